This is an optimization exercise on Yosys and OpenROAD, whose aim is small area and a short achievable clock period, not a production implementation.
Where RTL was checked, it was by simulation tests only, not by an equivalence proof against the original.
Runs are listed by start time; runs that overlapped did not see each other's results, and the first one shown may already differ from the original design.
Some runs may be left out. An edit can pass the tests and still lose a function that they never use.
For runs 2 to 7, 10, 11, 18, 21 to 24, 28 to 32, 36 and 38 to 41, only the layout was checked, not whether the RTL still works.
No activity file was given, so power comes from the tool's default toggle rates.

==> flow/config.mk <==
export PLATFORM = sky130hd
export DESIGN_NAME = yuv422_to_rgb
export DESIGN_NICKNAME = yuv422_to_rgb
export VERILOG_FILES = /design/flow/design.v
export SDC_FILE = /design/flow/constraint.sdc
export NUM_CORES = 4
export LEC_CHECK = 0
export CAP_MARGIN = 20
export CORE_MARGIN = 2
export CORE_UTILIZATION = 40
export SLEW_MARGIN = 20
==> flow/constraint.sdc <==
create_clock -name core_clock -period 4.5 [get_ports {clk}]
set_input_delay 0.9000 -clock core_clock [delete_from_list [all_inputs] [get_ports {clk}]]
set_output_delay 0.9000 -clock core_clock [all_outputs]
set_load 0.01 [all_outputs]
==> flow/design.v <==
module yuv422_to_rgb
(
    input       wire        clk     ,
    input       wire        cke     ,
    input       wire        yuv_hs  ,
    input       wire        yuv_vs  ,
    input       wire        yuv_de  ,
    input       wire [9 :0] yuv_y   ,
    input       wire [9 :0] yuv_c   ,
    output      wire        rgb_hs  ,
    output      wire        rgb_vs  ,
    output      wire        rgb_de  ,
    output      wire [23:0] rgb_dat
);
reg        cr;
reg [1 :0] sft_hs;
reg [1 :0] sft_vs;
reg [1 :0] sft_de;
reg [9 :0] yuv_y_r;
wire       yuv444_hs  = sft_hs[1];
wire       yuv444_vs  = sft_vs[1];
wire       yuv444_de  = sft_de[1];
reg [9 :0] yuv444_y;
reg [9 :0] yuv444_cb;
reg [9 :0] yuv444_cr;
always @(posedge clk) begin
    if (cke) begin
        yuv_y_r   <= yuv_y;
        yuv444_y  <= yuv_y_r;
        sft_hs    <= {sft_hs, yuv_hs};
        sft_vs    <= {sft_vs, yuv_vs};
        sft_de    <= {sft_de, yuv_de};
    end
end
always @(posedge clk) begin
    if(cke)begin
        if (yuv_de) begin
            cr <= ~cr;
        end else begin
            cr <= 1'd0;
        end
    end
end
reg signed [9:0]buffer_cb;
always @(posedge clk) begin
    if(cke&&yuv_de)begin
        if (cr==0) begin
            buffer_cb <= yuv_c;
        end else begin
            yuv444_cb <= buffer_cb;
            yuv444_cr <= yuv_c;
        end
    end
end
wire        [7 :0] yuv444_8b_y   =  (yuv444_y[9:2] < 16 )?16  :
                                    (yuv444_y[9:2] > 235)?235 :
                                     yuv444_y[9:2];
wire        [7 :0] yuv444_8b_cb  =  (yuv444_cb[9:2] < 16 )?16 :
                                    (yuv444_cb[9:2] > 239)?239:
                                     yuv444_cb[9:2];      
wire        [7 :0] yuv444_8b_cr  =  (yuv444_cr[9:2] < 16 )?16 :
                                    (yuv444_cr[9:2] > 239)?239:
                                     yuv444_cr[9:2];  
reg signed [8 :0]y_coe;
reg signed [8 :0]u_coe;
reg signed [8 :0]v_coe;
reg signed [19:0]rgb_int0;
reg signed [19:0]rgb_int1;
reg signed [19:0]rgb_int2;
reg signed [19:0]rgb_int3;
reg signed [19:0]rgb_int4;
reg signed [19:0]rgb_b;
reg signed [19:0]rgb_g;
reg signed [19:0]rgb_r;
wire signed[9:0]rgb_b_cut=rgb_b>>10;
wire signed[9:0]rgb_g_cut=rgb_g>>10;
wire signed[9:0]rgb_r_cut=rgb_r>>10;
reg signed [7 :0]rgb_8b_b;
reg signed [7 :0]rgb_8b_g;
reg signed [7 :0]rgb_8b_r;
reg        [3:0]sft_yuv444_hs;
reg        [3:0]sft_yuv444_vs;
reg        [3:0]sft_yuv444_de;
assign rgb_hs = sft_yuv444_hs[3];
assign rgb_vs = sft_yuv444_vs[3];
assign rgb_de = sft_yuv444_de[3];
assign rgb_dat = {rgb_8b_r,rgb_8b_g,rgb_8b_b};
always @(posedge clk) begin
    if (cke) begin
        y_coe <= yuv444_8b_y  -  16;
        u_coe <= yuv444_8b_cb - 128;
        v_coe <= yuv444_8b_cr - 128;
        rgb_int0 <= 1192*y_coe;
        rgb_int1 <= 1634*v_coe;
        rgb_int2 <= 833 *v_coe;
        rgb_int3 <= 400 *u_coe;
        rgb_int4 <= 2066*u_coe;
        rgb_r    <= rgb_int0 + rgb_int1;
        rgb_g    <= rgb_int0 - rgb_int2 - rgb_int3;
        rgb_b    <= rgb_int0 + rgb_int4;
        rgb_8b_b <= (rgb_b_cut>255)?255:
                    (rgb_b_cut<  0)?0  :
                     rgb_b_cut[7:0];
        rgb_8b_g <= (rgb_g_cut>255)?255:
                    (rgb_g_cut<  0)?0  :
                     rgb_g_cut[7:0];
        rgb_8b_r <= (rgb_r_cut>255)?255:
                    (rgb_r_cut<  0)?0  :
                     rgb_r_cut[7:0];
        sft_yuv444_hs <= {sft_yuv444_hs,yuv444_hs};
        sft_yuv444_vs <= {sft_yuv444_vs,yuv444_vs};
        sft_yuv444_de <= {sft_yuv444_de,yuv444_de};
    end
end
endmodule
==> flow/run.sh <==
#!/bin/bash
# synth_recipe.tcl (not shown) runs the flow's synth.tcl, then flattens the netlist and writes it again
# the make line also repeats each setting of config.mk as NAME=value (left out here)
make -C /OpenROAD-flow-scripts/flow DESIGN_CONFIG=/design/flow/config.mk WORK_HOME=/design/flow/orfs CLKGATE_MAP_FILE= SYNTH_SCRIPT=/design/flow/synth_recipe.tcl finish
==> flow_summary.rst, run 1 <==
.. list-table::
   :header-rows: 1

   * - Metric
     - Value
   * - Result of the run
     - complete, no violations
   * - Worst-path cell with the longest stage delay
     - edfxtp_1
   * - Clock latency on the worst-skew pair
     - 0.52 ns
   * - Arrival time of the worst setup path
     - 4.65 ns
   * - Nets
     - 1588
   * - Synthesized netlist cell count
     - 1180
   * - Maximum operating frequency
     - 233 MHz
   * - IR Drop Worst-Case VDD
     - 324 uV
   * - Yosys warning total
     - 1
   * - Area enclosed by the die boundary
     - 0.0378 mm^2
   * - Data required time of the worst path
     - 4.87 ns
   * - Post-cts sizing count
     - 0
   * - Level count of the clock H-tree
     - 1
   * - Net Sw Frac
     - 0.350
   * - Number of flip-flops and latches in the synthesized netlist
     - 220
   * - Reported net switching power
     - 3.27 mW
   * - Fraction of synthesized cell area taken by the top area cell type
     - 0.455
   * - Iteration count of the initial detailed-routing pass
     - 4
   * - TritonCTS clock tree
     - built
   * - Net count after synthesis
     - 1515
   * - Internal power
     - 6.09 mW
   * - Power density over cell area
     - 570 mW/mm^2
   * - Initial antenna violation count
     - 0
   * - Register share of total power
     - 0.355
   * - Num CTS Buffers
     - 24
   * - Setup Viol. Count Final
     - 0
   * - Maximum number of pins on one net before global-route repair
     - 116
   * - Clock network fraction of total power
     - 0.207
   * - Critical Path Max Stage Delay
     - 0.54 ns
   * - Category of the most critical setup path
     - register to register
   * - Worst Hold Class
     - register to register
   * - Netlist cell types
     - 58
   * - Number of diodes added for antenna fixing
     - 0
   * - Launch instance of the worst min-delay path
     - sft_de[0]$_DFFE_PP_
   * - Met1 layer usage reported by global route
     - 0.184
   * - Total congestion overflow after global routing
     - 0
   * - Number of synthesized flops with an enable pin
     - 220
   * - Count of antenna-violating nets left after detailed routing
     - 0
   * - Setup_tns
     - 0 ns
   * - Leading cell types by total area after synthesis
     - edfxtp_1, ha_1, fa_1
   * - Number of hold violations in the final report
     - 0
   * - Max Transition Viols Final
     - 0
   * - Top_reg_cell synth
     - edfxtp_1
   * - Via count of the first global-routing pass
     - 8450
   * - Finished Cell Area
     - 0.0164 mm^2
   * - Wire length of the first global-routing pass
     - 42.4 mm
   * - GRT met3 Usage
     - 0.0160
   * - RSZ-0062 raised after global routing
     - false
   * - Layout area overhead
     - 13.1%
   * - Final period demand of the worst path
     - 4.29 ns
   * - Final HPWL DP
     - 20.5 mm
   * - Placer Congestion
     - 0.807
   * - Static leakage
     - 7.19 nW
   * - Effective utilization at floorplan
     - 0.407
   * - Maximum buffer depth of the clock tree
     - 3
   * - Power after layout
     - 9.36 mW
   * - Vias
     - 8555
   * - Core box area
     - 0.0357 mm^2
   * - Average via count per standard cell
     - 4.96
   * - Reg-to-reg startpoint
     - v_coe[5]$_SDFFCE_PP0P_
   * - DRT iter0 DRCs
     - 415
   * - IO Port Bufs
     - 47
   * - Slew headroom
     - 0.472
   * - Final setup skew
     - 0.0219 ns
   * - Share of the core filled with cells
     - 0.460
   * - Area of the mapped netlist
     - 0.0145 mm^2
   * - Category of the worst setup path launch point
     - register
   * - Slew at the pin closest to its max-slew limit
     - 0.792 ns
   * - I/O pin count
     - 52
   * - Die X
     - 194 um
   * - Clk sinks
     - 220
   * - Synth Area per Inst
     - 12.3 um^2
   * - Ratio of final minimum period to clock period
     - 0.952
   * - Max_cap viols
     - 0
   * - Row cnt
     - 69
   * - Cell breakdown of the critical path
     - ha_1, inv_1, fa_1, inv_1, fa_1, fa_1, ha_1, ha_1, nand2_1, o211ai_1, nand3_1, or4b_1, nand3_1
   * - CTS Root Cell
     - clkbuf_16
   * - Post-DR wirelength/cell
     - 14.9 um
   * - Post-CTS Hold Fix Bufs
     - 0
   * - Synth async-reset ratio
     - 0
   * - Share of post-route cells with drive strength above 1
     - 0.0475
   * - Crit path launch
     - v_coe[5]$_SDFFCE_PP0P_
   * - Met2 track demand over resource
     - 0.241
   * - Dominant cell type by area after synthesis
     - edfxtp_1
   * - Clk slew on worst S/H paths
     - 0.06 ns
   * - Busiest layer in global routing
     - met2
   * - GRT Util Overall
     - 0.139
   * - Drc violations
     - 0
   * - WL final
     - 25.7 mm
   * - Buffer count from post-CTS setup fixing
     - 0
   * - Share of the yosys chip area belonging to registers
     - 0.455
   * - Vertical extent of the die
     - 194 um
   * - Category of the worst setup path capture point
     - register
   * - Placed instance area
     - 0.0156 mm^2
   * - Gate power share
     - 0.438
   * - Crit-path max FO
     - 6
routing by layer:
metal  up-vias  routed length, um
met5         -                  0
met4         0                488
met3        33                651
met2       109              12500
met1      4041              12000
li1       4372                  -
cells in the mapped netlist, types with 12 or more instances:
cell type  count
fa_1          58
nor2_1       107
inv_1        140
nor3_1        13
a21oi_1       60
o21bai_1      12
o21ai_0       21
nand3_1       13
ha_1         252
edfxtp_1     220
nand2_1       40
xor2_1        21
xnor2_1       52
a21o_1        22
power by group through the flow:
stage / clock [mW] / combinational [mW] / sequential [mW]
2_1_floorplan: 0 / 3.11 / 3.25
3_3_place_gp: 0 / 4.01 / 3.37
3_5_place_dp: 0 / 4.08 / 3.38
4_1_cts: 2.00 / 4.12 / 3.34
5_1_grt: 2.07 / 4.69 / 3.38
6_report: 1.94 / 4.10 / 3.32
final cells by class:
cell class	instances	area, um^2
clock buffer	28	616
clock inverter	8	154
fill	3193	19200
inverter	140	526
multi-input combinational	808	7360
sequential	220	6610
tap	461	577
timing repair buffer	59	577
logic make-up after synthesis:
group	share of synthesized area
buffers and inverters	0.0396
AND/OR/NAND/NOR	0.0753
flip-flops	0.455
adder cells (fa/ha/maj)	0.297
XOR/XNOR	0.0441
multiplexers	0.00138
AO/OA/AOI/OAI	0.0873
state kept, by name, summed over array words and instances, names as in the netlist, 9 cells and up:
signal	flops
rgb_g	10
rgb_int2	20
rgb_r	10
rgb_int3	11
rgb_int4	19
rgb_b	10
rgb_int0	17
y_coe	9
rgb_int1	15
worst max-delay path, delay by kind of cell (launching register included):
family,cells,cell delay [ns]
AND/OR/NAND/NOR,4,0.84
adder cells (fa/ha/maj),6,2.35
buffers and inverters,2,0.14
flip-flops,1,0.54
AO/OA/AOI/OAI,1,0.25
per-stage QoR:
step / worst slack [ns] / hold WS [ns] / std cells
after floorplan: 0.203 / 0.400 / 1180
after global placement: 0.0956 / 0.403 / 1688
after detailed placement: 0.120 / 0.405 / 1688
after CTS: 0.0965 / 0.418 / 1724
after global routing: 0.0198 / 0.421 / 1724
final: 0.215 / 0.417 / 1724
worst paths after layout:
check,endpoint,slack [ns],depth (start not counted)
worst max-delay path,rgb_int1[19]$_DFFE_PP_,0.21,13
worst min-delay path,sft_de[1]$_DFFE_PP_,0.42,0
worst max register to register,rgb_int1[19]$_DFFE_PP_,0.21,13
worst min register to register,sft_de[1]$_DFFE_PP_,0.42,0
cells in the final DEF (no fill, tap or decap), types with 8 or more instances in the layout:
master / Yosys / final
a21o_1: 22 / 22
nand2b_1: 8 / 8
buf_4: 1 / 11
clkdlybuf4s50_1: 0 / 46
nor2b_1: 9 / 9
nor2_1: 107 / 107
edfxtp_1: 220 / 220
nand3_1: 13 / 13
fa_1: 58 / 58
and3_1: 10 / 10
xor2_1: 21 / 21
a211oi_1: 11 / 11
o21bai_1: 12 / 12
ha_1: 252 / 250
inv_1: 140 / 140
nor3_1: 13 / 13
or3_1: 8 / 8
o21a_1: 8 / 8
nand2_1: 40 / 40
xnor2_1: 52 / 52
o21ai_0: 21 / 19
a21oi_1: 60 / 60
clkbuf_16: 0 / 24
==> run 2: changes to the inputs <==
==> flow/design.v (replaced) <==
module yuv422_to_rgb
(
    input       wire        clk     ,
    input       wire        cke     ,
    input       wire        yuv_hs  ,
    input       wire        yuv_vs  ,
    input       wire        yuv_de  ,
    input       wire [9 :0] yuv_y   ,
    input       wire [9 :0] yuv_c   ,
    output      wire        rgb_hs  ,
    output      wire        rgb_vs  ,
    output      wire        rgb_de  ,
    output      wire [23:0] rgb_dat
);
wire [7:0] y8 = yuv_y[9:2];
wire [7:0] c8 = yuv_c[9:2];
wire [7:0] y_in = (y8 < 8'd16) ? 8'd0 : (y8 > 8'd235) ? 8'd219 : (y8 - 8'd16);
wire [7:0] c_cl = (c8 < 8'd16) ? 8'd16 : (c8 > 8'd239) ? 8'd239 : c8;
wire [7:0] c_in = {~c_cl[7], c_cl[6:0]};    
reg        cr;
reg  [7:0] s1_y;
reg  [7:0] cbuf;
reg [14:0] s2_t;
reg  [7:0] p_u, p_v;
reg  [2:0] sy1, sy2, sy3, sy4, sy5, sy6;
always @(posedge clk) begin
    if (cke) begin
        cr   <= yuv_de & ~cr;
        s1_y <= y_in;
        if (yuv_de & ~cr) cbuf <= c_in;
        if (yuv_de &  cr) begin
            p_u <= cbuf;
            p_v <= c_in;
        end
        s2_t <= s1_y * 8'd149;
        sy1 <= {yuv_hs, yuv_vs, yuv_de};
        sy2 <= sy1; sy3 <= sy2; sy4 <= sy3; sy5 <= sy4; sy6 <= sy5;
    end
end
wire signed [8:0]  su = {p_u[7], p_u};
wire signed [8:0]  sv = {p_v[7], p_v};
wire signed [20:0] t8 = {3'b000, s2_t, 3'b000};
wire signed [20:0] sum_r = t8 + 21'sd1634 * sv;
wire signed [20:0] sum_g = t8 - 21'sd833 * sv - 21'sd400 * su;
wire signed [20:0] sum_b = t8 + 21'sd2066 * su;
reg [9:0] s3_r, s3_g, s3_b;
reg [7:0] s4_r, s4_g, s4_b, s5_r, s5_g, s5_b, s6_r, s6_g, s6_b;
function [7:0] sat;
    input [9:0] v;
    sat = v[9] ? 8'd0 : v[8] ? 8'd255 : v[7:0];
endfunction
always @(posedge clk) begin
    if (cke) begin
        s3_r <= sum_r[19:10];
        s3_g <= sum_g[19:10];
        s3_b <= sum_b[19:10];
        s4_r <= sat(s3_r); s4_g <= sat(s3_g); s4_b <= sat(s3_b);
        s5_r <= s4_r; s5_g <= s4_g; s5_b <= s4_b;
        s6_r <= s5_r; s6_g <= s5_g; s6_b <= s5_b;
    end
end
assign {rgb_hs, rgb_vs, rgb_de} = sy6;
assign rgb_dat = {s6_r, s6_g, s6_b};
endmodule
==> flow_summary.rst, run 2 <==
.. list-table::
   :header-rows: 1

   * - Metric
     - Value
   * - Post-CTS Hold Fix Bufs
     - 0
   * - Clk sinks
     - 168
   * - Slew at the pin closest to its max-slew limit
     - 0.658 ns
   * - Internal power
     - 6.89 mW
   * - Placed instance area
     - 0.0143 mm^2
   * - Vertical extent of the die
     - 179 um
   * - Post-DR wirelength/cell
     - 13.7 um
   * - Category of the worst setup path launch point
     - register
   * - Data required time of the worst path
     - 4.70 ns
   * - Netlist cell types
     - 56
   * - Nets
     - 1561
   * - Number of synthesized flops with an enable pin
     - 168
   * - Power density over cell area
     - 710 mW/mm^2
   * - Net Sw Frac
     - 0.374
   * - Top_reg_cell synth
     - edfxtp_1
   * - Worst setup slack after layout
     - -1.56 ns
   * - Final HPWL DP
     - 17.5 mm
   * - Synth async-reset ratio
     - 0
   * - Family with the most delay on the worst path
     - adder cells
   * - Result of the run
     - finished with violations
   * - Dpl cells
     - 1588
   * - Causes of the layout check failure
     - negative setup slack
   * - I/O pin count
     - 52
   * - Worst Hold Class
     - register to register
   * - Post-Route Hold Slack
     - 0.420 ns
   * - Flip-flop count of the largest register, all copies and words added
     - 15
   * - IO Port Bufs
     - 47
   * - Count of antenna-violating nets left after detailed routing
     - 0
   * - Number of hold violations in the final report
     - 0
   * - Share of the yosys chip area belonging to registers
     - 0.412
   * - Clock network fraction of total power
     - 0.133
   * - Row cnt
     - 64
   * - Leading cell type in the layout, fill and taps excluded
     - ha_1
   * - Share of post-route cells with drive strength above 1
     - 0.223
   * - Max_cap viols
     - 0
   * - Reported net switching power
     - 4.12 mW
   * - Maximum operating frequency
     - 165 MHz
   * - TritonCTS clock tree
     - built
   * - Wire length of the first global-routing pass
     - 37.1 mm
   * - Post-synth top cells
     - ha_1, edfxtp_1, inv_1, nor2_1, fa_1
   * - Setup_tns
     - -18.33 ns
   * - Number of diodes added for antenna fixing
     - 0
   * - Place WS
     - -1.63 ns
   * - Die X
     - 179 um
   * - DRT iter0 DRCs
     - 301
   * - Placer Congestion
     - 0.815
   * - Number of flip-flops and latches in the synthesized netlist
     - 168
   * - Maximum buffer depth of the clock tree
     - 2
   * - Dominant cell type by area after synthesis
     - edfxtp_1
   * - Category of the most critical setup path
     - register to register
   * - Net count after synthesis
     - 1354
   * - Critical Path Max Stage Delay
     - 0.57 ns
   * - Max Transition Viols Final
     - 0
   * - Share of the core filled with cells
     - 0.511
   * - CTS Root Cell
     - clkbuf_16
   * - Initial antenna violation count
     - 0
   * - Arrival time of the worst setup path
     - 6.26 ns
   * - Filler-free cell count of the finished design
     - 1654
   * - Leading cell types by total area after synthesis
     - edfxtp_1, ha_1, fa_1
   * - Synth Area per Inst
     - 11.8 um^2
   * - Average via count per standard cell
     - 4.74
   * - Area of the mapped netlist
     - 0.0122 mm^2
   * - Register share of total power
     - 0.240
   * - Maximum number of pins on one net before global-route repair
     - 88
   * - Static leakage
     - 6.98 nW
   * - Ratio of final minimum period to clock period
     - 1.35
   * - Register with the most flip-flops
     - s2_t
   * - IR Drop Worst-Case VDD
     - 538 uV
   * - Power after layout
     - 11.0 mW
   * - Vias
     - 7833
   * - Total congestion overflow after global routing
     - 0
   * - Category of the worst setup path capture point
     - register
   * - WL final
     - 22.7 mm
   * - Gate power share
     - 0.627
   * - GRT Util Overall
     - 0.150
   * - Setup Viol. Count Final
     - 16
   * - Slew headroom
     - 0.561
   * - Crit-path max FO
     - 4
   * - Drc violations
     - 0
   * - Count leader, synth
     - ha_1
   * - Worst-path cell with the longest stage delay
     - fa_1
   * - Iteration count of the initial detailed-routing pass
     - 4
   * - Yosys warning total
     - 1
   * - Via count of the first global-routing pass
     - 7601
   * - Clock latency on the worst-skew pair
     - 0.45 ns
   * - Area enclosed by the die boundary
     - 0.0320 mm^2
   * - Most used cell along the critical path
     - fa_1
   * - Cell breakdown of the critical path
     - ha_4, fa_1, ha_4, ha_4, a21o_1, a21oi_2, xnor2_1, ha_1, fa_1, fa_1, fa_1, fa_1, inv_2, ha_4, a21o_1, a21oi_4, o21ai_2, and2_4, a41oi_4, a21oi_2, xor2_1
   * - Effective utilization at floorplan
     - 0.403
   * - Fraction of synthesized cell area taken by the top area cell type
     - 0.412
   * - Num CTS Buffers
     - 17
   * - Level count of the clock H-tree
     - 4
   * - RSZ-0062 raised after global routing
     - true
   * - Core box area
     - 0.0303 mm^2
   * - Commonest non-fill, non-tap cells in the layout
     - ha_1, edfxtp_1, inv_1
   * - Layout area overhead
     - 26.6%
   * - Clk slew on worst S/H paths
     - 0.07 ns
   * - Final setup skew
     - 0.0132 ns
   * - Final period demand of the worst path
     - 6.06 ns
   * - Number of buffer and inverter instances along the worst setup path
     - 1
   * - Synthesized netlist cell count
     - 1038
   * - Finished Cell Area
     - 0.0155 mm^2
==> run 2: final timing paths <==
check,to,depth (start not counted),slack [ns],start
setup / recovery,s3_g[8]$_DFFE_PP_,21,-1.56,p_u[2]$_DFFE_PP_
hold / removal,s6_r[2]$_DFFE_PP_,0,0.42,s5_r[2]$_DFFE_PP_
setup reg to reg,s3_g[8]$_DFFE_PP_,21,-1.56,p_u[2]$_DFFE_PP_
hold reg to reg,s6_r[2]$_DFFE_PP_,0,0.42,s5_r[2]$_DFFE_PP_
==> run 2: worst register-to-register path: stages (launching register included) <==
cell	delay (ns)
edfxtp_1	0.51
ha_4	0.29
fa_1	0.57
ha_4	0.24
ha_4	0.23
a21o_1	0.17
a21oi_2	0.17
xnor2_1	0.14
ha_1	0.26
fa_1	0.47
fa_1	0.52
fa_1	0.43
fa_1	0.53
inv_2	0.05
ha_4	0.21
a21o_1	0.18
a21oi_4	0.16
o21ai_2	0.08
and2_4	0.16
a41oi_4	0.20
a21oi_2	0.08
xor2_1	0.16
==> run 2: final cells by class <==
class,instances,area [um^2]
Clock buffer,17,425
Multi-Input combinational cell,694,7050
Inverter,165,619
Timing Repair Buffer,199,1690
Sequential cell,168,5040
Clock inverter,15,183
Tap cell,396,495
Fill cell,2652,14800
==> run 2: power groups by stage <==
| stage | clock network, mW | logic, mW | registers [mW] |
|---|---|---|---|
| after floorplan | 0 | 3.91 | 2.55 |
| after global placement | 0 | 5.54 | 2.68 |
| after detailed placement | 0 | 5.68 | 2.69 |
| after CTS | 1.51 | 6.30 | 2.66 |
| after global routing | 1.57 | 7.69 | 2.69 |
| final | 1.46 | 6.91 | 2.65 |
==> run 2: logic make-up after synthesis <==
| logic type | after synthesis | share of synthesized area |
|---|---|---|
| AOI/OAI and AO/OA | 155 | 0.0837 |
| xor gates and xnor gates | 60 | 0.0429 |
| adders and majority gates | 291 | 0.335 |
| buffers and inverters | 176 | 0.0541 |
| DFF | 168 | 0.412 |
| muxes | 2 | 0.00164 |
| and+or+nand+nor | 186 | 0.0708 |
==> run 2: layer usage <==
layer | part of all wire | global-route usage | up-vias | routed length (um)
met5 | 0 | 0 | - | 0
met1 | 0.48 | 0.199 | 3657 | 10800
li1 | - | - | 4063 | -
met4 | 0.022 | 0.0606 | 0 | 499
met2 | 0.48 | 0.242 | 89 | 10800
met3 | 0.028 | 0.0254 | 24 | 626
==> run 2: timing repair <==
item	CTS	global route
setup endpoints to repair	21	23
pin swaps	47	56
resized for setup	31	56
buffers inserted	30	7
==> run 3: changes to the inputs <==
--- a/flow/design.v
+++ b/flow/design.v
@@ -18,3 +18,3 @@
 wire [7:0] c_cl = (c8 < 8'd16) ? 8'd16 : (c8 > 8'd239) ? 8'd239 : c8;
-wire [7:0] c_in = {~c_cl[7], c_cl[6:0]};    
+wire [7:0] c_in = {~c_cl[7], c_cl[6:0]};
 reg        cr;
@@ -22,5 +22,11 @@
 reg  [7:0] cbuf;
-reg [14:0] s2_t;
+reg [14:0] s2_t, s3_t;
 reg  [7:0] p_u, p_v;
+reg signed [15:0] c_r, c_g, c_b;
 reg  [2:0] sy1, sy2, sy3, sy4, sy5, sy6;
+wire signed [8:0]  su = {p_u[7], p_u};
+wire signed [8:0]  sv = {p_v[7], p_v};
+wire signed [19:0] m_r = (sv<<<9)+(sv<<<8)+(sv<<<5)+(sv<<<4)+sv;
+wire signed [19:0] m_g = -((sv<<<9)+(sv<<<8)+(sv<<<6)+sv) - ((su<<<8)+(su<<<7)+(su<<<4));
+wire signed [19:0] m_b = (su<<<10)+(su<<<3)+su;
 always @(posedge clk) begin
@@ -34,3 +40,7 @@
         end
-        s2_t <= s1_y * 8'd149;
+        s2_t <= {s1_y,7'b0} + {s1_y,4'b0} + {s1_y,2'b0} + s1_y;
+        s3_t <= s2_t;
+        c_r  <= m_r[17:2];
+        c_g  <= m_g[18:3];
+        c_b  <= m_b[17:2];
         sy1 <= {yuv_hs, yuv_vs, yuv_de};
@@ -39,10 +49,8 @@
 end
-wire signed [8:0]  su = {p_u[7], p_u};
-wire signed [8:0]  sv = {p_v[7], p_v};
-wire signed [20:0] t8 = {3'b000, s2_t, 3'b000};
-wire signed [20:0] sum_r = t8 + 21'sd1634 * sv;
-wire signed [20:0] sum_g = t8 - 21'sd833 * sv - 21'sd400 * su;
-wire signed [20:0] sum_b = t8 + 21'sd2066 * su;
-reg [9:0] s3_r, s3_g, s3_b;
-reg [7:0] s4_r, s4_g, s4_b, s5_r, s5_g, s5_b, s6_r, s6_g, s6_b;
+wire signed [16:0] t17 = {2'b00, s3_t};
+wire signed [16:0] sum_r = t17 + c_r;
+wire signed [16:0] sum_g = t17 + c_g;
+wire signed [16:0] sum_b = t17 + c_b;
+reg [9:0] s4_r, s4_g, s4_b;
+reg [7:0] s5_r, s5_g, s5_b, s6_r, s6_g, s6_b;
 function [7:0] sat;
@@ -53,7 +61,6 @@
     if (cke) begin
-        s3_r <= sum_r[19:10];
-        s3_g <= sum_g[19:10];
-        s3_b <= sum_b[19:10];
-        s4_r <= sat(s3_r); s4_g <= sat(s3_g); s4_b <= sat(s3_b);
-        s5_r <= s4_r; s5_g <= s4_g; s5_b <= s4_b;
+        s4_r <= sum_r[16:7];
+        s4_g <= sum_g[16:7];
+        s4_b <= sum_b[16:7];
+        s5_r <= sat(s4_r); s5_g <= sat(s4_g); s5_b <= sat(s4_b);
         s6_r <= s5_r; s6_g <= s5_g; s6_b <= s5_b;
==> flow_summary.rst, run 3 <==
.. list-table::
   :header-rows: 1

   * - Metric
     - Value
   * - Post-DR wirelength/cell
     - 14.4 um
   * - Filler-free cell count of the finished design
     - 1466
   * - Layout area overhead
     - 18.8%
   * - Category of the worst setup path capture point
     - register
   * - Max_cap viols
     - 0
   * - Crit-path max FO
     - 5
   * - Slew at the pin closest to its max-slew limit
     - 0.783 ns
   * - Commonest non-fill, non-tap cells in the layout
     - edfxtp_1, ha_1, nor2_1
   * - Max Transition Viols Final
     - 0
   * - Nets
     - 1286
   * - Category of the most critical setup path
     - register to register
   * - Dominant cell type by area after synthesis
     - edfxtp_1
   * - Maximum buffer depth of the clock tree
     - 3
   * - Data required time of the worst path
     - 4.78 ns
   * - Post-synth top cells
     - edfxtp_1, ha_1, nor2_1, inv_1, a21oi_1
   * - Area fraction in compound gates after synthesis
     - 0.0944
   * - Fraction of synthesized cell area taken by the top area cell type
     - 0.507
   * - Biggest regs
     - c_b (16), c_g (16), c_r (16)
   * - Clock latency on the worst-skew pair
     - 0.52 ns
   * - Level count of the clock H-tree
     - 1
   * - Slew headroom
     - 0.478
   * - Wire length of the first global-routing pass
     - 34.1 mm
   * - Clk slew on worst S/H paths
     - 0.06 ns
   * - Power after layout
     - 7.39 mW
   * - RSZ-0062 raised after global routing
     - true
   * - Yosys warning total
     - 1
   * - I/O pin count
     - 52
   * - Area share of xor/xnor cells in the synthesized design
     - 0.0521
   * - Vertical extent of the die
     - 179 um
   * - Setup_tns
     - -0.108 ns
   * - Via count of the first global-routing pass
     - 6750
   * - Net count after synthesis
     - 1178
   * - Most used cell along the critical path
     - fa_1
   * - Number of hold violations in the final report
     - 0
   * - Vias
     - 7072
   * - Area of the mapped netlist
     - 0.0123 mm^2
   * - Die X
     - 179 um
   * - Arrival time of the worst setup path
     - 4.82 ns
   * - Synth Area per Inst
     - 13.0 um^2
   * - Worst setup slack after layout
     - -0.0427 ns
   * - Causes of the layout check failure
     - negative setup slack
   * - Share of post-route cells with drive strength above 1
     - 0.128
   * - Multiplexer fraction of the synthesized cell area
     - 0
   * - GRT Util Overall
     - 0.135
   * - IR Drop Worst-Case VDD
     - 257 uV
   * - Static leakage
     - 5.92 nW
   * - Share of the core filled with cells
     - 0.480
   * - Dpl cells
     - 1419
   * - Adder-cell share of the synthesized area
     - 0.247
   * - Share of the yosys chip area belonging to registers
     - 0.507
   * - Count leader, synth
     - edfxtp_1
   * - Cell breakdown of the critical path
     - ha_2, fa_2, a21oi_2, nor2_1, nor2_2, xnor2_2, inv_1, fa_1, fa_1, fa_1, ha_4, ha_4, and2_4, a311oi_4, o21ai_1, a21oi_1, xnor2_1
   * - Basic-gate share of the synthesized area counting and, or, nand and nor cells
     - 0.0694
   * - Number of diodes added for antenna fixing
     - 0
   * - Area enclosed by the die boundary
     - 0.0321 mm^2
   * - Drc violations
     - 0
   * - Power density over cell area
     - 507 mW/mm^2
   * - Critical Path Max Stage Delay
     - 0.54 ns
   * - Total congestion overflow after global routing
     - 0
   * - Count of antenna-violating nets left after detailed routing
     - 0
   * - Final HPWL DP
     - 16.0 mm
   * - Maximum operating frequency
     - 220 MHz
   * - Top_reg_cell synth
     - edfxtp_1
   * - Synthesized netlist cell count
     - 945
   * - Leading cell type in the layout, fill and taps excluded
     - edfxtp_1
   * - Num CTS Buffers
     - 23
   * - Leading cell types by total area after synthesis
     - edfxtp_1, ha_1, fa_1
   * - Placer Congestion
     - 0.855
   * - TritonCTS clock tree
     - built
   * - Effective utilization at floorplan
     - 0.404
   * - Ratio of final minimum period to clock period
     - 1.01
   * - Number of synthesized flops with an enable pin
     - 207
   * - Initial antenna violation count
     - 0
   * - Final setup skew
     - 0.0146 ns
   * - Synth async-reset ratio
     - 0
   * - IO Port Bufs
     - 47
   * - Final period demand of the worst path
     - 4.54 ns
   * - Category of the worst setup path launch point
     - register
   * - Worst Hold Class
     - register to register
   * - Setup Viol. Count Final
     - 4
   * - WL final
     - 21.2 mm
   * - Row cnt
     - 64
   * - Maximum number of pins on one net before global-route repair
     - 142
   * - Clk sinks
     - 207
   * - CTS Root Cell
     - clkbuf_16
   * - Core box area
     - 0.0303 mm^2
   * - DRT iter0 DRCs
     - 354
   * - Iteration count of the initial detailed-routing pass
     - 4
   * - Number of flip-flops and latches in the synthesized netlist
     - 207
   * - Worst-path cell with the longest stage delay
     - fa_1
   * - Average via count per standard cell
     - 4.82
   * - Result of the run
     - finished with violations
   * - Combinational family with the most area after synthesis
     - adder cells
   * - Netlist cell types
     - 55
## run 3: cell count changes after synthesis, sizes merged, moves of 5 or more
cell	before	now
xnor2	36	54
nand4	11	4
edfxtp	168	207
fa	61	56
xor2	24	19
o21ai	31	18
nor2	83	90
a21oi	50	70
nor3	17	9
a31oi	7	14
ha	230	152
inv	165	89
a21o	19	25
## run 3: worst max-delay path, delay by kind of cell (launching register included)
kind            cells  cell delay, ns
compound gates      4            0.67
xor+xnor            2            0.23
fa+ha+maj           7            2.52
buf+inv             1            0.08
flops               1            0.44
simple gates        3            0.36
## run 3: path summary, 6_finish.rpt
check	from	to	slack, ns	cells past startpoint
setup / recovery	p_v[1]$_DFFE_PP_	c_g[15]$_DFFE_PP_	-0.04	17
hold / removal	s2_t[1]$_DFFE_PP_	s3_t[1]$_DFFE_PP_	0.41	0
setup reg to reg	p_v[1]$_DFFE_PP_	c_g[15]$_DFFE_PP_	-0.04	17
hold reg to reg	s2_t[1]$_DFFE_PP_	s3_t[1]$_DFFE_PP_	0.41	0
## run 3: area by class of cell
class	count	area (um^2)
fillers	2711	15800
well taps	396	495
repair buffers	94	845
inverters	89	338
clock buffers	27	591
flip-flops and latches	207	6220
clock inverters	15	146
multi-input cells	638	5930
## run 3: kinds of logic (layout without fill, tap and decap cells)
| family | Yosys count | after routing |
|---|---|---|
| compound gates | 176 | 176 |
| fa+ha+maj | 208 | 208 |
| buf+inv | 100 | 225 |
| simple gates | 181 | 181 |
| flops | 207 | 207 |
| xor+xnor | 73 | 73 |
## run 3: metrics by stage
stage | area (um^2) | hold slack [ns] | setup WS [ns]
floorplan | 12400 | 0.400 | -0.0834
global placement | 13700 | 0.400 | -0.125
detailed placement | 13700 | 0.405 | -0.214
CTS | 14500 | 0.413 | -0.0799
global route | 14600 | 0.420 | -0.265
finish | 14600 | 0.413 | -0.0427
## run 3: what timing repair did
action	in CTS	in global routing
resized for setup	13	13
buffers inserted	5	0
setup endpoints to repair	5	6
cloned	0	0
pin swaps	17	4
hold buffers	0	0
## run 3: power by group
part	internal (mW)	switching, mW	total, mW
clock	1.06	0.742	1.80
sequential	2.75	0.182	2.93
combinational	1.34	1.31	2.65
total	5.15	2.24	7.39
## run 3: layer usage
metal  part of all wire  global-route usage  vias up
met5                  0                   0        -
met4              0.023              0.0359        0
met3              0.037              0.0223       36
met2               0.46               0.228      117
met1               0.48               0.181     3301
li1                   -                   -     3618
==> run 4: changes to the inputs <==
==> flow/design.v (replaced) <==
module yuv422_to_rgb
(
    input       wire        clk     ,
    input       wire        cke     ,
    input       wire        yuv_hs  ,
    input       wire        yuv_vs  ,
    input       wire        yuv_de  ,
    input       wire [9 :0] yuv_y   ,
    input       wire [9 :0] yuv_c   ,
    output      wire        rgb_hs  ,
    output      wire        rgb_vs  ,
    output      wire        rgb_de  ,
    output      wire [23:0] rgb_dat
);
wire [7:0] y8 = yuv_y[9:2];
wire [7:0] c8 = yuv_c[9:2];
wire [7:0] y_cl = (y8[7:4] == 4'd0) ? 8'd16 : (y8 > 8'd235) ? 8'd235 : y8;
wire [7:0] c_cl = (c8[7:4] == 4'd0) ? 8'd16 : (c8[7:4] == 4'd15) ? 8'd239 : c8;
reg        cr;
reg  [7:0] s1_y, cbuf, s2_y, p_u, p_v;
reg [13:0] p_gu;
reg [15:0] s3_t, s3_r, s3_g, s3_b;
reg  [9:0] s4_r, s4_g, s4_b;
reg  [7:0] s5_r, s5_g, s5_b, s6_r, s6_g, s6_b;
reg  [2:0] sy1, sy2, sy3, sy4, sy5, sy6;
wire [15:0] tyh;
assign tyh[0] = 16'h0000 >> s2_y[7:4];
assign tyh[1] = 16'h0000 >> s2_y[7:4];
assign tyh[2] = 16'h0000 >> s2_y[7:4];
assign tyh[3] = 16'h0000 >> s2_y[7:4];
assign tyh[4] = 16'haaaa >> s2_y[7:4];
assign tyh[5] = 16'hcccc >> s2_y[7:4];
assign tyh[6] = 16'h5a5a >> s2_y[7:4];
assign tyh[7] = 16'h936c >> s2_y[7:4];
assign tyh[8] = 16'hb6da >> s2_y[7:4];
assign tyh[9] = 16'hdb6c >> s2_y[7:4];
assign tyh[10] = 16'h1c70 >> s2_y[7:4];
assign tyh[11] = 16'hb52a >> s2_y[7:4];
assign tyh[12] = 16'h264c >> s2_y[7:4];
assign tyh[13] = 16'h3870 >> s2_y[7:4];
assign tyh[14] = 16'h3f80 >> s2_y[7:4];
assign tyh[15] = 16'hc000 >> s2_y[7:4];
wire [11:0] tyl;
assign tyl[0] = 16'haaaa >> s2_y[3:0];
assign tyl[1] = 16'hcccc >> s2_y[3:0];
assign tyl[2] = 16'h5a5a >> s2_y[3:0];
assign tyl[3] = 16'h936c >> s2_y[3:0];
assign tyl[4] = 16'hb6da >> s2_y[3:0];
assign tyl[5] = 16'hdb6c >> s2_y[3:0];
assign tyl[6] = 16'h1c70 >> s2_y[3:0];
assign tyl[7] = 16'hb52a >> s2_y[3:0];
assign tyl[8] = 16'h264c >> s2_y[3:0];
assign tyl[9] = 16'h3870 >> s2_y[3:0];
assign tyl[10] = 16'h3f80 >> s2_y[3:0];
assign tyl[11] = 16'hc000 >> s2_y[3:0];
wire [15:0] trh;
assign trh[0] = 16'h0000 >> p_v[7:4];
assign trh[1] = 16'h0000 >> p_v[7:4];
assign trh[2] = 16'haaaa >> p_v[7:4];
assign trh[3] = 16'hcccc >> p_v[7:4];
assign trh[4] = 16'h0f0f >> p_v[7:4];
assign trh[5] = 16'h0ff0 >> p_v[7:4];
assign trh[6] = 16'h5aaa >> p_v[7:4];
assign trh[7] = 16'h3999 >> p_v[7:4];
assign trh[8] = 16'h52d2 >> p_v[7:4];
assign trh[9] = 16'h631c >> p_v[7:4];
assign trh[10] = 16'h294a >> p_v[7:4];
assign trh[11] = 16'h18c6 >> p_v[7:4];
assign trh[12] = 16'had6b >> p_v[7:4];
assign trh[13] = 16'h318c >> p_v[7:4];
assign trh[14] = 16'hc1f0 >> p_v[7:4];
assign trh[15] = 16'hfe00 >> p_v[7:4];
wire [11:0] trl;
assign trl[0] = 16'hf0f0 >> p_v[3:0];
assign trl[1] = 16'hff00 >> p_v[3:0];
assign trl[2] = 16'haaaa >> p_v[3:0];
assign trl[3] = 16'h6666 >> p_v[3:0];
assign trl[4] = 16'hb4b4 >> p_v[3:0];
assign trl[5] = 16'hc738 >> p_v[3:0];
assign trl[6] = 16'had6a >> p_v[3:0];
assign trl[7] = 16'h9ce6 >> p_v[3:0];
assign trl[8] = 16'hd6b4 >> p_v[3:0];
assign trl[9] = 16'he738 >> p_v[3:0];
assign trl[10] = 16'h07c0 >> p_v[3:0];
assign trl[11] = 16'hf800 >> p_v[3:0];
wire [15:0] tbh;
assign tbh[0] = 16'h0000 >> p_u[7:4];
assign tbh[1] = 16'h0000 >> p_u[7:4];
assign tbh[2] = 16'haaaa >> p_u[7:4];
assign tbh[3] = 16'hcccc >> p_u[7:4];
assign tbh[4] = 16'h0f0e >> p_u[7:4];
assign tbh[5] = 16'ha55a >> p_u[7:4];
assign tbh[6] = 16'h366c >> p_u[7:4];
assign tbh[7] = 16'hc78e >> p_u[7:4];
assign tbh[8] = 16'hf80e >> p_u[7:4];
assign tbh[9] = 16'hfff0 >> p_u[7:4];
assign tbh[10] = 16'hfffe >> p_u[7:4];
assign tbh[11] = 16'h0000 >> p_u[7:4];
assign tbh[12] = 16'h5554 >> p_u[7:4];
assign tbh[13] = 16'h9998 >> p_u[7:4];
assign tbh[14] = 16'he1e0 >> p_u[7:4];
assign tbh[15] = 16'hfe00 >> p_u[7:4];
wire [11:0] tbl;
assign tbl[0] = 16'hf0f0 >> p_u[3:0];
assign tbl[1] = 16'h55aa >> p_u[3:0];
assign tbl[2] = 16'h66cc >> p_u[3:0];
assign tbl[3] = 16'h78f0 >> p_u[3:0];
assign tbl[4] = 16'h7f00 >> p_u[3:0];
assign tbl[5] = 16'h8000 >> p_u[3:0];
assign tbl[6] = 16'h0000 >> p_u[3:0];
assign tbl[7] = 16'h0000 >> p_u[3:0];
assign tbl[8] = 16'haaaa >> p_u[3:0];
assign tbl[9] = 16'hcccc >> p_u[3:0];
assign tbl[10] = 16'hf0f0 >> p_u[3:0];
assign tbl[11] = 16'hff00 >> p_u[3:0];
wire [15:0] tgvh;
assign tgvh[0] = 16'h0000 >> p_v[7:4];
assign tgvh[1] = 16'h2aaa >> p_v[7:4];
assign tgvh[2] = 16'h6666 >> p_v[7:4];
assign tgvh[3] = 16'h61e1 >> p_v[7:4];
assign tgvh[4] = 16'h601f >> p_v[7:4];
assign tgvh[5] = 16'h1fff >> p_v[7:4];
assign tgvh[6] = 16'h7fff >> p_v[7:4];
assign tgvh[7] = 16'h5555 >> p_v[7:4];
assign tgvh[8] = 16'h4ccc >> p_v[7:4];
assign tgvh[9] = 16'h6969 >> p_v[7:4];
assign tgvh[10] = 16'h0e71 >> p_v[7:4];
assign tgvh[11] = 16'h252b >> p_v[7:4];
assign tgvh[12] = 16'h6318 >> p_v[7:4];
assign tgvh[13] = 16'h60f8 >> p_v[7:4];
assign tgvh[14] = 16'h1ff8 >> p_v[7:4];
assign tgvh[15] = 16'h0007 >> p_v[7:4];
wire [10:0] tgvl;
assign tgvl[0] = 16'h01fe >> p_v[3:0];
assign tgvl[1] = 16'h0001 >> p_v[3:0];
assign tgvl[2] = 16'h0000 >> p_v[3:0];
assign tgvl[3] = 16'h5555 >> p_v[3:0];
assign tgvl[4] = 16'h3333 >> p_v[3:0];
assign tgvl[5] = 16'h5a5a >> p_v[3:0];
assign tgvl[6] = 16'h639c >> p_v[3:0];
assign tgvl[7] = 16'h294a >> p_v[3:0];
assign tgvl[8] = 16'h18c6 >> p_v[3:0];
assign tgvl[9] = 16'h07c1 >> p_v[3:0];
assign tgvl[10] = 16'h003f >> p_v[3:0];
wire [13:0] tguh;
assign tguh[0] = 16'h0000 >> cbuf[7:4];
assign tguh[1] = 16'h0000 >> cbuf[7:4];
assign tguh[2] = 16'h0000 >> cbuf[7:4];
assign tguh[3] = 16'h0000 >> cbuf[7:4];
assign tguh[4] = 16'h0000 >> cbuf[7:4];
assign tguh[5] = 16'h2aaa >> cbuf[7:4];
assign tguh[6] = 16'h1999 >> cbuf[7:4];
assign tguh[7] = 16'h0787 >> cbuf[7:4];
assign tguh[8] = 16'h2ad5 >> cbuf[7:4];
assign tguh[9] = 16'h3319 >> cbuf[7:4];
assign tguh[10] = 16'h16b4 >> cbuf[7:4];
assign tguh[11] = 16'h0e73 >> cbuf[7:4];
assign tguh[12] = 16'h01f0 >> cbuf[7:4];
assign tguh[13] = 16'h000f >> cbuf[7:4];
wire [9:0] tgul;
assign tgul[0] = 16'h0000 >> cbuf[3:0];
assign tgul[1] = 16'h5555 >> cbuf[3:0];
assign tgul[2] = 16'h3333 >> cbuf[3:0];
assign tgul[3] = 16'h0f0f >> cbuf[3:0];
assign tgul[4] = 16'h55aa >> cbuf[3:0];
assign tgul[5] = 16'h6633 >> cbuf[3:0];
assign tgul[6] = 16'h2d69 >> cbuf[3:0];
assign tgul[7] = 16'h1ce7 >> cbuf[3:0];
assign tgul[8] = 16'h03e0 >> cbuf[3:0];
assign tgul[9] = 16'h001f >> cbuf[3:0];
wire [16:0] sum_r = s3_t + s3_r;
wire [16:0] sum_g = s3_t + s3_g;
wire [16:0] sum_b = s3_t + s3_b;
function [7:0] sat;
    input [9:0] z;
    sat = z[9] ? 8'd255 : (z[8] ? z[7:0] : 8'd0);
endfunction
always @(posedge clk) begin
    if (cke) begin
        cr   <= yuv_de & ~cr;
        s1_y <= y_cl;
        if (yuv_de & ~cr) cbuf <= c_cl;
        if (yuv_de &  cr) begin
            p_u <= cbuf;
            p_v <= c_cl;
            p_gu <= tguh + tgul;
        end
        s2_y <= s1_y;
        s3_t <= tyh + tyl;
        s3_r <= trh + trl;
        s3_g <= tgvh + tgvl + p_gu;
        s3_b <= tbh + tbl;
        s4_r <= sum_r[16:7];
        s4_g <= sum_g[16:7];
        s4_b <= sum_b[16:7];
        s5_r <= sat(s4_r); s5_g <= sat(s4_g); s5_b <= sat(s4_b);
        s6_r <= s5_r; s6_g <= s5_g; s6_b <= s5_b;
        sy1 <= {yuv_hs, yuv_vs, yuv_de};
        sy2 <= sy1; sy3 <= sy2; sy4 <= sy3; sy5 <= sy4; sy6 <= sy5;
    end
end
assign {rgb_hs, rgb_vs, rgb_de} = sy6;
assign rgb_dat = {s6_r, s6_g, s6_b};
endmodule
==> flow_summary.rst, run 4 <==
.. list-table::
   :header-rows: 1

   * - Metric
     - Value
   * - Top_reg_cell synth
     - edfxtp_1
   * - Netlist cell types
     - 71
   * - Post-cts sizing count
     - 0
   * - Commonest non-fill, non-tap cells in the layout
     - edfxtp_1, ha_1, a21oi_1
   * - Setup Viol. Count Final
     - 0
   * - Num CTS Buffers
     - 24
   * - Launch instance of the worst min-delay path
     - s5_b[2]$_SDFFCE_PP1P_
   * - Synth Area per Inst
     - 11.6 um^2
   * - Number of flip-flops and latches in the synthesized netlist
     - 214
   * - I/O pin count
     - 52
   * - Row cnt
     - 65
   * - Drc violations
     - 0
   * - Vias
     - 8094
   * - Level count of the clock H-tree
     - 1
   * - Maximum number of pins on one net before global-route repair
     - 106
   * - Maximum buffer depth of the clock tree
     - 3
   * - Number of diodes added for antenna fixing
     - 0
   * - Number of buffer and inverter instances along the worst setup path
     - 0
   * - Share of the yosys chip area belonging to registers
     - 0.501
   * - Max_cap viols
     - 0
   * - Worst-path cell with the longest stage delay
     - edfxtp_1
   * - Clock latency on the worst-skew pair
     - 0.52 ns
   * - GRT Util Overall
     - 0.140
   * - Vertical extent of the die
     - 183 um
   * - Highest routed layer
     - met4
   * - Post-synth top cells
     - edfxtp_1, ha_1, a21oi_1, nor2_1, inv_1
   * - Result of the run
     - complete, no violations
   * - Max Transition Viols Final
     - 0
   * - CTS Root Cell
     - clkbuf_16
   * - Worst Hold Class
     - register to register
   * - Dominant cell type by area after synthesis
     - edfxtp_1
   * - Wire length on met2
     - 10.8 mm
   * - Category of the worst setup path launch point
     - register
   * - Static leakage
     - 5.81 nW
   * - Final setup skew
     - 0.0164 ns
   * - Post-Route Hold Slack
     - 0.416 ns
   * - Setup_tns
     - 0 ns
   * - Average via count per standard cell
     - 5.16
   * - Core box area
     - 0.0316 mm^2
   * - Category of the worst setup path capture point
     - register
   * - Data required time of the worst path
     - 4.76 ns
   * - IO Port Bufs
     - 47
   * - Routed met3 length
     - 670 um
   * - Power after layout
     - 5.85 mW
   * - Leading cell types by total area after synthesis
     - edfxtp_1, ha_1, xnor2_1
   * - Critical Path Max Stage Delay
     - 0.77 ns
   * - Most used cell along the critical path
     - fa_1
   * - Via count of the first global-routing pass
     - 7775
   * - Ratio of final minimum period to clock period
     - 0.855
   * - Yosys warning total
     - 1
   * - Synth async-reset ratio
     - 0
   * - Post-CTS Hold Fix Bufs
     - 0
   * - Fraction of synthesized cell area taken by the top area cell type
     - 0.501
   * - Clk sinks
     - 214
   * - Net count after synthesis
     - 1278
   * - Nets
     - 1322
   * - Family with the most delay on the worst path
     - adder cells
   * - Crit-path max FO
     - 17
   * - Number of synthesized flops with an enable pin
     - 214
   * - Final HPWL DP
     - 17.1 mm
   * - Synthesized netlist cell count
     - 1108
   * - Share of post-route cells with drive strength above 1
     - 0.0531
   * - Post-DR wirelength/cell
     - 14.7 um
   * - Buffer count from post-CTS setup fixing
     - 0
   * - Reg-to-reg startpoint
     - p_v[7]$_DFFE_PP_
   * - WL final
     - 23.1 mm
   * - Count of antenna-violating nets left after detailed routing
     - 0
   * - Power density over cell area
     - 406 mW/mm^2
   * - TritonCTS clock tree
     - built
   * - RSZ-0062 raised after global routing
     - false
   * - Slew headroom
     - 0.520
   * - Layout area overhead
     - 12.4%
   * - Clk slew on worst S/H paths
     - 0.06 ns
   * - Crit path launch
     - p_v[7]$_DFFE_PP_
   * - Number of hold violations in the final report
     - 0
   * - Placer Congestion
     - 0.830
   * - Iteration count of the initial detailed-routing pass
     - 4
   * - Arrival time of the worst setup path
     - 4.11 ns
   * - DRT iter0 DRCs
     - 449
   * - Cell breakdown of the critical path
     - nand2_1, mux2_2, fa_1, ha_1, fa_1, a21o_1, nand3_1, a31oi_1, a211oi_1, a21oi_1, xor2_1
   * - Metal-1 WL
     - 11.1 mm
   * - Count leader, synth
     - edfxtp_1
   * - Die X
     - 183 um
   * - Total congestion overflow after global routing
     - 0
   * - Area of the mapped netlist
     - 0.0128 mm^2
   * - Wire length of the first global-routing pass
     - 38.3 mm
   * - Final period demand of the worst path
     - 3.85 ns
   * - Leading cell type in the layout, fill and taps excluded
     - edfxtp_1
   * - IR Drop Worst-Case VDD
     - 264 uV
   * - Slew at the pin closest to its max-slew limit
     - 0.720 ns
   * - Effective utilization at floorplan
     - 0.406
   * - Maximum operating frequency
     - 260 MHz
   * - Area enclosed by the die boundary
     - 0.0335 mm^2
   * - Category of the most critical setup path
     - register to register
   * - Initial antenna violation count
     - 0
[run 4: metrics by stage]
step,instances,utilization,setup WS [ns],instance area [um^2]
after floorplan,1108,-,0.848,12800
after global placement,1528,0.434,0.711,13700
after detailed placement,1528,0.434,0.678,13700
after CTS,1570,0.457,0.667,14400
after global routing,1570,0.457,0.384,14400
final,1570,0.457,0.655,14400
[run 4: area by class of cell]
| class | count | area (um^2) |
|---|---|---|
| clock buffer | 32 | 631 |
| clock inverter | 10 | 75.1 |
| fill | 2900 | 17100 |
| inverter | 77 | 289 |
| multi-input combinational | 781 | 5950 |
| sequential | 214 | 6430 |
| tap | 402 | 503 |
| timing repair buffer | 54 | 537 |
[run 4: worst paths after layout]
check | to | cells after the start | slack, ns
worst max-delay path | s3_g[14]$_DFFE_PP_ | 11 | 0.65
worst min-delay path | s6_b[2]$_DFFE_PP_ | 0 | 0.42
worst max register to register | s3_g[14]$_DFFE_PP_ | 11 | 0.65
worst min register to register | s6_b[2]$_DFFE_PP_ | 0 | 0.42
[run 4: report_power, final]
group          total, mW  switching (mW)  leakage, nW  internal (mW)
sequential          2.74           0.154         2.06           2.59
clock               1.75           0.758        0.341          0.991
combinational       1.36           0.730         3.40          0.633
[run 4: cells by family (layout without fill, tap and decap cells)]
group,count (synthesis),in the layout,synth area share
flops,214,214,0.501
mux,24,24,0.0216
xor+xnor,76,76,0.0519
compound gates,303,303,0.154
simple gates,233,233,0.0872
fa+ha+maj,145,145,0.150
buf+inv,113,173,0.0349
[run 4: worst register-to-register path: cells and delay by family (launching register included)]
family,cells,cell delay (ns)
xor+xnor,1,0.16
flops,1,0.77
mux,1,0.36
compound gates,4,0.83
simple gates,2,0.41
fa+ha+maj,3,1.06
[run 4: metal layers]
layer / track usage / up-vias
met3: 0.0189 / 30
met4: 0.0374 / 0
met1: 0.189 / 3755
met5: 0 / -
li1: - / 4175
met2: 0.238 / 134
==> run 5: changes to the inputs <==
--- a/flow/config.mk
+++ b/flow/config.mk
@@ -9,3 +9,4 @@
 export CORE_MARGIN = 2
-export CORE_UTILIZATION = 40
+export CORE_UTILIZATION = 65
+export CTS_BUF_LIST = sky130_fd_sc_hd__clkbuf_4
 export SLEW_MARGIN = 20
==> flow_summary.rst, run 5 <==
.. list-table::
   :header-rows: 1

   * - Metric
     - Value
   * - Number of hold violations in the final report
     - 0
   * - Cell count of the worst hold path
     - 0
   * - I/O pin count
     - 52
   * - Reported net switching power
     - 1.62 mW
   * - Maximum number of pins on one net before global-route repair
     - 179
   * - DRT iter0 DRCs
     - 480
   * - Final HPWL DP
     - 16.4 mm
   * - Die X
     - 144 um
   * - Area enclosed by the die boundary
     - 0.0209 mm^2
   * - Post-synth top cells
     - edfxtp_1, ha_1, a21oi_1, nor2_1, inv_1
   * - Slew at the pin closest to its max-slew limit
     - 0.950 ns
   * - Crit-path max FO
     - 8
   * - Result of the run
     - complete, no violations
   * - Max_cap viols
     - 0
   * - Post-DR wirelength/cell
     - 15.1 um
   * - Wire length of the first global-routing pass
     - 35.9 mm
   * - Depth of the most critical reg-to-reg path
     - 13
   * - GRT Util Overall
     - 0.219
   * - Family with the most delay on the worst path
     - compound AO/OA/AOI/OAI gates
   * - RSZ-0062 raised after global routing
     - false
   * - Critical Path Stages
     - 13
   * - Level count of the clock H-tree
     - 2
   * - Share of the yosys chip area belonging to registers
     - 0.501
   * - IO Port Bufs
     - 47
   * - Count leader, synth
     - edfxtp_1
   * - Gate power share
     - 0.238
   * - Clock network fraction of total power
     - 0.283
   * - Footprint of the flip-flops and latches
     - 0.00643 mm^2
   * - Slew headroom
     - 0.367
   * - Yosys warning total
     - 1
   * - Layout area overhead
     - 11.1%
   * - IR Drop Worst-Case VDD
     - 248 uV
   * - CTS Root Cell
     - clkbuf_4
   * - Setup Viol. Count Final
     - 0
   * - Data required time of the worst path
     - 4.88 ns
   * - Count of antenna-violating nets left after detailed routing
     - 0
   * - Row cnt
     - 51
   * - Post-CTS Hold Fix Bufs
     - 0
   * - Count of filler cells inserted in the layout
     - 1434
   * - Effective utilization at floorplan
     - 0.661
   * - Category of the worst setup path launch point
     - register
   * - Synth async-reset ratio
     - 0
   * - WL final
     - 22.5 mm
   * - Nets
     - 1350
   * - Final period demand of the worst path
     - 3.86 ns
   * - Category of the most critical setup path
     - register to register
   * - Vertical extent of the die
     - 144 um
   * - Buffer count from post-CTS setup fixing
     - 0
   * - Top_reg_cell synth
     - edfxtp_1
   * - Clock latency on the worst-skew pair
     - 0.64 ns
   * - Area of the mapped netlist
     - 0.0128 mm^2
   * - Net count after synthesis
     - 1278
   * - Netlist cell types
     - 71
   * - Post-cts sizing count
     - 0
   * - Ratio of final minimum period to clock period
     - 0.857
   * - Number of flip-flops and latches in the synthesized netlist
     - 214
   * - Net Sw Frac
     - 0.284
   * - Launch instance of the worst min-delay path
     - s5_r[2]$_SDFFCE_PP1P_
   * - Number of buffer and inverter instances along the worst setup path
     - 2
   * - Via count of the first global-routing pass
     - 7449
   * - Setup_tns
     - 0 ns
   * - Synth Area per Inst
     - 11.6 um^2
   * - Internal power
     - 4.10 mW
   * - Dpl cells
     - 1390
   * - Combined area of the multi-input logic cells
     - 0.00595 mm^2
   * - Max Transition Viols Final
     - 0
   * - Arrival time of the worst setup path
     - 4.24 ns
   * - Register share of total power
     - 0.479
   * - Leading cell type in the layout, fill and taps excluded
     - edfxtp_1
   * - Total congestion overflow after global routing
     - 0
   * - Num CTS Buffers
     - 53
   * - Final setup skew
     - 0.0262 ns
   * - Reg-to-reg startpoint
     - p_v[0]$_DFFE_PP_
   * - Leading cell types by total area after synthesis
     - edfxtp_1, ha_1, xnor2_1
   * - Power density over cell area
     - 402 mW/mm^2
   * - Number of synthesized flops with an enable pin
     - 214
   * - Critical Path Max Stage Delay
     - 0.56 ns
   * - Filler-free cell count of the finished design
     - 1489
   * - Category of the worst setup path capture point
     - register
   * - TritonCTS clock tree
     - built
   * - Average via count per standard cell
     - 5.61
   * - Placer Congestion
     - 0.875
   * - Synthesized netlist cell count
     - 1108
   * - Drc violations
     - 0
   * - Worst Hold Class
     - register to register
   * - Share of post-route cells with drive strength above 1
     - 0.0908
   * - Core box area
     - 0.0194 mm^2
   * - Initial antenna violation count
     - 1
   * - Commonest non-fill, non-tap cells in the layout
     - edfxtp_1, ha_1, a21oi_1
   * - Vias
     - 8359
   * - Fraction of synthesized cell area taken by the top area cell type
     - 0.501
   * - Crit path launch
     - p_v[0]$_DFFE_PP_
   * - Most used cell along the critical path
     - a21oi_1
   * - Clk slew on worst S/H paths
     - 0.06 ns
   * - Static leakage
     - 5.88 nW
   * - Cell breakdown of the critical path
     - inv_1, ha_1, nor2_1, a21oi_1, o21ai_0, fa_1, inv_1, ha_1, a21oi_1, a31oi_1, a211oi_1, a21oi_1, xor2_1
   * - Clk sinks
     - 214
   * - Dominant cell type by area after synthesis
     - edfxtp_1
   * - Maximum buffer depth of the clock tree
     - 3
   * - Iteration count of the initial detailed-routing pass
     - 6
   * - Maximum operating frequency
     - 259 MHz
   * - Worst-path cell with the longest stage delay
     - edfxtp_1
==> run 5: cells by family (layout without fill, tap and decap cells) <==
logic type,count (synthesis),in the layout,share of synthesized area
compound gates,303,303,0.154
xor+xnor,76,76,0.0519
mux,24,24,0.0216
fa+ha+maj,145,145,0.150
flops,214,214,0.501
other cells,0,1,0
buf+inv,113,228,0.0349
simple gates,233,233,0.0872
==> run 5: layout make-up <==
class / count / area share
flip-flops and latches: 214 / 0.451
multi-input cells: 781 / 0.418
clock buffers: 74 / 0.0390
repair buffers: 53 / 0.0377
well taps: 265 / 0.0233
inverters: 77 / 0.0203
clock inverters: 24 / 0.0105
diodes: 1 / 0.000176
==> run 5: path summary, 6_finish.rpt <==
| check | endpoint | slack (ns) |
|---|---|---|
| min reg2reg | s6_r[2]$_DFFE_PP_ | 0.41 |
| max reg2reg | s3_g[14]$_DFFE_PP_ | 0.64 |
| max | s3_g[14]$_DFFE_PP_ | 0.64 |
| min | s6_r[2]$_DFFE_PP_ | 0.41 |
==> run 5: power by group through the flow <==
stage / Clock, mW / Sequential, mW / Combinational [mW]
global placement: 0 / 2.78 / 1.30
CTS: 1.68 / 2.75 / 1.36
global route: 1.78 / 2.77 / 1.54
detailed placement: 0 / 2.79 / 1.34
floorplan: 0 / 2.71 / 1.06
finish: 1.62 / 2.74 / 1.36
==> run 5: routing by layer <==
metal  wire (um)  track usage
met1       10200        0.294
met3        1140       0.0424
met4         453       0.0680
met2       10700        0.362
met5           0            0
==> run 5: metrics by stage <==
step           hold WS (ns)  setup slack [ns]  total power [mW]  utilization  cell area, um^2
3_3_place_gp          0.400             0.791              4.08        0.697            13500
4_1_cts               0.416             0.661              5.78        0.734            14200
2_1_floorplan         0.400             0.848              3.77            -            12800
5_1_grt               0.425             0.418              6.09        0.734            14200
3_5_place_dp          0.405             0.673              4.13        0.698            13500
6_report              0.408             0.642              5.72        0.734            14200
==> run 6: changes to the inputs <==
--- a/flow/config.mk
+++ b/flow/config.mk
@@ -9,4 +9,4 @@
 export CORE_MARGIN = 2
-export CORE_UTILIZATION = 65
-export CTS_BUF_LIST = sky130_fd_sc_hd__clkbuf_4
+export CORE_UTILIZATION = 40
+export SETUP_SLACK_MARGIN = 1.0
 export SLEW_MARGIN = 20
==> flow_summary.rst, run 6 <==
.. list-table::
   :header-rows: 1

   * - Metric
     - Value
   * - Number of buffer and inverter instances along the worst setup path
     - 0
   * - Share of the core filled with cells
     - 0.465
   * - Vertical extent of the die
     - 183 um
   * - Vias
     - 8124
   * - WL final
     - 23.0 mm
   * - Effective utilization at floorplan
     - 0.406
   * - Share of the yosys chip area belonging to registers
     - 0.501
   * - Core box area
     - 0.0316 mm^2
   * - Family with the most delay on the worst path
     - adder cells
   * - Post-CTS Hold Fix Bufs
     - 0
   * - Synthesized netlist cell count
     - 1108
   * - Fraction of synthesized cell area taken by the top area cell type
     - 0.501
   * - Clk slew on worst S/H paths
     - 0.06 ns
   * - Category of the worst setup path capture point
     - register
   * - Area enclosed by the die boundary
     - 0.0335 mm^2
   * - Dpl cells
     - 1528
   * - TritonCTS clock tree
     - built
   * - Yosys warning total
     - 1
   * - Result of the run
     - complete, no violations
   * - Cell breakdown of the critical path
     - nand2_2, mux2_2, fa_1, ha_2, fa_1, a21o_1, nand3_1, a31oi_1, a211oi_2, a21oi_1, xor2_1
   * - Count of antenna-violating nets left after detailed routing
     - 0
   * - Data required time of the worst path
     - 4.76 ns
   * - Final setup skew
     - 0.0134 ns
   * - Synth async-reset ratio
     - 0
   * - Filler-free cell count of the finished design
     - 1576
   * - IR Drop Worst-Case VDD
     - 274 uV
   * - Arrival time of the worst setup path
     - 3.63 ns
   * - Static leakage
     - 5.90 nW
   * - GRT Util Overall
     - 0.139
   * - Critical Path Max Stage Delay
     - 0.53 ns
   * - Number of synthesized flops with an enable pin
     - 214
   * - Drc violations
     - 0
   * - Setup_tns
     - 0 ns
   * - Final HPWL DP
     - 17.0 mm
   * - Leading cell type in the layout, fill and taps excluded
     - edfxtp_1
   * - Iteration count of the initial detailed-routing pass
     - 5
   * - Placed instance area
     - 0.0137 mm^2
   * - Category of the worst setup path launch point
     - register
   * - Top_reg_cell synth
     - edfxtp_1
   * - Net count after synthesis
     - 1278
   * - Row cnt
     - 65
   * - Slew headroom
     - 0.516
   * - Count leader, synth
     - edfxtp_1
   * - Via count of the first global-routing pass
     - 7710
   * - Setup Viol. Count Final
     - 0
   * - Total congestion overflow after global routing
     - 0
   * - Number of diodes added for antenna fixing
     - 0
   * - Netlist cell types
     - 71
   * - Initial antenna violation count
     - 0
   * - Maximum number of pins on one net before global-route repair
     - 79
   * - Area of the mapped netlist
     - 0.0128 mm^2
   * - Post-synth top cells
     - edfxtp_1, ha_1, a21oi_1, nor2_1, inv_1
   * - Clock latency on the worst-skew pair
     - 0.52 ns
   * - Power density over cell area
     - 422 mW/mm^2
   * - Number of flip-flops and latches in the synthesized netlist
     - 214
   * - Dominant cell type by area after synthesis
     - edfxtp_1
   * - Maximum buffer depth of the clock tree
     - 3
   * - Post-Route Hold Slack
     - 0.416 ns
   * - DRT iter0 DRCs
     - 402
   * - Worst Hold Class
     - register to register
   * - Commonest non-fill, non-tap cells in the layout
     - edfxtp_1, ha_1, a21oi_1
   * - Average via count per standard cell
     - 5.15
   * - RSZ-0062 raised after global routing
     - true
   * - Ratio of final minimum period to clock period
     - 0.748
   * - Worst-path cell with the longest stage delay
     - edfxtp_1
   * - Placer Congestion
     - 0.830
   * - Slew at the pin closest to its max-slew limit
     - 0.726 ns
   * - Leading cell types by total area after synthesis
     - edfxtp_1, ha_1, xnor2_1
   * - Post-DR wirelength/cell
     - 14.6 um
   * - Share of post-route cells with drive strength above 1
     - 0.0792
   * - I/O pin count
     - 52
   * - Finished Cell Area
     - 0.0147 mm^2
   * - Layout area overhead
     - 14.4%
   * - Category of the most critical setup path
     - register to register
   * - IO Port Bufs
     - 47
   * - Synth Area per Inst
     - 11.6 um^2
   * - Power after layout
     - 6.19 mW
   * - Worst setup slack after layout
     - 1.13 ns
   * - Most used cell along the critical path
     - fa_1
   * - Num CTS Buffers
     - 25
   * - Clk sinks
     - 214
   * - Crit-path max FO
     - 8
   * - Place WS
     - 0.816 ns
   * - Die X
     - 183 um
   * - Max Transition Viols Final
     - 0
   * - Number of hold violations in the final report
     - 0
   * - Final period demand of the worst path
     - 3.37 ns
   * - CTS Root Cell
     - clkbuf_16
   * - Max_cap viols
     - 0
   * - Level count of the clock H-tree
     - 1
   * - Maximum operating frequency
     - 297 MHz
   * - Nets
     - 1329
   * - Wire length of the first global-routing pass
     - 38.0 mm
==> run 6: worst paths after layout <==
kind                    startpoint                 end  slack (ns)  cells past startpoint
hold / removal    sy2[1]$_DFFE_PP_    sy3[1]$_DFFE_PP_        0.42                      0
setup / recovery  p_v[7]$_DFFE_PP_  s3_g[14]$_DFFE_PP_        1.13                     11
hold reg to reg   sy2[1]$_DFFE_PP_    sy3[1]$_DFFE_PP_        0.42                      0
setup reg to reg  p_v[7]$_DFFE_PP_  s3_g[14]$_DFFE_PP_        1.13                     11
==> run 6: metal layers <==
metal	GRT usage	wire length (um)
met1	0.186	10900
met5	0	0
met4	0.0509	757
met2	0.232	10500
met3	0.0189	804
==> run 6: final cells by class <==
type / instances / area [um^2]
fill: 2897 / 16900
sequential: 214 / 6430
clock buffer: 25 / 626
clock inverter: 17 / 223
inverter: 77 / 292
multi-input combinational: 781 / 6010
timing repair buffer: 60 / 586
tap: 402 / 503
==> run 6: logic make-up (layout without fill, tap and decap cells) <==
group / after synthesis / in the layout / share of synthesized area
XOR/XNOR: 76 / 76 / 0.0519
buffers and inverters: 113 / 179 / 0.0349
multiplexers: 24 / 24 / 0.0216
AO/OA/AOI/OAI: 303 / 303 / 0.154
flip-flops: 214 / 214 / 0.501
adder cells (fa/ha/maj): 145 / 145 / 0.150
AND/OR/NAND/NOR: 233 / 233 / 0.0872
==> run 6: power by group <==
part / switching [mW] / internal [mW] / leakage, nW / total, mW
Clock: 0.776 / 1.29 / 0.413 / 2.07
Sequential: 0.151 / 2.59 / 2.06 / 2.74
Combinational: 0.736 / 0.642 / 3.43 / 1.38
Total: 1.66 / 4.52 / 5.90 / 6.19
==> run 6: what timing repair did <==
action                                  4_1_cts  5_1_grt
gates resized for setup                       2       19
endpoints found under the setup margin        6        7
pin swaps                                     0        2
setup buffers                                 3        3
==> run 7: changes to the inputs <==
--- a/flow/config.mk
+++ b/flow/config.mk
@@ -10,3 +10,3 @@
 export CORE_UTILIZATION = 40
-export SETUP_SLACK_MARGIN = 1.0
+export SETUP_SLACK_MARGIN = 1.5
 export SLEW_MARGIN = 20
==> flow_summary.rst, run 7 <==
.. list-table::
   :header-rows: 1

   * - Metric
     - Value
   * - Result of the run
     - complete, no violations
   * - RSZ-0062 raised after global routing
     - true
   * - Fraction of synthesized cell area taken by the top area cell type
     - 0.501
   * - Synth async-reset ratio
     - 0
   * - Maximum operating frequency
     - 299 MHz
   * - Critical Path Max Stage Delay
     - 0.51 ns
   * - Total congestion overflow after global routing
     - 0
   * - Vias
     - 8296
   * - Crit-path max FO
     - 5
   * - Worst Hold Class
     - register to register
   * - Power density over cell area
     - 398 mW/mm^2
   * - Setup Viol. Count Final
     - 0
   * - Basic-gate share of the synthesized area counting and, or, nand and nor cells
     - 0.0872
   * - Net Sw Frac
     - 0.271
   * - Slew headroom
     - 0.545
   * - Area share of xor/xnor cells in the synthesized design
     - 0.0519
   * - Reported net switching power
     - 1.64 mW
   * - Initial antenna violation count
     - 0
   * - Combined area of the multi-input logic cells
     - 0.00623 mm^2
   * - Core box area
     - 0.0316 mm^2
   * - Post-synth top cells
     - edfxtp_1, ha_1, a21oi_1, nor2_1, inv_1
   * - Final setup skew
     - 0.00794 ns
   * - Clk sinks
     - 214
   * - Worst-path cell with the longest stage delay
     - fa_1
   * - Post-CTS Hold Fix Bufs
     - 0
   * - Wire length on met2
     - 11.2 mm
   * - Iteration count of the initial detailed-routing pass
     - 6
   * - Metal-1 WL
     - 11.1 mm
   * - CTS Root Cell
     - clkbuf_16
   * - Leading cell types by total area after synthesis
     - edfxtp_1, ha_1, xnor2_1
   * - Share of post-route cells with drive strength above 1
     - 0.139
   * - Footprint of the flip-flops and latches
     - 0.00643 mm^2
   * - Share of the yosys chip area belonging to registers
     - 0.501
   * - Count of antenna-violating nets left after detailed routing
     - 0
   * - Setup_tns
     - 0 ns
   * - Multiplexer fraction of the synthesized cell area
     - 0.0216
   * - GRT Util Overall
     - 0.139
   * - Combinational family with the most area after synthesis
     - compound AO/OA/AOI/OAI gates
   * - Category of the most critical setup path
     - register to register
   * - Final period demand of the worst path
     - 3.35 ns
   * - Net count after synthesis
     - 1278
   * - Synth Area per Inst
     - 11.6 um^2
   * - Vertical extent of the die
     - 183 um
   * - TritonCTS clock tree
     - built
   * - Top_reg_cell synth
     - edfxtp_1
   * - Placer Congestion
     - 0.838
   * - Count leader, synth
     - edfxtp_1
   * - Clock latency on the worst-skew pair
     - 0.50 ns
   * - Drc violations
     - 0
   * - Die X
     - 183 um
   * - Max_cap viols
     - 0
   * - Internal power
     - 4.40 mW
   * - Num CTS Buffers
     - 24
   * - Level count of the clock H-tree
     - 1
   * - WL final
     - 23.7 mm
   * - Average via count per standard cell
     - 5.11
   * - Number of flip-flops and latches in the synthesized netlist
     - 214
   * - Gate power share
     - 0.242
   * - Area enclosed by the die boundary
     - 0.0335 mm^2
   * - Clock network fraction of total power
     - 0.306
   * - DRT iter0 DRCs
     - 444
   * - Clk slew on worst S/H paths
     - 0.06 ns
   * - Number of diodes added for antenna fixing
     - 0
   * - Category of the worst setup path launch point
     - register
   * - Count of filler cells inserted in the layout
     - 2853
   * - Static leakage
     - 6.10 nW
   * - Flop-to-flop setup slack
     - 1.15 ns
   * - Area of the mapped netlist
     - 0.0128 mm^2
   * - Layout area overhead
     - 18.1%
   * - Leading cell type in the layout, fill and taps excluded
     - edfxtp_1
   * - Maximum number of pins on one net before global-route repair
     - 123
   * - Number of synthesized flops with an enable pin
     - 214
   * - Number of hold violations in the final report
     - 0
   * - Synthesized netlist cell count
     - 1108
   * - Effective utilization at floorplan
     - 0.406
   * - Netlist cell types
     - 71
   * - Arrival time of the worst setup path
     - 3.60 ns
   * - Commonest non-fill, non-tap cells in the layout
     - edfxtp_1, ha_1, nor2_1
   * - IR Drop Worst-Case VDD
     - 294 uV
   * - Cell breakdown of the critical path
     - clkinvlp_4, ha_4, nor2_4, a21oi_2, mux2i_1, fa_1, inv_2, fa_2, a21o_1, nand3_2, a31oi_4, a211oi_2, a21oi_1, xor2_1
   * - Routed met3 length
     - 828 um
   * - Row cnt
     - 65
   * - Ratio of final minimum period to clock period
     - 0.744
   * - Slew at the pin closest to its max-slew limit
     - 0.683 ns
   * - IO Port Bufs
     - 47
   * - Post-Route Hold Slack
     - 0.412 ns
   * - Max Transition Viols Final
     - 0
   * - Area fraction in compound gates after synthesis
     - 0.154
   * - Via count of the first global-routing pass
     - 7800
   * - Register share of total power
     - 0.452
   * - Maximum buffer depth of the clock tree
     - 3
   * - Highest routed layer
     - met4
   * - I/O pin count
     - 52
   * - Nets
     - 1376
   * - Post-DR wirelength/cell
     - 14.6 um
   * - Wire length of the first global-routing pass
     - 38.2 mm
   * - Data required time of the worst path
     - 4.75 ns
   * - Category of the worst setup path capture point
     - register
   * - Final HPWL DP
     - 16.8 mm
   * - Yosys warning total
     - 1
   * - Adder-cell share of the synthesized area
     - 0.150
   * - Dominant cell type by area after synthesis
     - edfxtp_1
==> run 7: cell counts after synthesis <==
No cell type changed its count.
==> run 7: timing repair <==
action / CTS / global route
setup buffers: 26 / 29
pin swaps: 16 / 15
gates resized for setup: 29 / 27
cloned: 0 / 0
endpoints found under the hold margin: 0 / 0
endpoints found under the setup margin: 24 / 27
==> run 7: worst paths after layout <==
check        cells past startpoint                  to              from
max                             14  s3_g[14]$_DFFE_PP_  p_v[5]$_DFFE_PP_
min                              0    sy4[1]$_DFFE_PP_  sy3[1]$_DFFE_PP_
max reg2reg                     14  s3_g[14]$_DFFE_PP_  p_v[5]$_DFFE_PP_
min reg2reg                      0    sy4[1]$_DFFE_PP_  sy3[1]$_DFFE_PP_
==> run 7: per-stage QoR <==
step | power (mW) | util | std cells | setup WS (ns) | instance area, um^2
after floorplan | 3.78 | - | 1108 | 1.17 | 12900
after global placement | 4.12 | 0.436 | 1527 | 0.832 | 13800
after detailed placement | 4.14 | 0.436 | 1527 | 0.848 | 13800
after CTS | 6.07 | 0.471 | 1595 | 1.17 | 14900
after global routing | 6.39 | 0.480 | 1624 | 1.05 | 15200
final | 6.04 | 0.480 | 1624 | 1.15 | 15200
==> run 7: logic make-up (layout without fill, tap and decap cells) <==
family	count (synthesis)	after routing
flops	214	214
compound gates	303	303
buf+inv	113	227
xor+xnor	76	76
mux	24	24
simple gates	233	233
fa+ha+maj	145	145
==> run 7: worst max-delay path: cells and delay by family (launching register included) <==
kind,cells,cell delay [ns]
flip-flops,1,0.44
buffers and inverters,2,0.28
AO/OA/AOI/OAI,5,0.75
multiplexers,1,0.11
AND/OR/NAND/NOR,2,0.14
XOR/XNOR,1,0.14
adder cells (fa/ha/maj),3,1.23
==> run 7: layer usage <==
metal / vias to the layer above / GRT usage
met1: 3838 / 0.186
met5: - / 0
met3: 38 / 0.0187
met4: 0 / 0.0410
li1: 4291 / -
met2: 129 / 0.238
==> run 7: power groups by stage <==
stage	Sequential [mW]	Combinational, mW	Clock [mW]
5_1_grt	2.76	1.65	1.98
6_report	2.73	1.46	1.85
2_1_floorplan	2.71	1.07	0
3_3_place_gp	2.78	1.34	0
3_5_place_dp	2.78	1.36	0
4_1_cts	2.74	1.42	1.90
==> run 7: layout make-up <==
| class | count | share of cell area |
|---|---|---|
| Clock buffer | 31 | 0.0428 |
| Multi-Input combinational cell | 781 | 0.411 |
| Tap cell | 402 | 0.0332 |
| Sequential cell | 214 | 0.424 |
| Timing Repair Buffer | 108 | 0.0629 |
| Inverter | 77 | 0.0193 |
| Clock inverter | 11 | 0.00669 |
==> run 8: changes to the inputs <==
--- a/flow/design.v
+++ b/flow/design.v
@@ -20,6 +20,5 @@
 reg  [7:0] s1_y, cbuf, s2_y, p_u, p_v;
-reg [13:0] p_gu;
-reg [15:0] s3_t, s3_r, s3_g, s3_b;
-reg  [9:0] s4_r, s4_g, s4_b;
-reg  [7:0] s5_r, s5_g, s5_b, s6_r, s6_g, s6_b;
+reg [15:0] s3_t, s3_r, s3_b, s3_gv;
+reg [13:0] s3_gu;
+reg  [7:0] s4_r, s4_g, s4_b, s5_r, s5_g, s5_b, s6_r, s6_g, s6_b;
 reg  [2:0] sy1, sy2, sy3, sy4, sy5, sy6;
@@ -145,29 +144,29 @@
 wire [13:0] tguh;
-assign tguh[0] = 16'h0000 >> cbuf[7:4];
-assign tguh[1] = 16'h0000 >> cbuf[7:4];
-assign tguh[2] = 16'h0000 >> cbuf[7:4];
-assign tguh[3] = 16'h0000 >> cbuf[7:4];
-assign tguh[4] = 16'h0000 >> cbuf[7:4];
-assign tguh[5] = 16'h2aaa >> cbuf[7:4];
-assign tguh[6] = 16'h1999 >> cbuf[7:4];
-assign tguh[7] = 16'h0787 >> cbuf[7:4];
-assign tguh[8] = 16'h2ad5 >> cbuf[7:4];
-assign tguh[9] = 16'h3319 >> cbuf[7:4];
-assign tguh[10] = 16'h16b4 >> cbuf[7:4];
-assign tguh[11] = 16'h0e73 >> cbuf[7:4];
-assign tguh[12] = 16'h01f0 >> cbuf[7:4];
-assign tguh[13] = 16'h000f >> cbuf[7:4];
+assign tguh[0] = 16'h0000 >> p_u[7:4];
+assign tguh[1] = 16'h0000 >> p_u[7:4];
+assign tguh[2] = 16'h0000 >> p_u[7:4];
+assign tguh[3] = 16'h0000 >> p_u[7:4];
+assign tguh[4] = 16'h0000 >> p_u[7:4];
+assign tguh[5] = 16'h2aaa >> p_u[7:4];
+assign tguh[6] = 16'h1999 >> p_u[7:4];
+assign tguh[7] = 16'h0787 >> p_u[7:4];
+assign tguh[8] = 16'h2ad5 >> p_u[7:4];
+assign tguh[9] = 16'h3319 >> p_u[7:4];
+assign tguh[10] = 16'h16b4 >> p_u[7:4];
+assign tguh[11] = 16'h0e73 >> p_u[7:4];
+assign tguh[12] = 16'h01f0 >> p_u[7:4];
+assign tguh[13] = 16'h000f >> p_u[7:4];
 wire [9:0] tgul;
-assign tgul[0] = 16'h0000 >> cbuf[3:0];
-assign tgul[1] = 16'h5555 >> cbuf[3:0];
-assign tgul[2] = 16'h3333 >> cbuf[3:0];
-assign tgul[3] = 16'h0f0f >> cbuf[3:0];
-assign tgul[4] = 16'h55aa >> cbuf[3:0];
-assign tgul[5] = 16'h6633 >> cbuf[3:0];
-assign tgul[6] = 16'h2d69 >> cbuf[3:0];
-assign tgul[7] = 16'h1ce7 >> cbuf[3:0];
-assign tgul[8] = 16'h03e0 >> cbuf[3:0];
-assign tgul[9] = 16'h001f >> cbuf[3:0];
+assign tgul[0] = 16'h0000 >> p_u[3:0];
+assign tgul[1] = 16'h5555 >> p_u[3:0];
+assign tgul[2] = 16'h3333 >> p_u[3:0];
+assign tgul[3] = 16'h0f0f >> p_u[3:0];
+assign tgul[4] = 16'h55aa >> p_u[3:0];
+assign tgul[5] = 16'h6633 >> p_u[3:0];
+assign tgul[6] = 16'h2d69 >> p_u[3:0];
+assign tgul[7] = 16'h1ce7 >> p_u[3:0];
+assign tgul[8] = 16'h03e0 >> p_u[3:0];
+assign tgul[9] = 16'h001f >> p_u[3:0];
 wire [16:0] sum_r = s3_t + s3_r;
-wire [16:0] sum_g = s3_t + s3_g;
+wire [16:0] sum_g = s3_t + s3_gv + s3_gu;
 wire [16:0] sum_b = s3_t + s3_b;
@@ -185,3 +184,2 @@
             p_v <= c_cl;
-            p_gu <= tguh + tgul;
         end
@@ -190,8 +188,9 @@
         s3_r <= trh + trl;
-        s3_g <= tgvh + tgvl + p_gu;
+        s3_gv <= tgvh + tgvl;
+        s3_gu <= tguh + tgul;
         s3_b <= tbh + tbl;
-        s4_r <= sum_r[16:7];
-        s4_g <= sum_g[16:7];
-        s4_b <= sum_b[16:7];
-        s5_r <= sat(s4_r); s5_g <= sat(s4_g); s5_b <= sat(s4_b);
+        s4_r <= sat(sum_r[16:7]);
+        s4_g <= sat(sum_g[16:7]);
+        s4_b <= sat(sum_b[16:7]);
+        s5_r <= s4_r; s5_g <= s4_g; s5_b <= s4_b;
         s6_r <= s5_r; s6_g <= s5_g; s6_b <= s5_b;
--- a/flow/config.mk
+++ b/flow/config.mk
@@ -10,3 +10,3 @@
 export CORE_UTILIZATION = 40
-export SETUP_SLACK_MARGIN = 1.5
+export SETUP_SLACK_MARGIN = 1.9
 export SLEW_MARGIN = 20
==> flow_summary.rst, run 8 <==
.. list-table::
   :header-rows: 1

   * - Metric
     - Value
   * - Result of the run
     - complete, no violations
   * - Worst Hold Class
     - register to register
   * - CTS Root Cell
     - clkbuf_16
   * - Synthesized netlist cell count
     - 1051
   * - Synth async-reset ratio
     - 0
   * - Die X
     - 180 um
   * - RSZ-0062 raised after global routing
     - true
   * - Via count of the first global-routing pass
     - 8545
   * - Yosys warning total
     - 1
   * - Category of the worst setup path capture point
     - register
   * - Netlist cell types
     - 63
   * - Slew at the pin closest to its max-slew limit
     - 0.741 ns
   * - Area enclosed by the die boundary
     - 0.0325 mm^2
   * - Layout area overhead
     - 35.5%
   * - Worst-path cell with the longest stage delay
     - fa_1
   * - Filler-free cell count of the finished design
     - 1674
   * - Number of synthesized flops with an enable pin
     - 207
   * - Level count of the clock H-tree
     - 1
   * - Post-DR wirelength/cell
     - 16.8 um
   * - Post-synth top cells
     - edfxtp_1, ha_1, a21oi_1, nor2_1, o21ai_0
   * - Average via count per standard cell
     - 5.23
   * - Category of the worst setup path launch point
     - register
   * - Static leakage
     - 6.55 nW
   * - Final setup skew
     - 0.0139 ns
   * - Leading cell types by total area after synthesis
     - edfxtp_1, ha_1, a21oi_1
   * - Critical Path Max Stage Delay
     - 0.48 ns
   * - TritonCTS clock tree
     - built
   * - Number of diodes added for antenna fixing
     - 0
   * - Number of buffer and inverter instances along the worst setup path
     - 1
   * - Area share of xor/xnor cells in the synthesized design
     - 0.0493
   * - Final HPWL DP
     - 17.2 mm
   * - Final period demand of the worst path
     - 3.00 ns
   * - Adder-cell share of the synthesized area
     - 0.153
   * - Share of the yosys chip area belonging to registers
     - 0.500
   * - Power density over cell area
     - 395 mW/mm^2
   * - Area of the mapped netlist
     - 0.0124 mm^2
   * - Place WS
     - 1.18 ns
   * - Ratio of final minimum period to clock period
     - 0.666
   * - Arrival time of the worst setup path
     - 3.25 ns
   * - Max_cap viols
     - 0
   * - Worst setup slack after layout
     - 1.50 ns
   * - Clk slew on worst S/H paths
     - 0.06 ns
   * - Setup Viol. Count Final
     - 0
   * - Family with the most delay on the worst path
     - compound AO/OA/AOI/OAI gates
   * - Iteration count of the initial detailed-routing pass
     - 5
   * - Row cnt
     - 64
   * - Category of the most critical setup path
     - register to register
   * - Initial antenna violation count
     - 0
   * - Basic-gate share of the synthesized area counting and, or, nand and nor cells
     - 0.0884
   * - Setup_tns
     - 0 ns
   * - Post-CTS Hold Fix Bufs
     - 0
   * - Data required time of the worst path
     - 4.76 ns
   * - Total congestion overflow after global routing
     - 0
   * - Vias
     - 8750
   * - Area fraction in compound gates after synthesis
     - 0.147
   * - Dpl cells
     - 1467
   * - Count leader, synth
     - edfxtp_1
   * - GRT Util Overall
     - 0.164
   * - Core box area
     - 0.0306 mm^2
   * - Nets
     - 1430
   * - Crit-path max FO
     - 8
   * - Share of post-route cells with drive strength above 1
     - 0.340
   * - Effective utilization at floorplan
     - 0.407
   * - WL final
     - 28.1 mm
   * - Max Transition Viols Final
     - 0
   * - Num CTS Buffers
     - 23
   * - Combinational family with the most area after synthesis
     - adder cells
   * - Dominant cell type by area after synthesis
     - edfxtp_1
   * - Leading cell type in the layout, fill and taps excluded
     - edfxtp_1
   * - Vertical extent of the die
     - 180 um
   * - Net count after synthesis
     - 1218
   * - Synth Area per Inst
     - 11.8 um^2
   * - Commonest non-fill, non-tap cells in the layout
     - edfxtp_1, buf_4, ha_1
   * - IR Drop Worst-Case VDD
     - 228 uV
   * - Count of filler cells inserted in the layout
     - 2523
   * - Number of hold violations in the final report
     - 0
   * - Cell breakdown of the critical path
     - fa_1, ha_1, nand4b_1, a221oi_4, buf_6, a211oi_4, o21ai_2, a31oi_4, xnor2_4, a31o_2
   * - Top_reg_cell synth
     - edfxtp_1
   * - Clk sinks
     - 207
   * - Fraction of synthesized cell area taken by the top area cell type
     - 0.500
   * - DRT iter0 DRCs
     - 518
   * - I/O pin count
     - 52
   * - Slew headroom
     - 0.506
   * - Maximum buffer depth of the clock tree
     - 3
   * - Drc violations
     - 0
   * - Number of flip-flops and latches in the synthesized netlist
     - 207
   * - Clock latency on the worst-skew pair
     - 0.51 ns
   * - Count of antenna-violating nets left after detailed routing
     - 0
   * - Placer Congestion
     - 0.846
   * - Multiplexer fraction of the synthesized cell area
     - 0.0346
   * - Wire length of the first global-routing pass
     - 43.8 mm
   * - Maximum operating frequency
     - 334 MHz
   * - Maximum number of pins on one net before global-route repair
     - 109
   * - IO Port Bufs
     - 47
==> run 8: logic make-up (layout without fill, tap and decap cells) <==
kind of cell             after synthesis  in the layout
buffers and inverters                 89            316
adder cells (fa/ha/maj)              142            142
XOR/XNOR                              70             70
AO/OA/AOI/OAI                        287            287
AND/OR/NAND/NOR                      223            223
multiplexers                          33             33
flip-flops                           207            207
==> run 8: cell type report <==
| type | instances | area (um^2) | share of cell area |
|---|---|---|---|
| Clock inverter | 15 | 159 | 0.00943 |
| Sequential cell | 207 | 6220 | 0.369 |
| Inverter | 56 | 226 | 0.0134 |
| Tap cell | 396 | 495 | 0.0294 |
| Multi-Input combinational cell | 755 | 7210 | 0.428 |
| Timing Repair Buffer | 220 | 1970 | 0.117 |
| Clock buffer | 25 | 583 | 0.0346 |
==> run 8: worst paths after layout <==
kind	cells after the start	slack (ns)	startpoint	end
worst min-delay path	0	0.41	sy3[0]$_DFFE_PP_	sy4[0]$_DFFE_PP_
worst min register to register	0	0.41	sy3[0]$_DFFE_PP_	sy4[0]$_DFFE_PP_
worst max register to register	10	1.50	s3_t[2]$_DFFE_PP_	s4_g[0]$_SDFFCE_PP1P_
worst max-delay path	10	1.50	s3_t[2]$_DFFE_PP_	s4_g[0]$_SDFFCE_PP1P_
==> run 8: per-stage QoR <==
stage / hold slack [ns] / total power [mW] / cell area [um^2] / utilization
floorplan: 0.400 / 3.81 / 12800 / -
global placement: 0.400 / 4.21 / 13700 / 0.447
detailed placement: 0.405 / 4.24 / 13700 / 0.447
CTS: 0.410 / 6.51 / 16100 / 0.527
global route: 0.414 / 7.03 / 16900 / 0.551
finish: 0.408 / 6.66 / 16900 / 0.551
==> run 8: power breakdown <==
group / internal [mW] / total, mW / switching [mW]
combinational: 1.12 / 2.20 / 1.08
sequential: 2.49 / 2.61 / 0.127
clock: 1.11 / 1.84 / 0.736
total: 4.72 / 6.66 / 1.94
==> run 8: metal layers <==
layer | vias to the layer above | track usage | routed length [um]
li1 | 4334 | - | -
met1 | 4177 | 0.226 | 12600
met2 | 179 | 0.272 | 13500
met3 | 60 | 0.0188 | 1020
met4 | 0 | 0.0519 | 987
met5 | - | 0 | 0
==> run 8: timing repair <==
action,in CTS,in global routing
buffers inserted,131,36
endpoints found under the setup margin,60,61
pin swaps,109,83
gates resized for setup,152,90
==> run 9: changes to the inputs <==
--- a/flow/config.mk
+++ b/flow/config.mk
@@ -10,3 +10,3 @@
 export CORE_UTILIZATION = 40
-export SETUP_SLACK_MARGIN = 1.9
+export SETUP_SLACK_MARGIN = 1.5
 export SLEW_MARGIN = 20
==> flow_summary.rst, run 9 <==
.. list-table::
   :header-rows: 1

   * - Metric
     - Value
   * - Family with the most delay on the worst path
     - compound AO/OA/AOI/OAI gates
   * - Die X
     - 180 um
   * - Capturing point of the worst reg2reg path
     - s3_gv[14]$_DFFE_PP_
   * - Share of the yosys chip area belonging to registers
     - 0.500
   * - Number of hold violations in the final report
     - 0
   * - Area enclosed by the die boundary
     - 0.0325 mm^2
   * - Fraction of synthesized cell area taken by the top area cell type
     - 0.500
   * - Ratio of final minimum period to clock period
     - 0.665
   * - Power density over cell area
     - 408 mW/mm^2
   * - Share of post-route cells with drive strength above 1
     - 0.203
   * - Net count after synthesis
     - 1218
   * - Clock latency on the worst-skew pair
     - 0.51 ns
   * - Netlist cell types
     - 63
   * - IR Drop Worst-Case VDD
     - 208 uV
   * - Via count of the first global-routing pass
     - 7553
   * - Num CTS Buffers
     - 23
   * - Depth of the most critical reg-to-reg path
     - 14
   * - Commonest non-fill, non-tap cells in the layout
     - edfxtp_1, ha_1, buf_4
   * - Post-CTS Hold Fix Bufs
     - 0
   * - Setup_tns
     - 0 ns
   * - Leading cell types by total area after synthesis
     - edfxtp_1, ha_1, a21oi_1
   * - Placed instance area
     - 0.0134 mm^2
   * - Synth async-reset ratio
     - 0
   * - Routed met3 length
     - 1.00 mm
   * - Row cnt
     - 64
   * - Number of buffer and inverter instances along the worst setup path
     - 2
   * - Clk sinks
     - 207
   * - Area of the mapped netlist
     - 0.0124 mm^2
   * - Core box area
     - 0.0306 mm^2
   * - Iteration count of the initial detailed-routing pass
     - 5
   * - RSZ-0062 raised after global routing
     - true
   * - Number of synthesized flops with an enable pin
     - 207
   * - Maximum operating frequency
     - 334 MHz
   * - Post-synth top cells
     - edfxtp_1, ha_1, a21oi_1, nor2_1, o21ai_0
   * - Max Transition Viols Final
     - 0
   * - Number of diodes added for antenna fixing
     - 0
   * - Metal-1 WL
     - 12.0 mm
   * - Count leader, synth
     - edfxtp_1
   * - Drc violations
     - 0
   * - Highest routed layer
     - met4
   * - Post-DR wirelength/cell
     - 15.8 um
   * - CTS Root Cell
     - clkbuf_16
   * - Vias
     - 8317
   * - Wire length of the first global-routing pass
     - 39.6 mm
   * - Static leakage
     - 5.99 nW
   * - Final setup skew
     - 0.0172 ns
   * - Crit-path max FO
     - 6
   * - Layout area overhead
     - 22.6%
   * - Slew headroom
     - 0.521
   * - Reg-to-reg startpoint
     - p_v[4]$_DFFE_PP_
   * - WL final
     - 25.2 mm
   * - Max_cap viols
     - 0
   * - Finished Cell Area
     - 0.0152 mm^2
   * - Worst-path cell with the longest stage delay
     - edfxtp_1
   * - Maximum buffer depth of the clock tree
     - 3
   * - Dpl cells
     - 1466
   * - Synth Area per Inst
     - 11.8 um^2
   * - Setup Viol. Count Final
     - 0
   * - Launch instance of the worst min-delay path
     - s4_r[4]$_SDFFCE_PP1P_
   * - Total congestion overflow after global routing
     - 0
   * - Worst Hold Class
     - register to register
   * - Synthesized netlist cell count
     - 1051
   * - Vertical extent of the die
     - 180 um
   * - Dominant cell type by area after synthesis
     - edfxtp_1
   * - TritonCTS clock tree
     - built
   * - Count of antenna-violating nets left after detailed routing
     - 0
   * - DRT iter0 DRCs
     - 490
   * - Result of the run
     - complete, no violations
   * - Number of flip-flops and latches in the synthesized netlist
     - 207
   * - IO Port Bufs
     - 47
   * - Hold endpoint
     - s5_r[4]$_DFFE_PP_
   * - Cell breakdown of the critical path
     - buf_6, inv_8, ha_4, nand2b_4, o211ai_1, o21ai_1, ha_1, a31oi_4, o21ba_4, o211ai_1, nand4_1, nand3_2, mux2i_1, o21ai_1
   * - I/O pin count
     - 52
   * - Filler-free cell count of the finished design
     - 1595
   * - Final HPWL DP
     - 17.1 mm
   * - Data required time of the worst path
     - 4.74 ns
   * - Cell count of the worst hold path
     - 0
   * - Effective utilization at floorplan
     - 0.407
   * - Flop-to-flop setup slack
     - 1.51 ns
   * - Average via count per standard cell
     - 5.21
   * - Slew at the pin closest to its max-slew limit
     - 0.719 ns
   * - Wire length on met2
     - 11.8 mm
   * - Arrival time of the worst setup path
     - 3.23 ns
   * - Placer Congestion
     - 0.841
   * - Initial antenna violation count
     - 0
   * - Final period demand of the worst path
     - 2.99 ns
   * - Category of the worst setup path launch point
     - register
   * - Top_reg_cell synth
     - edfxtp_1
   * - Power after layout
     - 6.22 mW
   * - Level count of the clock H-tree
     - 1
   * - Leading cell type in the layout, fill and taps excluded
     - edfxtp_1
   * - Yosys warning total
     - 1
   * - Nets
     - 1350
   * - Clk slew on worst S/H paths
     - 0.06 ns
   * - Category of the most critical setup path
     - register to register
   * - Category of the worst setup path capture point
     - register
   * - Maximum number of pins on one net before global-route repair
     - 109
   * - Critical Path Max Stage Delay
     - 0.41 ns
   * - GRT Util Overall
     - 0.148
[run 9: cell counts after synthesis]
No cell type changed its count.
[run 9: power breakdown]
group / internal (mW) / switching, mW / total [mW]
clock: 1.17 / 0.718 / 1.89
combinational: 0.817 / 0.911 / 1.73
sequential: 2.49 / 0.123 / 2.61
[run 9: timing repair]
item	CTS	global route
resized for setup	47	66
setup buffers	35	52
cloned	0	1
setup endpoints to repair	33	32
endpoints found under the hold margin	0	0
pin swaps	24	57
[run 9: logic make-up after synthesis]
family | synth area share
DFF | 0.500
muxes | 0.0346
buffers and inverters | 0.0280
xor gates and xnor gates | 0.0493
AOI/OAI and AO/OA | 0.147
and+or+nand+nor | 0.0884
adders and majority gates | 0.153
[run 9: per-stage QoR]
step	hold WS [ns]	utilization	setup slack (ns)
global route	0.419	0.498	1.39
floorplan	0.400	-	1.49
CTS	0.412	0.476	1.46
detailed placement	0.405	0.437	1.05
global placement	0.400	0.437	1.08
finish	0.414	0.498	1.51
[run 9: worst max path at each step]
stage / from / endpoint / depth (start not counted)
6_report: p_v[4]$_DFFE_PP_ / s3_gv[14]$_DFFE_PP_ / 14
5_1_grt: p_v[4]$_DFFE_PP_ / s3_gv[14]$_DFFE_PP_ / 14
4_1_cts: p_v[1]$_DFFE_PP_ / s3_gv[12]$_DFFE_PP_ / 12
3_5_place_dp: p_v[0]$_DFFE_PP_ / s3_gv[15]$_DFFE_PP_ / 11
3_3_place_gp: p_v[5]$_DFFE_PP_ / s3_gv[15]$_DFFE_PP_ / 13
2_1_floorplan: p_v[5]$_DFFE_PP_ / s3_gv[15]$_DFFE_PP_ / 14
[run 9: layout make-up]
type,instances,area (um^2)
fill,2715,15300
multi-input combinational,755,6340
sequential,207,6220
timing repair buffer,140,1210
clock buffer,29,598
tap,396,495
inverter,56,220
clock inverter,12,163
[run 9: layer usage]
layer,GRT usage,up-vias
li1,-,4178
met1,0.214,3945
met2,0.231,159
met3,0.0245,35
met4,0.0355,0
met5,0,-
==> run 10: changes to the inputs <==
==> flow/design.v (replaced) <==
module yuv422_to_rgb
(
    input       wire        clk     ,
    input       wire        cke     ,
    input       wire        yuv_hs  ,
    input       wire        yuv_vs  ,
    input       wire        yuv_de  ,
    input       wire [9 :0] yuv_y   ,
    input       wire [9 :0] yuv_c   ,
    output      wire        rgb_hs  ,
    output      wire        rgb_vs  ,
    output      wire        rgb_de  ,
    output      wire [23:0] rgb_dat
);
wire [7:0] y8 = yuv_y[9:2];
wire [7:0] c8 = yuv_c[9:2];
wire [7:0] y_cl = (y8[7:4] == 4'd0) ? 8'd16 : (y8 > 8'd235) ? 8'd235 : y8;
wire [7:0] c_cl = (c8[7:4] == 4'd0) ? 8'd16 : (c8[7:4] == 4'd15) ? 8'd239 : c8;
reg        cr;
reg  [7:0] s1_y, cbuf, s2_y, p_u, p_v;
reg [15:0] s3_t;      
reg [17:0] s3_p;      
reg [12:0] s3_m;      
reg [15:0] s3_b;      
reg  [7:0] s4_r, s4_g, s4_b, s5_r, s5_g, s5_b, s6_r, s6_g, s6_b;
reg  [2:0] sy1, sy2, sy3, sy4, sy5, sy6;
wire [15:0] tyh;
assign tyh[0] = 16'h0000 >> s2_y[7:4];
assign tyh[1] = 16'h0000 >> s2_y[7:4];
assign tyh[2] = 16'h0000 >> s2_y[7:4];
assign tyh[3] = 16'h0000 >> s2_y[7:4];
assign tyh[4] = 16'haaaa >> s2_y[7:4];
assign tyh[5] = 16'hcccc >> s2_y[7:4];
assign tyh[6] = 16'h5a5a >> s2_y[7:4];
assign tyh[7] = 16'h936c >> s2_y[7:4];
assign tyh[8] = 16'hb6da >> s2_y[7:4];
assign tyh[9] = 16'hdb6c >> s2_y[7:4];
assign tyh[10] = 16'h1c70 >> s2_y[7:4];
assign tyh[11] = 16'hb52a >> s2_y[7:4];
assign tyh[12] = 16'h264c >> s2_y[7:4];
assign tyh[13] = 16'h3870 >> s2_y[7:4];
assign tyh[14] = 16'h3f80 >> s2_y[7:4];
assign tyh[15] = 16'hc000 >> s2_y[7:4];
wire [11:0] tyl;
assign tyl[0] = 16'haaaa >> s2_y[3:0];
assign tyl[1] = 16'hcccc >> s2_y[3:0];
assign tyl[2] = 16'h5a5a >> s2_y[3:0];
assign tyl[3] = 16'h936c >> s2_y[3:0];
assign tyl[4] = 16'hb6da >> s2_y[3:0];
assign tyl[5] = 16'hdb6c >> s2_y[3:0];
assign tyl[6] = 16'h1c70 >> s2_y[3:0];
assign tyl[7] = 16'hb52a >> s2_y[3:0];
assign tyl[8] = 16'h264c >> s2_y[3:0];
assign tyl[9] = 16'h3870 >> s2_y[3:0];
assign tyl[10] = 16'h3f80 >> s2_y[3:0];
assign tyl[11] = 16'hc000 >> s2_y[3:0];
wire [17:0] tph;
assign tph[0] = 16'h0000 >> p_v[7:4];
assign tph[1] = 16'h0000 >> p_v[7:4];
assign tph[2] = 16'h0000 >> p_v[7:4];
assign tph[3] = 16'h0000 >> p_v[7:4];
assign tph[4] = 16'h2aaa >> p_v[7:4];
assign tph[5] = 16'h4ccc >> p_v[7:4];
assign tph[6] = 16'h0f0f >> p_v[7:4];
assign tph[7] = 16'h0ff0 >> p_v[7:4];
assign tph[8] = 16'h5aaa >> p_v[7:4];
assign tph[9] = 16'h3999 >> p_v[7:4];
assign tph[10] = 16'h52d2 >> p_v[7:4];
assign tph[11] = 16'h631c >> p_v[7:4];
assign tph[12] = 16'h294a >> p_v[7:4];
assign tph[13] = 16'h18c6 >> p_v[7:4];
assign tph[14] = 16'h2d6b >> p_v[7:4];
assign tph[15] = 16'h318c >> p_v[7:4];
assign tph[16] = 16'h41f0 >> p_v[7:4];
assign tph[17] = 16'h7e00 >> p_v[7:4];
wire [13:0] tpl;
assign tpl[0] = 16'haaaa >> p_v[3:0];
assign tpl[1] = 16'hcccc >> p_v[3:0];
assign tpl[2] = 16'hf0f0 >> p_v[3:0];
assign tpl[3] = 16'hff00 >> p_v[3:0];
assign tpl[4] = 16'haaaa >> p_v[3:0];
assign tpl[5] = 16'h6666 >> p_v[3:0];
assign tpl[6] = 16'hb4b4 >> p_v[3:0];
assign tpl[7] = 16'hc738 >> p_v[3:0];
assign tpl[8] = 16'had6a >> p_v[3:0];
assign tpl[9] = 16'h9ce6 >> p_v[3:0];
assign tpl[10] = 16'hd6b4 >> p_v[3:0];
assign tpl[11] = 16'he738 >> p_v[3:0];
assign tpl[12] = 16'h07c0 >> p_v[3:0];
assign tpl[13] = 16'hf800 >> p_v[3:0];
wire [8:0]  m_a = p_v + p_u;
wire [9:0]  m_b = {p_u, 1'b0} + p_u;
wire [18:0] sum_r = {1'b0, s3_t, 2'b00} + s3_p;
wire [19:0] sum_g = {1'b0, s3_t, 3'b000} - s3_p - {s3_m, 4'b0000} + 20'd417856;
wire [16:0] sum_b = s3_t + s3_b;
function [7:0] sat;
    input [9:0] z;
    sat = z[9] ? 8'd255 : (z[8] ? z[7:0] : 8'd0);
endfunction
always @(posedge clk) begin
    if (cke) begin
        cr   <= yuv_de & ~cr;
        s1_y <= y_cl;
        if (yuv_de & ~cr) cbuf <= c_cl;
        if (yuv_de &  cr) begin
            p_u <= cbuf;
            p_v <= c_cl;
        end
        s2_y <= s1_y;
        s3_t <= tyh + tyl;
        s3_p <= tph + tpl;
        s3_m <= m_a + {m_b, 3'b000};
        s3_b <= {p_u, 2'b00, p_u[7:2]} + {p_u, 1'b0} - 16'd2672;
        s4_r <= sat(sum_r[18:9]);
        s4_g <= sat(sum_g[19:10]);
        s4_b <= sat(sum_b[16:7]);
        s5_r <= s4_r; s5_g <= s4_g; s5_b <= s4_b;
        s6_r <= s5_r; s6_g <= s5_g; s6_b <= s5_b;
        sy1 <= {yuv_hs, yuv_vs, yuv_de};
        sy2 <= sy1; sy3 <= sy2; sy4 <= sy3; sy5 <= sy4; sy6 <= sy5;
    end
end
assign {rgb_hs, rgb_vs, rgb_de} = sy6;
assign rgb_dat = {s6_r, s6_g, s6_b};
endmodule
==> flow_summary.rst, run 10 <==
.. list-table::
   :header-rows: 1

   * - Metric
     - Value
   * - Clock network fraction of total power
     - 0.231
   * - Category of the worst setup path capture point
     - register
   * - Core box area
     - 0.0288 mm^2
   * - Maximum buffer depth of the clock tree
     - 2
   * - Area enclosed by the die boundary
     - 0.0307 mm^2
   * - Final HPWL DP
     - 15.0 mm
   * - Gate power share
     - 0.392
   * - Static leakage
     - 6.13 nW
   * - Biggest regs
     - s3_p (18), s3_b (16), s3_t (16)
   * - DRT iter0 DRCs
     - 439
   * - Wire length of the first global-routing pass
     - 37.3 mm
   * - Category of the worst setup path launch point
     - register
   * - Ratio of final minimum period to clock period
     - 0.749
   * - Clk sinks
     - 194
   * - IO Port Bufs
     - 47
   * - Share of post-route cells with drive strength above 1
     - 0.273
   * - Yosys warning total
     - 1
   * - Dominant cell type by area after synthesis
     - edfxtp_1
   * - Register with the most flip-flops
     - s3_p
   * - Power after layout
     - 6.57 mW
   * - Die X
     - 175 um
   * - GRT Util Overall
     - 0.153
   * - Nets
     - 1350
   * - Netlist cell types
     - 58
   * - Maximum number of pins on one net before global-route repair
     - 148
   * - Commonest non-fill, non-tap cells in the layout
     - edfxtp_1, ha_1, inv_1
   * - TritonCTS clock tree
     - built
   * - Register share of total power
     - 0.377
   * - Placer Congestion
     - 0.825
   * - Total congestion overflow after global routing
     - 0
   * - Number of synthesized flops with an enable pin
     - 194
   * - Clock latency on the worst-skew pair
     - 0.44 ns
   * - Net Sw Frac
     - 0.332
   * - Top_reg_cell synth
     - edfxtp_1
   * - Count of antenna-violating nets left after detailed routing
     - 0
   * - Worst setup slack after layout
     - 1.13 ns
   * - Setup_tns
     - 0 ns
   * - Vias
     - 7841
   * - Leading cell type in the layout, fill and taps excluded
     - edfxtp_1
   * - Category of the most critical setup path
     - register to register
   * - Final setup skew
     - 0.0165 ns
   * - Data required time of the worst path
     - 4.69 ns
   * - RSZ-0062 raised after global routing
     - true
   * - Synth Area per Inst
     - 11.8 um^2
   * - Place WS
     - 0.863 ns
   * - Iteration count of the initial detailed-routing pass
     - 5
   * - Count of filler cells inserted in the layout
     - 2385
   * - Fraction of synthesized cell area taken by the top area cell type
     - 0.496
   * - Placed instance area
     - 0.0128 mm^2
   * - Power density over cell area
     - 434 mW/mm^2
   * - Result of the run
     - complete, no violations
   * - Area of the mapped netlist
     - 0.0117 mm^2
   * - Flop-to-flop setup slack
     - 1.13 ns
   * - Slew at the pin closest to its max-slew limit
     - 0.802 ns
   * - Post-DR wirelength/cell
     - 15.4 um
   * - Level count of the clock H-tree
     - 4
   * - Effective utilization at floorplan
     - 0.408
   * - WL final
     - 23.9 mm
   * - Flip-flop count of the largest register, all copies and words added
     - 18
   * - Share of the yosys chip area belonging to registers
     - 0.496
   * - CTS Root Cell
     - clkbuf_16
   * - Share of the core filled with cells
     - 0.526
   * - Count leader, synth
     - edfxtp_1
   * - Initial antenna violation count
     - 0
   * - Finished Cell Area
     - 0.0151 mm^2
   * - Maximum operating frequency
     - 297 MHz
   * - Crit-path max FO
     - 3
   * - Drc violations
     - 0
   * - I/O pin count
     - 52
   * - Slew headroom
     - 0.466
   * - Number of diodes added for antenna fixing
     - 0
   * - Arrival time of the worst setup path
     - 3.56 ns
   * - Number of hold violations in the final report
     - 0
   * - Average via count per standard cell
     - 5.05
   * - Max_cap viols
     - 0
   * - Post-synth top cells
     - edfxtp_1, ha_1, inv_1, a21oi_1, nor2_1
   * - IR Drop Worst-Case VDD
     - 273 uV
   * - Number of flip-flops and latches in the synthesized netlist
     - 194
   * - Worst Hold Class
     - register to register
   * - Internal power
     - 4.39 mW
   * - Vertical extent of the die
     - 175 um
   * - Via count of the first global-routing pass
     - 7513
   * - Final period demand of the worst path
     - 3.37 ns
   * - Layout area overhead
     - 28.9%
   * - Max Transition Viols Final
     - 0
   * - Reported net switching power
     - 2.18 mW
   * - Net count after synthesis
     - 1185
   * - Synth async-reset ratio
     - 0
   * - Row cnt
     - 62
   * - Setup Viol. Count Final
     - 0
   * - Num CTS Buffers
     - 17
   * - Clk slew on worst S/H paths
     - 0.08 ns
   * - Synthesized netlist cell count
     - 992
   * - Leading cell types by total area after synthesis
     - edfxtp_1, ha_1, fa_1
[run 10: changes by cell type after synthesis, moves of 12 or more]
cell,before,now
a21oi_1,89,76
edfxtp_1,207,194
ha_1,125,144
inv_1,56,110
o21bai_1,21,9
[run 10: layout make-up]
type                    count  area, um^2  area share
repair buffers            166        1490      0.0985
flip-flops and latches    194        5830       0.385
clock inverters            15         169      0.0112
well taps                 384         480      0.0317
inverters                 110         418      0.0276
multi-input cells         668        6330       0.418
clock buffers              17         425      0.0281
[run 10: worst max-delay path, cell delays in order (launching register included)]
cell      delay (ns)
edfxtp_1        0.50
inv_2           0.07
fa_1            0.55
inv_2           0.05
ha_4            0.26
ha_4            0.19
o21a_4          0.21
buf_6           0.12
o22ai_4         0.14
o21ai_2         0.09
a31oi_2         0.25
a31o_2          0.23
a21oi_4         0.08
a21boi_2        0.16
a211o_1         0.24
[run 10: what timing repair did]
item                                   4_1_cts  5_1_grt
resized for setup                           69      142
setup endpoints to repair                   36       44
endpoints found under the hold margin        0        0
hold buffers                                 0        0
setup buffers                               84       34
cloned                                       0        0
pin swaps                                   50       77
[run 10: worst paths after layout]
path	startpoint	end	cells after the start
max	s3_t[1]$_DFFE_PP_	s4_g[7]$_SDFFCE_PP1P_	14
min	sy5[1]$_DFFE_PP_	sy6[1]$_DFFE_PP_	0
max reg2reg	s3_t[1]$_DFFE_PP_	s4_g[7]$_SDFFCE_PP1P_	14
min reg2reg	sy5[1]$_DFFE_PP_	sy6[1]$_DFFE_PP_	0
[run 10: cells by family after synthesis]
kind of cell / Yosys count / share of synthesized area
mux: 11 / 0.0128
simple gates: 174 / 0.0688
flops: 194 / 0.496
buf+inv: 130 / 0.0415
xor+xnor: 67 / 0.0506
fa+ha+maj: 168 / 0.194
compound gates: 248 / 0.136
[run 10: power by group through the flow]
stage	clock (mW)	combinational, mW	sequential, mW
after floorplan	0	1.55	2.49
final	1.52	2.58	2.48
after CTS	1.55	2.27	2.48
after global placement	0	1.95	2.53
after detailed placement	0	1.98	2.54
after global routing	1.62	2.85	2.51
[run 10: per-layer routing]
layer | wire (um) | up-vias | global-route usage | part of all wire
met2 | 11800 | 131 | 0.263 | 0.49
li1 | - | 3924 | - | -
met3 | 642 | 42 | 0.0264 | 0.027
met4 | 772 | 0 | 0.0608 | 0.032
met1 | 10700 | 3744 | 0.193 | 0.45
met5 | 0 | - | 0 | 0
[run 10: metrics by stage]
stage | hold WS [ns] | std cells
2_1_floorplan | 0.400 | 992
3_3_place_gp | 0.400 | 1404
3_5_place_dp | 0.405 | 1404
4_1_cts | 0.416 | 1520
5_1_grt | 0.423 | 1554
6_report | 0.416 | 1554
==> run 11: changes to the inputs <==
--- a/flow/design.v
+++ b/flow/design.v
@@ -90,7 +90,5 @@
 assign tpl[13] = 16'hf800 >> p_v[3:0];
-wire [8:0]  m_a = p_v + p_u;
-wire [9:0]  m_b = {p_u, 1'b0} + p_u;
 wire [18:0] sum_r = {1'b0, s3_t, 2'b00} + s3_p;
 wire [19:0] sum_g = {1'b0, s3_t, 3'b000} - s3_p - {s3_m, 4'b0000} + 20'd417856;
-wire [16:0] sum_b = s3_t + s3_b;
+wire [16:0] sum_b = s3_t + s3_b - 17'd2672;
 function [7:0] sat;
@@ -111,4 +109,4 @@
         s3_p <= tph + tpl;
-        s3_m <= m_a + {m_b, 3'b000};
-        s3_b <= {p_u, 2'b00, p_u[7:2]} + {p_u, 1'b0} - 16'd2672;
+        s3_m <= p_v + {p_u, 4'b0000} + {p_u, 3'b000} + p_u;
+        s3_b <= {p_u, 2'b00, p_u[7:2]} + {p_u, 1'b0};
         s4_r <= sat(sum_r[18:9]);
==> flow_summary.rst, run 11 <==
.. list-table::
   :header-rows: 1

   * - Metric
     - Value
   * - Finished Cell Area
     - 0.0144 mm^2
   * - Met1 layer usage reported by global route
     - 0.184
   * - TritonCTS clock tree
     - built
   * - Via count of the first global-routing pass
     - 7151
   * - Post-DR wirelength/cell
     - 14.6 um
   * - Top_reg_cell synth
     - edfxtp_1
   * - Placer Congestion
     - 0.860
   * - Ratio of final minimum period to clock period
     - 0.690
   * - Vertical extent of the die
     - 176 um
   * - Count of filler cells inserted in the layout
     - 2609
   * - Area of the mapped netlist
     - 0.0119 mm^2
   * - Fraction of synthesized cell area taken by the top area cell type
     - 0.491
   * - Depth of the most critical reg-to-reg path
     - 12
   * - Clock latency on the worst-skew pair
     - 0.44 ns
   * - Reported net switching power
     - 2.04 mW
   * - Drc violations
     - 0
   * - Synth Area per Inst
     - 11.9 um^2
   * - GRT met3 Usage
     - 0.0278
   * - Row cnt
     - 63
   * - Area enclosed by the die boundary
     - 0.0311 mm^2
   * - Dominant cell type by area after synthesis
     - edfxtp_1
   * - Register with the most flip-flops
     - s3_p
   * - Netlist cell types
     - 68
   * - Hold endpoint
     - sy6[0]$_DFFE_PP_
   * - Launch instance of the worst min-delay path
     - sy5[0]$_DFFE_PP_
   * - Cell breakdown of the critical path
     - inv_2, fa_1, inv_1, ha_1, ha_1, o21a_1, o2111ai_2, o21ai_2, a31o_4, a21o_4, a21oi_4, o31ai_1
   * - Max_cap viols
     - 0
   * - Die X
     - 176 um
   * - Setup Viol. Count Final
     - 0
   * - Post-synth top cells
     - edfxtp_1, ha_1, inv_1, a21oi_1, nor2_1
   * - Most used cell along the critical path
     - ha_1
   * - Post-Route Hold Slack
     - 0.417 ns
   * - Result of the run
     - complete, no violations
   * - Static leakage
     - 5.88 nW
   * - Critical Path Max Stage Delay
     - 0.53 ns
   * - Num CTS Buffers
     - 17
   * - Number of buffer and inverter instances along the worst setup path
     - 2
   * - Clk slew on worst S/H paths
     - 0.08 ns
   * - DRT iter0 DRCs
     - 428
   * - IR Drop Worst-Case VDD
     - 213 uV
   * - Count leader, synth
     - edfxtp_1
   * - Leading cell types by total area after synthesis
     - edfxtp_1, ha_1, fa_1
   * - Max Transition Viols Final
     - 0
   * - Place WS
     - 1.01 ns
   * - Net Sw Frac
     - 0.325
   * - Synthesized netlist cell count
     - 998
   * - Nets
     - 1321
   * - Vias
     - 7525
   * - Critical Path Stages
     - 12
   * - Worst setup slack after layout
     - 1.40 ns
   * - Maximum number of pins on one net before global-route repair
     - 148
   * - Worst-path cell with the longest stage delay
     - fa_1
   * - Reg-to-reg startpoint
     - s3_t[2]$_DFFE_PP_
   * - Worst Hold Class
     - register to register
   * - IO Port Bufs
     - 47
   * - Crit-path max FO
     - 7
   * - CTS Root Cell
     - clkbuf_16
   * - Clk sinks
     - 194
   * - Data required time of the worst path
     - 4.68 ns
   * - Iteration count of the initial detailed-routing pass
     - 5
   * - Number of synthesized flops with an enable pin
     - 194
   * - Share of post-route cells with drive strength above 1
     - 0.168
   * - Maximum operating frequency
     - 322 MHz
   * - Met2 track demand over resource
     - 0.255
   * - Commonest non-fill, non-tap cells in the layout
     - edfxtp_1, ha_1, inv_1
   * - Effective utilization at floorplan
     - 0.404
   * - WL final
     - 22.2 mm
   * - Post-CTS Hold Fix Bufs
     - 0
   * - Total congestion overflow after global routing
     - 0
   * - Cell count of the worst hold path
     - 0
   * - Final setup skew
     - 0.0104 ns
   * - Core box area
     - 0.0294 mm^2
   * - Arrival time of the worst setup path
     - 3.29 ns
   * - Synth async-reset ratio
     - 0
   * - I/O pin count
     - 52
   * - Layout area overhead
     - 21.2%
   * - Number of diodes added for antenna fixing
     - 0
   * - Slew at the pin closest to its max-slew limit
     - 0.896 ns
   * - Final HPWL DP
     - 15.5 mm
   * - Biggest regs
     - s3_p (18), s3_b (16), s3_t (16)
   * - Power density over cell area
     - 436 mW/mm^2
   * - RSZ-0062 raised after global routing
     - true
   * - Share of the yosys chip area belonging to registers
     - 0.491
   * - Clock network fraction of total power
     - 0.238
   * - Flop-to-flop setup slack
     - 1.40 ns
   * - Final period demand of the worst path
     - 3.10 ns
   * - Gate power share
     - 0.365
   * - Register share of total power
     - 0.397
   * - Internal power
     - 4.23 mW
   * - Category of the worst setup path launch point
     - register
   * - Category of the most critical setup path
     - register to register
   * - Number of flip-flops and latches in the synthesized netlist
     - 194
   * - Leading cell type in the layout, fill and taps excluded
     - edfxtp_1
   * - Capturing point of the worst reg2reg path
     - s4_g[3]$_SDFFCE_PP1P_
   * - Level count of the clock H-tree
     - 4
   * - Yosys warning total
     - 1
   * - Maximum buffer depth of the clock tree
     - 2
   * - GRT Util Overall
     - 0.146
   * - Average via count per standard cell
     - 4.95
   * - Placed instance area
     - 0.0129 mm^2
   * - Family with the most delay on the worst path
     - compound AO/OA/AOI/OAI gates
   * - Setup_tns
     - 0 ns
   * - Category of the worst setup path capture point
     - register
   * - Share of the core filled with cells
     - 0.490
   * - Initial antenna violation count
     - 0
   * - Number of hold violations in the final report
     - 0
   * - Wire length of the first global-routing pass
     - 35.4 mm
   * - Busiest layer in global routing
     - met2
   * - Slew headroom
     - 0.403
   * - Count of antenna-violating nets left after detailed routing
     - 0
   * - Net count after synthesis
     - 1201
   * - Flip-flop count of the largest register, all copies and words added
     - 18
-- run 11: worst max path at each step --
stage / slack, ns / end / from
floorplan: 1.38 / s3_m[12]$_DFFE_PP_ / p_u[1]$_DFFE_PP_
global placement: 1.03 / s3_p[17]$_DFFE_PP_ / p_v[7]$_DFFE_PP_
detailed placement: 1.01 / s3_p[17]$_DFFE_PP_ / p_v[7]$_DFFE_PP_
CTS: 1.37 / s4_g[3]$_SDFFCE_PP1P_ / s3_m[0]$_DFFE_PP_
global route: 1.21 / s4_g[1]$_SDFFCE_PP1P_ / s3_m[0]$_DFFE_PP_
finish: 1.40 / s4_g[3]$_SDFFCE_PP1P_ / s3_t[2]$_DFFE_PP_
-- run 11: power by group through the flow --
| stage | logic [mW] | clock network, mW | registers [mW] |
|---|---|---|---|
| detailed placement | 2.00 | 0 | 2.55 |
| finish | 2.29 | 1.49 | 2.49 |
| CTS | 2.20 | 1.54 | 2.50 |
| global route | 2.59 | 1.61 | 2.52 |
| global placement | 1.97 | 0 | 2.54 |
| floorplan | 1.56 | 0 | 2.50 |
-- run 11: per-stage QoR --
step	instances	power [mW]
final	1521	6.27
after global routing	1521	6.71
after CTS	1491	6.23
after detailed placement	1417	4.55
after global placement	1417	4.50
after floorplan	998	4.06
-- run 11: kinds of logic after synthesis --
kind of cell	share of synthesized area
xor+xnor	0.0455
mux	0.0155
flops	0.491
fa+ha+maj	0.205
buf+inv	0.0447
simple gates	0.0743
compound gates	0.125
-- run 11: routing by layer --
metal	routed length, um	vias to the layer above	part of all wire
li1	-	3842	-
met1	10200	3577	0.46
met2	11200	83	0.51
met3	471	23	0.021
met4	303	0	0.014
met5	0	-	0
-- run 11: cell type report --
cell class,count,area [um^2],share of cell area
Clock buffer,17,425,0.0296
Clock inverter,15,149,0.0103
Inverter,120,453,0.0315
Multi-Input combinational cell,665,6010,0.417
Sequential cell,194,5830,0.405
Tap cell,390,488,0.0339
Timing Repair Buffer,120,1050,0.0728
-- run 11: repair_timing --
| item | in CTS | in global routing |
|---|---|---|
| resized for setup | 35 | 51 |
| pin swaps | 30 | 27 |
| hold endpoints to repair | 0 | 0 |
| endpoints found under the setup margin | 35 | 39 |
| buffers inserted | 42 | 30 |
==> run 12: changes to the inputs <==
==> flow/design.v: back to that of run 8 <==
==> flow/flow/run.sh (new file) <==
#!/bin/bash
# Standard ORFS layout (standard.sh) with two changes:
#  - ports are buffered with buf_2 instead of the default delay-cell choice
#  - CTS inserts no dummy load cells
set -o pipefail
cp standard.sh standard_sh.txt
export BUFFER_PORTS_ARGS="-buffer_cell sky130_fd_sc_hd__buf_2"
export CTS_ARGS="-sink_clustering_enable -repair_clock_nets -dont_use_dummy_load"
bash standard.sh > standard.log 2>&1
==> flow/standard.sh (new file) <==
#!/bin/bash
# synth_recipe.tcl (not shown) runs the flow's synth.tcl, then flattens the netlist and writes it again
# the make line also repeats each setting of config.mk as NAME=value (left out here)
make -C /OpenROAD-flow-scripts/flow DESIGN_CONFIG=/design/flow/config.mk WORK_HOME=/design/flow/orfs CLKGATE_MAP_FILE= SYNTH_SCRIPT=/design/flow/synth_recipe.tcl "${@:-finish}"
removed: flow/run.sh
==> flow_summary.rst, run 12 <==
.. list-table::
   :header-rows: 1

   * - Metric
     - Value
   * - Share of the yosys chip area belonging to registers
     - 0.500
   * - Clock latency on the worst-skew pair
     - 0.50 ns
   * - Synthesized netlist cell count
     - 1051
   * - Total congestion overflow after global routing
     - 0
   * - Post-synth top cells
     - edfxtp_1, ha_1, a21oi_1, nor2_1, o21ai_0
   * - Ratio of final minimum period to clock period
     - 0.665
   * - Leading cell types by total area after synthesis
     - edfxtp_1, ha_1, a21oi_1
   * - Final HPWL DP
     - 17.2 mm
   * - Result of the run
     - complete, no violations
   * - Synth Area per Inst
     - 11.8 um^2
   * - Placer Congestion
     - 0.850
   * - Row cnt
     - 64
   * - Setup_tns
     - 0 ns
   * - Vias
     - 8298
   * - TritonCTS clock tree
     - built
   * - Leading cell type in the layout, fill and taps excluded
     - edfxtp_1
   * - Maximum buffer depth of the clock tree
     - 3
   * - Number of flip-flops and latches in the synthesized netlist
     - 207
   * - Worst Hold Class
     - register to register
   * - Final period demand of the worst path
     - 2.99 ns
   * - GRT Util Overall
     - 0.148
   * - Setup Viol. Count Final
     - 0
   * - Count of antenna-violating nets left after detailed routing
     - 0
   * - Commonest non-fill, non-tap cells in the layout
     - edfxtp_1, ha_1, buf_4
   * - Category of the worst setup path capture point
     - register
   * - Category of the most critical setup path
     - register to register
   * - Clk slew on worst S/H paths
     - 0.06 ns
   * - Clock network fraction of total power
     - 0.256
   * - Cell breakdown of the critical path
     - buf_6, inv_6, ha_4, nand2b_4, o211ai_1, o21ai_2, ha_4, a31oi_2, o21ba_2, o211ai_1, nand4_1, nand3_2, mux2i_1, o21ai_2
   * - Gate power share
     - 0.298
   * - Iteration count of the initial detailed-routing pass
     - 5
   * - CTS Root Cell
     - clkbuf_16
   * - Post-CTS Hold Fix Bufs
     - 0
   * - Initial antenna violation count
     - 0
   * - Reported net switching power
     - 1.70 mW
   * - Category of the worst setup path launch point
     - register
   * - Data required time of the worst path
     - 4.73 ns
   * - IR Drop Worst-Case VDD
     - 185 uV
   * - Number of diodes added for antenna fixing
     - 0
   * - Internal power
     - 4.15 mW
   * - Synth async-reset ratio
     - 0
   * - Power density over cell area
     - 393 mW/mm^2
   * - Drc violations
     - 0
   * - Max_cap viols
     - 0
   * - Share of post-route cells with drive strength above 1
     - 0.252
   * - WL final
     - 25.6 mm
   * - Effective utilization at floorplan
     - 0.407
   * - Worst-path cell with the longest stage delay
     - edfxtp_1
   * - Average via count per standard cell
     - 5.27
   * - Num CTS Buffers
     - 22
   * - Power after layout
     - 5.85 mW
   * - Core box area
     - 0.0306 mm^2
   * - Slew at the pin closest to its max-slew limit
     - 0.724 ns
   * - DRT iter0 DRCs
     - 467
   * - Arrival time of the worst setup path
     - 3.22 ns
   * - Top_reg_cell synth
     - edfxtp_1
   * - Slew headroom
     - 0.517
   * - Clk sinks
     - 207
   * - Via count of the first global-routing pass
     - 7652
   * - Nets
     - 1347
   * - Net count after synthesis
     - 1218
   * - Yosys warning total
     - 1
   * - Level count of the clock H-tree
     - 1
   * - Crit-path max FO
     - 9
   * - Die X
     - 180 um
   * - Number of buffer and inverter instances along the worst setup path
     - 2
   * - Critical Path Max Stage Delay
     - 0.38 ns
   * - Number of hold violations in the final report
     - 0
   * - Post-DR wirelength/cell
     - 16.3 um
   * - Area of the mapped netlist
     - 0.0124 mm^2
   * - Wire length of the first global-routing pass
     - 39.7 mm
   * - Net Sw Frac
     - 0.291
   * - Final setup skew
     - 0.0129 ns
   * - Register share of total power
     - 0.446
   * - Static leakage
     - 5.91 nW
   * - Maximum number of pins on one net before global-route repair
     - 109
   * - IO Port Bufs
     - 47
   * - Layout area overhead
     - 19.9%
   * - Dominant cell type by area after synthesis
     - edfxtp_1
   * - Max Transition Viols Final
     - 0
   * - Netlist cell types
     - 63
   * - Family with the most delay on the worst path
     - compound AO/OA/AOI/OAI gates
   * - I/O pin count
     - 52
   * - Vertical extent of the die
     - 180 um
   * - Maximum operating frequency
     - 334 MHz
   * - RSZ-0062 raised after global routing
     - true
   * - Fraction of synthesized cell area taken by the top area cell type
     - 0.500
   * - Number of synthesized flops with an enable pin
     - 207
   * - Count leader, synth
     - edfxtp_1
   * - Area enclosed by the die boundary
     - 0.0325 mm^2
-- run 12: repair_timing --
action                                  4_1_cts  5_1_grt
gates cloned                                  0        1
endpoints found under the setup margin       34       39
gates resized for setup                      52       86
endpoints found under the hold margin         0        0
setup buffers                                45       40
pin swaps                                    23       54
-- run 12: final cells by class --
cell class,count,area (um^2)
fill,2704,15700
sequential,207,6220
timing repair buffer,138,993
clock buffer,22,551
tap,396,495
multi-input combinational,755,6440
inverter,56,220
-- run 12: worst paths after layout --
path	start	to	slack (ns)	cells after the start
hold / removal	s4_g[2]$_SDFFCE_PP1P_	s5_g[2]$_DFFE_PP_	0.41	0
hold reg to reg	s4_g[2]$_SDFFCE_PP1P_	s5_g[2]$_DFFE_PP_	0.41	0
setup reg to reg	p_v[4]$_DFFE_PP_	s3_gv[14]$_DFFE_PP_	1.51	14
setup / recovery	p_v[4]$_DFFE_PP_	s3_gv[14]$_DFFE_PP_	1.51	14
-- run 12: cell families after synthesis --
| family | Yosys count | synth area share |
|---|---|---|
| xor+xnor | 70 | 0.0493 |
| flops | 207 | 0.500 |
| simple gates | 223 | 0.0884 |
| compound gates | 287 | 0.147 |
| fa+ha+maj | 142 | 0.153 |
| mux | 33 | 0.0346 |
| buf+inv | 89 | 0.0280 |
-- run 12: stage by stage --
step	setup slack (ns)	area, um^2	hold WS, ns	cells	util
after global placement	1.06	13100	0.400	1466	0.430
final	1.51	14900	0.412	1574	0.488
after CTS	1.50	14200	0.415	1533	0.465
after detailed placement	1.03	13100	0.405	1466	0.430
after floorplan	1.49	12500	0.400	1051	-
after global routing	1.41	14900	0.418	1574	0.488
-- run 12: power groups by stage --
stage | Combinational (mW) | Clock (mW) | Sequential (mW)
finish | 1.75 | 1.50 | 2.61
global route | 1.95 | 1.61 | 2.64
CTS | 1.58 | 1.55 | 2.62
detailed placement | 1.46 | 0 | 2.67
global placement | 1.44 | 0 | 2.66
floorplan | 1.12 | 0 | 2.62
-- run 12: metal layers --
| metal | track usage | vias to the layer above | part of all wire |
|---|---|---|---|
| li1 | - | 4163 | - |
| met1 | 0.212 | 3937 | 0.48 |
| met2 | 0.239 | 156 | 0.47 |
| met3 | 0.0188 | 42 | 0.037 |
| met4 | 0.0381 | 0 | 0.021 |
| met5 | 0 | - | 0 |
-- run 12: worst reg2reg max path: stages (launching register included) --
cell and delay, ns:
edfxtp_1 0.38, buf_6 0.15, inv_6 0.09, ha_4 0.25, nand2b_4 0.16, o211ai_1 0.11
o21ai_2 0.13, ha_4 0.31, a31oi_2 0.10, o21ba_2 0.23, o211ai_1 0.26, nand4_1 0.15
nand3_2 0.11, mux2i_1 0.22, o21ai_2 0.09
==> run 13: changes to the inputs <==
==> flow/design.v (replaced) <==
module yuv422_to_rgb
(
    input       wire        clk     ,
    input       wire        cke     ,
    input       wire        yuv_hs  ,
    input       wire        yuv_vs  ,
    input       wire        yuv_de  ,
    input       wire [9 :0] yuv_y   ,
    input       wire [9 :0] yuv_c   ,
    output      wire        rgb_hs  ,
    output      wire        rgb_vs  ,
    output      wire        rgb_de  ,
    output      wire [23:0] rgb_dat
);
wire [7:0] y8 = yuv_y[9:2];
wire [7:0] c8 = yuv_c[9:2];
wire [7:0] y_cl = (y8[7:4] == 4'd0) ? 8'd16 : (y8 > 8'd235) ? 8'd235 : y8;
wire [7:0] c_cl = (c8[7:4] == 4'd0) ? 8'd16 : (c8[7:4] == 4'd15) ? 8'd239 : c8;
reg        cr;
reg  [7:0] s1_y, cbuf, s2_y, p_u, p_v;
reg  [6:0] t_l;  reg t_c;  reg [8:0] t_h;
reg  [9:0] p_l;  reg p_c;  reg [7:0] p_h;
reg  [5:0] m_l;  reg [1:0] m_c;  reg [6:0] m_h;
reg  [6:0] b_l;  reg b_c;  reg [8:0] b_h;
reg  [9:0] r_h, g_h, b4_h;
reg  [2:0] r_c;  reg [3:0] g_c;  reg [1:0] b4_c;
reg  [7:0] s5_r, s5_g, s5_b, s6_r, s6_g, s6_b;
reg  [2:0] sy1, sy2, sy3, sy4, sy5, sy6;
wire [15:0] tyh;
assign tyh[0] = 16'h0000 >> s2_y[7:4];
assign tyh[1] = 16'h0000 >> s2_y[7:4];
assign tyh[2] = 16'h0000 >> s2_y[7:4];
assign tyh[3] = 16'h0000 >> s2_y[7:4];
assign tyh[4] = 16'haaaa >> s2_y[7:4];
assign tyh[5] = 16'hcccc >> s2_y[7:4];
assign tyh[6] = 16'h5a5a >> s2_y[7:4];
assign tyh[7] = 16'h936c >> s2_y[7:4];
assign tyh[8] = 16'hb6da >> s2_y[7:4];
assign tyh[9] = 16'hdb6c >> s2_y[7:4];
assign tyh[10] = 16'h1c70 >> s2_y[7:4];
assign tyh[11] = 16'hb52a >> s2_y[7:4];
assign tyh[12] = 16'h264c >> s2_y[7:4];
assign tyh[13] = 16'h3870 >> s2_y[7:4];
assign tyh[14] = 16'h3f80 >> s2_y[7:4];
assign tyh[15] = 16'hc000 >> s2_y[7:4];
wire [11:0] tyl;
assign tyl[0] = 16'haaaa >> s2_y[3:0];
assign tyl[1] = 16'hcccc >> s2_y[3:0];
assign tyl[2] = 16'h5a5a >> s2_y[3:0];
assign tyl[3] = 16'h936c >> s2_y[3:0];
assign tyl[4] = 16'hb6da >> s2_y[3:0];
assign tyl[5] = 16'hdb6c >> s2_y[3:0];
assign tyl[6] = 16'h1c70 >> s2_y[3:0];
assign tyl[7] = 16'hb52a >> s2_y[3:0];
assign tyl[8] = 16'h264c >> s2_y[3:0];
assign tyl[9] = 16'h3870 >> s2_y[3:0];
assign tyl[10] = 16'h3f80 >> s2_y[3:0];
assign tyl[11] = 16'hc000 >> s2_y[3:0];
wire [17:0] tph;
assign tph[0] = 16'h0000 >> p_v[7:4];
assign tph[1] = 16'h0000 >> p_v[7:4];
assign tph[2] = 16'h0000 >> p_v[7:4];
assign tph[3] = 16'h0000 >> p_v[7:4];
assign tph[4] = 16'h2aaa >> p_v[7:4];
assign tph[5] = 16'h4ccc >> p_v[7:4];
assign tph[6] = 16'h0f0f >> p_v[7:4];
assign tph[7] = 16'h0ff0 >> p_v[7:4];
assign tph[8] = 16'h5aaa >> p_v[7:4];
assign tph[9] = 16'h3999 >> p_v[7:4];
assign tph[10] = 16'h52d2 >> p_v[7:4];
assign tph[11] = 16'h631c >> p_v[7:4];
assign tph[12] = 16'h294a >> p_v[7:4];
assign tph[13] = 16'h18c6 >> p_v[7:4];
assign tph[14] = 16'h2d6b >> p_v[7:4];
assign tph[15] = 16'h318c >> p_v[7:4];
assign tph[16] = 16'h41f0 >> p_v[7:4];
assign tph[17] = 16'h7e00 >> p_v[7:4];
wire [13:0] tpl;
assign tpl[0] = 16'haaaa >> p_v[3:0];
assign tpl[1] = 16'hcccc >> p_v[3:0];
assign tpl[2] = 16'hf0f0 >> p_v[3:0];
assign tpl[3] = 16'hff00 >> p_v[3:0];
assign tpl[4] = 16'haaaa >> p_v[3:0];
assign tpl[5] = 16'h6666 >> p_v[3:0];
assign tpl[6] = 16'hb4b4 >> p_v[3:0];
assign tpl[7] = 16'hc738 >> p_v[3:0];
assign tpl[8] = 16'had6a >> p_v[3:0];
assign tpl[9] = 16'h9ce6 >> p_v[3:0];
assign tpl[10] = 16'hd6b4 >> p_v[3:0];
assign tpl[11] = 16'he738 >> p_v[3:0];
assign tpl[12] = 16'h07c0 >> p_v[3:0];
assign tpl[13] = 16'hf800 >> p_v[3:0];
wire [7:0]  t_lo = tyh[6:0] + tyl[6:0];
wire [8:0]  t_hi = tyh[15:7] + tyl[11:7];
wire [10:0] p_lo = tph[9:0] + tpl[9:0];
wire [7:0]  p_hi = tph[17:10] + tpl[13:10];
wire [7:0]  m_lo = p_v[5:0] + p_u[5:0] + {p_u[2:0], 3'b000} + {p_u[1:0], 4'b0000};
wire [6:0]  m_hi = p_v[7:6] + p_u[7:6] + p_u[7:3] + p_u[7:2];
wire [7:0]  b_lo = {1'b0, p_u[7:2]} + {p_u[5:0], 1'b0} + 7'd16;
wire [8:0]  b_hi = {p_u, 1'b0} + p_u[7:6] - 9'd21;
wire [11:0] r_lo = {t_l, 2'b00} + p_l + {p_c, t_c, 9'd0};
wire [9:0]  r_hi = t_h + {p_h, 1'b0};
wire [13:0] g_lo = {t_l, 3'b000} + {4'b0000, ~p_l} + {~m_l, 4'b0000} + {t_c, 10'd0} + {~p_c, 10'd0} + {~m_c, 10'd0} + 14'd81;
wire [9:0]  g_hi = t_h + {2'b00, ~p_h} + {3'b000, ~m_h} + 10'd20;
wire [8:0]  b4_lo = t_l + b_l + {b_c, 7'd0} + {t_c, 7'd0};
wire [9:0]  b4_hi = t_h + b_h;
function [7:0] sat;
    input [9:0] z;
    sat = z[9] ? 8'd255 : (z[8] ? z[7:0] : 8'd0);
endfunction
always @(posedge clk) begin
    if (cke) begin
        cr   <= yuv_de & ~cr;
        s1_y <= y_cl;
        if (yuv_de & ~cr) cbuf <= c_cl;
        if (yuv_de &  cr) begin
            p_u <= cbuf;
            p_v <= c_cl;
        end
        s2_y <= s1_y;
        t_l <= t_lo[6:0];  t_c <= t_lo[7];   t_h <= t_hi;
        p_l <= p_lo[9:0];  p_c <= p_lo[10];  p_h <= p_hi;
        m_l <= m_lo[5:0];  m_c <= m_lo[7:6]; m_h <= m_hi;
        b_l <= b_lo[6:0];  b_c <= b_lo[7];   b_h <= b_hi;
        r_h  <= r_hi;   r_c  <= r_lo[11:9];
        g_h  <= g_hi;   g_c  <= g_lo[13:10];
        b4_h <= b4_hi;  b4_c <= b4_lo[8:7];
        s5_r <= sat(r_h + r_c);
        s5_g <= sat(g_h + g_c);
        s5_b <= sat(b4_h + b4_c);
        s6_r <= s5_r; s6_g <= s5_g; s6_b <= s5_b;
        sy1 <= {yuv_hs, yuv_vs, yuv_de};
        sy2 <= sy1; sy3 <= sy2; sy4 <= sy3; sy5 <= sy4; sy6 <= sy5;
    end
end
assign {rgb_hs, rgb_vs, rgb_de} = sy6;
assign rgb_dat = {s6_r, s6_g, s6_b};
endmodule
==> flow/run.sh (new file) <==
#!/bin/bash
# synth_recipe.tcl (not shown) runs the flow's synth.tcl, then flattens the netlist and writes it again
# the make line also repeats each setting of config.mk as NAME=value (left out here)
make -C /OpenROAD-flow-scripts/flow DESIGN_CONFIG=/design/flow/config.mk WORK_HOME=/design/flow/orfs CLKGATE_MAP_FILE= SYNTH_SCRIPT=/design/flow/synth_recipe.tcl finish
--- a/flow/config.mk
+++ b/flow/config.mk
@@ -10,3 +10,3 @@
 export CORE_UTILIZATION = 40
-export SETUP_SLACK_MARGIN = 1.5
+export SETUP_SLACK_MARGIN = 2.0
 export SLEW_MARGIN = 20
removed: flow/flow/run.sh
removed: flow/standard.sh
==> flow_summary.rst, run 13 <==
.. list-table::
   :header-rows: 1

   * - Metric
     - Value
   * - Num CTS Buffers
     - 25
   * - Initial antenna violation count
     - 0
   * - Worst Hold Class
     - register to register
   * - Count leader, synth
     - edfxtp_1
   * - Cell breakdown of the critical path
     - fa_2, inv_2, fa_1, ha_2, fa_2, a21o_1, a21oi_2, o21bai_1, a21oi_1, xnor2_1
   * - Placer Congestion
     - 0.815
   * - Category of the most critical setup path
     - register to register
   * - Number of buffer and inverter instances along the worst setup path
     - 1
   * - WL final
     - 23.8 mm
   * - Setup Viol. Count Final
     - 0
   * - Maximum number of pins on one net before global-route repair
     - 191
   * - DRT iter0 DRCs
     - 342
   * - Static leakage
     - 6.52 nW
   * - Clk slew on worst S/H paths
     - 0.07 ns
   * - Yosys warning total
     - 1
   * - Count of antenna-violating nets left after detailed routing
     - 0
   * - RSZ-0062 raised after global routing
     - true
   * - GRT Util Overall
     - 0.146
   * - Wire length of the first global-routing pass
     - 38.2 mm
   * - Final period demand of the worst path
     - 2.78 ns
   * - Post-synth top cells
     - edfxtp_1, ha_1, inv_1, a21oi_1, nor2_1
   * - Power density over cell area
     - 436 mW/mm^2
   * - Clock network fraction of total power
     - 0.272
   * - Maximum operating frequency
     - 359 MHz
   * - Commonest non-fill, non-tap cells in the layout
     - edfxtp_1, ha_1, inv_1
   * - Post-DR wirelength/cell
     - 15.0 um
   * - Internal power
     - 4.83 mW
   * - Slew headroom
     - 0.274
   * - Max Transition Viols Final
     - 0
   * - Top_reg_cell synth
     - edfxtp_1
   * - Category of the worst setup path capture point
     - register
   * - Critical Path Max Stage Delay
     - 0.41 ns
   * - Fraction of synthesized cell area taken by the top area cell type
     - 0.512
   * - Effective utilization at floorplan
     - 0.408
   * - Most used cell along the critical path
     - fa_2
   * - IO Port Bufs
     - 47
   * - Launch instance of the worst min-delay path
     - s5_b[5]$_SDFFCE_PP1P_
   * - Nets
     - 1396
   * - Final HPWL DP
     - 15.5 mm
   * - Dominant cell type by area after synthesis
     - edfxtp_1
   * - Reported net switching power
     - 2.04 mW
   * - Total congestion overflow after global routing
     - 0
   * - Share of post-route cells with drive strength above 1
     - 0.234
   * - Share of the yosys chip area belonging to registers
     - 0.512
   * - Category of the worst setup path launch point
     - register
   * - TritonCTS clock tree
     - built
   * - Dpl cells
     - 1434
   * - Level count of the clock H-tree
     - 1
   * - Area of the mapped netlist
     - 0.0126 mm^2
   * - Layout area overhead
     - 25.5%
   * - Core box area
     - 0.0307 mm^2
   * - Data required time of the worst path
     - 4.77 ns
   * - Reg-to-reg startpoint
     - m_h[1]$_DFFE_PP_
   * - Number of hold violations in the final report
     - 0
   * - Drc violations
     - 0
   * - Leading cell types by total area after synthesis
     - edfxtp_1, ha_1, fa_1
   * - Setup_tns
     - 0 ns
   * - Number of flip-flops and latches in the synthesized netlist
     - 214
   * - Max_cap viols
     - 0
   * - Via count of the first global-routing pass
     - 7659
   * - Leading cell type in the layout, fill and taps excluded
     - edfxtp_1
   * - Netlist cell types
     - 49
   * - Clock latency on the worst-skew pair
     - 0.53 ns
   * - Net Sw Frac
     - 0.297
   * - Average via count per standard cell
     - 4.83
   * - Maximum buffer depth of the clock tree
     - 3
   * - Number of synthesized flops with an enable pin
     - 214
   * - Number of diodes added for antenna fixing
     - 0
   * - Slew at the pin closest to its max-slew limit
     - 1.09 ns
   * - Worst-path cell with the longest stage delay
     - edfxtp_1
   * - Crit-path max FO
     - 2
   * - Arrival time of the worst setup path
     - 3.05 ns
   * - Final setup skew
     - 0.0244 ns
   * - Clk sinks
     - 214
   * - Vias
     - 7667
   * - Iteration count of the initial detailed-routing pass
     - 4
   * - Register share of total power
     - 0.415
   * - Crit path launch
     - m_h[1]$_DFFE_PP_
   * - Die X
     - 181 um
   * - Net count after synthesis
     - 1229
   * - Family with the most delay on the worst path
     - adder cells
   * - Row cnt
     - 64
   * - Gate power share
     - 0.312
   * - Synthesized netlist cell count
     - 1007
   * - Filler-free cell count of the finished design
     - 1588
   * - Synth Area per Inst
     - 12.5 um^2
   * - Area enclosed by the die boundary
     - 0.0328 mm^2
   * - Ratio of final minimum period to clock period
     - 0.618
   * - Vertical extent of the die
     - 181 um
   * - IR Drop Worst-Case VDD
     - 270 uV
   * - CTS Root Cell
     - clkbuf_16
   * - Synth async-reset ratio
     - 0
   * - Result of the run
     - complete, no violations
   * - I/O pin count
     - 52
-- run 13: cell types whose count changed after synthesis, moves of 11 or more --
cell and change:
a21oi_1 -23, fa_1 +19, ha_1 +36, inv_1 +69
mux2i_1 -11, nor2_1 -14, o21bai_1 -16
-- run 13: power groups by stage --
| stage | Clock (mW) | Sequential [mW] | Combinational (mW) |
|---|---|---|---|
| 4_1_cts | 1.92 | 2.86 | 2.01 |
| 5_1_grt | 2.01 | 2.89 | 2.43 |
| 6_report | 1.87 | 2.85 | 2.14 |
| 3_3_place_gp | 0 | 2.91 | 1.71 |
| 2_1_floorplan | 0 | 2.85 | 1.31 |
| 3_5_place_dp | 0 | 2.92 | 1.75 |
-- run 13: routing by layer --
layer  part of all wire  GRT usage  up-vias
li1                   -          -     3900
met1               0.44      0.180     3632
met2               0.51      0.266       95
met3              0.026     0.0173       40
met4              0.025     0.0429        0
met5                  0          0        -
-- run 13: worst paths after layout --
kind / endpoint / slack, ns / depth (start not counted)
hold / removal: s6_b[5]$_DFFE_PP_ / 0.42 / 0
setup reg to reg: g_h[8]$_DFFE_PP_ / 1.72 / 10
hold reg to reg: s6_b[5]$_DFFE_PP_ / 0.42 / 0
setup / recovery: g_h[8]$_DFFE_PP_ / 1.72 / 10
-- run 13: area by class of cell --
| cell class | instances | area (um^2) |
|---|---|---|
| multi-input combinational | 651 | 6210 |
| clock inverter | 17 | 129 |
| sequential | 214 | 6430 |
| clock buffer | 28 | 637 |
| tap | 396 | 495 |
| inverter | 125 | 477 |
| fill | 2705 | 15000 |
| timing repair buffer | 157 | 1370 |
-- run 13: kinds of logic after synthesis --
| family | count (synthesis) | synth area share |
|---|---|---|
| flip-flops | 214 | 0.512 |
| adder cells (fa/ha/maj) | 197 | 0.218 |
| AO/OA/AOI/OAI | 189 | 0.0905 |
| AND/OR/NAND/NOR | 170 | 0.0642 |
| buffers and inverters | 142 | 0.0437 |
| XOR/XNOR | 82 | 0.0572 |
| multiplexers | 13 | 0.0147 |
-- run 13: stage by stage --
stage / util / total power [mW] / hold slack, ns / instance area [um^2] / worst slack (ns)
floorplan: - / 4.17 / 0.400 / 12700 / 1.82
global placement: 0.443 / 4.62 / 0.400 / 13600 / 1.54
detailed placement: 0.443 / 4.67 / 0.405 / 13600 / 1.52
CTS: 0.498 / 6.79 / 0.416 / 15300 / 1.67
global route: 0.512 / 7.33 / 0.421 / 15800 / 1.57
finish: 0.512 / 6.87 / 0.418 / 15800 / 1.72
-- run 13: timing repair --
action,4_1_cts,5_1_grt
setup buffers,81,28
gates resized for setup,68,51
pin swaps,48,64
endpoints found under the setup margin,31,31
hold buffers,0,0
-- run 13: worst register-to-register path, stage by stage (launching register included) --
cell      delay, ns
edfxtp_1       0.41
fa_2           0.40
inv_2          0.06
fa_1           0.41
ha_2           0.20
fa_2           0.37
a21o_1         0.18
a21oi_2        0.15
o21bai_1       0.08
a21oi_1        0.17
xnor2_1        0.10
==> run 14: changes to the inputs <==
==> flow/flow/run.sh (new file) <==
#!/bin/bash
# Standard ORFS layout (standard.sh) with two changes:
#  - ports are buffered with buf_2 instead of the default delay-cell choice
#  - CTS inserts no dummy load cells
set -o pipefail
cp standard.sh standard_sh.txt
export BUFFER_PORTS_ARGS="-buffer_cell sky130_fd_sc_hd__buf_2"
export CTS_ARGS="-sink_clustering_enable -repair_clock_nets -dont_use_dummy_load"
bash standard.sh > standard.log 2>&1
==> flow/standard.sh (new file) <==
#!/bin/bash
# synth_recipe.tcl (not shown) runs the flow's synth.tcl, then flattens the netlist and writes it again
# the make line also repeats each setting of config.mk as NAME=value (left out here)
make -C /OpenROAD-flow-scripts/flow DESIGN_CONFIG=/design/flow/config.mk WORK_HOME=/design/flow/orfs CLKGATE_MAP_FILE= SYNTH_SCRIPT=/design/flow/synth_recipe.tcl "${@:-finish}"
removed: flow/run.sh
==> flow_summary.rst, run 14 <==
.. list-table::
   :header-rows: 1

   * - Metric
     - Value
   * - Maximum buffer depth of the clock tree
     - 3
   * - Maximum operating frequency
     - 364 MHz
   * - Data required time of the worst path
     - 4.77 ns
   * - Slew headroom
     - 0.527
   * - Post-synth top cells
     - edfxtp_1, ha_1, inv_1, a21oi_1, nor2_1
   * - Top_reg_cell synth
     - edfxtp_1
   * - Arrival time of the worst setup path
     - 3.01 ns
   * - IR Drop Worst-Case VDD
     - 299 uV
   * - Launch instance of the worst min-delay path
     - s5_g[2]$_SDFFCE_PP1P_
   * - TritonCTS clock tree
     - built
   * - Count of antenna-violating nets left after detailed routing
     - 0
   * - Share of the yosys chip area belonging to registers
     - 0.512
   * - I/O pin count
     - 52
   * - Max_cap viols
     - 0
   * - Commonest non-fill, non-tap cells in the layout
     - edfxtp_1, ha_1, inv_1
   * - Combinational family with the most area after synthesis
     - adder cells
   * - Core box area
     - 0.0307 mm^2
   * - Number of flip-flops and latches in the synthesized netlist
     - 214
   * - Reg-to-reg startpoint
     - m_h[1]$_DFFE_PP_
   * - Via count of the first global-routing pass
     - 7477
   * - Static leakage
     - 6.45 nW
   * - Critical Path Max Stage Delay
     - 0.42 ns
   * - Clk slew on worst S/H paths
     - 0.05 ns
   * - Post-CTS Hold Fix Bufs
     - 0
   * - Hold endpoint
     - s6_g[2]$_DFFE_PP_
   * - Count of filler cells inserted in the layout
     - 2704
   * - Fraction of synthesized cell area taken by the top area cell type
     - 0.512
   * - Level count of the clock H-tree
     - 1
   * - Area enclosed by the die boundary
     - 0.0328 mm^2
   * - Leading cell types by total area after synthesis
     - edfxtp_1, ha_1, fa_1
   * - Power density over cell area
     - 436 mW/mm^2
   * - RSZ-0062 raised after global routing
     - true
   * - Final setup skew
     - 0.0307 ns
   * - Metal-1 WL
     - 10.4 mm
   * - Row cnt
     - 64
   * - Synth async-reset ratio
     - 0
   * - Final HPWL DP
     - 15.3 mm
   * - Net count after synthesis
     - 1229
   * - Number of hold violations in the final report
     - 0
   * - Clock latency on the worst-skew pair
     - 0.51 ns
   * - Slew at the pin closest to its max-slew limit
     - 0.709 ns
   * - Nets
     - 1395
   * - Worst-path cell with the longest stage delay
     - fa_1
   * - Basic-gate share of the synthesized area counting and, or, nand and nor cells
     - 0.0642
   * - Netlist cell types
     - 49
   * - Area fraction in compound gates after synthesis
     - 0.0905
   * - Total congestion overflow after global routing
     - 0
   * - Area of the mapped netlist
     - 0.0126 mm^2
   * - CTS Root Cell
     - clkbuf_16
   * - Crit-path max FO
     - 2
   * - Vertical extent of the die
     - 181 um
   * - Effective utilization at floorplan
     - 0.408
   * - Result of the run
     - complete, no violations
   * - Initial antenna violation count
     - 0
   * - Wire length on met2
     - 11.5 mm
   * - Synthesized netlist cell count
     - 1007
   * - Worst Hold Class
     - register to register
   * - Category of the worst setup path capture point
     - register
   * - Capturing point of the worst reg2reg path
     - g_h[8]$_DFFE_PP_
   * - Leading cell type in the layout, fill and taps excluded
     - edfxtp_1
   * - Crit path launch
     - m_h[1]$_DFFE_PP_
   * - Wire length of the first global-routing pass
     - 37.5 mm
   * - Num CTS Buffers
     - 25
   * - Cell breakdown of the critical path
     - fa_2, inv_2, fa_1, ha_2, fa_2, a21o_1, a21oi_2, o21bai_1, a21oi_2, xnor2_1
   * - Yosys warning total
     - 1
   * - Adder-cell share of the synthesized area
     - 0.218
   * - Routed met3 length
     - 977 um
   * - Number of synthesized flops with an enable pin
     - 214
   * - IO Port Bufs
     - 47
   * - GRT Util Overall
     - 0.143
   * - Multiplexer fraction of the synthesized cell area
     - 0.0147
   * - Flop-to-flop setup slack
     - 1.75 ns
   * - Number of diodes added for antenna fixing
     - 0
   * - DRT iter0 DRCs
     - 315
   * - Clk sinks
     - 214
   * - Synth Area per Inst
     - 12.5 um^2
   * - Share of post-route cells with drive strength above 1
     - 0.278
   * - Iteration count of the initial detailed-routing pass
     - 4
   * - Count leader, synth
     - edfxtp_1
   * - Setup Viol. Count Final
     - 0
   * - Post-DR wirelength/cell
     - 15.0 um
   * - Layout area overhead
     - 23.5%
   * - Category of the worst setup path launch point
     - register
   * - Category of the most critical setup path
     - register to register
   * - Placer Congestion
     - 0.793
   * - Highest routed layer
     - met4
   * - Dominant cell type by area after synthesis
     - edfxtp_1
   * - Maximum number of pins on one net before global-route repair
     - 129
   * - Die X
     - 181 um
   * - Area share of xor/xnor cells in the synthesized design
     - 0.0572
   * - Vias
     - 7579
   * - Power after layout
     - 6.76 mW
   * - Cell count of the worst hold path
     - 0
   * - Final period demand of the worst path
     - 2.75 ns
   * - Drc violations
     - 0
   * - Max Transition Viols Final
     - 0
   * - Average via count per standard cell
     - 4.84
   * - WL final
     - 23.5 mm
   * - Depth of the most critical reg-to-reg path
     - 10
   * - Ratio of final minimum period to clock period
     - 0.610
   * - Setup_tns
     - 0 ns
run 14: cell counts after synthesis:
Identical to the previous run, type by type.
run 14: how the worst max path moves through the flow:
stage | endpoint | slack [ns] | depth (start not counted)
5_1_grt | g_h[8]$_DFFE_PP_ | 1.63 | 11
3_5_place_dp | m_h[6]$_DFFE_PP_ | 1.50 | 10
6_report | g_h[8]$_DFFE_PP_ | 1.75 | 10
4_1_cts | g_h[8]$_DFFE_PP_ | 1.69 | 11
2_1_floorplan | m_h[5]$_DFFE_PP_ | 1.82 | 11
3_3_place_gp | m_h[6]$_DFFE_PP_ | 1.53 | 10
run 14: per-stage QoR:
step / instances / utilization / setup WS [ns] / cell area (um^2) / hold WS (ns)
floorplan: 1007 / - / 1.82 / 12700 / 0.400
global placement: 1434 / 0.435 / 1.53 / 13400 / 0.400
detailed placement: 1434 / 0.435 / 1.50 / 13400 / 0.405
CTS: 1541 / 0.488 / 1.69 / 15000 / 0.415
global route: 1567 / 0.504 / 1.63 / 15500 / 0.422
finish: 1567 / 0.504 / 1.75 / 15500 / 0.414
run 14: repair_timing:
item	in CTS	in global routing
setup buffers	82	26
pin swaps	44	39
gates cloned	0	0
resized for setup	71	58
endpoints found under the setup margin	31	29
run 14: where the power goes:
part / internal (mW) / switching [mW] / leakage (nW)
sequential: 2.67 / 0.173 / 2.08
combinational: 1.13 / 1.13 / 4.06
clock: 0.965 / 0.690 / 0.308
run 14: logic make-up (layout without fill, tap and decap cells):
family                     count (synthesis)  count (layout)
DFF                                      214             214
adders and majority gates                197             197
AOI/OAI and AO/OA                        189             189
and+or+nand+nor                          170             170
buffers and inverters                    142             306
xor gates and xnor gates                  82              82
muxes                                     13              13
run 14: cell type report:
cell class / instances / area [um^2] / share of cell area
flip-flops and latches: 214 / 6430 / 0.414
multi-input cells: 651 / 6360 / 0.410
repair buffers: 156 / 1130 / 0.0730
clock buffers: 25 / 626 / 0.0403
well taps: 396 / 495 / 0.0320
inverters: 125 / 469 / 0.0303
run 14: per-layer routing:
layer  global-route usage  up-vias
met4               0.0433        0
met5                    0        -
met1                0.182     3543
met2                0.252      117
li1                     -     3876
met3               0.0187       43
run 14: worst max-delay path: cells and delay by family, from the launching register on:
family,cells,cell delay (ns)
fa+ha+maj,4,1.39
compound gates,4,0.55
flops,1,0.41
xor+xnor,1,0.08
buf+inv,1,0.06
==> run 15: changes to the inputs <==
--- a/flow/config.mk
+++ b/flow/config.mk
@@ -10,3 +10,3 @@
 export CORE_UTILIZATION = 40
-export SETUP_SLACK_MARGIN = 2.0
+export SETUP_SLACK_MARGIN = 1.8
 export SLEW_MARGIN = 20
==> flow_summary.rst, run 15 <==
.. list-table::
   :header-rows: 1

   * - Metric
     - Value
   * - Num CTS Buffers
     - 25
   * - Number of diodes added for antenna fixing
     - 0
   * - Nets
     - 1362
   * - Initial antenna violation count
     - 0
   * - Post-Route Hold Slack
     - 0.410 ns
   * - Clk slew on worst S/H paths
     - 0.06 ns
   * - Category of the worst setup path capture point
     - register
   * - Yosys warning total
     - 1
   * - Effective utilization at floorplan
     - 0.408
   * - Post-CTS Hold Fix Bufs
     - 0
   * - Final HPWL DP
     - 16.1 mm
   * - Ratio of final minimum period to clock period
     - 0.622
   * - Clk sinks
     - 214
   * - GRT Util Overall
     - 0.136
   * - RSZ-0062 raised after global routing
     - true
   * - IR Drop Worst-Case VDD
     - 248 uV
   * - Total congestion overflow after global routing
     - 0
   * - Cell breakdown of the critical path
     - fa_2, inv_2, fa_1, ha_2, fa_2, a21o_1, a21oi_2, o21bai_1, a21oi_1, xnor2_1
   * - Max_cap viols
     - 0
   * - Vias
     - 7486
   * - Maximum number of pins on one net before global-route repair
     - 129
   * - Net count after synthesis
     - 1229
   * - Level count of the clock H-tree
     - 1
   * - CTS Root Cell
     - clkbuf_16
   * - Drc violations
     - 0
   * - Crit-path max FO
     - 3
   * - Iteration count of the initial detailed-routing pass
     - 4
   * - Final period demand of the worst path
     - 2.80 ns
   * - Data required time of the worst path
     - 4.76 ns
   * - Maximum buffer depth of the clock tree
     - 3
   * - Maximum operating frequency
     - 357 MHz
   * - Average via count per standard cell
     - 4.88
   * - Layout area overhead
     - 18.4%
   * - Count of antenna-violating nets left after detailed routing
     - 0
   * - Static leakage
     - 6.24 nW
   * - Arrival time of the worst setup path
     - 3.06 ns
   * - Post-DR wirelength/cell
     - 14.8 um
   * - Power density over cell area
     - 442 mW/mm^2
   * - Dominant cell type by area after synthesis
     - edfxtp_1
   * - Number of hold violations in the final report
     - 0
   * - Row cnt
     - 64
   * - Synth async-reset ratio
     - 0
   * - Setup Viol. Count Final
     - 0
   * - Share of the yosys chip area belonging to registers
     - 0.512
   * - Area of the mapped netlist
     - 0.0126 mm^2
   * - IO Port Bufs
     - 47
   * - Die X
     - 181 um
   * - Number of synthesized flops with an enable pin
     - 214
   * - WL final
     - 22.6 mm
   * - Via count of the first global-routing pass
     - 7342
   * - Area enclosed by the die boundary
     - 0.0328 mm^2
   * - Worst Hold Class
     - register to register
   * - Wire length of the first global-routing pass
     - 36.2 mm
   * - Most used cell along the critical path
     - fa_2
   * - I/O pin count
     - 52
   * - Power after layout
     - 6.57 mW
   * - Synth Area per Inst
     - 12.5 um^2
   * - Count leader, synth
     - edfxtp_1
   * - TritonCTS clock tree
     - built
   * - Synthesized netlist cell count
     - 1007
   * - DRT iter0 DRCs
     - 330
   * - Vertical extent of the die
     - 181 um
   * - Commonest non-fill, non-tap cells in the layout
     - edfxtp_1, ha_1, inv_1
   * - Post-synth top cells
     - edfxtp_1, ha_1, inv_1, a21oi_1, nor2_1
   * - Leading cell type in the layout, fill and taps excluded
     - edfxtp_1
   * - Leading cell types by total area after synthesis
     - edfxtp_1, ha_1, fa_1
   * - Critical Path Max Stage Delay
     - 0.45 ns
   * - Count of filler cells inserted in the layout
     - 2701
   * - Slew headroom
     - 0.529
   * - Clock latency on the worst-skew pair
     - 0.51 ns
   * - Placer Congestion
     - 0.813
   * - Max Transition Viols Final
     - 0
   * - Top_reg_cell synth
     - edfxtp_1
   * - Category of the worst setup path launch point
     - register
   * - Netlist cell types
     - 49
   * - Setup_tns
     - 0 ns
   * - Final setup skew
     - 0.0201 ns
   * - Worst-path cell with the longest stage delay
     - edfxtp_1
   * - Slew at the pin closest to its max-slew limit
     - 0.705 ns
   * - Core box area
     - 0.0307 mm^2
   * - Share of post-route cells with drive strength above 1
     - 0.214
   * - Category of the most critical setup path
     - register to register
   * - Fraction of synthesized cell area taken by the top area cell type
     - 0.512
   * - Number of flip-flops and latches in the synthesized netlist
     - 214
   * - Result of the run
     - complete, no violations
[run 15: cell count changes in the layout (fill, tap and decap cells not counted), sizes merged]
| cell | previous run | this run |
|---|---|---|
| buf | 155 | 122 |
[run 15: final timing paths]
path | start | to | slack [ns] | cells past startpoint
max | p_h[1]$_DFFE_PP_ | g_h[8]$_DFFE_PP_ | 1.70 | 10
min | sy2[1]$_DFFE_PP_ | sy3[1]$_DFFE_PP_ | 0.41 | 0
max reg2reg | p_h[1]$_DFFE_PP_ | g_h[8]$_DFFE_PP_ | 1.70 | 10
min reg2reg | sy2[1]$_DFFE_PP_ | sy3[1]$_DFFE_PP_ | 0.41 | 0
[run 15: cell type report]
class                   count  area, um^2  area share
clock buffers              25         626      0.0421
inverters                 125         472      0.0317
multi-input cells         651        5980       0.402
flip-flops and latches    214        6430       0.432
well taps                 396         495      0.0333
repair buffers            123         862      0.0580
[run 15: per-layer routing]
layer  share of wire  global-route usage
met1            0.45               0.175
met2            0.48               0.235
met3           0.030              0.0189
met4           0.033              0.0498
met5               0                   0
[run 15: through the flow]
| stage | utilization | worst slack [ns] | std cells | instance area (um^2) |
|---|---|---|---|---|
| after CTS | 0.466 | 1.70 | 1500 | 14300 |
| after floorplan | - | 1.77 | 1007 | 12600 |
| after detailed placement | 0.431 | 1.50 | 1434 | 13300 |
| after global placement | 0.431 | 1.51 | 1434 | 13300 |
| final | 0.483 | 1.70 | 1534 | 14900 |
| after global routing | 0.483 | 1.61 | 1534 | 14900 |
[run 15: what timing repair did]
| item | CTS | global route |
|---|---|---|
| setup buffers | 41 | 34 |
| resized for setup | 29 | 59 |
| endpoints found under the setup margin | 24 | 23 |
| pin swaps | 24 | 28 |
[run 15: power by group]
group / total (mW) / switching [mW] / internal, mW
Sequential: 2.85 / 0.176 / 2.67
Combinational: 2.07 / 1.05 / 1.02
Clock: 1.65 / 0.687 / 0.966
Total: 6.57 / 1.91 / 4.66
[run 15: kinds of logic after synthesis]
group,count (synthesis),synth area share
fa+ha+maj,197,0.218
compound gates,189,0.0905
buf+inv,142,0.0437
mux,13,0.0147
simple gates,170,0.0642
xor+xnor,82,0.0572
flops,214,0.512
[run 15: worst max-delay path, delay by kind of cell, from the launching register on]
kind | cells | cell delay, ns
compound gates | 4 | 0.60
xor+xnor | 1 | 0.08
fa+ha+maj | 4 | 1.35
flops | 1 | 0.45
buf+inv | 1 | 0.06
==> run 16: changes to the inputs <==
--- a/flow/config.mk
+++ b/flow/config.mk
@@ -10,3 +10,3 @@
 export CORE_UTILIZATION = 40
-export SETUP_SLACK_MARGIN = 1.8
+export SETUP_SLACK_MARGIN = 1.6
 export SLEW_MARGIN = 20
==> flow_summary.rst, run 16 <==
.. list-table::
   :header-rows: 1

   * - Metric
     - Value
   * - Result of the run
     - complete, no violations
   * - Share of the yosys chip area belonging to registers
     - 0.512
   * - Maximum buffer depth of the clock tree
     - 3
   * - Clk sinks
     - 214
   * - Num CTS Buffers
     - 25
   * - Ratio of final minimum period to clock period
     - 0.635
   * - Area enclosed by the die boundary
     - 0.0328 mm^2
   * - Post-CTS Hold Fix Bufs
     - 0
   * - Arrival time of the worst setup path
     - 3.12 ns
   * - Final HPWL DP
     - 16.4 mm
   * - DRT iter0 DRCs
     - 265
   * - Worst Hold Class
     - register to register
   * - Level count of the clock H-tree
     - 1
   * - Final setup skew
     - 0.0197 ns
   * - Synth Area per Inst
     - 12.5 um^2
   * - Static leakage
     - 6.10 nW
   * - Drc violations
     - 0
   * - Die X
     - 181 um
   * - Final period demand of the worst path
     - 2.86 ns
   * - Maximum operating frequency
     - 350 MHz
   * - Netlist cell types
     - 49
   * - GRT Util Overall
     - 0.135
   * - Effective utilization at floorplan
     - 0.408
   * - WL final
     - 21.9 mm
   * - Slew at the pin closest to its max-slew limit
     - 0.725 ns
   * - Fraction of synthesized cell area taken by the top area cell type
     - 0.512
   * - Max Transition Viols Final
     - 0
   * - Yosys warning total
     - 1
   * - Maximum number of pins on one net before global-route repair
     - 87
   * - Synthesized netlist cell count
     - 1007
   * - Number of flip-flops and latches in the synthesized netlist
     - 214
   * - Top_reg_cell synth
     - edfxtp_1
   * - Number of diodes added for antenna fixing
     - 0
   * - RSZ-0062 raised after global routing
     - true
   * - Count of antenna-violating nets left after detailed routing
     - 0
   * - Share of the core filled with cells
     - 0.468
   * - Commonest non-fill, non-tap cells in the layout
     - edfxtp_1, ha_1, inv_1
   * - Category of the worst setup path launch point
     - register
   * - TritonCTS clock tree
     - built
   * - Count of filler cells inserted in the layout
     - 2800
   * - Dominant cell type by area after synthesis
     - edfxtp_1
   * - Data required time of the worst path
     - 4.76 ns
   * - Category of the most critical setup path
     - register to register
   * - Vias
     - 7314
   * - Placer Congestion
     - 0.836
   * - Finished Cell Area
     - 0.0144 mm^2
   * - Category of the worst setup path capture point
     - register
   * - Leading cell type in the layout, fill and taps excluded
     - edfxtp_1
   * - IR Drop Worst-Case VDD
     - 246 uV
   * - Total congestion overflow after global routing
     - 0
   * - Power density over cell area
     - 443 mW/mm^2
   * - Post-Route Hold Slack
     - 0.414 ns
   * - Wire length of the first global-routing pass
     - 35.8 mm
   * - Clk slew on worst S/H paths
     - 0.06 ns
   * - Initial antenna violation count
     - 0
   * - Core box area
     - 0.0307 mm^2
   * - Slew headroom
     - 0.517
   * - Setup_tns
     - 0 ns
   * - Post-synth top cells
     - edfxtp_1, ha_1, inv_1, a21oi_1, nor2_1
   * - Layout area overhead
     - 14.6%
   * - Leading cell types by total area after synthesis
     - edfxtp_1, ha_1, fa_1
   * - Max_cap viols
     - 0
   * - Iteration count of the initial detailed-routing pass
     - 4
   * - Count leader, synth
     - edfxtp_1
   * - Placed instance area
     - 0.0132 mm^2
   * - Nets
     - 1339
   * - Net count after synthesis
     - 1229
   * - Number of hold violations in the final report
     - 0
   * - Area of the mapped netlist
     - 0.0126 mm^2
   * - Row cnt
     - 64
   * - Power after layout
     - 6.37 mW
   * - Crit-path max FO
     - 2
   * - Synth async-reset ratio
     - 0
   * - CTS Root Cell
     - clkbuf_16
   * - Share of post-route cells with drive strength above 1
     - 0.162
   * - Post-DR wirelength/cell
     - 14.5 um
   * - Average via count per standard cell
     - 4.84
   * - Via count of the first global-routing pass
     - 7139
   * - I/O pin count
     - 52
   * - Vertical extent of the die
     - 181 um
   * - Clock latency on the worst-skew pair
     - 0.52 ns
   * - Number of synthesized flops with an enable pin
     - 214
   * - Setup Viol. Count Final
     - 0
   * - IO Port Bufs
     - 47
## run 16: cell counts after synthesis
Identical to the previous run, type by type.
## run 16: final cells by class
class                   count  area, um^2  area share
well taps                 396         495      0.0344
flip-flops and latches    214        6430       0.446
clock buffers              25         626      0.0435
repair buffers            100         646      0.0449
multi-input cells         651        5730       0.398
inverters                 125         469      0.0326
## run 16: final timing paths
check	start	endpoint	slack [ns]	cells after the start
max	p_h[1]$_DFFE_PP_	g_h[8]$_DFFE_PP_	1.64	10
min	cbuf[3]$_DFFE_PP_	p_u[3]$_DFFE_PP_	0.41	0
max reg2reg	p_h[1]$_DFFE_PP_	g_h[8]$_DFFE_PP_	1.64	10
min reg2reg	cbuf[3]$_DFFE_PP_	p_u[3]$_DFFE_PP_	0.41	0
## run 16: logic make-up (layout without fill, tap and decap cells)
group | after synthesis | count (layout) | synth area share
adder cells (fa/ha/maj) | 197 | 197 | 0.218
buffers and inverters | 142 | 250 | 0.0437
multiplexers | 13 | 13 | 0.0147
AND/OR/NAND/NOR | 170 | 170 | 0.0642
XOR/XNOR | 82 | 82 | 0.0572
AO/OA/AOI/OAI | 189 | 189 | 0.0905
flip-flops | 214 | 214 | 0.512
## run 16: through the flow
stage	std cells	worst slack, ns
floorplan	1007	1.63
global placement	1435	1.43
detailed placement	1435	1.41
CTS	1480	1.58
global route	1511	1.55
finish	1511	1.64
## run 16: repair_timing
action                                  CTS  global route
resized for setup                         4            40
pin swaps                                 0            19
buffers inserted                         20            31
endpoints found under the setup margin   10            11
## run 16: metal layers
metal / share of wire / up-vias / track usage
met4: 0.029 / 0 / 0.0423
met5: 0 / - / 0
li1: - / 3772 / -
met2: 0.48 / 105 / 0.231
met1: 0.46 / 3391 / 0.177
met3: 0.034 / 46 / 0.0208
## run 16: power breakdown
| part | switching (mW) | internal [mW] | leakage [nW] |
|---|---|---|---|
| sequential | 0.184 | 2.67 | 2.08 |
| clock | 0.678 | 0.966 | 0.308 |
| combinational | 0.976 | 0.893 | 3.71 |
## run 16: critical path, cell delays in order (launching register included)
cell,delay (ns)
edfxtp_1,0.43
fa_2,0.38
inv_2,0.06
fa_1,0.48
ha_4,0.21
fa_2,0.39
a21o_1,0.18
a21oi_2,0.16
o21bai_1,0.08
a21oi_1,0.17
xnor2_1,0.08
==> run 17: changes to the inputs <==
--- a/flow/config.mk
+++ b/flow/config.mk
@@ -10,3 +10,3 @@
 export CORE_UTILIZATION = 40
-export SETUP_SLACK_MARGIN = 1.6
+export SETUP_SLACK_MARGIN = 1.3
 export SLEW_MARGIN = 20
==> flow_summary.rst, run 17 <==
.. list-table::
   :header-rows: 1

   * - Metric
     - Value
   * - IO Port Bufs
     - 47
   * - Power density over cell area
     - 441 mW/mm^2
   * - Slew at the pin closest to its max-slew limit
     - 0.721 ns
   * - Result of the run
     - complete, no violations
   * - Slew headroom
     - 0.519
   * - Ratio of final minimum period to clock period
     - 0.680
   * - I/O pin count
     - 52
   * - Category of the worst setup path launch point
     - register
   * - Number of synthesized flops with an enable pin
     - 214
   * - Initial antenna violation count
     - 0
   * - Top_reg_cell synth
     - edfxtp_1
   * - IR Drop Worst-Case VDD
     - 244 uV
   * - Setup_tns
     - 0 ns
   * - Iteration count of the initial detailed-routing pass
     - 4
   * - Area enclosed by the die boundary
     - 0.0328 mm^2
   * - Die X
     - 181 um
   * - Max Transition Viols Final
     - 0
   * - Gate power share
     - 0.273
   * - Worst Hold Class
     - register to register
   * - Flop-to-flop setup slack
     - 1.44 ns
   * - Layout area overhead
     - 12.1%
   * - CTS Root Cell
     - clkbuf_16
   * - Area fraction in compound gates after synthesis
     - 0.0905
   * - Vias
     - 7175
   * - Setup Viol. Count Final
     - 0
   * - Level count of the clock H-tree
     - 1
   * - Number of diodes added for antenna fixing
     - 0
   * - Filler-free cell count of the finished design
     - 1488
   * - Clk slew on worst S/H paths
     - 0.05 ns
   * - Commonest non-fill, non-tap cells in the layout
     - edfxtp_1, ha_1, inv_1
   * - Wire length of the first global-routing pass
     - 35.2 mm
   * - Maximum number of pins on one net before global-route repair
     - 87
   * - Clock network fraction of total power
     - 0.265
   * - Clk sinks
     - 214
   * - Nets
     - 1316
   * - Post-DR wirelength/cell
     - 14.4 um
   * - Net count after synthesis
     - 1229
   * - Placed instance area
     - 0.0132 mm^2
   * - Footprint of the flip-flops and latches
     - 0.00643 mm^2
   * - Category of the worst setup path capture point
     - register
   * - Share of the yosys chip area belonging to registers
     - 0.512
   * - Final period demand of the worst path
     - 3.06 ns
   * - Category of the most critical setup path
     - register to register
   * - Area share of xor/xnor cells in the synthesized design
     - 0.0572
   * - Post-synth top cells
     - edfxtp_1, ha_1, inv_1, a21oi_1, nor2_1
   * - Fraction of synthesized cell area taken by the top area cell type
     - 0.512
   * - Final HPWL DP
     - 16.4 mm
   * - Combinational family with the most area after synthesis
     - adder cells
   * - Share of post-route cells with drive strength above 1
     - 0.108
   * - Reported net switching power
     - 1.78 mW
   * - Effective utilization at floorplan
     - 0.408
   * - Basic-gate share of the synthesized area counting and, or, nand and nor cells
     - 0.0642
   * - Post-CTS Hold Fix Bufs
     - 0
   * - GRT Util Overall
     - 0.133
   * - Via count of the first global-routing pass
     - 7017
   * - Num CTS Buffers
     - 25
   * - Internal power
     - 4.42 mW
   * - Combined area of the multi-input logic cells
     - 0.00558 mm^2
   * - Capturing point of the worst reg2reg path
     - t_h[8]$_DFFE_PP_
   * - Depth of the most critical reg-to-reg path
     - 11
   * - Total congestion overflow after global routing
     - 0
   * - Average via count per standard cell
     - 4.82
   * - Hold endpoint
     - s2_y[3]$_DFFE_PP_
   * - Final setup skew
     - 0.0189 ns
   * - Static leakage
     - 6.01 nW
   * - Number of flip-flops and latches in the synthesized netlist
     - 214
   * - RSZ-0062 raised after global routing
     - true
   * - Data required time of the worst path
     - 4.75 ns
   * - Cell count of the worst hold path
     - 0
   * - Arrival time of the worst setup path
     - 3.31 ns
   * - Leading cell type in the layout, fill and taps excluded
     - edfxtp_1
   * - Multiplexer fraction of the synthesized cell area
     - 0.0147
   * - Crit-path max FO
     - 6
   * - Reg-to-reg startpoint
     - s2_y[1]$_DFFE_PP_
   * - WL final
     - 21.4 mm
   * - Placer Congestion
     - 0.836
   * - Max_cap viols
     - 0
   * - Launch instance of the worst min-delay path
     - s1_y[3]$_SDFFCE_PP0P_
   * - Adder-cell share of the synthesized area
     - 0.218
   * - Dominant cell type by area after synthesis
     - edfxtp_1
   * - Core box area
     - 0.0307 mm^2
   * - Yosys warning total
     - 1
   * - DRT iter0 DRCs
     - 265
   * - Number of hold violations in the final report
     - 0
   * - Maximum buffer depth of the clock tree
     - 3
   * - Synthesized netlist cell count
     - 1007
   * - Leading cell types by total area after synthesis
     - edfxtp_1, ha_1, fa_1
   * - Count of antenna-violating nets left after detailed routing
     - 0
   * - Post-Route Hold Slack
     - 0.414 ns
   * - Register share of total power
     - 0.462
   * - Count leader, synth
     - edfxtp_1
   * - Maximum operating frequency
     - 327 MHz
   * - Clock latency on the worst-skew pair
     - 0.51 ns
   * - Synth async-reset ratio
     - 0
   * - Synth Area per Inst
     - 12.5 um^2
   * - Count of filler cells inserted in the layout
     - 2839
   * - Row cnt
     - 64
   * - Dpl cells
     - 1435
   * - Netlist cell types
     - 49
   * - Drc violations
     - 0
   * - Area of the mapped netlist
     - 0.0126 mm^2
   * - Net Sw Frac
     - 0.287
   * - Vertical extent of the die
     - 181 um
   * - TritonCTS clock tree
     - built
   * - Share of the core filled with cells
     - 0.458
   * - Finished Cell Area
     - 0.0141 mm^2
run 17: logic make-up (layout without fill, tap and decap cells):
logic type / after synthesis / count (layout)
flip-flops: 214 / 214
adder cells (fa/ha/maj): 197 / 197
AO/OA/AOI/OAI: 189 / 189
AND/OR/NAND/NOR: 170 / 170
buffers and inverters: 142 / 227
XOR/XNOR: 82 / 82
multiplexers: 13 / 13
run 17: stage by stage:
stage               setup WS, ns  power, mW
CTS                         1.40       6.28
global route                1.25       6.65
detailed placement          1.41       4.60
finish                      1.44       6.20
global placement            1.43       4.56
floorplan                   1.63       4.11
run 17: worst max path at each step:
stage / slack, ns / startpoint / to / depth (start not counted)
after global routing: 1.25 / s2_y[1]$_DFFE_PP_ / t_h[8]$_DFFE_PP_ / 11
final: 1.44 / s2_y[1]$_DFFE_PP_ / t_h[8]$_DFFE_PP_ / 11
after detailed placement: 1.41 / s2_y[1]$_DFFE_PP_ / t_h[8]$_DFFE_PP_ / 11
after global placement: 1.43 / t_h[1]$_DFFE_PP_ / g_h[8]$_DFFE_PP_ / 11
after floorplan: 1.63 / t_h[1]$_DFFE_PP_ / g_h[8]$_DFFE_PP_ / 11
after CTS: 1.40 / t_h[1]$_DFFE_PP_ / g_h[8]$_DFFE_PP_ / 11
run 17: power by group through the flow:
stage | sequential [mW] | combinational [mW] | clock, mW
6_report | 2.86 | 1.69 | 1.64
5_1_grt | 2.90 | 1.96 | 1.78
4_1_cts | 2.88 | 1.70 | 1.71
3_5_place_dp | 2.92 | 1.69 | 0
3_3_place_gp | 2.90 | 1.66 | 0
2_1_floorplan | 2.85 | 1.26 | 0
run 17: cell type report:
| cell class | count | area share |
|---|---|---|
| sequential | 214 | 0.457 |
| multi-input combinational | 651 | 0.397 |
| clock buffer | 25 | 0.0445 |
| tap | 396 | 0.0352 |
| timing repair buffer | 77 | 0.0333 |
| inverter | 125 | 0.0333 |
run 17: what timing repair did:
item / 4_1_cts / 5_1_grt
gates resized for setup: 0 / 1
setup endpoints to repair: 0 / 7
setup buffers: 0 / 28
run 17: metal layers:
metal | up-vias | GRT usage | wire, um
met5 | - | 0 | 0
li1 | 3727 | - | -
met2 | 97 | 0.225 | 10200
met1 | 3308 | 0.175 | 9950
met4 | 0 | 0.0413 | 569
met3 | 43 | 0.0206 | 700
run 17: critical path, stage by stage (launching register included):
cell	delay, ns
edfxtp_1	0.47
buf_4	0.18
ha_1	0.21
o311ai_0	0.30
o31ai_1	0.17
ha_1	0.27
fa_1	0.42
a21o_1	0.20
a21oi_1	0.21
nor2b_1	0.07
o21ai_1	0.20
o21ai_0	0.13
==> run 18: changes to the inputs <==
--- a/flow/design.v
+++ b/flow/design.v
@@ -23,5 +23,5 @@
 reg  [5:0] m_l;  reg [1:0] m_c;  reg [6:0] m_h;
-reg  [6:0] b_l;  reg b_c;  reg [8:0] b_h;
-reg  [9:0] r_h, g_h, b4_h;
-reg  [2:0] r_c;  reg [3:0] g_c;  reg [1:0] b4_c;
+reg  [7:0] s3_u;
+reg  [7:0] s4_r, s4_b;
+reg  [9:0] g_h;  reg [3:0] g_c;
 reg  [7:0] s5_r, s5_g, s5_b, s6_r, s6_g, s6_b;
@@ -98,10 +98,6 @@
 wire [6:0]  m_hi = p_v[7:6] + p_u[7:6] + p_u[7:3] + p_u[7:2];
-wire [7:0]  b_lo = {1'b0, p_u[7:2]} + {p_u[5:0], 1'b0} + 7'd16;
-wire [8:0]  b_hi = {p_u, 1'b0} + p_u[7:6] - 9'd21;
-wire [11:0] r_lo = {t_l, 2'b00} + p_l + {p_c, t_c, 9'd0};
-wire [9:0]  r_hi = t_h + {p_h, 1'b0};
+wire [19:0] r_sum = {1'b0, t_h, t_l, 2'b00} + {1'b0, p_h, p_l} + {t_c, 9'd0} + {p_c, 10'd0};
 wire [13:0] g_lo = {t_l, 3'b000} + {4'b0000, ~p_l} + {~m_l, 4'b0000} + {t_c, 10'd0} + {~p_c, 10'd0} + {~m_c, 10'd0} + 14'd81;
 wire [9:0]  g_hi = t_h + {2'b00, ~p_h} + {3'b000, ~m_h} + 10'd20;
-wire [8:0]  b4_lo = t_l + b_l + {b_c, 7'd0} + {t_c, 7'd0};
-wire [9:0]  b4_hi = t_h + b_h;
+wire [16:0] b_sum = {t_h, t_l} + {t_c, 7'd0} + {s3_u, 2'b00, s3_u[7:2]} + {s3_u, 1'b0} + 17'd128400;
 function [7:0] sat;
@@ -123,9 +119,9 @@
         m_l <= m_lo[5:0];  m_c <= m_lo[7:6]; m_h <= m_hi;
-        b_l <= b_lo[6:0];  b_c <= b_lo[7];   b_h <= b_hi;
-        r_h  <= r_hi;   r_c  <= r_lo[11:9];
+        s3_u <= p_u;
+        s4_r <= sat(r_sum[18:9]);
         g_h  <= g_hi;   g_c  <= g_lo[13:10];
-        b4_h <= b4_hi;  b4_c <= b4_lo[8:7];
-        s5_r <= sat(r_h + r_c);
+        s4_b <= sat(b_sum[16:7]);
+        s5_r <= s4_r;
         s5_g <= sat(g_h + g_c);
-        s5_b <= sat(b4_h + b4_c);
+        s5_b <= s4_b;
         s6_r <= s5_r; s6_g <= s5_g; s6_b <= s5_b;
--- a/flow/config.mk
+++ b/flow/config.mk
@@ -10,3 +10,3 @@
 export CORE_UTILIZATION = 40
-export SETUP_SLACK_MARGIN = 1.3
+export SETUP_SLACK_MARGIN = 1.6
 export SLEW_MARGIN = 20
==> flow_summary.rst, run 18 <==
.. list-table::
   :header-rows: 1

   * - Metric
     - Value
   * - Result of the run
     - complete, no violations
   * - Category of the worst setup path launch point
     - register
   * - Number of hold violations in the final report
     - 0
   * - Synth Area per Inst
     - 12.1 um^2
   * - WL final
     - 22.9 mm
   * - Drc violations
     - 0
   * - I/O pin count
     - 52
   * - Crit-path max FO
     - 8
   * - Final setup skew
     - 0.0271 ns
   * - Setup_tns
     - 0 ns
   * - Average via count per standard cell
     - 4.99
   * - Slew at the pin closest to its max-slew limit
     - 0.683 ns
   * - Maximum operating frequency
     - 332 MHz
   * - Cell breakdown of the critical path
     - ha_1, ha_1, ha_1, nand2_1, o21ai_2, a221o_1, or2_4, xnor2_4, o32ai_2
   * - Arrival time of the worst setup path
     - 3.17 ns
   * - Wire length of the first global-routing pass
     - 36.9 mm
   * - Count of filler cells inserted in the layout
     - 2688
   * - Clock latency on the worst-skew pair
     - 0.44 ns
   * - Layout area overhead
     - 18.9%
   * - Clk slew on worst S/H paths
     - 0.08 ns
   * - Area enclosed by the die boundary
     - 0.0319 mm^2
   * - Initial antenna violation count
     - 0
   * - Placed instance area
     - 0.0129 mm^2
   * - TritonCTS clock tree
     - built
   * - Max_cap viols
     - 0
   * - Category of the worst setup path capture point
     - register
   * - Share of the core filled with cells
     - 0.487
   * - Top_reg_cell synth
     - edfxtp_1
   * - RSZ-0062 raised after global routing
     - true
   * - Gate power share
     - 0.440
   * - Net count after synthesis
     - 1235
   * - Internal power
     - 4.65 mW
   * - Number of flip-flops and latches in the synthesized netlist
     - 196
   * - IO Port Bufs
     - 47
   * - DRT iter0 DRCs
     - 329
   * - Area of the mapped netlist
     - 0.0122 mm^2
   * - Level count of the clock H-tree
     - 4
   * - Synthesized netlist cell count
     - 1006
   * - Family with the most delay on the worst path
     - adder cells
   * - Count leader, synth
     - edfxtp_1
   * - Nets
     - 1374
   * - Number of buffer and inverter instances along the worst setup path
     - 0
   * - Final HPWL DP
     - 16.4 mm
   * - Commonest non-fill, non-tap cells in the layout
     - edfxtp_1, ha_1, inv_1
   * - Depth of the most critical reg-to-reg path
     - 9
   * - Reported net switching power
     - 2.31 mW
   * - Share of post-route cells with drive strength above 1
     - 0.235
   * - Power after layout
     - 6.96 mW
   * - Netlist cell types
     - 61
   * - Iteration count of the initial detailed-routing pass
     - 4
   * - Row cnt
     - 63
   * - Number of diodes added for antenna fixing
     - 0
   * - Yosys warning total
     - 1
   * - Post-synth top cells
     - edfxtp_1, ha_1, inv_1, a21oi_1, nor2_1
   * - Via count of the first global-routing pass
     - 7423
   * - Net Sw Frac
     - 0.332
   * - Combined area of the multi-input logic cells
     - 0.00624 mm^2
   * - Maximum number of pins on one net before global-route repair
     - 95
   * - Post-DR wirelength/cell
     - 14.9 um
   * - Power density over cell area
     - 480 mW/mm^2
   * - Maximum buffer depth of the clock tree
     - 2
   * - Final period demand of the worst path
     - 3.02 ns
   * - Placer Congestion
     - 0.877
   * - Worst Hold Class
     - register to register
   * - Slew headroom
     - 0.545
   * - Footprint of the flip-flops and latches
     - 0.00589 mm^2
   * - Finished Cell Area
     - 0.0145 mm^2
   * - Num CTS Buffers
     - 17
   * - Leading cell type in the layout, fill and taps excluded
     - edfxtp_1
   * - Data required time of the worst path
     - 4.66 ns
   * - Worst-path cell with the longest stage delay
     - edfxtp_1
   * - Clock network fraction of total power
     - 0.178
   * - Category of the most critical setup path
     - register to register
   * - Core box area
     - 0.0298 mm^2
   * - Critical Path Max Stage Delay
     - 0.49 ns
   * - Share of the yosys chip area belonging to registers
     - 0.483
   * - Vertical extent of the die
     - 179 um
   * - Cell count of the worst hold path
     - 0
   * - Max Transition Viols Final
     - 0
   * - Leading cell types by total area after synthesis
     - edfxtp_1, ha_1, fa_1
   * - Total congestion overflow after global routing
     - 0
   * - Effective utilization at floorplan
     - 0.409
   * - Count of antenna-violating nets left after detailed routing
     - 0
   * - Critical Path Stages
     - 9
   * - Static leakage
     - 6.20 nW
   * - Die X
     - 179 um
   * - Worst setup slack after layout
     - 1.48 ns
   * - Setup Viol. Count Final
     - 0
   * - Number of synthesized flops with an enable pin
     - 196
   * - Synth async-reset ratio
     - 0
   * - Vias
     - 7643
   * - Register share of total power
     - 0.382
   * - Biggest regs
     - g_h (10), p_l (10), t_h (9)
   * - IR Drop Worst-Case VDD
     - 331 uV
   * - Ratio of final minimum period to clock period
     - 0.670
   * - Clk sinks
     - 196
   * - CTS Root Cell
     - clkbuf_16
   * - GRT Util Overall
     - 0.150
   * - Fraction of synthesized cell area taken by the top area cell type
     - 0.483
   * - Dominant cell type by area after synthesis
     - edfxtp_1
   * - Place WS
     - 1.15 ns
   * - Most used cell along the critical path
     - ha_1
[run 18: changes by cell type after synthesis, moves of 4 or more]
cell | before | now
o21ai_1 | 4 | 23
edfxtp_1 | 214 | 196
o21ai_0 | 52 | 34
xnor2_1 | 50 | 39
xor2_1 | 32 | 21
a21oi_1 | 66 | 56
inv_1 | 125 | 134
o22ai_1 | 1 | 9
mux2i_1 | 5 | 11
nand3_1 | 9 | 15
a211o_1 | 0 | 4
ha_1 | 161 | 165
nand2_1 | 50 | 46
[run 18: kinds of logic after synthesis]
logic type	count (synthesis)	share of synthesized area
AO/OA/AOI/OAI	206	0.109
AND/OR/NAND/NOR	170	0.0669
XOR/XNOR	61	0.0453
adder cells (fa/ha/maj)	204	0.233
flip-flops	196	0.483
multiplexers	17	0.0164
buffers and inverters	152	0.0469
[run 18: worst register-to-register path, stage by stage, from the launching register on]
cell and delay, ns:
edfxtp_1 0.49, ha_1 0.35, ha_1 0.31, ha_1 0.39, nand2_1 0.14, o21ai_2 0.07, a221o_1 0.31, or2_4 0.26
xnor2_4 0.30, o32ai_2 0.13
[run 18: path summary, 6_finish.rpt]
| kind | from | to | slack, ns |
|---|---|---|---|
| max | t_h[2]$_DFFE_PP_ | s4_b[7]$_SDFFCE_PP1P_ | 1.48 |
| min | sy3[2]$_DFFE_PP_ | sy4[2]$_DFFE_PP_ | 0.40 |
| max reg2reg | t_h[2]$_DFFE_PP_ | s4_b[7]$_SDFFCE_PP1P_ | 1.48 |
| min reg2reg | sy3[2]$_DFFE_PP_ | sy4[2]$_DFFE_PP_ | 0.40 |
[run 18: layout make-up]
class,count,share of cell area
Clock buffer,17,0.0293
Inverter,134,0.0347
Multi-Input combinational cell,658,0.431
Sequential cell,196,0.406
Tap cell,390,0.0336
Timing Repair Buffer,138,0.0660
[run 18: timing repair]
item	in CTS	in global routing
pin swaps	46	25
setup buffers	49	40
hold buffers	0	0
resized for setup	61	50
endpoints found under the setup margin	29	31
[run 18: stage by stage]
stage	hold WS, ns	instances
detailed placement	0.405	1427
global placement	0.400	1427
CTS	0.404	1493
global route	0.407	1533
finish	0.404	1533
floorplan	0.400	1006
[run 18: layer usage]
metal / global-route usage / part of all wire / up-vias
met5: 0 / 0 / -
met4: 0.0396 / 0.012 / 0
met3: 0.0245 / 0.027 / 16
met2: 0.256 / 0.49 / 120
met1: 0.197 / 0.47 / 3670
li1: - / - / 3837
[run 18: power groups by stage]
| stage | Sequential (mW) | Combinational (mW) | Clock (mW) |
|---|---|---|---|
| 2_1_floorplan | 2.67 | 1.81 | 0 |
| 3_3_place_gp | 2.70 | 2.32 | 0 |
| 3_5_place_dp | 2.72 | 2.35 | 0 |
| 4_1_cts | 2.67 | 2.84 | 1.28 |
| 5_1_grt | 2.69 | 3.43 | 1.35 |
| 6_report | 2.66 | 3.06 | 1.24 |
==> run 19: changes to the inputs <==
--- a/flow/design.v
+++ b/flow/design.v
@@ -23,5 +23,5 @@
 reg  [5:0] m_l;  reg [1:0] m_c;  reg [6:0] m_h;
-reg  [7:0] s3_u;
-reg  [7:0] s4_r, s4_b;
-reg  [9:0] g_h;  reg [3:0] g_c;
+reg  [6:0] b_l;  reg b_c;  reg [8:0] b_h;
+reg  [9:0] r_h, g_h, b4_h;
+reg  [2:0] r_c;  reg [3:0] g_c;  reg [1:0] b4_c;
 reg  [7:0] s5_r, s5_g, s5_b, s6_r, s6_g, s6_b;
@@ -98,6 +98,10 @@
 wire [6:0]  m_hi = p_v[7:6] + p_u[7:6] + p_u[7:3] + p_u[7:2];
-wire [19:0] r_sum = {1'b0, t_h, t_l, 2'b00} + {1'b0, p_h, p_l} + {t_c, 9'd0} + {p_c, 10'd0};
+wire [7:0]  b_lo = {1'b0, p_u[7:2]} + {p_u[5:0], 1'b0} + 7'd16;
+wire [8:0]  b_hi = {p_u, 1'b0} + p_u[7:6] - 9'd21;
+wire [11:0] r_lo = {t_l, 2'b00} + p_l + {p_c, t_c, 9'd0};
+wire [9:0]  r_hi = t_h + {p_h, 1'b0};
 wire [13:0] g_lo = {t_l, 3'b000} + {4'b0000, ~p_l} + {~m_l, 4'b0000} + {t_c, 10'd0} + {~p_c, 10'd0} + {~m_c, 10'd0} + 14'd81;
 wire [9:0]  g_hi = t_h + {2'b00, ~p_h} + {3'b000, ~m_h} + 10'd20;
-wire [16:0] b_sum = {t_h, t_l} + {t_c, 7'd0} + {s3_u, 2'b00, s3_u[7:2]} + {s3_u, 1'b0} + 17'd128400;
+wire [8:0]  b4_lo = t_l + b_l + {b_c, 7'd0} + {t_c, 7'd0};
+wire [9:0]  b4_hi = t_h + b_h;
 function [7:0] sat;
@@ -119,9 +123,9 @@
         m_l <= m_lo[5:0];  m_c <= m_lo[7:6]; m_h <= m_hi;
-        s3_u <= p_u;
-        s4_r <= sat(r_sum[18:9]);
+        b_l <= b_lo[6:0];  b_c <= b_lo[7];   b_h <= b_hi;
+        r_h  <= r_hi;   r_c  <= r_lo[11:9];
         g_h  <= g_hi;   g_c  <= g_lo[13:10];
-        s4_b <= sat(b_sum[16:7]);
-        s5_r <= s4_r;
+        b4_h <= b4_hi;  b4_c <= b4_lo[8:7];
+        s5_r <= sat(r_h + r_c);
         s5_g <= sat(g_h + g_c);
-        s5_b <= s4_b;
+        s5_b <= sat(b4_h + b4_c);
         s6_r <= s5_r; s6_g <= s5_g; s6_b <= s5_b;
==> flow/flow/run.sh (replaced) <==
#!/bin/bash
# Standard ORFS layout (standard.sh) with changes that do not touch the design:
#  - ports are buffered with buf_2 instead of the default delay-cell choice
#  - CTS: no dummy load cells, chosen clock buffers and sink cluster size
set -o pipefail
export BUFFER_PORTS_ARGS="-buffer_cell sky130_fd_sc_hd__buf_2"
export CTS_ARGS="-sink_clustering_enable -repair_clock_nets -dont_use_dummy_load -buf_list sky130_fd_sc_hd__clkbuf_16 -sink_clustering_size 25 -sink_clustering_max_diameter 150"
bash standard.sh > standard.log 2>&1
==> flow_summary.rst, run 19 <==
.. list-table::
   :header-rows: 1

   * - Metric
     - Value
   * - Number of flip-flops and latches in the synthesized netlist
     - 214
   * - Category of the worst setup path capture point
     - register
   * - Vias
     - 7297
   * - Power density over cell area
     - 410 mW/mm^2
   * - Reported net switching power
     - 1.75 mW
   * - Maximum operating frequency
     - 349 MHz
   * - Synth async-reset ratio
     - 0
   * - Ratio of final minimum period to clock period
     - 0.637
   * - Leading cell type in the layout, fill and taps excluded
     - edfxtp_1
   * - TritonCTS clock tree
     - built
   * - Post-synth top cells
     - edfxtp_1, ha_1, inv_1, a21oi_1, nor2_1
   * - Area enclosed by the die boundary
     - 0.0328 mm^2
   * - Worst-path cell with the longest stage delay
     - fa_2
   * - Dominant cell type by area after synthesis
     - edfxtp_1
   * - IO Port Bufs
     - 47
   * - Final HPWL DP
     - 16.4 mm
   * - Clk sinks
     - 214
   * - Area of the mapped netlist
     - 0.0126 mm^2
   * - Iteration count of the initial detailed-routing pass
     - 4
   * - Category of the most critical setup path
     - register to register
   * - Synth Area per Inst
     - 12.5 um^2
   * - Worst setup slack after layout
     - 1.63 ns
   * - Final setup skew
     - 0.0464 ns
   * - Netlist cell types
     - 49
   * - DRT iter0 DRCs
     - 288
   * - Level count of the clock H-tree
     - 1
   * - Maximum buffer depth of the clock tree
     - 3
   * - Result of the run
     - complete, no violations
   * - Number of hold violations in the final report
     - 0
   * - Total congestion overflow after global routing
     - 0
   * - Net Sw Frac
     - 0.302
   * - Number of synthesized flops with an enable pin
     - 214
   * - Nets
     - 1331
   * - Max Transition Viols Final
     - 0
   * - Cell breakdown of the critical path
     - inv_2, fa_2, inv_2, fa_2, ha_2, fa_2, a21o_1, a21oi_2, o21bai_1, a21oi_1, xnor2_1
   * - Place WS
     - 1.41 ns
   * - Synthesized netlist cell count
     - 1007
   * - Placer Congestion
     - 0.836
   * - Average via count per standard cell
     - 4.85
   * - Clk slew on worst S/H paths
     - 0.10 ns
   * - Clock network fraction of total power
     - 0.185
   * - Final period demand of the worst path
     - 2.87 ns
   * - Register share of total power
     - 0.493
   * - Number of diodes added for antenna fixing
     - 0
   * - Crit-path max FO
     - 2
   * - Commonest non-fill, non-tap cells in the layout
     - edfxtp_1, ha_1, inv_1
   * - Count leader, synth
     - edfxtp_1
   * - WL final
     - 21.9 mm
   * - Placed instance area
     - 0.0132 mm^2
   * - Share of the yosys chip area belonging to registers
     - 0.512
   * - Internal power
     - 4.04 mW
   * - Most used cell along the critical path
     - fa_2
   * - Critical Path Max Stage Delay
     - 0.44 ns
   * - Wire length of the first global-routing pass
     - 35.5 mm
   * - Initial antenna violation count
     - 0
   * - Arrival time of the worst setup path
     - 3.12 ns
   * - Share of post-route cells with drive strength above 1
     - 0.155
   * - Worst Hold Class
     - register to register
   * - Yosys warning total
     - 1
   * - CTS Root Cell
     - clkbuf_16
   * - Leading cell types by total area after synthesis
     - edfxtp_1, ha_1, fa_1
   * - Num CTS Buffers
     - 12
   * - Top_reg_cell synth
     - edfxtp_1
   * - Clock latency on the worst-skew pair
     - 0.48 ns
   * - Layout area overhead
     - 12.3%
   * - Core box area
     - 0.0307 mm^2
   * - Count of filler cells inserted in the layout
     - 2833
   * - Post-DR wirelength/cell
     - 14.6 um
   * - Max_cap viols
     - 0
   * - I/O pin count
     - 52
   * - Static leakage
     - 5.97 nW
   * - Drc violations
     - 0
   * - Slew at the pin closest to its max-slew limit
     - 0.717 ns
   * - Data required time of the worst path
     - 4.75 ns
   * - Effective utilization at floorplan
     - 0.408
   * - RSZ-0062 raised after global routing
     - true
   * - Via count of the first global-routing pass
     - 7016
   * - Maximum number of pins on one net before global-route repair
     - 87
   * - Row cnt
     - 64
   * - Setup_tns
     - 0 ns
   * - Net count after synthesis
     - 1229
   * - Fraction of synthesized cell area taken by the top area cell type
     - 0.512
   * - Slew headroom
     - 0.522
   * - Vertical extent of the die
     - 181 um
   * - Finished Cell Area
     - 0.0141 mm^2
   * - Category of the worst setup path launch point
     - register
   * - Setup Viol. Count Final
     - 0
   * - IR Drop Worst-Case VDD
     - 212 uV
   * - Gate power share
     - 0.322
   * - Count of antenna-violating nets left after detailed routing
     - 0
   * - Die X
     - 181 um
   * - GRT Util Overall
     - 0.134
==> run 19: cell types whose count changed after synthesis, moves of 9 or more <==
cell	change
xor2_1	+11
xnor2_1	+11
edfxtp_1	+18
a21oi_1	+10
o21ai_0	+18
inv_1	-9
o21ai_1	-19
==> run 19: power by group through the flow <==
stage               registers, mW  logic, mW  clock network (mW)
finish                       2.85       1.86                1.07
global route                 2.89       2.13                1.18
CTS                          2.86       1.73                1.13
detailed placement           2.92       1.69                   0
global placement             2.90       1.66                   0
floorplan                    2.85       1.26                   0
==> run 19: cells by family after synthesis <==
logic type               after synthesis  synth area share
flip-flops                           214             0.512
adder cells (fa/ha/maj)              197             0.218
AO/OA/AOI/OAI                        189            0.0905
AND/OR/NAND/NOR                      170            0.0642
buffers and inverters                142            0.0437
XOR/XNOR                              82            0.0572
multiplexers                          13            0.0147
==> run 19: worst max-delay path: cells and delay by family, from the launching register on <==
kind,cells,cell delay [ns]
buffers and inverters,2,0.13
XOR/XNOR,1,0.08
adder cells (fa/ha/maj),4,1.43
flip-flops,1,0.39
AO/OA/AOI/OAI,4,0.60
==> run 19: metrics by stage <==
step | instances | total power, mW | utilization | hold slack, ns
3_3_place_gp | 1435 | 4.56 | 0.430 | 0.400
3_5_place_dp | 1435 | 4.60 | 0.430 | 0.405
5_1_grt | 1503 | 6.20 | 0.458 | 0.396
2_1_floorplan | 1007 | 4.11 | - | 0.400
4_1_cts | 1466 | 5.72 | 0.445 | 0.393
6_report | 1503 | 5.78 | 0.458 | 0.391
==> run 19: metal layers <==
| metal | global-route usage | routed length (um) | up-vias | share of wire |
|---|---|---|---|---|
| li1 | - | - | 3756 | - |
| met4 | 0.0410 | 610 | 0 | 0.028 |
| met1 | 0.177 | 10100 | 3416 | 0.46 |
| met5 | 0 | 0 | - | 0 |
| met3 | 0.0169 | 553 | 35 | 0.025 |
| met2 | 0.232 | 10600 | 90 | 0.48 |
==> run 19: repair_timing <==
| action | in CTS | in global routing |
|---|---|---|
| gates cloned | 0 | 0 |
| hold buffers | 0 | 0 |
| pin swaps | 0 | 19 |
| gates resized for setup | 3 | 39 |
| setup buffers | 19 | 37 |
| setup endpoints to repair | 10 | 11 |
==> run 19: final timing paths <==
kind | from | to | slack [ns] | cells past startpoint
worst min-delay path | s1_y[3]$_SDFFCE_PP0P_ | s2_y[3]$_DFFE_PP_ | 0.39 | 0
worst max register to register | t_h[1]$_DFFE_PP_ | g_h[8]$_DFFE_PP_ | 1.63 | 11
worst max-delay path | t_h[1]$_DFFE_PP_ | g_h[8]$_DFFE_PP_ | 1.63 | 11
worst min register to register | s1_y[3]$_SDFFCE_PP0P_ | s2_y[3]$_DFFE_PP_ | 0.39 | 0
==> run 19: area by class of cell <==
cell class / count / area, um^2 / share of cell area
clock buffers: 12 / 300 / 0.0213
inverters: 125 / 469 / 0.0333
multi-input cells: 651 / 5720 / 0.406
flip-flops and latches: 214 / 6430 / 0.456
well taps: 396 / 495 / 0.0352
repair buffers: 105 / 683 / 0.0485
==> run 20: changes to the inputs <==
--- a/flow/flow/run.sh
+++ b/flow/flow/run.sh
@@ -6,3 +6,3 @@
 export BUFFER_PORTS_ARGS="-buffer_cell sky130_fd_sc_hd__buf_2"
-export CTS_ARGS="-sink_clustering_enable -repair_clock_nets -dont_use_dummy_load -buf_list sky130_fd_sc_hd__clkbuf_16 -sink_clustering_size 25 -sink_clustering_max_diameter 150"
+export CTS_ARGS="-sink_clustering_enable -repair_clock_nets -dont_use_dummy_load -buf_list sky130_fd_sc_hd__clkbuf_8 -sink_clustering_size 16 -sink_clustering_max_diameter 100"
 bash standard.sh > standard.log 2>&1
==> flow_summary.rst, run 20 <==
.. list-table::
   :header-rows: 1

   * - Metric
     - Value
   * - Result of the run
     - complete, no violations
   * - Leading cell types by total area after synthesis
     - edfxtp_1, ha_1, fa_1
   * - Clk sinks
     - 214
   * - Core box area
     - 0.0307 mm^2
   * - Clk slew on worst S/H paths
     - 0.11 ns
   * - Effective utilization at floorplan
     - 0.408
   * - Vertical extent of the die
     - 181 um
   * - Worst setup slack after layout
     - 1.65 ns
   * - Number of diodes added for antenna fixing
     - 0
   * - Share of post-route cells with drive strength above 1
     - 0.162
   * - WL final
     - 22.0 mm
   * - Average via count per standard cell
     - 4.84
   * - Level count of the clock H-tree
     - 1
   * - Worst Hold Class
     - register to register
   * - IO Port Bufs
     - 47
   * - Slew at the pin closest to its max-slew limit
     - 0.719 ns
   * - Hold endpoint
     - sy6[2]$_DFFE_PP_
   * - Synth Area per Inst
     - 12.5 um^2
   * - Category of the worst setup path capture point
     - register
   * - Layout area overhead
     - 12.0%
   * - Dominant cell type by area after synthesis
     - edfxtp_1
   * - Flop-to-flop setup slack
     - 1.65 ns
   * - Data required time of the worst path
     - 4.79 ns
   * - CTS Root Cell
     - clkbuf_8
   * - RSZ-0062 raised after global routing
     - true
   * - Area enclosed by the die boundary
     - 0.0328 mm^2
   * - Vias
     - 7292
   * - Max_cap viols
     - 0
   * - Clock latency on the worst-skew pair
     - 0.53 ns
   * - Final setup skew
     - 0.0585 ns
   * - Power density over cell area
     - 405 mW/mm^2
   * - Post-DR wirelength/cell
     - 14.6 um
   * - Capturing point of the worst reg2reg path
     - g_h[8]$_DFFE_PP_
   * - Slew headroom
     - 0.521
   * - DRT iter0 DRCs
     - 277
   * - Setup Viol. Count Final
     - 0
   * - Num CTS Buffers
     - 17
   * - Max Transition Viols Final
     - 0
   * - Net count after synthesis
     - 1229
   * - Arrival time of the worst setup path
     - 3.14 ns
   * - Post-synth top cells
     - edfxtp_1, ha_1, inv_1, a21oi_1, nor2_1
   * - Share of the core filled with cells
     - 0.457
   * - Share of the yosys chip area belonging to registers
     - 0.512
   * - Static leakage
     - 5.95 nW
   * - Placer Congestion
     - 0.836
   * - Netlist cell types
     - 49
   * - Setup_tns
     - 0 ns
   * - IR Drop Worst-Case VDD
     - 203 uV
   * - Number of synthesized flops with an enable pin
     - 214
   * - Row cnt
     - 64
   * - Fraction of synthesized cell area taken by the top area cell type
     - 0.512
   * - Category of the worst setup path launch point
     - register
   * - Crit-path max FO
     - 2
   * - Top_reg_cell synth
     - edfxtp_1
   * - Leading cell type in the layout, fill and taps excluded
     - edfxtp_1
   * - Maximum buffer depth of the clock tree
     - 3
   * - Yosys warning total
     - 1
   * - Cell count of the worst hold path
     - 0
   * - Final period demand of the worst path
     - 2.85 ns
   * - Total congestion overflow after global routing
     - 0
   * - Die X
     - 181 um
   * - Maximum number of pins on one net before global-route repair
     - 87
   * - Area of the mapped netlist
     - 0.0126 mm^2
   * - TritonCTS clock tree
     - built
   * - Category of the most critical setup path
     - register to register
   * - Synthesized netlist cell count
     - 1007
   * - Commonest non-fill, non-tap cells in the layout
     - edfxtp_1, ha_1, inv_1
   * - Nets
     - 1336
   * - Iteration count of the initial detailed-routing pass
     - 4
   * - Reg-to-reg startpoint
     - t_h[1]$_DFFE_PP_
   * - Number of hold violations in the final report
     - 0
   * - Final HPWL DP
     - 16.4 mm
   * - Ratio of final minimum period to clock period
     - 0.633
   * - Place WS
     - 1.41 ns
   * - Wire length of the first global-routing pass
     - 35.5 mm
   * - Post-CTS Hold Fix Bufs
     - 0
   * - Maximum operating frequency
     - 351 MHz
   * - Launch instance of the worst min-delay path
     - sy5[2]$_DFFE_PP_
   * - I/O pin count
     - 52
   * - Count leader, synth
     - edfxtp_1
   * - Number of flip-flops and latches in the synthesized netlist
     - 214
   * - Via count of the first global-routing pass
     - 7033
   * - Initial antenna violation count
     - 0
   * - GRT Util Overall
     - 0.134
   * - Drc violations
     - 0
   * - Synth async-reset ratio
     - 0
   * - Depth of the most critical reg-to-reg path
     - 11
   * - Count of antenna-violating nets left after detailed routing
     - 0
## run 20: cell counts after synthesis
No cell type changed its count.
## run 20: worst max-delay path by stage
stage | endpoint | slack (ns) | start | depth (start not counted)
3_3_place_gp | g_h[8]$_DFFE_PP_ | 1.43 | t_h[1]$_DFFE_PP_ | 11
3_5_place_dp | t_h[8]$_DFFE_PP_ | 1.41 | s2_y[1]$_DFFE_PP_ | 11
4_1_cts | g_h[8]$_DFFE_PP_ | 1.51 | t_h[1]$_DFFE_PP_ | 11
2_1_floorplan | g_h[8]$_DFFE_PP_ | 1.63 | t_h[1]$_DFFE_PP_ | 11
5_1_grt | g_h[9]$_DFFE_PP_ | 1.56 | t_h[3]$_DFFE_PP_ | 10
6_report | g_h[8]$_DFFE_PP_ | 1.65 | t_h[1]$_DFFE_PP_ | 11
## run 20: area by class of cell
class                   instances  area (um^2)
fillers                      2841        16700
inverters                     125          469
well taps                     396          495
multi-input cells             651         5750
clock buffers                  17          234
flip-flops and latches        214         6430
repair buffers                105          683
## run 20: report_power, final
| group | switching, mW | internal [mW] |
|---|---|---|
| logic | 0.994 | 0.922 |
| clock network | 0.592 | 0.341 |
| registers | 0.184 | 2.67 |
## run 20: metal layers
metal  global-route usage  wire, um  vias to the layer above
met3               0.0173       543                       38
met5                    0         0                        -
met4               0.0433       694                        0
li1                     -         -                     3762
met2                0.230     10500                       88
met1                0.177     10200                     3404
## run 20: cell families after synthesis
logic type | Yosys count | synth area share
buf+inv | 142 | 0.0437
mux | 13 | 0.0147
flops | 214 | 0.512
fa+ha+maj | 197 | 0.218
simple gates | 170 | 0.0642
compound gates | 189 | 0.0905
xor+xnor | 82 | 0.0572
## run 20: worst max-delay path, cell delays in order (launching register included)
cell      delay [ns]
edfxtp_1        0.39
inv_2           0.07
fa_2            0.38
inv_2           0.06
fa_2            0.47
ha_4            0.20
fa_2            0.39
a21o_1          0.17
a21oi_2         0.15
o21bai_1        0.08
a21oi_1         0.16
xnor2_1         0.08
## run 20: metrics by stage
stage	power, mW	instances	hold slack (ns)	cell area (um^2)
after floorplan	4.11	1007	0.400	12600
after global placement	4.56	1435	0.400	13200
after detailed placement	4.60	1435	0.405	13200
after CTS	5.57	1469	0.420	13600
after global routing	6.12	1508	0.423	14100
final	5.70	1508	0.418	14100
## run 20: what timing repair did
action / in CTS / in global routing
hold endpoints to repair: 0 / 0
gates resized for setup: 2 / 47
endpoints found under the setup margin: 10 / 12
gates cloned: 0 / 0
buffers inserted: 17 / 39
pin swaps: 0 / 20
==> run 21: changes to the inputs <==
--- a/flow/design.v
+++ b/flow/design.v
@@ -103,3 +103,11 @@
 wire [13:0] g_lo = {t_l, 3'b000} + {4'b0000, ~p_l} + {~m_l, 4'b0000} + {t_c, 10'd0} + {~p_c, 10'd0} + {~m_c, 10'd0} + 14'd81;
-wire [9:0]  g_hi = t_h + {2'b00, ~p_h} + {3'b000, ~m_h} + 10'd20;
+wire [9:0]  ga = {1'b0, t_h};
+wire [9:0]  gb = {2'b00, ~p_h};
+wire [9:0]  gm = {3'b000, ~m_h};
+wire [9:0]  gs1 = ga ^ gb ^ gm;
+wire [9:0]  gc1 = {(ga[8:0] & gb[8:0]) | (ga[8:0] & gm[8:0]) | (gb[8:0] & gm[8:0]), 1'b0};
+wire [9:0]  gk = 10'd20;
+wire [9:0]  gs2 = gs1 ^ gc1 ^ gk;
+wire [9:0]  gc2 = {(gs1[8:0] & gc1[8:0]) | (gs1[8:0] & gk[8:0]) | (gc1[8:0] & gk[8:0]), 1'b0};
+wire [9:0]  g_hi = gs2 + gc2;
 wire [8:0]  b4_lo = t_l + b_l + {b_c, 7'd0} + {t_c, 7'd0};
==> flow_summary.rst, run 21 <==
.. list-table::
   :header-rows: 1

   * - Metric
     - Value
   * - Result of the run
     - complete, no violations
   * - Dpl cells
     - 1460
   * - Initial antenna violation count
     - 0
   * - Busiest layer in global routing
     - met2
   * - Maximum number of pins on one net before global-route repair
     - 118
   * - Flop-to-flop setup slack
     - 1.71 ns
   * - Launch instance of the worst min-delay path
     - sy2[1]$_DFFE_PP_
   * - Max Transition Viols Final
     - 0
   * - Filler-free cell count of the finished design
     - 1520
   * - Depth of the most critical reg-to-reg path
     - 10
   * - Total congestion overflow after global routing
     - 0
   * - Placed instance area
     - 0.0133 mm^2
   * - Leading cell types by total area after synthesis
     - edfxtp_1, ha_1, fa_1
   * - Share of post-route cells with drive strength above 1
     - 0.131
   * - Maximum operating frequency
     - 358 MHz
   * - Num CTS Buffers
     - 17
   * - Place WS
     - 1.28 ns
   * - Final period demand of the worst path
     - 2.79 ns
   * - Category of the worst setup path launch point
     - register
   * - TritonCTS clock tree
     - built
   * - Synth async-reset ratio
     - 0
   * - Yosys warning total
     - 1
   * - Net count after synthesis
     - 1249
   * - Average via count per standard cell
     - 4.88
   * - Cell count of the worst hold path
     - 0
   * - Post-CTS Hold Fix Bufs
     - 0
   * - Critical Path Max Stage Delay
     - 0.48 ns
   * - Met2 track demand over resource
     - 0.227
   * - Synth Area per Inst
     - 12.3 um^2
   * - Power density over cell area
     - 400 mW/mm^2
   * - CTS Root Cell
     - clkbuf_8
   * - Setup_tns
     - 0 ns
   * - Hold endpoint
     - sy3[1]$_DFFE_PP_
   * - GRT Util Overall
     - 0.129
   * - GRT met3 Usage
     - 0.0178
   * - Category of the worst setup path capture point
     - register
   * - Wire length of the first global-routing pass
     - 34.6 mm
   * - Number of hold violations in the final report
     - 0
   * - Effective utilization at floorplan
     - 0.403
   * - Maximum buffer depth of the clock tree
     - 3
   * - Worst setup slack after layout
     - 1.71 ns
   * - Leading cell type in the layout, fill and taps excluded
     - edfxtp_1
   * - Synthesized netlist cell count
     - 1028
   * - WL final
     - 21.5 mm
   * - Crit-path max FO
     - 4
   * - Power after layout
     - 5.59 mW
   * - Slew headroom
     - 0.492
   * - Layout area overhead
     - 10.8%
   * - Count of filler cells inserted in the layout
     - 2868
   * - Max_cap viols
     - 0
   * - Met1 layer usage reported by global route
     - 0.169
   * - RSZ-0062 raised after global routing
     - false
   * - Reg-to-reg startpoint
     - t_l[2]$_DFFE_PP_
   * - Ratio of final minimum period to clock period
     - 0.621
   * - Netlist cell types
     - 47
   * - Iteration count of the initial detailed-routing pass
     - 4
   * - Finished Cell Area
     - 0.0140 mm^2
   * - Area enclosed by the die boundary
     - 0.0330 mm^2
   * - Share of the yosys chip area belonging to registers
     - 0.509
   * - Arrival time of the worst setup path
     - 3.08 ns
   * - Dominant cell type by area after synthesis
     - edfxtp_1
   * - Placer Congestion
     - 0.766
   * - DRT iter0 DRCs
     - 312
   * - Commonest non-fill, non-tap cells in the layout
     - edfxtp_1, ha_1, inv_1
   * - Post-Route Hold Slack
     - 0.425 ns
   * - Vertical extent of the die
     - 182 um
   * - Nets
     - 1341
   * - I/O pin count
     - 52
   * - Slew at the pin closest to its max-slew limit
     - 0.763 ns
   * - Clk sinks
     - 214
   * - Number of buffer and inverter instances along the worst setup path
     - 2
   * - Fraction of synthesized cell area taken by the top area cell type
     - 0.509
   * - IR Drop Worst-Case VDD
     - 165 uV
   * - Capturing point of the worst reg2reg path
     - g_c[2]$_DFFE_PP_
   * - Category of the most critical setup path
     - register to register
   * - Via count of the first global-routing pass
     - 7043
   * - Count leader, synth
     - edfxtp_1
   * - Setup Viol. Count Final
     - 0
   * - Level count of the clock H-tree
     - 1
   * - Worst Hold Class
     - register to register
   * - Worst-path cell with the longest stage delay
     - fa_1
   * - Post-DR wirelength/cell
     - 14.1 um
   * - Cell breakdown of the critical path
     - inv_2, fa_2, fa_1, inv_1, ha_4, nand4_1, o211a_1, a211oi_4, o31a_2, a31oi_1
   * - IO Port Bufs
     - 47
   * - Final setup skew
     - 0.0672 ns
   * - Share of the core filled with cells
     - 0.447
   * - Footprint of the flip-flops and latches
     - 0.00643 mm^2
   * - Number of diodes added for antenna fixing
     - 0
   * - Core box area
     - 0.0313 mm^2
   * - Post-synth top cells
     - edfxtp_1, ha_1, inv_1, a21oi_1, nor2_1
   * - Number of synthesized flops with an enable pin
     - 214
   * - Combined area of the multi-input logic cells
     - 0.00579 mm^2
   * - Final HPWL DP
     - 15.6 mm
   * - Die X
     - 182 um
   * - Row cnt
     - 65
   * - Clock latency on the worst-skew pair
     - 0.53 ns
   * - Top_reg_cell synth
     - edfxtp_1
   * - Clk slew on worst S/H paths
     - 0.10 ns
   * - Area of the mapped netlist
     - 0.0126 mm^2
   * - Count of antenna-violating nets left after detailed routing
     - 0
   * - Data required time of the worst path
     - 4.78 ns
   * - Vias
     - 7412
   * - Family with the most delay on the worst path
     - adder cells
   * - Static leakage
     - 5.89 nW
   * - Drc violations
     - 0
   * - Number of flip-flops and latches in the synthesized netlist
     - 214
[run 21: worst max-delay path by stage]
stage	endpoint	start	slack, ns	cells past startpoint
detailed placement	t_h[8]$_DFFE_PP_	s2_y[0]$_DFFE_PP_	1.28	11
global route	g_c[2]$_DFFE_PP_	t_l[5]$_DFFE_PP_	1.58	10
global placement	p_h[6]$_DFFE_PP_	p_v[5]$_DFFE_PP_	1.38	12
floorplan	t_h[8]$_DFFE_PP_	s2_y[1]$_DFFE_PP_	1.67	9
finish	g_c[2]$_DFFE_PP_	t_l[2]$_DFFE_PP_	1.71	10
CTS	t_h[8]$_DFFE_PP_	s2_y[1]$_DFFE_PP_	1.58	9
[run 21: kinds of logic (layout without fill, tap and decap cells)]
kind of cell	Yosys count	after routing	synth area share
adders and majority gates	196	196	0.216
muxes	13	13	0.0147
xor gates and xnor gates	75	75	0.0520
DFF	214	214	0.509
and+or+nand+nor	189	189	0.0693
buffers and inverters	141	231	0.0419
AOI/OAI and AO/OA	200	200	0.0978
[run 21: repair_timing]
item                                   in CTS  in global routing
gates resized for setup                     3                 25
buffers inserted                           11                 32
setup endpoints to repair                   7                 14
pin swaps                                   1                 11
endpoints found under the hold margin       0                  0
[run 21: power by group]
part           internal, mW  switching [mW]  total [mW]  leakage (nW)
Combinational         0.842           0.964        1.81          3.69
Sequential             2.66           0.192        2.85          2.08
Clock                 0.342           0.592       0.933         0.122
[run 21: cell type report]
class / count / area share
Inverter: 123 / 0.0330
Tap cell: 402 / 0.0359
Timing Repair Buffer: 91 / 0.0419
Sequential cell: 214 / 0.459
Clock buffer: 17 / 0.0167
Multi-Input combinational cell: 673 / 0.413
[run 21: per-layer routing]
metal / share of wire / vias up
met5: 0 / -
met4: 0.024 / 0
met3: 0.033 / 32
met2: 0.49 / 101
met1: 0.45 / 3462
li1: - / 3817
==> run 22: changes to the inputs <==
--- a/flow/config.mk
+++ b/flow/config.mk
@@ -10,3 +10,3 @@
 export CORE_UTILIZATION = 40
-export SETUP_SLACK_MARGIN = 1.6
+export SETUP_SLACK_MARGIN = 1.7
 export SLEW_MARGIN = 20
==> flow_summary.rst, run 22 <==
.. list-table::
   :header-rows: 1

   * - Metric
     - Value
   * - Cell breakdown of the critical path
     - fa_2, fa_1, inv_2, ha_4, nand4_1, o211a_1, a211oi_4, o31a_2, a31oi_1
   * - Synth Area per Inst
     - 12.3 um^2
   * - Wire length of the first global-routing pass
     - 35.4 mm
   * - Category of the most critical setup path
     - register to register
   * - Initial antenna violation count
     - 0
   * - Depth of the most critical reg-to-reg path
     - 9
   * - Average via count per standard cell
     - 4.87
   * - Count leader, synth
     - edfxtp_1
   * - Layout area overhead
     - 12.3%
   * - Synth async-reset ratio
     - 0
   * - Effective utilization at floorplan
     - 0.403
   * - Worst Hold Class
     - register to register
   * - Fraction of synthesized cell area taken by the top area cell type
     - 0.509
   * - Nets
     - 1352
   * - Clk slew on worst S/H paths
     - 0.11 ns
   * - Count of filler cells inserted in the layout
     - 2866
   * - Combinational family with the most area after synthesis
     - adder cells
   * - Post-DR wirelength/cell
     - 14.5 um
   * - Ratio of final minimum period to clock period
     - 0.620
   * - Final HPWL DP
     - 15.8 mm
   * - Share of post-route cells with drive strength above 1
     - 0.158
   * - Num CTS Buffers
     - 17
   * - Launch instance of the worst min-delay path
     - cbuf[4]$_DFFE_PP_
   * - Data required time of the worst path
     - 4.77 ns
   * - Adder-cell share of the synthesized area
     - 0.216
   * - Category of the worst setup path capture point
     - register
   * - Footprint of the flip-flops and latches
     - 0.00643 mm^2
   * - Critical Path Max Stage Delay
     - 0.51 ns
   * - Max Transition Viols Final
     - 0
   * - Combined area of the multi-input logic cells
     - 0.00587 mm^2
   * - Setup Viol. Count Final
     - 0
   * - Number of hold violations in the final report
     - 0
   * - Row cnt
     - 65
   * - Area enclosed by the die boundary
     - 0.0330 mm^2
   * - Area fraction in compound gates after synthesis
     - 0.0978
   * - Routed met3 length
     - 619 um
   * - Arrival time of the worst setup path
     - 3.06 ns
   * - Reg-to-reg startpoint
     - m_l[1]$_DFFE_PP_
   * - I/O pin count
     - 52
   * - Max_cap viols
     - 0
   * - CTS Root Cell
     - clkbuf_8
   * - Netlist cell types
     - 47
   * - RSZ-0062 raised after global routing
     - true
   * - Level count of the clock H-tree
     - 1
   * - DRT iter0 DRCs
     - 382
   * - Leading cell types by total area after synthesis
     - edfxtp_1, ha_1, fa_1
   * - Number of diodes added for antenna fixing
     - 0
   * - Area share of xor/xnor cells in the synthesized design
     - 0.0520
   * - Number of flip-flops and latches in the synthesized netlist
     - 214
   * - TritonCTS clock tree
     - built
   * - Result of the run
     - complete, no violations
   * - WL final
     - 22.3 mm
   * - Vias
     - 7461
   * - Highest routed layer
     - met4
   * - Number of synthesized flops with an enable pin
     - 214
   * - Post-CTS Hold Fix Bufs
     - 0
   * - Worst-path cell with the longest stage delay
     - fa_1
   * - Post-Route Hold Slack
     - 0.405 ns
   * - Iteration count of the initial detailed-routing pass
     - 4
   * - Slew headroom
     - 0.506
   * - Metal-1 WL
     - 10.1 mm
   * - Total congestion overflow after global routing
     - 0
   * - Top_reg_cell synth
     - edfxtp_1
   * - Cell count of the worst hold path
     - 0
   * - Clk sinks
     - 214
   * - Slew at the pin closest to its max-slew limit
     - 0.739 ns
   * - Clock latency on the worst-skew pair
     - 0.53 ns
   * - Area of the mapped netlist
     - 0.0126 mm^2
   * - Yosys warning total
     - 1
   * - Wire length on met2
     - 11.1 mm
   * - Setup_tns
     - 0 ns
   * - Maximum operating frequency
     - 359 MHz
   * - Hold endpoint
     - p_u[4]$_DFFE_PP_
   * - Multiplexer fraction of the synthesized cell area
     - 0.0147
   * - Die X
     - 182 um
   * - Leading cell type in the layout, fill and taps excluded
     - edfxtp_1
   * - Vertical extent of the die
     - 182 um
   * - Via count of the first global-routing pass
     - 7117
   * - Capturing point of the worst reg2reg path
     - g_c[2]$_DFFE_PP_
   * - IR Drop Worst-Case VDD
     - 172 uV
   * - Placer Congestion
     - 0.799
   * - Crit-path max FO
     - 4
   * - Dominant cell type by area after synthesis
     - edfxtp_1
   * - Final period demand of the worst path
     - 2.79 ns
   * - Synthesized netlist cell count
     - 1028
   * - Power density over cell area
     - 399 mW/mm^2
   * - Maximum buffer depth of the clock tree
     - 3
   * - Drc violations
     - 0
   * - Post-synth top cells
     - edfxtp_1, ha_1, inv_1, a21oi_1, nor2_1
   * - Net count after synthesis
     - 1249
   * - Share of the yosys chip area belonging to registers
     - 0.509
   * - Commonest non-fill, non-tap cells in the layout
     - edfxtp_1, ha_1, inv_1
   * - Category of the worst setup path launch point
     - register
   * - IO Port Bufs
     - 47
   * - GRT Util Overall
     - 0.134
   * - Maximum number of pins on one net before global-route repair
     - 121
   * - Core box area
     - 0.0313 mm^2
   * - Count of antenna-violating nets left after detailed routing
     - 0
   * - Static leakage
     - 5.95 nW
   * - Final setup skew
     - 0.0550 ns
   * - Flop-to-flop setup slack
     - 1.71 ns
   * - Basic-gate share of the synthesized area counting and, or, nand and nor cells
     - 0.0693
## run 22: area by class of cell
cell class / count / share of cell area
Sequential cell: 214 / 0.453
Inverter: 123 / 0.0326
Clock buffer: 17 / 0.0165
Multi-Input combinational cell: 673 / 0.414
Timing Repair Buffer: 102 / 0.0483
Tap cell: 402 / 0.0355
## run 22: how the worst max path moves through the flow
stage,end,from,depth (start not counted)
6_report,g_c[2]$_DFFE_PP_,m_l[1]$_DFFE_PP_,9
5_1_grt,g_c[2]$_DFFE_PP_,t_l[2]$_DFFE_PP_,10
4_1_cts,g_h[8]$_DFFE_PP_,t_h[2]$_DFFE_PP_,11
3_5_place_dp,p_h[6]$_DFFE_PP_,p_v[5]$_DFFE_PP_,12
3_3_place_gp,p_h[6]$_DFFE_PP_,p_v[5]$_DFFE_PP_,12
2_1_floorplan,t_h[8]$_DFFE_PP_,s2_y[1]$_DFFE_PP_,9
## run 22: layer usage
| metal | vias to the layer above | GRT usage |
|---|---|---|
| met5 | - | 0 |
| met4 | 0 | 0.0299 |
| met3 | 24 | 0.0174 |
| met2 | 81 | 0.238 |
| met1 | 3512 | 0.174 |
| li1 | 3844 | - |
## run 22: report_power, final
group          switching, mW  internal [mW]  total [mW]
registers              0.187           2.66        2.85
logic                   1.00          0.868        1.87
clock network          0.600          0.342       0.941
## run 22: worst max-delay path: cells and delay by family (launching register included)
kind / cells / cell delay [ns]
compound gates: 4 / 0.84
buf+inv: 1 / 0.05
fa+ha+maj: 3 / 1.18
flops: 1 / 0.42
simple gates: 1 / 0.08
## run 22: stage by stage
step	instance area [um^2]	util	std cells	worst slack (ns)	power [mW]
after floorplan	12600	-	1028	1.73	4.15
after CTS	13900	0.443	1512	1.68	5.66
after global placement	13300	0.426	1460	1.36	4.57
after detailed placement	13300	0.426	1460	1.32	4.62
final	14200	0.453	1531	1.71	5.66
after global routing	14200	0.453	1531	1.59	6.09
## run 22: what timing repair did
action	CTS	global route
resized for setup	12	38
pin swaps	11	18
endpoints found under the setup margin	16	20
buffers inserted	35	19
## run 22: kinds of logic after synthesis
family	after synthesis
buffers and inverters	141
AND/OR/NAND/NOR	189
multiplexers	13
flip-flops	214
XOR/XNOR	75
adder cells (fa/ha/maj)	196
AO/OA/AOI/OAI	200
==> run 23: changes to the inputs <==
--- a/flow/config.mk
+++ b/flow/config.mk
@@ -9,4 +9,5 @@
 export CORE_MARGIN = 2
-export CORE_UTILIZATION = 40
-export SETUP_SLACK_MARGIN = 1.7
+export CORE_UTILIZATION = 60
+export PLACE_DENSITY = 0.75
+export SETUP_SLACK_MARGIN = 1.6
 export SLEW_MARGIN = 20
==> flow_summary.rst, run 23 <==
.. list-table::
   :header-rows: 1

   * - Metric
     - Value
   * - Result of the run
     - complete, no violations
   * - Yosys warning total
     - 1
   * - Crit path launch
     - t_l[2]$_DFFE_PP_
   * - Synthesized netlist cell count
     - 1028
   * - RSZ-0062 raised after global routing
     - true
   * - Share of post-route cells with drive strength above 1
     - 0.125
   * - Commonest non-fill, non-tap cells in the layout
     - edfxtp_1, ha_1, inv_1
   * - Average via count per standard cell
     - 5.42
   * - Category of the most critical setup path
     - register to register
   * - Flop-to-flop setup slack
     - 1.68 ns
   * - WL final
     - 21.1 mm
   * - Ratio of final minimum period to clock period
     - 0.626
   * - Static leakage
     - 5.85 nW
   * - Synth async-reset ratio
     - 0
   * - TritonCTS clock tree
     - built
   * - Synth Area per Inst
     - 12.3 um^2
   * - Vertical extent of the die
     - 149 um
   * - Reg-to-reg startpoint
     - t_l[2]$_DFFE_PP_
   * - Category of the worst setup path launch point
     - register
   * - Power density over cell area
     - 406 mW/mm^2
   * - Die X
     - 149 um
   * - Drc violations
     - 0
   * - Layout area overhead
     - 9.03%
   * - Nets
     - 1332
   * - Leading cell types by total area after synthesis
     - edfxtp_1, ha_1, fa_1
   * - Dominant cell type by area after synthesis
     - edfxtp_1
   * - Post-CTS Hold Fix Bufs
     - 0
   * - Wire length of the first global-routing pass
     - 34.4 mm
   * - Capturing point of the worst reg2reg path
     - g_c[2]$_DFFE_PP_
   * - Placed instance area
     - 0.0132 mm^2
   * - Count leader, synth
     - edfxtp_1
   * - Final HPWL DP
     - 15.6 mm
   * - Number of diodes added for antenna fixing
     - 0
   * - Maximum number of pins on one net before global-route repair
     - 104
   * - Post-synth top cells
     - edfxtp_1, ha_1, inv_1, a21oi_1, nor2_1
   * - Category of the worst setup path capture point
     - register
   * - Netlist cell types
     - 47
   * - Share of the yosys chip area belonging to registers
     - 0.509
   * - Num CTS Buffers
     - 17
   * - Total congestion overflow after global routing
     - 0
   * - Slew at the pin closest to its max-slew limit
     - 0.838 ns
   * - Data required time of the worst path
     - 4.76 ns
   * - Area enclosed by the die boundary
     - 0.0222 mm^2
   * - Worst Hold Class
     - register to register
   * - Via count of the first global-routing pass
     - 7224
   * - Crit-path max FO
     - 4
   * - Finished Cell Area
     - 0.0138 mm^2
   * - Depth of the most critical reg-to-reg path
     - 10
   * - Final setup skew
     - 0.0416 ns
   * - IR Drop Worst-Case VDD
     - 264 uV
   * - Top_reg_cell synth
     - edfxtp_1
   * - Placer Congestion
     - 0.839
   * - Clk slew on worst S/H paths
     - 0.10 ns
   * - Maximum buffer depth of the clock tree
     - 3
   * - Setup_tns
     - 0 ns
   * - DRT iter0 DRCs
     - 320
   * - Row cnt
     - 53
   * - Post-DR wirelength/cell
     - 15.2 um
   * - GRT Util Overall
     - 0.196
   * - Net count after synthesis
     - 1249
   * - Place WS
     - 1.38 ns
   * - Setup Viol. Count Final
     - 0
   * - Effective utilization at floorplan
     - 0.607
   * - Area of the mapped netlist
     - 0.0126 mm^2
   * - Number of hold violations in the final report
     - 0
   * - Maximum operating frequency
     - 355 MHz
   * - Number of synthesized flops with an enable pin
     - 214
   * - Clk sinks
     - 214
   * - Leading cell type in the layout, fill and taps excluded
     - edfxtp_1
   * - Core box area
     - 0.0208 mm^2
   * - Max Transition Viols Final
     - 0
   * - IO Port Bufs
     - 47
   * - Count of filler cells inserted in the layout
     - 1572
   * - Iteration count of the initial detailed-routing pass
     - 4
   * - Level count of the clock H-tree
     - 1
   * - Count of antenna-violating nets left after detailed routing
     - 0
   * - CTS Root Cell
     - clkbuf_8
   * - Clock latency on the worst-skew pair
     - 0.51 ns
   * - Slew headroom
     - 0.441
   * - Fraction of synthesized cell area taken by the top area cell type
     - 0.509
   * - Initial antenna violation count
     - 0
   * - Vias
     - 7503
   * - Arrival time of the worst setup path
     - 3.08 ns
   * - Final period demand of the worst path
     - 2.82 ns
   * - I/O pin count
     - 52
   * - Max_cap viols
     - 0
   * - Worst setup slack after layout
     - 1.68 ns
   * - Number of flip-flops and latches in the synthesized netlist
     - 214
   * - Endpoint of the worst setup timing path
     - g_c[2]$_DFFE_PP_
   * - Power after layout
     - 5.59 mW
-- run 23: cell counts after synthesis --
Identical to the previous run, type by type.
-- run 23: worst max-delay path, stage by stage, from the launching register on --
cell      delay, ns
edfxtp_1       0.40
inv_2          0.06
fa_2           0.39
fa_1           0.51
inv_2          0.05
ha_4           0.25
nand4_1        0.08
o211a_1        0.28
a211oi_4       0.29
o31a_2         0.20
a31oi_1        0.04
-- run 23: power by group --
| group | internal [mW] | switching [mW] | total [mW] | leakage [nW] |
|---|---|---|---|---|
| clock network | 0.342 | 0.571 | 0.913 | 0.122 |
| registers | 2.66 | 0.190 | 2.85 | 2.08 |
| logic | 0.837 | 0.985 | 1.82 | 3.65 |
| total | 3.84 | 1.75 | 5.59 | 5.85 |
-- run 23: cell type report --
cell class | instances | area (um^2) | share of cell area
sequential | 214 | 6430 | 0.467
multi-input combinational | 673 | 5790 | 0.420
timing repair buffer | 82 | 517 | 0.0375
inverter | 123 | 462 | 0.0335
tap | 275 | 344 | 0.0250
clock buffer | 17 | 234 | 0.0170
-- run 23: routing by layer --
metal	share of wire	up-vias	wire length, um	global-route usage
met2	0.51	105	10800	0.346
met4	0.024	0	516	0.0624
met1	0.44	3563	9220	0.254
li1	-	3805	-	-
met3	0.027	30	575	0.0226
met5	0	-	0	0
-- run 23: stage by stage --
stage          hold slack (ns)  utilization  cells
2_1_floorplan            0.400            -   1028
3_3_place_gp             0.400        0.632   1333
3_5_place_dp             0.405        0.632   1333
4_1_cts                  0.364        0.649   1365
5_1_grt                  0.379        0.661   1384
6_report                 0.367        0.661   1384
-- run 23: cells by family after synthesis --
kind of cell	Yosys count	synth area share
xor+xnor	75	0.0520
compound gates	200	0.0978
simple gates	189	0.0693
flops	214	0.509
buf+inv	141	0.0419
mux	13	0.0147
fa+ha+maj	196	0.216
-- run 23: repair_timing --
action	in CTS	in global routing
endpoints found under the setup margin	10	16
setup buffers	15	19
endpoints found under the hold margin	0	0
resized for setup	3	25
pin swaps	0	13
-- run 23: worst min-delay path by stage --
stage,to,startpoint,cells after the start,slack (ns)
after floorplan,p_u[0]$_DFFE_PP_,cbuf[0]$_DFFE_PP_,0,0.40
after global placement,s2_y[3]$_DFFE_PP_,s1_y[3]$_SDFFCE_PP0P_,0,0.40
after detailed placement,p_u[5]$_DFFE_PP_,cbuf[5]$_DFFE_PP_,0,0.40
after CTS,s2_y[4]$_DFFE_PP_,s1_y[4]$_SDFFCE_PP1P_,0,0.36
after global routing,s2_y[5]$_DFFE_PP_,s1_y[5]$_SDFFCE_PP0P_,0,0.38
final,s2_y[4]$_DFFE_PP_,s1_y[4]$_SDFFCE_PP1P_,0,0.37
==> run 24: changes to the inputs <==
--- a/flow/config.mk
+++ b/flow/config.mk
@@ -7,7 +7,7 @@
 export LEC_CHECK = 0
+export ABC_AREA = 1
 export CAP_MARGIN = 20
 export CORE_MARGIN = 2
-export CORE_UTILIZATION = 60
-export PLACE_DENSITY = 0.75
-export SETUP_SLACK_MARGIN = 1.6
+export CORE_UTILIZATION = 40
+export SETUP_SLACK_MARGIN = 1.7
 export SLEW_MARGIN = 20
==> flow_summary.rst, run 24 <==
.. list-table::
   :header-rows: 1

   * - Metric
     - Value
   * - Number of synthesized flops with an enable pin
     - 214
   * - Multiplexer fraction of the synthesized cell area
     - 0
   * - Wire length of the first global-routing pass
     - 37.6 mm
   * - Area share of xor/xnor cells in the synthesized design
     - 0.0386
   * - Commonest non-fill, non-tap cells in the layout
     - nand2_1, edfxtp_1, inv_1
   * - Leading cell type in the layout, fill and taps excluded
     - nand2_1
   * - Vias
     - 8291
   * - Power after layout
     - 5.69 mW
   * - Clk slew on worst S/H paths
     - 0.10 ns
   * - Number of diodes added for antenna fixing
     - 0
   * - Most used cell along the critical path
     - fa_1
   * - Via count of the first global-routing pass
     - 7920
   * - Reg-to-reg startpoint
     - p_u[3]$_DFFE_PP_
   * - Final period demand of the worst path
     - 2.71 ns
   * - Family with the most delay on the worst path
     - adder cells
   * - Dpl cells
     - 1705
   * - Number of buffer and inverter instances along the worst setup path
     - 0
   * - Depth of the most critical reg-to-reg path
     - 7
   * - Effective utilization at floorplan
     - 0.404
   * - Cell count of the worst hold path
     - 0
   * - Iteration count of the initial detailed-routing pass
     - 6
   * - Maximum number of pins on one net before global-route repair
     - 120
   * - Leading cell types by total area after synthesis
     - edfxtp_1, ha_1, nand2_1
   * - Drc violations
     - 0
   * - Slew at the pin closest to its max-slew limit
     - 0.652 ns
   * - Layout area overhead
     - 9.89%
   * - Hold endpoint
     - s2_y[2]$_DFFE_PP_
   * - Synthesized netlist cell count
     - 1225
   * - Filler-free cell count of the finished design
     - 1757
   * - RSZ-0062 raised after global routing
     - true
   * - Category of the worst setup path capture point
     - register
   * - I/O pin count
     - 52
   * - Nets
     - 1538
   * - Final setup skew
     - 0.0214 ns
   * - Netlist cell types
     - 44
   * - IR Drop Worst-Case VDD
     - 187 uV
   * - Core box area
     - 0.0324 mm^2
   * - Placer Congestion
     - 0.868
   * - Initial antenna violation count
     - 0
   * - Dominant cell type by area after synthesis
     - edfxtp_1
   * - CTS Root Cell
     - clkbuf_8
   * - Count leader, synth
     - nand2_1
   * - Vertical extent of the die
     - 185 um
   * - Adder-cell share of the synthesized area
     - 0.208
   * - GRT met3 Usage
     - 0.0185
   * - Max_cap viols
     - 0
   * - DRT iter0 DRCs
     - 432
   * - Setup_tns
     - 0 ns
   * - Post-CTS Hold Fix Bufs
     - 0
   * - Share of post-route cells with drive strength above 1
     - 0.118
   * - Post-DR wirelength/cell
     - 13.0 um
   * - Result of the run
     - complete, no violations
   * - Total congestion overflow after global routing
     - 0
   * - Setup Viol. Count Final
     - 0
   * - Basic-gate share of the synthesized area counting and, or, nand and nor cells
     - 0.139
   * - GRT Util Overall
     - 0.138
   * - Maximum buffer depth of the clock tree
     - 3
   * - Synth async-reset ratio
     - 0
   * - Row cnt
     - 66
   * - Max Transition Viols Final
     - 0
   * - Yosys warning total
     - 1
   * - Cell breakdown of the critical path
     - fa_1, fa_1, ha_2, fa_1, nand3_1, nand2_1, xor2_1
   * - Num CTS Buffers
     - 17
   * - Number of hold violations in the final report
     - 0
   * - Combinational family with the most area after synthesis
     - adder cells
   * - IO Port Bufs
     - 47
   * - Busiest layer in global routing
     - met2
   * - Average via count per standard cell
     - 4.72
   * - Data required time of the worst path
     - 4.76 ns
   * - Crit-path max FO
     - 3
   * - Clock latency on the worst-skew pair
     - 0.51 ns
   * - Area enclosed by the die boundary
     - 0.0342 mm^2
   * - Final HPWL DP
     - 17.2 mm
   * - WL final
     - 22.8 mm
   * - Static leakage
     - 6.59 nW
   * - Worst Hold Class
     - register to register
   * - Arrival time of the worst setup path
     - 2.96 ns
   * - Share of the yosys chip area belonging to registers
     - 0.491
   * - Post-synth top cells
     - nand2_1, edfxtp_1, inv_1, ha_1, nand3_1
   * - Top_reg_cell synth
     - edfxtp_1
   * - Synth Area per Inst
     - 10.7 um^2
   * - Category of the most critical setup path
     - register to register
   * - Launch instance of the worst min-delay path
     - s1_y[2]$_SDFFCE_PP0P_
   * - Area of the mapped netlist
     - 0.0131 mm^2
   * - Area fraction in compound gates after synthesis
     - 0.0607
   * - Met1 layer usage reported by global route
     - 0.177
   * - Capturing point of the worst reg2reg path
     - m_h[5]$_DFFE_PP_
   * - Ratio of final minimum period to clock period
     - 0.601
   * - Fraction of synthesized cell area taken by the top area cell type
     - 0.491
   * - Met2 track demand over resource
     - 0.240
   * - Count of antenna-violating nets left after detailed routing
     - 0
   * - Power density over cell area
     - 395 mW/mm^2
   * - TritonCTS clock tree
     - built
   * - Maximum operating frequency
     - 369 MHz
   * - Number of flip-flops and latches in the synthesized netlist
     - 214
   * - Net count after synthesis
     - 1446
   * - Critical Path Max Stage Delay
     - 0.60 ns
   * - Worst-path cell with the longest stage delay
     - fa_1
   * - Level count of the clock H-tree
     - 1
   * - Flop-to-flop setup slack
     - 1.79 ns
   * - Slew headroom
     - 0.565
   * - Die X
     - 185 um
   * - Category of the worst setup path launch point
     - register
   * - Clk sinks
     - 214
run 24: changes by cell type in the layout (fill, tap and decap cells not counted), sizes merged, moves of 13 or more:
cell,previous run,this run
a21o,24,6
xnor2,47,9
nor2b,16,0
nand3,9,71
xor2,28,47
nand4,5,18
o21ai,53,34
inv,123,204
nand2,57,239
run 24: worst max path at each step:
| stage | startpoint | to | slack [ns] | cells past startpoint |
|---|---|---|---|---|
| after floorplan | p_u[3]$_DFFE_PP_ | m_h[5]$_DFFE_PP_ | 1.81 | 7 |
| after global placement | p_v[0]$_DFFE_PP_ | p_h[6]$_DFFE_PP_ | 1.63 | 14 |
| after detailed placement | p_v[0]$_DFFE_PP_ | p_h[6]$_DFFE_PP_ | 1.59 | 14 |
| after CTS | p_u[1]$_DFFE_PP_ | m_c[1]$_DFFE_PP_ | 1.73 | 9 |
| after global routing | p_v[0]$_DFFE_PP_ | p_h[6]$_DFFE_PP_ | 1.66 | 14 |
| final | p_u[3]$_DFFE_PP_ | m_h[5]$_DFFE_PP_ | 1.79 | 7 |
run 24: layout make-up:
class,instances,area [um^2]
clock buffer,17,234
fill,3099,18000
inverter,204,768
multi-input combinational,796,5870
sequential,214,6430
tap,442,553
timing repair buffer,84,534
run 24: where the power goes:
group	leakage, nW	internal (mW)	switching, mW	total (mW)
logic	4.39	0.772	1.15	1.92
registers	2.08	2.65	0.192	2.84
clock network	0.122	0.341	0.587	0.928
total	6.59	3.76	1.93	5.69
run 24: timing repair:
action | 4_1_cts | 5_1_grt
endpoints found under the setup margin | 5 | 17
gates resized for setup | 0 | 10
setup buffers | 6 | 29
pin swaps | 0 | 1
run 24: metal layers:
layer,vias up,share of wire
li1,4306,-
met1,3823,0.47
met2,128,0.48
met3,34,0.030
met4,0,0.029
met5,-,0
run 24: cells by family (layout without fill, tap and decap cells):
kind of cell / count (synthesis) / in the layout
XOR/XNOR: 56 / 56
AO/OA/AOI/OAI: 138 / 138
flip-flops: 214 / 214
buffers and inverters: 215 / 305
adder cells (fa/ha/maj): 196 / 196
AND/OR/NAND/NOR: 406 / 406
run 24: metrics by stage:
stage	instance area, um^2	setup slack [ns]	util	hold WS [ns]
floorplan	13100	1.81	-	0.400
global placement	13900	1.63	0.428	0.400
detailed placement	13900	1.59	0.428	0.405
CTS	14100	1.73	0.437	0.406
global route	14400	1.66	0.444	0.406
finish	14400	1.79	0.444	0.402
==> run 25: changes to the inputs <==
--- a/flow/design.v
+++ b/flow/design.v
@@ -20,5 +20,6 @@
 reg  [7:0] s1_y, cbuf, s2_y, p_u, p_v;
+reg [12:0] p_25u;      
 reg  [6:0] t_l;  reg t_c;  reg [8:0] t_h;
 reg  [9:0] p_l;  reg p_c;  reg [7:0] p_h;
-reg  [5:0] m_l;  reg [1:0] m_c;  reg [6:0] m_h;
+reg  [5:0] m_l;  reg m_c;  reg [6:0] m_h;
 reg  [6:0] b_l;  reg b_c;  reg [8:0] b_h;
@@ -96,4 +97,5 @@
 wire [7:0]  p_hi = tph[17:10] + tpl[13:10];
-wire [7:0]  m_lo = p_v[5:0] + p_u[5:0] + {p_u[2:0], 3'b000} + {p_u[1:0], 4'b0000};
-wire [6:0]  m_hi = p_v[7:6] + p_u[7:6] + p_u[7:3] + p_u[7:2];
+wire [12:0] u25  = {cbuf, 4'b0000} + {cbuf, 3'b000} + cbuf;
+wire [6:0]  m_lo = p_v[5:0] + p_25u[5:0];
+wire [6:0]  m_hi = p_v[7:6] + p_25u[12:6];
 wire [7:0]  b_lo = {1'b0, p_u[7:2]} + {p_u[5:0], 1'b0} + 7'd16;
@@ -102,3 +104,3 @@
 wire [9:0]  r_hi = t_h + {p_h, 1'b0};
-wire [13:0] g_lo = {t_l, 3'b000} + {4'b0000, ~p_l} + {~m_l, 4'b0000} + {t_c, 10'd0} + {~p_c, 10'd0} + {~m_c, 10'd0} + 14'd81;
+wire [13:0] g_lo = {t_l, 3'b000} + {4'b0000, ~p_l} + {~m_l, 4'b0000} + {t_c, 10'd0} + {~p_c, 10'd0} + {~m_c, 10'd0} + 14'd2129;
 wire [9:0]  ga = {1'b0, t_h};
@@ -126,2 +128,3 @@
             p_v <= c_cl;
+            p_25u <= u25;
         end
@@ -130,3 +133,3 @@
         p_l <= p_lo[9:0];  p_c <= p_lo[10];  p_h <= p_hi;
-        m_l <= m_lo[5:0];  m_c <= m_lo[7:6]; m_h <= m_hi;
+        m_l <= m_lo[5:0];  m_c <= m_lo[6]; m_h <= m_hi;
         b_l <= b_lo[6:0];  b_c <= b_lo[7];   b_h <= b_hi;
--- a/flow/config.mk
+++ b/flow/config.mk
@@ -11,3 +11,3 @@
 export CORE_UTILIZATION = 40
-export SETUP_SLACK_MARGIN = 1.7
+export SETUP_SLACK_MARGIN = 2.1
 export SLEW_MARGIN = 20
==> flow_summary.rst, run 25 <==
.. list-table::
   :header-rows: 1

   * - Metric
     - Value
   * - Result of the run
     - complete, no violations
   * - DRT iter0 DRCs
     - 398
   * - Count leader, synth
     - nand2_1
   * - Layout area overhead
     - 16.1%
   * - Clk sinks
     - 223
   * - Area of the mapped netlist
     - 0.0135 mm^2
   * - Fraction of synthesized cell area taken by the top area cell type
     - 0.495
   * - Final setup skew
     - 0.0319 ns
   * - Category of the worst setup path launch point
     - register
   * - Core box area
     - 0.0334 mm^2
   * - Share of post-route cells with drive strength above 1
     - 0.209
   * - Share of the yosys chip area belonging to registers
     - 0.495
   * - Vias
     - 8927
   * - Maximum number of pins on one net before global-route repair
     - 115
   * - IO Port Bufs
     - 47
   * - Number of flip-flops and latches in the synthesized netlist
     - 223
   * - Worst Hold Class
     - register to register
   * - Net count after synthesis
     - 1495
   * - Commonest non-fill, non-tap cells in the layout
     - nand2_1, edfxtp_1, inv_1
   * - Initial antenna violation count
     - 0
   * - Count of antenna-violating nets left after detailed routing
     - 0
   * - Synth Area per Inst
     - 10.6 um^2
   * - Reg-to-reg startpoint
     - t_h[2]$_DFFE_PP_
   * - RSZ-0062 raised after global routing
     - true
   * - Data required time of the worst path
     - 4.77 ns
   * - Category of the worst setup path capture point
     - register
   * - Number of synthesized flops with an enable pin
     - 223
   * - Number of buffer and inverter instances along the worst setup path
     - 2
   * - Drc violations
     - 0
   * - Area enclosed by the die boundary
     - 0.0353 mm^2
   * - Leading cell types by total area after synthesis
     - edfxtp_1, ha_1, nand2_1
   * - Effective utilization at floorplan
     - 0.405
   * - Number of hold violations in the final report
     - 0
   * - Final HPWL DP
     - 18.3 mm
   * - Slew headroom
     - 0.263
   * - Slew at the pin closest to its max-slew limit
     - 1.10 ns
   * - Launch instance of the worst min-delay path
     - s5_g[1]$_SDFFCE_PP1P_
   * - TritonCTS clock tree
     - built
   * - Dominant cell type by area after synthesis
     - edfxtp_1
   * - Arrival time of the worst setup path
     - 2.75 ns
   * - Worst-path cell with the longest stage delay
     - edfxtp_1
   * - Final period demand of the worst path
     - 2.48 ns
   * - Max Transition Viols Final
     - 0
   * - Power after layout
     - 6.36 mW
   * - Synth async-reset ratio
     - 0
   * - Category of the most critical setup path
     - register to register
   * - Wire length of the first global-routing pass
     - 41.0 mm
   * - I/O pin count
     - 52
   * - Static leakage
     - 6.88 nW
   * - Synthesized netlist cell count
     - 1281
   * - Placer Congestion
     - 0.882
   * - Number of diodes added for antenna fixing
     - 0
   * - Top_reg_cell synth
     - edfxtp_1
   * - Yosys warning total
     - 1
   * - CTS Root Cell
     - clkbuf_8
   * - Ratio of final minimum period to clock period
     - 0.550
   * - Average via count per standard cell
     - 4.82
   * - Max_cap viols
     - 0
   * - Clock latency on the worst-skew pair
     - 0.54 ns
   * - GRT Util Overall
     - 0.143
   * - Leading cell type in the layout, fill and taps excluded
     - nand2_1
   * - Most used cell along the critical path
     - inv_2
   * - Setup_tns
     - 0 ns
   * - IR Drop Worst-Case VDD
     - 248 uV
   * - Num CTS Buffers
     - 17
   * - Via count of the first global-routing pass
     - 8546
   * - Iteration count of the initial detailed-routing pass
     - 4
   * - Post-synth top cells
     - nand2_1, edfxtp_1, inv_1, ha_1, nand3_1
   * - Critical Path Max Stage Delay
     - 0.47 ns
   * - Power density over cell area
     - 405 mW/mm^2
   * - Crit path launch
     - t_h[2]$_DFFE_PP_
   * - Maximum operating frequency
     - 404 MHz
   * - WL final
     - 25.7 mm
   * - Maximum buffer depth of the clock tree
     - 3
   * - Family with the most delay on the worst path
     - adder cells
   * - Nets
     - 1620
   * - Die X
     - 188 um
   * - Vertical extent of the die
     - 188 um
   * - Total congestion overflow after global routing
     - 0
   * - Row cnt
     - 67
   * - Crit-path max FO
     - 3
   * - Cell breakdown of the critical path
     - inv_2, fa_1, ha_1, inv_2, ha_4, fa_2, nand4_1, nand3_1, xor2_1
   * - Clk slew on worst S/H paths
     - 0.10 ns
   * - Netlist cell types
     - 42
   * - Post-DR wirelength/cell
     - 13.9 um
   * - Setup Viol. Count Final
     - 0
   * - Level count of the clock H-tree
     - 1
-- run 25: changes by cell type after synthesis, moves of 4 or more --
cell / before / now
nor3_1: 12 / 8
nor2_1: 49 / 57
nand3_1: 65 / 75
nand3_2: 6 / 2
xnor2_1: 9 / 18
xor2_1: 45 / 49
edfxtp_1: 214 / 223
o21ai_0: 26 / 32
nand4_1: 18 / 22
ha_1: 160 / 156
nand2_1: 228 / 253
-- run 25: report_power, final --
| part | leakage (nW) | switching, mW | internal, mW | total (mW) |
|---|---|---|---|---|
| registers | 2.16 | 0.191 | 2.74 | 2.93 |
| clock network | 0.122 | 0.616 | 0.342 | 0.958 |
| logic | 4.60 | 1.37 | 1.10 | 2.47 |
| total | 6.88 | 2.18 | 4.18 | 6.36 |
-- run 25: repair_timing --
action                     4_1_cts  5_1_grt
resized for setup               60       86
cloned                           0        1
setup endpoints to repair       27       26
pin swaps                       18       42
setup buffers                   33       36
hold buffers                     0        0
-- run 25: metal layers --
metal  global-route usage  share of wire  wire length, um
met4               0.0472          0.033              853
met5                    0              0                0
met1                0.183           0.45            11600
met2                0.251           0.49            12600
met3               0.0178          0.029              740
-- run 25: cell families after synthesis --
group,after synthesis,synth area share
xor gates and xnor gates,67,0.0434
buffers and inverters,212,0.0612
DFF,223,0.495
AOI/OAI and AO/OA,143,0.0609
and+or+nand+nor,447,0.146
adders and majority gates,189,0.193
-- run 25: cell type report --
type                            count  area [um^2]
Clock buffer                       17          234
Fill cell                        3095        17700
Inverter                          199          758
Multi-Input combinational cell    846         6630
Sequential cell                   223         6700
Tap cell                          448          561
Timing Repair Buffer              118          806
Timing Repair inverter              1         5.00
-- run 25: per-stage QoR --
step	setup slack (ns)	util	std cells	hold WS, ns	cell area [um^2]
2_1_floorplan	2.11	-	1281	0.400	13500
6_report	2.02	0.470	1852	0.405	15700
4_1_cts	2.04	0.452	1815	0.409	15100
3_3_place_gp	1.68	0.428	1765	0.400	14300
5_1_grt	1.94	0.470	1852	0.421	15700
3_5_place_dp	1.54	0.428	1765	0.405	14300
-- run 25: worst paths after layout --
path                                           to  cells past startpoint  slack, ns
worst max register to register   g_h[8]$_DFFE_PP_                      9       2.02
worst min-delay path            s6_g[1]$_DFFE_PP_                      0       0.41
worst min register to register  s6_g[1]$_DFFE_PP_                      0       0.41
worst max-delay path             g_h[8]$_DFFE_PP_                      9       2.02
==> run 26: changes to the inputs <==
--- a/flow/config.mk
+++ b/flow/config.mk
@@ -11,3 +11,3 @@
 export CORE_UTILIZATION = 40
-export SETUP_SLACK_MARGIN = 2.1
+export SETUP_SLACK_MARGIN = 1.7
 export SLEW_MARGIN = 20
==> flow_summary.rst, run 26 <==
.. list-table::
   :header-rows: 1

   * - Metric
     - Value
   * - Result of the run
     - complete, no violations
   * - Hold endpoint
     - s6_b[2]$_DFFE_PP_
   * - Launch instance of the worst min-delay path
     - s5_b[2]$_SDFFCE_PP1P_
   * - Most used cell along the critical path
     - nand2_1
   * - Vertical extent of the die
     - 188 um
   * - Setup_tns
     - 0 ns
   * - Crit-path max FO
     - 3
   * - Iteration count of the initial detailed-routing pass
     - 5
   * - Row cnt
     - 67
   * - Power density over cell area
     - 396 mW/mm^2
   * - Max Transition Viols Final
     - 0
   * - Final period demand of the worst path
     - 2.66 ns
   * - Crit path launch
     - t_l[4]$_DFFE_PP_
   * - TritonCTS clock tree
     - built
   * - Synth Area per Inst
     - 10.6 um^2
   * - Number of flip-flops and latches in the synthesized netlist
     - 223
   * - Netlist cell types
     - 42
   * - Level count of the clock H-tree
     - 1
   * - Wire length of the first global-routing pass
     - 39.6 mm
   * - GRT Util Overall
     - 0.137
   * - Area enclosed by the die boundary
     - 0.0353 mm^2
   * - Number of synthesized flops with an enable pin
     - 223
   * - Cell count of the worst hold path
     - 0
   * - Average via count per standard cell
     - 4.72
   * - Die X
     - 188 um
   * - Via count of the first global-routing pass
     - 8235
   * - Final HPWL DP
     - 18.2 mm
   * - Data required time of the worst path
     - 4.76 ns
   * - Core box area
     - 0.0334 mm^2
   * - Maximum number of pins on one net before global-route repair
     - 116
   * - Final setup skew
     - 0.0320 ns
   * - Drc violations
     - 0
   * - Synthesized netlist cell count
     - 1281
   * - Arrival time of the worst setup path
     - 2.92 ns
   * - Yosys warning total
     - 1
   * - Static leakage
     - 6.63 nW
   * - Family with the most delay on the worst path
     - adder cells
   * - Category of the worst setup path capture point
     - register
   * - Reg-to-reg startpoint
     - t_l[4]$_DFFE_PP_
   * - Capturing point of the worst reg2reg path
     - g_c[2]$_DFFE_PP_
   * - Nets
     - 1570
   * - Top_reg_cell synth
     - edfxtp_1
   * - Placer Congestion
     - 0.870
   * - Slew at the pin closest to its max-slew limit
     - 1.05 ns
   * - Dominant cell type by area after synthesis
     - edfxtp_1
   * - Number of hold violations in the final report
     - 0
   * - Maximum operating frequency
     - 375 MHz
   * - Area of the mapped netlist
     - 0.0135 mm^2
   * - Depth of the most critical reg-to-reg path
     - 11
   * - Category of the most critical setup path
     - register to register
   * - Synth async-reset ratio
     - 0
   * - Post-CTS Hold Fix Bufs
     - 0
   * - Category of the worst setup path launch point
     - register
   * - Ratio of final minimum period to clock period
     - 0.592
   * - Number of diodes added for antenna fixing
     - 0
   * - Total congestion overflow after global routing
     - 0
   * - WL final
     - 23.8 mm
   * - RSZ-0062 raised after global routing
     - false
   * - IR Drop Worst-Case VDD
     - 219 uV
   * - Clk sinks
     - 223
   * - Cell breakdown of the critical path
     - inv_1, fa_1, inv_1, ha_1, ha_1, a21oi_1, o21ai_0, nand2_1, nand3_1, nand2_1, nand2_1
   * - Leading cell type in the layout, fill and taps excluded
     - nand2_1
   * - Count leader, synth
     - nand2_1
   * - Leading cell types by total area after synthesis
     - edfxtp_1, ha_1, nand2_1
   * - Post-synth top cells
     - nand2_1, edfxtp_1, inv_1, ha_1, nand3_1
   * - Effective utilization at floorplan
     - 0.405
   * - Number of buffer and inverter instances along the worst setup path
     - 2
   * - Vias
     - 8497
   * - Critical Path Max Stage Delay
     - 0.54 ns
   * - Clock latency on the worst-skew pair
     - 0.53 ns
   * - Num CTS Buffers
     - 17
   * - Clk slew on worst S/H paths
     - 0.10 ns
   * - Dpl cells
     - 1765
   * - Share of post-route cells with drive strength above 1
     - 0.0960
   * - Flop-to-flop setup slack
     - 1.84 ns
   * - Count of antenna-violating nets left after detailed routing
     - 0
   * - Maximum buffer depth of the clock tree
     - 3
   * - Max_cap viols
     - 0
   * - Filler-free cell count of the finished design
     - 1802
   * - Initial antenna violation count
     - 0
   * - Commonest non-fill, non-tap cells in the layout
     - nand2_1, edfxtp_1, inv_1
   * - DRT iter0 DRCs
     - 339
   * - Worst-path cell with the longest stage delay
     - fa_1
   * - Setup Viol. Count Final
     - 0
   * - IO Port Bufs
     - 47
   * - Slew headroom
     - 0.291
   * - Net count after synthesis
     - 1495
   * - I/O pin count
     - 52
   * - Share of the yosys chip area belonging to registers
     - 0.495
   * - CTS Root Cell
     - clkbuf_8
   * - Fraction of synthesized cell area taken by the top area cell type
     - 0.495
   * - Worst Hold Class
     - register to register
   * - Post-DR wirelength/cell
     - 13.2 um
   * - Layout area overhead
     - 8.63%
-- run 26: cell types whose count changed in the layout (fill, tap and decap cells not counted), moves of 7 or more --
cell / previous run / this run
buf_4: 65 / 21
nand3_1: 65 / 73
o21ai_0: 21 / 31
ha_2: 8 / 0
ha_4: 26 / 0
nand3_2: 11 / 4
inv_1: 170 / 193
nand2_1: 235 / 253
nand2_2: 27 / 11
ha_1: 122 / 156
inv_2: 25 / 4
-- run 26: layer usage --
layer	track usage	vias up	wire length, um
li1	-	4459	-
met1	0.175	3897	11100
met2	0.245	109	11400
met3	0.0183	32	687
met4	0.0366	0	592
met5	0	-	0
-- run 26: layout make-up --
cell class / count / area, um^2
fillers: 3238 / 18700
flip-flops and latches: 223 / 6700
multi-input cells: 846 / 6020
inverters: 199 / 752
well taps: 448 / 561
repair buffers: 69 / 419
clock buffers: 17 / 234
-- run 26: worst register-to-register path, delay by kind of cell (launching register included) --
kind / cells / cell delay, ns
fa+ha+maj: 3 / 1.15
buf+inv: 2 / 0.13
compound gates: 2 / 0.31
flops: 1 / 0.46
simple gates: 4 / 0.33
-- run 26: kinds of logic after synthesis --
kind of cell	Yosys count	synth area share
adder cells (fa/ha/maj)	189	0.193
AND/OR/NAND/NOR	447	0.146
XOR/XNOR	67	0.0434
buffers and inverters	212	0.0612
AO/OA/AOI/OAI	143	0.0609
flip-flops	223	0.495
-- run 26: metrics by stage --
step                utilization  hold slack (ns)  worst slack [ns]  instance area [um^2]  total power [mW]
global placement          0.428            0.400              1.67                 14300              4.86
global route              0.440            0.433              1.70                 14700              6.28
detailed placement        0.428            0.405              1.61                 14300              4.89
finish                    0.440            0.418              1.84                 14700              5.82
floorplan                     -            0.400              1.96                 13500              4.35
CTS                       0.435            0.423              1.75                 14500              5.87
-- run 26: worst max-delay path by stage --
stage | to | slack [ns] | depth (start not counted)
final | g_c[2]$_DFFE_PP_ | 1.84 | 11
after global routing | p_c$_DFFE_PP_ | 1.70 | 12
after CTS | p_h[6]$_DFFE_PP_ | 1.75 | 11
after detailed placement | p_h[6]$_DFFE_PP_ | 1.61 | 14
after global placement | cbuf[1]$_DFFE_PP_ | 1.67 | 3
after floorplan | t_h[6]$_DFFE_PP_ | 1.96 | 14
-- run 26: power by group --
part	switching [mW]	total (mW)	internal [mW]	leakage (nW)
clock network	0.613	0.954	0.342	0.122
logic	1.16	1.93	0.768	4.35
registers	0.198	2.94	2.74	2.16
-- run 26: repair_timing --
item	CTS	global route
buffers inserted	3	17
resized for setup	0	8
pin swaps	0	1
setup endpoints to repair	4	9
==> run 27: changes to the inputs <==
--- a/flow/config.mk
+++ b/flow/config.mk
@@ -11,3 +11,3 @@
 export CORE_UTILIZATION = 40
-export SETUP_SLACK_MARGIN = 1.7
+export SETUP_SLACK_MARGIN = 1.9
 export SLEW_MARGIN = 20
==> flow_summary.rst, run 27 <==
.. list-table::
   :header-rows: 1

   * - Metric
     - Value
   * - Maximum number of pins on one net before global-route repair
     - 116
   * - Netlist cell types
     - 42
   * - Nets
     - 1577
   * - GRT Util Overall
     - 0.139
   * - Post-DR wirelength/cell
     - 13.4 um
   * - Count of antenna-violating nets left after detailed routing
     - 0
   * - Count leader, synth
     - nand2_1
   * - Die X
     - 188 um
   * - Average via count per standard cell
     - 4.75
   * - Number of flip-flops and latches in the synthesized netlist
     - 223
   * - Leading cell type in the layout, fill and taps excluded
     - nand2_1
   * - Finished Cell Area
     - 0.0149 mm^2
   * - Fraction of synthesized cell area taken by the top area cell type
     - 0.495
   * - Row cnt
     - 67
   * - Area enclosed by the die boundary
     - 0.0353 mm^2
   * - RSZ-0062 raised after global routing
     - true
   * - Layout area overhead
     - 10.4%
   * - Setup Viol. Count Final
     - 0
   * - Slew at the pin closest to its max-slew limit
     - 1.04 ns
   * - Clk sinks
     - 223
   * - Area fraction in compound gates after synthesis
     - 0.0609
   * - Placed instance area
     - 0.0143 mm^2
   * - Adder-cell share of the synthesized area
     - 0.193
   * - Drc violations
     - 0
   * - Synth Area per Inst
     - 10.6 um^2
   * - Final period demand of the worst path
     - 2.52 ns
   * - Core box area
     - 0.0334 mm^2
   * - Dpl cells
     - 1765
   * - Initial antenna violation count
     - 0
   * - Post-synth top cells
     - nand2_1, edfxtp_1, inv_1, ha_1, nand3_1
   * - Net count after synthesis
     - 1495
   * - Category of the worst setup path capture point
     - register
   * - IR Drop Worst-Case VDD
     - 219 uV
   * - DRT iter0 DRCs
     - 378
   * - Clock latency on the worst-skew pair
     - 0.53 ns
   * - Area of the mapped netlist
     - 0.0135 mm^2
   * - Iteration count of the initial detailed-routing pass
     - 4
   * - Multiplexer fraction of the synthesized cell area
     - 0
   * - Maximum operating frequency
     - 398 MHz
   * - Via count of the first global-routing pass
     - 8260
   * - Filler-free cell count of the finished design
     - 1809
   * - Slew headroom
     - 0.301
   * - Net Sw Frac
     - 0.339
   * - Result of the run
     - complete, no violations
   * - Level count of the clock H-tree
     - 1
   * - Max_cap viols
     - 0
   * - Final setup skew
     - 0.0287 ns
   * - TritonCTS clock tree
     - built
   * - Max Transition Viols Final
     - 0
   * - Crit-path max FO
     - 3
   * - Worst Hold Class
     - register to register
   * - Area share of xor/xnor cells in the synthesized design
     - 0.0434
   * - Vertical extent of the die
     - 188 um
   * - Commonest non-fill, non-tap cells in the layout
     - nand2_1, edfxtp_1, inv_1
   * - Number of synthesized flops with an enable pin
     - 223
   * - Power after layout
     - 6.00 mW
   * - Static leakage
     - 6.65 nW
   * - Num CTS Buffers
     - 17
   * - Leading cell types by total area after synthesis
     - edfxtp_1, ha_1, nand2_1
   * - Share of the yosys chip area belonging to registers
     - 0.495
   * - Basic-gate share of the synthesized area counting and, or, nand and nor cells
     - 0.146
   * - Category of the most critical setup path
     - register to register
   * - IO Port Bufs
     - 47
   * - Placer Congestion
     - 0.870
   * - Register share of total power
     - 0.489
   * - Top_reg_cell synth
     - edfxtp_1
   * - Combinational family with the most area after synthesis
     - adder cells
   * - Clk slew on worst S/H paths
     - 0.10 ns
   * - Total congestion overflow after global routing
     - 0
   * - Arrival time of the worst setup path
     - 2.78 ns
   * - Synth async-reset ratio
     - 0
   * - Effective utilization at floorplan
     - 0.405
   * - Reported net switching power
     - 2.03 mW
   * - Category of the worst setup path launch point
     - register
   * - Vias
     - 8601
   * - Count of filler cells inserted in the layout
     - 3193
   * - Internal power
     - 3.96 mW
   * - I/O pin count
     - 52
   * - Place WS
     - 1.61 ns
   * - Number of hold violations in the final report
     - 0
   * - Data required time of the worst path
     - 4.76 ns
   * - Gate power share
     - 0.352
   * - Final HPWL DP
     - 18.2 mm
   * - Maximum buffer depth of the clock tree
     - 3
   * - Worst setup slack after layout
     - 1.98 ns
   * - WL final
     - 24.3 mm
   * - Setup_tns
     - 0 ns
   * - Yosys warning total
     - 1
   * - Clock network fraction of total power
     - 0.159
   * - Ratio of final minimum period to clock period
     - 0.559
   * - Wire length of the first global-routing pass
     - 40.0 mm
   * - Number of diodes added for antenna fixing
     - 0
   * - Synthesized netlist cell count
     - 1281
   * - Power density over cell area
     - 402 mW/mm^2
   * - CTS Root Cell
     - clkbuf_8
   * - Dominant cell type by area after synthesis
     - edfxtp_1
   * - Share of post-route cells with drive strength above 1
     - 0.126
==> run 27: cell counts after synthesis <==
Identical to the previous run, type by type.
==> run 27: final timing paths <==
path | start | to | slack (ns) | depth (start not counted)
worst max-delay path | t_l[3]$_DFFE_PP_ | g_c[1]$_DFFE_PP_ | 1.98 | 10
worst min register to register | s5_b[2]$_SDFFCE_PP1P_ | s6_b[2]$_DFFE_PP_ | 0.42 | 0
worst min-delay path | s5_b[2]$_SDFFCE_PP1P_ | s6_b[2]$_DFFE_PP_ | 0.42 | 0
worst max register to register | t_l[3]$_DFFE_PP_ | g_c[1]$_DFFE_PP_ | 1.98 | 10
==> run 27: per-stage QoR <==
step,utilization,hold slack [ns]
finish,0.447,0.419
global route,0.447,0.433
CTS,0.439,0.423
detailed placement,0.428,0.405
global placement,0.428,0.400
floorplan,-,0.400
==> run 27: area by class of cell <==
cell class                 count  area (um^2)  area share
clock buffer                  17          234      0.0157
multi-input combinational    846         6210       0.416
timing repair buffer          76          472      0.0316
tap                          448          561      0.0376
inverter                     199          752      0.0504
sequential                   223         6700       0.449
==> run 27: power by group through the flow <==
stage | clock [mW] | combinational [mW] | sequential, mW
finish | 0.955 | 2.11 | 2.93
global placement | 0 | 1.86 | 2.99
CTS | 1.01 | 1.94 | 2.94
global route | 1.07 | 2.42 | 2.97
floorplan | 0 | 1.41 | 2.93
detailed placement | 0 | 1.89 | 3.00
==> run 27: cell families (layout without fill, tap and decap cells) <==
kind of cell               Yosys count  in the layout
xor gates and xnor gates            67             67
adders and majority gates          189            189
and+or+nand+nor                    447            447
AOI/OAI and AO/OA                  143            143
DFF                                223            223
buffers and inverters              212            292
==> run 27: repair_timing <==
action                                 4_1_cts  5_1_grt
buffers inserted                            19        8
setup endpoints to repair                   14       17
endpoints found under the hold margin        0        0
pin swaps                                    0        9
hold buffers                                 0        0
resized for setup                            5       44
==> run 27: worst max-delay path, stage by stage, from the launching register on <==
cell	delay [ns]
edfxtp_1	0.44
inv_1	0.07
ha_1	0.32
fa_1	0.51
inv_1	0.06
ha_4	0.27
nand2_1	0.07
nor3_2	0.19
nand3_2	0.10
nand4_1	0.11
nand2_1	0.11
==> run 27: routing by layer <==
metal | up-vias | track usage | share of wire
li1 | 4475 | - | -
met1 | 3956 | 0.180 | 0.46
met2 | 139 | 0.246 | 0.48
met3 | 31 | 0.0189 | 0.036
met4 | 0 | 0.0357 | 0.024
met5 | - | 0 | 0
==> run 28: changes to the inputs <==
--- a/flow/design.v
+++ b/flow/design.v
@@ -24,3 +24,3 @@
 reg  [5:0] m_l;  reg m_c;  reg [6:0] m_h;
-reg  [6:0] b_l;  reg b_c;  reg [8:0] b_h;
+reg  [7:0] s3_u;
 reg  [9:0] r_h, g_h, b4_h;
@@ -100,4 +100,2 @@
 wire [6:0]  m_hi = p_v[7:6] + p_25u[12:6];
-wire [7:0]  b_lo = {1'b0, p_u[7:2]} + {p_u[5:0], 1'b0} + 7'd16;
-wire [8:0]  b_hi = {p_u, 1'b0} + p_u[7:6] - 9'd21;
 wire [11:0] r_lo = {t_l, 2'b00} + p_l + {p_c, t_c, 9'd0};
@@ -114,4 +112,4 @@
 wire [9:0]  g_hi = gs2 + gc2;
-wire [8:0]  b4_lo = t_l + b_l + {b_c, 7'd0} + {t_c, 7'd0};
-wire [9:0]  b4_hi = t_h + b_h;
+wire [8:0]  b4_lo = t_l + {1'b0, s3_u[7:2]} + {s3_u[5:0], 1'b0} + {t_c, 7'd0} + 7'd16;
+wire [9:0]  b4_hi = t_h + {s3_u, 1'b0} + s3_u[7:6] - 10'd21;
 function [7:0] sat;
@@ -134,3 +132,3 @@
         m_l <= m_lo[5:0];  m_c <= m_lo[6]; m_h <= m_hi;
-        b_l <= b_lo[6:0];  b_c <= b_lo[7];   b_h <= b_hi;
+        s3_u <= p_u;
         r_h  <= r_hi;   r_c  <= r_lo[11:9];
==> flow_summary.rst, run 28 <==
.. list-table::
   :header-rows: 1

   * - Metric
     - Value
   * - Layout area overhead
     - 10.8%
   * - Clk sinks
     - 214
   * - Net count after synthesis
     - 1476
   * - Wire length of the first global-routing pass
     - 39.0 mm
   * - Clock latency on the worst-skew pair
     - 0.54 ns
   * - Area enclosed by the die boundary
     - 0.0342 mm^2
   * - Max_cap viols
     - 0
   * - Category of the worst setup path capture point
     - register
   * - Area of the mapped netlist
     - 0.0131 mm^2
   * - Count of antenna-violating nets left after detailed routing
     - 0
   * - Top_reg_cell synth
     - edfxtp_1
   * - Data required time of the worst path
     - 4.80 ns
   * - Leading cell type in the layout, fill and taps excluded
     - nand2_1
   * - Count of filler cells inserted in the layout
     - 3020
   * - Total congestion overflow after global routing
     - 0
   * - Placed instance area
     - 0.0139 mm^2
   * - Final period demand of the worst path
     - 2.55 ns
   * - Maximum number of pins on one net before global-route repair
     - 101
   * - Share of post-route cells with drive strength above 1
     - 0.120
   * - Count leader, synth
     - nand2_1
   * - Core box area
     - 0.0324 mm^2
   * - Synth Area per Inst
     - 10.4 um^2
   * - Final setup skew
     - 0.0641 ns
   * - Die X
     - 185 um
   * - Synthesized netlist cell count
     - 1263
   * - Num CTS Buffers
     - 17
   * - Leading cell types by total area after synthesis
     - edfxtp_1, ha_1, nand2_1
   * - Slew at the pin closest to its max-slew limit
     - 0.851 ns
   * - Clk slew on worst S/H paths
     - 0.10 ns
   * - Post-DR wirelength/cell
     - 13.4 um
   * - Netlist cell types
     - 41
   * - Vertical extent of the die
     - 185 um
   * - Max Transition Viols Final
     - 0
   * - Via count of the first global-routing pass
     - 8195
   * - Crit-path max FO
     - 4
   * - Filler-free cell count of the finished design
     - 1791
   * - IO Port Bufs
     - 47
   * - Level count of the clock H-tree
     - 1
   * - Setup Viol. Count Final
     - 0
   * - Dpl cells
     - 1742
   * - Worst setup slack after layout
     - 1.95 ns
   * - Slew headroom
     - 0.433
   * - Fraction of synthesized cell area taken by the top area cell type
     - 0.491
   * - I/O pin count
     - 52
   * - Yosys warning total
     - 1
   * - Final HPWL DP
     - 17.7 mm
   * - Number of hold violations in the final report
     - 0
   * - Iteration count of the initial detailed-routing pass
     - 7
   * - Worst Hold Class
     - register to register
   * - Static leakage
     - 6.59 nW
   * - Drc violations
     - 0
   * - Category of the worst setup path launch point
     - register
   * - Vias
     - 8455
   * - IR Drop Worst-Case VDD
     - 212 uV
   * - Power after layout
     - 6.00 mW
   * - Dominant cell type by area after synthesis
     - edfxtp_1
   * - GRT Util Overall
     - 0.142
   * - Nets
     - 1564
   * - Maximum operating frequency
     - 392 MHz
   * - Number of diodes added for antenna fixing
     - 0
   * - CTS Root Cell
     - clkbuf_8
   * - Commonest non-fill, non-tap cells in the layout
     - nand2_1, edfxtp_1, inv_1
   * - RSZ-0062 raised after global routing
     - false
   * - Share of the core filled with cells
     - 0.448
   * - Maximum buffer depth of the clock tree
     - 3
   * - Effective utilization at floorplan
     - 0.404
   * - Ratio of final minimum period to clock period
     - 0.567
   * - Post-Route Hold Slack
     - 0.418 ns
   * - Share of the yosys chip area belonging to registers
     - 0.491
   * - Power density over cell area
     - 414 mW/mm^2
   * - Initial antenna violation count
     - 0
   * - Finished Cell Area
     - 0.0145 mm^2
   * - Place WS
     - 1.74 ns
   * - Placer Congestion
     - 0.870
   * - Setup_tns
     - 0 ns
   * - Row cnt
     - 66
   * - Number of synthesized flops with an enable pin
     - 214
   * - TritonCTS clock tree
     - built
   * - WL final
     - 24.0 mm
   * - Result of the run
     - complete, no violations
   * - DRT iter0 DRCs
     - 389
   * - Post-synth top cells
     - nand2_1, inv_1, edfxtp_1, ha_1, nand3_1
   * - Average via count per standard cell
     - 4.72
   * - Number of flip-flops and latches in the synthesized netlist
     - 214
   * - Synth async-reset ratio
     - 0
   * - Category of the most critical setup path
     - register to register
   * - Arrival time of the worst setup path
     - 2.85 ns
run 28: layer usage:
metal,routed length (um),global-route usage,vias to the layer above
met1,10800,0.175,3903
li1,-,-,4388
met4,874,0.0540,0
met3,787,0.0201,49
met5,0,0,-
met2,11500,0.252,115
run 28: power breakdown:
group / total, mW / internal, mW / switching (mW)
clock: 0.953 / 0.341 / 0.612
sequential: 2.86 / 2.66 / 0.196
combinational: 2.19 / 0.916 / 1.28
total: 6.00 / 3.92 / 2.09
run 28: final timing paths:
path | startpoint | endpoint | slack (ns) | cells after the start
max | s2_y[0]$_DFFE_PP_ | t_h[5]$_DFFE_PP_ | 1.95 | 12
min | sy5[0]$_DFFE_PP_ | sy6[0]$_DFFE_PP_ | 0.42 | 0
min reg2reg | sy5[0]$_DFFE_PP_ | sy6[0]$_DFFE_PP_ | 0.42 | 0
max reg2reg | s2_y[0]$_DFFE_PP_ | t_h[5]$_DFFE_PP_ | 1.95 | 12
run 28: area by class of cell:
type | instances | area, um^2 | area share
clock buffers | 17 | 234 | 0.0161
inverters | 226 | 848 | 0.0584
multi-input cells | 810 | 5940 | 0.409
flip-flops and latches | 214 | 6430 | 0.443
well taps | 442 | 553 | 0.0381
repair buffers | 82 | 517 | 0.0356
run 28: worst max-delay path, cell delays in order, from the launching register on:
cell	delay (ns)
edfxtp_1	0.44
buf_4	0.16
buf_4	0.12
ha_1	0.18
nor2_1	0.09
nor2_1	0.06
nor3_1	0.32
ha_1	0.34
a21oi_1	0.15
nand2_1	0.10
nand2_1	0.07
nand2_1	0.10
xor2_1	0.17
run 28: logic make-up after synthesis:
family | Yosys count | share of synthesized area
flops | 214 | 0.491
simple gates | 415 | 0.136
buf+inv | 239 | 0.0695
xor+xnor | 54 | 0.0367
fa+ha+maj | 188 | 0.200
compound gates | 153 | 0.0665
run 28: timing repair:
action | 4_1_cts | 5_1_grt
resized for setup | 6 | 38
pin swaps | 0 | 7
buffers inserted | 19 | 13
hold buffers | 0 | 0
setup endpoints to repair | 17 | 23
==> run 29: changes to the inputs <==
--- a/flow/design.v
+++ b/flow/design.v
@@ -19,3 +19,3 @@
 reg        cr;
-reg  [7:0] s1_y, cbuf, s2_y, p_u, p_v;
+reg  [7:0] y1, c1, s2_y, cbuf, s3_y, p_u, p_v;
 reg [12:0] p_25u;      
@@ -25,36 +25,36 @@
 reg  [7:0] s3_u;
-reg  [9:0] r_h, g_h, b4_h;
-reg  [2:0] r_c;  reg [3:0] g_c;  reg [1:0] b4_c;
-reg  [7:0] s5_r, s5_g, s5_b, s6_r, s6_g, s6_b;
+reg  [9:0] g_h, b4_h;
+reg  [3:0] g_c;  reg [1:0] b4_c;
+reg  [7:0] s5_r, s6_r, s6_g, s6_b;
 reg  [2:0] sy1, sy2, sy3, sy4, sy5, sy6;
 wire [15:0] tyh;
-assign tyh[0] = 16'h0000 >> s2_y[7:4];
-assign tyh[1] = 16'h0000 >> s2_y[7:4];
-assign tyh[2] = 16'h0000 >> s2_y[7:4];
-assign tyh[3] = 16'h0000 >> s2_y[7:4];
-assign tyh[4] = 16'haaaa >> s2_y[7:4];
-assign tyh[5] = 16'hcccc >> s2_y[7:4];
-assign tyh[6] = 16'h5a5a >> s2_y[7:4];
-assign tyh[7] = 16'h936c >> s2_y[7:4];
-assign tyh[8] = 16'hb6da >> s2_y[7:4];
-assign tyh[9] = 16'hdb6c >> s2_y[7:4];
-assign tyh[10] = 16'h1c70 >> s2_y[7:4];
-assign tyh[11] = 16'hb52a >> s2_y[7:4];
-assign tyh[12] = 16'h264c >> s2_y[7:4];
-assign tyh[13] = 16'h3870 >> s2_y[7:4];
-assign tyh[14] = 16'h3f80 >> s2_y[7:4];
-assign tyh[15] = 16'hc000 >> s2_y[7:4];
+assign tyh[0] = 16'h0000 >> s3_y[7:4];
+assign tyh[1] = 16'h0000 >> s3_y[7:4];
+assign tyh[2] = 16'h0000 >> s3_y[7:4];
+assign tyh[3] = 16'h0000 >> s3_y[7:4];
+assign tyh[4] = 16'haaaa >> s3_y[7:4];
+assign tyh[5] = 16'hcccc >> s3_y[7:4];
+assign tyh[6] = 16'h5a5a >> s3_y[7:4];
+assign tyh[7] = 16'h936c >> s3_y[7:4];
+assign tyh[8] = 16'hb6da >> s3_y[7:4];
+assign tyh[9] = 16'hdb6c >> s3_y[7:4];
+assign tyh[10] = 16'h1c70 >> s3_y[7:4];
+assign tyh[11] = 16'hb52a >> s3_y[7:4];
+assign tyh[12] = 16'h264c >> s3_y[7:4];
+assign tyh[13] = 16'h3870 >> s3_y[7:4];
+assign tyh[14] = 16'h3f80 >> s3_y[7:4];
+assign tyh[15] = 16'hc000 >> s3_y[7:4];
 wire [11:0] tyl;
-assign tyl[0] = 16'haaaa >> s2_y[3:0];
-assign tyl[1] = 16'hcccc >> s2_y[3:0];
-assign tyl[2] = 16'h5a5a >> s2_y[3:0];
-assign tyl[3] = 16'h936c >> s2_y[3:0];
-assign tyl[4] = 16'hb6da >> s2_y[3:0];
-assign tyl[5] = 16'hdb6c >> s2_y[3:0];
-assign tyl[6] = 16'h1c70 >> s2_y[3:0];
-assign tyl[7] = 16'hb52a >> s2_y[3:0];
-assign tyl[8] = 16'h264c >> s2_y[3:0];
-assign tyl[9] = 16'h3870 >> s2_y[3:0];
-assign tyl[10] = 16'h3f80 >> s2_y[3:0];
-assign tyl[11] = 16'hc000 >> s2_y[3:0];
+assign tyl[0] = 16'haaaa >> s3_y[3:0];
+assign tyl[1] = 16'hcccc >> s3_y[3:0];
+assign tyl[2] = 16'h5a5a >> s3_y[3:0];
+assign tyl[3] = 16'h936c >> s3_y[3:0];
+assign tyl[4] = 16'hb6da >> s3_y[3:0];
+assign tyl[5] = 16'hdb6c >> s3_y[3:0];
+assign tyl[6] = 16'h1c70 >> s3_y[3:0];
+assign tyl[7] = 16'hb52a >> s3_y[3:0];
+assign tyl[8] = 16'h264c >> s3_y[3:0];
+assign tyl[9] = 16'h3870 >> s3_y[3:0];
+assign tyl[10] = 16'h3f80 >> s3_y[3:0];
+assign tyl[11] = 16'hc000 >> s3_y[3:0];
 wire [17:0] tph;
@@ -100,4 +100,3 @@
 wire [6:0]  m_hi = p_v[7:6] + p_25u[12:6];
-wire [11:0] r_lo = {t_l, 2'b00} + p_l + {p_c, t_c, 9'd0};
-wire [9:0]  r_hi = t_h + {p_h, 1'b0};
+wire [19:0] r_sum = {1'b0, t_h, t_l, 2'b00} + {1'b0, p_h, p_l} + {t_c, 9'd0} + {p_c, 10'd0};
 wire [13:0] g_lo = {t_l, 3'b000} + {4'b0000, ~p_l} + {~m_l, 4'b0000} + {t_c, 10'd0} + {~p_c, 10'd0} + {~m_c, 10'd0} + 14'd2129;
@@ -120,11 +119,13 @@
     if (cke) begin
-        cr   <= yuv_de & ~cr;
-        s1_y <= y_cl;
-        if (yuv_de & ~cr) cbuf <= c_cl;
-        if (yuv_de &  cr) begin
-            p_u <= cbuf;
-            p_v <= c_cl;
+        y1   <= y_cl;
+        c1   <= c_cl;
+        s2_y <= y1;
+        cr   <= sy1[0] & ~cr;
+        if (sy1[0] & ~cr) cbuf <= c1;
+        if (sy1[0] &  cr) begin
+            p_u   <= cbuf;
+            p_v   <= c1;
             p_25u <= u25;
         end
-        s2_y <= s1_y;
+        s3_y <= s2_y;
         t_l <= t_lo[6:0];  t_c <= t_lo[7];   t_h <= t_hi;
@@ -133,9 +134,8 @@
         s3_u <= p_u;
-        r_h  <= r_hi;   r_c  <= r_lo[11:9];
+        s5_r <= sat(r_sum[18:9]);
         g_h  <= g_hi;   g_c  <= g_lo[13:10];
         b4_h <= b4_hi;  b4_c <= b4_lo[8:7];
-        s5_r <= sat(r_h + r_c);
-        s5_g <= sat(g_h + g_c);
-        s5_b <= sat(b4_h + b4_c);
-        s6_r <= s5_r; s6_g <= s5_g; s6_b <= s5_b;
+        s6_r <= s5_r;
+        s6_g <= sat(g_h + g_c);
+        s6_b <= sat(b4_h + b4_c);
         sy1 <= {yuv_hs, yuv_vs, yuv_de};
==> flow_summary.rst, run 29 <==
.. list-table::
   :header-rows: 1

   * - Metric
     - Value
   * - Result of the run
     - complete, no violations
   * - Initial antenna violation count
     - 0
   * - Fraction of synthesized cell area taken by the top area cell type
     - 0.472
   * - Final HPWL DP
     - 17.5 mm
   * - Net count after synthesis
     - 1464
   * - Drc violations
     - 0
   * - WL final
     - 24.5 mm
   * - Number of synthesized flops with an enable pin
     - 201
   * - Maximum operating frequency
     - 383 MHz
   * - Post-synth top cells
     - nand2_1, inv_1, edfxtp_1, ha_1, a21oi_1
   * - Place WS
     - 1.64 ns
   * - Dominant cell type by area after synthesis
     - edfxtp_1
   * - Worst setup slack after layout
     - 1.89 ns
   * - Leading cell types by total area after synthesis
     - edfxtp_1, ha_1, nand2_1
   * - Nets
     - 1576
   * - Netlist cell types
     - 47
   * - Number of buffer and inverter instances along the worst setup path
     - 4
   * - Family with the most delay on the worst path
     - adder cells
   * - Post-CTS Hold Fix Bufs
     - 0
   * - Ratio of final minimum period to clock period
     - 0.580
   * - Slew at the pin closest to its max-slew limit
     - 1.06 ns
   * - Cell breakdown of the critical path
     - inv_2, fa_1, ha_1, inv_2, ha_4, fa_2, nand3_2, nand2_2, buf_4, buf_4, xor2_1
   * - Level count of the clock H-tree
     - 1
   * - Slew headroom
     - 0.288
   * - Number of flip-flops and latches in the synthesized netlist
     - 201
   * - Vias
     - 8482
   * - Power density over cell area
     - 422 mW/mm^2
   * - Synth async-reset ratio
     - 0
   * - Leading cell type in the layout, fill and taps excluded
     - nand2_1
   * - Layout area overhead
     - 14.5%
   * - Max Transition Viols Final
     - 0
   * - Die X
     - 183 um
   * - Maximum buffer depth of the clock tree
     - 3
   * - Final period demand of the worst path
     - 2.61 ns
   * - Synthesized netlist cell count
     - 1241
   * - Count leader, synth
     - nand2_1
   * - Via count of the first global-routing pass
     - 8080
   * - Arrival time of the worst setup path
     - 2.86 ns
   * - Category of the most critical setup path
     - register to register
   * - Wire length of the first global-routing pass
     - 39.5 mm
   * - Max_cap viols
     - 0
   * - Iteration count of the initial detailed-routing pass
     - 5
   * - Effective utilization at floorplan
     - 0.405
   * - GRT Util Overall
     - 0.147
   * - Count of filler cells inserted in the layout
     - 2927
   * - Count of antenna-violating nets left after detailed routing
     - 0
   * - Top_reg_cell synth
     - edfxtp_1
   * - Category of the worst setup path capture point
     - register
   * - Data required time of the worst path
     - 4.75 ns
   * - Category of the worst setup path launch point
     - register
   * - Area of the mapped netlist
     - 0.0128 mm^2
   * - Final setup skew
     - 0.0415 ns
   * - Row cnt
     - 65
   * - Critical Path Max Stage Delay
     - 0.45 ns
   * - Total congestion overflow after global routing
     - 0
   * - Worst-path cell with the longest stage delay
     - edfxtp_1
   * - Yosys warning total
     - 1
   * - Clk slew on worst S/H paths
     - 0.10 ns
   * - Synth Area per Inst
     - 10.3 um^2
   * - Core box area
     - 0.0316 mm^2
   * - Vertical extent of the die
     - 183 um
   * - I/O pin count
     - 52
   * - Clk sinks
     - 201
   * - Share of post-route cells with drive strength above 1
     - 0.186
   * - RSZ-0062 raised after global routing
     - true
   * - Placer Congestion
     - 0.852
   * - IO Port Bufs
     - 47
   * - Setup Viol. Count Final
     - 0
   * - Crit-path max FO
     - 2
   * - Area enclosed by the die boundary
     - 0.0334 mm^2
   * - IR Drop Worst-Case VDD
     - 202 uV
   * - Post-DR wirelength/cell
     - 14.0 um
   * - CTS Root Cell
     - clkbuf_8
   * - Commonest non-fill, non-tap cells in the layout
     - nand2_1, edfxtp_1, inv_1
   * - Number of hold violations in the final report
     - 0
   * - Num CTS Buffers
     - 16
   * - Worst Hold Class
     - register to register
   * - Share of the yosys chip area belonging to registers
     - 0.472
   * - DRT iter0 DRCs
     - 478
   * - Maximum number of pins on one net before global-route repair
     - 142
   * - Average via count per standard cell
     - 4.84
   * - Static leakage
     - 6.63 nW
   * - TritonCTS clock tree
     - built
   * - Setup_tns
     - 0 ns
   * - Number of diodes added for antenna fixing
     - 0
   * - Clock latency on the worst-skew pair
     - 0.53 ns
[run 29: cell types whose count changed in the layout (fill, tap and decap cells not counted), sizes merged, moves of 7 or more]
cell / previous run / this run
nand2: 245 / 238
inv: 226 / 215
ha: 152 / 162
xor2: 40 / 48
edfxtp: 214 / 201
buf: 82 / 106
o21ai: 51 / 44
[run 29: timing repair]
| item | CTS | global route |
|---|---|---|
| buffers inserted | 28 | 29 |
| setup endpoints to repair | 24 | 30 |
| pin swaps | 13 | 36 |
| gates resized for setup | 21 | 94 |
[run 29: worst reg2reg max path, stage by stage, from the launching register on]
cell and delay [ns]:
edfxtp_1 0.45, inv_2 0.08, fa_1 0.42, ha_1 0.30, inv_2 0.05, ha_4 0.15, fa_2 0.35, nand3_2 0.09
nand2_2 0.07, buf_4 0.13, buf_4 0.12, xor2_1 0.13
[run 29: final timing paths]
| path | cells after the start | end | from | slack, ns |
|---|---|---|---|---|
| worst max-delay path | 11 | g_h[6]$_DFFE_PP_ | t_h[2]$_DFFE_PP_ | 1.89 |
| worst min-delay path | 0 | s3_y[4]$_DFFE_PP_ | s2_y[4]$_DFFE_PP_ | 0.42 |
| worst max register to register | 11 | g_h[6]$_DFFE_PP_ | t_h[2]$_DFFE_PP_ | 1.89 |
| worst min register to register | 0 | s3_y[4]$_DFFE_PP_ | s2_y[4]$_DFFE_PP_ | 0.42 |
[run 29: kinds of logic after synthesis]
group | Yosys count | share of synthesized area
AND/OR/NAND/NOR | 413 | 0.141
buffers and inverters | 227 | 0.0683
flip-flops | 201 | 0.472
adder cells (fa/ha/maj) | 198 | 0.215
AO/OA/AOI/OAI | 139 | 0.0608
XOR/XNOR | 63 | 0.0437
[run 29: area by class of cell]
cell class	instances	area (um^2)	share of cell area
clock buffers	16	220	0.0150
well taps	402	503	0.0343
flip-flops and latches	201	6040	0.412
inverters	215	810	0.0552
repair buffers	106	708	0.0483
multi-input cells	813	6380	0.435
[run 29: through the flow]
stage	cell area, um^2	std cells	hold slack, ns	utilization	power, mW
after detailed placement	13500	1680	0.405	0.428	4.90
final	14700	1753	0.416	0.464	6.19
after global placement	13500	1680	0.401	0.428	4.86
after floorplan	12800	1241	0.400	-	4.35
after global routing	14700	1753	0.426	0.464	6.72
after CTS	14100	1724	0.414	0.446	6.00
[run 29: metal layers]
| layer | wire length, um | vias up | global-route usage |
|---|---|---|---|
| li1 | - | 4350 | - |
| met1 | 11000 | 3949 | 0.189 |
| met2 | 12200 | 150 | 0.261 |
| met3 | 800 | 33 | 0.0185 |
| met4 | 563 | 0 | 0.0394 |
| met5 | 0 | - | 0 |
[run 29: report_power, final]
| group | total [mW] | internal [mW] | leakage (nW) | switching, mW |
|---|---|---|---|---|
| registers | 2.65 | 2.49 | 1.95 | 0.161 |
| logic | 2.65 | 1.15 | 4.57 | 1.50 |
| clock network | 0.891 | 0.322 | 0.115 | 0.569 |
==> run 30: changes to the inputs <==
--- a/flow/config.mk
+++ b/flow/config.mk
@@ -11,3 +11,3 @@
 export CORE_UTILIZATION = 40
-export SETUP_SLACK_MARGIN = 1.9
+export SETUP_SLACK_MARGIN = 2.0
 export SLEW_MARGIN = 20
==> flow_summary.rst, run 30 <==
.. list-table::
   :header-rows: 1

   * - Metric
     - Value
   * - Result of the run
     - complete, no violations
   * - Post-synth top cells
     - nand2_1, inv_1, edfxtp_1, ha_1, a21oi_1
   * - Launch instance of the worst min-delay path
     - s2_y[6]$_DFFE_PP_
   * - Cell count of the worst hold path
     - 0
   * - Combined area of the multi-input logic cells
     - 0.00673 mm^2
   * - Slew at the pin closest to its max-slew limit
     - 1.08 ns
   * - Final period demand of the worst path
     - 2.59 ns
   * - Num CTS Buffers
     - 16
   * - Category of the worst setup path capture point
     - register
   * - Net count after synthesis
     - 1464
   * - DRT iter0 DRCs
     - 480
   * - Die X
     - 183 um
   * - Synth Area per Inst
     - 10.3 um^2
   * - Initial antenna violation count
     - 0
   * - Data required time of the worst path
     - 4.78 ns
   * - Cell breakdown of the critical path
     - fa_1, ha_1, inv_2, ha_4, fa_2, nand3_2, nand2_2, a21oi_2, nor2_1, nor2_1, xnor2_1
   * - Synthesized netlist cell count
     - 1241
   * - Yosys warning total
     - 1
   * - Average via count per standard cell
     - 4.82
   * - Static leakage
     - 6.79 nW
   * - Power density over cell area
     - 425 mW/mm^2
   * - Placer Congestion
     - 0.853
   * - IO Port Bufs
     - 47
   * - Clk slew on worst S/H paths
     - 0.10 ns
   * - Critical Path Max Stage Delay
     - 0.51 ns
   * - Area of the mapped netlist
     - 0.0128 mm^2
   * - Filler-free cell count of the finished design
     - 1778
   * - Share of the yosys chip area belonging to registers
     - 0.472
   * - Slew headroom
     - 0.282
   * - Clock latency on the worst-skew pair
     - 0.53 ns
   * - Maximum buffer depth of the clock tree
     - 3
   * - Family with the most delay on the worst path
     - adder cells
   * - Leading cell type in the layout, fill and taps excluded
     - nand2_1
   * - Number of synthesized flops with an enable pin
     - 201
   * - Total congestion overflow after global routing
     - 0
   * - Leading cell types by total area after synthesis
     - edfxtp_1, ha_1, nand2_1
   * - Commonest non-fill, non-tap cells in the layout
     - nand2_1, edfxtp_1, inv_1
   * - Reg-to-reg startpoint
     - p_h[2]$_DFFE_PP_
   * - Nets
     - 1601
   * - Vias
     - 8576
   * - Final setup skew
     - 0.0233 ns
   * - I/O pin count
     - 52
   * - Count leader, synth
     - nand2_1
   * - Category of the worst setup path launch point
     - register
   * - Crit-path max FO
     - 2
   * - Depth of the most critical reg-to-reg path
     - 11
   * - Worst Hold Class
     - register to register
   * - Max_cap viols
     - 0
   * - Max Transition Viols Final
     - 0
   * - Crit path launch
     - p_h[2]$_DFFE_PP_
   * - Iteration count of the initial detailed-routing pass
     - 5
   * - Worst-path cell with the longest stage delay
     - fa_1
   * - Flop-to-flop setup slack
     - 1.91 ns
   * - Synth async-reset ratio
     - 0
   * - Layout area overhead
     - 19.0%
   * - Setup Viol. Count Final
     - 0
   * - Via count of the first global-routing pass
     - 8096
   * - Drc violations
     - 0
   * - Wire length of the first global-routing pass
     - 39.6 mm
   * - Footprint of the flip-flops and latches
     - 0.00604 mm^2
   * - Maximum operating frequency
     - 385 MHz
   * - GRT Util Overall
     - 0.147
   * - Dominant cell type by area after synthesis
     - edfxtp_1
   * - Fraction of synthesized cell area taken by the top area cell type
     - 0.472
   * - WL final
     - 25.3 mm
   * - Capturing point of the worst reg2reg path
     - g_h[8]$_DFFE_PP_
   * - Ratio of final minimum period to clock period
     - 0.577
   * - Number of hold violations in the final report
     - 0
   * - Row cnt
     - 65
   * - Count of filler cells inserted in the layout
     - 2887
   * - Number of diodes added for antenna fixing
     - 0
   * - Level count of the clock H-tree
     - 1
   * - TritonCTS clock tree
     - built
   * - Clk sinks
     - 201
   * - Hold endpoint
     - s3_y[6]$_DFFE_PP_
   * - Post-DR wirelength/cell
     - 14.2 um
   * - Effective utilization at floorplan
     - 0.405
   * - Number of buffer and inverter instances along the worst setup path
     - 1
   * - Arrival time of the worst setup path
     - 2.88 ns
   * - Setup_tns
     - 0 ns
   * - Final HPWL DP
     - 17.4 mm
   * - Netlist cell types
     - 47
   * - RSZ-0062 raised after global routing
     - true
   * - Count of antenna-violating nets left after detailed routing
     - 0
   * - CTS Root Cell
     - clkbuf_8
   * - Core box area
     - 0.0316 mm^2
   * - Vertical extent of the die
     - 183 um
   * - IR Drop Worst-Case VDD
     - 210 uV
   * - Post-CTS Hold Fix Bufs
     - 0
   * - Share of post-route cells with drive strength above 1
     - 0.256
   * - Number of flip-flops and latches in the synthesized netlist
     - 201
   * - Most used cell along the critical path
     - nor2_1
   * - Top_reg_cell synth
     - edfxtp_1
   * - Area enclosed by the die boundary
     - 0.0334 mm^2
   * - Category of the most critical setup path
     - register to register
   * - Dpl cells
     - 1680
   * - Maximum number of pins on one net before global-route repair
     - 168
==> run 30: area by class of cell <==
| class | instances | area share |
|---|---|---|
| clock buffer | 16 | 0.0145 |
| timing repair buffer | 131 | 0.0611 |
| multi-input combinational | 813 | 0.442 |
| sequential | 201 | 0.396 |
| inverter | 215 | 0.0535 |
| tap | 402 | 0.0330 |
==> run 30: power by group <==
group          leakage [nW]  switching, mW  internal, mW
registers              1.95          0.163          2.49
clock network         0.115          0.570         0.322
logic                  4.73           1.63          1.30
total                  6.79           2.36          4.11
==> run 30: timing repair <==
| item | in CTS | in global routing |
|---|---|---|
| pin swaps | 23 | 80 |
| setup endpoints to repair | 31 | 31 |
| gates resized for setup | 49 | 169 |
| buffers inserted | 45 | 37 |
==> run 30: metrics by stage <==
| stage | cell area [um^2] | worst slack (ns) | hold WS, ns | power [mW] | util |
|---|---|---|---|---|---|
| 2_1_floorplan | 12800 | 1.99 | 0.400 | 4.35 | - |
| 3_3_place_gp | 13500 | 1.70 | 0.401 | 4.87 | 0.429 |
| 3_5_place_dp | 13500 | 1.69 | 0.405 | 4.91 | 0.429 |
| 4_1_cts | 14300 | 1.85 | 0.411 | 6.05 | 0.453 |
| 5_1_grt | 15200 | 1.78 | 0.432 | 6.98 | 0.483 |
| 6_report | 15200 | 1.91 | 0.410 | 6.47 | 0.483 |
==> run 30: logic make-up after synthesis <==
kind of cell	after synthesis	share of synthesized area
buffers and inverters	227	0.0683
AO/OA/AOI/OAI	139	0.0608
flip-flops	201	0.472
XOR/XNOR	63	0.0437
AND/OR/NAND/NOR	413	0.141
adder cells (fa/ha/maj)	198	0.215
==> run 30: how the worst max path moves through the flow <==
stage	cells past startpoint	end	slack [ns]
finish	11	g_h[8]$_DFFE_PP_	1.91
floorplan	12	t_h[6]$_DFFE_PP_	1.99
CTS	12	g_h[8]$_DFFE_PP_	1.85
global placement	15	p_h[6]$_DFFE_PP_	1.70
global route	12	b4_c[1]$_DFFE_PP_	1.78
detailed placement	15	p_h[6]$_DFFE_PP_	1.69
==> run 30: layer usage <==
layer	up-vias	track usage	wire length (um)
met5	-	0	0
met3	34	0.0171	898
li1	4406	-	-
met4	0	0.0358	581
met2	155	0.263	12700
met1	3981	0.189	11100
==> run 31: changes to the inputs <==
--- a/flow/design.v
+++ b/flow/design.v
@@ -25,5 +25,5 @@
 reg  [7:0] s3_u;
-reg  [9:0] g_h, b4_h;
-reg  [3:0] g_c;  reg [1:0] b4_c;
-reg  [7:0] s5_r, s6_r, s6_g, s6_b;
+reg  [9:0] r_h, g_h, b4_h;
+reg  [2:0] r_c;  reg [3:0] g_c;  reg [1:0] b4_c;
+reg  [7:0] s6_r, s6_g, s6_b;
 reg  [2:0] sy1, sy2, sy3, sy4, sy5, sy6;
@@ -100,3 +100,4 @@
 wire [6:0]  m_hi = p_v[7:6] + p_25u[12:6];
-wire [19:0] r_sum = {1'b0, t_h, t_l, 2'b00} + {1'b0, p_h, p_l} + {t_c, 9'd0} + {p_c, 10'd0};
+wire [11:0] r_lo = {t_l, 2'b00} + p_l + {p_c, t_c, 9'd0};
+wire [9:0]  r_hi = t_h + {p_h, 1'b0};
 wire [13:0] g_lo = {t_l, 3'b000} + {4'b0000, ~p_l} + {~m_l, 4'b0000} + {t_c, 10'd0} + {~p_c, 10'd0} + {~m_c, 10'd0} + 14'd2129;
@@ -134,6 +135,6 @@
         s3_u <= p_u;
-        s5_r <= sat(r_sum[18:9]);
+        r_h  <= r_hi;   r_c  <= r_lo[11:9];
         g_h  <= g_hi;   g_c  <= g_lo[13:10];
         b4_h <= b4_hi;  b4_c <= b4_lo[8:7];
-        s6_r <= s5_r;
+        s6_r <= sat(r_h + r_c);
         s6_g <= sat(g_h + g_c);
==> flow/flow/run.sh (replaced) <==
#!/bin/bash
# Standard ORFS layout (standard.sh) with changes that do not touch the design:
#  - ports are buffered with buf_1 instead of the default delay-cell choice
#  - CTS: no dummy load cells, chosen clock buffers and sink cluster size
set -o pipefail
export BUFFER_PORTS_ARGS="-buffer_cell sky130_fd_sc_hd__buf_1"
export CTS_ARGS="-sink_clustering_enable -repair_clock_nets -dont_use_dummy_load -buf_list sky130_fd_sc_hd__clkbuf_8 -sink_clustering_size 16 -sink_clustering_max_diameter 100"
bash standard.sh > standard.log 2>&1
--- a/flow/config.mk
+++ b/flow/config.mk
@@ -11,3 +11,3 @@
 export CORE_UTILIZATION = 40
-export SETUP_SLACK_MARGIN = 2.0
+export SETUP_SLACK_MARGIN = 1.9
 export SLEW_MARGIN = 20
==> flow_summary.rst, run 31 <==
.. list-table::
   :header-rows: 1

   * - Metric
     - Value
   * - Result of the run
     - complete, no violations
   * - CTS Root Cell
     - clkbuf_8
   * - Reported net switching power
     - 2.01 mW
   * - Share of post-route cells with drive strength above 1
     - 0.0803
   * - Layout area overhead
     - 9.83%
   * - Total congestion overflow after global routing
     - 0
   * - Netlist cell types
     - 41
   * - Vias
     - 8208
   * - Final HPWL DP
     - 17.4 mm
   * - Maximum operating frequency
     - 399 MHz
   * - Post-synth top cells
     - nand2_1, inv_1, edfxtp_1, ha_1, nand3_1
   * - Filler-free cell count of the finished design
     - 1735
   * - Number of flip-flops and latches in the synthesized netlist
     - 206
   * - Worst Hold Class
     - register to register
   * - TritonCTS clock tree
     - built
   * - Commonest non-fill, non-tap cells in the layout
     - nand2_1, inv_1, edfxtp_1
   * - Power density over cell area
     - 409 mW/mm^2
   * - Area of the mapped netlist
     - 0.0128 mm^2
   * - Area fraction in compound gates after synthesis
     - 0.0661
   * - Area enclosed by the die boundary
     - 0.0335 mm^2
   * - Basic-gate share of the synthesized area counting and, or, nand and nor cells
     - 0.139
   * - Slew headroom
     - 0.377
   * - Category of the most critical setup path
     - register to register
   * - Maximum buffer depth of the clock tree
     - 3
   * - Share of the core filled with cells
     - 0.447
   * - GRT Util Overall
     - 0.139
   * - Dpl cells
     - 1691
   * - Gate power share
     - 0.374
   * - Vertical extent of the die
     - 183 um
   * - Capturing point of the worst reg2reg path
     - g_c[2]$_DFFE_PP_
   * - RSZ-0062 raised after global routing
     - true
   * - Final setup skew
     - 0.0161 ns
   * - Dominant cell type by area after synthesis
     - edfxtp_1
   * - Count leader, synth
     - nand2_1
   * - Maximum number of pins on one net before global-route repair
     - 78
   * - Area share of xor/xnor cells in the synthesized design
     - 0.0381
   * - WL final
     - 22.6 mm
   * - Internal power
     - 3.76 mW
   * - Cell breakdown of the critical path
     - inv_1, fa_2, fa_1, inv_1, ha_4, nand2_1, nor3_2, nand3_2, nand4_1, nand2_1
   * - Final period demand of the worst path
     - 2.51 ns
   * - Setup_tns
     - 0 ns
   * - Share of the yosys chip area belonging to registers
     - 0.482
   * - Fraction of synthesized cell area taken by the top area cell type
     - 0.482
   * - Via count of the first global-routing pass
     - 8084
   * - Wire length of the first global-routing pass
     - 37.8 mm
   * - Adder-cell share of the synthesized area
     - 0.204
   * - Level count of the clock H-tree
     - 1
   * - Number of synthesized flops with an enable pin
     - 206
   * - Hold endpoint
     - sy6[2]$_DFFE_PP_
   * - Die X
     - 183 um
   * - IO Port Bufs
     - 47
   * - Ratio of final minimum period to clock period
     - 0.558
   * - Power after layout
     - 5.77 mW
   * - Number of diodes added for antenna fixing
     - 0
   * - Post-CTS Hold Fix Bufs
     - 0
   * - Leading cell types by total area after synthesis
     - edfxtp_1, ha_1, nand2_1
   * - Number of hold violations in the final report
     - 0
   * - Synthesized netlist cell count
     - 1251
   * - Leading cell type in the layout, fill and taps excluded
     - nand2_1
   * - Category of the worst setup path capture point
     - register
   * - Clk slew on worst S/H paths
     - 0.10 ns
   * - Post-Route Hold Slack
     - 0.422 ns
   * - Cell count of the worst hold path
     - 0
   * - Count of filler cells inserted in the layout
     - 2967
   * - Yosys warning total
     - 1
   * - Place WS
     - 1.74 ns
   * - Clk sinks
     - 206
   * - Synth async-reset ratio
     - 0
   * - Register share of total power
     - 0.472
   * - Arrival time of the worst setup path
     - 2.78 ns
   * - IR Drop Worst-Case VDD
     - 172 uV
   * - Core box area
     - 0.0316 mm^2
   * - I/O pin count
     - 52
   * - Data required time of the worst path
     - 4.77 ns
   * - Static leakage
     - 6.33 nW
   * - Row cnt
     - 65
   * - Setup Viol. Count Final
     - 0
   * - Nets
     - 1548
   * - Synth Area per Inst
     - 10.3 um^2
   * - Max Transition Viols Final
     - 0
   * - Critical Path Max Stage Delay
     - 0.49 ns
   * - Post-DR wirelength/cell
     - 13.0 um
   * - Max_cap viols
     - 0
   * - Clock latency on the worst-skew pair
     - 0.51 ns
   * - Worst setup slack after layout
     - 1.99 ns
   * - Reg-to-reg startpoint
     - t_l[2]$_DFFE_PP_
   * - Launch instance of the worst min-delay path
     - sy5[2]$_DFFE_PP_
   * - Initial antenna violation count
     - 0
   * - Worst-path cell with the longest stage delay
     - fa_1
   * - Iteration count of the initial detailed-routing pass
     - 5
   * - DRT iter0 DRCs
     - 353
   * - Category of the worst setup path launch point
     - register
   * - Clock network fraction of total power
     - 0.153
   * - Drc violations
     - 0
   * - Combinational family with the most area after synthesis
     - adder cells
   * - Net Sw Frac
     - 0.349
   * - Flop-to-flop setup slack
     - 1.99 ns
   * - Top_reg_cell synth
     - edfxtp_1
   * - Placed instance area
     - 0.0135 mm^2
   * - Average via count per standard cell
     - 4.73
   * - Crit-path max FO
     - 3
   * - Effective utilization at floorplan
     - 0.407
   * - Num CTS Buffers
     - 16
   * - Placer Congestion
     - 0.864
   * - Slew at the pin closest to its max-slew limit
     - 0.935 ns
   * - Net count after synthesis
     - 1464
   * - Finished Cell Area
     - 0.0141 mm^2
   * - Multiplexer fraction of the synthesized cell area
     - 0
   * - Depth of the most critical reg-to-reg path
     - 10
   * - Count of antenna-violating nets left after detailed routing
     - 0
run 31: cell types whose count changed in the layout (fill, tap and decap cells not counted), moves of 10 or more:
cell     delta
inv_2      -31
o21ai_0    +14
nand2_2    -22
nand3_1    +14
a21oi_2    -10
buf_4      -41
inv_1      +42
buf_1      +46
buf_6      -10
o21ai_2    -12
nand2_1    +31
buf_2      -46
ha_4       -24
ha_1       +16
run 31: worst max-delay path, delay by kind of cell (launching register included):
family	cells	cell delay, ns
adders and majority gates	3	1.17
and+or+nand+nor	5	0.57
DFF	1	0.38
buffers and inverters	2	0.15
run 31: worst max-delay path by stage:
| stage | depth (start not counted) | startpoint | to |
|---|---|---|---|
| floorplan | 2 | cke | p_25u[10]$_DFFE_PP_ |
| global placement | 11 | t_l[2]$_DFFE_PP_ | g_c[3]$_DFFE_PP_ |
| detailed placement | 12 | p_v[1]$_DFFE_PP_ | p_h[6]$_DFFE_PP_ |
| CTS | 10 | t_l[5]$_DFFE_PP_ | g_c[2]$_DFFE_PP_ |
| global route | 11 | t_c$_DFFE_PP_ | g_c[2]$_DFFE_PP_ |
| finish | 10 | t_l[2]$_DFFE_PP_ | g_c[2]$_DFFE_PP_ |
run 31: power by group through the flow:
stage	combinational, mW	clock (mW)	sequential (mW)
floorplan	1.51	0	2.75
global placement	1.94	0	2.78
detailed placement	1.97	0	2.79
CTS	2.01	0.935	2.74
global route	2.52	1.00	2.77
finish	2.16	0.886	2.73
run 31: cell type report:
cell class                 count  area (um^2)  share of cell area
sequential                   206         6190               0.439
inverter                     224          841              0.0596
tap                          402          503              0.0357
multi-input combinational    808         5930               0.421
timing repair buffer          79          420              0.0298
clock buffer                  16          220              0.0156
run 31: cells by family after synthesis:
family,Yosys count
AO/OA/AOI/OAI,149
XOR/XNOR,55
flip-flops,206
buffers and inverters,237
AND/OR/NAND/NOR,416
adder cells (fa/ha/maj),188
run 31: repair_timing:
item | in CTS | in global routing
endpoints found under the setup margin | 12 | 22
hold endpoints to repair | 0 | 0
gates resized for setup | 3 | 39
pin swaps | 0 | 9
setup buffers | 12 | 16
run 31: routing by layer:
layer / up-vias / routed length, um / track usage / part of all wire
li1: 4329 / - / - / -
met1: 3745 / 10400 / 0.174 / 0.46
met2: 100 / 11000 / 0.251 / 0.49
met3: 34 / 692 / 0.0179 / 0.031
met4: 0 / 481 / 0.0368 / 0.021
met5: - / 0 / 0 / 0
==> run 32: changes to the inputs <==
==> flow/flow/run.sh (replaced) <==
#!/bin/bash
# Standard ORFS layout (standard.sh) with changes that do not touch the design:
#  - ports are buffered with buf_2 instead of the default delay-cell choice
#  - CTS: no dummy load cells, chosen clock buffers and sink cluster size
set -o pipefail
export BUFFER_PORTS_ARGS="-buffer_cell sky130_fd_sc_hd__buf_2"
export CTS_ARGS="-sink_clustering_enable -repair_clock_nets -dont_use_dummy_load -buf_list sky130_fd_sc_hd__clkbuf_8 -sink_clustering_size 16 -sink_clustering_max_diameter 100"
bash standard.sh > standard.log 2>&1
==> flow_summary.rst, run 32 <==
.. list-table::
   :header-rows: 1

   * - Metric
     - Value
   * - Clk sinks
     - 206
   * - Worst Hold Class
     - register to register
   * - Critical Path Max Stage Delay
     - 0.53 ns
   * - Worst-path cell with the longest stage delay
     - fa_1
   * - Category of the worst setup path launch point
     - register
   * - Dpl cells
     - 1690
   * - Max Transition Viols Final
     - 0
   * - Clk slew on worst S/H paths
     - 0.10 ns
   * - RSZ-0062 raised after global routing
     - true
   * - Slew at the pin closest to its max-slew limit
     - 0.916 ns
   * - Final HPWL DP
     - 17.5 mm
   * - Synthesized netlist cell count
     - 1251
   * - Combined area of the multi-input logic cells
     - 0.00597 mm^2
   * - Core box area
     - 0.0316 mm^2
   * - Via count of the first global-routing pass
     - 7848
   * - Footprint of the flip-flops and latches
     - 0.00619 mm^2
   * - Post-Route Hold Slack
     - 0.418 ns
   * - Filler-free cell count of the finished design
     - 1742
   * - Net count after synthesis
     - 1464
   * - Count leader, synth
     - nand2_1
   * - Dominant cell type by area after synthesis
     - edfxtp_1
   * - Top_reg_cell synth
     - edfxtp_1
   * - Area enclosed by the die boundary
     - 0.0335 mm^2
   * - Commonest non-fill, non-tap cells in the layout
     - nand2_1, inv_1, edfxtp_1
   * - Leading cell type in the layout, fill and taps excluded
     - nand2_1
   * - Total congestion overflow after global routing
     - 0
   * - Crit-path max FO
     - 4
   * - Nets
     - 1555
   * - Synth Area per Inst
     - 10.3 um^2
   * - Count of filler cells inserted in the layout
     - 2939
   * - Vias
     - 8314
   * - Drc violations
     - 0
   * - Iteration count of the initial detailed-routing pass
     - 5
   * - CTS Root Cell
     - clkbuf_8
   * - GRT Util Overall
     - 0.138
   * - Arrival time of the worst setup path
     - 2.81 ns
   * - Initial antenna violation count
     - 0
   * - Number of diodes added for antenna fixing
     - 0
   * - Area of the mapped netlist
     - 0.0128 mm^2
   * - Power density over cell area
     - 408 mW/mm^2
   * - Setup Viol. Count Final
     - 0
   * - DRT iter0 DRCs
     - 344
   * - WL final
     - 23.0 mm
   * - Wire length of the first global-routing pass
     - 37.4 mm
   * - Slew headroom
     - 0.390
   * - Vertical extent of the die
     - 183 um
   * - Average via count per standard cell
     - 4.77
   * - Number of synthesized flops with an enable pin
     - 206
   * - Level count of the clock H-tree
     - 1
   * - Final setup skew
     - 0.0113 ns
   * - Cell breakdown of the critical path
     - inv_1, fa_1, inv_1, ha_4, ha_4, nand2_1, nor2_2, nand4_1, nand4_1, nand2_1
   * - Result of the run
     - complete, no violations
   * - Setup_tns
     - 0 ns
   * - Netlist cell types
     - 41
   * - Post-CTS Hold Fix Bufs
     - 0
   * - Placer Congestion
     - 0.858
   * - Die X
     - 183 um
   * - Count of antenna-violating nets left after detailed routing
     - 0
   * - Ratio of final minimum period to clock period
     - 0.565
   * - Number of hold violations in the final report
     - 0
   * - Placed instance area
     - 0.0135 mm^2
   * - Data required time of the worst path
     - 4.76 ns
   * - I/O pin count
     - 52
   * - Clock latency on the worst-skew pair
     - 0.51 ns
   * - Maximum number of pins on one net before global-route repair
     - 76
   * - Fraction of synthesized cell area taken by the top area cell type
     - 0.482
   * - TritonCTS clock tree
     - built
   * - IO Port Bufs
     - 47
   * - Number of flip-flops and latches in the synthesized netlist
     - 206
   * - IR Drop Worst-Case VDD
     - 198 uV
   * - Leading cell types by total area after synthesis
     - edfxtp_1, ha_1, nand2_1
   * - Layout area overhead
     - 11.0%
   * - Power after layout
     - 5.82 mW
   * - Maximum buffer depth of the clock tree
     - 3
   * - Category of the most critical setup path
     - register to register
   * - Post-synth top cells
     - nand2_1, inv_1, edfxtp_1, ha_1, nand3_1
   * - Row cnt
     - 65
   * - Post-DR wirelength/cell
     - 13.2 um
   * - Share of post-route cells with drive strength above 1
     - 0.126
   * - Synth async-reset ratio
     - 0
   * - Static leakage
     - 6.48 nW
   * - Share of the yosys chip area belonging to registers
     - 0.482
   * - Effective utilization at floorplan
     - 0.407
   * - Max_cap viols
     - 0
   * - Num CTS Buffers
     - 16
   * - Finished Cell Area
     - 0.0143 mm^2
   * - Category of the worst setup path capture point
     - register
   * - Yosys warning total
     - 1
   * - Final period demand of the worst path
     - 2.54 ns
   * - Flop-to-flop setup slack
     - 1.96 ns
   * - Maximum operating frequency
     - 393 MHz
-- run 32: cell types whose count changed in the layout (fill, tap and decap cells not counted), moves of 3 or more --
cell   previous run  this run
inv_2            10        14
buf_4            32        39
ha_1            139       135
inv_1           214       210
ha_4              9        12
buf_1            46         0
buf_2             0        46
-- run 32: final cells by class --
class | count | share of cell area
flip-flops and latches | 206 | 0.434
multi-input cells | 808 | 0.419
repair buffers | 86 | 0.0375
well taps | 402 | 0.0353
clock buffers | 16 | 0.0154
inverters | 224 | 0.0590
-- run 32: where the power goes --
part	switching, mW	internal [mW]	leakage [nW]
logic	1.29	0.941	4.37
registers	0.183	2.54	1.99
clock network	0.547	0.321	0.115
total	2.02	3.80	6.48
-- run 32: per-stage QoR --
| step | setup WS, ns | utilization |
|---|---|---|
| final | 1.96 | 0.452 |
| after global routing | 1.87 | 0.452 |
| after CTS | 1.90 | 0.439 |
| after detailed placement | 1.76 | 0.429 |
| after global placement | 1.77 | 0.429 |
| after floorplan | 2.04 | - |
-- run 32: cell families (layout without fill, tap and decap cells) --
logic type / Yosys count / in the layout / synth area share
DFF: 206 / 206 / 0.482
adders and majority gates: 188 / 188 / 0.204
AOI/OAI and AO/OA: 149 / 149 / 0.0661
and+or+nand+nor: 416 / 416 / 0.139
buffers and inverters: 237 / 326 / 0.0703
xor gates and xnor gates: 55 / 55 / 0.0381
-- run 32: path summary, 6_finish.rpt --
kind,start,end,depth (start not counted)
setup / recovery,t_c$_DFFE_PP_,g_c[1]$_DFFE_PP_,10
hold / removal,s2_y[3]$_DFFE_PP_,s3_y[3]$_DFFE_PP_,0
setup reg to reg,t_c$_DFFE_PP_,g_c[1]$_DFFE_PP_,10
hold reg to reg,s2_y[3]$_DFFE_PP_,s3_y[3]$_DFFE_PP_,0
-- run 32: what timing repair did --
| item | CTS | global route |
|---|---|---|
| gates resized for setup | 4 | 49 |
| pin swaps | 0 | 9 |
| gates cloned | 0 | 0 |
| setup buffers | 11 | 25 |
| endpoints found under the setup margin | 17 | 21 |
-- run 32: per-layer routing --
metal,track usage,part of all wire,routed length [um]
met1,0.173,0.45,10400
met2,0.250,0.49,11300
met5,0,0,0
met3,0.0155,0.025,581
met4,0.0429,0.028,643
-- run 32: critical path: cells and delay by family (launching register included) --
family,cells,cell delay (ns)
adder cells (fa/ha/maj),3,1.06
AND/OR/NAND/NOR,5,0.67
flip-flops,1,0.43
buffers and inverters,2,0.14
==> run 33: changes to the inputs <==
==> flow/design.v (replaced) <==
module yuv422_to_rgb
(
    input       wire        clk     ,
    input       wire        cke     ,
    input       wire        yuv_hs  ,
    input       wire        yuv_vs  ,
    input       wire        yuv_de  ,
    input       wire [9 :0] yuv_y   ,
    input       wire [9 :0] yuv_c   ,
    output      wire        rgb_hs  ,
    output      wire        rgb_vs  ,
    output      wire        rgb_de  ,
    output      wire [23:0] rgb_dat
);
wire [7:0] y8 = yuv_y[9:2];
wire [7:0] c8 = yuv_c[9:2];
wire [7:0] y_cl = (y8[7:4] == 4'd0) ? 8'd16 : (y8 > 8'd235) ? 8'd235 : y8;
wire [7:0] c_cl = (c8[7:4] == 4'd0) ? 8'd16 : (c8[7:4] == 4'd15) ? 8'd239 : c8;
reg  [2:0] sy1, sy2, sy3, sy4, sy5, sy6;        
reg  [7:0] y1, c1;                               
reg  [7:0] y2, cbuf;  reg cr;                    
reg  [7:0] y3, p_u, p_v;  reg [12:0] p_25u;      
reg  [6:0] t_l;  reg t_c;  reg [8:0] t_h;        
reg  [9:0] p_l;  reg p_c;  reg [7:0] p_h;
reg  [5:0] m_l;  reg m_c;  reg [6:0] m_h;
reg  [7:0] u4;
reg  [9:0] r_h, g_h, b_h;                        
reg  [2:0] r_c;  reg [3:0] g_c;  reg [1:0] b_c;
reg  [7:0] o_r, o_g, o_b;                        
wire [15:0] tyh;
assign tyh[0] = 16'h0000 >> y3[7:4];
assign tyh[1] = 16'h0000 >> y3[7:4];
assign tyh[2] = 16'h0000 >> y3[7:4];
assign tyh[3] = 16'h0000 >> y3[7:4];
assign tyh[4] = 16'haaaa >> y3[7:4];
assign tyh[5] = 16'hcccc >> y3[7:4];
assign tyh[6] = 16'h5a5a >> y3[7:4];
assign tyh[7] = 16'h936c >> y3[7:4];
assign tyh[8] = 16'hb6da >> y3[7:4];
assign tyh[9] = 16'hdb6c >> y3[7:4];
assign tyh[10] = 16'h1c70 >> y3[7:4];
assign tyh[11] = 16'hb52a >> y3[7:4];
assign tyh[12] = 16'h264c >> y3[7:4];
assign tyh[13] = 16'h3870 >> y3[7:4];
assign tyh[14] = 16'h3f80 >> y3[7:4];
assign tyh[15] = 16'hc000 >> y3[7:4];
wire [11:0] tyl;
assign tyl[0] = 16'haaaa >> y3[3:0];
assign tyl[1] = 16'hcccc >> y3[3:0];
assign tyl[2] = 16'h5a5a >> y3[3:0];
assign tyl[3] = 16'h936c >> y3[3:0];
assign tyl[4] = 16'hb6da >> y3[3:0];
assign tyl[5] = 16'hdb6c >> y3[3:0];
assign tyl[6] = 16'h1c70 >> y3[3:0];
assign tyl[7] = 16'hb52a >> y3[3:0];
assign tyl[8] = 16'h264c >> y3[3:0];
assign tyl[9] = 16'h3870 >> y3[3:0];
assign tyl[10] = 16'h3f80 >> y3[3:0];
assign tyl[11] = 16'hc000 >> y3[3:0];
wire [17:0] tph;
assign tph[0] = 16'h0000 >> p_v[7:4];
assign tph[1] = 16'h0000 >> p_v[7:4];
assign tph[2] = 16'h0000 >> p_v[7:4];
assign tph[3] = 16'h0000 >> p_v[7:4];
assign tph[4] = 16'h2aaa >> p_v[7:4];
assign tph[5] = 16'h4ccc >> p_v[7:4];
assign tph[6] = 16'h0f0f >> p_v[7:4];
assign tph[7] = 16'h0ff0 >> p_v[7:4];
assign tph[8] = 16'h5aaa >> p_v[7:4];
assign tph[9] = 16'h3999 >> p_v[7:4];
assign tph[10] = 16'h52d2 >> p_v[7:4];
assign tph[11] = 16'h631c >> p_v[7:4];
assign tph[12] = 16'h294a >> p_v[7:4];
assign tph[13] = 16'h18c6 >> p_v[7:4];
assign tph[14] = 16'h2d6b >> p_v[7:4];
assign tph[15] = 16'h318c >> p_v[7:4];
assign tph[16] = 16'h41f0 >> p_v[7:4];
assign tph[17] = 16'h7e00 >> p_v[7:4];
wire [13:0] tpl;
assign tpl[0] = 16'haaaa >> p_v[3:0];
assign tpl[1] = 16'hcccc >> p_v[3:0];
assign tpl[2] = 16'hf0f0 >> p_v[3:0];
assign tpl[3] = 16'hff00 >> p_v[3:0];
assign tpl[4] = 16'haaaa >> p_v[3:0];
assign tpl[5] = 16'h6666 >> p_v[3:0];
assign tpl[6] = 16'hb4b4 >> p_v[3:0];
assign tpl[7] = 16'hc738 >> p_v[3:0];
assign tpl[8] = 16'had6a >> p_v[3:0];
assign tpl[9] = 16'h9ce6 >> p_v[3:0];
assign tpl[10] = 16'hd6b4 >> p_v[3:0];
assign tpl[11] = 16'he738 >> p_v[3:0];
assign tpl[12] = 16'h07c0 >> p_v[3:0];
assign tpl[13] = 16'hf800 >> p_v[3:0];
wire [12:0] u25  = {cbuf, 4'b0000} + {cbuf, 3'b000} + cbuf;
wire [7:0]  t_lo = tyh[6:0] + tyl[6:0];
wire [8:0]  t_hi = tyh[15:7] + tyl[11:7];
wire [10:0] p_lo = tph[9:0] + tpl[9:0];
wire [7:0]  p_hi = tph[17:10] + tpl[13:10];
wire [6:0]  m_lo = p_v[5:0] + p_25u[5:0];
wire [6:0]  m_hi = p_v[7:6] + p_25u[12:6];
wire [11:0] r_lo = {t_l, 2'b00} + p_l + {p_c, t_c, 9'd0};
wire [9:0]  r_hi = t_h + {p_h, 1'b0};
wire [13:0] g_lo = {t_l, 3'b000} + {4'b0000, ~p_l} + {~m_l, 4'b0000}
                 + {t_c, 10'd0} + {~p_c, 10'd0} + {~m_c, 10'd0} + 14'd2129;
wire [9:0]  ga  = {1'b0, t_h};
wire [9:0]  gb  = {2'b00, ~p_h};
wire [9:0]  gm  = {3'b000, ~m_h};
wire [9:0]  gs1 = ga ^ gb ^ gm;
wire [9:0]  gc1 = {(ga[8:0] & gb[8:0]) | (ga[8:0] & gm[8:0]) | (gb[8:0] & gm[8:0]), 1'b0};
wire [9:0]  gk  = 10'd20;
wire [9:0]  gs2 = gs1 ^ gc1 ^ gk;
wire [9:0]  gc2 = {(gs1[8:0] & gc1[8:0]) | (gs1[8:0] & gk[8:0]) | (gc1[8:0] & gk[8:0]), 1'b0};
wire [9:0]  g_hi = gs2 + gc2;
wire [8:0]  b_lo = t_l + {1'b0, u4[7:2]} + {u4[5:0], 1'b0} + {t_c, 7'd0} + 7'd16;
wire [9:0]  b_hi = t_h + {u4, 1'b0} + u4[7:6] - 10'd21;
function [7:0] sat;
    input [9:0] z;
    sat = z[9] ? 8'd255 : (z[8] ? z[7:0] : 8'd0);
endfunction
always @(posedge clk) begin
    if (cke) begin
        sy1 <= {yuv_hs, yuv_vs, yuv_de};
        sy2 <= sy1; sy3 <= sy2; sy4 <= sy3; sy5 <= sy4; sy6 <= sy5;
        y1 <= y_cl;
        c1 <= c_cl;
        y2 <= y1;
        cr <= sy1[0] & ~cr;
        if (sy1[0] & ~cr) cbuf <= c1;
        y3 <= y2;
        if (sy1[0] & cr) begin
            p_u   <= cbuf;
            p_v   <= c1;
            p_25u <= u25;
        end
        t_l <= t_lo[6:0];  t_c <= t_lo[7];   t_h <= t_hi;
        p_l <= p_lo[9:0];  p_c <= p_lo[10];  p_h <= p_hi;
        m_l <= m_lo[5:0];  m_c <= m_lo[6];   m_h <= m_hi;
        u4  <= p_u;
        r_h <= r_hi;  r_c <= r_lo[11:9];
        g_h <= g_hi;  g_c <= g_lo[13:10];
        b_h <= b_hi;  b_c <= b_lo[8:7];
        o_r <= sat(r_h + r_c);
        o_g <= sat(g_h + g_c);
        o_b <= sat(b_h + b_c);
    end
end
assign {rgb_hs, rgb_vs, rgb_de} = sy6;
assign rgb_dat = {o_r, o_g, o_b};
endmodule
==> flow/flow/run.sh (replaced) <==
#!/bin/bash
# Standard ORFS layout (standard.sh) with changes that do not touch the design:
#  - ports are buffered with buf_1 instead of the default delay-cell choice
#  - CTS: no dummy load cells, chosen clock buffers and sink cluster size
set -o pipefail
export BUFFER_PORTS_ARGS="-buffer_cell sky130_fd_sc_hd__buf_1"
export CTS_ARGS="-sink_clustering_enable -repair_clock_nets -dont_use_dummy_load -buf_list sky130_fd_sc_hd__clkbuf_8 -sink_clustering_size 16 -sink_clustering_max_diameter 100"
bash standard.sh > standard.log 2>&1
==> flow_summary.rst, run 33 <==
.. list-table::
   :header-rows: 1

   * - Metric
     - Value
   * - Placer Congestion
     - 0.857
   * - Netlist cell types
     - 40
   * - Critical Path Max Stage Delay
     - 0.49 ns
   * - Yosys warning total
     - 1
   * - Arrival time of the worst setup path
     - 2.77 ns
   * - Max_cap viols
     - 0
   * - Vias
     - 8345
   * - Number of flip-flops and latches in the synthesized netlist
     - 206
   * - Cell breakdown of the critical path
     - inv_1, fa_2, fa_1, inv_1, ha_1, nand2_2, nor3_2, nand3_1, nand4_1, nand2_1
   * - Core box area
     - 0.0316 mm^2
   * - Clk sinks
     - 206
   * - Level count of the clock H-tree
     - 1
   * - Result of the run
     - complete, no violations
   * - Category of the worst setup path capture point
     - register
   * - Maximum number of pins on one net before global-route repair
     - 86
   * - Data required time of the worst path
     - 4.76 ns
   * - Ratio of final minimum period to clock period
     - 0.556
   * - Average via count per standard cell
     - 4.77
   * - Place WS
     - 1.69 ns
   * - Placed instance area
     - 0.0135 mm^2
   * - Area of the mapped netlist
     - 0.0129 mm^2
   * - Maximum operating frequency
     - 399 MHz
   * - Total congestion overflow after global routing
     - 0
   * - Wire length of the first global-routing pass
     - 38.3 mm
   * - Via count of the first global-routing pass
     - 8057
   * - Initial antenna violation count
     - 0
   * - RSZ-0062 raised after global routing
     - true
   * - Area enclosed by the die boundary
     - 0.0337 mm^2
   * - Dominant cell type by area after synthesis
     - edfxtp_1
   * - Clk slew on worst S/H paths
     - 0.10 ns
   * - Worst-path cell with the longest stage delay
     - fa_1
   * - GRT Util Overall
     - 0.140
   * - Synthesized netlist cell count
     - 1263
   * - CTS Root Cell
     - clkbuf_8
   * - Count of antenna-violating nets left after detailed routing
     - 0
   * - IR Drop Worst-Case VDD
     - 195 uV
   * - Most used cell along the critical path
     - inv_1
   * - Leading cell type in the layout, fill and taps excluded
     - nand2_1
   * - DRT iter0 DRCs
     - 419
   * - Power density over cell area
     - 411 mW/mm^2
   * - Static leakage
     - 6.45 nW
   * - Synth async-reset ratio
     - 0
   * - Count leader, synth
     - nand2_1
   * - Final HPWL DP
     - 17.5 mm
   * - Category of the most critical setup path
     - register to register
   * - Num CTS Buffers
     - 17
   * - Share of the core filled with cells
     - 0.449
   * - Maximum buffer depth of the clock tree
     - 3
   * - Number of diodes added for antenna fixing
     - 0
   * - Category of the worst setup path launch point
     - register
   * - Crit-path max FO
     - 3
   * - Commonest non-fill, non-tap cells in the layout
     - nand2_1, inv_1, edfxtp_1
   * - Footprint of the flip-flops and latches
     - 0.00619 mm^2
   * - I/O pin count
     - 52
   * - Post-synth top cells
     - nand2_1, inv_1, edfxtp_1, ha_1, nand3_1
   * - Combined area of the multi-input logic cells
     - 0.00596 mm^2
   * - Layout area overhead
     - 10.3%
   * - Setup_tns
     - 0 ns
   * - Iteration count of the initial detailed-routing pass
     - 7
   * - WL final
     - 23.2 mm
   * - Worst setup slack after layout
     - 2.00 ns
   * - Share of the yosys chip area belonging to registers
     - 0.480
   * - Final setup skew
     - 0.0392 ns
   * - Post-Route Hold Slack
     - 0.397 ns
   * - Synth Area per Inst
     - 10.2 um^2
   * - Number of synthesized flops with an enable pin
     - 206
   * - Worst Hold Class
     - register to register
   * - Max Transition Viols Final
     - 0
   * - Count of filler cells inserted in the layout
     - 2893
   * - Finished Cell Area
     - 0.0142 mm^2
   * - Vertical extent of the die
     - 183 um
   * - Setup Viol. Count Final
     - 0
   * - Nets
     - 1564
   * - Row cnt
     - 65
   * - Net count after synthesis
     - 1476
   * - Number of buffer and inverter instances along the worst setup path
     - 2
   * - Slew headroom
     - 0.381
   * - Top_reg_cell synth
     - edfxtp_1
   * - Family with the most delay on the worst path
     - adder cells
   * - Fraction of synthesized cell area taken by the top area cell type
     - 0.480
   * - IO Port Bufs
     - 47
   * - Clock latency on the worst-skew pair
     - 0.54 ns
   * - Slew at the pin closest to its max-slew limit
     - 0.928 ns
   * - Share of post-route cells with drive strength above 1
     - 0.0815
   * - Number of hold violations in the final report
     - 0
   * - Post-DR wirelength/cell
     - 13.2 um
   * - Drc violations
     - 0
   * - Leading cell types by total area after synthesis
     - edfxtp_1, ha_1, nand2_1
   * - Effective utilization at floorplan
     - 0.407
   * - TritonCTS clock tree
     - built
   * - Final period demand of the worst path
     - 2.50 ns
   * - Die X
     - 183 um
[run 33: changes by cell type after synthesis, moves of 2 or more]
cell     change
inv_2        +2
a21oi_1      +3
or2_2        -2
o21ai_0      -9
nand3_1      +9
inv_1        +6
nand2_1     +15
nor2_1       -6
o21ai_1      -4
xnor2_1      +2
xor2_1       -2
nand2_2      -3
[run 33: power by group]
part / internal, mW / switching [mW]
Combinational: 0.918 / 1.28
Sequential: 2.54 / 0.188
Clock: 0.341 / 0.575
Total: 3.80 / 2.04
[run 33: stage by stage]
stage                     instances  power [mW]
after floorplan                1263        4.29
after global placement         1703        4.76
after detailed placement       1703        4.80
after CTS                      1734        5.77
after global routing           1751        6.38
final                          1751        5.85
[run 33: kinds of logic after synthesis]
family,after synthesis,share of synthesized area
flops,206,0.480
fa+ha+maj,188,0.204
simple gates,429,0.143
compound gates,140,0.0623
xor+xnor,56,0.0392
buf+inv,244,0.0722
[run 33: final cells by class]
| type | instances | area share |
|---|---|---|
| flip-flops and latches | 206 | 0.435 |
| multi-input cells | 813 | 0.419 |
| inverters | 232 | 0.0613 |
| well taps | 402 | 0.0354 |
| repair buffers | 81 | 0.0323 |
| clock buffers | 17 | 0.0165 |
[run 33: per-layer routing]
metal	wire (um)	track usage	vias up
li1	-	-	4368
met1	10400	0.177	3813
met2	11200	0.248	122
met3	780	0.0192	42
met4	738	0.0464	0
met5	0	0	-
[run 33: path summary, 6_finish.rpt]
path              depth (start not counted)        startpoint  slack (ns)               end
setup / recovery                         10  t_l[2]$_DFFE_PP_        2.00  g_c[2]$_DFFE_PP_
hold / removal                            0   y2[1]$_DFFE_PP_        0.40   y3[1]$_DFFE_PP_
setup reg to reg                         10  t_l[2]$_DFFE_PP_        2.00  g_c[2]$_DFFE_PP_
hold reg to reg                           0   y2[1]$_DFFE_PP_        0.40   y3[1]$_DFFE_PP_
[run 33: worst reg2reg max path, stage by stage, from the launching register on]
cell and delay [ns]:
edfxtp_1 0.38, inv_1 0.07, fa_2 0.39, fa_1 0.49
inv_1 0.04, ha_1 0.31, nand2_2 0.07, nor3_2 0.15
nand3_1 0.13, nand4_1 0.13, nand2_1 0.06
[run 33: timing repair]
action	CTS	global route
hold buffers	0	0
endpoints found under the setup margin	12	20
resized for setup	1	39
pin swaps	0	5
buffers inserted	14	16
gates cloned	0	0
==> run 34: changes to the inputs <==
--- a/flow/config.mk
+++ b/flow/config.mk
@@ -11,3 +11,3 @@
 export CORE_UTILIZATION = 40
-export SETUP_SLACK_MARGIN = 1.9
+export SETUP_SLACK_MARGIN = 2.0
 export SLEW_MARGIN = 20
==> flow_summary.rst, run 34 <==
.. list-table::
   :header-rows: 1

   * - Metric
     - Value
   * - Count leader, synth
     - nand2_1
   * - Post-synth top cells
     - nand2_1, inv_1, edfxtp_1, ha_1, nand3_1
   * - Row cnt
     - 65
   * - Setup_tns
     - 0 ns
   * - Static leakage
     - 6.47 nW
   * - Reg-to-reg startpoint
     - m_l[1]$_DFFE_PP_
   * - Share of post-route cells with drive strength above 1
     - 0.119
   * - Clk sinks
     - 206
   * - Initial antenna violation count
     - 0
   * - Final HPWL DP
     - 17.5 mm
   * - Commonest non-fill, non-tap cells in the layout
     - nand2_1, edfxtp_1, inv_1
   * - Level count of the clock H-tree
     - 1
   * - Yosys warning total
     - 1
   * - DRT iter0 DRCs
     - 398
   * - Count of antenna-violating nets left after detailed routing
     - 0
   * - Clock latency on the worst-skew pair
     - 0.54 ns
   * - Final setup skew
     - 0.0377 ns
   * - Synthesized netlist cell count
     - 1263
   * - Leading cell type in the layout, fill and taps excluded
     - nand2_1
   * - Net Sw Frac
     - 0.351
   * - Effective utilization at floorplan
     - 0.407
   * - Leading cell types by total area after synthesis
     - edfxtp_1, ha_1, nand2_1
   * - Final period demand of the worst path
     - 2.47 ns
   * - Worst-path cell with the longest stage delay
     - fa_1
   * - Synth async-reset ratio
     - 0
   * - Category of the worst setup path capture point
     - register
   * - Internal power
     - 3.90 mW
   * - Cell breakdown of the critical path
     - fa_2, fa_1, inv_2, ha_4, inv_1, o21bai_1, nand2_1, nand4_1, nand2_1
   * - Filler-free cell count of the finished design
     - 1759
   * - Flop-to-flop setup slack
     - 2.03 ns
   * - Die X
     - 183 um
   * - I/O pin count
     - 52
   * - Crit path launch
     - m_l[1]$_DFFE_PP_
   * - Setup Viol. Count Final
     - 0
   * - Synth Area per Inst
     - 10.2 um^2
   * - RSZ-0062 raised after global routing
     - true
   * - Most used cell along the critical path
     - nand2_1
   * - Total congestion overflow after global routing
     - 0
   * - Drc violations
     - 0
   * - Maximum buffer depth of the clock tree
     - 3
   * - Top_reg_cell synth
     - edfxtp_1
   * - Net count after synthesis
     - 1476
   * - Family with the most delay on the worst path
     - adder cells
   * - Capturing point of the worst reg2reg path
     - g_c[1]$_DFFE_PP_
   * - Cell count of the worst hold path
     - 0
   * - Power after layout
     - 6.01 mW
   * - Iteration count of the initial detailed-routing pass
     - 4
   * - IO Port Bufs
     - 47
   * - GRT Util Overall
     - 0.143
   * - Number of buffer and inverter instances along the worst setup path
     - 2
   * - Max Transition Viols Final
     - 0
   * - Post-CTS Hold Fix Bufs
     - 0
   * - Area of the mapped netlist
     - 0.0129 mm^2
   * - Power density over cell area
     - 415 mW/mm^2
   * - Dominant cell type by area after synthesis
     - edfxtp_1
   * - Slew headroom
     - 0.380
   * - Placer Congestion
     - 0.857
   * - Number of hold violations in the final report
     - 0
   * - Worst Hold Class
     - register to register
   * - Critical Path Max Stage Delay
     - 0.53 ns
   * - Number of synthesized flops with an enable pin
     - 206
   * - Netlist cell types
     - 40
   * - Post-DR wirelength/cell
     - 13.4 um
   * - Category of the most critical setup path
     - register to register
   * - Vias
     - 8344
   * - Arrival time of the worst setup path
     - 2.77 ns
   * - Maximum operating frequency
     - 405 MHz
   * - Number of flip-flops and latches in the synthesized netlist
     - 206
   * - Ratio of final minimum period to clock period
     - 0.548
   * - Hold endpoint
     - y3[1]$_DFFE_PP_
   * - Num CTS Buffers
     - 17
   * - Wire length of the first global-routing pass
     - 38.9 mm
   * - Gate power share
     - 0.393
   * - Clk slew on worst S/H paths
     - 0.10 ns
   * - Maximum number of pins on one net before global-route repair
     - 86
   * - Average via count per standard cell
     - 4.74
   * - Register share of total power
     - 0.454
   * - Via count of the first global-routing pass
     - 8173
   * - TritonCTS clock tree
     - built
   * - Vertical extent of the die
     - 183 um
   * - Reported net switching power
     - 2.11 mW
   * - Dpl cells
     - 1703
   * - Layout area overhead
     - 12.4%
   * - Area enclosed by the die boundary
     - 0.0337 mm^2
   * - Max_cap viols
     - 0
   * - Result of the run
     - complete, no violations
   * - Number of diodes added for antenna fixing
     - 0
   * - CTS Root Cell
     - clkbuf_8
   * - Fraction of synthesized cell area taken by the top area cell type
     - 0.480
   * - WL final
     - 23.5 mm
   * - Share of the yosys chip area belonging to registers
     - 0.480
   * - Category of the worst setup path launch point
     - register
   * - Core box area
     - 0.0316 mm^2
   * - Data required time of the worst path
     - 4.80 ns
   * - IR Drop Worst-Case VDD
     - 195 uV
   * - Clock network fraction of total power
     - 0.153
   * - Depth of the most critical reg-to-reg path
     - 9
   * - Nets
     - 1572
   * - Crit-path max FO
     - 2
   * - Slew at the pin closest to its max-slew limit
     - 0.931 ns
   * - Launch instance of the worst min-delay path
     - y2[1]$_DFFE_PP_
## run 34: cell types whose count changed in the layout (fill, tap and decap cells not counted), moves of 4 or more
cell and change:
ha_1 -14, ha_4 +11, inv_1 -15, nand2_1 -4, a21oi_1 -4, inv_2 +15
buf_4 +7, a21oi_2 +4
## run 34: worst reg2reg max path: cells and delay by family, from the launching register on
| family | cells | cell delay, ns |
|---|---|---|
| buffers and inverters | 2 | 0.10 |
| AOI/OAI and AO/OA | 1 | 0.17 |
| and+or+nand+nor | 3 | 0.31 |
| DFF | 1 | 0.43 |
| adders and majority gates | 3 | 1.22 |
## run 34: worst max-delay path by stage
stage,slack [ns],endpoint,cells after the start
floorplan,2.04,p_25u[10]$_DFFE_PP_,2
global placement,1.74,p_h[6]$_DFFE_PP_,12
detailed placement,1.69,p_h[6]$_DFFE_PP_,12
CTS,2.00,g_h[8]$_DFFE_PP_,9
global route,1.88,g_c[1]$_DFFE_PP_,9
finish,2.03,g_c[1]$_DFFE_PP_,9
## run 34: what timing repair did
action,CTS,global route
endpoints found under the hold margin,0,0
setup buffers,26,12
endpoints found under the setup margin,20,23
gates resized for setup,27,64
pin swaps,6,19
## run 34: layout make-up
type                            instances  area, um^2
Fill cell                            2855       17200
Sequential cell                       206        6190
Multi-Input combinational cell        813        6170
Inverter                              232         871
Timing Repair Buffer                   89         523
Tap cell                              402         503
Clock buffer                           17         234
## run 34: cells by family after synthesis
logic type,Yosys count,synth area share
AND/OR/NAND/NOR,429,0.143
buffers and inverters,244,0.0722
flip-flops,206,0.480
adder cells (fa/ha/maj),188,0.204
AO/OA/AOI/OAI,140,0.0623
XOR/XNOR,56,0.0392
## run 34: power by group through the flow
| stage | registers, mW | logic (mW) | clock network (mW) |
|---|---|---|---|
| after floorplan | 2.75 | 1.55 | 0 |
| after global placement | 2.79 | 1.97 | 0 |
| after detailed placement | 2.79 | 2.00 | 0 |
| after CTS | 2.74 | 2.20 | 0.980 |
| after global routing | 2.77 | 2.75 | 1.03 |
| final | 2.73 | 2.36 | 0.917 |
## run 34: through the flow
step           utilization  worst slack, ns  instance area (um^2)  hold slack [ns]
2_1_floorplan            -             2.04                 12900            0.400
6_report             0.458             2.03                 14500            0.394
5_1_grt              0.458             1.88                 14500            0.400
4_1_cts              0.446             2.00                 14100            0.400
3_5_place_dp         0.428             1.69                 13500            0.405
3_3_place_gp         0.428             1.74                 13500            0.401
## run 34: layer usage
metal	vias to the layer above	track usage	part of all wire
met5	-	0	0
met3	44	0.0194	0.028
li1	4386	-	-
met4	0	0.0518	0.033
met2	101	0.251	0.49
met1	3813	0.179	0.45
==> run 35: changes to the inputs <==
--- a/flow/config.mk
+++ b/flow/config.mk
@@ -11,3 +11,3 @@
 export CORE_UTILIZATION = 40
-export SETUP_SLACK_MARGIN = 2.0
+export SETUP_SLACK_MARGIN = 1.8
 export SLEW_MARGIN = 20
==> flow_summary.rst, run 35 <==
.. list-table::
   :header-rows: 1

   * - Metric
     - Value
   * - GRT met3 Usage
     - 0.0192
   * - Synthesized netlist cell count
     - 1263
   * - Clock latency on the worst-skew pair
     - 0.54 ns
   * - Category of the most critical setup path
     - register to register
   * - Number of diodes added for antenna fixing
     - 0
   * - IO Port Bufs
     - 47
   * - Final period demand of the worst path
     - 2.59 ns
   * - Data required time of the worst path
     - 4.76 ns
   * - Iteration count of the initial detailed-routing pass
     - 5
   * - Count of filler cells inserted in the layout
     - 2911
   * - Slew headroom
     - 0.379
   * - Maximum buffer depth of the clock tree
     - 3
   * - Yosys warning total
     - 1
   * - Crit path launch
     - t_l[4]$_DFFE_PP_
   * - Busiest layer in global routing
     - met2
   * - Ratio of final minimum period to clock period
     - 0.575
   * - Netlist cell types
     - 40
   * - Max_cap viols
     - 0
   * - Level count of the clock H-tree
     - 1
   * - I/O pin count
     - 52
   * - Max Transition Viols Final
     - 0
   * - Category of the worst setup path launch point
     - register
   * - GRT Util Overall
     - 0.138
   * - Placer Congestion
     - 0.857
   * - Vertical extent of the die
     - 183 um
   * - Share of the yosys chip area belonging to registers
     - 0.480
   * - Core box area
     - 0.0316 mm^2
   * - Filler-free cell count of the finished design
     - 1742
   * - Power after layout
     - 5.72 mW
   * - Setup Viol. Count Final
     - 0
   * - Wire length of the first global-routing pass
     - 37.9 mm
   * - Result of the run
     - complete, no violations
   * - Final setup skew
     - 0.0432 ns
   * - Die X
     - 183 um
   * - Area of the mapped netlist
     - 0.0129 mm^2
   * - Fraction of synthesized cell area taken by the top area cell type
     - 0.480
   * - Average via count per standard cell
     - 4.72
   * - Depth of the most critical reg-to-reg path
     - 11
   * - Clk slew on worst S/H paths
     - 0.10 ns
   * - Synth Area per Inst
     - 10.2 um^2
   * - CTS Root Cell
     - clkbuf_8
   * - Nets
     - 1555
   * - Vias
     - 8228
   * - Capturing point of the worst reg2reg path
     - g_c[2]$_DFFE_PP_
   * - Layout area overhead
     - 8.66%
   * - Dominant cell type by area after synthesis
     - edfxtp_1
   * - Leading cell type in the layout, fill and taps excluded
     - nand2_1
   * - Post-synth top cells
     - nand2_1, inv_1, edfxtp_1, ha_1, nand3_1
   * - Count of antenna-violating nets left after detailed routing
     - 0
   * - Effective utilization at floorplan
     - 0.407
   * - Flop-to-flop setup slack
     - 1.91 ns
   * - Clk sinks
     - 206
   * - Static leakage
     - 6.40 nW
   * - Post-DR wirelength/cell
     - 12.8 um
   * - Number of synthesized flops with an enable pin
     - 206
   * - Arrival time of the worst setup path
     - 2.85 ns
   * - Power density over cell area
     - 409 mW/mm^2
   * - Number of flip-flops and latches in the synthesized netlist
     - 206
   * - Dpl cells
     - 1703
   * - Synth async-reset ratio
     - 0
   * - Crit-path max FO
     - 3
   * - Share of post-route cells with drive strength above 1
     - 0.0604
   * - Area enclosed by the die boundary
     - 0.0337 mm^2
   * - Top_reg_cell synth
     - edfxtp_1
   * - Via count of the first global-routing pass
     - 7994
   * - Final HPWL DP
     - 17.5 mm
   * - Maximum number of pins on one net before global-route repair
     - 86
   * - Setup_tns
     - 0 ns
   * - DRT iter0 DRCs
     - 394
   * - Net count after synthesis
     - 1476
   * - Worst Hold Class
     - register to register
   * - Drc violations
     - 0
   * - Number of hold violations in the final report
     - 0
   * - Leading cell types by total area after synthesis
     - edfxtp_1, ha_1, nand2_1
   * - Count leader, synth
     - nand2_1
   * - Num CTS Buffers
     - 17
   * - Category of the worst setup path capture point
     - register
   * - Met2 track demand over resource
     - 0.243
   * - Slew at the pin closest to its max-slew limit
     - 0.931 ns
   * - TritonCTS clock tree
     - built
   * - Reg-to-reg startpoint
     - t_l[4]$_DFFE_PP_
   * - Row cnt
     - 65
   * - Maximum operating frequency
     - 386 MHz
   * - RSZ-0062 raised after global routing
     - true
   * - WL final
     - 22.4 mm
   * - Initial antenna violation count
     - 0
   * - Commonest non-fill, non-tap cells in the layout
     - nand2_1, inv_1, edfxtp_1
   * - Met1 layer usage reported by global route
     - 0.176
   * - Endpoint of the worst setup timing path
     - g_c[2]$_DFFE_PP_
   * - IR Drop Worst-Case VDD
     - 194 uV
   * - Total congestion overflow after global routing
     - 0
[run 35: layer usage]
layer / share of wire / wire length, um
met1: 0.46 / 10300
met2: 0.48 / 10700
met3: 0.031 / 685
met4: 0.030 / 677
met5: 0 / 0
[run 35: repair_timing]
item / CTS / global route
pin swaps: 0 / 4
buffers inserted: 3 / 18
resized for setup: 0 / 15
hold buffers: 0 / 0
endpoints found under the setup margin: 3 / 15
[run 35: how the worst min path moves through the flow]
stage / from / endpoint / slack [ns] / cells past startpoint
detailed placement: y1[3]$_SDFFCE_PP0P_ / y2[3]$_DFFE_PP_ / 0.40 / 0
global placement: sy3[2]$_DFFE_PP_ / sy4[2]$_DFFE_PP_ / 0.40 / 0
CTS: y2[1]$_DFFE_PP_ / y3[1]$_DFFE_PP_ / 0.40 / 0
global route: y2[1]$_DFFE_PP_ / y3[1]$_DFFE_PP_ / 0.40 / 0
floorplan: sy1[1]$_DFFE_PP_ / sy2[1]$_DFFE_PP_ / 0.40 / 0
finish: y2[1]$_DFFE_PP_ / y3[1]$_DFFE_PP_ / 0.40 / 0
[run 35: report_power, final]
group	total [mW]	leakage [nW]	internal (mW)	switching [mW]
registers	2.73	1.99	2.54	0.191
clock network	0.915	0.122	0.340	0.574
logic	2.07	4.28	0.845	1.23
[run 35: logic make-up (layout without fill, tap and decap cells)]
group                    Yosys count  count (layout)  synth area share
buffers and inverters            244             321            0.0722
XOR/XNOR                          56              56            0.0392
AO/OA/AOI/OAI                    140             140            0.0623
AND/OR/NAND/NOR                  429             429             0.143
flip-flops                       206             206             0.480
adder cells (fa/ha/maj)          188             188             0.204
[run 35: per-stage QoR]
| stage | instance area [um^2] | setup WS [ns] | hold slack (ns) | util |
|---|---|---|---|---|
| 2_1_floorplan | 12900 | 2.04 | 0.400 | - |
| 3_3_place_gp | 13500 | 1.74 | 0.401 | 0.428 |
| 3_5_place_dp | 13500 | 1.69 | 0.405 | 0.428 |
| 4_1_cts | 13800 | 1.84 | 0.400 | 0.436 |
| 5_1_grt | 14000 | 1.75 | 0.400 | 0.443 |
| 6_report | 14000 | 1.91 | 0.397 | 0.443 |
[run 35: cell type report]
class,instances,area [um^2],share of cell area
multi-input cells,813,5820,0.416
repair buffers,72,388,0.0277
inverters,232,871,0.0622
clock buffers,17,234,0.0167
flip-flops and latches,206,6190,0.442
well taps,402,503,0.0359
[run 35: critical path: stages (launching register included)]
cell	delay, ns
edfxtp_1	0.40
inv_1	0.10
fa_1	0.53
inv_1	0.04
ha_1	0.28
ha_1	0.35
a21oi_2	0.18
o21ai_0	0.12
nand2_1	0.10
nand3_1	0.08
nand2_1	0.07
nand2_1	0.06
==> run 36: changes to the inputs <==
--- a/flow/design.v
+++ b/flow/design.v
@@ -26,4 +26,5 @@
 reg  [7:0] u4;
-reg  [9:0] r_h, g_h, b_h;                        
-reg  [2:0] r_c;  reg [3:0] g_c;  reg [1:0] b_c;
+reg  [7:0] r5;                                   
+reg  [9:0] g_h, b_h;
+reg  [3:0] g_c;  reg [1:0] b_c;
 reg  [7:0] o_r, o_g, o_b;                        
@@ -100,4 +101,3 @@
 wire [6:0]  m_hi = p_v[7:6] + p_25u[12:6];
-wire [11:0] r_lo = {t_l, 2'b00} + p_l + {p_c, t_c, 9'd0};
-wire [9:0]  r_hi = t_h + {p_h, 1'b0};
+wire [19:0] r_sum = {1'b0, t_h, t_l, 2'b00} + {1'b0, p_h, p_l} + {t_c, 9'd0} + {p_c, 10'd0};
 wire [13:0] g_lo = {t_l, 3'b000} + {4'b0000, ~p_l} + {~m_l, 4'b0000}
@@ -138,6 +138,6 @@
         u4  <= p_u;
-        r_h <= r_hi;  r_c <= r_lo[11:9];
+        r5  <= sat(r_sum[18:9]);
         g_h <= g_hi;  g_c <= g_lo[13:10];
         b_h <= b_hi;  b_c <= b_lo[8:7];
-        o_r <= sat(r_h + r_c);
+        o_r <= r5;
         o_g <= sat(g_h + g_c);
--- a/flow/config.mk
+++ b/flow/config.mk
@@ -11,3 +11,3 @@
 export CORE_UTILIZATION = 40
-export SETUP_SLACK_MARGIN = 1.8
+export SETUP_SLACK_MARGIN = 1.9
 export SLEW_MARGIN = 20
==> flow_summary.rst, run 36 <==
.. list-table::
   :header-rows: 1

   * - Metric
     - Value
   * - Result of the run
     - complete, no violations
   * - Capturing point of the worst reg2reg path
     - p_h[6]$_DFFE_PP_
   * - Layout area overhead
     - 13.8%
   * - Depth of the most critical reg-to-reg path
     - 13
   * - Number of buffer and inverter instances along the worst setup path
     - 1
   * - GRT Util Overall
     - 0.144
   * - Leading cell types by total area after synthesis
     - edfxtp_1, ha_1, nand2_1
   * - Clk slew on worst S/H paths
     - 0.10 ns
   * - Drc violations
     - 0
   * - Max Transition Viols Final
     - 0
   * - Endpoint of the worst setup timing path
     - p_h[6]$_DFFE_PP_
   * - Vertical extent of the die
     - 183 um
   * - Basic-gate share of the synthesized area counting and, or, nand and nor cells
     - 0.136
   * - Category of the most critical setup path
     - register to register
   * - Final HPWL DP
     - 18.0 mm
   * - Nets
     - 1584
   * - Count leader, synth
     - nand2_1
   * - Number of diodes added for antenna fixing
     - 0
   * - Number of hold violations in the final report
     - 0
   * - DRT iter0 DRCs
     - 443
   * - Final period demand of the worst path
     - 2.63 ns
   * - Post-synth top cells
     - nand2_1, inv_1, edfxtp_1, ha_1, a21oi_1
   * - Vias
     - 8451
   * - Ratio of final minimum period to clock period
     - 0.585
   * - Family with the most delay on the worst path
     - adder cells
   * - Area of the mapped netlist
     - 0.0128 mm^2
   * - Dominant cell type by area after synthesis
     - edfxtp_1
   * - Synth async-reset ratio
     - 0
   * - Worst Hold Class
     - register to register
   * - Average via count per standard cell
     - 4.79
   * - Commonest non-fill, non-tap cells in the layout
     - nand2_1, edfxtp_1, inv_1
   * - Count of filler cells inserted in the layout
     - 2900
   * - Filler-free cell count of the finished design
     - 1764
   * - Share of post-route cells with drive strength above 1
     - 0.144
   * - Placer Congestion
     - 0.886
   * - Reg-to-reg startpoint
     - p_v[5]$_DFFE_PP_
   * - Slew headroom
     - 0.292
   * - Share of the core filled with cells
     - 0.462
   * - Area share of xor/xnor cells in the synthesized design
     - 0.0423
   * - Maximum operating frequency
     - 380 MHz
   * - Final setup skew
     - 0.0530 ns
   * - Crit-path max FO
     - 3
   * - Dpl cells
     - 1692
   * - IO Port Bufs
     - 47
   * - Maximum number of pins on one net before global-route repair
     - 73
   * - Area fraction in compound gates after synthesis
     - 0.0654
   * - Worst-path cell with the longest stage delay
     - edfxtp_1
   * - Clk sinks
     - 201
   * - Effective utilization at floorplan
     - 0.406
   * - Area enclosed by the die boundary
     - 0.0335 mm^2
   * - Power density over cell area
     - 425 mW/mm^2
   * - Number of synthesized flops with an enable pin
     - 201
   * - Netlist cell types
     - 47
   * - CTS Root Cell
     - clkbuf_8
   * - Multiplexer fraction of the synthesized cell area
     - 0
   * - Leading cell type in the layout, fill and taps excluded
     - nand2_1
   * - Max_cap viols
     - 0
   * - Core box area
     - 0.0316 mm^2
   * - Synthesized netlist cell count
     - 1255
   * - Post-Route Hold Slack
     - 0.407 ns
   * - WL final
     - 24.3 mm
   * - Category of the worst setup path launch point
     - register
   * - Data required time of the worst path
     - 4.78 ns
   * - TritonCTS clock tree
     - built
   * - Combinational family with the most area after synthesis
     - adder cells
   * - Cell breakdown of the critical path
     - ha_2, or2_4, nor2_4, inv_2, nor2_4, a211oi_2, ha_2, fa_2, nand2_1, nand2_1, a21oi_2, nor3_2, xor2_1
   * - Flop-to-flop setup slack
     - 1.87 ns
   * - Net count after synthesis
     - 1475
   * - Share of the yosys chip area belonging to registers
     - 0.471
   * - Setup Viol. Count Final
     - 0
   * - I/O pin count
     - 52
   * - Post-DR wirelength/cell
     - 13.7 um
   * - Maximum buffer depth of the clock tree
     - 3
   * - Number of flip-flops and latches in the synthesized netlist
     - 201
   * - Count of antenna-violating nets left after detailed routing
     - 0
   * - Die X
     - 183 um
   * - Critical Path Max Stage Delay
     - 0.48 ns
   * - Critical Path Stages
     - 13
   * - Iteration count of the initial detailed-routing pass
     - 5
   * - Clock latency on the worst-skew pair
     - 0.52 ns
   * - Crit path launch
     - p_v[5]$_DFFE_PP_
   * - Adder-cell share of the synthesized area
     - 0.212
   * - Fraction of synthesized cell area taken by the top area cell type
     - 0.471
   * - Setup_tns
     - 0 ns
   * - Level count of the clock H-tree
     - 1
   * - Num CTS Buffers
     - 16
   * - Yosys warning total
     - 1
   * - Initial antenna violation count
     - 0
   * - Via count of the first global-routing pass
     - 8011
   * - Total congestion overflow after global routing
     - 0
   * - Synth Area per Inst
     - 10.2 um^2
   * - RSZ-0062 raised after global routing
     - true
   * - Slew at the pin closest to its max-slew limit
     - 1.05 ns
   * - IR Drop Worst-Case VDD
     - 191 uV
   * - Wire length of the first global-routing pass
     - 38.9 mm
   * - Top_reg_cell synth
     - edfxtp_1
   * - Category of the worst setup path capture point
     - register
   * - Row cnt
     - 65
   * - Static leakage
     - 6.52 nW
   * - Arrival time of the worst setup path
     - 2.91 ns
run 36: cell types whose count changed after synthesis, moves of 5 or more:
cell / delta
nand3_1: -20
a21oi_1: +10
xor2_1: +9
inv_1: -8
nand2_1: -8
ha_1: +7
edfxtp_1: -5
nor2_1: +5
run 36: repair_timing:
action | 4_1_cts | 5_1_grt
resized for setup | 22 | 94
setup endpoints to repair | 24 | 29
hold buffers | 0 | 0
pin swaps | 14 | 52
buffers inserted | 26 | 30
run 36: worst min path at each step:
stage                              from          endpoint  slack [ns]  depth (start not counted)
global route           sy3[0]$_DFFE_PP_  sy4[0]$_DFFE_PP_        0.40                          0
CTS                    sy3[0]$_DFFE_PP_  sy4[0]$_DFFE_PP_        0.40                          0
finish                 sy3[0]$_DFFE_PP_  sy4[0]$_DFFE_PP_        0.41                          0
global placement    r5[2]$_SDFFCE_PP1P_  o_r[2]$_DFFE_PP_        0.40                          0
floorplan           r5[0]$_SDFFCE_PP1P_  o_r[0]$_DFFE_PP_        0.40                          0
detailed placement      y2[1]$_DFFE_PP_   y3[1]$_DFFE_PP_        0.40                          0
run 36: where the power goes:
group	leakage (nW)	switching, mW	internal (mW)
registers	1.95	0.160	2.49
logic	4.45	1.52	1.15
clock network	0.115	0.547	0.321
run 36: worst register-to-register path, cell delays in order, from the launching register on:
cell and delay (ns):
edfxtp_1 0.48, ha_2 0.23, or2_4 0.24, nor2_4 0.10
inv_2 0.06, nor2_4 0.12, a211oi_2 0.06, ha_2 0.20
fa_2 0.39, nand2_1 0.08, nand2_1 0.06, a21oi_2 0.17
nor3_2 0.07, xor2_1 0.14
run 36: cell type report:
cell class | count | area, um^2 | area share
clock buffer | 16 | 220 | 0.0151
inverter | 226 | 851 | 0.0584
multi-input combinational | 813 | 6320 | 0.434
sequential | 201 | 6040 | 0.414
tap | 402 | 503 | 0.0345
timing repair buffer | 106 | 638 | 0.0438
run 36: metrics by stage:
stage,setup slack (ns),cell area [um^2],power (mW)
final,1.87,14600,6.19
after global routing,1.75,14600,6.71
after CTS,1.86,14000,5.94
after detailed placement,1.60,13400,4.89
after global placement,1.62,13400,4.86
after floorplan,1.91,12800,4.34
run 36: cell families after synthesis:
| logic type | after synthesis |
|---|---|
| AND/OR/NAND/NOR | 409 |
| buffers and inverters | 241 |
| flip-flops | 201 |
| adder cells (fa/ha/maj) | 195 |
| AO/OA/AOI/OAI | 148 |
| XOR/XNOR | 61 |
run 36: layer usage:
layer  share of wire  global-route usage  vias up
met5               0                   0        -
met4           0.024              0.0346        0
met3           0.033              0.0171       31
met2            0.49               0.259      148
met1            0.45               0.186     3882
li1                -                   -     4390
==> run 37: changes to the inputs <==
--- a/flow/design.v
+++ b/flow/design.v
@@ -26,5 +26,4 @@
 reg  [7:0] u4;
-reg  [7:0] r5;                                   
-reg  [9:0] g_h, b_h;
-reg  [3:0] g_c;  reg [1:0] b_c;
+reg  [9:0] r_h, g_h, b_h;                        
+reg  [2:0] r_c;  reg [3:0] g_c;  reg [1:0] b_c;
 reg  [7:0] o_r, o_g, o_b;                        
@@ -101,3 +100,4 @@
 wire [6:0]  m_hi = p_v[7:6] + p_25u[12:6];
-wire [19:0] r_sum = {1'b0, t_h, t_l, 2'b00} + {1'b0, p_h, p_l} + {t_c, 9'd0} + {p_c, 10'd0};
+wire [11:0] r_lo = {t_l, 2'b00} + p_l + {p_c, t_c, 9'd0};
+wire [9:0]  r_hi = t_h + {p_h, 1'b0};
 wire [13:0] g_lo = {t_l, 3'b000} + {4'b0000, ~p_l} + {~m_l, 4'b0000}
@@ -138,6 +138,6 @@
         u4  <= p_u;
-        r5  <= sat(r_sum[18:9]);
+        r_h <= r_hi;  r_c <= r_lo[11:9];
         g_h <= g_hi;  g_c <= g_lo[13:10];
         b_h <= b_hi;  b_c <= b_lo[8:7];
-        o_r <= r5;
+        o_r <= sat(r_h + r_c);
         o_g <= sat(g_h + g_c);
--- a/flow/flow/run.sh
+++ b/flow/flow/run.sh
@@ -6,3 +6,3 @@
 export BUFFER_PORTS_ARGS="-buffer_cell sky130_fd_sc_hd__buf_1"
-export CTS_ARGS="-sink_clustering_enable -repair_clock_nets -dont_use_dummy_load -buf_list sky130_fd_sc_hd__clkbuf_8 -sink_clustering_size 16 -sink_clustering_max_diameter 100"
+export CTS_ARGS="-sink_clustering_enable -repair_clock_nets -dont_use_dummy_load -buf_list sky130_fd_sc_hd__clkbuf_16 -sink_clustering_size 30 -sink_clustering_max_diameter 150"
 bash standard.sh > standard.log 2>&1
==> flow_summary.rst, run 37 <==
.. list-table::
   :header-rows: 1

   * - Metric
     - Value
   * - Category of the most critical setup path
     - register to register
   * - Commonest non-fill, non-tap cells in the layout
     - nand2_1, inv_1, edfxtp_1
   * - Category of the worst setup path capture point
     - register
   * - Iteration count of the initial detailed-routing pass
     - 5
   * - CTS Root Cell
     - clkbuf_16
   * - IR Drop Worst-Case VDD
     - 269 uV
   * - Net count after synthesis
     - 1476
   * - Vias
     - 8261
   * - Number of diodes added for antenna fixing
     - 0
   * - Layout area overhead
     - 9.99%
   * - IO Port Bufs
     - 47
   * - Static leakage
     - 6.42 nW
   * - Area enclosed by the die boundary
     - 0.0337 mm^2
   * - Launch instance of the worst min-delay path
     - y2[1]$_DFFE_PP_
   * - Core box area
     - 0.0316 mm^2
   * - Leading cell types by total area after synthesis
     - edfxtp_1, ha_1, nand2_1
   * - Setup Viol. Count Final
     - 0
   * - Area of the mapped netlist
     - 0.0129 mm^2
   * - Most used cell along the critical path
     - nand2_1
   * - WL final
     - 22.8 mm
   * - Dominant cell type by area after synthesis
     - edfxtp_1
   * - Number of synthesized flops with an enable pin
     - 206
   * - Level count of the clock H-tree
     - 1
   * - GRT Util Overall
     - 0.140
   * - Nets
     - 1553
   * - Fraction of synthesized cell area taken by the top area cell type
     - 0.480
   * - Yosys warning total
     - 1
   * - Number of flip-flops and latches in the synthesized netlist
     - 206
   * - Dpl cells
     - 1703
   * - Placed instance area
     - 0.0135 mm^2
   * - Maximum number of pins on one net before global-route repair
     - 86
   * - RSZ-0062 raised after global routing
     - true
   * - Maximum operating frequency
     - 400 MHz
   * - Result of the run
     - complete, no violations
   * - DRT iter0 DRCs
     - 422
   * - Top_reg_cell synth
     - edfxtp_1
   * - Leading cell type in the layout, fill and taps excluded
     - nand2_1
   * - Vertical extent of the die
     - 183 um
   * - Maximum buffer depth of the clock tree
     - 3
   * - Average via count per standard cell
     - 4.75
   * - Die X
     - 183 um
   * - Slew at the pin closest to its max-slew limit
     - 0.938 ns
   * - Post-DR wirelength/cell
     - 13.1 um
   * - Synth async-reset ratio
     - 0
   * - Count of antenna-violating nets left after detailed routing
     - 0
   * - Row cnt
     - 65
   * - Count of filler cells inserted in the layout
     - 2880
   * - TritonCTS clock tree
     - built
   * - Number of hold violations in the final report
     - 0
   * - Category of the worst setup path launch point
     - register
   * - Crit-path max FO
     - 6
   * - Total congestion overflow after global routing
     - 0
   * - Clk sinks
     - 206
   * - Finished Cell Area
     - 0.0142 mm^2
   * - Routed met3 length
     - 519 um
   * - Highest routed layer
     - met4
   * - Max_cap viols
     - 0
   * - Final HPWL DP
     - 17.5 mm
   * - Synth Area per Inst
     - 10.2 um^2
   * - Wire length of the first global-routing pass
     - 38.2 mm
   * - Final period demand of the worst path
     - 2.50 ns
   * - Endpoint of the worst setup timing path
     - g_h[8]$_DFFE_PP_
   * - Ratio of final minimum period to clock period
     - 0.556
   * - Flop-to-flop setup slack
     - 2.00 ns
   * - Metal-1 WL
     - 10.5 mm
   * - Effective utilization at floorplan
     - 0.407
   * - Slew headroom
     - 0.375
   * - Depth of the most critical reg-to-reg path
     - 10
   * - Critical Path Max Stage Delay
     - 0.50 ns
   * - Post-CTS Hold Fix Bufs
     - 0
   * - Count leader, synth
     - nand2_1
   * - Setup_tns
     - 0 ns
   * - Synthesized netlist cell count
     - 1263
   * - Final setup skew
     - 0.0234 ns
   * - Clk slew on worst S/H paths
     - 0.11 ns
   * - Power density over cell area
     - 416 mW/mm^2
   * - Share of post-route cells with drive strength above 1
     - 0.0732
   * - Drc violations
     - 0
   * - Placer Congestion
     - 0.857
   * - Cell breakdown of the critical path
     - inv_1, fa_1, inv_1, ha_1, ha_1, nand2_1, nand2_1, nand2_1, nand3_1, xor2_1
   * - Power after layout
     - 5.89 mW
   * - Num CTS Buffers
     - 10
   * - Max Transition Viols Final
     - 0
   * - Via count of the first global-routing pass
     - 8026
   * - Initial antenna violation count
     - 0
   * - Worst-path cell with the longest stage delay
     - fa_1
   * - Post-synth top cells
     - nand2_1, inv_1, edfxtp_1, ha_1, nand3_1
   * - Data required time of the worst path
     - 4.73 ns
   * - Arrival time of the worst setup path
     - 2.73 ns
   * - Crit path launch
     - t_h[5]$_DFFE_PP_
   * - Clock latency on the worst-skew pair
     - 0.48 ns
   * - Netlist cell types
     - 40
   * - Worst Hold Class
     - register to register
   * - Share of the core filled with cells
     - 0.448
   * - Capturing point of the worst reg2reg path
     - g_h[8]$_DFFE_PP_
   * - I/O pin count
     - 52
   * - Share of the yosys chip area belonging to registers
     - 0.480
   * - Filler-free cell count of the finished design
     - 1740
   * - Reg-to-reg startpoint
     - t_h[5]$_DFFE_PP_
   * - Wire length on met2
     - 11.2 mm
## run 37: metal layers
metal	up-vias	track usage
li1	4349	-
met1	3791	0.177
met2	95	0.250
met3	26	0.0155
met4	0	0.0474
met5	-	0
## run 37: cell type report
cell class	instances	area [um^2]	share of cell area
Multi-Input combinational cell	813	5930	0.419
Sequential cell	206	6190	0.436
Inverter	232	871	0.0614
Timing Repair Buffer	77	429	0.0303
Tap cell	402	503	0.0355
Clock buffer	10	250	0.0177
## run 37: where the power goes
| part | switching (mW) | internal, mW |
|---|---|---|
| Combinational | 1.28 | 0.916 |
| Clock | 0.565 | 0.404 |
| Sequential | 0.189 | 2.54 |
| Total | 2.03 | 3.86 |
## run 37: cell families after synthesis
group / Yosys count / share of synthesized area
AO/OA/AOI/OAI: 140 / 0.0623
flip-flops: 206 / 0.480
AND/OR/NAND/NOR: 429 / 0.143
buffers and inverters: 244 / 0.0722
XOR/XNOR: 56 / 0.0392
adder cells (fa/ha/maj): 188 / 0.204
## run 37: worst min path at each step
stage	slack, ns	cells after the start	to
after floorplan	0.40	0	sy2[1]$_DFFE_PP_
after global placement	0.40	0	sy4[2]$_DFFE_PP_
after detailed placement	0.40	0	y2[3]$_DFFE_PP_
after CTS	0.42	0	y3[1]$_DFFE_PP_
after global routing	0.43	0	y3[1]$_DFFE_PP_
final	0.42	0	y3[1]$_DFFE_PP_
## run 37: per-stage QoR
step / hold slack [ns] / setup WS [ns]
after CTS: 0.421 / 1.90
after global placement: 0.401 / 1.74
after global routing: 0.426 / 1.88
after detailed placement: 0.405 / 1.69
after floorplan: 0.400 / 2.04
final: 0.422 / 2.00
## run 37: timing repair
action | 4_1_cts | 5_1_grt
cloned | 0 | 0
resized for setup | 1 | 37
setup endpoints to repair | 10 | 20
pin swaps | 0 | 8
setup buffers | 12 | 14
## run 37: worst max-delay path, delay by kind of cell (launching register included)
| family | cells | cell delay, ns |
|---|---|---|
| buf+inv | 2 | 0.18 |
| fa+ha+maj | 3 | 1.16 |
| simple gates | 4 | 0.33 |
| xor+xnor | 1 | 0.15 |
| flops | 1 | 0.46 |
==> run 38: changes to the inputs <==
--- a/flow/design.v
+++ b/flow/design.v
@@ -22,8 +22,8 @@
 reg  [7:0] y3, p_u, p_v;  reg [12:0] p_25u;      
-reg  [6:0] t_l;  reg t_c;  reg [8:0] t_h;        
-reg  [9:0] p_l;  reg p_c;  reg [7:0] p_h;
-reg  [5:0] m_l;  reg m_c;  reg [6:0] m_h;
-reg  [7:0] u4;
+reg  [6:0] t_l;  reg t_c;  reg [3:0] t_h;  reg t_c2;  reg [4:0] t_u;    
+reg  [9:0] p_l;  reg p_c;  reg [3:0] p_h;  reg p_c2;  reg [3:0] p_u4;
+reg  [5:0] m_l;  reg m_c;  reg [7:0] m_g;
+reg  [6:0] c_l;  reg c_c;  reg [8:0] c_h;
 reg  [9:0] r_h, g_h, b_h;                        
-reg  [2:0] r_c;  reg [3:0] g_c;  reg [1:0] b_c;
+reg  [2:0] r_c;  reg r_x1, r_x2;  reg [1:0] g_c;  reg [5:0] g_x;  reg [1:0] b_c;  reg b_x;
 reg  [7:0] o_r, o_g, o_b;                        
@@ -95,22 +95,22 @@
 wire [7:0]  t_lo = tyh[6:0] + tyl[6:0];
-wire [8:0]  t_hi = tyh[15:7] + tyl[11:7];
+wire [4:0]  t_hi = tyh[10:7] + tyl[10:7];
+wire [4:0]  t_up = tyh[15:11] + tyl[11];
 wire [10:0] p_lo = tph[9:0] + tpl[9:0];
-wire [7:0]  p_hi = tph[17:10] + tpl[13:10];
+wire [4:0]  p_hi = tph[13:10] + tpl[13:10];
 wire [6:0]  m_lo = p_v[5:0] + p_25u[5:0];
-wire [6:0]  m_hi = p_v[7:6] + p_25u[12:6];
+wire [7:0]  c_lo = {1'b0, p_u[7:2]} + {p_u[5:0], 1'b0} + 7'd16;
+wire [8:0]  c_hi = {p_u, 1'b0} + p_u[7:6] - 9'd21;
+wire [7:0]  m_hi = 8'd149 - p_v[7:6] - p_25u[12:6];
 wire [11:0] r_lo = {t_l, 2'b00} + p_l + {p_c, t_c, 9'd0};
-wire [9:0]  r_hi = t_h + {p_h, 1'b0};
-wire [13:0] g_lo = {t_l, 3'b000} + {4'b0000, ~p_l} + {~m_l, 4'b0000}
-                 + {t_c, 10'd0} + {~p_c, 10'd0} + {~m_c, 10'd0} + 14'd2129;
-wire [9:0]  ga  = {1'b0, t_h};
-wire [9:0]  gb  = {2'b00, ~p_h};
-wire [9:0]  gm  = {3'b000, ~m_h};
+wire [9:0]  r_hi = {t_u, t_h} + {p_u4, p_h, 1'b0};
+wire [11:0] g_lo = {t_l, 3'b000} + {2'b00, ~p_l} + {2'b00, ~m_l, 4'b0000} + 12'd81;
+wire [9:0]  ga  = {1'b0, t_u, t_h};
+wire [9:0]  gb  = {2'b00, ~p_u4, ~p_h};
+wire [9:0]  gm  = {2'b00, m_g} - 10'd16;
 wire [9:0]  gs1 = ga ^ gb ^ gm;
 wire [9:0]  gc1 = {(ga[8:0] & gb[8:0]) | (ga[8:0] & gm[8:0]) | (gb[8:0] & gm[8:0]), 1'b0};
-wire [9:0]  gk  = 10'd20;
-wire [9:0]  gs2 = gs1 ^ gc1 ^ gk;
-wire [9:0]  gc2 = {(gs1[8:0] & gc1[8:0]) | (gs1[8:0] & gk[8:0]) | (gc1[8:0] & gk[8:0]), 1'b0};
-wire [9:0]  g_hi = gs2 + gc2;
-wire [8:0]  b_lo = t_l + {1'b0, u4[7:2]} + {u4[5:0], 1'b0} + {t_c, 7'd0} + 7'd16;
-wire [9:0]  b_hi = t_h + {u4, 1'b0} + u4[7:6] - 10'd21;
+wire [9:0]  g_hi = gs1 + gc1;
+wire [5:0]  g_xx = t_c + {~p_c} + {~m_c} + {t_c2, 4'b0000} + {~p_c2, 4'b0000};
+wire [8:0]  b_lo = t_l + c_l + {t_c, 7'd0} + {c_c, 7'd0};
+wire [9:0]  b_hi = {t_u, t_h} + c_h;
 function [7:0] sat;
@@ -134,12 +134,12 @@
         end
-        t_l <= t_lo[6:0];  t_c <= t_lo[7];   t_h <= t_hi;
-        p_l <= p_lo[9:0];  p_c <= p_lo[10];  p_h <= p_hi;
-        m_l <= m_lo[5:0];  m_c <= m_lo[6];   m_h <= m_hi;
-        u4  <= p_u;
-        r_h <= r_hi;  r_c <= r_lo[11:9];
-        g_h <= g_hi;  g_c <= g_lo[13:10];
-        b_h <= b_hi;  b_c <= b_lo[8:7];
-        o_r <= sat(r_h + r_c);
-        o_g <= sat(g_h + g_c);
-        o_b <= sat(b_h + b_c);
+        t_l <= t_lo[6:0];  t_c <= t_lo[7];   t_h <= t_hi[3:0];  t_c2 <= t_hi[4];  t_u <= t_up;
+        p_l <= p_lo[9:0];  p_c <= p_lo[10];  p_h <= p_hi[3:0];  p_c2 <= p_hi[4];  p_u4 <= tph[17:14];
+        m_l <= m_lo[5:0];  m_c <= m_lo[6];   m_g <= m_hi;
+        c_l <= c_lo[6:0];  c_c <= c_lo[7];   c_h <= c_hi;
+        r_h <= r_hi;  r_c <= r_lo[11:9];  r_x1 <= t_c2;  r_x2 <= p_c2;
+        g_h <= g_hi;  g_c <= g_lo[11:10];  g_x <= g_xx;
+        b_h <= b_hi;  b_c <= b_lo[8:7];  b_x <= t_c2;
+        o_r <= sat(r_h + r_c + {r_x2, r_x1, 4'b0000});
+        o_g <= sat(g_h + g_c + g_x);
+        o_b <= sat(b_h + b_c + {b_x, 4'b0000});
     end
--- a/flow/flow/run.sh
+++ b/flow/flow/run.sh
@@ -6,3 +6,3 @@
 export BUFFER_PORTS_ARGS="-buffer_cell sky130_fd_sc_hd__buf_1"
-export CTS_ARGS="-sink_clustering_enable -repair_clock_nets -dont_use_dummy_load -buf_list sky130_fd_sc_hd__clkbuf_16 -sink_clustering_size 30 -sink_clustering_max_diameter 150"
+export CTS_ARGS="-sink_clustering_enable -repair_clock_nets -dont_use_dummy_load -buf_list sky130_fd_sc_hd__clkbuf_8 -sink_clustering_size 16 -sink_clustering_max_diameter 100"
 bash standard.sh > standard.log 2>&1
--- a/flow/config.mk
+++ b/flow/config.mk
@@ -11,3 +11,3 @@
 export CORE_UTILIZATION = 40
-export SETUP_SLACK_MARGIN = 1.9
+export SETUP_SLACK_MARGIN = 2.1
 export SLEW_MARGIN = 20
==> flow_summary.rst, run 38 <==
.. list-table::
   :header-rows: 1

   * - Metric
     - Value
   * - Count leader, synth
     - nand2_1
   * - Final period demand of the worst path
     - 2.43 ns
   * - Dominant cell type by area after synthesis
     - edfxtp_1
   * - Num CTS Buffers
     - 17
   * - Wire length of the first global-routing pass
     - 39.4 mm
   * - Vias
     - 8473
   * - GRT Util Overall
     - 0.136
   * - Initial antenna violation count
     - 0
   * - Internal power
     - 3.83 mW
   * - Slew at the pin closest to its max-slew limit
     - 1.04 ns
   * - Net count after synthesis
     - 1505
   * - Number of diodes added for antenna fixing
     - 0
   * - IO Port Bufs
     - 47
   * - Number of flip-flops and latches in the synthesized netlist
     - 222
   * - Max Transition Viols Final
     - 0
   * - Gate power share
     - 0.336
   * - RSZ-0062 raised after global routing
     - true
   * - Core box area
     - 0.0334 mm^2
   * - Category of the worst setup path capture point
     - register
   * - Via count of the first global-routing pass
     - 8193
   * - Effective utilization at floorplan
     - 0.404
   * - Synthesized netlist cell count
     - 1285
   * - Critical Path Max Stage Delay
     - 0.42 ns
   * - DRT iter0 DRCs
     - 382
   * - Filler-free cell count of the finished design
     - 1824
   * - Hold endpoint
     - sy3[1]$_DFFE_PP_
   * - Data required time of the worst path
     - 4.78 ns
   * - Launch instance of the worst min-delay path
     - sy2[1]$_DFFE_PP_
   * - Maximum operating frequency
     - 412 MHz
   * - Layout area overhead
     - 10.9%
   * - Power density over cell area
     - 384 mW/mm^2
   * - IR Drop Worst-Case VDD
     - 212 uV
   * - Commonest non-fill, non-tap cells in the layout
     - nand2_1, edfxtp_1, inv_1
   * - Combined area of the multi-input logic cells
     - 0.00615 mm^2
   * - Static leakage
     - 6.67 nW
   * - Net Sw Frac
     - 0.332
   * - Nets
     - 1598
   * - Category of the most critical setup path
     - register to register
   * - Slew headroom
     - 0.305
   * - Iteration count of the initial detailed-routing pass
     - 5
   * - Average via count per standard cell
     - 4.65
   * - Level count of the clock H-tree
     - 1
   * - Post-synth top cells
     - nand2_1, edfxtp_1, inv_1, ha_1, a21oi_1
   * - Number of synthesized flops with an enable pin
     - 222
   * - Number of hold violations in the final report
     - 0
   * - Final setup skew
     - 0.0210 ns
   * - Clock latency on the worst-skew pair
     - 0.53 ns
   * - TritonCTS clock tree
     - built
   * - Category of the worst setup path launch point
     - register
   * - Share of the yosys chip area belonging to registers
     - 0.495
   * - Most used cell along the critical path
     - inv_2
   * - Clk slew on worst S/H paths
     - 0.11 ns
   * - Leading cell type in the layout, fill and taps excluded
     - nand2_1
   * - Total congestion overflow after global routing
     - 0
   * - Flop-to-flop setup slack
     - 2.07 ns
   * - Footprint of the flip-flops and latches
     - 0.00667 mm^2
   * - Vertical extent of the die
     - 187 um
   * - Number of buffer and inverter instances along the worst setup path
     - 4
   * - Dpl cells
     - 1773
   * - Capturing point of the worst reg2reg path
     - o_g[2]$_SDFFCE_PP1P_
   * - Clk sinks
     - 222
   * - Fraction of synthesized cell area taken by the top area cell type
     - 0.495
   * - Ratio of final minimum period to clock period
     - 0.540
   * - Worst-path cell with the longest stage delay
     - fa_1
   * - Depth of the most critical reg-to-reg path
     - 12
   * - Reg-to-reg startpoint
     - g_x[1]$_DFFE_PP_
   * - I/O pin count
     - 52
   * - Cell count of the worst hold path
     - 0
   * - Crit-path max FO
     - 8
   * - Share of post-route cells with drive strength above 1
     - 0.0974
   * - WL final
     - 23.7 mm
   * - Count of antenna-violating nets left after detailed routing
     - 0
   * - Reported net switching power
     - 1.90 mW
   * - Post-CTS Hold Fix Bufs
     - 0
   * - Arrival time of the worst setup path
     - 2.71 ns
   * - Final HPWL DP
     - 17.6 mm
   * - Netlist cell types
     - 39
   * - Maximum number of pins on one net before global-route repair
     - 189
   * - Count of filler cells inserted in the layout
     - 3195
   * - Result of the run
     - complete, no violations
   * - Setup_tns
     - 0 ns
   * - Register share of total power
     - 0.498
   * - Synth async-reset ratio
     - 0
   * - Leading cell types by total area after synthesis
     - edfxtp_1, ha_1, nand2_1
   * - Setup Viol. Count Final
     - 0
   * - Max_cap viols
     - 0
   * - Top_reg_cell synth
     - edfxtp_1
   * - Placer Congestion
     - 0.873
   * - Family with the most delay on the worst path
     - adder cells
   * - Area of the mapped netlist
     - 0.0135 mm^2
   * - Die X
     - 187 um
   * - Drc violations
     - 0
   * - Maximum buffer depth of the clock tree
     - 3
   * - Worst Hold Class
     - register to register
   * - Area enclosed by the die boundary
     - 0.0352 mm^2
   * - Row cnt
     - 67
   * - Yosys warning total
     - 1
   * - Cell breakdown of the critical path
     - inv_2, fa_1, inv_1, ha_2, inv_2, fa_2, nor2_4, nand3_2, o211ai_1, nand2_1, inv_2, nand2_1
   * - Post-DR wirelength/cell
     - 13.0 um
   * - Clock network fraction of total power
     - 0.166
   * - Synth Area per Inst
     - 10.5 um^2
   * - CTS Root Cell
     - clkbuf_8
## run 38: repair_timing
action                                  4_1_cts  5_1_grt
gates resized for setup                       8       53
cloned                                        0        0
hold endpoints to repair                      0        0
setup buffers                                13       21
endpoints found under the setup margin       21       27
pin swaps                                     1       30
## run 38: metrics by stage
| step | utilization | hold WS, ns | area, um^2 | worst slack [ns] | power, mW |
|---|---|---|---|---|---|
| final | 0.448 | 0.426 | 14900 | 2.07 | 5.74 |
| after global routing | 0.448 | 0.439 | 14900 | 1.94 | 6.20 |
| after CTS | 0.436 | 0.429 | 14600 | 2.10 | 5.65 |
| after detailed placement | 0.426 | 0.405 | 14200 | 1.89 | 4.65 |
| after global placement | 0.425 | 0.401 | 14200 | 1.91 | 4.60 |
| after floorplan | - | 0.400 | 13500 | 2.22 | 4.19 |
## run 38: layout make-up
class                   instances  share of cell area
clock buffers                  17              0.0157
inverters                     224              0.0563
repair buffers                 85              0.0323
well taps                     448              0.0375
multi-input cells             828               0.412
flip-flops and latches        222               0.446
## run 38: cell families (layout without fill, tap and decap cells)
group	after synthesis	count (layout)	synth area share
compound gates	152	152	0.0635
xor+xnor	60	60	0.0390
fa+ha+maj	195	195	0.201
buf+inv	235	326	0.0664
flops	222	222	0.495
simple gates	421	421	0.135
## run 38: worst max path at each step
stage / startpoint / end / slack (ns) / cells after the start
after floorplan: m_g[4]$_DFFE_PP_ / g_h[9]$_DFFE_PP_ / 2.22 / 10
after global placement: t_l[2]$_DFFE_PP_ / g_c[1]$_DFFE_PP_ / 1.91 / 11
after detailed placement: t_l[2]$_DFFE_PP_ / g_c[1]$_DFFE_PP_ / 1.89 / 11
after CTS: g_c[1]$_DFFE_PP_ / o_g[0]$_SDFFCE_PP1P_ / 2.10 / 12
after global routing: g_x[1]$_DFFE_PP_ / o_g[7]$_SDFFCE_PP1P_ / 1.94 / 14
final: g_x[1]$_DFFE_PP_ / o_g[2]$_SDFFCE_PP1P_ / 2.07 / 12
## run 38: power groups by stage
stage,Clock [mW],Sequential [mW],Combinational (mW)
after CTS,1.01,2.86,1.78
after global placement,0,2.91,1.69
after floorplan,0,2.88,1.31
after detailed placement,0,2.92,1.73
final,0.954,2.85,1.93
after global routing,1.06,2.89,2.25
## run 38: per-layer routing
| layer | vias up | part of all wire | wire length (um) | GRT usage |
|---|---|---|---|---|
| li1 | 4473 | - | - | - |
| met1 | 3836 | 0.46 | 11000 | 0.178 |
| met2 | 132 | 0.48 | 11400 | 0.241 |
| met3 | 32 | 0.031 | 736 | 0.0163 |
| met4 | 0 | 0.023 | 546 | 0.0342 |
| met5 | - | 0 | 0 | 0 |
==> run 39: changes to the inputs <==
--- a/flow/config.mk
+++ b/flow/config.mk
@@ -11,3 +11,3 @@
 export CORE_UTILIZATION = 40
-export SETUP_SLACK_MARGIN = 2.1
+export SETUP_SLACK_MARGIN = 2.2
 export SLEW_MARGIN = 20
==> flow_summary.rst, run 39 <==
.. list-table::
   :header-rows: 1

   * - Metric
     - Value
   * - Layout area overhead
     - 13.5%
   * - Placer Congestion
     - 0.873
   * - Arrival time of the worst setup path
     - 2.63 ns
   * - Netlist cell types
     - 39
   * - Fraction of synthesized cell area taken by the top area cell type
     - 0.495
   * - GRT Util Overall
     - 0.138
   * - Setup Viol. Count Final
     - 0
   * - CTS Root Cell
     - clkbuf_8
   * - Leading cell type in the layout, fill and taps excluded
     - nand2_1
   * - Final period demand of the worst path
     - 2.35 ns
   * - Power density over cell area
     - 380 mW/mm^2
   * - Count of antenna-violating nets left after detailed routing
     - 0
   * - Synth async-reset ratio
     - 0
   * - Gate power share
     - 0.345
   * - Data required time of the worst path
     - 4.78 ns
   * - Post-CTS Hold Fix Bufs
     - 0
   * - Metal-1 WL
     - 11.0 mm
   * - Synthesized netlist cell count
     - 1285
   * - Level count of the clock H-tree
     - 1
   * - Worst Hold Class
     - register to register
   * - IO Port Bufs
     - 47
   * - Result of the run
     - complete, no violations
   * - Crit-path max FO
     - 8
   * - Commonest non-fill, non-tap cells in the layout
     - nand2_1, edfxtp_1, inv_1
   * - Row cnt
     - 67
   * - Dominant cell type by area after synthesis
     - edfxtp_1
   * - Drc violations
     - 0
   * - Total congestion overflow after global routing
     - 0
   * - Number of diodes added for antenna fixing
     - 0
   * - Clock latency on the worst-skew pair
     - 0.53 ns
   * - Reg-to-reg startpoint
     - g_c[1]$_DFFE_PP_
   * - Core box area
     - 0.0334 mm^2
   * - Wire length of the first global-routing pass
     - 39.8 mm
   * - Max Transition Viols Final
     - 0
   * - Crit path launch
     - g_c[1]$_DFFE_PP_
   * - Nets
     - 1619
   * - Iteration count of the initial detailed-routing pass
     - 6
   * - Clock network fraction of total power
     - 0.164
   * - Clk slew on worst S/H paths
     - 0.11 ns
   * - Num CTS Buffers
     - 17
   * - Area of the mapped netlist
     - 0.0135 mm^2
   * - Top_reg_cell synth
     - edfxtp_1
   * - Launch instance of the worst min-delay path
     - sy2[1]$_DFFE_PP_
   * - Maximum buffer depth of the clock tree
     - 3
   * - Post-synth top cells
     - nand2_1, edfxtp_1, inv_1, ha_1, a21oi_1
   * - DRT iter0 DRCs
     - 356
   * - Initial antenna violation count
     - 0
   * - IR Drop Worst-Case VDD
     - 214 uV
   * - Worst-path cell with the longest stage delay
     - fa_1
   * - Number of buffer and inverter instances along the worst setup path
     - 4
   * - Internal power
     - 3.88 mW
   * - Category of the most critical setup path
     - register to register
   * - Vertical extent of the die
     - 187 um
   * - Ratio of final minimum period to clock period
     - 0.523
   * - Share of the yosys chip area belonging to registers
     - 0.495
   * - Average via count per standard cell
     - 4.64
   * - Number of synthesized flops with an enable pin
     - 222
   * - Leading cell types by total area after synthesis
     - edfxtp_1, ha_1, nand2_1
   * - Count leader, synth
     - nand2_1
   * - Effective utilization at floorplan
     - 0.404
   * - Wire length on met2
     - 11.9 mm
   * - Register share of total power
     - 0.491
   * - Number of hold violations in the final report
     - 0
   * - TritonCTS clock tree
     - built
   * - Final HPWL DP
     - 17.6 mm
   * - I/O pin count
     - 52
   * - Highest routed layer
     - met4
   * - Post-DR wirelength/cell
     - 13.1 um
   * - Max_cap viols
     - 0
   * - WL final
     - 24.2 mm
   * - Setup_tns
     - 0 ns
   * - Slew headroom
     - 0.298
   * - Clk sinks
     - 222
   * - Vias
     - 8565
   * - Family with the most delay on the worst path
     - adder cells
   * - Maximum operating frequency
     - 425 MHz
   * - Yosys warning total
     - 1
   * - Die X
     - 187 um
   * - Net count after synthesis
     - 1505
   * - Slew at the pin closest to its max-slew limit
     - 1.05 ns
   * - Net Sw Frac
     - 0.331
   * - Critical Path Max Stage Delay
     - 0.41 ns
   * - Cell breakdown of the critical path
     - inv_2, fa_1, inv_1, ha_2, inv_2, fa_2, nor2_4, nand3_2, o211ai_1, nand2_1, inv_2, nand2_1
   * - Area enclosed by the die boundary
     - 0.0352 mm^2
   * - Reported net switching power
     - 1.92 mW
   * - Share of post-route cells with drive strength above 1
     - 0.137
   * - Synth Area per Inst
     - 10.5 um^2
   * - Routed met3 length
     - 650 um
   * - Maximum number of pins on one net before global-route repair
     - 189
   * - Category of the worst setup path launch point
     - register
   * - Static leakage
     - 6.78 nW
   * - Most used cell along the critical path
     - inv_2
   * - Post-Route Hold Slack
     - 0.426 ns
   * - RSZ-0062 raised after global routing
     - true
   * - Final setup skew
     - 0.0166 ns
   * - Via count of the first global-routing pass
     - 8302
   * - Number of flip-flops and latches in the synthesized netlist
     - 222
   * - Category of the worst setup path capture point
     - register
==> run 39: cell counts after synthesis <==
Identical to the previous run, type by type.
==> run 39: metrics by stage <==
stage               instance area [um^2]  std cells   util  power [mW]  setup WS (ns)
floorplan                          13500       1285      -        4.19           2.22
global placement                   14200       1772  0.425        4.60           1.91
detailed placement                 14200       1773  0.426        4.65           1.89
CTS                                14700       1813  0.441        5.71           2.11
global route                       15300       1845  0.458        6.28           1.98
finish                             15300       1845  0.458        5.80           2.15
==> run 39: layout make-up <==
type                    instances  area [um^2]
clock buffers                  17          234
inverters                     224          843
flip-flops and latches        222         6670
well taps                     448          561
multi-input cells             828         6330
repair buffers                106          654
fillers                      3154        18100
==> run 39: timing repair <==
action | 4_1_cts | 5_1_grt
pin swaps | 14 | 47
gates resized for setup | 29 | 84
buffers inserted | 23 | 32
endpoints found under the setup margin | 27 | 33
==> run 39: logic make-up after synthesis <==
kind of cell,share of synthesized area
XOR/XNOR,0.0390
buffers and inverters,0.0664
adder cells (fa/ha/maj),0.201
AO/OA/AOI/OAI,0.0635
flip-flops,0.495
AND/OR/NAND/NOR,0.135
==> run 39: final timing paths <==
| path | cells after the start | slack (ns) | end |
|---|---|---|---|
| max | 12 | 2.15 | o_g[0]$_SDFFCE_PP1P_ |
| min | 0 | 0.43 | sy3[1]$_DFFE_PP_ |
| max reg2reg | 12 | 2.15 | o_g[0]$_SDFFCE_PP1P_ |
| min reg2reg | 0 | 0.43 | sy3[1]$_DFFE_PP_ |
==> run 39: power groups by stage <==
stage          logic [mW]  clock network (mW)  registers, mW
2_1_floorplan        1.31                   0           2.88
3_3_place_gp         1.69                   0           2.91
3_5_place_dp         1.73                   0           2.92
4_1_cts              1.84                1.01           2.86
5_1_grt              2.34                1.06           2.89
6_report             2.00               0.951           2.85
==> run 39: routing by layer <==
metal | track usage | vias up
li1 | - | 4517
met1 | 0.176 | 3899
met2 | 0.247 | 115
met3 | 0.0173 | 34
met4 | 0.0339 | 0
met5 | 0 | -
==> run 40: changes to the inputs <==
--- a/flow/design.v
+++ b/flow/design.v
@@ -25,3 +25,3 @@
 reg  [5:0] m_l;  reg m_c;  reg [7:0] m_g;
-reg  [6:0] c_l;  reg c_c;  reg [8:0] c_h;
+reg  [7:0] u4;
 reg  [9:0] r_h, g_h, b_h;                        
@@ -100,4 +100,2 @@
 wire [6:0]  m_lo = p_v[5:0] + p_25u[5:0];
-wire [7:0]  c_lo = {1'b0, p_u[7:2]} + {p_u[5:0], 1'b0} + 7'd16;
-wire [8:0]  c_hi = {p_u, 1'b0} + p_u[7:6] - 9'd21;
 wire [7:0]  m_hi = 8'd149 - p_v[7:6] - p_25u[12:6];
@@ -113,4 +111,4 @@
 wire [5:0]  g_xx = t_c + {~p_c} + {~m_c} + {t_c2, 4'b0000} + {~p_c2, 4'b0000};
-wire [8:0]  b_lo = t_l + c_l + {t_c, 7'd0} + {c_c, 7'd0};
-wire [9:0]  b_hi = {t_u, t_h} + c_h;
+wire [8:0]  b_lo = t_l + {1'b0, u4[7:2]} + {u4[5:0], 1'b0} + {t_c, 7'd0} + 7'd16;
+wire [9:0]  b_hi = {t_u, t_h} + {u4, 1'b0} + u4[7:6] - 10'd21;
 function [7:0] sat;
@@ -137,3 +135,3 @@
         m_l <= m_lo[5:0];  m_c <= m_lo[6];   m_g <= m_hi;
-        c_l <= c_lo[6:0];  c_c <= c_lo[7];   c_h <= c_hi;
+        u4  <= p_u;
         r_h <= r_hi;  r_c <= r_lo[11:9];  r_x1 <= t_c2;  r_x2 <= p_c2;
==> flow_summary.rst, run 40 <==
.. list-table::
   :header-rows: 1

   * - Metric
     - Value
   * - Effective utilization at floorplan
     - 0.405
   * - Yosys warning total
     - 1
   * - Average via count per standard cell
     - 4.69
   * - Num CTS Buffers
     - 17
   * - Clk slew on worst S/H paths
     - 0.10 ns
   * - Static leakage
     - 6.66 nW
   * - Leading cell types by total area after synthesis
     - edfxtp_1, ha_1, nand2_1
   * - Share of post-route cells with drive strength above 1
     - 0.159
   * - Ratio of final minimum period to clock period
     - 0.530
   * - Category of the most critical setup path
     - register to register
   * - Power density over cell area
     - 399 mW/mm^2
   * - Top_reg_cell synth
     - edfxtp_1
   * - Final HPWL DP
     - 17.7 mm
   * - TritonCTS clock tree
     - built
   * - Category of the worst setup path launch point
     - register
   * - Iteration count of the initial detailed-routing pass
     - 7
   * - Post-synth top cells
     - nand2_1, inv_1, edfxtp_1, ha_1
   * - Area enclosed by the die boundary
     - 0.0342 mm^2
   * - Filler-free cell count of the finished design
     - 1814
   * - Setup_tns
     - 0 ns
   * - Crit path launch
     - g_c[1]$_DFFE_PP_
   * - Synthesized netlist cell count
     - 1264
   * - Endpoint of the worst setup timing path
     - o_g[3]$_SDFFCE_PP1P_
   * - Post-Route Hold Slack
     - 0.417 ns
   * - Number of flip-flops and latches in the synthesized netlist
     - 213
   * - Final period demand of the worst path
     - 2.39 ns
   * - Area of the mapped netlist
     - 0.0131 mm^2
   * - IR Drop Worst-Case VDD
     - 187 uV
   * - Capturing point of the worst reg2reg path
     - o_g[3]$_SDFFCE_PP1P_
   * - Synth Area per Inst
     - 10.4 um^2
   * - Maximum operating frequency
     - 419 MHz
   * - Synth async-reset ratio
     - 0
   * - Count of antenna-violating nets left after detailed routing
     - 0
   * - Slew at the pin closest to its max-slew limit
     - 0.993 ns
   * - Clk sinks
     - 213
   * - Dpl cells
     - 1743
   * - Crit-path max FO
     - 8
   * - Level count of the clock H-tree
     - 1
   * - RSZ-0062 raised after global routing
     - true
   * - Met1 layer usage reported by global route
     - 0.186
   * - Reg-to-reg startpoint
     - g_c[1]$_DFFE_PP_
   * - Via count of the first global-routing pass
     - 8081
   * - Depth of the most critical reg-to-reg path
     - 12
   * - Drc violations
     - 0
   * - Fraction of synthesized cell area taken by the top area cell type
     - 0.488
   * - GRT met3 Usage
     - 0.0187
   * - Dominant cell type by area after synthesis
     - edfxtp_1
   * - Final setup skew
     - 0.0269 ns
   * - Category of the worst setup path capture point
     - register
   * - Layout area overhead
     - 13.9%
   * - CTS Root Cell
     - clkbuf_8
   * - Number of synthesized flops with an enable pin
     - 213
   * - Leading cell type in the layout, fill and taps excluded
     - nand2_1
   * - GRT Util Overall
     - 0.144
   * - Max Transition Viols Final
     - 0
   * - Max_cap viols
     - 0
   * - Count leader, synth
     - nand2_1
   * - Total congestion overflow after global routing
     - 0
   * - Slew headroom
     - 0.333
   * - Placer Congestion
     - 0.857
   * - Flop-to-flop setup slack
     - 2.11 ns
   * - I/O pin count
     - 52
   * - Share of the core filled with cells
     - 0.461
   * - Busiest layer in global routing
     - met2
   * - Clock latency on the worst-skew pair
     - 0.52 ns
   * - Share of the yosys chip area belonging to registers
     - 0.488
   * - Number of diodes added for antenna fixing
     - 0
   * - Vertical extent of the die
     - 185 um
   * - Net count after synthesis
     - 1481
   * - Initial antenna violation count
     - 0
   * - IO Port Bufs
     - 47
   * - Nets
     - 1591
   * - Die X
     - 185 um
   * - Data required time of the worst path
     - 4.76 ns
   * - Netlist cell types
     - 40
   * - Arrival time of the worst setup path
     - 2.65 ns
   * - Maximum number of pins on one net before global-route repair
     - 163
   * - WL final
     - 24.3 mm
   * - Commonest non-fill, non-tap cells in the layout
     - nand2_1, edfxtp_1, inv_1
   * - Result of the run
     - complete, no violations
   * - Post-DR wirelength/cell
     - 13.4 um
   * - Row cnt
     - 66
   * - DRT iter0 DRCs
     - 417
   * - Number of hold violations in the final report
     - 0
   * - Met2 track demand over resource
     - 0.254
   * - Worst Hold Class
     - register to register
   * - Maximum buffer depth of the clock tree
     - 3
   * - Setup Viol. Count Final
     - 0
   * - Wire length of the first global-routing pass
     - 39.4 mm
   * - Core box area
     - 0.0324 mm^2
   * - Vias
     - 8509
==> run 40: changes by cell type in the layout (fill, tap and decap cells not counted), sizes merged, moves of 4 or more <==
| cell | previous run | this run |
|---|---|---|
| a21oi | 69 | 64 |
| edfxtp | 222 | 213 |
| ha | 159 | 153 |
| inv | 224 | 240 |
| nand2 | 256 | 252 |
==> run 40: metrics by stage <==
| step | instance area [um^2] | total power [mW] | setup WS, ns |
|---|---|---|---|
| after floorplan | 13100 | 4.21 | 2.22 |
| after global placement | 13800 | 4.67 | 1.94 |
| after detailed placement | 13800 | 4.72 | 1.92 |
| after CTS | 14400 | 5.84 | 2.08 |
| after global routing | 14900 | 6.45 | 2.00 |
| final | 14900 | 5.95 | 2.11 |
==> run 40: how the worst min path moves through the flow <==
stage | from | to | slack (ns) | depth (start not counted)
final | p_u[5]$_DFFE_PP_ | u4[5]$_DFFE_PP_ | 0.42 | 0
after global routing | p_u[3]$_DFFE_PP_ | u4[3]$_DFFE_PP_ | 0.44 | 0
after CTS | p_u[4]$_DFFE_PP_ | u4[4]$_DFFE_PP_ | 0.42 | 0
after detailed placement | sy5[1]$_DFFE_PP_ | sy6[1]$_DFFE_PP_ | 0.40 | 0
after global placement | y2[0]$_DFFE_PP_ | y3[0]$_DFFE_PP_ | 0.40 | 0
after floorplan | sy1[1]$_DFFE_PP_ | sy2[1]$_DFFE_PP_ | 0.40 | 0
==> run 40: layer usage <==
| layer | wire (um) | part of all wire |
|---|---|---|
| met5 | 0 | 0 |
| met4 | 533 | 0.022 |
| met3 | 768 | 0.032 |
| met2 | 12000 | 0.49 |
| met1 | 11000 | 0.45 |
==> run 40: repair_timing <==
| action | CTS | global route |
|---|---|---|
| pin swaps | 33 | 57 |
| setup buffers | 27 | 27 |
| resized for setup | 47 | 92 |
| hold buffers | 0 | 0 |
| endpoints found under the setup margin | 30 | 34 |
==> run 40: final cells by class <==
| cell class | count | area [um^2] |
|---|---|---|
| fillers | 3024 | 17500 |
| clock buffers | 17 | 234 |
| repair buffers | 103 | 639 |
| flip-flops and latches | 213 | 6400 |
| inverters | 242 | 915 |
| multi-input cells | 797 | 6180 |
| well taps | 442 | 553 |
==> run 40: kinds of logic (layout without fill, tap and decap cells) <==
kind of cell	after synthesis	in the layout	synth area share
compound gates	140	140	0.0596
fa+ha+maj	192	192	0.206
buf+inv	254	362	0.0736
xor+xnor	54	54	0.0361
flops	213	213	0.488
simple gates	411	411	0.137
==> run 40: critical path: stages (launching register included) <==
cell	delay (ns)
edfxtp_1	0.40
inv_2	0.07
fa_1	0.41
inv_1	0.07
ha_2	0.20
inv_2	0.04
fa_2	0.36
nor2_4	0.16
nand3_2	0.07
o211ai_1	0.08
nand2_1	0.09
inv_2	0.13
nand2_1	0.07
==> run 40: power by group <==
part	internal (mW)	switching (mW)
Clock	0.342	0.606
Sequential	2.59	0.172
Combinational	0.947	1.29
Total	3.88	2.07
==> run 41: changes to the inputs <==
--- a/flow/config.mk
+++ b/flow/config.mk
@@ -11,3 +11,3 @@
 export CORE_UTILIZATION = 40
-export SETUP_SLACK_MARGIN = 2.2
+export SETUP_SLACK_MARGIN = 2.1
 export SLEW_MARGIN = 20
==> flow_summary.rst, run 41 <==
.. list-table::
   :header-rows: 1

   * - Metric
     - Value
   * - Result of the run
     - complete, no violations
   * - Number of flip-flops and latches in the synthesized netlist
     - 213
   * - IR Drop Worst-Case VDD
     - 186 uV
   * - Power density over cell area
     - 400 mW/mm^2
   * - Finished Cell Area
     - 0.0146 mm^2
   * - Data required time of the worst path
     - 4.76 ns
   * - Count leader, synth
     - nand2_1
   * - Arrival time of the worst setup path
     - 2.64 ns
   * - WL final
     - 23.7 mm
   * - Total congestion overflow after global routing
     - 0
   * - Setup_tns
     - 0 ns
   * - Cell count of the worst hold path
     - 0
   * - Category of the worst setup path capture point
     - register
   * - Worst setup slack after layout
     - 2.12 ns
   * - Clock latency on the worst-skew pair
     - 0.52 ns
   * - Post-synth top cells
     - nand2_1, inv_1, edfxtp_1, ha_1
   * - Met1 layer usage reported by global route
     - 0.184
   * - CTS Root Cell
     - clkbuf_8
   * - Flop-to-flop setup slack
     - 2.12 ns
   * - Slew at the pin closest to its max-slew limit
     - 0.993 ns
   * - Share of the core filled with cells
     - 0.450
   * - Setup Viol. Count Final
     - 0
   * - Effective utilization at floorplan
     - 0.405
   * - Depth of the most critical reg-to-reg path
     - 9
   * - Clk sinks
     - 213
   * - Via count of the first global-routing pass
     - 7969
   * - Net count after synthesis
     - 1481
   * - Share of post-route cells with drive strength above 1
     - 0.108
   * - IO Port Bufs
     - 47
   * - Category of the most critical setup path
     - register to register
   * - GRT met3 Usage
     - 0.0193
   * - Placed instance area
     - 0.0138 mm^2
   * - Area enclosed by the die boundary
     - 0.0342 mm^2
   * - Leading cell types by total area after synthesis
     - edfxtp_1, ha_1, nand2_1
   * - DRT iter0 DRCs
     - 399
   * - Num CTS Buffers
     - 17
   * - Place WS
     - 1.92 ns
   * - TritonCTS clock tree
     - built
   * - Category of the worst setup path launch point
     - register
   * - Average via count per standard cell
     - 4.67
   * - Count of antenna-violating nets left after detailed routing
     - 0
   * - Synthesized netlist cell count
     - 1264
   * - Fraction of synthesized cell area taken by the top area cell type
     - 0.488
   * - Met2 track demand over resource
     - 0.245
   * - Number of diodes added for antenna fixing
     - 0
   * - Maximum buffer depth of the clock tree
     - 3
   * - Maximum number of pins on one net before global-route repair
     - 163
   * - Iteration count of the initial detailed-routing pass
     - 5
   * - Max Transition Viols Final
     - 0
   * - Yosys warning total
     - 1
   * - Vias
     - 8396
   * - Ratio of final minimum period to clock period
     - 0.530
   * - I/O pin count
     - 52
   * - Dominant cell type by area after synthesis
     - edfxtp_1
   * - Maximum operating frequency
     - 420 MHz
   * - Top_reg_cell synth
     - edfxtp_1
   * - Layout area overhead
     - 11.2%
   * - Initial antenna violation count
     - 0
   * - Synth Area per Inst
     - 10.4 um^2
   * - Netlist cell types
     - 40
   * - Slew headroom
     - 0.333
   * - Final HPWL DP
     - 17.7 mm
   * - Synth async-reset ratio
     - 0
   * - Area of the mapped netlist
     - 0.0131 mm^2
   * - Max_cap viols
     - 0
   * - Share of the yosys chip area belonging to registers
     - 0.488
   * - Busiest layer in global routing
     - met2
   * - Final period demand of the worst path
     - 2.38 ns
   * - Post-DR wirelength/cell
     - 13.2 um
   * - Die X
     - 185 um
   * - Core box area
     - 0.0324 mm^2
   * - Row cnt
     - 66
   * - Nets
     - 1575
   * - Number of hold violations in the final report
     - 0
   * - Vertical extent of the die
     - 185 um
   * - Worst Hold Class
     - register to register
   * - Drc violations
     - 0
   * - Final setup skew
     - 0.0295 ns
   * - Placer Congestion
     - 0.857
   * - Leading cell type in the layout, fill and taps excluded
     - nand2_1
   * - Clk slew on worst S/H paths
     - 0.10 ns
   * - RSZ-0062 raised after global routing
     - true
   * - Level count of the clock H-tree
     - 1
   * - Static leakage
     - 6.58 nW
   * - Wire length of the first global-routing pass
     - 38.6 mm
   * - Crit-path max FO
     - 6
   * - Commonest non-fill, non-tap cells in the layout
     - nand2_1, inv_1, edfxtp_1
   * - GRT Util Overall
     - 0.141
   * - Number of synthesized flops with an enable pin
     - 213
==> run 41: per-stage QoR <==
step,cells,power [mW],hold WS (ns)
after floorplan,1264,4.21,0.400
after global placement,1743,4.67,0.400
after detailed placement,1743,4.72,0.405
after CTS,1773,5.77,0.421
after global routing,1798,6.32,0.438
final,1798,5.83,0.418
==> run 41: path summary, 6_finish.rpt <==
| path | from | endpoint |
|---|---|---|
| min reg2reg | p_u[4]$_DFFE_PP_ | u4[4]$_DFFE_PP_ |
| max reg2reg | p_v[4]$_DFFE_PP_ | p_c$_DFFE_PP_ |
| min | p_u[4]$_DFFE_PP_ | u4[4]$_DFFE_PP_ |
| max | p_v[4]$_DFFE_PP_ | p_c$_DFFE_PP_ |
==> run 41: what timing repair did <==
| item | 4_1_cts | 5_1_grt |
|---|---|---|
| pin swaps | 12 | 34 |
| setup endpoints to repair | 23 | 30 |
| hold buffers | 0 | 0 |
| buffers inserted | 13 | 25 |
| resized for setup | 25 | 40 |
==> run 41: cells by family (layout without fill, tap and decap cells) <==
| kind of cell | Yosys count | after routing | share of synthesized area |
|---|---|---|---|
| buffers and inverters | 254 | 346 | 0.0736 |
| DFF | 213 | 213 | 0.488 |
| xor gates and xnor gates | 54 | 54 | 0.0361 |
| adders and majority gates | 192 | 192 | 0.206 |
| AOI/OAI and AO/OA | 140 | 140 | 0.0596 |
| and+or+nand+nor | 411 | 411 | 0.137 |
==> run 41: worst max-delay path, cell delays in order, from the launching register on <==
cell and delay, ns:
edfxtp_1 0.52, ha_1 0.27, nand2_1 0.11, o21ai_0 0.16
ha_2 0.23, fa_1 0.41, nand3_1 0.09, nand2_1 0.08
a21oi_1 0.16, o21bai_1 0.10
==> run 41: layer usage <==
layer,vias up,share of wire,wire length (um)
met5,-,0,0
met4,0,0.021,504
met3,36,0.031,730
met2,122,0.49,11500
met1,3881,0.46,10900
li1,4357,-,-
==> run 41: area by class of cell <==
class,instances,area (um^2)
fill,3052,17800
sequential,213,6400
multi-input combinational,797,5960
inverter,242,912
tap,442,553
timing repair buffer,87,505
clock buffer,17,234
==> run 41: report_power, final <==
group          total [mW]  switching [mW]  leakage, nW  internal, mW
registers            2.77           0.176         2.06          2.60
logic                2.11            1.23         4.40         0.876
clock network       0.946           0.604        0.122         0.342
total                5.83            2.01         6.58          3.81
==> run 42: changes to the inputs <==
--- a/flow/design.v
+++ b/flow/design.v
@@ -27,3 +27,3 @@
 reg  [9:0] r_h, g_h, b_h;                        
-reg  [2:0] r_c;  reg r_x1, r_x2;  reg [1:0] g_c;  reg [5:0] g_x;  reg [1:0] b_c;  reg b_x;
+reg  [2:0] r_c;  reg [1:0] g_c, g_x;  reg [1:0] b_c;  reg x_t, x_p;
 reg  [7:0] o_r, o_g, o_b;                        
@@ -110,3 +110,3 @@
 wire [9:0]  g_hi = gs1 + gc1;
-wire [5:0]  g_xx = t_c + {~p_c} + {~m_c} + {t_c2, 4'b0000} + {~p_c2, 4'b0000};
+wire [1:0]  g_xx = t_c + {~p_c} + {~m_c};
 wire [8:0]  b_lo = t_l + {1'b0, u4[7:2]} + {u4[5:0], 1'b0} + {t_c, 7'd0} + 7'd16;
@@ -136,8 +136,9 @@
         u4  <= p_u;
-        r_h <= r_hi;  r_c <= r_lo[11:9];  r_x1 <= t_c2;  r_x2 <= p_c2;
+        r_h <= r_hi;  r_c <= r_lo[11:9];
         g_h <= g_hi;  g_c <= g_lo[11:10];  g_x <= g_xx;
-        b_h <= b_hi;  b_c <= b_lo[8:7];  b_x <= t_c2;
-        o_r <= sat(r_h + r_c + {r_x2, r_x1, 4'b0000});
-        o_g <= sat(g_h + g_c + g_x);
-        o_b <= sat(b_h + b_c + {b_x, 4'b0000});
+        b_h <= b_hi;  b_c <= b_lo[8:7];
+        x_t <= t_c2;  x_p <= p_c2;
+        o_r <= sat(r_h + r_c + {x_p, x_t, 4'b0000});
+        o_g <= sat(g_h + g_c + g_x + {x_t, 4'b0000} + {~x_p, 4'b0000});
+        o_b <= sat(b_h + b_c + {x_t, 4'b0000});
     end
==> flow_summary.rst, run 42 <==
.. list-table::
   :header-rows: 1

   * - Metric
     - Value
   * - Worst Hold Class
     - register to register
   * - Reg-to-reg startpoint
     - g_x[1]$_DFFE_PP_
   * - Ratio of final minimum period to clock period
     - 0.543
   * - Layout area overhead
     - 11.6%
   * - Final HPWL DP
     - 18.1 mm
   * - Count of antenna-violating nets left after detailed routing
     - 0
   * - Result of the run
     - complete, no violations
   * - Total congestion overflow after global routing
     - 0
   * - Slew headroom
     - 0.407
   * - Wire length of the first global-routing pass
     - 38.5 mm
   * - Level count of the clock H-tree
     - 1
   * - DRT iter0 DRCs
     - 286
   * - Clk slew on worst S/H paths
     - 0.10 ns
   * - Synth Area per Inst
     - 10.3 um^2
   * - Placed instance area
     - 0.0137 mm^2
   * - Die X
     - 184 um
   * - Clock latency on the worst-skew pair
     - 0.53 ns
   * - Maximum operating frequency
     - 409 MHz
   * - Number of synthesized flops with an enable pin
     - 211
   * - Share of the yosys chip area belonging to registers
     - 0.488
   * - Yosys warning total
     - 1
   * - Depth of the most critical reg-to-reg path
     - 14
   * - WL final
     - 23.8 mm
   * - Top_reg_cell synth
     - edfxtp_1
   * - Area of the mapped netlist
     - 0.0130 mm^2
   * - TritonCTS clock tree
     - built
   * - Number of buffer and inverter instances along the worst setup path
     - 4
   * - IO Port Bufs
     - 47
   * - Category of the most critical setup path
     - register to register
   * - Post-DR wirelength/cell
     - 13.3 um
   * - Register share of total power
     - 0.477
   * - GRT Util Overall
     - 0.142
   * - Num CTS Buffers
     - 17
   * - RSZ-0062 raised after global routing
     - true
   * - Max Transition Viols Final
     - 0
   * - Cell breakdown of the critical path
     - inv_2, fa_1, inv_1, ha_2, inv_2, fa_2, nor2_2, nand2_1, nand2_2, nand3_2, nand2_1, nand2_2, clkinv_4, nand2_1
   * - Iteration count of the initial detailed-routing pass
     - 5
   * - Worst-path cell with the longest stage delay
     - fa_1
   * - Data required time of the worst path
     - 4.77 ns
   * - Cell count of the worst hold path
     - 0
   * - Reported net switching power
     - 1.98 mW
   * - Vertical extent of the die
     - 184 um
   * - IR Drop Worst-Case VDD
     - 179 uV
   * - Dpl cells
     - 1729
   * - Critical Path Max Stage Delay
     - 0.40 ns
   * - Effective utilization at floorplan
     - 0.408
   * - Net Sw Frac
     - 0.345
   * - Crit path launch
     - g_x[1]$_DFFE_PP_
   * - Leading cell type in the layout, fill and taps excluded
     - nand2_1
   * - CTS Root Cell
     - clkbuf_8
   * - Core box area
     - 0.0318 mm^2
   * - Synth async-reset ratio
     - 0
   * - Nets
     - 1567
   * - Critical Path Stages
     - 14
   * - Drc violations
     - 0
   * - Final period demand of the worst path
     - 2.44 ns
   * - Power density over cell area
     - 397 mW/mm^2
   * - Family with the most delay on the worst path
     - adder cells
   * - Max_cap viols
     - 0
   * - Synthesized netlist cell count
     - 1256
   * - Crit-path max FO
     - 8
   * - Maximum buffer depth of the clock tree
     - 3
   * - Share of the core filled with cells
     - 0.456
   * - Count leader, synth
     - nand2_1
   * - Fraction of synthesized cell area taken by the top area cell type
     - 0.488
   * - Via count of the first global-routing pass
     - 7906
   * - Flop-to-flop setup slack
     - 2.06 ns
   * - Row cnt
     - 65
   * - Netlist cell types
     - 39
   * - Placer Congestion
     - 0.885
   * - Dominant cell type by area after synthesis
     - edfxtp_1
   * - Average via count per standard cell
     - 4.70
   * - Post-synth top cells
     - nand2_1, inv_1, edfxtp_1, ha_1, nand3_1
   * - Clk sinks
     - 211
   * - Power after layout
     - 5.75 mW
   * - Category of the worst setup path capture point
     - register
   * - Capturing point of the worst reg2reg path
     - o_g[2]$_SDFFCE_PP1P_
   * - Gate power share
     - 0.363
   * - Commonest non-fill, non-tap cells in the layout
     - nand2_1, edfxtp_1, inv_1
   * - Clock network fraction of total power
     - 0.160
   * - Leading cell types by total area after synthesis
     - edfxtp_1, ha_1, nand2_1
   * - Setup_tns
     - 0 ns
   * - Finished Cell Area
     - 0.0145 mm^2
   * - Maximum number of pins on one net before global-route repair
     - 109
   * - Filler-free cell count of the finished design
     - 1786
   * - Number of hold violations in the final report
     - 0
   * - Area enclosed by the die boundary
     - 0.0339 mm^2
   * - Endpoint of the worst setup timing path
     - o_g[2]$_SDFFCE_PP1P_
   * - Vias
     - 8390
   * - Initial antenna violation count
     - 0
   * - Slew at the pin closest to its max-slew limit
     - 0.890 ns
   * - Share of post-route cells with drive strength above 1
     - 0.116
   * - Net count after synthesis
     - 1470
   * - Number of diodes added for antenna fixing
     - 0
   * - Number of flip-flops and latches in the synthesized netlist
     - 211
   * - Static leakage
     - 6.51 nW
   * - Setup Viol. Count Final
     - 0
   * - Internal power
     - 3.77 mW
   * - Final setup skew
     - 0.0519 ns
   * - Most used cell along the critical path
     - nand2_1
   * - Category of the worst setup path launch point
     - register
   * - I/O pin count
     - 52
   * - Arrival time of the worst setup path
     - 2.71 ns
run 42: stage by stage:
stage,worst slack [ns],hold WS (ns)
4_1_cts,2.10,0.364
3_5_place_dp,1.94,0.405
6_report,2.06,0.361
2_1_floorplan,2.20,0.400
3_3_place_gp,1.94,0.401
5_1_grt,1.91,0.384
run 42: layout make-up:
type | count | area [um^2]
inverter | 235 | 887
multi-input combinational | 798 | 5970
tap | 435 | 544
sequential | 211 | 6340
timing repair buffer | 90 | 515
clock buffer | 17 | 234
fill | 2996 | 17300
run 42: power groups by stage:
stage / logic, mW / clock network (mW) / registers, mW
6_report: 2.09 / 0.922 / 2.74
4_1_cts: 1.95 / 0.973 / 2.75
3_5_place_dp: 1.88 / 0 / 2.80
3_3_place_gp: 1.85 / 0 / 2.79
2_1_floorplan: 1.39 / 0 / 2.76
5_1_grt: 2.40 / 1.03 / 2.78
run 42: how the worst min path moves through the flow:
stage,slack (ns),start,end
6_report,0.36,sy2[0]$_DFFE_PP_,sy3[0]$_DFFE_PP_
4_1_cts,0.36,sy2[0]$_DFFE_PP_,sy3[0]$_DFFE_PP_
2_1_floorplan,0.40,sy1[1]$_DFFE_PP_,sy2[1]$_DFFE_PP_
3_3_place_gp,0.40,y2[6]$_DFFE_PP_,y3[6]$_DFFE_PP_
5_1_grt,0.38,sy2[0]$_DFFE_PP_,sy3[0]$_DFFE_PP_
3_5_place_dp,0.40,y1[7]$_SDFFCE_PP0P_,y2[7]$_DFFE_PP_
run 42: timing repair:
item	in CTS	in global routing
gates resized for setup	17	66
buffers inserted	16	24
hold buffers	0	0
pin swaps	2	33
setup endpoints to repair	23	29
run 42: kinds of logic after synthesis:
kind of cell | after synthesis | share of synthesized area
xor+xnor | 54 | 0.0364
flops | 211 | 0.488
fa+ha+maj | 189 | 0.205
buf+inv | 247 | 0.0723
simple gates | 413 | 0.136
compound gates | 142 | 0.0620
run 42: per-layer routing:
layer	GRT usage	wire (um)	vias to the layer above	share of wire
met5	0	0	-	0
met4	0.0403	653	0	0.027
met3	0.0168	680	37	0.029
met2	0.244	11400	119	0.48
met1	0.190	11000	3880	0.46
li1	-	-	4354	-
run 42: worst register-to-register path, stage by stage, from the launching register on:
cell      delay, ns
edfxtp_1       0.39
inv_2          0.07
fa_1           0.40
inv_1          0.07
ha_2           0.18
inv_2          0.04
fa_2           0.39
nor2_2         0.13
nand2_1        0.07
nand2_2        0.10
nand3_2        0.07
nand2_1        0.09
nand2_2        0.07
clkinv_4       0.09
nand2_1        0.06
==> run 43: changes to the inputs <==
--- a/flow/config.mk
+++ b/flow/config.mk
@@ -11,3 +11,3 @@
 export CORE_UTILIZATION = 40
-export SETUP_SLACK_MARGIN = 2.1
+export SETUP_SLACK_MARGIN = 2.0
 export SLEW_MARGIN = 20
==> flow_summary.rst, run 43 <==
.. list-table::
   :header-rows: 1

   * - Metric
     - Value
   * - Result of the run
     - complete, no violations
   * - Multiplexer fraction of the synthesized cell area
     - 0
   * - GRT Util Overall
     - 0.140
   * - Final setup skew
     - 0.0516 ns
   * - Area enclosed by the die boundary
     - 0.0339 mm^2
   * - Clk slew on worst S/H paths
     - 0.11 ns
   * - Final period demand of the worst path
     - 2.44 ns
   * - Effective utilization at floorplan
     - 0.408
   * - Total congestion overflow after global routing
     - 0
   * - Share of the yosys chip area belonging to registers
     - 0.488
   * - Area of the mapped netlist
     - 0.0130 mm^2
   * - Adder-cell share of the synthesized area
     - 0.205
   * - Vias
     - 8380
   * - Leading cell type in the layout, fill and taps excluded
     - nand2_1
   * - Yosys warning total
     - 1
   * - Number of synthesized flops with an enable pin
     - 211
   * - Slew headroom
     - 0.360
   * - Crit-path max FO
     - 8
   * - Maximum operating frequency
     - 410 MHz
   * - Net count after synthesis
     - 1470
   * - Nets
     - 1558
   * - Power density over cell area
     - 400 mW/mm^2
   * - TritonCTS clock tree
     - built
   * - Fraction of synthesized cell area taken by the top area cell type
     - 0.488
   * - Core box area
     - 0.0318 mm^2
   * - Row cnt
     - 65
   * - Iteration count of the initial detailed-routing pass
     - 5
   * - Die X
     - 184 um
   * - Clock latency on the worst-skew pair
     - 0.52 ns
   * - Clk sinks
     - 211
   * - Static leakage
     - 6.48 nW
   * - Top_reg_cell synth
     - edfxtp_1
   * - Setup_tns
     - 0 ns
   * - Worst-path cell with the longest stage delay
     - fa_2
   * - Clock network fraction of total power
     - 0.161
   * - Number of hold violations in the final report
     - 0
   * - Wire length of the first global-routing pass
     - 38.1 mm
   * - Most used cell along the critical path
     - nand2_2
   * - Vertical extent of the die
     - 184 um
   * - Dominant cell type by area after synthesis
     - edfxtp_1
   * - Register share of total power
     - 0.479
   * - Count leader, synth
     - nand2_1
   * - Basic-gate share of the synthesized area counting and, or, nand and nor cells
     - 0.136
   * - Category of the most critical setup path
     - register to register
   * - Arrival time of the worst setup path
     - 2.70 ns
   * - Cell breakdown of the critical path
     - inv_2, fa_1, inv_1, ha_2, inv_2, fa_2, nor2_4, nand2_2, nand2_4, nand3_2, nand2_1, nand2_2, clkinv_4, nand2_2
   * - Max_cap viols
     - 0
   * - WL final
     - 23.4 mm
   * - Post-Route Hold Slack
     - 0.369 ns
   * - Number of flip-flops and latches in the synthesized netlist
     - 211
   * - Max Transition Viols Final
     - 0
   * - Via count of the first global-routing pass
     - 7956
   * - Commonest non-fill, non-tap cells in the layout
     - nand2_1, inv_1, edfxtp_1
   * - IR Drop Worst-Case VDD
     - 238 uV
   * - Area fraction in compound gates after synthesis
     - 0.0620
   * - Count of antenna-violating nets left after detailed routing
     - 0
   * - Share of post-route cells with drive strength above 1
     - 0.0872
   * - Post-synth top cells
     - nand2_1, inv_1, edfxtp_1, ha_1, nand3_1
   * - Placed instance area
     - 0.0137 mm^2
   * - RSZ-0062 raised after global routing
     - true
   * - Level count of the clock H-tree
     - 1
   * - Slew at the pin closest to its max-slew limit
     - 0.960 ns
   * - Number of diodes added for antenna fixing
     - 0
   * - Reported net switching power
     - 1.98 mW
   * - Average via count per standard cell
     - 4.72
   * - I/O pin count
     - 52
   * - Number of buffer and inverter instances along the worst setup path
     - 4
   * - CTS Root Cell
     - clkbuf_8
   * - Netlist cell types
     - 39
   * - Synth async-reset ratio
     - 0
   * - Layout area overhead
     - 10.3%
   * - Post-DR wirelength/cell
     - 13.2 um
   * - Initial antenna violation count
     - 0
   * - Synthesized netlist cell count
     - 1256
   * - Final HPWL DP
     - 17.8 mm
   * - Maximum number of pins on one net before global-route repair
     - 178
   * - Finished Cell Area
     - 0.0143 mm^2
   * - Count of filler cells inserted in the layout
     - 3017
   * - Critical Path Max Stage Delay
     - 0.41 ns
   * - Maximum buffer depth of the clock tree
     - 3
   * - Leading cell types by total area after synthesis
     - edfxtp_1, ha_1, nand2_1
   * - Synth Area per Inst
     - 10.3 um^2
   * - Category of the worst setup path capture point
     - register
   * - Placer Congestion
     - 0.884
   * - Area share of xor/xnor cells in the synthesized design
     - 0.0364
   * - Setup Viol. Count Final
     - 0
   * - Data required time of the worst path
     - 4.76 ns
   * - Gate power share
     - 0.359
   * - Drc violations
     - 0
   * - Category of the worst setup path launch point
     - register
   * - Family with the most delay on the worst path
     - adder cells
   * - Internal power
     - 3.75 mW
   * - Net Sw Frac
     - 0.345
   * - IO Port Bufs
     - 47
   * - Worst Hold Class
     - register to register
   * - DRT iter0 DRCs
     - 448
   * - Combinational family with the most area after synthesis
     - adder cells
   * - Num CTS Buffers
     - 17
   * - Ratio of final minimum period to clock period
     - 0.541
[run 43: cell counts after synthesis]
No cell type changed its count.
[run 43: stage by stage]
stage,util,setup slack (ns),cells,power [mW]
after CTS,0.439,1.96,1748,5.64
after detailed placement,0.430,1.90,1728,4.69
after global routing,0.450,1.91,1777,6.20
after global placement,0.430,1.93,1728,4.65
after floorplan,-,2.04,1256,4.16
final,0.450,2.06,1777,5.72
[run 43: layout make-up]
| class | instances | area (um^2) | share of cell area |
|---|---|---|---|
| flip-flops and latches | 211 | 6340 | 0.443 |
| multi-input cells | 798 | 5870 | 0.410 |
| inverters | 235 | 887 | 0.0620 |
| well taps | 435 | 544 | 0.0380 |
| repair buffers | 81 | 449 | 0.0314 |
| clock buffers | 17 | 234 | 0.0163 |
[run 43: cell families (layout without fill, tap and decap cells)]
logic type | count (synthesis) | after routing
adder cells (fa/ha/maj) | 189 | 189
AO/OA/AOI/OAI | 142 | 142
buffers and inverters | 247 | 333
AND/OR/NAND/NOR | 413 | 413
flip-flops | 211 | 211
XOR/XNOR | 54 | 54
[run 43: repair_timing]
item	CTS	global route
endpoints found under the setup margin	14	24
hold buffers	0	0
pin swaps	0	24
resized for setup	6	45
buffers inserted	3	28
[run 43: per-layer routing]
layer,part of all wire,GRT usage,vias to the layer above
li1,-,-,4333
met1,0.46,0.186,3870
met2,0.48,0.239,146
met3,0.038,0.0182,31
met4,0.025,0.0397,0
met5,0,0,-
[run 43: power by group through the flow]
stage / clock [mW] / sequential, mW / combinational [mW]
floorplan: 0 / 2.77 / 1.39
finish: 0.924 / 2.74 / 2.06
global placement: 0 / 2.79 / 1.85
CTS: 0.979 / 2.75 / 1.91
detailed placement: 0 / 2.80 / 1.89
global route: 1.04 / 2.78 / 2.38
[run 43: worst reg2reg max path, delay by kind of cell (launching register included)]
| family | cells | cell delay [ns] |
|---|---|---|
| simple gates | 7 | 0.52 |
| flops | 1 | 0.39 |
| buf+inv | 4 | 0.27 |
| fa+ha+maj | 3 | 0.99 |
[run 43: worst paths after layout]
kind,from,to,slack [ns],cells past startpoint
worst max register to register,g_x[1]$_DFFE_PP_,o_g[0]$_SDFFCE_PP1P_,2.06,14
worst min register to register,sy3[0]$_DFFE_PP_,sy4[0]$_DFFE_PP_,0.37,0
worst max-delay path,g_x[1]$_DFFE_PP_,o_g[0]$_SDFFCE_PP1P_,2.06,14
worst min-delay path,sy3[0]$_DFFE_PP_,sy4[0]$_DFFE_PP_,0.37,0
==> run 44: changes to the inputs <==
--- a/flow/config.mk
+++ b/flow/config.mk
@@ -11,3 +11,3 @@
 export CORE_UTILIZATION = 40
-export SETUP_SLACK_MARGIN = 2.0
+export SETUP_SLACK_MARGIN = 1.9
 export SLEW_MARGIN = 20
==> flow_summary.rst, run 44 <==
.. list-table::
   :header-rows: 1

   * - Metric
     - Value
   * - Leading cell type in the layout, fill and taps excluded
     - nand2_1
   * - RSZ-0062 raised after global routing
     - true
   * - Cell breakdown of the critical path
     - inv_1, fa_1, inv_1, ha_1, ha_1, a21oi_2, o21a_1, nand2_1, nand2_1, nand2_1
   * - Synth async-reset ratio
     - 0
   * - Top_reg_cell synth
     - edfxtp_1
   * - Maximum buffer depth of the clock tree
     - 3
   * - DRT iter0 DRCs
     - 463
   * - Data required time of the worst path
     - 4.76 ns
   * - TritonCTS clock tree
     - built
   * - Core box area
     - 0.0318 mm^2
   * - Max_cap viols
     - 0
   * - Count leader, synth
     - nand2_1
   * - Dominant cell type by area after synthesis
     - edfxtp_1
   * - Category of the worst setup path capture point
     - register
   * - WL final
     - 23.1 mm
   * - Post-synth top cells
     - nand2_1, inv_1, edfxtp_1, ha_1, nand3_1
   * - Wire length of the first global-routing pass
     - 38.1 mm
   * - Maximum operating frequency
     - 405 MHz
   * - Layout area overhead
     - 8.83%
   * - Category of the worst setup path launch point
     - register
   * - Vias
     - 8323
   * - Power density over cell area
     - 399 mW/mm^2
   * - Initial antenna violation count
     - 0
   * - Flop-to-flop setup slack
     - 2.03 ns
   * - Clk slew on worst S/H paths
     - 0.11 ns
   * - Net count after synthesis
     - 1470
   * - Leading cell types by total area after synthesis
     - edfxtp_1, ha_1, nand2_1
   * - Count of filler cells inserted in the layout
     - 3031
   * - I/O pin count
     - 52
   * - Category of the most critical setup path
     - register to register
   * - Number of diodes added for antenna fixing
     - 0
   * - Share of post-route cells with drive strength above 1
     - 0.0662
   * - Ratio of final minimum period to clock period
     - 0.548
   * - Worst Hold Class
     - register to register
   * - Commonest non-fill, non-tap cells in the layout
     - nand2_1, inv_1, edfxtp_1
   * - Vertical extent of the die
     - 184 um
   * - Clk sinks
     - 211
   * - Combined area of the multi-input logic cells
     - 0.00577 mm^2
   * - Area enclosed by the die boundary
     - 0.0339 mm^2
   * - Slew headroom
     - 0.364
   * - Number of hold violations in the final report
     - 0
   * - Fraction of synthesized cell area taken by the top area cell type
     - 0.488
   * - Effective utilization at floorplan
     - 0.408
   * - Level count of the clock H-tree
     - 1
   * - Synth Area per Inst
     - 10.3 um^2
   * - Footprint of the flip-flops and latches
     - 0.00634 mm^2
   * - Most used cell along the critical path
     - nand2_1
   * - Die X
     - 184 um
   * - GRT Util Overall
     - 0.140
   * - Row cnt
     - 65
   * - Static leakage
     - 6.42 nW
   * - Post-Route Hold Slack
     - 0.369 ns
   * - Maximum number of pins on one net before global-route repair
     - 178
   * - Max Transition Viols Final
     - 0
   * - Netlist cell types
     - 39
   * - Final HPWL DP
     - 17.8 mm
   * - Total congestion overflow after global routing
     - 0
   * - CTS Root Cell
     - clkbuf_8
   * - Number of flip-flops and latches in the synthesized netlist
     - 211
   * - Final setup skew
     - 0.0522 ns
   * - Worst-path cell with the longest stage delay
     - fa_1
   * - Nets
     - 1546
   * - IR Drop Worst-Case VDD
     - 238 uV
   * - Slew at the pin closest to its max-slew limit
     - 0.954 ns
   * - Critical Path Max Stage Delay
     - 0.54 ns
   * - Average via count per standard cell
     - 4.72
   * - Share of the yosys chip area belonging to registers
     - 0.488
   * - Clock latency on the worst-skew pair
     - 0.52 ns
   * - Post-DR wirelength/cell
     - 13.1 um
   * - Yosys warning total
     - 1
   * - Post-CTS Hold Fix Bufs
     - 0
   * - Placer Congestion
     - 0.884
   * - Arrival time of the worst setup path
     - 2.73 ns
   * - IO Port Bufs
     - 47
   * - Num CTS Buffers
     - 17
   * - Final period demand of the worst path
     - 2.47 ns
   * - Setup Viol. Count Final
     - 0
   * - Setup_tns
     - 0 ns
   * - Area of the mapped netlist
     - 0.0130 mm^2
   * - Result of the run
     - complete, no violations
   * - Iteration count of the initial detailed-routing pass
     - 5
   * - Number of synthesized flops with an enable pin
     - 211
   * - Crit-path max FO
     - 2
   * - Count of antenna-violating nets left after detailed routing
     - 0
   * - Synthesized netlist cell count
     - 1256
   * - Via count of the first global-routing pass
     - 7926
   * - Drc violations
     - 0
-- run 44: cell types whose count changed in the layout (fill, tap and decap cells not counted), sizes merged --
cell	previous run	this run
buf	80	68
-- run 44: cells by family after synthesis --
kind of cell / synth area share
flops: 0.488
simple gates: 0.136
buf+inv: 0.0723
fa+ha+maj: 0.205
xor+xnor: 0.0364
compound gates: 0.0620
-- run 44: layer usage --
metal	wire length, um	track usage	vias to the layer above	share of wire
met5	0	0	-	0
met4	605	0.0394	0	0.026
met3	792	0.0182	29	0.034
met2	11000	0.239	136	0.48
met1	10700	0.186	3852	0.46
li1	-	-	4306	-
-- run 44: path summary, 6_finish.rpt --
path | cells after the start | endpoint | start
setup / recovery | 10 | g_c[0]$_DFFE_PP_ | t_l[4]$_DFFE_PP_
hold / removal | 0 | sy4[0]$_DFFE_PP_ | sy3[0]$_DFFE_PP_
setup reg to reg | 10 | g_c[0]$_DFFE_PP_ | t_l[4]$_DFFE_PP_
hold reg to reg | 0 | sy4[0]$_DFFE_PP_ | sy3[0]$_DFFE_PP_
-- run 44: repair_timing --
item	4_1_cts	5_1_grt
resized for setup	1	28
setup endpoints to repair	2	22
pin swaps	0	13
setup buffers	0	19
-- run 44: per-stage QoR --
step | worst slack, ns | instance area (um^2) | cells | power (mW) | util
after floorplan | 2.04 | 13000 | 1256 | 4.16 | -
after global placement | 1.93 | 13700 | 1728 | 4.65 | 0.430
after detailed placement | 1.90 | 13700 | 1728 | 4.69 | 0.430
after CTS | 1.93 | 13900 | 1745 | 5.63 | 0.438
after global routing | 1.88 | 14100 | 1765 | 6.13 | 0.444
final | 2.03 | 14100 | 1765 | 5.64 | 0.444
-- run 44: area by class of cell --
cell class / instances / area share
Sequential cell: 211 / 0.448
Multi-Input combinational cell: 798 / 0.409
Inverter: 235 / 0.0628
Tap cell: 435 / 0.0385
Timing Repair Buffer: 69 / 0.0251
Clock buffer: 17 / 0.0166
-- run 44: critical path: cells and delay by family, from the launching register on --
family | cells | cell delay [ns]
AOI/OAI and AO/OA | 2 | 0.30
adders and majority gates | 3 | 1.15
DFF | 1 | 0.40
buffers and inverters | 2 | 0.15
and+or+nand+nor | 3 | 0.21
-- run 44: where the power goes --
part | internal (mW) | leakage (nW) | total [mW] | switching (mW)
registers | 2.57 | 2.04 | 2.74 | 0.176
clock network | 0.341 | 0.122 | 0.924 | 0.583
logic | 0.792 | 4.26 | 1.98 | 1.18
total | 3.70 | 6.42 | 5.64 | 1.94
==> run 45: changes to the inputs <==
--- a/flow/config.mk
+++ b/flow/config.mk
@@ -7,3 +7,2 @@
 export LEC_CHECK = 0
-export ABC_AREA = 1
 export CAP_MARGIN = 20
@@ -11,3 +10,3 @@
 export CORE_UTILIZATION = 40
-export SETUP_SLACK_MARGIN = 1.9
+export SETUP_SLACK_MARGIN = 2.0
 export SLEW_MARGIN = 20
==> flow_summary.rst, run 45 <==
.. list-table::
   :header-rows: 1

   * - Metric
     - Value
   * - Max_cap viols
     - 0
   * - Footprint of the flip-flops and latches
     - 0.00634 mm^2
   * - Nets
     - 1324
   * - Category of the worst setup path capture point
     - register
   * - Arrival time of the worst setup path
     - 3.03 ns
   * - Level count of the clock H-tree
     - 1
   * - Share of the yosys chip area belonging to registers
     - 0.506
   * - Commonest non-fill, non-tap cells in the layout
     - edfxtp_1, inv_1, ha_1
   * - Post-DR wirelength/cell
     - 14.9 um
   * - Number of synthesized flops with an enable pin
     - 211
   * - Average via count per standard cell
     - 4.85
   * - Post-CTS Hold Fix Bufs
     - 0
   * - Slew at the pin closest to its max-slew limit
     - 0.910 ns
   * - RSZ-0062 raised after global routing
     - true
   * - Number of flip-flops and latches in the synthesized netlist
     - 211
   * - Post-synth top cells
     - edfxtp_1, inv_1, ha_1, a21oi_1, xnor2_1
   * - Category of the most critical setup path
     - register to register
   * - Maximum number of pins on one net before global-route repair
     - 163
   * - Leading cell types by total area after synthesis
     - edfxtp_1, ha_1, fa_1
   * - Synth async-reset ratio
     - 0
   * - Maximum buffer depth of the clock tree
     - 3
   * - Dominant cell type by area after synthesis
     - edfxtp_1
   * - Synthesized netlist cell count
     - 1007
   * - Yosys warning total
     - 1
   * - I/O pin count
     - 52
   * - Final HPWL DP
     - 16.1 mm
   * - Count leader, synth
     - edfxtp_1
   * - Initial antenna violation count
     - 0
   * - Data required time of the worst path
     - 4.76 ns
   * - Iteration count of the initial detailed-routing pass
     - 4
   * - Netlist cell types
     - 56
   * - Combined area of the multi-input logic cells
     - 0.00591 mm^2
   * - Drc violations
     - 0
   * - DRT iter0 DRCs
     - 488
   * - Die X
     - 181 um
   * - Wire length of the first global-routing pass
     - 36.0 mm
   * - Category of the worst setup path launch point
     - register
   * - Vias
     - 7287
   * - Number of diodes added for antenna fixing
     - 0
   * - Placer Congestion
     - 0.826
   * - Num CTS Buffers
     - 17
   * - Core box area
     - 0.0307 mm^2
   * - WL final
     - 22.5 mm
   * - IO Port Bufs
     - 47
   * - Row cnt
     - 64
   * - Placed instance area
     - 0.0132 mm^2
   * - Net count after synthesis
     - 1221
   * - Fraction of synthesized cell area taken by the top area cell type
     - 0.506
   * - Via count of the first global-routing pass
     - 7214
   * - Setup_tns
     - 0 ns
   * - Maximum operating frequency
     - 360 MHz
   * - Total congestion overflow after global routing
     - 0
   * - Max Transition Viols Final
     - 0
   * - Worst Hold Class
     - register to register
   * - Synth Area per Inst
     - 12.4 um^2
   * - Final setup skew
     - 0.0831 ns
   * - Power after layout
     - 5.77 mW
   * - Power density over cell area
     - 407 mW/mm^2
   * - Area enclosed by the die boundary
     - 0.0327 mm^2
   * - Final period demand of the worst path
     - 2.77 ns
   * - Clk slew on worst S/H paths
     - 0.10 ns
   * - Count of filler cells inserted in the layout
     - 2819
   * - Clk sinks
     - 211
   * - Setup Viol. Count Final
     - 0
   * - Static leakage
     - 5.83 nW
   * - Number of hold violations in the final report
     - 0
   * - Result of the run
     - complete, no violations
   * - Share of post-route cells with drive strength above 1
     - 0.146
   * - Vertical extent of the die
     - 181 um
   * - Area of the mapped netlist
     - 0.0125 mm^2
   * - Crit-path max FO
     - 2
   * - Leading cell type in the layout, fill and taps excluded
     - edfxtp_1
   * - GRT Util Overall
     - 0.136
   * - IR Drop Worst-Case VDD
     - 177 uV
   * - CTS Root Cell
     - clkbuf_8
   * - Layout area overhead
     - 13.2%
   * - Effective utilization at floorplan
     - 0.407
   * - TritonCTS clock tree
     - built
   * - Slew headroom
     - 0.393
   * - Finished Cell Area
     - 0.0142 mm^2
   * - Ratio of final minimum period to clock period
     - 0.617
   * - Count of antenna-violating nets left after detailed routing
     - 0
   * - Clock latency on the worst-skew pair
     - 0.53 ns
   * - Top_reg_cell synth
     - edfxtp_1
## run 45: cell types whose count changed after synthesis, sizes merged, moves of 8 or more
cell and delta:
nand3 -47, nand2b +8, nor2 -14, a21o +18, xnor2 +36, inv -82
mux2i +15, o21bai +8, nand4 -15, nand2 -216
## run 45: cell families (layout without fill, tap and decap cells)
| family | Yosys count | in the layout | share of synthesized area |
|---|---|---|---|
| fa+ha+maj | 189 | 189 | 0.213 |
| xor+xnor | 84 | 84 | 0.0593 |
| buf+inv | 169 | 270 | 0.0508 |
| simple gates | 148 | 148 | 0.0561 |
| compound gates | 184 | 184 | 0.0931 |
| flops | 211 | 211 | 0.506 |
| mux | 22 | 22 | 0.0219 |
## run 45: through the flow
step / worst slack, ns / utilization / std cells / hold WS [ns]
floorplan: 1.84 / - / 1007 / 0.400
global placement: 1.69 / 0.429 / 1434 / 0.400
detailed placement: 1.67 / 0.429 / 1435 / 0.405
CTS: 1.70 / 0.451 / 1491 / 0.381
global route: 1.64 / 0.461 / 1504 / 0.404
finish: 1.73 / 0.461 / 1504 / 0.384
## run 45: path summary, 6_finish.rpt
check | from | end | slack (ns) | cells after the start
setup / recovery | t_l[4]$_DFFE_PP_ | g_c[0]$_DFFE_PP_ | 1.73 | 10
hold / removal | c1[7]$_SDFFCE_PN0P_ | cbuf[7]$_DFFE_PP_ | 0.38 | 0
setup reg to reg | t_l[4]$_DFFE_PP_ | g_c[0]$_DFFE_PP_ | 1.73 | 10
hold reg to reg | c1[7]$_SDFFCE_PN0P_ | cbuf[7]$_DFFE_PP_ | 0.38 | 0
## run 45: power breakdown
part	switching [mW]	internal [mW]
Sequential	0.197	2.60
Clock	0.588	0.341
Combinational	1.09	0.957
Total	1.87	3.90
## run 45: cell type report
class	instances	share of cell area
Sequential cell	211	0.447
Multi-Input combinational cell	627	0.417
Tap cell	396	0.0350
Clock buffer	17	0.0165
Inverter	152	0.0402
Timing Repair Buffer	101	0.0443
## run 45: timing repair
action | CTS | global route
pin swaps | 35 | 38
resized for setup | 36 | 47
buffers inserted | 39 | 13
setup endpoints to repair | 26 | 26
## run 45: routing by layer
metal,track usage,share of wire,up-vias
li1,-,-,3730
met1,0.178,0.46,3431
met2,0.240,0.49,93
met3,0.0167,0.025,33
met4,0.0364,0.025,0
met5,0,0,-
## run 45: worst max-delay path, stage by stage, from the launching register on
cell and delay [ns]:
edfxtp_1 0.40, inv_2 0.07, fa_1 0.53, inv_1 0.05, ha_1 0.33, ha_4 0.23, and4_1 0.18, a221o_1 0.30
a21o_1 0.17, a21oi_2 0.17, xnor2_1 0.09
==> run 46: changes to the inputs <==
--- a/flow/config.mk
+++ b/flow/config.mk
@@ -10,3 +10,3 @@
 export CORE_UTILIZATION = 40
-export SETUP_SLACK_MARGIN = 2.0
+export SETUP_SLACK_MARGIN = 1.8
 export SLEW_MARGIN = 20
==> flow_summary.rst, run 46 <==
.. list-table::
   :header-rows: 1

   * - Metric
     - Value
   * - Result of the run
     - complete, no violations
   * - Worst Hold Class
     - register to register
   * - Setup Viol. Count Final
     - 0
   * - Area enclosed by the die boundary
     - 0.0327 mm^2
   * - Maximum number of pins on one net before global-route repair
     - 163
   * - Post-DR wirelength/cell
     - 14.6 um
   * - TritonCTS clock tree
     - built
   * - Effective utilization at floorplan
     - 0.407
   * - Maximum buffer depth of the clock tree
     - 3
   * - Average via count per standard cell
     - 4.85
   * - Final period demand of the worst path
     - 2.82 ns
   * - Filler-free cell count of the finished design
     - 1489
   * - Number of diodes added for antenna fixing
     - 0
   * - Initial antenna violation count
     - 0
   * - Clk sinks
     - 211
   * - Count of antenna-violating nets left after detailed routing
     - 0
   * - Worst-path cell with the longest stage delay
     - fa_1
   * - Synth async-reset ratio
     - 0
   * - Core box area
     - 0.0307 mm^2
   * - Final setup skew
     - 0.0601 ns
   * - Maximum operating frequency
     - 355 MHz
   * - Dominant cell type by area after synthesis
     - edfxtp_1
   * - Vias
     - 7224
   * - Power density over cell area
     - 407 mW/mm^2
   * - Net count after synthesis
     - 1221
   * - Fraction of synthesized cell area taken by the top area cell type
     - 0.506
   * - Wire length of the first global-routing pass
     - 35.5 mm
   * - Share of the yosys chip area belonging to registers
     - 0.506
   * - Family with the most delay on the worst path
     - adder cells
   * - Via count of the first global-routing pass
     - 7040
   * - Arrival time of the worst setup path
     - 3.08 ns
   * - Count leader, synth
     - edfxtp_1
   * - Number of flip-flops and latches in the synthesized netlist
     - 211
   * - IO Port Bufs
     - 47
   * - Share of post-route cells with drive strength above 1
     - 0.103
   * - Ratio of final minimum period to clock period
     - 0.626
   * - Count of filler cells inserted in the layout
     - 2909
   * - Nets
     - 1309
   * - Category of the worst setup path launch point
     - register
   * - I/O pin count
     - 52
   * - Number of hold violations in the final report
     - 0
   * - Commonest non-fill, non-tap cells in the layout
     - edfxtp_1, inv_1, ha_1
   * - Category of the most critical setup path
     - register to register
   * - Layout area overhead
     - 10.7%
   * - Max_cap viols
     - 0
   * - IR Drop Worst-Case VDD
     - 187 uV
   * - Synth Area per Inst
     - 12.4 um^2
   * - Max Transition Viols Final
     - 0
   * - Drc violations
     - 0
   * - Cell breakdown of the critical path
     - fa_1, inv_1, ha_1, ha_1, and4_1, a221o_1, a21o_1, a21oi_2, xnor2_1
   * - Leading cell types by total area after synthesis
     - edfxtp_1, ha_1, fa_1
   * - Clock latency on the worst-skew pair
     - 0.52 ns
   * - Leading cell type in the layout, fill and taps excluded
     - edfxtp_1
   * - Data required time of the worst path
     - 4.77 ns
   * - Total congestion overflow after global routing
     - 0
   * - Static leakage
     - 5.74 nW
   * - Yosys warning total
     - 1
   * - Die X
     - 181 um
   * - Final HPWL DP
     - 16.1 mm
   * - Num CTS Buffers
     - 17
   * - Area of the mapped netlist
     - 0.0125 mm^2
   * - Netlist cell types
     - 56
   * - Synthesized netlist cell count
     - 1007
   * - Category of the worst setup path capture point
     - register
   * - Post-synth top cells
     - edfxtp_1, inv_1, ha_1, a21oi_1, xnor2_1
   * - Dpl cells
     - 1435
   * - Crit-path max FO
     - 2
   * - Number of synthesized flops with an enable pin
     - 211
   * - Critical Path Max Stage Delay
     - 0.52 ns
   * - Row cnt
     - 64
   * - Level count of the clock H-tree
     - 1
   * - Top_reg_cell synth
     - edfxtp_1
   * - Number of buffer and inverter instances along the worst setup path
     - 1
   * - DRT iter0 DRCs
     - 386
   * - Slew at the pin closest to its max-slew limit
     - 0.980 ns
   * - Iteration count of the initial detailed-routing pass
     - 5
   * - Vertical extent of the die
     - 181 um
   * - RSZ-0062 raised after global routing
     - true
   * - Slew headroom
     - 0.346
   * - Setup_tns
     - 0 ns
   * - Placer Congestion
     - 0.849
   * - WL final
     - 21.7 mm
   * - CTS Root Cell
     - clkbuf_8
   * - GRT Util Overall
     - 0.134
   * - Most used cell along the critical path
     - ha_1
   * - Post-CTS Hold Fix Bufs
     - 0
   * - Clk slew on worst S/H paths
     - 0.10 ns
run 46: changes by cell type in the layout (fill, tap and decap cells not counted), moves of 5 or more:
cell   before  now
ha_1      128  140
inv_1     130  141
inv_2      22   11
buf_4      46   37
ha_4       15    6
buf_6       6    1
run 46: cell type report:
| type | count | area, um^2 | share of cell area |
|---|---|---|---|
| Sequential cell | 211 | 6340 | 0.457 |
| Multi-Input combinational cell | 627 | 5730 | 0.414 |
| Inverter | 152 | 571 | 0.0412 |
| Tap cell | 396 | 495 | 0.0357 |
| Timing Repair Buffer | 86 | 489 | 0.0353 |
| Clock buffer | 17 | 234 | 0.0169 |
run 46: logic make-up (layout without fill, tap and decap cells):
family	Yosys count	after routing	synth area share
DFF	211	211	0.506
adders and majority gates	189	189	0.213
AOI/OAI and AO/OA	184	184	0.0931
buffers and inverters	169	255	0.0508
and+or+nand+nor	148	148	0.0561
xor gates and xnor gates	84	84	0.0593
muxes	22	22	0.0219
run 46: metrics by stage:
| stage | utilization | total power [mW] | worst slack, ns | hold WS [ns] | area [um^2] |
|---|---|---|---|---|---|
| after floorplan | - | 4.11 | 1.81 | 0.400 | 12500 |
| after global placement | 0.428 | 4.55 | 1.63 | 0.400 | 13200 |
| after detailed placement | 0.428 | 4.60 | 1.57 | 0.405 | 13200 |
| after CTS | 0.441 | 5.60 | 1.66 | 0.425 | 13600 |
| after global routing | 0.451 | 6.09 | 1.55 | 0.427 | 13900 |
| final | 0.451 | 5.65 | 1.68 | 0.423 | 13900 |
run 46: worst paths after layout:
kind	from	end	slack, ns	cells past startpoint
setup / recovery	p_l[7]$_DFFE_PP_	g_c[0]$_DFFE_PP_	1.68	9
hold / removal	sy5[1]$_DFFE_PP_	sy6[1]$_DFFE_PP_	0.42	0
setup reg to reg	p_l[7]$_DFFE_PP_	g_c[0]$_DFFE_PP_	1.68	9
hold reg to reg	sy5[1]$_DFFE_PP_	sy6[1]$_DFFE_PP_	0.42	0
run 46: power breakdown:
| part | switching [mW] | leakage, nW | internal (mW) | total (mW) |
|---|---|---|---|---|
| registers | 0.196 | 2.04 | 2.60 | 2.80 |
| logic | 1.05 | 3.57 | 0.886 | 1.93 |
| clock network | 0.578 | 0.122 | 0.341 | 0.918 |
run 46: repair_timing:
action                                  CTS  global route
gates resized for setup                  18            33
buffers inserted                         14            23
pin swaps                                18            32
endpoints found under the setup margin   17            20
run 46: routing by layer:
metal,wire length (um),global-route usage,up-vias
met3,510,0.0185,23
met2,10500,0.233,78
met5,0,0,-
met1,10300,0.179,3426
li1,-,-,3697
met4,376,0.0263,0

static timing again, ports no longer ideal:
How much do the figures lean on ideal ports? The routed layouts below were timed once more, with nothing changed but the port constraints.
Step 1: set_driving_cell puts a clkbuf_16 on clk and a buf_2 on each other input, an assumption about the parent block.
Step 2, shift: input delay + t, output delay - t, t = (earliest + latest rising clock arrival at the registers) / 2. This alone moves slack from input paths to output paths.
Three values: no drivers, after step 1, after step 2; two values: the first two.
run | shift t [ns] | setup slack, ns | hold WS [ns] | worst register clock-pin slew, ns
run 1 | 0.560 | 0.215 / 0.215 / 0.215 | 0.417 / 0.417 / 0.417 | 0.06 / 0.06
run 2 | 0.487 | -1.563 / -1.563 / -1.563 | 0.420 / 0.420 / 0.420 | 0.08 / 0.08
run 3 | 0.560 | -0.043 / -0.043 / -0.043 | 0.413 / 0.413 / 0.413 | 0.06 / 0.06
run 4 | 0.559 | 0.655 / 0.655 / 0.655 | 0.416 / 0.416 / 0.416 | 0.06 / 0.06
run 5 | 0.669 | 0.642 / 0.642 / 0.642 | 0.408 / 0.408 / 0.408 | 0.08 / 0.08
run 6 | 0.564 | 1.135 / 1.135 / 1.135 | 0.416 / 0.416 / 0.416 | 0.06 / 0.06
run 7 | 0.545 | 1.152 / 1.152 / 1.152 | 0.412 / 0.412 / 0.412 | 0.06 / 0.06
run 8 | 0.554 | 1.504 / 1.504 / 1.504 | 0.408 / 0.408 / 0.408 | 0.06 / 0.06
run 9 | 0.554 | 1.506 / 1.506 / 1.506 | 0.414 / 0.414 / 0.414 | 0.06 / 0.06
run 10 | 0.479 | 1.128 / 1.128 / 1.128 | 0.416 / 0.416 / 0.416 | 0.08 / 0.08
run 11 | 0.488 | 1.396 / 1.396 / 1.396 | 0.417 / 0.417 / 0.417 | 0.08 / 0.08
run 12 | 0.542 | 1.509 / 1.509 / 1.509 | 0.412 / 0.412 / 0.412 | 0.06 / 0.06
run 13 | 0.565 | 1.718 / 1.718 / 1.718 | 0.418 / 0.418 / 0.418 | 0.07 / 0.07
run 14 | 0.548 | 1.754 / 1.754 / 1.754 | 0.414 / 0.414 / 0.414 | 0.06 / 0.06
run 15 | 0.552 | 1.700 / 1.700 / 1.700 | 0.410 / 0.410 / 0.410 | 0.06 / 0.06
run 16 | 0.552 | 1.641 / 1.641 / 1.641 | 0.414 / 0.414 / 0.414 | 0.06 / 0.06
run 17 | 0.552 | 1.440 / 1.440 / 1.440 | 0.414 / 0.414 / 0.414 | 0.06 / 0.06
run 18 | 0.472 | 1.483 / 1.483 / 1.483 | 0.404 / 0.404 / 0.404 | 0.08 / 0.08
run 19 | 0.510 | 1.634 / 1.634 / 1.634 | 0.391 / 0.391 / 0.391 | 0.10 / 0.10
run 20 | 0.547 | 1.650 / 1.650 / 1.650 | 0.418 / 0.418 / 0.418 | 0.11 / 0.11
run 21 | 0.541 | 1.707 / 1.707 / 1.707 | 0.425 / 0.425 / 0.425 | 0.11 / 0.11
run 22 | 0.549 | 1.711 / 1.711 / 1.711 | 0.405 / 0.405 / 0.405 | 0.11 / 0.11
run 23 | 0.532 | 1.685 / 1.685 / 1.685 | 0.367 / 0.367 / 0.367 | 0.11 / 0.11
run 24 | 0.547 | 1.794 / 1.794 / 1.794 | 0.402 / 0.402 / 0.402 | 0.11 / 0.11
run 25 | 0.558 | 2.025 / 2.025 / 1.682 | 0.405 / 0.405 / 0.405 | 0.11 / 0.11
run 26 | 0.557 | 1.836 / 1.836 / 1.695 | 0.418 / 0.418 / 0.418 | 0.11 / 0.11
run 27 | 0.554 | 1.985 / 1.985 / 1.712 | 0.419 / 0.419 / 0.419 | 0.11 / 0.11
run 28 | 0.553 | 1.949 / 1.949 / 1.949 | 0.418 / 0.418 / 0.418 | 0.11 / 0.11
run 29 | 0.549 | 1.891 / 1.891 / 1.891 | 0.416 / 0.416 / 0.416 | 0.11 / 0.11
run 30 | 0.558 | 1.905 / 1.905 / 1.905 | 0.410 / 0.410 / 0.410 | 0.11 / 0.11
run 31 | 0.548 | 1.991 / 1.991 / 1.963 | 0.422 / 0.422 / 0.422 | 0.11 / 0.11
run 32 | 0.542 | 1.959 / 1.959 / 1.959 | 0.418 / 0.418 / 0.418 | 0.10 / 0.10
run 33 | 0.553 | 1.997 / 1.997 / 1.997 | 0.397 / 0.397 / 0.397 | 0.10 / 0.10
run 34 | 0.554 | 2.034 / 2.034 / 2.034 | 0.394 / 0.394 / 0.394 | 0.10 / 0.10
run 35 | 0.554 | 1.911 / 1.911 / 1.911 | 0.397 / 0.397 / 0.397 | 0.10 / 0.10
run 36 | 0.542 | 1.867 / 1.867 / 1.867 | 0.407 / 0.407 / 0.407 | 0.10 / 0.10
run 37 | 0.522 | 1.997 / 1.997 / 1.997 | 0.422 / 0.422 / 0.422 | 0.12 / 0.12
run 38 | 0.562 | 2.070 / 2.070 / 2.070 | 0.426 / 0.426 / 0.426 | 0.11 / 0.11
run 39 | 0.562 | 2.147 / 2.147 / 2.147 | 0.426 / 0.426 / 0.426 | 0.11 / 0.11
run 40 | 0.556 | 2.113 / 2.113 / 2.026 | 0.417 / 0.417 / 0.417 | 0.11 / 0.11
run 41 | 0.553 | 2.117 / 2.117 / 2.027 | 0.418 / 0.418 / 0.418 | 0.10 / 0.10
run 42 | 0.543 | 2.055 / 2.055 / 2.055 | 0.361 / 0.361 / 0.361 | 0.11 / 0.11
run 43 | 0.541 | 2.063 / 2.063 / 2.063 | 0.369 / 0.369 / 0.369 | 0.11 / 0.11
run 44 | 0.544 | 2.032 / 2.032 / 2.032 | 0.369 / 0.369 / 0.369 | 0.11 / 0.11
run 45 | 0.529 | 1.725 / 1.725 / 1.725 | 0.384 / 0.384 / 0.384 | 0.11 / 0.11
run 46 | 0.532 | 1.685 / 1.685 / 1.685 | 0.423 / 0.423 / 0.423 | 0.10 / 0.10
For run 25, which loses most, drivers alone change the setup slack by 0.000 ns; drivers and shift together by -0.343 ns.
